From an optimization exercise on the open Yosys and OpenROAD flow, aimed at small area and a short achievable clock period; shortcuts taken in it are not production practice.
At most, simulation tests tie the RTL to the original design; equivalence was not proved.
The runs stand in the order in which they began. Some may have run side by side, so a run need not build on the results above it, and the first need not be the original design.
Some runs may be left out. An edit can pass the tests and still lose a function that they never use.
Function not checked in runs 2, 6, 7, 10 to 12, 18, 19, 22, 29 and 30: the RTL went through the layout flow alone.

File: flow/run.sh
#!/bin/bash
# synth_recipe.tcl (not shown) runs the flow's synth.tcl, then flattens the netlist and writes it again
# the make line also repeats each setting of config.mk as NAME=value (left out here)
make -C /OpenROAD-flow-scripts/flow DESIGN_CONFIG=/design/flow/config.mk WORK_HOME=/design/flow/orfs CLKGATE_MAP_FILE= SYNTH_SCRIPT=/design/flow/synth_recipe.tcl finish
File: flow/config.mk
export PLATFORM = sky130hd
export DESIGN_NAME = hex_to_dec
export DESIGN_NICKNAME = hex_to_dec
export VERILOG_FILES = /design/flow/design.v
export SDC_FILE = /design/flow/constraint.sdc
export NUM_CORES = 4
export LEC_CHECK = 0
export CAP_MARGIN = 20
export CORE_MARGIN = 2
export CORE_UTILIZATION = 40
export SLEW_MARGIN = 20
File: flow/constraint.sdc
create_clock -name core_clock -period 75.0 [get_ports {clk_25MHz}]
set_input_delay 15.0000 -clock core_clock [delete_from_list [all_inputs] [get_ports {clk_25MHz}]]
set_output_delay 15.0000 -clock core_clock [all_outputs]
set_load 0.01 [all_outputs]
File: flow/design.v
module hex_to_dec(
    input wire clk_25MHz,
    input wire [31: 0]hex,
    output reg [31: 0]dec
);
reg [26: 0]temp7;
reg [23: 0]temp6;
reg [19: 0]temp5;
reg [16: 0]temp4;
reg [13: 0]temp3;
reg [9: 0]temp2;
reg [6: 0]temp1;
reg [3: 0]temp0;
always @(posedge clk_25MHz)begin
    temp7 = hex[26: 0];
    dec[31: 28] = temp7 / 27'd10_000_000;
    temp6 = temp7 - dec[31: 28] * 27'd10_000_000;
    dec[27: 24] = temp6 / 24'd1_000_000;
    temp5 = temp6 - dec[27: 24] * 24'd1_000_000;
    dec[23: 20] = temp5 / 20'd100_000;
    temp4 = temp5 - dec[23: 20] * 20'd100_000;
    dec[19: 16] = temp4 / 17'd10_000;
    temp3 = temp4 - dec[19: 16] * 17'd10_000;
    dec[15: 12] = temp3 / 14'd1_000;
    temp2 = temp3 - dec[15: 12] * 14'd1_000;
    dec[11: 8] = temp2 / 10'd100;
    temp1 = temp2 - dec[11: 8] * 10'd100;
    dec[7: 4] =  temp1 / 7'd10;
    temp0 = temp1 - dec[7: 4] * 7'd10;
    dec[3: 0] =  temp0;
end
endmodule
==> results of run 1 <==
-- logic make-up (layout without fill, tap and decap cells) --
group,Yosys count,after routing
flops,32,32
compound gates,678,678
simple gates,701,701
xor+xnor,153,153
fa+ha+maj,151,151
mux,56,56
buf+inv,210,227
-- cells in the mapped netlist (12+ instances only) --
library cell  count
o31ai_1          15
buf_6            17
nor4_1           28
xnor2_1         110
o211ai_1         24
a21o_1           31
a211oi_1         24
o21ai_0          91
nand2_1         165
and2_1           13
o22ai_1          15
inv_1           125
a21boi_0         12
nand4_1          22
o21a_1           23
or3_1            22
nand3_1          63
nor2b_1          15
mux2i_1          37
dfxtp_1          32
nor2_1          172
nor3_1           75
o21bai_1         26
or2_2            12
ha_1            126
xor2_1           38
clkbuf_1         26
o21ai_1          14
a21oi_1         123
fa_1             19
a31oi_1          31
-- layout make-up --
cell class	count	area, µm²
clock buffers	5	125
clock inverters	3	42.5
fillers	3630	20100
flip-flops and latches	32	641
repair buffers	72	688
inverters	147	572
well taps	461	577
multi-input cells	1739	12900
-- stage by stage --
step | instance area [µm²] | hold WS, ns | utilization | setup slack, ns
after detailed placement | 15400 | 15.65 | 0.431 | 12.78
after floorplan | 14500 | 15.03 | - | 22.03
final | 15500 | 15.32 | 0.435 | 12.59
after global placement | 15400 | 15.67 | 0.431 | 12.96
after CTS | 15500 | 15.30 | 0.435 | 12.99
after global routing | 15500 | 15.34 | 0.435 | 9.18
-- path summary, 6_finish.rpt --
path | startpoint | end | cells after the start
worst min-delay path | hex[0] | dec[0]$_DFF_P_ | 1
worst max-delay path | hex[22] | dec[3]$_DFF_P_ | 166
-- cell usage in the layout (no fill, tap or decap), drive strengths merged, types with 23 or more instances in the layout --
cell           synthesis  routed
o211ai                24      24
clkdlybuf4s50          0      59
or3                   30      30
o21bai                27      27
dfxtp                 32      32
nor4                  32      32
a21o                  41      41
inv                  138     138
nand2                169     169
a21oi                129     129
a211oi                32      32
xor2                  38      38
o21ai                113     113
ha                   126     126
nor3                  80      80
xnor2                114     114
mux2i                 40      40
a31oi                 33      33
nand4                 23      23
nor2                 179     179
o21a                  24      24
nand3                 64      64
-- metal layers --
metal  global-route usage  share of wire
met5                    0              0
met4               0.0684          0.023
met3               0.0274          0.054
met2                0.368           0.45
met1                0.311           0.47
==> results.ini, run 1 <==
[critical_path]
worst-setup-path-type=primary input to flop
path_common_cell=ha_1
crit_required_ns=75.21
worstPathArrival_ns=62.61
crit_family=compound AO/OA/AOI/OAI gates
path_max_fanout=26
cp-start-kind=primary input
cp_slowest_cell=a21oi_1
crit_buf_inv=23
end_kind=flop
cpPeakStageDelay_ns=0.81

[logic_synthesis]
synthTopCellsByArea=ha_1 11%, xnor2_1 6.6%, nor2_1 4.4%
synth_top_area_cell=ha_1
yosysTopAreaCellShare=0.108
synth.yosys.seq_area_share=0.0441
synth_top_family_by_area=compound AO/OA/AOI/OAI gates
synth_compound_area_frac=0.358
synthFlopType=dfxtp_1
synth.cell_area_um2=14500
synth_cells=1981
yosysWarnings=1
yosys.area_share.simple=0.249
synthAdderAreaFrac=0.139
muxShareOfSynthArea=0.0423
ys_types=156
synth_edf_count=0
synthArstFlopShare=0
synth_seq_cells=32
syn_avg_cell_area_um2=7.34
synth_xor_area_frac=0.0967

[place]
io_buffers=59
dp_hpwl_um=35200
place.gp.congestion=0.882
post-place-cells=2451

[hold_path]
min_path_type=primary input to flop

[clocking]
htree_levels=2
postCtsHoldBufs=0
clockBufferDepth=2
clkTransAtPathRegs_ns=0.06
cts_resized=0
postCtsSetupRepairBufs=0
cts_num_sinks=32
cts-buffers-inserted=5
cts_tree=done
clock-root-buffer=clkbuf_16

[routing]
antenna_left=0
drc_errors=0
viasPerCell=6.25
post_drt_wl_per_cell_um=17.8
drtIter0Drc=1330
dr.pass1.iters=5
wl_um=43700
dr_total_vias=15373

[grt]
grt_start_max_net_pins=27
first_global_vias=14209
antenna_found_initial=0
grtUsageTotal=0.226
overflow=0
grt_pass1_wl_um=71900

[floorplanning]
start_util=0.408
fp-row-count=69
core_area_um2=35700
die_area_um2=37900
io_pins=65
die_w_um=195
fp.dieH_um=195

[timing]
worst_pin_slew_ns=1.03
slew_viol_final=0
finalCritPeriodShare=0.832
tns_ns=0
setup_viol=0
relSlewSlack=0.311
fmax_mhz=16.0
rsz0062_at_grt=false
hold_violations=0
min_period_ns=62.41

[finish]
largest_reg_flops=32
drive_gt1_frac=0.117
stdcell_count=2459
antenna_cells=0
syn_to_final_growth_pct=6.74
fin_nets=2175

[status]
outcome=no timing/DRC/antenna violations

[flow_run]
drv_cap=0

Power of run 1 is not shown: default switching activity piles up to over one toggle a cycle in this logic, so the estimate is an artifact.
==> run 2: changes to the inputs <==
==> flow/design.v (replaced) <==
module dd_cell(input wire [3:0] d, input wire b, output wire [3:0] q, output wire c);
assign c = d[3] | (d[2] & (d[1] | d[0]));
assign q[0] = b;
assign q[1] = (~d[3] & ~d[2] & d[0]) | (d[2] & d[1] & ~d[0]) | (d[3] & ~d[0]);
assign q[2] = (d[1] & (~d[2] | d[0])) | (d[3] & ~d[0]);
assign q[3] = (d[2] & ~d[1] & ~d[0]) | (d[3] & d[0]);
endmodule
module hex_to_dec(
    input wire clk_25MHz,
    input wire [31: 0]hex,
    output reg [31: 0]dec
);
wire [3:0] w1;
wire w1_c;
dd_cell c1(.d({1'b0,hex[26],hex[25],hex[24]}), .b(hex[23]), .q(w1), .c(w1_c));
wire [3:0] w2;
wire w2_c;
dd_cell c2(.d({w1[3],w1[2],w1[1],w1[0]}), .b(hex[22]), .q(w2), .c(w2_c));
wire [3:0] w3;
wire w3_c;
dd_cell c3(.d({w2[3],w2[2],w2[1],w2[0]}), .b(hex[21]), .q(w3), .c(w3_c));
wire [3:0] w4;
wire w4_c;
dd_cell c4(.d({w3[3],w3[2],w3[1],w3[0]}), .b(hex[20]), .q(w4), .c(w4_c));
wire [3:0] w5;
wire w5_c;
dd_cell c5(.d({w4[3],w4[2],w4[1],w4[0]}), .b(hex[19]), .q(w5), .c(w5_c));
wire [3:0] w6;
wire w6_c;
dd_cell c6(.d({w1_c,w2_c,w3_c,w4_c}), .b(w5_c), .q(w6), .c(w6_c));
wire [3:0] w7;
wire w7_c;
dd_cell c7(.d({w5[3],w5[2],w5[1],w5[0]}), .b(hex[18]), .q(w7), .c(w7_c));
wire [3:0] w8;
wire w8_c;
dd_cell c8(.d({w6[3],w6[2],w6[1],w6[0]}), .b(w7_c), .q(w8), .c(w8_c));
wire [3:0] w9;
wire w9_c;
dd_cell c9(.d({w7[3],w7[2],w7[1],w7[0]}), .b(hex[17]), .q(w9), .c(w9_c));
wire [3:0] w10;
wire w10_c;
dd_cell c10(.d({w8[3],w8[2],w8[1],w8[0]}), .b(w9_c), .q(w10), .c(w10_c));
wire [3:0] w11;
wire w11_c;
dd_cell c11(.d({w9[3],w9[2],w9[1],w9[0]}), .b(hex[16]), .q(w11), .c(w11_c));
wire [3:0] w12;
wire w12_c;
dd_cell c12(.d({w10[3],w10[2],w10[1],w10[0]}), .b(w11_c), .q(w12), .c(w12_c));
wire [3:0] w13;
wire w13_c;
dd_cell c13(.d({1'b0,w6_c,w8_c,w10_c}), .b(w12_c), .q(w13), .c(w13_c));
wire [3:0] w14;
wire w14_c;
dd_cell c14(.d({w11[3],w11[2],w11[1],w11[0]}), .b(hex[15]), .q(w14), .c(w14_c));
wire [3:0] w15;
wire w15_c;
dd_cell c15(.d({w12[3],w12[2],w12[1],w12[0]}), .b(w14_c), .q(w15), .c(w15_c));
wire [3:0] w16;
wire w16_c;
dd_cell c16(.d({w13[3],w13[2],w13[1],w13[0]}), .b(w15_c), .q(w16), .c(w16_c));
wire [3:0] w17;
wire w17_c;
dd_cell c17(.d({w14[3],w14[2],w14[1],w14[0]}), .b(hex[14]), .q(w17), .c(w17_c));
wire [3:0] w18;
wire w18_c;
dd_cell c18(.d({w15[3],w15[2],w15[1],w15[0]}), .b(w17_c), .q(w18), .c(w18_c));
wire [3:0] w19;
wire w19_c;
dd_cell c19(.d({w16[3],w16[2],w16[1],w16[0]}), .b(w18_c), .q(w19), .c(w19_c));
wire [3:0] w20;
wire w20_c;
dd_cell c20(.d({w17[3],w17[2],w17[1],w17[0]}), .b(hex[13]), .q(w20), .c(w20_c));
wire [3:0] w21;
wire w21_c;
dd_cell c21(.d({w18[3],w18[2],w18[1],w18[0]}), .b(w20_c), .q(w21), .c(w21_c));
wire [3:0] w22;
wire w22_c;
dd_cell c22(.d({w19[3],w19[2],w19[1],w19[0]}), .b(w21_c), .q(w22), .c(w22_c));
wire [3:0] w23;
wire w23_c;
dd_cell c23(.d({1'b0,w13_c,w16_c,w19_c}), .b(w22_c), .q(w23), .c(w23_c));
wire [3:0] w24;
wire w24_c;
dd_cell c24(.d({w20[3],w20[2],w20[1],w20[0]}), .b(hex[12]), .q(w24), .c(w24_c));
wire [3:0] w25;
wire w25_c;
dd_cell c25(.d({w21[3],w21[2],w21[1],w21[0]}), .b(w24_c), .q(w25), .c(w25_c));
wire [3:0] w26;
wire w26_c;
dd_cell c26(.d({w22[3],w22[2],w22[1],w22[0]}), .b(w25_c), .q(w26), .c(w26_c));
wire [3:0] w27;
wire w27_c;
dd_cell c27(.d({w23[3],w23[2],w23[1],w23[0]}), .b(w26_c), .q(w27), .c(w27_c));
wire [3:0] w28;
wire w28_c;
dd_cell c28(.d({w24[3],w24[2],w24[1],w24[0]}), .b(hex[11]), .q(w28), .c(w28_c));
wire [3:0] w29;
wire w29_c;
dd_cell c29(.d({w25[3],w25[2],w25[1],w25[0]}), .b(w28_c), .q(w29), .c(w29_c));
wire [3:0] w30;
wire w30_c;
dd_cell c30(.d({w26[3],w26[2],w26[1],w26[0]}), .b(w29_c), .q(w30), .c(w30_c));
wire [3:0] w31;
wire w31_c;
dd_cell c31(.d({w27[3],w27[2],w27[1],w27[0]}), .b(w30_c), .q(w31), .c(w31_c));
wire [3:0] w32;
wire w32_c;
dd_cell c32(.d({w28[3],w28[2],w28[1],w28[0]}), .b(hex[10]), .q(w32), .c(w32_c));
wire [3:0] w33;
wire w33_c;
dd_cell c33(.d({w29[3],w29[2],w29[1],w29[0]}), .b(w32_c), .q(w33), .c(w33_c));
wire [3:0] w34;
wire w34_c;
dd_cell c34(.d({w30[3],w30[2],w30[1],w30[0]}), .b(w33_c), .q(w34), .c(w34_c));
wire [3:0] w35;
wire w35_c;
dd_cell c35(.d({w31[3],w31[2],w31[1],w31[0]}), .b(w34_c), .q(w35), .c(w35_c));
wire [3:0] w36;
wire w36_c;
dd_cell c36(.d({w32[3],w32[2],w32[1],w32[0]}), .b(hex[9]), .q(w36), .c(w36_c));
wire [3:0] w37;
wire w37_c;
dd_cell c37(.d({w33[3],w33[2],w33[1],w33[0]}), .b(w36_c), .q(w37), .c(w37_c));
wire [3:0] w38;
wire w38_c;
dd_cell c38(.d({w34[3],w34[2],w34[1],w34[0]}), .b(w37_c), .q(w38), .c(w38_c));
wire [3:0] w39;
wire w39_c;
dd_cell c39(.d({w35[3],w35[2],w35[1],w35[0]}), .b(w38_c), .q(w39), .c(w39_c));
wire [3:0] w40;
wire w40_c;
dd_cell c40(.d({w23_c,w27_c,w31_c,w35_c}), .b(w39_c), .q(w40), .c(w40_c));
wire [3:0] w41;
wire w41_c;
dd_cell c41(.d({w36[3],w36[2],w36[1],w36[0]}), .b(hex[8]), .q(w41), .c(w41_c));
wire [3:0] w42;
wire w42_c;
dd_cell c42(.d({w37[3],w37[2],w37[1],w37[0]}), .b(w41_c), .q(w42), .c(w42_c));
wire [3:0] w43;
wire w43_c;
dd_cell c43(.d({w38[3],w38[2],w38[1],w38[0]}), .b(w42_c), .q(w43), .c(w43_c));
wire [3:0] w44;
wire w44_c;
dd_cell c44(.d({w39[3],w39[2],w39[1],w39[0]}), .b(w43_c), .q(w44), .c(w44_c));
wire [3:0] w45;
wire w45_c;
dd_cell c45(.d({w40[3],w40[2],w40[1],w40[0]}), .b(w44_c), .q(w45), .c(w45_c));
wire [3:0] w46;
wire w46_c;
dd_cell c46(.d({w41[3],w41[2],w41[1],w41[0]}), .b(hex[7]), .q(w46), .c(w46_c));
wire [3:0] w47;
wire w47_c;
dd_cell c47(.d({w42[3],w42[2],w42[1],w42[0]}), .b(w46_c), .q(w47), .c(w47_c));
wire [3:0] w48;
wire w48_c;
dd_cell c48(.d({w43[3],w43[2],w43[1],w43[0]}), .b(w47_c), .q(w48), .c(w48_c));
wire [3:0] w49;
wire w49_c;
dd_cell c49(.d({w44[3],w44[2],w44[1],w44[0]}), .b(w48_c), .q(w49), .c(w49_c));
wire [3:0] w50;
wire w50_c;
dd_cell c50(.d({w45[3],w45[2],w45[1],w45[0]}), .b(w49_c), .q(w50), .c(w50_c));
wire [3:0] w51;
wire w51_c;
dd_cell c51(.d({w46[3],w46[2],w46[1],w46[0]}), .b(hex[6]), .q(w51), .c(w51_c));
wire [3:0] w52;
wire w52_c;
dd_cell c52(.d({w47[3],w47[2],w47[1],w47[0]}), .b(w51_c), .q(w52), .c(w52_c));
wire [3:0] w53;
wire w53_c;
dd_cell c53(.d({w48[3],w48[2],w48[1],w48[0]}), .b(w52_c), .q(w53), .c(w53_c));
wire [3:0] w54;
wire w54_c;
dd_cell c54(.d({w49[3],w49[2],w49[1],w49[0]}), .b(w53_c), .q(w54), .c(w54_c));
wire [3:0] w55;
wire w55_c;
dd_cell c55(.d({w50[3],w50[2],w50[1],w50[0]}), .b(w54_c), .q(w55), .c(w55_c));
wire [3:0] w56;
wire w56_c;
dd_cell c56(.d({1'b0,w40_c,w45_c,w50_c}), .b(w55_c), .q(w56), .c(w56_c));
wire [3:0] w57;
wire w57_c;
dd_cell c57(.d({w51[3],w51[2],w51[1],w51[0]}), .b(hex[5]), .q(w57), .c(w57_c));
wire [3:0] w58;
wire w58_c;
dd_cell c58(.d({w52[3],w52[2],w52[1],w52[0]}), .b(w57_c), .q(w58), .c(w58_c));
wire [3:0] w59;
wire w59_c;
dd_cell c59(.d({w53[3],w53[2],w53[1],w53[0]}), .b(w58_c), .q(w59), .c(w59_c));
wire [3:0] w60;
wire w60_c;
dd_cell c60(.d({w54[3],w54[2],w54[1],w54[0]}), .b(w59_c), .q(w60), .c(w60_c));
wire [3:0] w61;
wire w61_c;
dd_cell c61(.d({w55[3],w55[2],w55[1],w55[0]}), .b(w60_c), .q(w61), .c(w61_c));
wire [3:0] w62;
wire w62_c;
dd_cell c62(.d({w56[3],w56[2],w56[1],w56[0]}), .b(w61_c), .q(w62), .c(w62_c));
wire [3:0] w63;
wire w63_c;
dd_cell c63(.d({w57[3],w57[2],w57[1],w57[0]}), .b(hex[4]), .q(w63), .c(w63_c));
wire [3:0] w64;
wire w64_c;
dd_cell c64(.d({w58[3],w58[2],w58[1],w58[0]}), .b(w63_c), .q(w64), .c(w64_c));
wire [3:0] w65;
wire w65_c;
dd_cell c65(.d({w59[3],w59[2],w59[1],w59[0]}), .b(w64_c), .q(w65), .c(w65_c));
wire [3:0] w66;
wire w66_c;
dd_cell c66(.d({w60[3],w60[2],w60[1],w60[0]}), .b(w65_c), .q(w66), .c(w66_c));
wire [3:0] w67;
wire w67_c;
dd_cell c67(.d({w61[3],w61[2],w61[1],w61[0]}), .b(w66_c), .q(w67), .c(w67_c));
wire [3:0] w68;
wire w68_c;
dd_cell c68(.d({w62[3],w62[2],w62[1],w62[0]}), .b(w67_c), .q(w68), .c(w68_c));
wire [3:0] w69;
wire w69_c;
dd_cell c69(.d({w63[3],w63[2],w63[1],w63[0]}), .b(hex[3]), .q(w69), .c(w69_c));
wire [3:0] w70;
wire w70_c;
dd_cell c70(.d({w64[3],w64[2],w64[1],w64[0]}), .b(w69_c), .q(w70), .c(w70_c));
wire [3:0] w71;
wire w71_c;
dd_cell c71(.d({w65[3],w65[2],w65[1],w65[0]}), .b(w70_c), .q(w71), .c(w71_c));
wire [3:0] w72;
wire w72_c;
dd_cell c72(.d({w66[3],w66[2],w66[1],w66[0]}), .b(w71_c), .q(w72), .c(w72_c));
wire [3:0] w73;
wire w73_c;
dd_cell c73(.d({w67[3],w67[2],w67[1],w67[0]}), .b(w72_c), .q(w73), .c(w73_c));
wire [3:0] w74;
wire w74_c;
dd_cell c74(.d({w68[3],w68[2],w68[1],w68[0]}), .b(w73_c), .q(w74), .c(w74_c));
wire [3:0] w75;
wire w75_c;
dd_cell c75(.d({1'b0,w56_c,w62_c,w68_c}), .b(w74_c), .q(w75), .c(w75_c));
wire [3:0] w76;
wire w76_c;
dd_cell c76(.d({w69[3],w69[2],w69[1],w69[0]}), .b(hex[2]), .q(w76), .c(w76_c));
wire [3:0] w77;
wire w77_c;
dd_cell c77(.d({w70[3],w70[2],w70[1],w70[0]}), .b(w76_c), .q(w77), .c(w77_c));
wire [3:0] w78;
wire w78_c;
dd_cell c78(.d({w71[3],w71[2],w71[1],w71[0]}), .b(w77_c), .q(w78), .c(w78_c));
wire [3:0] w79;
wire w79_c;
dd_cell c79(.d({w72[3],w72[2],w72[1],w72[0]}), .b(w78_c), .q(w79), .c(w79_c));
wire [3:0] w80;
wire w80_c;
dd_cell c80(.d({w73[3],w73[2],w73[1],w73[0]}), .b(w79_c), .q(w80), .c(w80_c));
wire [3:0] w81;
wire w81_c;
dd_cell c81(.d({w74[3],w74[2],w74[1],w74[0]}), .b(w80_c), .q(w81), .c(w81_c));
wire [3:0] w82;
wire w82_c;
dd_cell c82(.d({w75[3],w75[2],w75[1],w75[0]}), .b(w81_c), .q(w82), .c(w82_c));
wire [3:0] w83;
wire w83_c;
dd_cell c83(.d({w76[3],w76[2],w76[1],w76[0]}), .b(hex[1]), .q(w83), .c(w83_c));
wire [3:0] w84;
wire w84_c;
dd_cell c84(.d({w77[3],w77[2],w77[1],w77[0]}), .b(w83_c), .q(w84), .c(w84_c));
wire [3:0] w85;
wire w85_c;
dd_cell c85(.d({w78[3],w78[2],w78[1],w78[0]}), .b(w84_c), .q(w85), .c(w85_c));
wire [3:0] w86;
wire w86_c;
dd_cell c86(.d({w79[3],w79[2],w79[1],w79[0]}), .b(w85_c), .q(w86), .c(w86_c));
wire [3:0] w87;
wire w87_c;
dd_cell c87(.d({w80[3],w80[2],w80[1],w80[0]}), .b(w86_c), .q(w87), .c(w87_c));
wire [3:0] w88;
wire w88_c;
dd_cell c88(.d({w81[3],w81[2],w81[1],w81[0]}), .b(w87_c), .q(w88), .c(w88_c));
wire [3:0] w89;
wire w89_c;
dd_cell c89(.d({w82[3],w82[2],w82[1],w82[0]}), .b(w88_c), .q(w89), .c(w89_c));
wire [3:0] w90;
wire w90_c;
dd_cell c90(.d({w83[3],w83[2],w83[1],w83[0]}), .b(hex[0]), .q(w90), .c(w90_c));
wire [3:0] w91;
wire w91_c;
dd_cell c91(.d({w84[3],w84[2],w84[1],w84[0]}), .b(w90_c), .q(w91), .c(w91_c));
wire [3:0] w92;
wire w92_c;
dd_cell c92(.d({w85[3],w85[2],w85[1],w85[0]}), .b(w91_c), .q(w92), .c(w92_c));
wire [3:0] w93;
wire w93_c;
dd_cell c93(.d({w86[3],w86[2],w86[1],w86[0]}), .b(w92_c), .q(w93), .c(w93_c));
wire [3:0] w94;
wire w94_c;
dd_cell c94(.d({w87[3],w87[2],w87[1],w87[0]}), .b(w93_c), .q(w94), .c(w94_c));
wire [3:0] w95;
wire w95_c;
dd_cell c95(.d({w88[3],w88[2],w88[1],w88[0]}), .b(w94_c), .q(w95), .c(w95_c));
wire [3:0] w96;
wire w96_c;
dd_cell c96(.d({w89[3],w89[2],w89[1],w89[0]}), .b(w95_c), .q(w96), .c(w96_c));
always @(posedge clk_25MHz) begin
    dec <= {{w75_c,w82_c,w89_c,w96_c},{w96[3],w96[2],w96[1],w96[0]},{w95[3],w95[2],w95[1],w95[0]},{w94[3],w94[2],w94[1],w94[0]},{w93[3],w93[2],w93[1],w93[0]},{w92[3],w92[2],w92[1],w92[0]},{w91[3],w91[2],w91[1],w91[0]},{w90[3],w90[2],w90[1],w90[0]}};
end
endmodule
==> run 2 against run 1 <==
Net effect:
- setup slack improved by 34 ns
- sequential share of layout area about the same
- final area increased by 0.38%
- area after synthesis increased by 2.8%
- core utilization decreased by 1.1 points
- maximum frequency increased by 120%
- die area increased by 2.7%
- sequential cell count unchanged
- critical path type unchanged
- largest cell class unchanged
==> results.ini, run 2 <==
[clocking]
postCtsHoldBufs=0  ; unchanged
cts_tree=done
clkTransAtPathRegs_ns=0.06  ; about the same
htree_levels=2  ; unchanged
cts_resized=0  ; unchanged
cts-buffers-inserted=5  ; unchanged
postCtsSetupRepairBufs=0  ; unchanged
clockBufferDepth=2  ; unchanged
clock-root-buffer=clkbuf_16
cts_num_sinks=32  ; unchanged

[floorplanning]
fp-row-count=70  ; +1.4%
io_pins=65  ; unchanged
die_area_um2=38900  ; +2.7%
core_area_um2=36700  ; +2.9%
fp.dieH_um=197  ; +1.3%
die_w_um=197  ; +1.3%
start_util=0.407  ; -0.000638

[grt]
overflow=0  ; unchanged
first_global_vias=15864  ; +12%
antenna_found_initial=0  ; unchanged
grt_pass1_wl_um=75600  ; +5.2%
grt_start_max_net_pins=43  ; +59%
grtUsageTotal=0.216  ; -0.0100

[critical_path]
path_common_cell=a32oi_1
cpPeakStageDelay_ns=1.04  ; +0.23 ns
cp-start-kind=primary input
worstPathArrival_ns=28.22  ; -34.39 ns
crit_family=compound AO/OA/AOI/OAI gates
path_max_fanout=28  ; +7.7%
worst-setup-path-type=primary input to flop
crit_required_ns=75.17  ; -0.04 ns
end_kind=flop
crit_buf_inv=2  ; -91%
cp_slowest_cell=clkdlybuf4s50_1

[finish]
drive_gt1_frac=0.0813  ; -0.0353
largest_reg_flops=32  ; unchanged
layout_common_cells=232 x nor2_1, 203 x nand2_1, 161 x a21oi_1, 144 x o21ai_0, 103 x nand3_1
syn_to_final_growth_pct=4.26
fillers=3752  ; +3.4%
final_common_cell=nor2_1
fin_nets=2234  ; +2.7%
antenna_cells=0  ; unchanged

[routing]
dr.pass1.iters=6  ; +1
wl_um=44100  ; +1.0%
met1_length_um=20600  ; -0.26%
viasPerCell=6.81  ; +9.0%
antenna_left=0  ; unchanged
post_drt_wl_per_cell_um=16.5  ; -7.0%
wl_met3_um=2510  ; +5.5%
dr_total_vias=18194  ; +18%
topRoutingLayerUsed=met4
wl_met2_um=20900  ; +5.9%
drc_errors=0  ; unchanged
drtIter0Drc=1924  ; +45%

[logic_synthesis]
synth_top_area_cell=nor2_1
synthFlopType=dfxtp_1
yosysWarnings=1  ; unchanged
synth_most_common_cell=nor2_1
syn_avg_cell_area_um2=6.51  ; -11%
synth_top_cells_by_count=232 x nor2_1, 203 x nand2_1, 163 x a21oi_1
synthTopCellsByArea=nor2_1 5.8%, a21oi_1 5.5%, nand2_1 5.1%
yosysTopAreaCellShare=0.0583  ; -0.0501
synth.yosys.seq_area_share=0.0429  ; -0.00118
synth_edf_count=0  ; unchanged
synth.cell_area_um2=14900  ; +2.8%
ys_types=131  ; -16%
synth_seq_cells=32  ; unchanged
synthArstFlopShare=0  ; unchanged
synth_cells=2296  ; +16%

[timing]
layout_setup_ws_ns=46.95  ; +34.36 ns
slew_viol_final=0  ; unchanged
relSlewSlack=0.230  ; -0.0814
fmax_mhz=35.7  ; +120%
min_period_ns=28.05  ; -34.36 ns
rsz0062_at_grt=false
hold-worst-slack_ns=15.16  ; -0.157 ns
tns_ns=0  ; unchanged
worst_pin_slew_ns=1.16  ; +0.130 ns
finalCritPeriodShare=0.374  ; -0.458
hold_violations=0  ; unchanged
setup_viol=0  ; unchanged

[place]
dp_hpwl_um=31400  ; -11%
io_buffers=59  ; unchanged
place.gp.congestion=0.907  ; +2.8%
place_ws_ns=46.47  ; +33.69 ns

[hold_path]
min_path_type=primary input to flop

[flow_run]
drv_cap=0  ; unchanged

[status]
outcome=no timing/DRC/antenna violations

[run 2: cells by family (layout without fill, tap and decap cells)]
kind of cell	count (synthesis)	after routing	synth area share
multiplexers	54	54	0.0379
AND/OR/NAND/NOR	891	891	0.297
flip-flops	32	32	0.0429
XOR/XNOR	25	25	0.0147
buffers and inverters	240	146	0.0754
AO/OA/AOI/OAI	1040	1040	0.522
adder cells (fa/ha/maj)	14	14	0.00955
[run 2: per-stage QoR]
stage,utilization,cells,area [µm²]
after global routing,0.425,2670,15600
final,0.425,2670,15600
after global placement,0.420,2662,15400
after floorplan,-,2296,14900
after detailed placement,0.420,2662,15400
after CTS,0.424,2670,15600
[run 2: worst paths after layout]
check,from,to,cells past startpoint
max,hex[23],dec[21]$_DFF_P_,35
min,hex[0],dec[0]$_DFF_P_,1
[run 2: area by class of cell]
type / instances / area (µm²) / area share
well taps: 468 / 586 / 0.0376
clock inverters: 3 / 23.8 / 0.00153
inverters: 49 / 184 / 0.0118
multi-input cells: 2024 / 13200 / 0.848
repair buffers: 89 / 811 / 0.0520
clock buffers: 5 / 125 / 0.00803
flip-flops and latches: 32 / 641 / 0.0411
[run 2: per-layer routing]
layer  vias to the layer above  GRT usage
met4                         0     0.0192
met5                         -          0
li1                       8937          -
met2                       687      0.365
met1                      8541      0.308
met3                        29     0.0186
Power of run 2 is left out for the same reason.
==> run 3: changes to the inputs <==
--- a/flow/design.v
+++ b/flow/design.v
@@ -10,3 +10,3 @@
     input wire [31: 0]hex,
-    output reg [31: 0]dec
+    output wire [31: 0]dec
 );
@@ -81,17 +81,47 @@
 dd_cell c23(.d({1'b0,w13_c,w16_c,w19_c}), .b(w22_c), .q(w23), .c(w23_c));
+reg s_d0_0;
+reg s_d0_1;
+reg s_d0_2;
+reg s_d0_3;
+reg s_d1_0;
+reg s_d1_1;
+reg s_d1_2;
+reg s_d1_3;
+reg s_d2_0;
+reg s_d2_1;
+reg s_d2_2;
+reg s_d2_3;
+reg s_d3_0;
+reg s_d3_1;
+reg s_d3_2;
+reg s_d3_3;
+reg s_d4_0;
+reg s_h12;
+reg s_h11;
+reg s_h10;
+reg s_h9;
+reg s_h8;
+reg s_h7;
+reg s_h6;
+reg s_h5;
+reg s_h4;
+reg s_h3;
+reg s_h2;
+reg s_h1;
+reg s_h0;
 wire [3:0] w24;
 wire w24_c;
-dd_cell c24(.d({w20[3],w20[2],w20[1],w20[0]}), .b(hex[12]), .q(w24), .c(w24_c));
+dd_cell c24(.d({s_d0_3,s_d0_2,s_d0_1,s_d0_0}), .b(s_h12), .q(w24), .c(w24_c));
 wire [3:0] w25;
 wire w25_c;
-dd_cell c25(.d({w21[3],w21[2],w21[1],w21[0]}), .b(w24_c), .q(w25), .c(w25_c));
+dd_cell c25(.d({s_d1_3,s_d1_2,s_d1_1,s_d1_0}), .b(w24_c), .q(w25), .c(w25_c));
 wire [3:0] w26;
 wire w26_c;
-dd_cell c26(.d({w22[3],w22[2],w22[1],w22[0]}), .b(w25_c), .q(w26), .c(w26_c));
+dd_cell c26(.d({s_d2_3,s_d2_2,s_d2_1,s_d2_0}), .b(w25_c), .q(w26), .c(w26_c));
 wire [3:0] w27;
 wire w27_c;
-dd_cell c27(.d({w23[3],w23[2],w23[1],w23[0]}), .b(w26_c), .q(w27), .c(w27_c));
+dd_cell c27(.d({s_d3_3,s_d3_2,s_d3_1,s_d3_0}), .b(w26_c), .q(w27), .c(w27_c));
 wire [3:0] w28;
 wire w28_c;
-dd_cell c28(.d({w24[3],w24[2],w24[1],w24[0]}), .b(hex[11]), .q(w28), .c(w28_c));
+dd_cell c28(.d({w24[3],w24[2],w24[1],w24[0]}), .b(s_h11), .q(w28), .c(w28_c));
 wire [3:0] w29;
@@ -107,3 +137,3 @@
 wire w32_c;
-dd_cell c32(.d({w28[3],w28[2],w28[1],w28[0]}), .b(hex[10]), .q(w32), .c(w32_c));
+dd_cell c32(.d({w28[3],w28[2],w28[1],w28[0]}), .b(s_h10), .q(w32), .c(w32_c));
 wire [3:0] w33;
@@ -119,3 +149,3 @@
 wire w36_c;
-dd_cell c36(.d({w32[3],w32[2],w32[1],w32[0]}), .b(hex[9]), .q(w36), .c(w36_c));
+dd_cell c36(.d({w32[3],w32[2],w32[1],w32[0]}), .b(s_h9), .q(w36), .c(w36_c));
 wire [3:0] w37;
@@ -131,6 +161,6 @@
 wire w40_c;
-dd_cell c40(.d({w23_c,w27_c,w31_c,w35_c}), .b(w39_c), .q(w40), .c(w40_c));
+dd_cell c40(.d({s_d4_0,w27_c,w31_c,w35_c}), .b(w39_c), .q(w40), .c(w40_c));
 wire [3:0] w41;
 wire w41_c;
-dd_cell c41(.d({w36[3],w36[2],w36[1],w36[0]}), .b(hex[8]), .q(w41), .c(w41_c));
+dd_cell c41(.d({w36[3],w36[2],w36[1],w36[0]}), .b(s_h8), .q(w41), .c(w41_c));
 wire [3:0] w42;
@@ -149,3 +179,3 @@
 wire w46_c;
-dd_cell c46(.d({w41[3],w41[2],w41[1],w41[0]}), .b(hex[7]), .q(w46), .c(w46_c));
+dd_cell c46(.d({w41[3],w41[2],w41[1],w41[0]}), .b(s_h7), .q(w46), .c(w46_c));
 wire [3:0] w47;
@@ -164,3 +194,3 @@
 wire w51_c;
-dd_cell c51(.d({w46[3],w46[2],w46[1],w46[0]}), .b(hex[6]), .q(w51), .c(w51_c));
+dd_cell c51(.d({w46[3],w46[2],w46[1],w46[0]}), .b(s_h6), .q(w51), .c(w51_c));
 wire [3:0] w52;
@@ -182,3 +212,3 @@
 wire w57_c;
-dd_cell c57(.d({w51[3],w51[2],w51[1],w51[0]}), .b(hex[5]), .q(w57), .c(w57_c));
+dd_cell c57(.d({w51[3],w51[2],w51[1],w51[0]}), .b(s_h5), .q(w57), .c(w57_c));
 wire [3:0] w58;
@@ -200,3 +230,3 @@
 wire w63_c;
-dd_cell c63(.d({w57[3],w57[2],w57[1],w57[0]}), .b(hex[4]), .q(w63), .c(w63_c));
+dd_cell c63(.d({w57[3],w57[2],w57[1],w57[0]}), .b(s_h4), .q(w63), .c(w63_c));
 wire [3:0] w64;
@@ -218,3 +248,3 @@
 wire w69_c;
-dd_cell c69(.d({w63[3],w63[2],w63[1],w63[0]}), .b(hex[3]), .q(w69), .c(w69_c));
+dd_cell c69(.d({w63[3],w63[2],w63[1],w63[0]}), .b(s_h3), .q(w69), .c(w69_c));
 wire [3:0] w70;
@@ -239,3 +269,3 @@
 wire w76_c;
-dd_cell c76(.d({w69[3],w69[2],w69[1],w69[0]}), .b(hex[2]), .q(w76), .c(w76_c));
+dd_cell c76(.d({w69[3],w69[2],w69[1],w69[0]}), .b(s_h2), .q(w76), .c(w76_c));
 wire [3:0] w77;
@@ -260,3 +290,3 @@
 wire w83_c;
-dd_cell c83(.d({w76[3],w76[2],w76[1],w76[0]}), .b(hex[1]), .q(w83), .c(w83_c));
+dd_cell c83(.d({w76[3],w76[2],w76[1],w76[0]}), .b(s_h1), .q(w83), .c(w83_c));
 wire [3:0] w84;
@@ -281,3 +311,3 @@
 wire w90_c;
-dd_cell c90(.d({w83[3],w83[2],w83[1],w83[0]}), .b(hex[0]), .q(w90), .c(w90_c));
+dd_cell c90(.d({w83[3],w83[2],w83[1],w83[0]}), .b(s_h0), .q(w90), .c(w90_c));
 wire [3:0] w91;
@@ -301,4 +331,34 @@
 always @(posedge clk_25MHz) begin
-    dec <= {{w75_c,w82_c,w89_c,w96_c},{w96[3],w96[2],w96[1],w96[0]},{w95[3],w95[2],w95[1],w95[0]},{w94[3],w94[2],w94[1],w94[0]},{w93[3],w93[2],w93[1],w93[0]},{w92[3],w92[2],w92[1],w92[0]},{w91[3],w91[2],w91[1],w91[0]},{w90[3],w90[2],w90[1],w90[0]}};
+    s_d0_0 <= w20[0];
+    s_d0_1 <= w20[1];
+    s_d0_2 <= w20[2];
+    s_d0_3 <= w20[3];
+    s_d1_0 <= w21[0];
+    s_d1_1 <= w21[1];
+    s_d1_2 <= w21[2];
+    s_d1_3 <= w21[3];
+    s_d2_0 <= w22[0];
+    s_d2_1 <= w22[1];
+    s_d2_2 <= w22[2];
+    s_d2_3 <= w22[3];
+    s_d3_0 <= w23[0];
+    s_d3_1 <= w23[1];
+    s_d3_2 <= w23[2];
+    s_d3_3 <= w23[3];
+    s_d4_0 <= w23_c;
+    s_h12 <= hex[12];
+    s_h11 <= hex[11];
+    s_h10 <= hex[10];
+    s_h9 <= hex[9];
+    s_h8 <= hex[8];
+    s_h7 <= hex[7];
+    s_h6 <= hex[6];
+    s_h5 <= hex[5];
+    s_h4 <= hex[4];
+    s_h3 <= hex[3];
+    s_h2 <= hex[2];
+    s_h1 <= hex[1];
+    s_h0 <= hex[0];
 end
+assign dec = {{w75_c,w82_c,w89_c,w96_c},{w96[3],w96[2],w96[1],w96[0]},{w95[3],w95[2],w95[1],w95[0]},{w94[3],w94[2],w94[1],w94[0]},{w93[3],w93[2],w93[1],w93[0]},{w92[3],w92[2],w92[1],w92[0]},{w91[3],w91[2],w91[1],w91[0]},{w90[3],w90[2],w90[1],w90[0]}};
 endmodule
==> run 3 against run 2 <==
Net effect:
- still clean on timing, DRC and antenna
- worst hold slack got worse by 0.0052 ns
- final area fell by 11%
- core utilization fell by 0.66 points
- routed wire length decreased by 18%
- critical path depth decreased by 13
- non-clock buffer count fell by 12
- sequential cell count decreased by 2
- die area down 10%
- count of clock-buffer cells in the layout stayed put
- synthesized cell count decreased by 10%
- sequential share of layout area grew 0.21 points
- largest cell class unchanged
==> results.ini, run 3 <==
[timing]
hold-worst-slack_ns=15.16  ; -0.00520 ns
worst_pin_slew_ns=1.06  ; -0.0947 ns
rsz0062_at_grt=false
hold_violations=0  ; unchanged
min_period_ns=24.43  ; -3.62 ns
fmax_mhz=40.9  ; +15%
relSlewSlack=0.293  ; +0.0631
tns_ns=0  ; unchanged
setup_viol=0  ; unchanged
slew_viol_final=0  ; unchanged
finalCritPeriodShare=0.326  ; -0.0483

[finish]
syn_to_final_growth_pct=3.87
layout_common_cells=191 x nor2_1, 191 x nand2_1, 148 x a21oi_1, 135 x o21ai_0, 111 x nand3_1
antenna_cells=0  ; unchanged
postLayoutCellArea_um2=13900  ; -11%
fin_nets=1996  ; -11%
stdcell_count=2412  ; -9.7%
fillers=3518  ; -6.2%
drive_gt1_frac=0.0855  ; +0.00425

[critical_path]
end_kind=output pin
worstPathArrival_ns=9.43  ; -18.79 ns
crit_buf_inv=1  ; -1
cpPeakStageDelay_ns=1.02  ; -0.02 ns
cp-start-kind=flop
path_max_fanout=28  ; unchanged
crit_chain=or3b_4 -> o2111a_1 -> mux2i_1 -> a211oi_1 -> and2_1 -> o311ai_2 -> nor3_1 -> o211a_2 -> a211oi_2 -> o21ai_1 -> o211ai_1 -> a221oi_2 -> or2_1 -> o221a_1 -> nand2_2 -> o2bb2ai_4 -> nand2_2 -> a2111oi_4 -> mux2_4 -> a311oi_1 -> a32oi_1 -> clkdlybuf4s50_1
crit_required_ns=60.00  ; -15.17 ns
crit_family=compound AO/OA/AOI/OAI gates
path_common_cell=nand2_2
worst-setup-path-type=flop to output pin
cp_slowest_cell=a2111oi_4

[logic_synthesis]
synthFlopType=dfxtp_1
yosysWarnings=1  ; unchanged
synthTopCellsByArea=a21oi_1 5.5%, nand2_1 5.4%, nor2_1 5.4%
ys_types=141  ; +7.6%
synthArstFlopShare=0  ; unchanged
synth_edf_count=0  ; unchanged
syn_avg_cell_area_um2=6.50  ; -0.15%
synth.yosys.seq_area_share=0.0448  ; +0.00197
synth_top_cells_by_count=191 x nand2_1, 191 x nor2_1, 148 x a21oi_1
synth_top_area_cell=a21oi_1
synth_cells=2061  ; -10%
yosysTopAreaCellShare=0.0553  ; -0.00297
synth_seq_cells=30  ; -6.3%
synth.cell_area_um2=13400  ; -10%

[grt]
overflow=0  ; unchanged
grtUsageTotal=0.195  ; -0.0212
grt-busiest-layer=met2
grt_start_max_net_pins=34  ; -21%
first_global_vias=13443  ; -15%
use_met3=0.0107  ; -0.00792
grt_pass1_wl_um=62400  ; -17%
antenna_found_initial=0  ; unchanged
use_met2=0.326  ; -0.0389
use_met1=0.280  ; -0.0280

[flow_run]
drv_cap=0  ; unchanged

[floorplanning]
core_area_um2=33300  ; -9.3%
fp.dieH_um=187  ; -5.2%
die_area_um2=35000  ; -10%
die_w_um=187  ; -5.2%
fp-row-count=67  ; -4.3%
io_pins=65  ; unchanged
start_util=0.402  ; -0.00477

[place]
post-place-cells=2404  ; -9.7%
dp_hpwl_um=26000  ; -17%
place_area_um2=13700  ; -11%
io_buffers=59  ; unchanged
place.gp.congestion=0.899  ; -0.94%

[routing]
viasPerCell=6.46  ; -5.2%
drc_errors=0  ; unchanged
post_drt_wl_per_cell_um=15.0  ; -9.0%
dr.pass1.iters=6  ; unchanged
antenna_left=0  ; unchanged
drtIter0Drc=1457  ; -24%
wl_um=36300  ; -18%
dr_total_vias=15585  ; -14%

[clocking]
cts_num_sinks=30  ; -6.3%
clock-root-buffer=clkbuf_16
cts_tree=done
clockBufferDepth=2  ; unchanged
cts_resized=0  ; unchanged
clkTransAtPathRegs_ns=0.06  ; about the same
postCtsHoldBufs=0  ; unchanged
htree_levels=2  ; unchanged
postCtsSetupRepairBufs=0  ; unchanged
cts-buffers-inserted=5  ; unchanged

[hold_path]
min_path_type=primary input to flop

[status]
outcome=no timing/DRC/antenna violations

[run 3: changes by cell type after synthesis, sizes merged, moves of 11 or more]
cell,before,now
a31oi,46,32
or3,25,14
nor2b,11,22
nor2,238,196
a211oi,64,41
a21oi,167,151
o21ai,200,171
[run 3: logic make-up (layout without fill, tap and decap cells)]
family / Yosys count / count (layout) / synth area share
flops: 30 / 30 / 0.0448
simple gates: 850 / 850 / 0.322
buf+inv: 233 / 136 / 0.0865
xor+xnor: 28 / 28 / 0.0189
compound gates: 857 / 857 / 0.479
mux: 50 / 50 / 0.0393
fa+ha+maj: 13 / 13 / 0.00981
[run 3: per-stage QoR]
stage | utilization | setup slack, ns
after floorplan | - | 54.01
after global placement | 0.412 | 51.01
after detailed placement | 0.412 | 51.00
after CTS | 0.417 | 50.67
after global routing | 0.418 | 49.66
final | 0.418 | 50.57
[run 3: cell type report]
type	count	area [µm²]	area share
Multi-Input combinational cell	1798	11700	0.839
Timing Repair Buffer	77	726	0.0522
Sequential cell	30	601	0.0432
Tap cell	448	561	0.0403
Inverter	51	191	0.0138
Clock buffer	5	125	0.00899
Clock inverter	3	40.0	0.00288
[run 3: final timing paths]
| path | from | to | slack [ns] | cells after the start |
|---|---|---|---|---|
| worst max-delay path | s_d0_2$_DFF_P_ | dec[22] | 50.57 | 22 |
| worst min-delay path | hex[2] | s_h2$_DFF_P_ | 15.16 | 1 |
[run 3: per-layer routing]
layer / up-vias / part of all wire
li1: 7872 / -
met1: 7256 / 0.49
met2: 433 / 0.46
met3: 24 / 0.042
met4: 0 / 0.0071
met5: - / 0
Power of run 3 is left out for the same reason.
==> run 4: changes to the inputs <==
--- a/flow/config.mk
+++ b/flow/config.mk
@@ -7,2 +7,3 @@
 export LEC_CHECK = 0
+export ABC_AREA = 1
 export CAP_MARGIN = 20
==> run 4 against run 3 <==
Net effect:
- area after synthesis down 40%
- first-iteration DRC count down 74%
- largest cell class unchanged
- count of clock-buffer cells in the layout up 2
- worst hold slack better by 0.0072 ns
- critical endpoint is now dec[9]
- core utilization up 4.2 points
- cell count down 20%
==> results.ini, run 4 <==
[status]
outcome=no timing/DRC/antenna violations

[logic_synthesis]
synth_most_common_cell=nand2_1
ys_types=34  ; -76%
yosys.area_share.simple=0.642  ; +0.320
synth_top_family_by_area=simple AND/OR/NAND/NOR gates
synth_top_area_cell=nand2_1
synth.cell_area_um2=8010  ; -40%
yosysTopAreaCellShare=0.259  ; +0.204
syn_avg_cell_area_um2=4.97  ; -23%
synth_xor_area_frac=0  ; -0.0189
synth_cells=1611  ; -22%
muxShareOfSynthArea=0  ; -0.0393
synthTopCellsByArea=nand2_1 26%, nand3_1 14%, nor2_1 9.2%
synth_edf_count=0  ; unchanged
synthArstFlopShare=0  ; unchanged
yosysWarnings=1  ; unchanged
synthAdderAreaFrac=0  ; -0.00981
synth_compound_area_frac=0.168  ; -0.311
synth_seq_cells=30  ; unchanged
synthFlopType=dfxtp_1
synth.yosys.seq_area_share=0.0749  ; +0.0301
synth_top_cells_by_count=554 x nand2_1, 218 x nand3_1, 196 x nor2_1

[place]
io_buffers=59  ; unchanged
place.gp.congestion=0.821  ; -8.6%
dp_hpwl_um=14300  ; -45%
place_area_um2=8850  ; -35%

[critical_path]
crit_buf_inv=4  ; +3
cpPeakStageDelay_ns=0.53  ; -0.49 ns
crit_required_ns=60.00  ; about the same
cp-start-kind=flop
crit_family=simple AND/OR/NAND/NOR gates
worst-setup-path-type=flop to output pin
worstPathArrival_ns=5.05  ; -4.38 ns
end_kind=output pin
path_common_cell=nand2_1
path_max_fanout=6  ; -79%
cp_slowest_cell=clkdlybuf4s50_1
cp-startpoint=s_d0_0$_DFF_P_

[routing]
dr_total_vias=9325  ; -40%
drtIter0Drc=374  ; -74%
drc_errors=0  ; unchanged
antenna_left=0  ; unchanged
post_drt_wl_per_cell_um=8.64  ; -43%
dr.pass1.iters=5  ; -1
wl_um=16700  ; -54%
viasPerCell=4.83  ; -25%

[grt]
grtUsageTotal=0.156  ; -0.0392
first_global_vias=7862  ; -42%
grt_start_max_net_pins=10  ; -71%
antenna_found_initial=0  ; unchanged
grt_pass1_wl_um=30900  ; -50%
overflow=0  ; unchanged

[clocking]
htree_levels=2  ; unchanged
postCtsHoldBufs=0  ; unchanged
clock-root-buffer=clkbuf_16
cts_tree=done
cts_resized=0  ; unchanged
cts_num_sinks=30  ; unchanged
cts-buffers-inserted=5  ; unchanged
clkTransAtPathRegs_ns=0.05  ; about the same
clockBufferDepth=2  ; unchanged
postCtsSetupRepairBufs=0  ; unchanged

[timing]
fmax_mhz=49.9  ; +22%
slew_viol_final=0  ; unchanged
worst_pin_slew_ns=0.459  ; -0.602 ns
min_period_ns=20.05  ; -4.38 ns
rsz0062_at_grt=false
setup_viol=0  ; unchanged
hold_violations=0  ; unchanged
relSlewSlack=0.692  ; +0.399
finalCritPeriodShare=0.267  ; -0.0584
tns_ns=0  ; unchanged

[finish]
fin_nets=1699  ; -15%
antenna_cells=0  ; unchanged
final_common_cell=nand2_1
syn_to_final_growth_pct=12.5
drive_gt1_frac=0.141  ; +0.0554
postLayoutCellArea_um2=9020  ; -35%
layout_common_cells=554 x nand2_1, 218 x nand3_1, 196 x nor2_1, 174 x inv_1, 67 x nand2_2

[flow_run]
drv_cap=0  ; unchanged

[floorplanning]
fp.dieH_um=146  ; -22%
fp-row-count=51  ; -24%
start_util=0.409  ; +0.00666
io_pins=65  ; unchanged
die_w_um=146  ; -22%
core_area_um2=19600  ; -41%
die_area_um2=21200  ; -39%

[hold_path]
worstHoldStart=hex[12]
min_path_type=primary input to flop

==> run 4: cell count changes after synthesis, moves of 80 or more <==
cell,before,now
o21ai_0,135,26
nor3_1,87,7
nand3_1,111,218
nand2_1,191,554
a21oi_1,148,47
clkbuf_1,96,0
inv_1,39,174
==> run 4: through the flow <==
step	setup slack (ns)	std cells	utilization	hold slack, ns
final	54.95	1932	0.460	15.17
after global routing	54.18	1932	0.460	15.16
after CTS	54.94	1932	0.460	15.16
after detailed placement	55.24	1924	0.452	15.45
after global placement	55.29	1924	0.452	15.45
after floorplan	56.24	1611	-	15.03
==> run 4: cells by family (layout without fill, tap and decap cells) <==
family,count (synthesis),count (layout)
and+or+nand+nor,1146,1146
DFF,30,30
AOI/OAI and AO/OA,199,199
buffers and inverters,236,292
==> run 4: routing by layer <==
metal  wire [µm]  track usage  vias up
met3         261      0.00752        4
met5           0            0        -
met2        7270        0.270       78
met4          73       0.0216        0
li1            -            -     5326
met1        9090        0.219     3917
==> run 4: cell type report <==
class / count / area, µm²
fill: 2181 / 10600
tap: 265 / 332
inverter: 225 / 845
clock buffer: 7 / 133
timing repair buffer: 59 / 591
multi-input combinational: 1345 / 6490
clock inverter: 1 / 30.0
sequential: 30 / 601
==> run 4: worst paths after layout <==
| kind | endpoint | slack (ns) | cells after the start |
|---|---|---|---|
| worst min-delay path | s_h12$_DFF_P_ | 15.17 | 1 |
| worst max-delay path | dec[9] | 54.95 | 32 |
Power of run 4 is left out for the same reason.
==> run 5: changes to the inputs <==
--- a/flow/config.mk
+++ b/flow/config.mk
@@ -12 +12,3 @@
 export SLEW_MARGIN = 20
+export SYNTH_HIERARCHICAL = 1
+export SYNTH_MINIMUM_KEEP_SIZE = 0
==> run 5 against run 4 <==
Net effect:
- worst hold slack worse by 0.0031 ns
- via count is 17% lower
- non-clock buffer count stayed put
- area after synthesis is 11% lower
- global-route usage is 1.7 points lower
- synthesized cell count is 8.4% lower
- highest routed layer unchanged
- sequential cell count stayed put
- setup slack worse by 0.26 ns
==> results.ini, run 5 <==
[critical_path]
crit_family=simple AND/OR/NAND/NOR gates
cp.depth=36  ; +13%
worst-setup-path-type=flop to output pin
crit_buf_inv=6  ; +2
end_kind=output pin
crit_required_ns=60.00  ; about the same
path_common_cell=nand2_1
cpPeakStageDelay_ns=0.54  ; about the same
worstPathArrival_ns=5.32  ; +0.27 ns
cp_slowest_cell=clkdlybuf4s50_1
cp-start-kind=flop
path_max_fanout=4  ; -2

[finish]
fillers=1946  ; -11%
multiInputGateArea_um2=5120  ; -21%
syn_to_final_growth_pct=4.83
postLayoutCellArea_um2=7460  ; -17%
fin_nets=1493  ; -12%
antenna_cells=0  ; unchanged
regArea_um2=601  ; unchanged
final_common_cell=nand2_1
drive_gt1_frac=0.137  ; -0.00408
layout_common_cells=576 x nand2_1, 192 x nand3_1

[grt]
grt_pass1_wl_um=23500  ; -24%
overflow=0  ; unchanged
first_global_vias=6285  ; -20%
antenna_found_initial=0  ; unchanged
grt_start_max_net_pins=11  ; +1
grtUsageTotal=0.138  ; -0.0174

[logic_synthesis]
yosysWarnings=7  ; +6
synth_cells=1475  ; -8.4%
synthArstFlopShare=0  ; unchanged
synth_top_area_cell=nand2_1
synthTopCellsByArea=nand2_1 30%, nand3_1 13%, buf_4 11%
synth_top_cells_by_count=576 x nand2_1, 192 x nand3_1, 100 x buf_4
syn_avg_cell_area_um2=4.83  ; -3.0%
synthFlopType=dfxtp_1
synth.yosys.seq_area_share=0.0843  ; +0.00940
synth_most_common_cell=nand2_1
synth.cell_area_um2=7120  ; -11%
synth_seq_cells=30  ; unchanged
ys_types=11  ; -68%
synth_edf_count=0  ; unchanged
yosysTopAreaCellShare=0.304  ; +0.0442

[floorplanning]
io_pins=65  ; unchanged
core_area_um2=17400  ; -11%
fp.dieH_um=137  ; -5.6%
die_w_um=137  ; -5.6%
die_area_um2=18900  ; -11%
fp-row-count=48  ; -5.9%
start_util=0.410  ; +0.00117

[clocking]
cts_tree=done
clkTransAtPathRegs_ns=0.05  ; about the same
cts-buffers-inserted=5  ; unchanged
cts_num_sinks=30  ; unchanged
htree_levels=2  ; unchanged
postCtsSetupRepairBufs=0  ; unchanged
clock-root-buffer=clkbuf_16
clockBufferDepth=2  ; unchanged
cts_resized=0  ; unchanged
postCtsHoldBufs=0  ; unchanged

[status]
outcome=no timing/DRC/antenna violations

[place]
place_area_um2=7310  ; -17%
io_buffers=59  ; unchanged
place.gp.congestion=0.768  ; -6.5%
dp_hpwl_um=10900  ; -24%

[timing]
finalCritPeriodShare=0.271  ; +0.00352
rsz0062_at_grt=false
min_period_ns=20.32  ; +0.264 ns
slew_viol_final=0  ; unchanged
setup_viol=0  ; unchanged
tns_ns=0  ; unchanged
hold_violations=0  ; unchanged
fmax_mhz=49.2  ; -1.3%

[hold_path]
worstHoldStart=hex[3]
holdPathStages=1  ; unchanged
min_path_type=primary input to flop
whs_endpoint=s_h3$_DFF_P_

[flow_run]
drv_cap=0  ; unchanged

[routing]
dr_total_vias=7775  ; -17%
post_drt_wl_per_cell_um=7.47  ; -14%
viasPerCell=4.61  ; -4.5%
drc_errors=0  ; unchanged
wl_um=12600  ; -25%
antenna_left=0  ; unchanged
drtIter0Drc=310  ; -17%
dr.pass1.iters=5  ; unchanged

[run 5: kinds of logic after synthesis]
group | synth area share
simple gates | 0.574
buf+inv | 0.207
compound gates | 0.135
flops | 0.0843
other cells | 0.000527
[run 5: layer usage]
layer,up-vias,share of wire,wire length (µm),global-route usage
li1,4516,-,-,-
met1,3202,0.51,6450,0.177
met2,52,0.47,5870,0.253
met3,5,0.013,160,0.00993
met4,0,0.0090,113,0.0281
met5,-,0,0,0
[run 5: final cells by class]
class / count / share of cell area
clock buffers: 6 / 0.0186
repair buffers: 59 / 0.0791
clock inverters: 2 / 0.00168
well taps: 225 / 0.0377
multi-input cells: 1172 / 0.686
inverters: 192 / 0.0965
flip-flops and latches: 30 / 0.0805
[run 5: worst max-delay path by stage]
stage                        start      end  slack (ns)
global placement    s_d0_0$_DFF_P_  dec[19]       55.05
floorplan           s_d0_1$_DFF_P_  dec[28]       55.73
detailed placement  s_d0_0$_DFF_P_  dec[23]       54.91
finish              s_d0_0$_DFF_P_  dec[19]       54.68
global route        s_d0_0$_DFF_P_  dec[19]       53.85
CTS                 s_d0_0$_DFF_P_  dec[23]       54.61
[run 5: per-module statistics from Yosys (local to each module, per instance)]
| module | times used | area, µm² | flip-flops and latches |
|---|---|---|---|
| dd_cell | 96 | 67.6 | 0 |
| hex_to_dec | 1 | 634 | 30 |
[run 5: metrics by stage]
step | instances | setup WS, ns | hold slack (ns) | util
3_3_place_gp | 1678 | 55.05 | 15.45 | 0.421
3_5_place_dp | 1678 | 54.91 | 15.45 | 0.421
4_1_cts | 1686 | 54.61 | 15.15 | 0.430
2_1_floorplan | 1494 | 55.73 | 15.03 | -
6_report | 1686 | 54.68 | 15.16 | 0.430
5_1_grt | 1686 | 53.85 | 15.16 | 0.430
Power of run 5 is left out for the same reason.
==> run 6: changes to the inputs <==
--- a/flow/design.v
+++ b/flow/design.v
@@ -81,2 +81,26 @@
 dd_cell c23(.d({1'b0,w13_c,w16_c,w19_c}), .b(w22_c), .q(w23), .c(w23_c));
+wire [3:0] w24;
+wire w24_c;
+dd_cell c24(.d({w20[3],w20[2],w20[1],w20[0]}), .b(hex[12]), .q(w24), .c(w24_c));
+wire [3:0] w25;
+wire w25_c;
+dd_cell c25(.d({w21[3],w21[2],w21[1],w21[0]}), .b(w24_c), .q(w25), .c(w25_c));
+wire [3:0] w26;
+wire w26_c;
+dd_cell c26(.d({w22[3],w22[2],w22[1],w22[0]}), .b(w25_c), .q(w26), .c(w26_c));
+wire [3:0] w27;
+wire w27_c;
+dd_cell c27(.d({w23[3],w23[2],w23[1],w23[0]}), .b(w26_c), .q(w27), .c(w27_c));
+wire [3:0] w28;
+wire w28_c;
+dd_cell c28(.d({w24[3],w24[2],w24[1],w24[0]}), .b(hex[11]), .q(w28), .c(w28_c));
+wire [3:0] w29;
+wire w29_c;
+dd_cell c29(.d({w25[3],w25[2],w25[1],w25[0]}), .b(w28_c), .q(w29), .c(w29_c));
+wire [3:0] w30;
+wire w30_c;
+dd_cell c30(.d({w26[3],w26[2],w26[1],w26[0]}), .b(w29_c), .q(w30), .c(w30_c));
+wire [3:0] w31;
+wire w31_c;
+dd_cell c31(.d({w27[3],w27[2],w27[1],w27[0]}), .b(w30_c), .q(w31), .c(w31_c));
 reg s_d0_0;
@@ -98,4 +122,4 @@
 reg s_d4_0;
-reg s_h12;
-reg s_h11;
+reg s_d4_1;
+reg s_d4_2;
 reg s_h10;
@@ -111,38 +135,14 @@
 reg s_h0;
-wire [3:0] w24;
-wire w24_c;
-dd_cell c24(.d({s_d0_3,s_d0_2,s_d0_1,s_d0_0}), .b(s_h12), .q(w24), .c(w24_c));
-wire [3:0] w25;
-wire w25_c;
-dd_cell c25(.d({s_d1_3,s_d1_2,s_d1_1,s_d1_0}), .b(w24_c), .q(w25), .c(w25_c));
-wire [3:0] w26;
-wire w26_c;
-dd_cell c26(.d({s_d2_3,s_d2_2,s_d2_1,s_d2_0}), .b(w25_c), .q(w26), .c(w26_c));
-wire [3:0] w27;
-wire w27_c;
-dd_cell c27(.d({s_d3_3,s_d3_2,s_d3_1,s_d3_0}), .b(w26_c), .q(w27), .c(w27_c));
-wire [3:0] w28;
-wire w28_c;
-dd_cell c28(.d({w24[3],w24[2],w24[1],w24[0]}), .b(s_h11), .q(w28), .c(w28_c));
-wire [3:0] w29;
-wire w29_c;
-dd_cell c29(.d({w25[3],w25[2],w25[1],w25[0]}), .b(w28_c), .q(w29), .c(w29_c));
-wire [3:0] w30;
-wire w30_c;
-dd_cell c30(.d({w26[3],w26[2],w26[1],w26[0]}), .b(w29_c), .q(w30), .c(w30_c));
-wire [3:0] w31;
-wire w31_c;
-dd_cell c31(.d({w27[3],w27[2],w27[1],w27[0]}), .b(w30_c), .q(w31), .c(w31_c));
 wire [3:0] w32;
 wire w32_c;
-dd_cell c32(.d({w28[3],w28[2],w28[1],w28[0]}), .b(s_h10), .q(w32), .c(w32_c));
+dd_cell c32(.d({s_d0_3,s_d0_2,s_d0_1,s_d0_0}), .b(s_h10), .q(w32), .c(w32_c));
 wire [3:0] w33;
 wire w33_c;
-dd_cell c33(.d({w29[3],w29[2],w29[1],w29[0]}), .b(w32_c), .q(w33), .c(w33_c));
+dd_cell c33(.d({s_d1_3,s_d1_2,s_d1_1,s_d1_0}), .b(w32_c), .q(w33), .c(w33_c));
 wire [3:0] w34;
 wire w34_c;
-dd_cell c34(.d({w30[3],w30[2],w30[1],w30[0]}), .b(w33_c), .q(w34), .c(w34_c));
+dd_cell c34(.d({s_d2_3,s_d2_2,s_d2_1,s_d2_0}), .b(w33_c), .q(w34), .c(w34_c));
 wire [3:0] w35;
 wire w35_c;
-dd_cell c35(.d({w31[3],w31[2],w31[1],w31[0]}), .b(w34_c), .q(w35), .c(w35_c));
+dd_cell c35(.d({s_d3_3,s_d3_2,s_d3_1,s_d3_0}), .b(w34_c), .q(w35), .c(w35_c));
 wire [3:0] w36;
@@ -161,3 +161,3 @@
 wire w40_c;
-dd_cell c40(.d({s_d4_0,w27_c,w31_c,w35_c}), .b(w39_c), .q(w40), .c(w40_c));
+dd_cell c40(.d({s_d4_2,s_d4_1,s_d4_0,w35_c}), .b(w39_c), .q(w40), .c(w40_c));
 wire [3:0] w41;
@@ -331,21 +331,21 @@
 always @(posedge clk_25MHz) begin
-    s_d0_0 <= w20[0];
-    s_d0_1 <= w20[1];
-    s_d0_2 <= w20[2];
-    s_d0_3 <= w20[3];
-    s_d1_0 <= w21[0];
-    s_d1_1 <= w21[1];
-    s_d1_2 <= w21[2];
-    s_d1_3 <= w21[3];
-    s_d2_0 <= w22[0];
-    s_d2_1 <= w22[1];
-    s_d2_2 <= w22[2];
-    s_d2_3 <= w22[3];
-    s_d3_0 <= w23[0];
-    s_d3_1 <= w23[1];
-    s_d3_2 <= w23[2];
-    s_d3_3 <= w23[3];
-    s_d4_0 <= w23_c;
-    s_h12 <= hex[12];
-    s_h11 <= hex[11];
+    s_d0_0 <= w28[0];
+    s_d0_1 <= w28[1];
+    s_d0_2 <= w28[2];
+    s_d0_3 <= w28[3];
+    s_d1_0 <= w29[0];
+    s_d1_1 <= w29[1];
+    s_d1_2 <= w29[2];
+    s_d1_3 <= w29[3];
+    s_d2_0 <= w30[0];
+    s_d2_1 <= w30[1];
+    s_d2_2 <= w30[2];
+    s_d2_3 <= w30[3];
+    s_d3_0 <= w31[0];
+    s_d3_1 <= w31[1];
+    s_d3_2 <= w31[2];
+    s_d3_3 <= w31[3];
+    s_d4_0 <= w31_c;
+    s_d4_1 <= w27_c;
+    s_d4_2 <= w23_c;
     s_h10 <= hex[10];
--- a/flow/config.mk
+++ b/flow/config.mk
@@ -8,2 +8,3 @@
 export ABC_AREA = 1
+export ABC_CLOCK_PERIOD_IN_PS = 100000
 export CAP_MARGIN = 20
==> run 6 against run 5 <==
Net effect:
- synthesized cell count stayed put
- highest routed layer unchanged
- global-route usage decreased by 0.052 points
- critical endpoint is now dec[21]
- setup slack gained 0.66 ns
- sequential share of layout area is the same
- maximum frequency is 3.4% higher
==> results.ini, run 6 <==
[critical_path]
path_max_fanout=4  ; unchanged
path_common_cell=nand2_1
cp-startpoint=s_d2_0$_DFF_P_
crit_required_ns=60.00  ; about the same
worstPathArrival_ns=4.66  ; -0.66 ns
end_kind=output pin
cp_slowest_cell=clkdlybuf4s50_1
cp-start-kind=flop
worst-setup-path-type=flop to output pin
cpPeakStageDelay_ns=0.53  ; about the same
endpoint=dec[21]

[logic_synthesis]
yosysWarnings=7  ; unchanged
synth_cells=1475  ; unchanged
synth_top_area_cell=nand2_1
synth.cell_area_um2=7120  ; unchanged
synth_seq_cells=30  ; unchanged
yosysTopAreaCellShare=0.304  ; unchanged
synth_edf_count=0  ; unchanged
yosys.area_share.simple=0.574  ; unchanged
muxShareOfSynthArea=0  ; unchanged
ys_types=11  ; unchanged
synthAdderAreaFrac=0  ; unchanged
synth_top_cells_by_count=576 x nand2_1, 192 x nand3_1, 100 x buf_4
syn_avg_cell_area_um2=4.83  ; unchanged
synthTopCellsByArea=nand2_1 30%, nand3_1 13%, buf_4 11%
synth.yosys.seq_area_share=0.0843  ; unchanged
synthFlopType=dfxtp_1
synth_most_common_cell=nand2_1
synth_compound_area_frac=0.135  ; unchanged
synth_top_family_by_area=simple AND/OR/NAND/NOR gates
synthArstFlopShare=0  ; unchanged
synth_xor_area_frac=0  ; unchanged

[grt]
overflow=0  ; unchanged
antenna_found_initial=0  ; unchanged
grtUsageTotal=0.138  ; -0.000519
grt_start_max_net_pins=11  ; unchanged
grt_pass1_wl_um=23600  ; +0.15%
first_global_vias=6372  ; +1.4%

[timing]
min_period_ns=19.66  ; -0.659 ns
hold_violations=0  ; unchanged
fmax_mhz=50.9  ; +3.4%
rsz0062_at_grt=false
finalCritPeriodShare=0.262  ; -0.00879
tns_ns=0  ; unchanged
setup_viol=0  ; unchanged
slew_viol_final=0  ; unchanged

[finish]
regArea_um2=601  ; unchanged
drive_gt1_frac=0.137  ; unchanged
antenna_cells=0  ; unchanged
multiInputGateArea_um2=5120  ; unchanged
syn_to_final_growth_pct=4.83  ; unchanged
fillers=1928  ; -0.92%
final_common_cell=nand2_1
layout_common_cells=576 x nand2_1, 192 x nand3_1
postLayoutCellArea_um2=7460  ; unchanged
fin_nets=1493  ; unchanged

[routing]
topRoutingLayerUsed=met4
antenna_left=0  ; unchanged
drtIter0Drc=331  ; +6.8%
drc_errors=0  ; unchanged
dr.pass1.iters=4  ; -1
post_drt_wl_per_cell_um=7.45  ; -0.31%
wl_met3_um=198  ; +24%
viasPerCell=4.66  ; +0.96%
met1_length_um=6510  ; +0.88%
wl_met2_um=5770  ; -1.7%
wl_um=12600  ; -0.31%
dr_total_vias=7850  ; +0.96%

[clocking]
cts-buffers-inserted=5  ; unchanged
postCtsHoldBufs=0  ; unchanged
clkTransAtPathRegs_ns=0.05  ; about the same
clock-root-buffer=clkbuf_16
postCtsSetupRepairBufs=0  ; unchanged
clockBufferDepth=2  ; unchanged
cts_num_sinks=30  ; unchanged
htree_levels=2  ; unchanged
cts_resized=0  ; unchanged
cts_tree=done

[status]
outcome=no timing/DRC/antenna violations

[place]
place.gp.congestion=0.767  ; -0.17%
io_buffers=59  ; unchanged
dp_hpwl_um=10900  ; +0.13%
place_area_um2=7310  ; unchanged

[floorplanning]
die_area_um2=18900  ; unchanged
die_w_um=137  ; unchanged
core_area_um2=17400  ; unchanged
start_util=0.410  ; unchanged
io_pins=65  ; unchanged
fp-row-count=48  ; unchanged
fp.dieH_um=137  ; unchanged

[flow_run]
drv_cap=0  ; unchanged

[hold_path]
min_path_type=primary input to flop

[run 6: cell counts in the layout (fill, tap and decap cells not counted)]
No cell type changed its count.
[run 6: final cells by class]
cell class,count,area share
Timing Repair Buffer,59,0.0791
Clock buffer,6,0.0186
Sequential cell,30,0.0805
Clock inverter,2,0.00168
Inverter,192,0.0965
Tap cell,225,0.0377
Multi-Input combinational cell,1172,0.686
[run 6: cell families (layout without fill, tap and decap cells)]
| logic type | count (synthesis) | in the layout |
|---|---|---|
| buf+inv | 292 | 259 |
| flops | 30 | 30 |
| other cells | 1 | 20 |
| compound gates | 192 | 192 |
| simple gates | 960 | 960 |
[run 6: metrics by stage]
| step | utilization | setup WS, ns | std cells | hold WS [ns] |
|---|---|---|---|---|
| after CTS | 0.430 | 55.32 | 1686 | 15.16 |
| after detailed placement | 0.421 | 55.28 | 1678 | 15.45 |
| after global routing | 0.430 | 54.67 | 1686 | 15.16 |
| after global placement | 0.421 | 55.33 | 1678 | 15.45 |
| after floorplan | - | 56.28 | 1494 | 15.03 |
| final | 0.430 | 55.34 | 1686 | 15.17 |
[run 6: critical path: cells and delay by family (launching register included)]
kind / cells / cell delay, ns
AOI/OAI and AO/OA: 7 / 1.57
DFF: 1 / 0.34
buffers and inverters: 5 / 0.90
and+or+nand+nor: 18 / 1.58
[run 6: worst min path at each step]
stage	from	end	slack (ns)	depth (start not counted)
finish	hex[9]	s_h9$_DFF_P_	15.17	1
global route	hex[6]	s_h6$_DFF_P_	15.16	1
CTS	hex[4]	s_h4$_DFF_P_	15.16	1
detailed placement	hex[11]	s_d0_0$_DFF_P_	15.45	1
global placement	hex[0]	s_h0$_DFF_P_	15.45	1
floorplan	hex[0]	s_h0$_DFF_P_	15.03	0
[run 6: per-module statistics from Yosys, one instance, submodules excluded]
module,area [µm²],cells inside,copies in the design
dd_cell,67.6,15,96
hex_to_dec,634,35,1
[run 6: metal layers]
metal | vias up | track usage
met3 | 5 | 0.00625
met1 | 3267 | 0.177
li1 | 4524 | -
met2 | 54 | 0.257
met4 | 0 | 0.0241
met5 | - | 0
Power of run 6 is left out for the same reason.
==> run 7: changes to the inputs <==
==> flow/design.v (replaced) <==
module enter0(input wire [3:0] i, output wire [4:0] o);
wire w_new_n10;
wire w_new_n11;
wire w_new_n12;
wire w_new_n13;
wire w_new_n14;
wire w_new_n15;
wire w_new_n17;
wire w_new_n18;
wire w_new_n19;
wire w_new_n20;
wire w_new_n22;
wire w_new_n24;
assign w_new_n10 = (~i[3]);
assign w_new_n11 = (i[1]) | (w_new_n10);
assign w_new_n12 = (~i[2]);
assign w_new_n13 = (~w_new_n12) | (~w_new_n10) | (~i[1]);
assign w_new_n14 = (~i[0]);
assign w_new_n15 = (~w_new_n14) | (~i[2]);
assign o[0] = (~w_new_n11) | (~w_new_n13) | (~w_new_n15);
assign w_new_n17 = (~w_new_n10) | (~i[1]);
assign w_new_n18 = (~w_new_n17) | (~w_new_n12);
assign w_new_n19 = (~w_new_n18) | (~w_new_n14);
assign w_new_n20 = (~w_new_n17) | (~i[0]) | (~w_new_n12);
assign o[1] = (~w_new_n19) | (~w_new_n20);
assign w_new_n22 = (~w_new_n14) | (~w_new_n10) | (~i[1]);
assign o[2] = (~w_new_n10&~w_new_n15) | (~w_new_n22);
assign w_new_n24 = (~i[0]&~w_new_n12);
assign o[3] = (~i[1]&~w_new_n24) | (~w_new_n22);
assign o[4] = (~i[1]&~w_new_n14&~w_new_n12);
endmodule
module step0(input wire [3:0] i, output wire [3:0] o);
wire w_new_n10;
wire w_new_n11;
wire w_new_n12;
wire w_new_n13;
wire w_new_n14;
wire w_new_n15;
wire w_new_n17;
wire w_new_n18;
wire w_new_n9;
assign w_new_n9 = (~i[0]);
assign w_new_n10 = (~w_new_n9) | (~i[2]);
assign w_new_n11 = (~i[2]);
assign w_new_n12 = (~w_new_n11) | (~i[1]);
assign w_new_n13 = (~w_new_n10) | (~w_new_n12) | (~i[3]);
assign w_new_n14 = (~i[3]);
assign w_new_n15 = (~w_new_n14) | (~i[1]);
assign o[0] = (~w_new_n13) | (~w_new_n15);
assign w_new_n17 = (~w_new_n15) | (~i[0]);
assign w_new_n18 = (~w_new_n9) | (~w_new_n14) | (~i[1]);
assign o[1] = (~w_new_n17) | (~w_new_n18) | (~w_new_n11);
assign o[2] = (~w_new_n11&~w_new_n14) | (~w_new_n18);
assign o[3] = (~i[0]&~i[3]) | (~i[1]);
endmodule
module enter1(input wire [4:0] i, output wire [4:0] o);
wire w_new_n11;
wire w_new_n12;
wire w_new_n13;
wire w_new_n14;
wire w_new_n15;
wire w_new_n16;
wire w_new_n17;
wire w_new_n18;
wire w_new_n19;
wire w_new_n20;
wire w_new_n21;
wire w_new_n22;
wire w_new_n23;
wire w_new_n25;
wire w_new_n26;
wire w_new_n27;
wire w_new_n28;
wire w_new_n29;
wire w_new_n31;
wire w_new_n32;
wire w_new_n33;
wire w_new_n34;
wire w_new_n35;
wire w_new_n36;
wire w_new_n38;
wire w_new_n39;
wire w_new_n40;
wire w_new_n41;
wire w_new_n42;
assign w_new_n11 = (~i[2]);
assign w_new_n12 = (~w_new_n11) | (~i[0]);
assign w_new_n13 = (~i[4]);
assign w_new_n14 = (~w_new_n13) | (~i[1]);
assign w_new_n15 = (~w_new_n12) | (~w_new_n14);
assign w_new_n16 = (~i[3]);
assign w_new_n17 = (~i[1]);
assign w_new_n18 = (~w_new_n17) | (~i[4]);
assign w_new_n19 = (~w_new_n15) | (~w_new_n16) | (~w_new_n18);
assign w_new_n20 = (~i[0]&~w_new_n11);
assign w_new_n21 = (~i[4]&~w_new_n20) | (~i[3]);
assign w_new_n22 = (~w_new_n18);
assign w_new_n23 = (~w_new_n22) | (~w_new_n12);
assign o[0] = (~w_new_n19) | (~w_new_n21) | (~w_new_n23);
assign w_new_n25 = (~i[4]&~w_new_n16);
assign w_new_n26 = (~w_new_n20&~w_new_n25) | (~w_new_n18&~w_new_n25);
assign w_new_n27 = (~i[0]);
assign w_new_n28 = (~w_new_n27) | (~i[2]);
assign w_new_n29 = (~w_new_n22) | (~w_new_n28);
assign o[1] = (~w_new_n26) | (~w_new_n12) | (~w_new_n29);
assign w_new_n31 = (~i[2]&~w_new_n27);
assign w_new_n32 = (~w_new_n31&~i[3]) | (~w_new_n14&~i[3]);
assign w_new_n33 = (~w_new_n29) | (~w_new_n12);
assign w_new_n34 = (~w_new_n32) | (~w_new_n33);
assign w_new_n35 = (~i[1]&~i[2]);
assign w_new_n36 = (~w_new_n35&~w_new_n20) | (~w_new_n25);
assign o[2] = (~w_new_n34) | (~w_new_n36);
assign w_new_n38 = (~w_new_n35&~w_new_n22) | (~i[0]);
assign w_new_n39 = (~i[2]) | (~i[3]);
assign w_new_n40 = (~w_new_n12) | (~i[1]) | (~w_new_n39);
assign w_new_n41 = (~i[0]&~i[2]);
assign w_new_n42 = (~i[3]&~i[4]) | (~w_new_n41);
assign o[3] = (~w_new_n38) | (~w_new_n40) | (~w_new_n42);
assign o[4] = (i[3]) | (w_new_n35) | (w_new_n41);
endmodule
module step1(input wire [3:0] i, output wire [3:0] o);
wire w_new_n10;
wire w_new_n11;
wire w_new_n13;
wire w_new_n14;
wire w_new_n15;
wire w_new_n9;
assign w_new_n9 = (i[1]) | (i[3]);
assign w_new_n10 = (~i[2]);
assign w_new_n11 = (~i[1]) | (~i[3]);
assign o[0] = (~w_new_n9) | (~w_new_n10) | (~w_new_n11);
assign w_new_n13 = (~i[0]);
assign w_new_n14 = (~w_new_n13) | (~i[1]) | (~i[3]);
assign w_new_n15 = (~w_new_n11) | (~i[0]);
assign o[1] = (~w_new_n14) | (~w_new_n15) | (~w_new_n10);
assign o[2] = (~w_new_n10&~i[3]) | (~w_new_n14);
assign o[3] = (~i[1]&~i[2]) | (~w_new_n14);
endmodule
module enter2(input wire [3:0] i, output wire [4:0] o);
wire w_new_n10;
wire w_new_n11;
wire w_new_n12;
wire w_new_n13;
wire w_new_n14;
wire w_new_n15;
wire w_new_n16;
wire w_new_n18;
wire w_new_n19;
wire w_new_n20;
wire w_new_n21;
wire w_new_n22;
wire w_new_n24;
wire w_new_n25;
wire w_new_n26;
wire w_new_n28;
wire w_new_n29;
wire w_new_n30;
wire w_new_n32;
assign w_new_n10 = (~i[1]);
assign w_new_n11 = (~i[3]&~w_new_n10);
assign w_new_n12 = (~i[0]) | (~i[2]);
assign w_new_n13 = (~w_new_n12) | (~w_new_n10) | (~i[3]);
assign w_new_n14 = (~w_new_n12);
assign w_new_n15 = (~w_new_n10) | (~i[3]);
assign w_new_n16 = (~w_new_n14) | (~w_new_n15);
assign o[0] = (w_new_n11) | (~w_new_n13) | (~w_new_n16);
assign w_new_n18 = (~i[0]);
assign w_new_n19 = (~i[2]);
assign w_new_n20 = (~w_new_n18) | (~w_new_n19);
assign w_new_n21 = (~w_new_n20) | (~w_new_n10) | (~i[3]);
assign w_new_n22 = (~w_new_n15) | (~w_new_n18) | (~w_new_n19);
assign o[1] = (~w_new_n21) | (~w_new_n22) | (~w_new_n12);
assign w_new_n24 = (~w_new_n11) | (~w_new_n14);
assign w_new_n25 = (~w_new_n24) | (~w_new_n13);
assign w_new_n26 = (~w_new_n25) | (~w_new_n20);
assign o[2] = (~w_new_n26);
assign w_new_n28 = (~w_new_n10&~w_new_n12);
assign w_new_n29 = (~w_new_n12) | (~w_new_n10);
assign w_new_n30 = (~w_new_n20&~w_new_n29) | (~i[3]&~w_new_n29);
assign o[3] = (~w_new_n28&~w_new_n30);
assign w_new_n32 = (~w_new_n18&~w_new_n10) | (~i[2]);
assign o[4] = (~w_new_n32);
endmodule
module enter3(input wire [3:0] i, output wire [4:0] o);
wire w_new_n10;
wire w_new_n11;
wire w_new_n12;
wire w_new_n13;
wire w_new_n14;
wire w_new_n15;
wire w_new_n16;
wire w_new_n18;
wire w_new_n19;
wire w_new_n20;
wire w_new_n21;
wire w_new_n22;
wire w_new_n23;
wire w_new_n25;
wire w_new_n26;
wire w_new_n27;
wire w_new_n28;
wire w_new_n29;
wire w_new_n30;
wire w_new_n31;
wire w_new_n33;
wire w_new_n34;
wire w_new_n35;
assign w_new_n10 = (~i[0]) | (~i[2]);
assign w_new_n11 = (~w_new_n10) | (~i[3]);
assign w_new_n12 = (~w_new_n11) | (~i[1]);
assign w_new_n13 = (~i[2]);
assign w_new_n14 = (i[3]) | (w_new_n13);
assign w_new_n15 = (~i[1]);
assign w_new_n16 = (~w_new_n15) | (~w_new_n13) | (~i[3]);
assign o[0] = (~w_new_n12) | (~w_new_n14) | (~w_new_n16);
assign w_new_n18 = (~w_new_n15) | (~i[3]);
assign w_new_n19 = (~w_new_n18) | (~w_new_n13);
assign w_new_n20 = (~w_new_n15) | (~i[2]);
assign w_new_n21 = (~i[0]);
assign w_new_n22 = (~w_new_n20) | (~w_new_n21);
assign w_new_n23 = (~w_new_n19) | (~w_new_n22);
assign o[1] = (~i[0]&~w_new_n19) | (~w_new_n23);
assign w_new_n25 = (~i[3]&~w_new_n15);
assign w_new_n26 = (~w_new_n10);
assign w_new_n27 = (~w_new_n25) | (~w_new_n26);
assign w_new_n28 = (~w_new_n10) | (~w_new_n15) | (~i[3]);
assign w_new_n29 = (~w_new_n27) | (~w_new_n28);
assign w_new_n30 = (~w_new_n21) | (~w_new_n13);
assign w_new_n31 = (~w_new_n29) | (~w_new_n30);
assign o[2] = (~w_new_n31);
assign w_new_n33 = (~w_new_n15&~w_new_n10);
assign w_new_n34 = (~w_new_n10) | (~w_new_n15);
assign w_new_n35 = (~w_new_n30&~w_new_n34) | (~i[3]&~w_new_n34);
assign o[3] = (~w_new_n33&~w_new_n35);
assign o[4] = (~i[0]&~w_new_n13) | (~i[1]&~w_new_n13);
endmodule
module out0(input wire [2:0] i, output wire [2:0] o);
wire w_new_n7;
wire w_new_n9;
assign w_new_n7 = (~i[0]);
assign o[0] = (~i[2]&~w_new_n7);
assign w_new_n9 = (~i[1]);
assign o[1] = (~i[2]&~w_new_n9);
assign o[2] = (i[2]);
endmodule
module hex_to_dec(
    input wire clk_25MHz,
    input wire [31: 0]hex,
    output wire [31: 0]dec
);
reg s0_h;
reg s0_r0;
reg s0_r1;
reg s0_r2;
reg s1_h;
reg s1_r0;
reg s1_r1;
reg s1_r2;
reg s2_h;
reg s2_r0;
reg s2_r1;
reg s2_r2;
reg s3_h;
reg s3_r0;
reg s3_r1;
reg s3_r2;
reg s4_0;
reg s_x12;
reg s_x11;
reg s_x10;
reg s_x9;
reg s_x8;
reg s_x7;
reg s_x6;
reg s_x5;
reg s_x4;
reg s_x3;
reg s_x2;
reg s_x1;
reg s_x0;
wire [4:0] n1;
enter0 u1(.i({hex[23],hex[26],hex[25],hex[24]}), .o(n1));
wire [3:0] n2;
step0 u2(.i({hex[22],n1[2],n1[1],n1[0]}), .o(n2));
wire [3:0] n3;
step0 u3(.i({hex[21],n2[2],n2[1],n2[0]}), .o(n3));
wire [3:0] n4;
step0 u4(.i({hex[20],n3[2],n3[1],n3[0]}), .o(n4));
wire [3:0] n5;
step0 u5(.i({hex[19],n4[2],n4[1],n4[0]}), .o(n5));
wire [4:0] n6;
enter1 u6(.i({n4[3],n1[4],n1[3],n2[3],n3[3]}), .o(n6));
wire [3:0] n7;
step0 u7(.i({hex[18],n5[2],n5[1],n5[0]}), .o(n7));
wire [3:0] n8;
step1 u8(.i({n5[3],n6[2],n6[1],n6[0]}), .o(n8));
wire [3:0] n9;
step0 u9(.i({hex[17],n7[2],n7[1],n7[0]}), .o(n9));
wire [3:0] n10;
step1 u10(.i({n7[3],n8[2],n8[1],n8[0]}), .o(n10));
wire [3:0] n11;
step0 u11(.i({hex[16],n9[2],n9[1],n9[0]}), .o(n11));
wire [3:0] n12;
step1 u12(.i({n9[3],n10[2],n10[1],n10[0]}), .o(n12));
wire [4:0] n13;
enter2 u13(.i({n10[3],n6[4],n6[3],n8[3]}), .o(n13));
wire [3:0] n14;
step0 u14(.i({hex[15],n11[2],n11[1],n11[0]}), .o(n14));
wire [3:0] n15;
step1 u15(.i({n11[3],n12[2],n12[1],n12[0]}), .o(n15));
wire [3:0] n16;
step1 u16(.i({n12[3],n13[2],n13[1],n13[0]}), .o(n16));
wire [3:0] n17;
step0 u17(.i({hex[14],n14[2],n14[1],n14[0]}), .o(n17));
wire [3:0] n18;
step1 u18(.i({n14[3],n15[2],n15[1],n15[0]}), .o(n18));
wire [3:0] n19;
step1 u19(.i({n15[3],n16[2],n16[1],n16[0]}), .o(n19));
wire [3:0] n20;
step0 u20(.i({hex[13],n17[2],n17[1],n17[0]}), .o(n20));
wire [3:0] n21;
step1 u21(.i({n17[3],n18[2],n18[1],n18[0]}), .o(n21));
wire [3:0] n22;
step1 u22(.i({n18[3],n19[2],n19[1],n19[0]}), .o(n22));
wire [4:0] n23;
enter3 u23(.i({n19[3],n13[4],n13[3],n16[3]}), .o(n23));
wire [3:0] n24;
step0 u24(.i({s_x12,s0_r2,s0_r1,s0_r0}), .o(n24));
wire [3:0] n25;
step1 u25(.i({s0_h,s1_r2,s1_r1,s1_r0}), .o(n25));
wire [3:0] n26;
step1 u26(.i({s1_h,s2_r2,s2_r1,s2_r0}), .o(n26));
wire [3:0] n27;
step1 u27(.i({s2_h,s3_r2,s3_r1,s3_r0}), .o(n27));
wire [3:0] n28;
step0 u28(.i({s_x11,n24[2],n24[1],n24[0]}), .o(n28));
wire [3:0] n29;
step1 u29(.i({n24[3],n25[2],n25[1],n25[0]}), .o(n29));
wire [3:0] n30;
step1 u30(.i({n25[3],n26[2],n26[1],n26[0]}), .o(n30));
wire [3:0] n31;
step1 u31(.i({n26[3],n27[2],n27[1],n27[0]}), .o(n31));
wire [3:0] n32;
step0 u32(.i({s_x10,n28[2],n28[1],n28[0]}), .o(n32));
wire [3:0] n33;
step1 u33(.i({n28[3],n29[2],n29[1],n29[0]}), .o(n33));
wire [3:0] n34;
step1 u34(.i({n29[3],n30[2],n30[1],n30[0]}), .o(n34));
wire [3:0] n35;
step1 u35(.i({n30[3],n31[2],n31[1],n31[0]}), .o(n35));
wire [3:0] n36;
step0 u36(.i({s_x9,n32[2],n32[1],n32[0]}), .o(n36));
wire [3:0] n37;
step1 u37(.i({n32[3],n33[2],n33[1],n33[0]}), .o(n37));
wire [3:0] n38;
step1 u38(.i({n33[3],n34[2],n34[1],n34[0]}), .o(n38));
wire [3:0] n39;
step1 u39(.i({n34[3],n35[2],n35[1],n35[0]}), .o(n39));
wire [4:0] n40;
enter1 u40(.i({n35[3],s4_0,s3_h,n27[3],n31[3]}), .o(n40));
wire [3:0] n41;
step0 u41(.i({s_x8,n36[2],n36[1],n36[0]}), .o(n41));
wire [3:0] n42;
step1 u42(.i({n36[3],n37[2],n37[1],n37[0]}), .o(n42));
wire [3:0] n43;
step1 u43(.i({n37[3],n38[2],n38[1],n38[0]}), .o(n43));
wire [3:0] n44;
step1 u44(.i({n38[3],n39[2],n39[1],n39[0]}), .o(n44));
wire [3:0] n45;
step1 u45(.i({n39[3],n40[2],n40[1],n40[0]}), .o(n45));
wire [3:0] n46;
step0 u46(.i({s_x7,n41[2],n41[1],n41[0]}), .o(n46));
wire [3:0] n47;
step1 u47(.i({n41[3],n42[2],n42[1],n42[0]}), .o(n47));
wire [3:0] n48;
step1 u48(.i({n42[3],n43[2],n43[1],n43[0]}), .o(n48));
wire [3:0] n49;
step1 u49(.i({n43[3],n44[2],n44[1],n44[0]}), .o(n49));
wire [3:0] n50;
step1 u50(.i({n44[3],n45[2],n45[1],n45[0]}), .o(n50));
wire [3:0] n51;
step0 u51(.i({s_x6,n46[2],n46[1],n46[0]}), .o(n51));
wire [3:0] n52;
step1 u52(.i({n46[3],n47[2],n47[1],n47[0]}), .o(n52));
wire [3:0] n53;
step1 u53(.i({n47[3],n48[2],n48[1],n48[0]}), .o(n53));
wire [3:0] n54;
step1 u54(.i({n48[3],n49[2],n49[1],n49[0]}), .o(n54));
wire [3:0] n55;
step1 u55(.i({n49[3],n50[2],n50[1],n50[0]}), .o(n55));
wire [4:0] n56;
enter2 u56(.i({n50[3],n40[4],n40[3],n45[3]}), .o(n56));
wire [3:0] n57;
step0 u57(.i({s_x5,n51[2],n51[1],n51[0]}), .o(n57));
wire [3:0] n58;
step1 u58(.i({n51[3],n52[2],n52[1],n52[0]}), .o(n58));
wire [3:0] n59;
step1 u59(.i({n52[3],n53[2],n53[1],n53[0]}), .o(n59));
wire [3:0] n60;
step1 u60(.i({n53[3],n54[2],n54[1],n54[0]}), .o(n60));
wire [3:0] n61;
step1 u61(.i({n54[3],n55[2],n55[1],n55[0]}), .o(n61));
wire [3:0] n62;
step1 u62(.i({n55[3],n56[2],n56[1],n56[0]}), .o(n62));
wire [3:0] n63;
step0 u63(.i({s_x4,n57[2],n57[1],n57[0]}), .o(n63));
wire [3:0] n64;
step1 u64(.i({n57[3],n58[2],n58[1],n58[0]}), .o(n64));
wire [3:0] n65;
step1 u65(.i({n58[3],n59[2],n59[1],n59[0]}), .o(n65));
wire [3:0] n66;
step1 u66(.i({n59[3],n60[2],n60[1],n60[0]}), .o(n66));
wire [3:0] n67;
step1 u67(.i({n60[3],n61[2],n61[1],n61[0]}), .o(n67));
wire [3:0] n68;
step1 u68(.i({n61[3],n62[2],n62[1],n62[0]}), .o(n68));
wire [3:0] n69;
step0 u69(.i({s_x3,n63[2],n63[1],n63[0]}), .o(n69));
wire [3:0] n70;
step1 u70(.i({n63[3],n64[2],n64[1],n64[0]}), .o(n70));
wire [3:0] n71;
step1 u71(.i({n64[3],n65[2],n65[1],n65[0]}), .o(n71));
wire [3:0] n72;
step1 u72(.i({n65[3],n66[2],n66[1],n66[0]}), .o(n72));
wire [3:0] n73;
step1 u73(.i({n66[3],n67[2],n67[1],n67[0]}), .o(n73));
wire [3:0] n74;
step1 u74(.i({n67[3],n68[2],n68[1],n68[0]}), .o(n74));
wire [4:0] n75;
enter3 u75(.i({n68[3],n56[4],n56[3],n62[3]}), .o(n75));
wire [3:0] n76;
step0 u76(.i({s_x2,n69[2],n69[1],n69[0]}), .o(n76));
wire [3:0] n77;
step1 u77(.i({n69[3],n70[2],n70[1],n70[0]}), .o(n77));
wire [3:0] n78;
step1 u78(.i({n70[3],n71[2],n71[1],n71[0]}), .o(n78));
wire [3:0] n79;
step1 u79(.i({n71[3],n72[2],n72[1],n72[0]}), .o(n79));
wire [3:0] n80;
step1 u80(.i({n72[3],n73[2],n73[1],n73[0]}), .o(n80));
wire [3:0] n81;
step1 u81(.i({n73[3],n74[2],n74[1],n74[0]}), .o(n81));
wire [3:0] n82;
step1 u82(.i({n74[3],n75[2],n75[1],n75[0]}), .o(n82));
wire [3:0] n83;
step0 u83(.i({s_x1,n76[2],n76[1],n76[0]}), .o(n83));
wire [3:0] n84;
step1 u84(.i({n76[3],n77[2],n77[1],n77[0]}), .o(n84));
wire [3:0] n85;
step1 u85(.i({n77[3],n78[2],n78[1],n78[0]}), .o(n85));
wire [3:0] n86;
step1 u86(.i({n78[3],n79[2],n79[1],n79[0]}), .o(n86));
wire [3:0] n87;
step1 u87(.i({n79[3],n80[2],n80[1],n80[0]}), .o(n87));
wire [3:0] n88;
step1 u88(.i({n80[3],n81[2],n81[1],n81[0]}), .o(n88));
wire [3:0] n89;
step1 u89(.i({n81[3],n82[2],n82[1],n82[0]}), .o(n89));
wire [2:0] n90;
out0 u90(.i({n83[2],n83[1],n83[0]}), .o(n90));
wire [2:0] n91;
out0 u91(.i({n84[2],n84[1],n84[0]}), .o(n91));
wire [2:0] n92;
out0 u92(.i({n85[2],n85[1],n85[0]}), .o(n92));
wire [2:0] n93;
out0 u93(.i({n86[2],n86[1],n86[0]}), .o(n93));
wire [2:0] n94;
out0 u94(.i({n87[2],n87[1],n87[0]}), .o(n94));
wire [2:0] n95;
out0 u95(.i({n88[2],n88[1],n88[0]}), .o(n95));
wire [2:0] n96;
out0 u96(.i({n89[2],n89[1],n89[0]}), .o(n96));
always @(posedge clk_25MHz) begin
    s0_h <= n20[3];
    s0_r0 <= n20[0];
    s0_r1 <= n20[1];
    s0_r2 <= n20[2];
    s1_h <= n21[3];
    s1_r0 <= n21[0];
    s1_r1 <= n21[1];
    s1_r2 <= n21[2];
    s2_h <= n22[3];
    s2_r0 <= n22[0];
    s2_r1 <= n22[1];
    s2_r2 <= n22[2];
    s3_h <= n23[3];
    s3_r0 <= n23[0];
    s3_r1 <= n23[1];
    s3_r2 <= n23[2];
    s4_0 <= n23[4];
    s_x12 <= hex[12];
    s_x11 <= hex[11];
    s_x10 <= hex[10];
    s_x9 <= hex[9];
    s_x8 <= hex[8];
    s_x7 <= hex[7];
    s_x6 <= hex[6];
    s_x5 <= hex[5];
    s_x4 <= hex[4];
    s_x3 <= hex[3];
    s_x2 <= hex[2];
    s_x1 <= hex[1];
    s_x0 <= hex[0];
end
assign dec = {{n75[4],~n75[3],~n82[3],~n89[3]}, {n96[2],n96[1],n96[0],~n88[3]}, {n95[2],n95[1],n95[0],~n87[3]}, {n94[2],n94[1],n94[0],~n86[3]}, {n93[2],n93[1],n93[0],~n85[3]}, {n92[2],n92[1],n92[0],~n84[3]}, {n91[2],n91[1],n91[0],~n83[3]}, {n90[2],n90[1],n90[0],s_x0}};
endmodule
--- a/flow/config.mk
+++ b/flow/config.mk
@@ -8,3 +8,2 @@
 export ABC_AREA = 1
-export ABC_CLOCK_PERIOD_IN_PS = 100000
 export CAP_MARGIN = 20
==> run 7 against run 6 <==
Net effect:
- maximum frequency fell by 5.5%
- area after synthesis fell by 20%
- sequential share of layout area rose by 1.1 points
- synthesized cell count fell by 17%
- cell count fell by 13%
- critical endpoint is now dec[19]
- final area fell by 12%
==> results.ini, run 7 <==
[critical_path]
path_common_cell=o21ai_0
worst-setup-path-type=flop to output pin
cp_slowest_cell=clkdlybuf4s50_1
cpPeakStageDelay_ns=0.59  ; +0.06 ns
worstPathArrival_ns=5.80  ; +1.14 ns
path_max_fanout=5  ; +1
crit_buf_inv=10  ; +5
end_kind=output pin
crit_family=compound AO/OA/AOI/OAI gates
crit_required_ns=60.00  ; about the same
cp-start-kind=flop

[logic_synthesis]
synth_top_cells_by_count=357 x nand2_1, 219 x inv_1, 213 x nand3_1
yosysWarnings=7  ; unchanged
yosysTopAreaCellShare=0.235  ; -0.0689
synth_cells=1222  ; -17%
synthArstFlopShare=0  ; unchanged
synthFlopType=dfxtp_1
synth.cell_area_um2=5710  ; -20%
synth_edf_count=0  ; unchanged
syn_avg_cell_area_um2=4.67  ; -3.2%
synthTopCellsByArea=nand2_1 23%, nand3_1 19%, inv_1 14%
synth_top_area_cell=nand2_1
synth_seq_cells=30  ; unchanged
ys_types=19  ; +8
synth.yosys.seq_area_share=0.105  ; +0.0209
synth_most_common_cell=nand2_1

[grt]
overflow=0  ; unchanged
grt_start_max_net_pins=10  ; -1
grt_pass1_wl_um=20900  ; -11%
first_global_vias=5724  ; -10%
grtUsageTotal=0.153  ; +0.0154
antenna_found_initial=0  ; unchanged

[timing]
fmax_mhz=48.1  ; -5.5%
worst_pin_slew_ns=0.725
slew_viol_final=0  ; unchanged
hold_violations=0  ; unchanged
relSlewSlack=0.513
setup_viol=0  ; unchanged
rsz0062_at_grt=false
finalCritPeriodShare=0.277  ; +0.0153
min_period_ns=20.80  ; +1.14 ns
tns_ns=0  ; unchanged

[floorplanning]
start_util=0.410  ; -0.000625
io_pins=65  ; unchanged
core_area_um2=13900  ; -20%
die_w_um=123  ; -10%
fp.dieH_um=123  ; -10%
die_area_um2=15200  ; -19%
fp-row-count=43  ; -10%

[clocking]
clkTransAtPathRegs_ns=0.05  ; about the same
cts_num_sinks=30  ; unchanged
postCtsHoldBufs=0  ; unchanged
cts_tree=done
cts_resized=0  ; unchanged
postCtsSetupRepairBufs=0  ; unchanged
htree_levels=2  ; unchanged
cts-buffers-inserted=5  ; unchanged
clock-root-buffer=clkbuf_16
clockBufferDepth=2  ; unchanged

[place]
dp_hpwl_um=9730  ; -11%
place.gp.congestion=0.784  ; +2.2%
io_buffers=59  ; unchanged
post-place-cells=1453  ; -13%

[routing]
dr.pass1.iters=5  ; +1
viasPerCell=4.68  ; +0.49%
wl_um=11200  ; -11%
post_drt_wl_per_cell_um=7.64  ; +2.6%
drtIter0Drc=209  ; -37%
dr_total_vias=6831  ; -13%
antenna_left=0  ; unchanged
drc_errors=0  ; unchanged

[finish]
regArea_um2=601  ; unchanged
syn_to_final_growth_pct=15.6
layout_common_cells=357 x nand2_1, 219 x inv_1, 213 x nand3_1, 151 x nor2_1, 147 x o21ai_0
multiInputGateArea_um2=4120  ; -19%
drive_gt1_frac=0.0547  ; -0.0822
antenna_cells=0  ; unchanged
fin_nets=1313  ; -12%
final_common_cell=nand2_1
fillers=1516  ; -21%
stdcell_count=1460  ; -13%

[hold_path]
holdPathStages=1  ; unchanged
worstHoldStart=hex[2]
whs_endpoint=s_x2$_DFF_P_
min_path_type=primary input to flop

[flow_run]
drv_cap=0  ; unchanged

[status]
outcome=no timing/DRC/antenna violations

run 7: cell types whose count changed after synthesis, sizes merged, moves of 2 or more:
cell    before  now
o21ai      192  170
nand4        0    2
a21oi        0    4
nor2        96  157
o21bai       0    2
a21boi       0    2
buf        100    8
nand2      672  385
inv        192  246
nand3      192  214
run 7: how the worst max path moves through the flow:
| stage | startpoint | slack, ns | cells after the start | end |
|---|---|---|---|---|
| 6_report | s1_r1$_DFF_P_ | 54.20 | 28 | dec[19] |
| 5_1_grt | s1_r1$_DFF_P_ | 53.26 | 28 | dec[19] |
| 4_1_cts | s1_r1$_DFF_P_ | 54.14 | 28 | dec[19] |
| 3_5_place_dp | s1_r1$_DFF_P_ | 54.44 | 28 | dec[19] |
| 3_3_place_gp | s1_r1$_DFF_P_ | 54.52 | 28 | dec[19] |
| 2_1_floorplan | s1_r1$_DFF_P_ | 55.78 | 28 | dec[19] |
run 7: area by class of cell:
class	instances	area share
repair buffers	59	0.0895
inverters	246	0.140
multi-input cells	938	0.625
flip-flops and latches	30	0.0910
well taps	180	0.0341
clock inverters	2	0.00152
clock buffers	5	0.0190
run 7: per-module statistics from Yosys (local to each module, per instance), a selection:
module,flops+latches,times used
enter0,0,1
step1,0,60
enter2,0,2
hex_to_dec,30,1
step0,0,22
out0,0,7
enter3,0,2
run 7: cells by family after synthesis:
kind of cell    count (synthesis)  share of synthesized area
compound gates                178                      0.158
flops                          30                      0.105
simple gates                  760                      0.564
buf+inv                       254                      0.172
run 7: metal layers:
layer  GRT usage  vias up  wire (µm)
li1            -     3964          -
met1       0.200     2818       5840
met2       0.280       45       5090
met3     0.00830        4        136
met4      0.0277        0         87
met5           0        -          0
run 7: stage by stage:
step / hold slack (ns) / setup WS (ns) / utilization / area (µm²)
final: 15.17 / 54.20 / 0.474 / 6600
after global routing: 15.16 / 53.26 / 0.474 / 6600
after CTS: 15.16 / 54.14 / 0.474 / 6600
after detailed placement: 15.45 / 54.44 / 0.464 / 6460
after global placement: 15.45 / 54.52 / 0.464 / 6460
after floorplan: 15.03 / 55.78 / - / 5710
Power of run 7 is left out for the same reason.
==> run 8: changes to the inputs <==
==> flow/design.v (replaced) <==
module enter0(input wire [3:0] i, output wire [4:0] o);
wire w_new_n10;
wire w_new_n11;
wire w_new_n12;
wire w_new_n13;
wire w_new_n15;
wire w_new_n16;
wire w_new_n17;
wire w_new_n18;
wire w_new_n20;
wire w_new_n22;
wire w_new_n23;
assign w_new_n10 = (i[1]) | (i[3]);
assign w_new_n11 = (~i[0]);
assign w_new_n12 = (~w_new_n11) | (~i[2]);
assign w_new_n13 = (~i[1]) | (~i[3]);
assign o[0] = (~w_new_n10) | (~w_new_n12) | (~w_new_n13);
assign w_new_n15 = (~i[2]);
assign w_new_n16 = (~w_new_n13) | (~w_new_n15);
assign w_new_n17 = (~w_new_n16) | (~w_new_n11);
assign w_new_n18 = (~w_new_n13) | (~i[0]) | (~w_new_n15);
assign o[1] = (~w_new_n17) | (~w_new_n18);
assign w_new_n20 = (~w_new_n11) | (~i[1]) | (~i[3]);
assign o[2] = (~i[3]&~w_new_n12) | (~w_new_n20);
assign w_new_n22 = (~i[1]);
assign w_new_n23 = (~w_new_n12) | (~w_new_n22);
assign o[3] = (~w_new_n23) | (~w_new_n20);
assign o[4] = (~i[0]) | (~i[2]);
endmodule
module step0(input wire [3:0] i, output wire [3:0] o);
wire w_new_n10;
wire w_new_n11;
wire w_new_n13;
wire w_new_n14;
wire w_new_n15;
wire w_new_n9;
assign w_new_n9 = (i[1]) | (i[3]);
assign w_new_n10 = (~i[2]);
assign w_new_n11 = (~i[1]) | (~i[3]);
assign o[0] = (~w_new_n9) | (~w_new_n10) | (~w_new_n11);
assign w_new_n13 = (~i[0]);
assign w_new_n14 = (~w_new_n13) | (~i[1]) | (~i[3]);
assign w_new_n15 = (~w_new_n11) | (~i[0]);
assign o[1] = (~w_new_n14) | (~w_new_n15) | (~w_new_n10);
assign o[2] = (~w_new_n10&~i[3]) | (~w_new_n14);
assign o[3] = (~i[1]&~i[2]) | (~w_new_n14);
endmodule
module conv0(input wire [3:0] i, output wire [3:0] o);
wire w_new_n10;
wire w_new_n11;
wire w_new_n13;
wire w_new_n14;
wire w_new_n15;
wire w_new_n16;
wire w_new_n17;
wire w_new_n9;
assign w_new_n9 = (~i[2]);
assign w_new_n10 = (i[0]) | (w_new_n9);
assign w_new_n11 = (~w_new_n9) | (~i[0]);
assign o[0] = (~w_new_n10) | (~w_new_n11) | (~i[3]);
assign w_new_n13 = (~i[3]);
assign w_new_n14 = (~w_new_n9) | (~w_new_n13);
assign w_new_n15 = (~i[1]) | (~i[3]);
assign w_new_n16 = (~w_new_n14) | (~w_new_n11) | (~w_new_n15);
assign w_new_n17 = (~w_new_n9) | (~i[0]) | (~i[1]);
assign o[1] = (~w_new_n16) | (~w_new_n17);
assign o[2] = (~i[0]&~i[3]) | (~w_new_n17);
assign o[3] = (~w_new_n9&~w_new_n13) | (~w_new_n17);
endmodule
module conv1(input wire [2:0] i, output wire [3:0] o);
wire w_new_n10;
wire w_new_n11;
wire w_new_n13;
wire w_new_n14;
wire w_new_n15;
wire w_new_n8;
wire w_new_n9;
assign w_new_n8 = (~i[2]);
assign w_new_n9 = (~w_new_n8) | (~i[0]);
assign w_new_n10 = (~i[0]);
assign w_new_n11 = (~w_new_n10) | (~i[2]);
assign o[0] = (~w_new_n9) | (~w_new_n11);
assign w_new_n13 = (~i[1]);
assign w_new_n14 = (~w_new_n9) | (~w_new_n13);
assign w_new_n15 = (~w_new_n8) | (~i[0]) | (~i[1]);
assign o[1] = (~w_new_n14) | (~w_new_n15);
assign o[2] = (~w_new_n15);
assign o[3] = (~w_new_n10&~w_new_n13) | (~w_new_n8);
endmodule
module conv2(input wire [2:0] i, output wire [3:0] o);
wire w_new_n10;
wire w_new_n11;
wire w_new_n13;
wire w_new_n14;
wire w_new_n15;
wire w_new_n18;
wire w_new_n8;
wire w_new_n9;
assign w_new_n8 = (~i[2]);
assign w_new_n9 = (~w_new_n8) | (~i[0]);
assign w_new_n10 = (~i[0]);
assign w_new_n11 = (~w_new_n10) | (~i[2]);
assign o[0] = (~w_new_n9) | (~w_new_n11);
assign w_new_n13 = (~w_new_n8) | (~i[0]) | (~i[1]);
assign w_new_n14 = (~i[1]);
assign w_new_n15 = (~w_new_n14) | (~i[2]);
assign o[1] = (~w_new_n13) | (~w_new_n15);
assign o[2] = (~w_new_n13);
assign w_new_n18 = (~i[0]) | (~i[1]);
assign o[3] = (~w_new_n18) | (~w_new_n8);
endmodule
module out0(input wire [2:0] i, output wire [2:0] o);
wire w_new_n7;
wire w_new_n9;
assign w_new_n7 = (~i[0]);
assign o[0] = (~i[2]&~w_new_n7);
assign w_new_n9 = (~i[1]);
assign o[1] = (~i[2]&~w_new_n9);
assign o[2] = (i[2]);
endmodule
module hex_to_dec(
    input wire clk_25MHz,
    input wire [31: 0]hex,
    output wire [31: 0]dec
);
reg s0_h;
reg s0_r0;
reg s0_r1;
reg s0_r2;
reg s1_h;
reg s1_r0;
reg s1_r1;
reg s1_r2;
reg s2_h;
reg s2_r0;
reg s2_r1;
reg s2_r2;
reg s3_h;
reg s3_r0;
reg s3_r1;
reg s3_r2;
reg s4_0;
reg s_x12;
reg s_x11;
reg s_x10;
reg s_x9;
reg s_x8;
reg s_x7;
reg s_x6;
reg s_x5;
reg s_x4;
reg s_x3;
reg s_x2;
reg s_x1;
reg s_x0;
wire [4:0] n1;
enter0 u1(.i({~hex[23],hex[26],hex[25],hex[24]}), .o(n1));
wire [3:0] n2;
step0 u2(.i({~hex[22],n1[2],n1[1],n1[0]}), .o(n2));
wire [3:0] n3;
step0 u3(.i({~hex[21],n2[2],n2[1],n2[0]}), .o(n3));
wire [3:0] n4;
step0 u4(.i({~hex[20],n3[2],n3[1],n3[0]}), .o(n4));
wire [3:0] n5;
step0 u5(.i({~hex[19],n4[2],n4[1],n4[0]}), .o(n5));
wire [3:0] n6;
conv0 u6(.i({n1[4],n1[3],n2[3],n3[3]}), .o(n6));
wire [3:0] n7;
step0 u7(.i({n4[3],n6[2],n6[1],n6[0]}), .o(n7));
wire [3:0] n8;
step0 u8(.i({~hex[18],n5[2],n5[1],n5[0]}), .o(n8));
wire [3:0] n9;
step0 u9(.i({n5[3],n7[2],n7[1],n7[0]}), .o(n9));
wire [3:0] n10;
step0 u10(.i({~hex[17],n8[2],n8[1],n8[0]}), .o(n10));
wire [3:0] n11;
step0 u11(.i({n8[3],n9[2],n9[1],n9[0]}), .o(n11));
wire [3:0] n12;
step0 u12(.i({~hex[16],n10[2],n10[1],n10[0]}), .o(n12));
wire [3:0] n13;
step0 u13(.i({n10[3],n11[2],n11[1],n11[0]}), .o(n13));
wire [3:0] n14;
conv1 u14(.i({n6[3],n7[3],n9[3]}), .o(n14));
wire [3:0] n15;
step0 u15(.i({n11[3],n14[2],n14[1],n14[0]}), .o(n15));
wire [3:0] n16;
step0 u16(.i({~hex[15],n12[2],n12[1],n12[0]}), .o(n16));
wire [3:0] n17;
step0 u17(.i({n12[3],n13[2],n13[1],n13[0]}), .o(n17));
wire [3:0] n18;
step0 u18(.i({n13[3],n15[2],n15[1],n15[0]}), .o(n18));
wire [3:0] n19;
step0 u19(.i({~hex[14],n16[2],n16[1],n16[0]}), .o(n19));
wire [3:0] n20;
step0 u20(.i({n16[3],n17[2],n17[1],n17[0]}), .o(n20));
wire [3:0] n21;
step0 u21(.i({n17[3],n18[2],n18[1],n18[0]}), .o(n21));
wire [3:0] n22;
step0 u22(.i({~hex[13],n19[2],n19[1],n19[0]}), .o(n22));
wire [3:0] n23;
step0 u23(.i({n19[3],n20[2],n20[1],n20[0]}), .o(n23));
wire [3:0] n24;
step0 u24(.i({n20[3],n21[2],n21[1],n21[0]}), .o(n24));
wire [3:0] n25;
conv2 u25(.i({n14[3],n15[3],n18[3]}), .o(n25));
wire [3:0] n26;
step0 u26(.i({n21[3],n25[2],n25[1],n25[0]}), .o(n26));
wire [3:0] n27;
step0 u27(.i({~s_x12,s0_r2,s0_r1,s0_r0}), .o(n27));
wire [3:0] n28;
step0 u28(.i({s0_h,s1_r2,s1_r1,s1_r0}), .o(n28));
wire [3:0] n29;
step0 u29(.i({s1_h,s2_r2,s2_r1,s2_r0}), .o(n29));
wire [3:0] n30;
step0 u30(.i({s2_h,s3_r2,s3_r1,s3_r0}), .o(n30));
wire [3:0] n31;
step0 u31(.i({~s_x11,n27[2],n27[1],n27[0]}), .o(n31));
wire [3:0] n32;
step0 u32(.i({n27[3],n28[2],n28[1],n28[0]}), .o(n32));
wire [3:0] n33;
step0 u33(.i({n28[3],n29[2],n29[1],n29[0]}), .o(n33));
wire [3:0] n34;
step0 u34(.i({n29[3],n30[2],n30[1],n30[0]}), .o(n34));
wire [3:0] n35;
step0 u35(.i({~s_x10,n31[2],n31[1],n31[0]}), .o(n35));
wire [3:0] n36;
step0 u36(.i({n31[3],n32[2],n32[1],n32[0]}), .o(n36));
wire [3:0] n37;
step0 u37(.i({n32[3],n33[2],n33[1],n33[0]}), .o(n37));
wire [3:0] n38;
step0 u38(.i({n33[3],n34[2],n34[1],n34[0]}), .o(n38));
wire [3:0] n39;
step0 u39(.i({~s_x9,n35[2],n35[1],n35[0]}), .o(n39));
wire [3:0] n40;
step0 u40(.i({n35[3],n36[2],n36[1],n36[0]}), .o(n40));
wire [3:0] n41;
step0 u41(.i({n36[3],n37[2],n37[1],n37[0]}), .o(n41));
wire [3:0] n42;
step0 u42(.i({n37[3],n38[2],n38[1],n38[0]}), .o(n42));
wire [3:0] n43;
conv0 u43(.i({s4_0,s3_h,n30[3],n34[3]}), .o(n43));
wire [3:0] n44;
step0 u44(.i({n38[3],n43[2],n43[1],n43[0]}), .o(n44));
wire [3:0] n45;
step0 u45(.i({~s_x8,n39[2],n39[1],n39[0]}), .o(n45));
wire [3:0] n46;
step0 u46(.i({n39[3],n40[2],n40[1],n40[0]}), .o(n46));
wire [3:0] n47;
step0 u47(.i({n40[3],n41[2],n41[1],n41[0]}), .o(n47));
wire [3:0] n48;
step0 u48(.i({n41[3],n42[2],n42[1],n42[0]}), .o(n48));
wire [3:0] n49;
step0 u49(.i({n42[3],n44[2],n44[1],n44[0]}), .o(n49));
wire [3:0] n50;
step0 u50(.i({~s_x7,n45[2],n45[1],n45[0]}), .o(n50));
wire [3:0] n51;
step0 u51(.i({n45[3],n46[2],n46[1],n46[0]}), .o(n51));
wire [3:0] n52;
step0 u52(.i({n46[3],n47[2],n47[1],n47[0]}), .o(n52));
wire [3:0] n53;
step0 u53(.i({n47[3],n48[2],n48[1],n48[0]}), .o(n53));
wire [3:0] n54;
step0 u54(.i({n48[3],n49[2],n49[1],n49[0]}), .o(n54));
wire [3:0] n55;
step0 u55(.i({~s_x6,n50[2],n50[1],n50[0]}), .o(n55));
wire [3:0] n56;
step0 u56(.i({n50[3],n51[2],n51[1],n51[0]}), .o(n56));
wire [3:0] n57;
step0 u57(.i({n51[3],n52[2],n52[1],n52[0]}), .o(n57));
wire [3:0] n58;
step0 u58(.i({n52[3],n53[2],n53[1],n53[0]}), .o(n58));
wire [3:0] n59;
step0 u59(.i({n53[3],n54[2],n54[1],n54[0]}), .o(n59));
wire [3:0] n60;
conv1 u60(.i({n43[3],n44[3],n49[3]}), .o(n60));
wire [3:0] n61;
step0 u61(.i({n54[3],n60[2],n60[1],n60[0]}), .o(n61));
wire [3:0] n62;
step0 u62(.i({~s_x5,n55[2],n55[1],n55[0]}), .o(n62));
wire [3:0] n63;
step0 u63(.i({n55[3],n56[2],n56[1],n56[0]}), .o(n63));
wire [3:0] n64;
step0 u64(.i({n56[3],n57[2],n57[1],n57[0]}), .o(n64));
wire [3:0] n65;
step0 u65(.i({n57[3],n58[2],n58[1],n58[0]}), .o(n65));
wire [3:0] n66;
step0 u66(.i({n58[3],n59[2],n59[1],n59[0]}), .o(n66));
wire [3:0] n67;
step0 u67(.i({n59[3],n61[2],n61[1],n61[0]}), .o(n67));
wire [3:0] n68;
step0 u68(.i({~s_x4,n62[2],n62[1],n62[0]}), .o(n68));
wire [3:0] n69;
step0 u69(.i({n62[3],n63[2],n63[1],n63[0]}), .o(n69));
wire [3:0] n70;
step0 u70(.i({n63[3],n64[2],n64[1],n64[0]}), .o(n70));
wire [3:0] n71;
step0 u71(.i({n64[3],n65[2],n65[1],n65[0]}), .o(n71));
wire [3:0] n72;
step0 u72(.i({n65[3],n66[2],n66[1],n66[0]}), .o(n72));
wire [3:0] n73;
step0 u73(.i({n66[3],n67[2],n67[1],n67[0]}), .o(n73));
wire [3:0] n74;
step0 u74(.i({~s_x3,n68[2],n68[1],n68[0]}), .o(n74));
wire [3:0] n75;
step0 u75(.i({n68[3],n69[2],n69[1],n69[0]}), .o(n75));
wire [3:0] n76;
step0 u76(.i({n69[3],n70[2],n70[1],n70[0]}), .o(n76));
wire [3:0] n77;
step0 u77(.i({n70[3],n71[2],n71[1],n71[0]}), .o(n77));
wire [3:0] n78;
step0 u78(.i({n71[3],n72[2],n72[1],n72[0]}), .o(n78));
wire [3:0] n79;
step0 u79(.i({n72[3],n73[2],n73[1],n73[0]}), .o(n79));
wire [3:0] n80;
conv2 u80(.i({n60[3],n61[3],n67[3]}), .o(n80));
wire [3:0] n81;
step0 u81(.i({n73[3],n80[2],n80[1],n80[0]}), .o(n81));
wire [3:0] n82;
step0 u82(.i({~s_x2,n74[2],n74[1],n74[0]}), .o(n82));
wire [3:0] n83;
step0 u83(.i({n74[3],n75[2],n75[1],n75[0]}), .o(n83));
wire [3:0] n84;
step0 u84(.i({n75[3],n76[2],n76[1],n76[0]}), .o(n84));
wire [3:0] n85;
step0 u85(.i({n76[3],n77[2],n77[1],n77[0]}), .o(n85));
wire [3:0] n86;
step0 u86(.i({n77[3],n78[2],n78[1],n78[0]}), .o(n86));
wire [3:0] n87;
step0 u87(.i({n78[3],n79[2],n79[1],n79[0]}), .o(n87));
wire [3:0] n88;
step0 u88(.i({n79[3],n81[2],n81[1],n81[0]}), .o(n88));
wire [3:0] n89;
step0 u89(.i({~s_x1,n82[2],n82[1],n82[0]}), .o(n89));
wire [3:0] n90;
step0 u90(.i({n82[3],n83[2],n83[1],n83[0]}), .o(n90));
wire [3:0] n91;
step0 u91(.i({n83[3],n84[2],n84[1],n84[0]}), .o(n91));
wire [3:0] n92;
step0 u92(.i({n84[3],n85[2],n85[1],n85[0]}), .o(n92));
wire [3:0] n93;
step0 u93(.i({n85[3],n86[2],n86[1],n86[0]}), .o(n93));
wire [3:0] n94;
step0 u94(.i({n86[3],n87[2],n87[1],n87[0]}), .o(n94));
wire [3:0] n95;
step0 u95(.i({n87[3],n88[2],n88[1],n88[0]}), .o(n95));
wire [2:0] n96;
out0 u96(.i({n89[2],n89[1],n89[0]}), .o(n96));
wire [2:0] n97;
out0 u97(.i({n90[2],n90[1],n90[0]}), .o(n97));
wire [2:0] n98;
out0 u98(.i({n91[2],n91[1],n91[0]}), .o(n98));
wire [2:0] n99;
out0 u99(.i({n92[2],n92[1],n92[0]}), .o(n99));
wire [2:0] n100;
out0 u100(.i({n93[2],n93[1],n93[0]}), .o(n100));
wire [2:0] n101;
out0 u101(.i({n94[2],n94[1],n94[0]}), .o(n101));
wire [2:0] n102;
out0 u102(.i({n95[2],n95[1],n95[0]}), .o(n102));
always @(posedge clk_25MHz) begin
    s0_h <= n22[3];
    s0_r0 <= n22[0];
    s0_r1 <= n22[1];
    s0_r2 <= n22[2];
    s1_h <= n23[3];
    s1_r0 <= n23[0];
    s1_r1 <= n23[1];
    s1_r2 <= n23[2];
    s2_h <= n24[3];
    s2_r0 <= n24[0];
    s2_r1 <= n24[1];
    s2_r2 <= n24[2];
    s3_h <= n26[3];
    s3_r0 <= n26[0];
    s3_r1 <= n26[1];
    s3_r2 <= n26[2];
    s4_0 <= n25[3];
    s_x12 <= hex[12];
    s_x11 <= hex[11];
    s_x10 <= hex[10];
    s_x9 <= hex[9];
    s_x8 <= hex[8];
    s_x7 <= hex[7];
    s_x6 <= hex[6];
    s_x5 <= hex[5];
    s_x4 <= hex[4];
    s_x3 <= hex[3];
    s_x2 <= hex[2];
    s_x1 <= hex[1];
    s_x0 <= hex[0];
end
assign dec = {{~n80[3],~n81[3],~n88[3],~n95[3]}, {n102[2],n102[1],n102[0],~n94[3]}, {n101[2],n101[1],n101[0],~n93[3]}, {n100[2],n100[1],n100[0],~n92[3]}, {n99[2],n99[1],n99[0],~n91[3]}, {n98[2],n98[1],n98[0],~n90[3]}, {n97[2],n97[1],n97[0],~n89[3]}, {n96[2],n96[1],n96[0],s_x0}};
endmodule
==> flow/flow/run.sh (new file) <==
#!/bin/bash
# The standard layout (standard.sh), except that the buffers that the flow puts
# on every input and output port are buf_1 cells instead of the resizer's
# default choice (a 10 um2 delay buffer).
set -euo pipefail
bash standard.sh BUFFER_PORTS_ARGS="-buffer_cell sky130_fd_sc_hd__buf_1" finish > standard_make.log 2>&1
==> flow/standard.sh (new file) <==
#!/bin/bash
# synth_recipe.tcl (not shown) runs the flow's synth.tcl, then flattens the netlist and writes it again
# the make line also repeats each setting of config.mk as NAME=value (left out here)
make -C /OpenROAD-flow-scripts/flow DESIGN_CONFIG=/design/flow/config.mk WORK_HOME=/design/flow/orfs CLKGATE_MAP_FILE= SYNTH_SCRIPT=/design/flow/synth_recipe.tcl "${@:-finish}"
removed: flow/run.sh
==> run 8 against run 7 <==
Net effect:
- via count shrank 7.8%
- final area shrank 11%
- synthesized cell count shrank 6.6%
- area after synthesis shrank 6.4%
- global-route usage shrank 1.3 points
- non-clock buffer count is the same
- largest cell class unchanged
- routed wire length shrank 12%
- count of clock-buffer cells in the layout grew 1
- core utilization shrank 2.6 points
- still clean
- maximum frequency grew 2.4%
- setup slack gained 0.49 ns
- critical path depth is the same
==> results.ini, run 8 <==
[status]
outcome=no timing/DRC/antenna violations

[place]
io_buffers=59  ; unchanged
dp_hpwl_um=8570  ; -12%
place.gp.congestion=0.767  ; -2.2%

[critical_path]
end_kind=output pin
cp-start-kind=flop
worstPathArrival_ns=5.31  ; -0.49 ns
cp-startpoint=s_x12$_DFF_P_
cpPeakStageDelay_ns=0.30  ; -0.29 ns
path_common_cell=o21ai_0
cp_slowest_cell=o21ai_0
cp.depth=28  ; unchanged
worst-setup-path-type=flop to output pin
path_max_fanout=4  ; -1
crit_family=compound AO/OA/AOI/OAI gates
crit_buf_inv=8  ; -2
endpoint=dec[22]
crit_required_ns=60.00  ; about the same

[finish]
layout_common_cells=292 x nand2_1, 241 x inv_1, 190 x nor2_1, 180 x nand3_1, 178 x o21ai_0
fin_nets=1240  ; -5.6%
final_common_cell=nand2_1
syn_to_final_growth_pct=9.98
fillers=1505  ; -0.73%
antenna_cells=0  ; unchanged
drive_gt1_frac=0.0150  ; -0.0397

[grt]
overflow=0  ; unchanged
grtUsageTotal=0.140  ; -0.0131
grt_pass1_wl_um=18400  ; -12%
antenna_found_initial=0  ; unchanged
grt_start_max_net_pins=11  ; +1
first_global_vias=5151  ; -10%

[timing]
tns_ns=0  ; unchanged
min_period_ns=20.31  ; -0.491 ns
rsz0062_at_grt=false
fmax_mhz=49.2  ; +2.4%
slew_viol_final=0  ; unchanged
hold_violations=0  ; unchanged
setup_viol=0  ; unchanged
hold-worst-slack_ns=14.82  ; -0.349 ns
worst_pin_slew_ns=0.514  ; -0.211 ns
relSlewSlack=0.654  ; +0.141
finalCritPeriodShare=0.271  ; -0.00655

[clocking]
cts-buffers-inserted=5  ; unchanged
cts_resized=0  ; unchanged
postCtsSetupRepairBufs=0  ; unchanged
clock-root-buffer=clkbuf_16
cts_tree=done
cts_num_sinks=30  ; unchanged
clockBufferDepth=2  ; unchanged
clkTransAtPathRegs_ns=0.05  ; about the same
postCtsHoldBufs=0  ; unchanged
htree_levels=2  ; unchanged

[logic_synthesis]
ys_types=13  ; -6
yosysWarnings=7  ; unchanged
synthFlopType=dfxtp_1
synthArstFlopShare=0  ; unchanged
synth_top_cells_by_count=292 x nand2_1, 241 x inv_1, 190 x nor2_1
synth.cell_area_um2=5340  ; -6.4%
synth_top_area_cell=nand2_1
synth_most_common_cell=nand2_1
synth_edf_count=0  ; unchanged
synth_cells=1141  ; -6.6%
yosysTopAreaCellShare=0.205  ; -0.0296
synth_seq_cells=30  ; unchanged
synth.yosys.seq_area_share=0.112  ; +0.00722
synthTopCellsByArea=nand2_1 21%, inv_1 17%, nand3_1 17%
syn_avg_cell_area_um2=4.68  ; +0.22%

[routing]
drtIter0Drc=217  ; +3.8%
dr.pass1.iters=5  ; unchanged
wl_um=9770  ; -12%
viasPerCell=4.58  ; -2.1%
dr_total_vias=6300  ; -7.8%
post_drt_wl_per_cell_um=7.10  ; -7.1%
drc_errors=0  ; unchanged
antenna_left=0  ; unchanged

[flow_run]
drv_cap=0  ; unchanged

[floorplanning]
start_util=0.407  ; -0.00305
fp.dieH_um=120  ; -3.2%
die_area_um2=14300  ; -6.2%
fp-row-count=42  ; -2.3%
die_w_um=120  ; -3.2%
core_area_um2=13100  ; -5.7%
io_pins=65  ; unchanged

[hold_path]
min_path_type=primary input to flop

run 8: cell types whose count changed in the layout (fill, tap and decap cells not counted), moves of 22 or more:
cell	before	now
nand2_1	357	292
nand3_1	213	180
inv_2	27	5
o21ai_0	147	178
nand2_2	28	4
buf_1	0	59
inv_1	219	241
clkdlybuf4s50_1	59	0
nor2_1	151	190
run 8: cell type report:
type / count / area [µm²] / area share
multi-input combinational: 857 / 3760 / 0.640
inverter: 246 / 923 / 0.157
sequential: 30 / 601 / 0.102
timing repair buffer: 59 / 221 / 0.0377
tap: 176 / 220 / 0.0375
clock buffer: 6 / 139 / 0.0236
clock inverter: 2 / 12.5 / 0.00213
run 8: worst min path at each step:
| stage | start | endpoint | slack, ns | cells after the start |
|---|---|---|---|---|
| finish | hex[1] | s_x1$_DFF_P_ | 14.82 | 1 |
| global route | hex[0] | s_x0$_DFF_P_ | 14.81 | 1 |
| CTS | hex[1] | s_x1$_DFF_P_ | 14.81 | 1 |
| detailed placement | hex[5] | s_x5$_DFF_P_ | 15.10 | 1 |
| global placement | hex[0] | s_x0$_DFF_P_ | 15.09 | 1 |
| floorplan | hex[0] | s_x0$_DFF_P_ | 15.03 | 0 |
run 8: modules after synthesis, one instance, submodules excluded:
module      cell area [µm²]  cells
conv2                  46.3     10
step0                  46.3     11
conv1                  46.3      7
hex_to_dec              732     64
conv0                  57.6     12
out0                   22.5      5
enter0                 77.6     16
run 8: cells by family after synthesis:
logic type,synth area share
and+or+nand+nor,0.515
buffers and inverters,0.184
AOI/OAI and AO/OA,0.170
DFF,0.112
adders and majority gates,0.0187
run 8: routing by layer:
layer	vias to the layer above	wire length (µm)	track usage
met4	0	50	0.0294
li1	3700	-	-
met1	2552	5210	0.182
met2	46	4380	0.255
met5	-	0	0
met3	2	126	0.00856
run 8: per-stage QoR:
| step | area (µm²) | util | setup slack, ns | std cells |
|---|---|---|---|---|
| after floorplan | 5340 | - | 55.80 | 1141 |
| after global placement | 5720 | 0.436 | 55.06 | 1368 |
| after detailed placement | 5720 | 0.436 | 54.95 | 1368 |
| after CTS | 5870 | 0.447 | 54.65 | 1376 |
| after global routing | 5870 | 0.447 | 53.84 | 1376 |
| final | 5870 | 0.447 | 54.69 | 1376 |
Power of run 8 is left out for the same reason.
==> run 9: changes to the inputs <==
--- a/flow/config.mk
+++ b/flow/config.mk
@@ -11,2 +11,3 @@
 export CORE_UTILIZATION = 40
+export CTS_BUF_LIST = sky130_fd_sc_hd__clkbuf_4
 export SLEW_MARGIN = 20
==> run 9 against run 8 <==
Net effect:
- still clean on timing, DRC and antenna
- sequential cell count unchanged
- worst hold slack got worse by 0.057 ns
- die area unchanged
- cell count did not move
==> results.ini, run 9 <==
[logic_synthesis]
synth_edf_count=0  ; unchanged
yosysTopAreaCellShare=0.205  ; unchanged
synth.yosys.seq_area_share=0.112  ; unchanged
syn_avg_cell_area_um2=4.68  ; unchanged
synth_top_area_cell=nand2_1
synthArstFlopShare=0  ; unchanged
synth_seq_cells=30  ; unchanged
synth.cell_area_um2=5340  ; unchanged
synthTopCellsByArea=nand2_1 21%, inv_1 17%, nand3_1 17%
synth_most_common_cell=nand2_1
yosysWarnings=7  ; unchanged
synth_cells=1141  ; unchanged
synth_top_cells_by_count=292 x nand2_1, 241 x inv_1, 190 x nor2_1
synthFlopType=dfxtp_1
ys_types=13  ; unchanged

[floorplanning]
die_w_um=120  ; unchanged
die_area_um2=14300  ; unchanged
fp-row-count=42  ; unchanged
start_util=0.407  ; unchanged
fp.dieH_um=120  ; unchanged
io_pins=65  ; unchanged
core_area_um2=13100  ; unchanged

[grt]
use_met2=0.256  ; +0.000714
first_global_vias=5164  ; +0.25%
antenna_found_initial=0  ; unchanged
use_met3=0.00713  ; -0.00143
grtUsageTotal=0.140  ; +0.000201
grt-busiest-layer=met2
grt_pass1_wl_um=18500  ; +0.18%
overflow=0  ; unchanged
grt_start_max_net_pins=11  ; unchanged
use_met1=0.182  ; unchanged

[timing]
hold-worst-slack_ns=14.76  ; -0.0570 ns
setup_viol=0  ; unchanged
fmax_mhz=49.1  ; -0.31%
hold_violations=0  ; unchanged
worst_pin_slew_ns=0.522  ; +0.00835 ns
min_period_ns=20.37  ; +0.0629 ns
finalCritPeriodShare=0.272  ; +0.000839
relSlewSlack=0.648  ; -0.00563
slew_viol_final=0  ; unchanged
rsz0062_at_grt=false
tns_ns=0  ; unchanged

[finish]
antenna_cells=0  ; unchanged
syn_to_final_growth_pct=8.15
final_common_cell=nand2_1
postLayoutCellArea_um2=5780  ; -1.7%
drive_gt1_frac=0.0142  ; -0.000833
layout_common_cells=292 x nand2_1, 241 x inv_1, 190 x nor2_1, 180 x nand3_1, 178 x o21ai_0
fin_nets=1240  ; unchanged

[routing]
antenna_left=0  ; unchanged
dr.pass1.iters=4  ; -1
viasPerCell=4.58  ; about the same
post_drt_wl_per_cell_um=7.11  ; about the same
drtIter0Drc=240  ; +11%
wl_um=9780  ; about the same
dr_total_vias=6305  ; +0.079%
drc_errors=0  ; unchanged

[place]
io_buffers=59  ; unchanged
place.gp.congestion=0.767  ; unchanged
place_area_um2=5720  ; unchanged
dp_hpwl_um=8570  ; unchanged

[critical_path]
crit_buf_inv=8  ; unchanged
cpPeakStageDelay_ns=0.31  ; about the same
path_common_cell=o21ai_0
worst-setup-path-type=flop to output pin
crit_required_ns=60.00  ; about the same
cp_slowest_cell=dfxtp_1
path_max_fanout=4  ; unchanged
crit_family=compound AO/OA/AOI/OAI gates
end_kind=output pin
worstPathArrival_ns=5.37  ; +0.06 ns
cp-start-kind=flop

[status]
outcome=no timing/DRC/antenna violations

[clocking]
postCtsHoldBufs=0  ; unchanged
clock-root-buffer=clkbuf_4
cts_resized=0  ; unchanged
clkTransAtPathRegs_ns=0.10  ; +0.05 ns
htree_levels=2  ; unchanged
postCtsSetupRepairBufs=0  ; unchanged
cts-buffers-inserted=5  ; unchanged
cts_num_sinks=30  ; unchanged
clockBufferDepth=2  ; unchanged
cts_tree=done

[flow_run]
drv_cap=0  ; unchanged

[hold_path]
min_path_type=primary input to flop

run 9: cell counts after synthesis:
No cell type changed its count.
run 9: kinds of logic (layout without fill, tap and decap cells):
family / Yosys count / count (layout) / synth area share
DFF: 30 / 30 / 0.112
adders and majority gates: 8 / 8 / 0.0187
buffers and inverters: 254 / 313 / 0.184
AOI/OAI and AO/OA: 181 / 181 / 0.170
and+or+nand+nor: 668 / 668 / 0.515
run 9: through the flow:
stage                util  std cells  worst slack, ns
floorplan               -       1141            55.80
global placement    0.436       1368            55.06
detailed placement  0.436       1368            54.95
CTS                 0.440       1376            54.56
global route        0.440       1376            53.74
finish              0.440       1376            54.63
run 9: metal layers:
layer	vias up	share of wire
met5	-	0
met4	0	0.0094
met3	5	0.013
met2	47	0.45
met1	2549	0.53
li1	3704	-
run 9: worst paths after layout:
kind                          start  cells after the start           end  slack, ns
worst max-delay path  s_x12$_DFF_P_                     28       dec[22]      54.63
worst min-delay path         hex[0]                      1  s_x0$_DFF_P_      14.76
run 9: modules after synthesis (local to each module, per instance):
module | copies in the design | cells
hex_to_dec | 1 | 64
conv2 | 2 | 10
conv1 | 2 | 7
step0 | 88 | 11
out0 | 7 | 5
enter0 | 1 | 16
conv0 | 2 | 12
run 9: final cells by class:
class	count	area (µm²)
Sequential cell	30	601
Multi-Input combinational cell	857	3760
Clock inverter	3	16.3
Clock buffer	5	37.5
Fill cell	1516	7360
Timing Repair Buffer	59	221
Tap cell	176	220
Inverter	246	923
Power of run 9 is left out for the same reason.
==> run 10: changes to the inputs <==
--- a/flow/design.v
+++ b/flow/design.v
@@ -142,3 +142,3 @@
 reg s4_0;
-reg s_x12;
+reg s4_1;
 reg s_x11;
@@ -208,17 +208,17 @@
 wire [3:0] n27;
-step0 u27(.i({~s_x12,s0_r2,s0_r1,s0_r0}), .o(n27));
+step0 u27(.i({~hex[12],n22[2],n22[1],n22[0]}), .o(n27));
 wire [3:0] n28;
-step0 u28(.i({s0_h,s1_r2,s1_r1,s1_r0}), .o(n28));
+step0 u28(.i({n22[3],n23[2],n23[1],n23[0]}), .o(n28));
 wire [3:0] n29;
-step0 u29(.i({s1_h,s2_r2,s2_r1,s2_r0}), .o(n29));
+step0 u29(.i({n23[3],n24[2],n24[1],n24[0]}), .o(n29));
 wire [3:0] n30;
-step0 u30(.i({s2_h,s3_r2,s3_r1,s3_r0}), .o(n30));
+step0 u30(.i({n24[3],n26[2],n26[1],n26[0]}), .o(n30));
 wire [3:0] n31;
-step0 u31(.i({~s_x11,n27[2],n27[1],n27[0]}), .o(n31));
+step0 u31(.i({~s_x11,s0_r2,s0_r1,s0_r0}), .o(n31));
 wire [3:0] n32;
-step0 u32(.i({n27[3],n28[2],n28[1],n28[0]}), .o(n32));
+step0 u32(.i({s0_h,s1_r2,s1_r1,s1_r0}), .o(n32));
 wire [3:0] n33;
-step0 u33(.i({n28[3],n29[2],n29[1],n29[0]}), .o(n33));
+step0 u33(.i({s1_h,s2_r2,s2_r1,s2_r0}), .o(n33));
 wire [3:0] n34;
-step0 u34(.i({n29[3],n30[2],n30[1],n30[0]}), .o(n34));
+step0 u34(.i({s2_h,s3_r2,s3_r1,s3_r0}), .o(n34));
 wire [3:0] n35;
@@ -240,3 +240,3 @@
 wire [3:0] n43;
-conv0 u43(.i({s4_0,s3_h,n30[3],n34[3]}), .o(n43));
+conv0 u43(.i({s4_1,s4_0,s3_h,n34[3]}), .o(n43));
 wire [3:0] n44;
@@ -360,20 +360,20 @@
 always @(posedge clk_25MHz) begin
-    s0_h <= n22[3];
-    s0_r0 <= n22[0];
-    s0_r1 <= n22[1];
-    s0_r2 <= n22[2];
-    s1_h <= n23[3];
-    s1_r0 <= n23[0];
-    s1_r1 <= n23[1];
-    s1_r2 <= n23[2];
-    s2_h <= n24[3];
-    s2_r0 <= n24[0];
-    s2_r1 <= n24[1];
-    s2_r2 <= n24[2];
-    s3_h <= n26[3];
-    s3_r0 <= n26[0];
-    s3_r1 <= n26[1];
-    s3_r2 <= n26[2];
-    s4_0 <= n25[3];
-    s_x12 <= hex[12];
+    s0_h <= n27[3];
+    s0_r0 <= n27[0];
+    s0_r1 <= n27[1];
+    s0_r2 <= n27[2];
+    s1_h <= n28[3];
+    s1_r0 <= n28[0];
+    s1_r1 <= n28[1];
+    s1_r2 <= n28[2];
+    s2_h <= n29[3];
+    s2_r0 <= n29[0];
+    s2_r1 <= n29[1];
+    s2_r2 <= n29[2];
+    s3_h <= n30[3];
+    s3_r0 <= n30[0];
+    s3_r1 <= n30[1];
+    s3_r2 <= n30[2];
+    s4_0 <= n26[3];
+    s4_1 <= n25[3];
     s_x11 <= hex[11];
==> run 10 against run 9 <==
Net effect:
- critical path type unchanged
- sequential share of layout area is the same
- area after synthesis is the same
- worst hold slack lost 0.010 ns
- die area is the same
- highest routed layer unchanged
- critical path depth shrank 4
==> results.ini, run 10 <==
[status]
outcome=no timing/DRC/antenna violations

[routing]
drtIter0Drc=261  ; +8.8%
dr.pass1.iters=5  ; +1
wl_um=9780  ; about the same
antenna_left=0  ; unchanged
viasPerCell=4.61  ; +0.54%
post_drt_wl_per_cell_um=7.11  ; about the same
drc_errors=0  ; unchanged
dr_total_vias=6339  ; +0.54%

[place]
io_buffers=59  ; unchanged
dp_hpwl_um=8530  ; -0.45%
place.gp.congestion=0.759  ; -1.0%
place_ws_ns=55.34  ; +0.392 ns
place_area_um2=5720  ; unchanged

[floorplanning]
fp-row-count=42  ; unchanged
io_pins=65  ; unchanged
fp.dieH_um=120  ; unchanged
core_area_um2=13100  ; unchanged
die_area_um2=14300  ; unchanged
die_w_um=120  ; unchanged
start_util=0.407  ; unchanged

[critical_path]
cpPeakStageDelay_ns=0.41  ; +0.10 ns
path_max_fanout=4  ; unchanged
cp-startpoint=s1_r1$_DFF_P_
end_kind=output pin
path_common_cell=o21ai_0
worst-setup-path-type=flop to output pin
crit_chain=o21ai_0 -> nand3_1 -> o21ai_0 -> nand3_1 -> o21ai_0 -> nand3_1 -> o21ai_0 -> ha_1 -> ha_1 -> inv_1 -> nand3_1 -> o21ai_0 -> inv_1 -> o21ai_0 -> inv_1 -> o21ai_0 -> inv_1 -> o21ai_0 -> inv_1 -> o21ai_0 -> inv_1 -> o21ai_0 -> nor2_1 -> buf_1
cp_slowest_cell=o21ai_0
endpoint=dec[21]
crit_required_ns=60.00  ; about the same
cp-start-kind=flop
worstPathArrival_ns=5.00  ; -0.37 ns

[finish]
postLayoutCellArea_um2=5780  ; unchanged
fillers=1505  ; -0.73%
antenna_cells=0  ; unchanged
drive_gt1_frac=0.0142  ; unchanged
final_common_cell=nand2_1
regArea_um2=601  ; unchanged
fin_nets=1240  ; unchanged
layout_common_cells=292 x nand2_1, 241 x inv_1, 190 x nor2_1, 180 x nand3_1, 178 x o21ai_0
multiInputGateArea_um2=3760  ; unchanged
syn_to_final_growth_pct=8.15  ; unchanged

[timing]
finalCritPeriodShare=0.267  ; -0.00497
worst_pin_slew_ns=0.499  ; -0.0233 ns
fmax_mhz=50.0  ; +1.9%
rsz0062_at_grt=false
hold_violations=0  ; unchanged
min_period_ns=20.00  ; -0.373 ns
tns_ns=0  ; unchanged
slew_viol_final=0  ; unchanged
setup_viol=0  ; unchanged
hold-worst-slack_ns=14.75  ; -0.0103 ns
layout_setup_ws_ns=55.00  ; +0.373 ns
relSlewSlack=0.664  ; +0.0157

[clocking]
cts_num_sinks=30  ; unchanged
clockBufferDepth=2  ; unchanged
postCtsSetupRepairBufs=0  ; unchanged
cts_tree=done
postCtsHoldBufs=0  ; unchanged
cts-buffers-inserted=5  ; unchanged
cts_resized=0  ; unchanged
htree_levels=2  ; unchanged
clkTransAtPathRegs_ns=0.10  ; about the same
clock-root-buffer=clkbuf_4

[logic_synthesis]
synth_cells=1141  ; unchanged
yosysWarnings=7  ; unchanged
synth_xor_area_frac=0  ; unchanged
synthFlopType=dfxtp_1
muxShareOfSynthArea=0  ; unchanged
synth_most_common_cell=nand2_1
syn_avg_cell_area_um2=4.68  ; unchanged
synthTopCellsByArea=nand2_1 21%, inv_1 17%, nand3_1 17%
synth.yosys.seq_area_share=0.112  ; unchanged
yosys.area_share.simple=0.515  ; unchanged
synth_seq_cells=30  ; unchanged
synth_top_cells_by_count=292 x nand2_1, 241 x inv_1, 190 x nor2_1
yosysTopAreaCellShare=0.205  ; unchanged
synthArstFlopShare=0  ; unchanged
synthAdderAreaFrac=0.0187  ; unchanged
synth.cell_area_um2=5340  ; unchanged
synth_top_area_cell=nand2_1
synth_edf_count=0  ; unchanged
ys_types=13  ; unchanged
synth_compound_area_frac=0.170  ; unchanged
synth_top_family_by_area=simple AND/OR/NAND/NOR gates

[flow_run]
drv_cap=0  ; unchanged

[grt]
grt_pass1_wl_um=18700  ; +1.4%
grtUsageTotal=0.142  ; +0.00201
first_global_vias=5217  ; +1.0%
antenna_found_initial=0  ; unchanged
overflow=0  ; unchanged
grt_start_max_net_pins=11  ; unchanged

[hold_path]
min_path_type=primary input to flop

[run 10: cell counts after synthesis]
No cell type changed its count.
[run 10: cell type report]
class | count | share of cell area
multi-input cells | 857 | 0.650
inverters | 246 | 0.160
flip-flops and latches | 30 | 0.104
repair buffers | 59 | 0.0383
well taps | 176 | 0.0381
clock buffers | 5 | 0.00650
clock inverters | 3 | 0.00282
[run 10: logic make-up (layout without fill, tap and decap cells)]
family | Yosys count | after routing
flops | 30 | 30
fa+ha+maj | 8 | 8
simple gates | 668 | 668
buf+inv | 254 | 313
compound gates | 181 | 181
[run 10: worst min path at each step]
stage / end / cells past startpoint / start / slack (ns)
floorplan: s_x0$_DFF_P_ / 0 / hex[0] / 15.03
global placement: s_x0$_DFF_P_ / 1 / hex[0] / 15.09
detailed placement: s_x6$_DFF_P_ / 1 / hex[6] / 15.09
CTS: s_x11$_DFF_P_ / 1 / hex[11] / 14.73
global route: s_x3$_DFF_P_ / 1 / hex[3] / 14.74
finish: s_x0$_DFF_P_ / 1 / hex[0] / 14.75
[run 10: per-stage QoR]
stage               instances  utilization
CTS                      1376        0.440
finish                   1376        0.440
global route             1376        0.440
floorplan                1141            -
detailed placement       1368        0.436
global placement         1368        0.436
[run 10: Yosys stat by module, one instance, submodules excluded]
module      flops+latches  cells  cell area (µm²)  times used
out0                    0      5             22.5           7
conv2                   0     10             46.3           2
conv0                   0     12             57.6           2
step0                   0     11             46.3          88
hex_to_dec             30     64              732           1
conv1                   0      7             46.3           2
enter0                  0     16             77.6           1
[run 10: critical path: cells and delay by family, from the launching register on]
kind / cells / cell delay (ns)
buffers and inverters: 7 / 0.68
adder cells (fa/ha/maj): 2 / 0.41
flip-flops: 1 / 0.34
AND/OR/NAND/NOR: 5 / 0.71
AO/OA/AOI/OAI: 10 / 2.52
[run 10: layer usage]
metal	wire length (µm)	vias up	global-route usage
li1	-	3698	-
met5	0	-	0
met2	4390	44	0.261
met1	5150	2590	0.183
met3	130	7	0.00570
met4	106	0	0.0346
Power of run 10 is left out for the same reason.
==> run 11: changes to the inputs <==
--- a/flow/design.v
+++ b/flow/design.v
@@ -143,3 +143,3 @@
 reg s4_1;
-reg s_x11;
+reg s4_2;
 reg s_x10;
@@ -216,17 +216,17 @@
 wire [3:0] n31;
-step0 u31(.i({~s_x11,s0_r2,s0_r1,s0_r0}), .o(n31));
+step0 u31(.i({~hex[11],n27[2],n27[1],n27[0]}), .o(n31));
 wire [3:0] n32;
-step0 u32(.i({s0_h,s1_r2,s1_r1,s1_r0}), .o(n32));
+step0 u32(.i({n27[3],n28[2],n28[1],n28[0]}), .o(n32));
 wire [3:0] n33;
-step0 u33(.i({s1_h,s2_r2,s2_r1,s2_r0}), .o(n33));
+step0 u33(.i({n28[3],n29[2],n29[1],n29[0]}), .o(n33));
 wire [3:0] n34;
-step0 u34(.i({s2_h,s3_r2,s3_r1,s3_r0}), .o(n34));
+step0 u34(.i({n29[3],n30[2],n30[1],n30[0]}), .o(n34));
 wire [3:0] n35;
-step0 u35(.i({~s_x10,n31[2],n31[1],n31[0]}), .o(n35));
+step0 u35(.i({~s_x10,s0_r2,s0_r1,s0_r0}), .o(n35));
 wire [3:0] n36;
-step0 u36(.i({n31[3],n32[2],n32[1],n32[0]}), .o(n36));
+step0 u36(.i({s0_h,s1_r2,s1_r1,s1_r0}), .o(n36));
 wire [3:0] n37;
-step0 u37(.i({n32[3],n33[2],n33[1],n33[0]}), .o(n37));
+step0 u37(.i({s1_h,s2_r2,s2_r1,s2_r0}), .o(n37));
 wire [3:0] n38;
-step0 u38(.i({n33[3],n34[2],n34[1],n34[0]}), .o(n38));
+step0 u38(.i({s2_h,s3_r2,s3_r1,s3_r0}), .o(n38));
 wire [3:0] n39;
@@ -240,3 +240,3 @@
 wire [3:0] n43;
-conv0 u43(.i({s4_1,s4_0,s3_h,n34[3]}), .o(n43));
+conv0 u43(.i({s4_2,s4_1,s4_0,s3_h}), .o(n43));
 wire [3:0] n44;
@@ -360,21 +360,21 @@
 always @(posedge clk_25MHz) begin
-    s0_h <= n27[3];
-    s0_r0 <= n27[0];
-    s0_r1 <= n27[1];
-    s0_r2 <= n27[2];
-    s1_h <= n28[3];
-    s1_r0 <= n28[0];
-    s1_r1 <= n28[1];
-    s1_r2 <= n28[2];
-    s2_h <= n29[3];
-    s2_r0 <= n29[0];
-    s2_r1 <= n29[1];
-    s2_r2 <= n29[2];
-    s3_h <= n30[3];
-    s3_r0 <= n30[0];
-    s3_r1 <= n30[1];
-    s3_r2 <= n30[2];
-    s4_0 <= n26[3];
-    s4_1 <= n25[3];
-    s_x11 <= hex[11];
+    s0_h <= n31[3];
+    s0_r0 <= n31[0];
+    s0_r1 <= n31[1];
+    s0_r2 <= n31[2];
+    s1_h <= n32[3];
+    s1_r0 <= n32[0];
+    s1_r1 <= n32[1];
+    s1_r2 <= n32[2];
+    s2_h <= n33[3];
+    s2_r0 <= n33[0];
+    s2_r1 <= n33[1];
+    s2_r2 <= n33[2];
+    s3_h <= n34[3];
+    s3_r0 <= n34[0];
+    s3_r1 <= n34[1];
+    s3_r2 <= n34[2];
+    s4_0 <= n30[3];
+    s4_1 <= n26[3];
+    s4_2 <= n25[3];
     s_x10 <= hex[10];
==> run 11 against run 10 <==
Net effect:
- routed wire length barely moved
- highest routed layer unchanged
- setup slack improved by 0.41 ns
- maximum frequency rose by 2.1%
- area after synthesis did not move
- sequential share of layout area is the same
- via count down 1.4%
- sequential cell count unchanged
- core utilization unchanged
- final area unchanged
- count of clock-buffer cells in the layout did not move
- largest cell class unchanged
==> results.ini, run 11 <==
[routing]
dr_total_vias=6249  ; -1.4%
drtIter0Drc=262  ; +0.38%
post_drt_wl_per_cell_um=7.10  ; about the same
wl_um=9770  ; about the same
topRoutingLayerUsed=met4
antenna_left=0  ; unchanged
wl_met2_um=4340  ; -1.3%
viasPerCell=4.54  ; -1.4%
wl_met3_um=108  ; -17%
drc_errors=0  ; unchanged
dr.pass1.iters=4  ; -1
met1_length_um=5250  ; +2.1%

[floorplanning]
io_pins=65  ; unchanged
start_util=0.407  ; unchanged
die_area_um2=14300  ; unchanged
fp-row-count=42  ; unchanged
die_w_um=120  ; unchanged
core_area_um2=13100  ; unchanged
fp.dieH_um=120  ; unchanged

[timing]
slew_viol_final=0  ; unchanged
hold_violations=0  ; unchanged
fmax_mhz=51.1  ; +2.1%
tns_ns=0  ; unchanged
setup_viol=0  ; unchanged
relSlewSlack=0.636  ; -0.0278
rsz0062_at_grt=false
finalCritPeriodShare=0.261  ; -0.00550
worst_pin_slew_ns=0.540  ; +0.0412 ns
min_period_ns=19.59  ; -0.413 ns

[critical_path]
path_max_fanout=3  ; -1
end_kind=output pin
crit_required_ns=60.00  ; about the same
worstPathArrival_ns=4.59  ; -0.41 ns
cpPeakStageDelay_ns=0.31  ; -0.10 ns
worst-setup-path-type=flop to output pin
cp_slowest_cell=dfxtp_1
cp-start-kind=flop
cp-startpoint=s4_1$_DFF_P_
crit_chain=inv_1 -> ha_1 -> nand2_1 -> o21ai_0 -> inv_1 -> o21ai_0 -> inv_1 -> o21ai_0 -> inv_1 -> o21ai_0 -> inv_1 -> o21ai_0 -> inv_1 -> o21ai_0 -> inv_1 -> o21ai_0 -> inv_1 -> o21ai_0 -> inv_1 -> o21ai_0 -> inv_1 -> o21ai_0 -> nor2_1 -> buf_1

[place]
post-place-cells=1368  ; unchanged
io_buffers=59  ; unchanged
place.gp.congestion=0.763  ; +0.58%
dp_hpwl_um=8550  ; +0.23%

[finish]
final_common_cell=nand2_1
drive_gt1_frac=0.0142  ; unchanged
layout_common_cells=292 x nand2_1, 241 x inv_1, 190 x nor2_1, 180 x nand3_1, 178 x o21ai_0
antenna_cells=0  ; unchanged
fin_nets=1240  ; unchanged
stdcell_count=1376  ; unchanged
syn_to_final_growth_pct=8.15  ; unchanged

[logic_synthesis]
synthTopCellsByArea=nand2_1 21%, inv_1 17%, nand3_1 17%
synthArstFlopShare=0  ; unchanged
synth_seq_cells=30  ; unchanged
yosysWarnings=7  ; unchanged
synth_edf_count=0  ; unchanged
synthFlopType=dfxtp_1
synth.cell_area_um2=5340  ; unchanged
synth_top_area_cell=nand2_1
synth_most_common_cell=nand2_1
yosysTopAreaCellShare=0.205  ; unchanged
syn_avg_cell_area_um2=4.68  ; unchanged
synth.yosys.seq_area_share=0.112  ; unchanged
synth_top_cells_by_count=292 x nand2_1, 241 x inv_1, 190 x nor2_1
ys_types=13  ; unchanged
synth_cells=1141  ; unchanged

[hold_path]
worstHoldStart=hex[5]
min_path_type=primary input to flop
holdPathStages=1  ; unchanged
whs_endpoint=s_x5$_DFF_P_

[clocking]
postCtsSetupRepairBufs=0  ; unchanged
clockBufferDepth=2  ; unchanged
clock-root-buffer=clkbuf_4
cts_num_sinks=30  ; unchanged
cts_resized=0  ; unchanged
cts-buffers-inserted=5  ; unchanged
cts_tree=done
clkTransAtPathRegs_ns=0.10  ; about the same
postCtsHoldBufs=0  ; unchanged
htree_levels=2  ; unchanged

[flow_run]
drv_cap=0  ; unchanged

[grt]
first_global_vias=5380  ; +3.1%
antenna_found_initial=0  ; unchanged
grtUsageTotal=0.147  ; +0.00440
overflow=0  ; unchanged
grt_pass1_wl_um=19400  ; +3.7%
grt_start_max_net_pins=11  ; unchanged

[status]
outcome=no timing/DRC/antenna violations

==> run 11: cell counts in the layout (fill, tap and decap cells not counted) <==
No cell type changed its count.
==> run 11: critical path, delay by kind of cell (launching register included) <==
kind                     cells  cell delay (ns)
AO/OA/AOI/OAI               10             2.62
adder cells (fa/ha/maj)      1             0.16
buffers and inverters       11             1.02
flip-flops                   1             0.31
AND/OR/NAND/NOR              2             0.16
==> run 11: kinds of logic (layout without fill, tap and decap cells) <==
| group | Yosys count | in the layout | share of synthesized area |
|---|---|---|---|
| buffers and inverters | 254 | 313 | 0.184 |
| AND/OR/NAND/NOR | 668 | 668 | 0.515 |
| adder cells (fa/ha/maj) | 8 | 8 | 0.0187 |
| AO/OA/AOI/OAI | 181 | 181 | 0.170 |
| flip-flops | 30 | 30 | 0.112 |
==> run 11: cell type report <==
type	count	area, µm²
clock buffer	5	37.5
clock inverter	3	16.3
timing repair buffer	59	221
multi-input combinational	857	3760
fill	1514	7360
sequential	30	601
tap	176	220
inverter	246	923
==> run 11: per-module statistics from Yosys (local to each module, per instance) <==
module      flip-flops and latches  times used  cells inside
conv0                            0           2            12
out0                             0           7             5
hex_to_dec                      30           1            64
enter0                           0           1            16
conv2                            0           2            10
step0                            0          88            11
conv1                            0           2             7
==> run 11: how the worst max path moves through the flow <==
stage	slack, ns	depth (start not counted)	end
final	55.41	24	dec[17]
after CTS	55.34	23	dec[22]
after global routing	54.53	22	dec[6]
after floorplan	56.04	34	s2_r2$_DFF_P_
after detailed placement	55.28	28	s2_r2$_DFF_P_
after global placement	55.26	28	s0_r2$_DFF_P_
==> run 11: per-layer routing <==
layer  up-vias  global-route usage
li1       3694                   -
met3         4             0.00618
met1      2513               0.191
met2        38               0.269
met4         0              0.0294
met5         -                   0
==> run 11: stage by stage <==
step	instance area [µm²]	hold WS, ns	worst slack, ns	util
floorplan	5340	15.03	56.04	-
global placement	5720	15.09	55.26	0.436
detailed placement	5720	15.10	55.28	0.436
CTS	5780	14.75	55.34	0.440
global route	5780	14.74	54.53	0.440
finish	5780	14.76	55.41	0.440
Power of run 11 is left out for the same reason.
==> run 12: changes to the inputs <==
--- a/flow/design.v
+++ b/flow/design.v
@@ -144,3 +144,3 @@
 reg s4_2;
-reg s_x10;
+reg s4_3;
 reg s_x9;
@@ -224,21 +224,21 @@
 wire [3:0] n35;
-step0 u35(.i({~s_x10,s0_r2,s0_r1,s0_r0}), .o(n35));
+step0 u35(.i({~hex[10],n31[2],n31[1],n31[0]}), .o(n35));
 wire [3:0] n36;
-step0 u36(.i({s0_h,s1_r2,s1_r1,s1_r0}), .o(n36));
+step0 u36(.i({n31[3],n32[2],n32[1],n32[0]}), .o(n36));
 wire [3:0] n37;
-step0 u37(.i({s1_h,s2_r2,s2_r1,s2_r0}), .o(n37));
+step0 u37(.i({n32[3],n33[2],n33[1],n33[0]}), .o(n37));
 wire [3:0] n38;
-step0 u38(.i({s2_h,s3_r2,s3_r1,s3_r0}), .o(n38));
+step0 u38(.i({n33[3],n34[2],n34[1],n34[0]}), .o(n38));
 wire [3:0] n39;
-step0 u39(.i({~s_x9,n35[2],n35[1],n35[0]}), .o(n39));
+step0 u39(.i({~s_x9,s0_r2,s0_r1,s0_r0}), .o(n39));
 wire [3:0] n40;
-step0 u40(.i({n35[3],n36[2],n36[1],n36[0]}), .o(n40));
+step0 u40(.i({s0_h,s1_r2,s1_r1,s1_r0}), .o(n40));
 wire [3:0] n41;
-step0 u41(.i({n36[3],n37[2],n37[1],n37[0]}), .o(n41));
+step0 u41(.i({s1_h,s2_r2,s2_r1,s2_r0}), .o(n41));
 wire [3:0] n42;
-step0 u42(.i({n37[3],n38[2],n38[1],n38[0]}), .o(n42));
+step0 u42(.i({s2_h,s3_r2,s3_r1,s3_r0}), .o(n42));
 wire [3:0] n43;
-conv0 u43(.i({s4_2,s4_1,s4_0,s3_h}), .o(n43));
+conv0 u43(.i({s4_3,s4_2,s4_1,s4_0}), .o(n43));
 wire [3:0] n44;
-step0 u44(.i({n38[3],n43[2],n43[1],n43[0]}), .o(n44));
+step0 u44(.i({s3_h,n43[2],n43[1],n43[0]}), .o(n44));
 wire [3:0] n45;
@@ -360,22 +360,22 @@
 always @(posedge clk_25MHz) begin
-    s0_h <= n31[3];
-    s0_r0 <= n31[0];
-    s0_r1 <= n31[1];
-    s0_r2 <= n31[2];
-    s1_h <= n32[3];
-    s1_r0 <= n32[0];
-    s1_r1 <= n32[1];
-    s1_r2 <= n32[2];
-    s2_h <= n33[3];
-    s2_r0 <= n33[0];
-    s2_r1 <= n33[1];
-    s2_r2 <= n33[2];
-    s3_h <= n34[3];
-    s3_r0 <= n34[0];
-    s3_r1 <= n34[1];
-    s3_r2 <= n34[2];
-    s4_0 <= n30[3];
-    s4_1 <= n26[3];
-    s4_2 <= n25[3];
-    s_x10 <= hex[10];
+    s0_h <= n35[3];
+    s0_r0 <= n35[0];
+    s0_r1 <= n35[1];
+    s0_r2 <= n35[2];
+    s1_h <= n36[3];
+    s1_r0 <= n36[0];
+    s1_r1 <= n36[1];
+    s1_r2 <= n36[2];
+    s2_h <= n37[3];
+    s2_r0 <= n37[0];
+    s2_r1 <= n37[1];
+    s2_r2 <= n37[2];
+    s3_h <= n38[3];
+    s3_r0 <= n38[0];
+    s3_r1 <= n38[1];
+    s3_r2 <= n38[2];
+    s4_0 <= n34[3];
+    s4_1 <= n30[3];
+    s4_2 <= n26[3];
+    s4_3 <= n25[3];
     s_x9 <= hex[9];
==> run 12 against run 11 <==
Net effect:
- critical path depth up 6
- cell count unchanged
- sequential share of layout area unchanged
- first-iteration DRC count down 37%
- area after synthesis unchanged
- routed wire length down 1.0%
- synthesized cell count unchanged
- die area unchanged
- core utilization unchanged
==> results.ini, run 12 <==
[timing]
relSlewSlack=0.652  ; +0.0164
worst_pin_slew_ns=0.516  ; -0.0244 ns
slew_viol_final=0  ; unchanged
hold-worst-slack_ns=14.76  ; +0.00350 ns
fmax_mhz=50.6  ; -0.93%
finalCritPeriodShare=0.264  ; +0.00245
rsz0062_at_grt=false
hold_violations=0  ; unchanged
setup_viol=0  ; unchanged
min_period_ns=19.77  ; +0.183 ns
tns_ns=0  ; unchanged

[logic_synthesis]
yosysTopAreaCellShare=0.205  ; unchanged
synth.cell_area_um2=5340  ; unchanged
ys_types=13  ; unchanged
synth_top_area_cell=nand2_1
synth_top_cells_by_count=292 x nand2_1, 241 x inv_1, 190 x nor2_1
synth_edf_count=0  ; unchanged
synthFlopType=dfxtp_1
synthTopCellsByArea=nand2_1 21%, inv_1 17%, nand3_1 17%
synthArstFlopShare=0  ; unchanged
synth.yosys.seq_area_share=0.112  ; unchanged
synth_cells=1141  ; unchanged
yosysWarnings=7  ; unchanged
syn_avg_cell_area_um2=4.68  ; unchanged
synth_most_common_cell=nand2_1
synth_seq_cells=30  ; unchanged

[floorplanning]
fp-row-count=42  ; unchanged
core_area_um2=13100  ; unchanged
die_area_um2=14300  ; unchanged
start_util=0.407  ; unchanged
io_pins=65  ; unchanged
fp.dieH_um=120  ; unchanged
die_w_um=120  ; unchanged

[place]
io_buffers=59  ; unchanged
place_area_um2=5720  ; unchanged
place.gp.congestion=0.759  ; -0.52%
dp_hpwl_um=8490  ; -0.68%

[flow_run]
drv_cap=0  ; unchanged

[routing]
antenna_left=0  ; unchanged
drc_errors=0  ; unchanged
wl_um=9670  ; -1.0%
drtIter0Drc=165  ; -37%
viasPerCell=4.53  ; -0.34%
dr_total_vias=6228  ; -0.34%
post_drt_wl_per_cell_um=7.03  ; -1.0%
dr.pass1.iters=5  ; +1

[critical_path]
path_max_fanout=4  ; +1
worstPathArrival_ns=20.01  ; +15.42 ns
end_kind=flop
cp-start-kind=primary input
path_common_cell=o21ai_0
cpPeakStageDelay_ns=0.29  ; -0.02 ns
cp_slowest_cell=o21ai_0
worst-setup-path-type=primary input to flop
crit_required_ns=75.24  ; +15.24 ns

[clocking]
cts_resized=0  ; unchanged
postCtsHoldBufs=0  ; unchanged
postCtsSetupRepairBufs=0  ; unchanged
cts_tree=done
cts-buffers-inserted=5  ; unchanged
clockBufferDepth=2  ; unchanged
cts_num_sinks=30  ; unchanged
clkTransAtPathRegs_ns=0.10  ; about the same
clock-root-buffer=clkbuf_4
htree_levels=2  ; unchanged

[grt]
grt_start_max_net_pins=11  ; unchanged
grt_pass1_wl_um=18900  ; -2.7%
overflow=0  ; unchanged
grtUsageTotal=0.143  ; -0.00419
antenna_found_initial=0  ; unchanged
first_global_vias=5299  ; -1.5%

[hold_path]
min_path_type=primary input to flop

[finish]
drive_gt1_frac=0.0142  ; unchanged
fin_nets=1240  ; unchanged
fillers=1513  ; -0.066%
antenna_cells=0  ; unchanged
fin_util=0.440  ; unchanged
layout_common_cells=292 x nand2_1, 241 x inv_1, 190 x nor2_1, 180 x nand3_1, 178 x o21ai_0
postLayoutCellArea_um2=5780  ; unchanged
syn_to_final_growth_pct=8.15  ; unchanged
multiInputGateArea_um2=3760  ; unchanged
final_common_cell=nand2_1
regArea_um2=601  ; unchanged

[status]
outcome=no timing/DRC/antenna violations

-- run 12: critical path, delay by kind of cell --
family	cells	cell delay, ns
AOI/OAI and AO/OA	13	3.08
buffers and inverters	12	1.09
adders and majority gates	2	0.48
and+or+nand+nor	3	0.35
-- run 12: cells by family (layout without fill, tap and decap cells) --
kind of cell | after synthesis | in the layout | synth area share
buffers and inverters | 254 | 313 | 0.184
and+or+nand+nor | 668 | 668 | 0.515
adders and majority gates | 8 | 8 | 0.0187
DFF | 30 | 30 | 0.112
AOI/OAI and AO/OA | 181 | 181 | 0.170
-- run 12: final timing paths --
path | start | end | slack [ns] | depth (start not counted)
worst max-delay path | hex[24] | s2_r2$_DFF_P_ | 55.23 | 30
worst min-delay path | hex[2] | s_x2$_DFF_P_ | 14.76 | 1
-- run 12: area by class of cell --
class / count / share of cell area
timing repair buffer: 59 / 0.0383
multi-input combinational: 857 / 0.650
sequential: 30 / 0.104
tap: 176 / 0.0381
clock inverter: 3 / 0.00282
inverter: 246 / 0.160
clock buffer: 5 / 0.00650
-- run 12: per-layer routing --
| layer | global-route usage | vias up | part of all wire |
|---|---|---|---|
| met5 | 0 | - | 0 |
| met4 | 0.0309 | 0 | 0.0067 |
| met3 | 0.00665 | 4 | 0.014 |
| met2 | 0.264 | 40 | 0.45 |
| met1 | 0.183 | 2495 | 0.53 |
| li1 | - | 3689 | - |
-- run 12: through the flow --
stage | instances | worst slack (ns)
6_report | 1376 | 55.23
3_5_place_dp | 1368 | 54.87
5_1_grt | 1376 | 54.19
2_1_floorplan | 1141 | 55.74
3_3_place_gp | 1368 | 54.87
4_1_cts | 1376 | 55.21
-- run 12: modules after synthesis (local to each module, per instance) --
module,cells,flops+latches,copies in the design
conv2,10,0,2
hex_to_dec,64,30,1
conv1,7,0,2
out0,5,0,7
enter0,16,0,1
conv0,12,0,2
step0,11,0,88
Power of run 12 is left out for the same reason.
==> run 13: changes to the inputs <==
--- a/flow/design.v
+++ b/flow/design.v
@@ -111,10 +111,25 @@
 endmodule
-module out0(input wire [2:0] i, output wire [2:0] o);
-wire w_new_n7;
+module stepout0(input wire [3:0] i, output wire [3:0] o);
+wire w_new_n10;
+wire w_new_n11;
+wire w_new_n13;
+wire w_new_n14;
+wire w_new_n15;
+wire w_new_n16;
+wire w_new_n17;
+wire w_new_n19;
 wire w_new_n9;
-assign w_new_n7 = (~i[0]);
-assign o[0] = (~i[2]&~w_new_n7);
-assign w_new_n9 = (~i[1]);
-assign o[1] = (~i[2]&~w_new_n9);
-assign o[2] = (i[2]);
+assign w_new_n9 = (~i[3]);
+assign w_new_n10 = (~i[2]&~w_new_n9);
+assign w_new_n11 = (~i[0]) | (~i[1]) | (~i[3]);
+assign o[0] = (~i[1]&~w_new_n10) | (~w_new_n11);
+assign w_new_n13 = (~i[2]);
+assign w_new_n14 = (~w_new_n13) | (~w_new_n9);
+assign w_new_n15 = (~w_new_n14) | (~i[1]);
+assign w_new_n16 = (~w_new_n15) | (~i[0]);
+assign w_new_n17 = (~i[2]) | (~i[3]);
+assign o[1] = (~w_new_n16) | (~w_new_n17);
+assign w_new_n19 = (~i[1]) | (~i[3]);
+assign o[2] = (~i[0]&~w_new_n19) | (~i[3]&~w_new_n13);
+assign o[3] = (~i[0]&~w_new_n9) | (~i[1]);
 endmodule
@@ -144,3 +159,3 @@
 reg s4_2;
-reg s4_3;
+reg s_x10;
 reg s_x9;
@@ -224,21 +239,21 @@
 wire [3:0] n35;
-step0 u35(.i({~hex[10],n31[2],n31[1],n31[0]}), .o(n35));
+step0 u35(.i({~s_x10,s0_r2,s0_r1,s0_r0}), .o(n35));
 wire [3:0] n36;
-step0 u36(.i({n31[3],n32[2],n32[1],n32[0]}), .o(n36));
+step0 u36(.i({s0_h,s1_r2,s1_r1,s1_r0}), .o(n36));
 wire [3:0] n37;
-step0 u37(.i({n32[3],n33[2],n33[1],n33[0]}), .o(n37));
+step0 u37(.i({s1_h,s2_r2,s2_r1,s2_r0}), .o(n37));
 wire [3:0] n38;
-step0 u38(.i({n33[3],n34[2],n34[1],n34[0]}), .o(n38));
+step0 u38(.i({s2_h,s3_r2,s3_r1,s3_r0}), .o(n38));
 wire [3:0] n39;
-step0 u39(.i({~s_x9,s0_r2,s0_r1,s0_r0}), .o(n39));
+step0 u39(.i({~s_x9,n35[2],n35[1],n35[0]}), .o(n39));
 wire [3:0] n40;
-step0 u40(.i({s0_h,s1_r2,s1_r1,s1_r0}), .o(n40));
+step0 u40(.i({n35[3],n36[2],n36[1],n36[0]}), .o(n40));
 wire [3:0] n41;
-step0 u41(.i({s1_h,s2_r2,s2_r1,s2_r0}), .o(n41));
+step0 u41(.i({n36[3],n37[2],n37[1],n37[0]}), .o(n41));
 wire [3:0] n42;
-step0 u42(.i({s2_h,s3_r2,s3_r1,s3_r0}), .o(n42));
+step0 u42(.i({n37[3],n38[2],n38[1],n38[0]}), .o(n42));
 wire [3:0] n43;
-conv0 u43(.i({s4_3,s4_2,s4_1,s4_0}), .o(n43));
+conv0 u43(.i({s4_2,s4_1,s4_0,s3_h}), .o(n43));
 wire [3:0] n44;
-step0 u44(.i({s3_h,n43[2],n43[1],n43[0]}), .o(n44));
+step0 u44(.i({n38[3],n43[2],n43[1],n43[0]}), .o(n44));
 wire [3:0] n45;
@@ -332,50 +347,36 @@
 wire [3:0] n89;
-step0 u89(.i({~s_x1,n82[2],n82[1],n82[0]}), .o(n89));
+stepout0 u89(.i({~s_x1,n82[2],n82[1],n82[0]}), .o(n89));
 wire [3:0] n90;
-step0 u90(.i({n82[3],n83[2],n83[1],n83[0]}), .o(n90));
+stepout0 u90(.i({n82[3],n83[2],n83[1],n83[0]}), .o(n90));
 wire [3:0] n91;
-step0 u91(.i({n83[3],n84[2],n84[1],n84[0]}), .o(n91));
+stepout0 u91(.i({n83[3],n84[2],n84[1],n84[0]}), .o(n91));
 wire [3:0] n92;
-step0 u92(.i({n84[3],n85[2],n85[1],n85[0]}), .o(n92));
+stepout0 u92(.i({n84[3],n85[2],n85[1],n85[0]}), .o(n92));
 wire [3:0] n93;
-step0 u93(.i({n85[3],n86[2],n86[1],n86[0]}), .o(n93));
+stepout0 u93(.i({n85[3],n86[2],n86[1],n86[0]}), .o(n93));
 wire [3:0] n94;
-step0 u94(.i({n86[3],n87[2],n87[1],n87[0]}), .o(n94));
+stepout0 u94(.i({n86[3],n87[2],n87[1],n87[0]}), .o(n94));
 wire [3:0] n95;
-step0 u95(.i({n87[3],n88[2],n88[1],n88[0]}), .o(n95));
-wire [2:0] n96;
-out0 u96(.i({n89[2],n89[1],n89[0]}), .o(n96));
-wire [2:0] n97;
-out0 u97(.i({n90[2],n90[1],n90[0]}), .o(n97));
-wire [2:0] n98;
-out0 u98(.i({n91[2],n91[1],n91[0]}), .o(n98));
-wire [2:0] n99;
-out0 u99(.i({n92[2],n92[1],n92[0]}), .o(n99));
-wire [2:0] n100;
-out0 u100(.i({n93[2],n93[1],n93[0]}), .o(n100));
-wire [2:0] n101;
-out0 u101(.i({n94[2],n94[1],n94[0]}), .o(n101));
-wire [2:0] n102;
-out0 u102(.i({n95[2],n95[1],n95[0]}), .o(n102));
+stepout0 u95(.i({n87[3],n88[2],n88[1],n88[0]}), .o(n95));
 always @(posedge clk_25MHz) begin
-    s0_h <= n35[3];
-    s0_r0 <= n35[0];
-    s0_r1 <= n35[1];
-    s0_r2 <= n35[2];
-    s1_h <= n36[3];
-    s1_r0 <= n36[0];
-    s1_r1 <= n36[1];
-    s1_r2 <= n36[2];
-    s2_h <= n37[3];
-    s2_r0 <= n37[0];
-    s2_r1 <= n37[1];
-    s2_r2 <= n37[2];
-    s3_h <= n38[3];
-    s3_r0 <= n38[0];
-    s3_r1 <= n38[1];
-    s3_r2 <= n38[2];
-    s4_0 <= n34[3];
-    s4_1 <= n30[3];
-    s4_2 <= n26[3];
-    s4_3 <= n25[3];
+    s0_h <= n31[3];
+    s0_r0 <= n31[0];
+    s0_r1 <= n31[1];
+    s0_r2 <= n31[2];
+    s1_h <= n32[3];
+    s1_r0 <= n32[0];
+    s1_r1 <= n32[1];
+    s1_r2 <= n32[2];
+    s2_h <= n33[3];
+    s2_r0 <= n33[0];
+    s2_r1 <= n33[1];
+    s2_r2 <= n33[2];
+    s3_h <= n34[3];
+    s3_r0 <= n34[0];
+    s3_r1 <= n34[1];
+    s3_r2 <= n34[2];
+    s4_0 <= n30[3];
+    s4_1 <= n26[3];
+    s4_2 <= n25[3];
+    s_x10 <= hex[10];
     s_x9 <= hex[9];
@@ -391,3 +392,3 @@
 end
-assign dec = {{~n80[3],~n81[3],~n88[3],~n95[3]}, {n102[2],n102[1],n102[0],~n94[3]}, {n101[2],n101[1],n101[0],~n93[3]}, {n100[2],n100[1],n100[0],~n92[3]}, {n99[2],n99[1],n99[0],~n91[3]}, {n98[2],n98[1],n98[0],~n90[3]}, {n97[2],n97[1],n97[0],~n89[3]}, {n96[2],n96[1],n96[0],s_x0}};
+assign dec = {{~n80[3],~n81[3],~n88[3],~n95[3]}, {n95[2],n95[1],n95[0],~n94[3]}, {n94[2],n94[1],n94[0],~n93[3]}, {n93[2],n93[1],n93[0],~n92[3]}, {n92[2],n92[1],n92[0],~n91[3]}, {n91[2],n91[1],n91[0],~n90[3]}, {n90[2],n90[1],n90[0],~n89[3]}, {n89[2],n89[1],n89[0],s_x0}};
 endmodule
==> run 13 against run 12 <==
Net effect:
- still clean on timing, DRC and antenna
- maximum frequency is 1.4% higher
- die area fell by 1.4%
- count of clock-buffer cells in the layout stayed put
- cell count shrank 1.8%
- core utilization up 1.2 points
- area after synthesis fell by 1.5%
- sequential cell count unchanged
- final area down 0.54%
- worst hold slack got worse by 0.0087 ns
- critical endpoint is now dec[5]
- highest routed layer unchanged
==> results.ini, run 13 <==
[critical_path]
path_max_fanout=4  ; unchanged
cp-startpoint=s0_r1$_DFF_P_
worst-setup-path-type=flop to output pin
worstPathArrival_ns=4.50  ; -15.51 ns
end_kind=output pin
endpoint=dec[5]
crit_required_ns=60.00  ; -15.24 ns
cp-start-kind=flop

[timing]
slew_viol_final=0  ; unchanged
min_period_ns=19.50  ; -0.270 ns
finalCritPeriodShare=0.260  ; -0.00360
worst_pin_slew_ns=0.669  ; +0.154 ns
setup_viol=0  ; unchanged
tns_ns=0  ; unchanged
rsz0062_at_grt=false
fmax_mhz=51.3  ; +1.4%
hold_violations=0  ; unchanged
relSlewSlack=0.549  ; -0.103
hold-worst-slack_ns=14.75  ; -0.00870 ns

[hold_path]
min_path_type=primary input to flop
holdPathStages=1  ; unchanged

[logic_synthesis]
synth_xor_area_frac=0  ; unchanged
yosysTopAreaCellShare=0.218  ; +0.0131
ys_types=15  ; +2
synth.yosys.seq_area_share=0.114  ; +0.00168
synth_compound_area_frac=0.190  ; +0.0208
synth_top_area_cell=nand2_1
yosysWarnings=7  ; unchanged
yosys.area_share.simple=0.515  ; -0.000606
synthArstFlopShare=0  ; unchanged
synthFlopType=dfxtp_1
synth_top_cells_by_count=306 x nand2_1, 213 x inv_1, 173 x nand3_1
synthAdderAreaFrac=0.0190  ; +0.000281
synth_seq_cells=30  ; unchanged
synth_top_family_by_area=simple AND/OR/NAND/NOR gates
synthTopCellsByArea=nand2_1 22%, nand3_1 16%, o21ai_0 16%
synth.cell_area_um2=5260  ; -1.5%
synth_most_common_cell=nand2_1
synth_edf_count=0  ; unchanged
muxShareOfSynthArea=0  ; unchanged
synth_cells=1113  ; -2.5%
syn_avg_cell_area_um2=4.73  ; +1.0%

[routing]
dr_total_vias=6255  ; +0.43%
dr.pass1.iters=5  ; unchanged
drc_errors=0  ; unchanged
antenna_left=0  ; unchanged
viasPerCell=4.63  ; +2.3%
post_drt_wl_per_cell_um=7.31  ; +3.9%
drtIter0Drc=281  ; +70%
wl_um=9870  ; +2.0%

[finish]
fin_nets=1219  ; -1.7%
layout_common_cells=306 x nand2_1, 213 x inv_1, 173 x nand3_1, 164 x o21ai_0, 162 x nor2_1
drive_gt1_frac=0.0322  ; +0.0181
antenna_cells=0  ; unchanged
syn_to_final_growth_pct=9.18
regArea_um2=601  ; unchanged
final_common_cell=nand2_1
multiInputGateArea_um2=3810  ; +1.4%
fillers=1478  ; -2.3%
postLayoutCellArea_um2=5750  ; -0.54%

[clocking]
clockBufferDepth=2  ; unchanged
cts_resized=0  ; unchanged
clkTransAtPathRegs_ns=0.10  ; about the same
postCtsHoldBufs=0  ; unchanged
cts_tree=done
clock-root-buffer=clkbuf_4
cts-buffers-inserted=5  ; unchanged
cts_num_sinks=30  ; unchanged
postCtsSetupRepairBufs=0  ; unchanged
htree_levels=2  ; unchanged

[floorplanning]
start_util=0.414  ; +0.00708
fp-row-count=41  ; -2.4%
io_pins=65  ; unchanged
die_w_um=119  ; -0.72%
die_area_um2=14100  ; -1.4%
fp.dieH_um=119  ; -0.72%
core_area_um2=12700  ; -3.2%

[place]
dp_hpwl_um=8530  ; +0.53%
place.gp.congestion=0.791  ; +4.2%
place_area_um2=5690  ; -0.55%
io_buffers=59  ; unchanged

[grt]
antenna_found_initial=0  ; unchanged
overflow=0  ; unchanged
grt_start_max_net_pins=11  ; unchanged
grtUsageTotal=0.147  ; +0.00459
first_global_vias=5223  ; -1.4%
grt_pass1_wl_um=19100  ; +1.4%

[status]
outcome=no timing/DRC/antenna violations

[flow_run]
drv_cap=0  ; unchanged

[run 13: cell count changes after synthesis]
cell / before / now
inv_1: 241 / 213
nor2_1: 190 / 162
o21ai_1: 3 / 24
nand2_1: 292 / 306
o21ai_0: 178 / 164
buf_4: 8 / 1
inv_2: 5 / 12
nand3_1: 180 / 173
nor2_2: 0 / 7
o21ai_2: 0 / 7
[run 13: layer usage]
layer / track usage / share of wire
met1: 0.192 / 0.53
met2: 0.267 / 0.45
met3: 0.00483 / 0.014
met4: 0.0335 / 0.0075
met5: 0 / 0
[run 13: worst min-delay path by stage]
stage	startpoint	endpoint	slack, ns
2_1_floorplan	hex[0]	s_x0$_DFF_P_	15.03
3_5_place_dp	hex[1]	s_x1$_DFF_P_	15.09
3_3_place_gp	hex[0]	s_x0$_DFF_P_	15.09
6_report	hex[3]	s_x3$_DFF_P_	14.75
4_1_cts	hex[4]	s_x4$_DFF_P_	14.74
5_1_grt	hex[7]	s_x7$_DFF_P_	14.74
[run 13: layout make-up]
class,instances,area share
tap,172,0.0375
clock inverter,3,0.00283
clock buffer,5,0.00653
multi-input combinational,857,0.663
inverter,225,0.147
timing repair buffer,59,0.0385
sequential,30,0.105
[run 13: per-stage QoR]
stage	std cells	worst slack, ns	util
global placement	1343	55.25	0.447
detailed placement	1343	55.27	0.447
global route	1351	54.60	0.452
floorplan	1113	56.04	-
CTS	1351	55.48	0.452
finish	1351	55.50	0.452
[run 13: modules after synthesis (local to each module, per instance)]
module / cells inside / times used
hex_to_dec: 64 / 1
stepout0: 12 / 7
enter0: 16 / 1
step0: 11 / 81
conv0: 12 / 2
conv1: 7 / 2
conv2: 10 / 2
[run 13: cell families after synthesis]
family | Yosys count
fa+ha+maj | 8
flops | 30
buf+inv | 226
compound gates | 195
simple gates | 654
[run 13: worst max-delay path, cell delays in order, from the launching register on]
cell	delay, ns
dfxtp_1	0.34
o21ai_0	0.37
nand3_1	0.18
o21ai_0	0.17
inv_1	0.09
o21ai_0	0.28
inv_1	0.09
o21ai_0	0.27
inv_1	0.09
o21ai_0	0.28
inv_1	0.09
o21ai_0	0.28
inv_1	0.09
o21ai_0	0.26
inv_1	0.09
o21ai_0	0.29
inv_1	0.10
o21ai_0	0.43
nor2_2	0.08
o21ai_1	0.13
buf_1	0.16
Power of run 13 is left out for the same reason.
==> run 14: changes to the inputs <==
--- a/flow/config.mk
+++ b/flow/config.mk
@@ -10,4 +10,5 @@
 export CORE_MARGIN = 2
-export CORE_UTILIZATION = 40
+export CORE_UTILIZATION = 65
 export CTS_BUF_LIST = sky130_fd_sc_hd__clkbuf_4
+export PLACE_DENSITY = 0.8
 export SLEW_MARGIN = 20
==> run 14 against run 13 <==
Net effect:
- worst hold slack better by 0.012 ns
- synthesized cell count stayed put
- critical path depth is 2 higher
- count of clock-buffer cells in the layout stayed put
- core utilization is 28 points higher
- first-iteration DRC count is 52% lower
- non-clock buffer count stayed put
- area after synthesis stayed put
==> results.ini, run 14 <==
[status]
outcome=no timing/DRC/antenna violations

[grt]
grt_start_max_net_pins=10  ; -1
antenna_found_initial=0  ; unchanged
first_global_vias=5328  ; +2.0%
grt_pass1_wl_um=18200  ; -5.1%
grtUsageTotal=0.231  ; +0.0838
overflow=0  ; unchanged

[critical_path]
worst-setup-path-type=flop to output pin
end_kind=output pin
path_max_fanout=4  ; unchanged
crit_required_ns=60.00  ; about the same
worstPathArrival_ns=4.55  ; +0.05 ns
cp-start-kind=flop

[timing]
hold_violations=0  ; unchanged
finalCritPeriodShare=0.261  ; +0.000645
tns_ns=0  ; unchanged
slew_viol_final=0  ; unchanged
worst_pin_slew_ns=0.561  ; -0.109 ns
rsz0062_at_grt=false
fmax_mhz=51.2  ; -0.25%
setup_viol=0  ; unchanged
min_period_ns=19.55  ; +0.0484 ns
relSlewSlack=0.622  ; +0.0732

[routing]
viasPerCell=4.96  ; +7.1%
dr.pass1.iters=5  ; unchanged
topRoutingLayerUsed=met4
drtIter0Drc=134  ; -52%
met1_length_um=4570  ; -13%
drc_errors=0  ; unchanged
antenna_left=0  ; unchanged
wl_met3_um=149  ; +4.9%
dr_total_vias=6348  ; +1.5%
post_drt_wl_per_cell_um=7.51  ; +2.7%
wl_um=9610  ; -2.7%
wl_met2_um=4790  ; +8.4%

[clocking]
cts-buffers-inserted=5  ; unchanged
postCtsHoldBufs=0  ; unchanged
cts_tree=done
cts_num_sinks=30  ; unchanged
htree_levels=2  ; unchanged
clkTransAtPathRegs_ns=0.09  ; about the same
clockBufferDepth=2  ; unchanged
postCtsSetupRepairBufs=0  ; unchanged
cts_resized=0  ; unchanged
clock-root-buffer=clkbuf_4

[logic_synthesis]
yosysTopAreaCellShare=0.218  ; unchanged
synth.yosys.seq_area_share=0.114  ; unchanged
synth_top_area_cell=nand2_1
synthArstFlopShare=0  ; unchanged
synth_seq_cells=30  ; unchanged
synth_top_cells_by_count=306 x nand2_1, 213 x inv_1, 173 x nand3_1
syn_avg_cell_area_um2=4.73  ; unchanged
synthFlopType=dfxtp_1
synth_edf_count=0  ; unchanged
ys_types=15  ; unchanged
synth.cell_area_um2=5260  ; unchanged
synth_most_common_cell=nand2_1
synthTopCellsByArea=nand2_1 22%, nand3_1 16%, o21ai_0 16%
yosysWarnings=7  ; unchanged
synth_cells=1113  ; unchanged

[place]
io_buffers=59  ; unchanged
dp_hpwl_um=8400  ; -1.6%
place.gp.congestion=0.806  ; +1.9%

[finish]
drive_gt1_frac=0.0314  ; -0.000822
fillers=783  ; -47%
fin_nets=1219  ; unchanged
multiInputGateArea_um2=3810  ; unchanged
layout_common_cells=306 x nand2_1, 213 x inv_1, 173 x nand3_1, 164 x o21ai_0, 162 x nor2_1
antenna_cells=0  ; unchanged
regArea_um2=601  ; unchanged
final_common_cell=nand2_1
syn_to_final_growth_pct=7.85

[floorplanning]
die_area_um2=8830  ; -37%
start_util=0.678  ; +0.264
die_w_um=94.0  ; -21%
fp-row-count=32  ; -22%
core_area_um2=7770  ; -39%
fp.dieH_um=94.0  ; -21%
io_pins=65  ; unchanged

[flow_run]
drv_cap=0  ; unchanged

[hold_path]
worstHoldStart=hex[4]
min_path_type=primary input to flop
whs_endpoint=s_x4$_DFF_P_
holdPathStages=1  ; unchanged

run 14: changes by cell type in the layout (fill, tap and decap cells not counted):
cell        change
clkinv_2        -1
bufinv_16       +1
clkinvlp_4      -1
run 14: critical path, cell delays in order (launching register included):
cell	delay, ns
dfxtp_1	0.33
o21ai_0	0.47
nand2_1	0.13
nand2_1	0.09
nand3_1	0.13
nand3_1	0.15
o21ai_0	0.13
ha_1	0.22
ha_1	0.26
inv_1	0.10
nand3_1	0.12
o21ai_0	0.17
inv_1	0.09
o21ai_0	0.26
inv_1	0.10
o21ai_0	0.29
inv_1	0.09
o21ai_0	0.26
inv_1	0.08
o21ai_0	0.40
nand2_1	0.13
o21ai_2	0.07
buf_1	0.16
run 14: how the worst max path moves through the flow:
stage                  startpoint            end  slack [ns]
finish              s3_r1$_DFF_P_        dec[23]       55.45
global route              hex[24]  s0_r2$_DFF_P_       54.49
CTS                  s4_1$_DFF_P_        dec[23]       55.47
detailed placement        hex[24]  s0_r2$_DFF_P_       55.30
global placement          hex[24]  s0_r2$_DFF_P_       55.32
floorplan                 hex[23]  s2_r2$_DFF_P_       56.04
run 14: layout make-up:
type | instances | share of cell area
repair buffers | 59 | 0.0390
well taps | 102 | 0.0225
clock buffers | 5 | 0.00661
inverters | 225 | 0.149
clock inverters | 2 | 0.00595
flip-flops and latches | 30 | 0.106
multi-input cells | 857 | 0.671
run 14: metal layers:
layer  vias to the layer above  GRT usage
met3                         6     0.0201
met2                        59      0.460
met5                         -          0
met1                      2613      0.261
met4                         0     0.0531
li1                       3670          -
run 14: logic make-up (layout without fill, tap and decap cells):
kind of cell,count (synthesis),count (layout),synth area share
compound gates,195,195,0.190
fa+ha+maj,8,8,0.0190
buf+inv,226,291,0.162
flops,30,30,0.114
simple gates,654,654,0.515
run 14: metrics by stage:
stage / cells / hold slack [ns] / worst slack, ns / util / cell area (µm²)
CTS: 1280 / 14.75 / 55.47 / 0.731 / 5680
global placement: 1273 / 15.09 / 55.32 / 0.721 / 5600
finish: 1280 / 14.76 / 55.45 / 0.731 / 5680
detailed placement: 1273 / 15.09 / 55.30 / 0.721 / 5600
floorplan: 1113 / 15.03 / 56.04 / - / 5260
global route: 1280 / 14.75 / 54.49 / 0.731 / 5680
run 14: modules after synthesis (local to each module, per instance):
module / area [µm²] / flip-flops and latches
conv0: 57.6 / 0
stepout0: 57.6 / 0
hex_to_dec: 732 / 30
conv1: 46.3 / 0
step0: 46.3 / 0
enter0: 77.6 / 0
conv2: 46.3 / 0
Power of run 14 is left out for the same reason.
==> run 15: changes to the inputs <==
==> flow/flow/run.sh (replaced) <==
#!/bin/bash
# The standard layout (standard.sh), with two changes:
# - the buffers that the flow puts on every input and output port are buf_1
#   cells instead of the resizer's default choice (a 10 um2 delay buffer);
# - the weakest drive of some cells is not used where the next drive has the
#   same area (o21ai_0 -> o21ai_1 and so on), so paths get faster at no area.
#   The list repeats the platform's own don't-use cells.
set -euo pipefail
DU="sky130_fd_sc_hd__probe_p_8 sky130_fd_sc_hd__probec_p_8 sky130_fd_sc_hd__lpflow_bleeder_1 sky130_fd_sc_hd__lpflow_clkbufkapwr_1 sky130_fd_sc_hd__lpflow_clkbufkapwr_16 sky130_fd_sc_hd__lpflow_clkbufkapwr_2 sky130_fd_sc_hd__lpflow_clkbufkapwr_4 sky130_fd_sc_hd__lpflow_clkbufkapwr_8 sky130_fd_sc_hd__lpflow_clkinvkapwr_1 sky130_fd_sc_hd__lpflow_clkinvkapwr_16 sky130_fd_sc_hd__lpflow_clkinvkapwr_2 sky130_fd_sc_hd__lpflow_clkinvkapwr_4 sky130_fd_sc_hd__lpflow_clkinvkapwr_8 sky130_fd_sc_hd__lpflow_decapkapwr_12 sky130_fd_sc_hd__lpflow_decapkapwr_3 sky130_fd_sc_hd__lpflow_decapkapwr_4 sky130_fd_sc_hd__lpflow_decapkapwr_6 sky130_fd_sc_hd__lpflow_decapkapwr_8 sky130_fd_sc_hd__lpflow_inputiso0n_1 sky130_fd_sc_hd__lpflow_inputiso0p_1 sky130_fd_sc_hd__lpflow_inputiso1n_1 sky130_fd_sc_hd__lpflow_inputiso1p_1 sky130_fd_sc_hd__lpflow_inputisolatch_1 sky130_fd_sc_hd__lpflow_isobufsrc_1 sky130_fd_sc_hd__lpflow_isobufsrc_16 sky130_fd_sc_hd__lpflow_isobufsrc_2 sky130_fd_sc_hd__lpflow_isobufsrc_4 sky130_fd_sc_hd__lpflow_isobufsrc_8 sky130_fd_sc_hd__lpflow_isobufsrckapwr_16 sky130_fd_sc_hd__lpflow_lsbuf_lh_hl_isowell_tap_1 sky130_fd_sc_hd__lpflow_lsbuf_lh_hl_isowell_tap_2 sky130_fd_sc_hd__lpflow_lsbuf_lh_hl_isowell_tap_4 sky130_fd_sc_hd__lpflow_lsbuf_lh_isowell_4 sky130_fd_sc_hd__lpflow_lsbuf_lh_isowell_tap_1 sky130_fd_sc_hd__lpflow_lsbuf_lh_isowell_tap_2 sky130_fd_sc_hd__lpflow_lsbuf_lh_isowell_tap_4  sky130_fd_sc_hd__o21ai_0 sky130_fd_sc_hd__a21boi_0 sky130_fd_sc_hd__and2_0 sky130_fd_sc_hd__or2_0 sky130_fd_sc_hd__o311ai_0"
bash standard.sh BUFFER_PORTS_ARGS="-buffer_cell sky130_fd_sc_hd__buf_1" DONT_USE_CELLS="$DU" finish > standard_make.log 2>&1
--- a/flow/config.mk
+++ b/flow/config.mk
@@ -10,5 +10,4 @@
 export CORE_MARGIN = 2
-export CORE_UTILIZATION = 65
+export CORE_UTILIZATION = 40
 export CTS_BUF_LIST = sky130_fd_sc_hd__clkbuf_4
-export PLACE_DENSITY = 0.8
 export SLEW_MARGIN = 20
==> run 15 against run 14 <==
Net effect:
- setup slack better by 0.39 ns
- sequential cell count unchanged
- cell count increased by 13%
- routed wire length grew 2.1%
- maximum frequency is 2.0% higher
- area after synthesis up 7.5%
- count of clock-buffer cells in the layout is the same
- via count is 2.4% higher
- sequential share of layout area down 0.82 points
- first-iteration DRC count is 6.7% higher
- non-clock buffer count unchanged
==> results.ini, run 15 <==
[timing]
fmax_mhz=52.2  ; +2.0%
worst_pin_slew_ns=0.397  ; -0.164 ns
slew_viol_final=0  ; unchanged
relSlewSlack=0.734  ; +0.112
min_period_ns=19.16  ; -0.391 ns
hold_violations=0  ; unchanged
tns_ns=0  ; unchanged
rsz0062_at_grt=false
layout_setup_ws_ns=55.84  ; +0.391 ns
setup_viol=0  ; unchanged
finalCritPeriodShare=0.255  ; -0.00521

[logic_synthesis]
yosysTopAreaCellShare=0.249  ; +0.0312
synth_seq_cells=30  ; unchanged
ys_types=12  ; -3
syn_avg_cell_area_um2=4.74  ; +0.22%
synth_edf_count=0  ; unchanged
synth.yosys.seq_area_share=0.106  ; -0.00797
synth.cell_area_um2=5660  ; +7.5%
synth_most_common_cell=inv_1
synth_top_area_cell=inv_1
synthFlopType=dfxtp_1
synth_top_cells_by_count=376 x inv_1, 308 x nand2_1, 255 x nand3_1
synthArstFlopShare=0  ; unchanged
synth_cells=1194  ; +7.3%
yosysWarnings=7  ; unchanged
synthTopCellsByArea=inv_1 25%, nand3_1 23%, nand2_1 20%

[place]
place.gp.congestion=0.775  ; -3.9%
place_ws_ns=55.54  ; +0.243 ns
dp_hpwl_um=8720  ; +3.8%
io_buffers=59  ; unchanged

[finish]
final_common_cell=inv_1
syn_to_final_growth_pct=8.71
layout_common_cells=376 x inv_1, 308 x nand2_1, 255 x nand3_1, 188 x o21ai_1, 59 x buf_1
fin_nets=1300  ; +6.6%
drive_gt1_frac=0.0270  ; -0.00443
regArea_um2=601  ; unchanged
antenna_cells=0  ; unchanged
multiInputGateArea_um2=3600  ; -5.6%
fillers=1595  ; +100%

[clocking]
postCtsHoldBufs=0  ; unchanged
htree_levels=2  ; unchanged
cts_num_sinks=30  ; unchanged
cts_tree=done
postCtsSetupRepairBufs=0  ; unchanged
cts-buffers-inserted=5  ; unchanged
clock-root-buffer=clkbuf_4
clkTransAtPathRegs_ns=0.10  ; about the same
cts_resized=0  ; unchanged
clockBufferDepth=2  ; unchanged

[critical_path]
endpoint=dec[27]
cpPeakStageDelay_ns=0.31  ; -0.16 ns
crit_buf_inv=2  ; -4
path_max_fanout=5  ; +1
crit_chain=inv_1 -> nand3_1 -> o21ai_1 -> nand3_1 -> o21ai_1 -> nand3_1 -> o21ai_1 -> nand3_1 -> o21ai_1 -> nand3_1 -> o21ai_1 -> nand3_1 -> nand3_1 -> nand2_1 -> nand2_1 -> nand3_1 -> nand2_1 -> nand2_1 -> nand3_1 -> nand3_1 -> o21ai_1 -> nand2_1 -> o21ai_2 -> buf_1
end_kind=output pin
cp.depth=24  ; +9.1%
cp-startpoint=s_x10$_DFF_P_
worstPathArrival_ns=4.16  ; -0.39 ns
worst-setup-path-type=flop to output pin
cp_slowest_cell=dfxtp_1
path_common_cell=nand3_1
crit_required_ns=60.00  ; about the same
cp-start-kind=flop
crit_family=simple AND/OR/NAND/NOR gates

[hold_path]
min_path_type=primary input to flop

[flow_run]
drv_cap=0  ; unchanged

[grt]
grtUsageTotal=0.134  ; -0.0971
grt_start_max_net_pins=11  ; +1
grt_pass1_wl_um=18300  ; +0.53%
antenna_found_initial=0  ; unchanged
overflow=0  ; unchanged
first_global_vias=5103  ; -4.2%

[routing]
dr_total_vias=6502  ; +2.4%
drtIter0Drc=143  ; +6.7%
viasPerCell=4.52  ; -9.0%
drc_errors=0  ; unchanged
dr.pass1.iters=4  ; -1
wl_um=9810  ; +2.1%
post_drt_wl_per_cell_um=6.81  ; -9.2%
antenna_left=0  ; unchanged

[status]
outcome=no timing/DRC/antenna violations

[floorplanning]
fp-row-count=43  ; +34%
die_area_um2=15100  ; +71%
fp.dieH_um=123  ; +31%
io_pins=65  ; unchanged
die_w_um=123  ; +31%
start_util=0.409  ; -0.268
core_area_um2=13800  ; +78%

## run 15: cell types whose count changed after synthesis
cell     before  now
inv_1       213  376
nand3_1     173  255
nand3_2       1    0
nor2_1      162    0
o21ai_0     164    0
o21ai_1      24  188
nand2_1     306  308
inv_2        12   11
nand2_2       4    2
## run 15: area by class of cell
cell class,count,share of cell area
clock buffers,5,0.00610
clock inverters,3,0.00264
inverters,387,0.236
multi-input cells,776,0.585
flip-flops and latches,30,0.0976
well taps,180,0.0366
repair buffers,59,0.0360
## run 15: stage by stage
step | util | instances | hold WS, ns | instance area (µm²)
after floorplan | - | 1194 | 15.03 | 5660
after global placement | 0.441 | 1432 | 15.09 | 6100
after detailed placement | 0.441 | 1432 | 15.09 | 6100
after CTS | 0.445 | 1440 | 14.75 | 6150
after global routing | 0.445 | 1440 | 14.75 | 6150
final | 0.445 | 1440 | 14.76 | 6150
## run 15: per-module statistics from Yosys, one instance, submodules excluded
module,times used,flops+latches,cell area (µm²),cells
conv1,2,0,46.3,7
conv2,2,0,46.3,10
stepout0,7,0,57.6,12
step0,81,0,51.3,12
enter0,1,0,67.6,16
hex_to_dec,1,30,732,64
conv0,2,0,57.6,12
## run 15: how the worst min path moves through the flow
stage                     slack (ns)            to  cells after the start  startpoint
after floorplan                15.03  s_x0$_DFF_P_                      0      hex[0]
after global placement         15.09  s_x0$_DFF_P_                      1      hex[0]
after detailed placement       15.09  s_x0$_DFF_P_                      1      hex[0]
after CTS                      14.75  s_x3$_DFF_P_                      1      hex[3]
after global routing           14.75  s_x4$_DFF_P_                      1      hex[4]
final                          14.76  s_x3$_DFF_P_                      1      hex[3]
## run 15: layer usage
layer  routed length (µm)  GRT usage
met3                  119    0.00692
met4                   65     0.0259
met2                 4400      0.245
met5                    0          0
met1                 5230      0.174
## run 15: logic make-up (layout without fill, tap and decap cells)
kind of cell	count (synthesis)	in the layout	synth area share
adder cells (fa/ha/maj)	8	8	0.0177
buffers and inverters	388	454	0.258
AND/OR/NAND/NOR	573	573	0.441
AO/OA/AOI/OAI	195	195	0.177
flip-flops	30	30	0.106
Power of run 15 is left out for the same reason.
==> run 16: changes to the inputs <==
==> flow/flow/run.sh (replaced) <==
#!/bin/bash
# The standard layout (standard.sh), with two changes:
# - the buffers that the flow puts on every input and output port are buf_1
#   cells instead of the resizer's default choice (a 10 um2 delay buffer);
# - the weakest drive of some cells is not used where the next drive has the
#   same area (o21ai_0 -> o21ai_1, inv_1 -> inv_2 and so on), so paths get faster at no area.
#   The list repeats the platform's own don't-use cells.
set -euo pipefail
DU="sky130_fd_sc_hd__probe_p_8 sky130_fd_sc_hd__probec_p_8 sky130_fd_sc_hd__lpflow_bleeder_1 sky130_fd_sc_hd__lpflow_clkbufkapwr_1 sky130_fd_sc_hd__lpflow_clkbufkapwr_16 sky130_fd_sc_hd__lpflow_clkbufkapwr_2 sky130_fd_sc_hd__lpflow_clkbufkapwr_4 sky130_fd_sc_hd__lpflow_clkbufkapwr_8 sky130_fd_sc_hd__lpflow_clkinvkapwr_1 sky130_fd_sc_hd__lpflow_clkinvkapwr_16 sky130_fd_sc_hd__lpflow_clkinvkapwr_2 sky130_fd_sc_hd__lpflow_clkinvkapwr_4 sky130_fd_sc_hd__lpflow_clkinvkapwr_8 sky130_fd_sc_hd__lpflow_decapkapwr_12 sky130_fd_sc_hd__lpflow_decapkapwr_3 sky130_fd_sc_hd__lpflow_decapkapwr_4 sky130_fd_sc_hd__lpflow_decapkapwr_6 sky130_fd_sc_hd__lpflow_decapkapwr_8 sky130_fd_sc_hd__lpflow_inputiso0n_1 sky130_fd_sc_hd__lpflow_inputiso0p_1 sky130_fd_sc_hd__lpflow_inputiso1n_1 sky130_fd_sc_hd__lpflow_inputiso1p_1 sky130_fd_sc_hd__lpflow_inputisolatch_1 sky130_fd_sc_hd__lpflow_isobufsrc_1 sky130_fd_sc_hd__lpflow_isobufsrc_16 sky130_fd_sc_hd__lpflow_isobufsrc_2 sky130_fd_sc_hd__lpflow_isobufsrc_4 sky130_fd_sc_hd__lpflow_isobufsrc_8 sky130_fd_sc_hd__lpflow_isobufsrckapwr_16 sky130_fd_sc_hd__lpflow_lsbuf_lh_hl_isowell_tap_1 sky130_fd_sc_hd__lpflow_lsbuf_lh_hl_isowell_tap_2 sky130_fd_sc_hd__lpflow_lsbuf_lh_hl_isowell_tap_4 sky130_fd_sc_hd__lpflow_lsbuf_lh_isowell_4 sky130_fd_sc_hd__lpflow_lsbuf_lh_isowell_tap_1 sky130_fd_sc_hd__lpflow_lsbuf_lh_isowell_tap_2 sky130_fd_sc_hd__lpflow_lsbuf_lh_isowell_tap_4  sky130_fd_sc_hd__o21ai_0 sky130_fd_sc_hd__a21boi_0 sky130_fd_sc_hd__and2_0 sky130_fd_sc_hd__or2_0 sky130_fd_sc_hd__o311ai_0 sky130_fd_sc_hd__inv_1"
bash standard.sh BUFFER_PORTS_ARGS="-buffer_cell sky130_fd_sc_hd__buf_1" DONT_USE_CELLS="$DU" finish > standard_make.log 2>&1
==> run 16 against run 15 <==
Net effect:
- still clean
- critical path depth fell by 3
- routed wire length fell by 0.45%
- first-iteration DRC count rose by 2.8%
- synthesized cell count did not move
- setup slack got worse by 0.25 ns
==> results.ini, run 16 <==
[critical_path]
crit_required_ns=60.00  ; about the same
cp-start-kind=flop
end_kind=output pin
worstPathArrival_ns=4.40  ; +0.24 ns
worst-setup-path-type=flop to output pin
path_max_fanout=4  ; -1

[grt]
overflow=0  ; unchanged
grt_pass1_wl_um=18100  ; -1.2%
grtUsageTotal=0.133  ; -0.000750
first_global_vias=5025  ; -1.5%
antenna_found_initial=0  ; unchanged
grt_start_max_net_pins=10  ; -1

[logic_synthesis]
synthFlopType=dfxtp_1
syn_avg_cell_area_um2=4.74  ; +0.13%
synth_cells=1194  ; unchanged
yosysWarnings=7  ; unchanged
synthArstFlopShare=0  ; unchanged
synth_top_area_cell=nand3_1
synthTopCellsByArea=nand3_1 23%, nand2_1 20%, inv_2 20%
synth_most_common_cell=nand2_1
synth.cell_area_um2=5670  ; +0.13%
synth.yosys.seq_area_share=0.106  ; -0.000141
synth_seq_cells=30  ; unchanged
synth_top_cells_by_count=305 x nand2_1, 304 x inv_2, 255 x nand3_1
ys_types=12  ; unchanged
yosysTopAreaCellShare=0.225  ; -0.0242
synth_edf_count=0  ; unchanged

[timing]
finalCritPeriodShare=0.259  ; +0.00329
tns_ns=0  ; unchanged
rsz0062_at_grt=false
fmax_mhz=51.5  ; -1.3%
slew_viol_final=0  ; unchanged
min_period_ns=19.40  ; +0.247 ns
hold_violations=0  ; unchanged
setup_viol=0  ; unchanged
worst_pin_slew_ns=0.445  ; +0.0479 ns
relSlewSlack=0.702  ; -0.0322

[routing]
viasPerCell=4.51  ; -0.22%
antenna_left=0  ; unchanged
drtIter0Drc=147  ; +2.8%
wl_um=9770  ; -0.45%
drc_errors=0  ; unchanged
dr.pass1.iters=4  ; unchanged
post_drt_wl_per_cell_um=6.79  ; -0.38%
dr_total_vias=6483  ; -0.29%

[floorplanning]
fp.dieH_um=123  ; about the same
die_area_um2=15100  ; +0.13%
die_w_um=123  ; about the same
io_pins=65  ; unchanged
start_util=0.408  ; -0.00105
core_area_um2=13900  ; +0.39%
fp-row-count=43  ; unchanged

[clocking]
postCtsSetupRepairBufs=0  ; unchanged
cts-buffers-inserted=5  ; unchanged
htree_levels=2  ; unchanged
clock-root-buffer=clkbuf_4
cts_resized=0  ; unchanged
cts_tree=done
clockBufferDepth=2  ; unchanged
clkTransAtPathRegs_ns=0.09  ; about the same
postCtsHoldBufs=0  ; unchanged
cts_num_sinks=30  ; unchanged

[finish]
layout_common_cells=305 x nand2_1, 304 x inv_2, 255 x nand3_1, 188 x o21ai_1, 84 x clkinv_1
syn_to_final_growth_pct=9.01
fillers=1586  ; -0.56%
regArea_um2=601  ; unchanged
antenna_cells=0  ; unchanged
fin_nets=1300  ; unchanged
drive_gt1_frac=0.261  ; +0.234
final_common_cell=nand2_1
multiInputGateArea_um2=3600  ; +0.21%

[place]
dp_hpwl_um=8790  ; +0.82%
io_buffers=59  ; unchanged
place.gp.congestion=0.766  ; -1.1%

[status]
outcome=no timing/DRC/antenna violations

[hold_path]
min_path_type=primary input to flop

[flow_run]
drv_cap=0  ; unchanged

[run 16: cell families (layout without fill, tap and decap cells)]
logic type | after synthesis | after routing | share of synthesized area
and+or+nand+nor | 573 | 573 | 0.442
DFF | 30 | 30 | 0.106
adders and majority gates | 8 | 8 | 0.0177
AOI/OAI and AO/OA | 195 | 195 | 0.177
buffers and inverters | 388 | 453 | 0.258
[run 16: routing by layer]
layer	GRT usage	wire length, µm
met5	0	0
met1	0.172	5150
met3	0.00692	135
met4	0.0341	48
met2	0.241	4430
[run 16: path summary, 6_finish.rpt]
check                      from           end  slack [ns]  cells past startpoint
setup / recovery  s0_r1$_DFF_P_       dec[25]       55.60                     21
hold / removal           hex[3]  s_x3$_DFF_P_       14.76                      1
[run 16: area by class of cell]
class	instances	share of cell area
multi-input cells	776	0.584
inverters	387	0.235
flip-flops and latches	30	0.0972
well taps	180	0.0365
repair buffers	59	0.0359
clock buffers	5	0.00608
clock inverters	2	0.00547
[run 16: Yosys stat by module (local to each module, per instance)]
module,cells,area [µm²],times used,flip-flops and latches
hex_to_dec,64,732,1,30
enter0,16,70.1,1,0
conv0,12,57.6,2,0
stepout0,12,57.6,7,0
step0,12,51.3,81,0
conv2,10,48.8,2,0
conv1,7,46.3,2,0
[run 16: metrics by stage]
stage,std cells,setup WS [ns],hold slack (ns),util,area (µm²)
after CTS,1439,55.52,14.73,0.445,6180
final,1439,55.60,14.76,0.445,6180
after floorplan,1194,55.98,15.03,-,5670
after detailed placement,1432,55.34,15.09,0.440,6100
after global routing,1439,54.95,14.74,0.445,6180
after global placement,1432,55.37,15.09,0.440,6100
[run 16: worst max-delay path, stage by stage (launching register included)]
cell      delay, ns
dfxtp_1        0.39
nand3_1        0.13
o21ai_1        0.21
nand3_1        0.17
o21ai_1        0.24
nand3_1        0.18
o21ai_1        0.22
nand3_1        0.17
o21ai_1        0.21
nand3_1        0.16
o21ai_1        0.22
nand3_1        0.17
nand3_1        0.17
nand3_1        0.14
o21ai_1        0.21
nand3_1        0.17
o21ai_1        0.14
clkinv_1       0.13
o21ai_1        0.30
nor2_2         0.07
o21ai_1        0.11
buf_1          0.16
Power of run 16 is left out for the same reason.
==> run 17: changes to the inputs <==
==> flow/flow/run.sh (replaced) <==
#!/bin/bash
# The standard layout (standard.sh), with two changes:
# - the buffers that the flow puts on every input and output port are buf_1
#   cells instead of the resizer's default choice (a 10 um2 delay buffer);
# - after synthesis, cells whose next drive strength has the same area are
#   swapped to it (o21ai_0 -> o21ai_1 and so on, see swap.tcl): same
#   function, same area, faster.
set -euo pipefail
here=$(pwd)
args=(BUFFER_PORTS_ARGS="-buffer_cell sky130_fd_sc_hd__buf_1")
bash standard.sh "${args[@]}" synth > standard_synth.log 2>&1
res=orfs/results/$FLOW_PLATFORM/hex_to_dec/base
SWAP_DB=$res/1_synth.odb openroad -no_init -exit flow/swap.tcl > swap.log 2>&1
bash standard.sh "${args[@]}" finish > standard_finish.log 2>&1
==> flow/flow/swap.tcl (new file) <==
# Swap cells for the same-area next drive strength in the synthesized design.
set pairs {
  sky130_fd_sc_hd__o21ai_0 sky130_fd_sc_hd__o21ai_1
  sky130_fd_sc_hd__a21boi_0 sky130_fd_sc_hd__a21boi_1
  sky130_fd_sc_hd__and2_0 sky130_fd_sc_hd__and2_1
  sky130_fd_sc_hd__or2_0 sky130_fd_sc_hd__or2_2
  sky130_fd_sc_hd__or2_1 sky130_fd_sc_hd__or2_2
  sky130_fd_sc_hd__o311ai_0 sky130_fd_sc_hd__o311ai_1
  sky130_fd_sc_hd__a21bo_1 sky130_fd_sc_hd__a21bo_2
  sky130_fd_sc_hd__a31o_1 sky130_fd_sc_hd__a31o_2
  sky130_fd_sc_hd__mux2_1 sky130_fd_sc_hd__mux2_2
  sky130_fd_sc_hd__o211a_1 sky130_fd_sc_hd__o211a_2
  sky130_fd_sc_hd__o21ba_1 sky130_fd_sc_hd__o21ba_2
  sky130_fd_sc_hd__o221a_1 sky130_fd_sc_hd__o221a_2
  sky130_fd_sc_hd__or3b_1 sky130_fd_sc_hd__or3b_2
  sky130_fd_sc_hd__or4b_1 sky130_fd_sc_hd__or4b_2
  sky130_fd_sc_hd__and4bb_1 sky130_fd_sc_hd__and4bb_2
}
if {[info exists ::env(SWAP_EXTRA)]} { lappend pairs {*}$::env(SWAP_EXTRA) }
read_db $::env(SWAP_DB)
set db [ord::get_db]
set block [ord::get_db_block]
array set to {}
foreach {a b} $pairs { set to($a) $b }
set n 0
foreach inst [$block getInsts] {
  set m [[$inst getMaster] getName]
  if {[info exists to($m)]} {
    set nm [$db findMaster $to($m)]
    if {$nm ne "NULL" && $nm ne ""} {
      $inst swapMaster $nm
      incr n
    }
  }
}
puts "swapped $n cells"
write_db $::env(SWAP_DB)
==> run 17 against run 16 <==
Net effect:
- final area is 7.0% lower
- die area is 6.9% lower
- area after synthesis is 7.1% lower
- synthesized cell count is 6.8% lower
- sequential cell count stayed put
- global-route usage is 1.3 points higher
- first-iteration DRC count is 52% higher
- setup slack better by 0.24 ns
- via count is 2.8% lower
- maximum frequency is 1.3% higher
- critical endpoint is now dec[26]
- routed wire length is 0.71% higher
- cell count is 6.1% lower
- still clean on timing, DRC and antenna
- largest cell class unchanged
==> results.ini, run 17 <==
[status]
outcome=no timing/DRC/antenna violations

[routing]
wl_um=9840  ; +0.71%
post_drt_wl_per_cell_um=7.28  ; +7.3%
antenna_left=0  ; unchanged
drtIter0Drc=224  ; +52%
dr_total_vias=6303  ; -2.8%
viasPerCell=4.67  ; +3.6%
drc_errors=0  ; unchanged
dr.pass1.iters=5  ; +1

[grt]
first_global_vias=5188  ; +3.2%
grt_start_max_net_pins=11  ; +1
antenna_found_initial=0  ; unchanged
grtUsageTotal=0.146  ; +0.0132
overflow=0  ; unchanged
grt_pass1_wl_um=19100  ; +5.6%

[logic_synthesis]
yosysWarnings=7  ; unchanged
synthFlopType=dfxtp_1
synth_top_area_cell=nand2_1
synth_most_common_cell=nand2_1
synthArstFlopShare=0  ; unchanged
synth_top_cells_by_count=306 x nand2_1, 213 x inv_1, 173 x nand3_1
ys_types=15  ; +3
synth.cell_area_um2=5260  ; -7.1%
synth_edf_count=0  ; unchanged
synth_seq_cells=30  ; unchanged
synth.yosys.seq_area_share=0.114  ; +0.00812
synth_cells=1113  ; -6.8%
yosysTopAreaCellShare=0.218  ; -0.00701
synthTopCellsByArea=nand2_1 22%, nand3_1 16%, o21ai_0 16%
syn_avg_cell_area_um2=4.73  ; -0.35%

[place]
post-place-cells=1343  ; -6.2%
place.gp.congestion=0.772  ; +0.74%
place_area_um2=5690  ; -6.8%
io_buffers=59  ; unchanged
dp_hpwl_um=8570  ; -2.5%

[floorplanning]
core_area_um2=12700  ; -8.3%
fp-row-count=41  ; -4.7%
start_util=0.414  ; +0.00550
fp.dieH_um=119  ; -3.5%
die_area_um2=14100  ; -6.9%
die_w_um=119  ; -3.5%
io_pins=65  ; unchanged

[hold_path]
worstHoldStart=hex[3]
min_path_type=primary input to flop

[clocking]
clock-root-buffer=clkbuf_4
cts-buffers-inserted=5  ; unchanged
cts_num_sinks=30  ; unchanged
postCtsSetupRepairBufs=0  ; unchanged
postCtsHoldBufs=0  ; unchanged
clkTransAtPathRegs_ns=0.10  ; about the same
cts_resized=0  ; unchanged
clockBufferDepth=2  ; unchanged
htree_levels=2  ; unchanged
cts_tree=done

[critical_path]
path_common_cell=nand3_1
cp-start-kind=flop
cp-startpoint=s_x10$_DFF_P_
cp_slowest_cell=dfxtp_1
worstPathArrival_ns=4.16  ; -0.24 ns
end_kind=output pin
worst-setup-path-type=flop to output pin
cpPeakStageDelay_ns=0.31  ; -0.08 ns
crit_chain=inv_1 -> nand3_1 -> o21ai_1 -> nand3_1 -> o21ai_1 -> nand3_1 -> o21ai_1 -> nand3_1 -> o21ai_1 -> nand3_1 -> o21ai_1 -> nand3_1 -> nand3_1 -> nand3_1 -> o21ai_1 -> nand2_1 -> nand2_1 -> nand3_1 -> nand3_1 -> o21ai_1 -> o21ai_1 -> nand2_1 -> nand2_1 -> buf_1
path_max_fanout=4  ; unchanged
crit_required_ns=60.00  ; about the same

[finish]
final_common_cell=nand2_1
postLayoutCellArea_um2=5750  ; -7.0%
drive_gt1_frac=0.0331  ; -0.228
layout_common_cells=306 x nand2_1, 213 x inv_1, 188 x o21ai_1, 173 x nand3_1, 162 x nor2_1
fin_util=0.452  ; +0.00669
fin_nets=1219  ; -6.2%
stdcell_count=1351  ; -6.1%
syn_to_final_growth_pct=9.18
antenna_cells=0  ; unchanged

[timing]
slew_viol_final=0  ; unchanged
setup_viol=0  ; unchanged
worst_pin_slew_ns=0.454  ; +0.00952 ns
rsz0062_at_grt=false
hold_violations=0  ; unchanged
tns_ns=0  ; unchanged
relSlewSlack=0.695  ; -0.00639
min_period_ns=19.16  ; -0.245 ns
finalCritPeriodShare=0.255  ; -0.00326
fmax_mhz=52.2  ; +1.3%

[flow_run]
drv_cap=0  ; unchanged

run 17: cell types whose count changed after synthesis:
cell	change
o21ai_1	-164
nand2_1	+1
nand3_1	-82
inv_1	+213
o21ai_0	+164
nor2_1	+162
inv_2	-292
nand2_2	-1
nand3_2	+1
clkinv_1	-83
run 17: critical path, delay by kind of cell (launching register included):
family	cells	cell delay (ns)
compound gates	8	1.46
buf+inv	2	0.25
flops	1	0.31
simple gates	14	1.84
run 17: worst paths after layout:
kind,end,slack [ns],cells after the start
setup / recovery,dec[26],55.84,24
hold / removal,s_x3$_DFF_P_,14.76,1
run 17: layout make-up:
class / instances / area (µm²)
well taps: 172 / 215
flip-flops and latches: 30 / 601
repair buffers: 59 / 221
fillers: 1530 / 6980
inverters: 225 / 845
clock buffers: 5 / 37.5
multi-input cells: 857 / 3810
clock inverters: 3 / 16.3
run 17: metrics by stage:
stage	hold slack [ns]	worst slack, ns
2_1_floorplan	15.03	56.08
3_3_place_gp	15.09	55.52
3_5_place_dp	15.09	55.51
4_1_cts	14.74	55.80
5_1_grt	14.74	55.08
6_report	14.76	55.84
run 17: Yosys stat by module, one instance, submodules excluded:
module,flip-flops and latches,cells inside,cell area [µm²]
conv2,0,10,46.3
hex_to_dec,30,64,732
conv1,0,7,46.3
enter0,0,16,77.6
conv0,0,12,57.6
stepout0,0,12,57.6
step0,0,11,46.3
run 17: layer usage:
layer	up-vias	global-route usage	share of wire
met4	0	0.0313	0.0071
li1	3685	-	-
met2	42	0.259	0.45
met1	2572	0.195	0.54
met3	4	0.00869	0.013
met5	-	0	0
run 17: cells by family after synthesis:
| group | count (synthesis) | share of synthesized area |
|---|---|---|
| buffers and inverters | 226 | 0.162 |
| DFF | 30 | 0.114 |
| AOI/OAI and AO/OA | 195 | 0.190 |
| adders and majority gates | 8 | 0.0190 |
| and+or+nand+nor | 654 | 0.515 |
Power of run 17 is left out for the same reason.
==> run 18: changes to the inputs <==
==> flow/design.v (replaced) <==
module conv0(input wire [2:0] i, output wire [3:0] o);
assign o[0] = i[0] | (~i[1] & ~i[2]);
assign o[1] = (~i[0] & ~i[1]) | (i[0] & i[1]) | i[2];
assign o[2] = (~i[0] & i[2]) | (i[0] & i[1] & ~i[2]);
assign o[3] = ~i[0] | ~i[2];
endmodule
module step0(input wire [3:0] i, output wire [3:0] o);
assign o[0] = (i[1] & i[3]) | (~i[2] & ~i[3]);
assign o[1] = ~i[0] | (~i[1] & ~i[3]) | (i[1] & ~i[2] & i[3]);
assign o[2] = (~i[0] & i[1]) | (~i[0] & i[3]) | (i[0] & ~i[1] & ~i[3]);
assign o[3] = (i[0] & ~i[2]) | (i[1] & ~i[2]) | (~i[2] & i[3]);
endmodule
module conv1(input wire [3:0] i, output wire [3:0] o);
assign o[0] = (~i[0] & ~i[1] & i[2]) | (i[0] & i[1] & i[2]) | (~i[0] & i[1] & i[3]) | (i[0] & ~i[1] & ~i[2] & i[3]);
assign o[1] = (i[0] & i[1]) | (i[1] & ~i[2]) | (~i[0] & ~i[1] & i[2]) | ~i[3];
assign o[2] = (i[0] & i[1] & ~i[2]) | (~i[0] & ~i[1] & i[2]) | ~i[3];
assign o[3] = (i[0] & i[1] & ~i[2]) | (i[2] & i[3]);
endmodule
module conv2(input wire [2:0] i, output wire [3:0] o);
assign o[0] = (~i[0] & i[1]) | (~i[0] & i[2]) | (i[1] & i[2]) | (i[0] & ~i[1] & ~i[2]);
assign o[1] = (i[0] & i[1]) | (i[1] & ~i[2]) | (~i[0] & ~i[1] & i[2]);
assign o[2] = (i[0] & i[1] & ~i[2]) | (~i[0] & ~i[1] & i[2]);
assign o[3] = (i[0] & i[1]) | i[2];
endmodule
module conv3(input wire [2:0] i, output wire [3:0] o);
assign o[0] = ~i[0] | (~i[1] & ~i[2]) | (i[1] & i[2]);
assign o[1] = (~i[0] & ~i[1]) | (i[0] & i[1]) | (~i[0] & ~i[2]);
assign o[2] = (~i[0] & ~i[1]) | (i[0] & i[1] & ~i[2]);
assign o[3] = (i[0] & i[1]) | i[2];
endmodule
module stepout0(input wire [3:0] i, output wire [3:0] o);
assign o[0] = (i[2] & i[3]) | (i[0] & ~i[2] & ~i[3]);
assign o[1] = (i[0] & ~i[1]) | (~i[0] & i[1] & i[3]) | (i[0] & i[2] & ~i[3]);
assign o[2] = (~i[0] & i[1] & ~i[3]) | (~i[0] & ~i[1] & i[3]);
assign o[3] = (i[0] & ~i[2]) | (i[1] & ~i[2]) | (~i[2] & i[3]);
endmodule
module hex_to_dec(
    input wire clk_25MHz,
    input wire [31: 0]hex,
    output wire [31: 0]dec
);
reg s0_h;
reg s0_r0;
reg s0_r1;
reg s0_r2;
reg s1_h;
reg s1_r0;
reg s1_r1;
reg s1_r2;
reg s2_h;
reg s2_r0;
reg s2_r1;
reg s2_r2;
reg s3_h;
reg s3_r0;
reg s3_r1;
reg s3_r2;
reg s4_0;
reg s4_1;
reg s4_2;
reg s_x10;
reg s_x9;
reg s_x8;
reg s_x7;
reg s_x6;
reg s_x5;
reg s_x4;
reg s_x3;
reg s_x2;
reg s_x1;
reg s_x0;
wire [3:0] n1;
conv0 u1(.i({hex[26],hex[25],hex[24]}), .o(n1));
wire [3:0] n2;
step0 u2(.i({~hex[23],n1[2],n1[1],n1[0]}), .o(n2));
wire [3:0] n3;
step0 u3(.i({~hex[22],n2[2],n2[1],n2[0]}), .o(n3));
wire [3:0] n4;
step0 u4(.i({~hex[21],n3[2],n3[1],n3[0]}), .o(n4));
wire [3:0] n5;
step0 u5(.i({~hex[20],n4[2],n4[1],n4[0]}), .o(n5));
wire [3:0] n6;
step0 u6(.i({~hex[19],n5[2],n5[1],n5[0]}), .o(n6));
wire [3:0] n7;
conv1 u7(.i({n1[3],n2[3],n3[3],n4[3]}), .o(n7));
wire [3:0] n8;
step0 u8(.i({n5[3],n7[2],n7[1],n7[0]}), .o(n8));
wire [3:0] n9;
step0 u9(.i({~hex[18],n6[2],n6[1],n6[0]}), .o(n9));
wire [3:0] n10;
step0 u10(.i({n6[3],n8[2],n8[1],n8[0]}), .o(n10));
wire [3:0] n11;
step0 u11(.i({~hex[17],n9[2],n9[1],n9[0]}), .o(n11));
wire [3:0] n12;
step0 u12(.i({n9[3],n10[2],n10[1],n10[0]}), .o(n12));
wire [3:0] n13;
step0 u13(.i({~hex[16],n11[2],n11[1],n11[0]}), .o(n13));
wire [3:0] n14;
step0 u14(.i({n11[3],n12[2],n12[1],n12[0]}), .o(n14));
wire [3:0] n15;
conv2 u15(.i({n7[3],n8[3],n10[3]}), .o(n15));
wire [3:0] n16;
step0 u16(.i({n12[3],n15[2],n15[1],n15[0]}), .o(n16));
wire [3:0] n17;
step0 u17(.i({~hex[15],n13[2],n13[1],n13[0]}), .o(n17));
wire [3:0] n18;
step0 u18(.i({n13[3],n14[2],n14[1],n14[0]}), .o(n18));
wire [3:0] n19;
step0 u19(.i({n14[3],n16[2],n16[1],n16[0]}), .o(n19));
wire [3:0] n20;
step0 u20(.i({~hex[14],n17[2],n17[1],n17[0]}), .o(n20));
wire [3:0] n21;
step0 u21(.i({n17[3],n18[2],n18[1],n18[0]}), .o(n21));
wire [3:0] n22;
step0 u22(.i({n18[3],n19[2],n19[1],n19[0]}), .o(n22));
wire [3:0] n23;
step0 u23(.i({~hex[13],n20[2],n20[1],n20[0]}), .o(n23));
wire [3:0] n24;
step0 u24(.i({n20[3],n21[2],n21[1],n21[0]}), .o(n24));
wire [3:0] n25;
step0 u25(.i({n21[3],n22[2],n22[1],n22[0]}), .o(n25));
wire [3:0] n26;
conv3 u26(.i({n15[3],n16[3],n19[3]}), .o(n26));
wire [3:0] n27;
step0 u27(.i({n22[3],n26[2],n26[1],n26[0]}), .o(n27));
wire [3:0] n28;
step0 u28(.i({~hex[12],n23[2],n23[1],n23[0]}), .o(n28));
wire [3:0] n29;
step0 u29(.i({n23[3],n24[2],n24[1],n24[0]}), .o(n29));
wire [3:0] n30;
step0 u30(.i({n24[3],n25[2],n25[1],n25[0]}), .o(n30));
wire [3:0] n31;
step0 u31(.i({n25[3],n27[2],n27[1],n27[0]}), .o(n31));
wire [3:0] n32;
step0 u32(.i({~hex[11],n28[2],n28[1],n28[0]}), .o(n32));
wire [3:0] n33;
step0 u33(.i({n28[3],n29[2],n29[1],n29[0]}), .o(n33));
wire [3:0] n34;
step0 u34(.i({n29[3],n30[2],n30[1],n30[0]}), .o(n34));
wire [3:0] n35;
step0 u35(.i({n30[3],n31[2],n31[1],n31[0]}), .o(n35));
wire [3:0] n36;
step0 u36(.i({~s_x10,s0_r2,s0_r1,s0_r0}), .o(n36));
wire [3:0] n37;
step0 u37(.i({s0_h,s1_r2,s1_r1,s1_r0}), .o(n37));
wire [3:0] n38;
step0 u38(.i({s1_h,s2_r2,s2_r1,s2_r0}), .o(n38));
wire [3:0] n39;
step0 u39(.i({s2_h,s3_r2,s3_r1,s3_r0}), .o(n39));
wire [3:0] n40;
step0 u40(.i({~s_x9,n36[2],n36[1],n36[0]}), .o(n40));
wire [3:0] n41;
step0 u41(.i({n36[3],n37[2],n37[1],n37[0]}), .o(n41));
wire [3:0] n42;
step0 u42(.i({n37[3],n38[2],n38[1],n38[0]}), .o(n42));
wire [3:0] n43;
step0 u43(.i({n38[3],n39[2],n39[1],n39[0]}), .o(n43));
wire [3:0] n44;
conv1 u44(.i({s4_2,s4_1,s4_0,s3_h}), .o(n44));
wire [3:0] n45;
step0 u45(.i({n39[3],n44[2],n44[1],n44[0]}), .o(n45));
wire [3:0] n46;
step0 u46(.i({~s_x8,n40[2],n40[1],n40[0]}), .o(n46));
wire [3:0] n47;
step0 u47(.i({n40[3],n41[2],n41[1],n41[0]}), .o(n47));
wire [3:0] n48;
step0 u48(.i({n41[3],n42[2],n42[1],n42[0]}), .o(n48));
wire [3:0] n49;
step0 u49(.i({n42[3],n43[2],n43[1],n43[0]}), .o(n49));
wire [3:0] n50;
step0 u50(.i({n43[3],n45[2],n45[1],n45[0]}), .o(n50));
wire [3:0] n51;
step0 u51(.i({~s_x7,n46[2],n46[1],n46[0]}), .o(n51));
wire [3:0] n52;
step0 u52(.i({n46[3],n47[2],n47[1],n47[0]}), .o(n52));
wire [3:0] n53;
step0 u53(.i({n47[3],n48[2],n48[1],n48[0]}), .o(n53));
wire [3:0] n54;
step0 u54(.i({n48[3],n49[2],n49[1],n49[0]}), .o(n54));
wire [3:0] n55;
step0 u55(.i({n49[3],n50[2],n50[1],n50[0]}), .o(n55));
wire [3:0] n56;
step0 u56(.i({~s_x6,n51[2],n51[1],n51[0]}), .o(n56));
wire [3:0] n57;
step0 u57(.i({n51[3],n52[2],n52[1],n52[0]}), .o(n57));
wire [3:0] n58;
step0 u58(.i({n52[3],n53[2],n53[1],n53[0]}), .o(n58));
wire [3:0] n59;
step0 u59(.i({n53[3],n54[2],n54[1],n54[0]}), .o(n59));
wire [3:0] n60;
step0 u60(.i({n54[3],n55[2],n55[1],n55[0]}), .o(n60));
wire [3:0] n61;
conv2 u61(.i({n44[3],n45[3],n50[3]}), .o(n61));
wire [3:0] n62;
step0 u62(.i({n55[3],n61[2],n61[1],n61[0]}), .o(n62));
wire [3:0] n63;
step0 u63(.i({~s_x5,n56[2],n56[1],n56[0]}), .o(n63));
wire [3:0] n64;
step0 u64(.i({n56[3],n57[2],n57[1],n57[0]}), .o(n64));
wire [3:0] n65;
step0 u65(.i({n57[3],n58[2],n58[1],n58[0]}), .o(n65));
wire [3:0] n66;
step0 u66(.i({n58[3],n59[2],n59[1],n59[0]}), .o(n66));
wire [3:0] n67;
step0 u67(.i({n59[3],n60[2],n60[1],n60[0]}), .o(n67));
wire [3:0] n68;
step0 u68(.i({n60[3],n62[2],n62[1],n62[0]}), .o(n68));
wire [3:0] n69;
step0 u69(.i({~s_x4,n63[2],n63[1],n63[0]}), .o(n69));
wire [3:0] n70;
step0 u70(.i({n63[3],n64[2],n64[1],n64[0]}), .o(n70));
wire [3:0] n71;
step0 u71(.i({n64[3],n65[2],n65[1],n65[0]}), .o(n71));
wire [3:0] n72;
step0 u72(.i({n65[3],n66[2],n66[1],n66[0]}), .o(n72));
wire [3:0] n73;
step0 u73(.i({n66[3],n67[2],n67[1],n67[0]}), .o(n73));
wire [3:0] n74;
step0 u74(.i({n67[3],n68[2],n68[1],n68[0]}), .o(n74));
wire [3:0] n75;
step0 u75(.i({~s_x3,n69[2],n69[1],n69[0]}), .o(n75));
wire [3:0] n76;
step0 u76(.i({n69[3],n70[2],n70[1],n70[0]}), .o(n76));
wire [3:0] n77;
step0 u77(.i({n70[3],n71[2],n71[1],n71[0]}), .o(n77));
wire [3:0] n78;
step0 u78(.i({n71[3],n72[2],n72[1],n72[0]}), .o(n78));
wire [3:0] n79;
step0 u79(.i({n72[3],n73[2],n73[1],n73[0]}), .o(n79));
wire [3:0] n80;
step0 u80(.i({n73[3],n74[2],n74[1],n74[0]}), .o(n80));
wire [3:0] n81;
conv3 u81(.i({n61[3],n62[3],n68[3]}), .o(n81));
wire [3:0] n82;
step0 u82(.i({n74[3],n81[2],n81[1],n81[0]}), .o(n82));
wire [3:0] n83;
step0 u83(.i({~s_x2,n75[2],n75[1],n75[0]}), .o(n83));
wire [3:0] n84;
step0 u84(.i({n75[3],n76[2],n76[1],n76[0]}), .o(n84));
wire [3:0] n85;
step0 u85(.i({n76[3],n77[2],n77[1],n77[0]}), .o(n85));
wire [3:0] n86;
step0 u86(.i({n77[3],n78[2],n78[1],n78[0]}), .o(n86));
wire [3:0] n87;
step0 u87(.i({n78[3],n79[2],n79[1],n79[0]}), .o(n87));
wire [3:0] n88;
step0 u88(.i({n79[3],n80[2],n80[1],n80[0]}), .o(n88));
wire [3:0] n89;
step0 u89(.i({n80[3],n82[2],n82[1],n82[0]}), .o(n89));
wire [3:0] n90;
stepout0 u90(.i({~s_x1,n83[2],n83[1],n83[0]}), .o(n90));
wire [3:0] n91;
stepout0 u91(.i({n83[3],n84[2],n84[1],n84[0]}), .o(n91));
wire [3:0] n92;
stepout0 u92(.i({n84[3],n85[2],n85[1],n85[0]}), .o(n92));
wire [3:0] n93;
stepout0 u93(.i({n85[3],n86[2],n86[1],n86[0]}), .o(n93));
wire [3:0] n94;
stepout0 u94(.i({n86[3],n87[2],n87[1],n87[0]}), .o(n94));
wire [3:0] n95;
stepout0 u95(.i({n87[3],n88[2],n88[1],n88[0]}), .o(n95));
wire [3:0] n96;
stepout0 u96(.i({n88[3],n89[2],n89[1],n89[0]}), .o(n96));
always @(posedge clk_25MHz) begin
    s0_h <= n32[3];
    s0_r0 <= n32[0];
    s0_r1 <= n32[1];
    s0_r2 <= n32[2];
    s1_h <= n33[3];
    s1_r0 <= n33[0];
    s1_r1 <= n33[1];
    s1_r2 <= n33[2];
    s2_h <= n34[3];
    s2_r0 <= n34[0];
    s2_r1 <= n34[1];
    s2_r2 <= n34[2];
    s3_h <= n35[3];
    s3_r0 <= n35[0];
    s3_r1 <= n35[1];
    s3_r2 <= n35[2];
    s4_0 <= n31[3];
    s4_1 <= n27[3];
    s4_2 <= n26[3];
    s_x10 <= hex[10];
    s_x9 <= hex[9];
    s_x8 <= hex[8];
    s_x7 <= hex[7];
    s_x6 <= hex[6];
    s_x5 <= hex[5];
    s_x4 <= hex[4];
    s_x3 <= hex[3];
    s_x2 <= hex[2];
    s_x1 <= hex[1];
    s_x0 <= hex[0];
end
assign dec = {{~n81[3],~n82[3],~n89[3],~n96[3]}, {n96[2],n96[1],n96[0],~n95[3]}, {n95[2],n95[1],n95[0],~n94[3]}, {n94[2],n94[1],n94[0],~n93[3]}, {n93[2],n93[1],n93[0],~n92[3]}, {n92[2],n92[1],n92[0],~n91[3]}, {n91[2],n91[1],n91[0],~n90[3]}, {n90[2],n90[1],n90[0],s_x0}};
endmodule
==> flow/flow/run.sh (replaced) <==
#!/bin/bash
# Layout flow: the standard layout (standard.sh) with three changes.
# 1. Synthesis maps each module's logic with flow/abc_area.script instead of
#    ORFS's abc_area.script: the design is synthesized one module at a time
#    (SYNTH_HIERARCHICAL 1) and its modules are small cells, so ABC can
#    collapse each one to its function and map that for area.  To do so the
#    synthesis step runs on a copy of ORFS's scripts folder in which only
#    abc_area.script differs; synthesis is otherwise the standard one
#    (synth_recipe.tcl: -nofsm -noshare, flattened, renamed).
# 2. After synthesis, cells whose next drive strength has the same area are
#    swapped to it (o21ai_0 -> o21ai_1 and so on, see flow/swap.tcl).
# 3. The buffers the flow puts on every input and output port are buf_1
#    cells instead of the resizer's default choice (a 10 um2 delay buffer).
# Each step's full output goes to a log file of its own in this folder.
set -euo pipefail
rm -rf scripts_local
mkdir -p scripts_local
cp -r "$FLOW_HOME/scripts/." scripts_local/
cp flow/abc_area.script scripts_local/abc_area.script
args=(BUFFER_PORTS_ARGS="-buffer_cell sky130_fd_sc_hd__buf_1")
bash standard.sh "${args[@]}" SCRIPTS_DIR="$PWD/scripts_local" synth > standard_synth.log 2>&1
res=orfs/results/$FLOW_PLATFORM/hex_to_dec/base
SWAP_DB=$res/1_synth.odb openroad -no_init -exit flow/swap.tcl > swap.log 2>&1
bash standard.sh "${args[@]}" finish > standard_finish.log 2>&1
==> flow/flow/abc_area.script (new file) <==
collapse
strash
dch -f
map -a
==> run 18 against run 17 <==
Net effect:
- still clean
- core utilization barely moved
- synthesized cell count shrank 23%
- sequential share of layout area is 1.2 points higher
- sequential cell count unchanged
- count of clock-buffer cells in the layout stayed put
- setup slack lost 1.2 ns
- via count shrank 20%
- global-route usage down 1.7 points
- final area decreased by 10%
- largest cell class unchanged
- highest routed layer unchanged
==> results.ini, run 18 <==
[timing]
finalCritPeriodShare=0.271  ; +0.0158
worst_pin_slew_ns=0.344  ; -0.110 ns
hold_violations=0  ; unchanged
tns_ns=0  ; unchanged
min_period_ns=20.34  ; +1.18 ns
rsz0062_at_grt=false
fmax_mhz=49.2  ; -5.8%
setup_viol=0  ; unchanged
slew_viol_final=0  ; unchanged
relSlewSlack=0.769  ; +0.0741

[critical_path]
cp_slowest_cell=ha_1
worst-setup-path-type=primary input to flop
path_common_cell=nor2_1
path_max_fanout=4  ; unchanged
worstPathArrival_ns=20.54  ; +16.38 ns
end_kind=flop
cp-start-kind=primary input
crit_required_ns=75.20  ; +15.20 ns
cpPeakStageDelay_ns=0.28  ; -0.03 ns

[clocking]
postCtsSetupRepairBufs=0  ; unchanged
cts_tree=done
htree_levels=2  ; unchanged
cts_num_sinks=30  ; unchanged
clockBufferDepth=2  ; unchanged
clock-root-buffer=clkbuf_4
cts-buffers-inserted=5  ; unchanged
postCtsHoldBufs=0  ; unchanged
cts_resized=0  ; unchanged
clkTransAtPathRegs_ns=0.09  ; about the same

[flow_run]
drv_cap=0  ; unchanged

[logic_synthesis]
ys_types=16  ; +1
synth.yosys.seq_area_share=0.127  ; +0.0129
synthTopCellsByArea=nor2_1 20%, xnor2_1 16%, o211ai_1 14%
synthFlopType=dfxtp_1
synth.cell_area_um2=4730  ; -10%
synthArstFlopShare=0  ; unchanged
synth_top_area_cell=nor2_1
synth_cells=857  ; -23%
synth_top_cells_by_count=255 x nor2_1, 139 x clkinv_1, 111 x nand2_1
syn_avg_cell_area_um2=5.52  ; +17%
synth_most_common_cell=nor2_1
synth_edf_count=0  ; unchanged
yosysTopAreaCellShare=0.202  ; -0.0158
yosysWarnings=7  ; unchanged
synth_seq_cells=30  ; unchanged

[floorplanning]
io_pins=65  ; unchanged
fp-row-count=39  ; -4.9%
die_area_um2=12700  ; -9.8%
die_w_um=113  ; -5.0%
core_area_um2=11500  ; -9.9%
fp.dieH_um=113  ; -5.0%
start_util=0.412  ; -0.00143

[status]
outcome=no timing/DRC/antenna violations

[grt]
overflow=0  ; unchanged
first_global_vias=4126  ; -20%
grt_pass1_wl_um=15100  ; -21%
grtUsageTotal=0.130  ; -0.0169
grt_start_max_net_pins=11  ; unchanged
antenna_found_initial=0  ; unchanged

[routing]
dr_total_vias=5052  ; -20%
drtIter0Drc=112  ; -50%
antenna_left=0  ; unchanged
post_drt_wl_per_cell_um=7.30  ; +0.29%
dr.pass1.iters=4  ; -1
viasPerCell=4.74  ; +1.6%
drc_errors=0  ; unchanged
wl_um=7780  ; -21%

[finish]
antenna_cells=0  ; unchanged
final_common_cell=nor2_1
drive_gt1_frac=0.00758  ; -0.0255
fin_nets=960  ; -21%
syn_to_final_growth_pct=9.45
fillers=1223  ; -20%
layout_common_cells=255 x nor2_1, 140 x clkinv_1, 111 x nand2_1, 88 x o21ai_1, 86 x o211ai_1

[place]
dp_hpwl_um=7120  ; -17%
io_buffers=59  ; unchanged
place.gp.congestion=0.748  ; -3.1%

[hold_path]
worstHoldStart=hex[10]
min_path_type=primary input to flop
whs_endpoint=s_x10$_DFF_P_
holdPathStages=1  ; unchanged

[run 18: cell count changes after synthesis, sizes merged, moves of 8 or more]
cell / previous run / this run
a21oi: 0 / 32
clkinv: 0 / 139
inv: 225 / 0
nand2: 310 / 111
nand3: 174 / 2
nor2: 169 / 255
o211ai: 0 / 86
o21a: 0 / 8
o21ai: 195 / 88
xnor2: 0 / 84
[run 18: Yosys stat by module, one instance, submodules excluded, excerpt]
module | flip-flops and latches | cells inside | times used | cell area [µm²]
hex_to_dec | 30 | 64 | 1 | 732
conv1 | 0 | 12 | 2 | 58.8
conv2 | 0 | 10 | 2 | 51.3
stepout0 | 0 | 9 | 7 | 45.0
step0 | 0 | 8 | 82 | 40.0
conv0 | 0 | 6 | 1 | 38.8
[run 18: metrics by stage]
step / area (µm²) / hold slack, ns / utilization / setup slack, ns / cells
4_1_cts: 5170 / 14.74 / 0.451 / 54.62 / 1066
5_1_grt: 5170 / 14.73 / 0.451 / 53.74 / 1066
3_3_place_gp: 5120 / 15.09 / 0.446 / 54.31 / 1058
3_5_place_dp: 5120 / 15.10 / 0.446 / 54.28 / 1058
2_1_floorplan: 4730 / 15.03 / - / 55.04 / 857
6_report: 5170 / 14.76 / 0.451 / 54.66 / 1066
[run 18: cell families (layout without fill, tap and decap cells)]
kind of cell	after synthesis	count (layout)	synth area share
simple gates	370	370	0.295
compound gates	226	226	0.294
buf+inv	140	206	0.112
xor+xnor	86	86	0.159
flops	30	30	0.127
fa+ha+maj	5	5	0.0132
[run 18: worst max path at each step]
stage	from	to	slack [ns]	depth (start not counted)
after floorplan	hex[24]	s3_h$_DFF_P_	55.04	45
after global placement	hex[24]	s3_h$_DFF_P_	54.31	46
after CTS	hex[24]	s3_h$_DFF_P_	54.62	46
final	hex[24]	s3_h$_DFF_P_	54.66	46
after global routing	hex[24]	s3_h$_DFF_P_	53.74	46
after detailed placement	hex[24]	s3_h$_DFF_P_	54.28	46
[run 18: area by class of cell]
cell class | instances | area (µm²) | share of cell area
multi-input cells | 687 | 3600 | 0.695
flip-flops and latches | 30 | 601 | 0.116
inverters | 139 | 522 | 0.101
repair buffers | 59 | 221 | 0.0428
well taps | 143 | 179 | 0.0346
clock buffers | 5 | 37.5 | 0.00726
clock inverters | 3 | 16.3 | 0.00314
[run 18: worst max-delay path: cells and delay by family]
family	cells	cell delay, ns
compound gates	9	0.94
xor+xnor	1	0.16
fa+ha+maj	2	0.56
buf+inv	13	1.20
simple gates	21	2.66
[run 18: layer usage]
metal | global-route usage | up-vias | wire length, µm
met5 | 0 | - | 0
met4 | 0.0317 | 0 | 85
met3 | 0.0112 | 8 | 173
met2 | 0.222 | 50 | 3380
met1 | 0.176 | 2022 | 4150
li1 | - | 2972 | -
Power of run 18 is left out for the same reason.
==> run 19: changes to the inputs <==
--- a/flow/design.v
+++ b/flow/design.v
@@ -1,36 +1,36 @@
 module conv0(input wire [2:0] i, output wire [3:0] o);
-assign o[0] = i[0] | (~i[1] & ~i[2]);
-assign o[1] = (~i[0] & ~i[1]) | (i[0] & i[1]) | i[2];
-assign o[2] = (~i[0] & i[2]) | (i[0] & i[1] & ~i[2]);
-assign o[3] = ~i[0] | ~i[2];
+assign o[0] = ~i[1] | (i[0] & i[2]);
+assign o[1] = (i[0] & i[2]) | (~i[1] & ~i[2]);
+assign o[2] = (i[0] & i[1]) | (i[0] & ~i[2]) | (~i[0] & i[2]);
+assign o[3] = (i[0] & ~i[1] & i[2]);
 endmodule
 module step0(input wire [3:0] i, output wire [3:0] o);
-assign o[0] = (i[1] & i[3]) | (~i[2] & ~i[3]);
-assign o[1] = ~i[0] | (~i[1] & ~i[3]) | (i[1] & ~i[2] & i[3]);
-assign o[2] = (~i[0] & i[1]) | (~i[0] & i[3]) | (i[0] & ~i[1] & ~i[3]);
-assign o[3] = (i[0] & ~i[2]) | (i[1] & ~i[2]) | (~i[2] & i[3]);
+assign o[0] = ~i[2] | (~i[0] & ~i[3]) | (i[0] & ~i[1] & i[3]);
+assign o[1] = (i[0] & ~i[2]) | (~i[2] & i[3]) | (~i[0] & i[2] & ~i[3]);
+assign o[2] = (i[0] & i[3]) | (~i[1] & ~i[3]);
+assign o[3] = (i[0] & ~i[1]) | (~i[1] & i[2]) | (~i[1] & i[3]);
 endmodule
 module conv1(input wire [3:0] i, output wire [3:0] o);
-assign o[0] = (~i[0] & ~i[1] & i[2]) | (i[0] & i[1] & i[2]) | (~i[0] & i[1] & i[3]) | (i[0] & ~i[1] & ~i[2] & i[3]);
-assign o[1] = (i[0] & i[1]) | (i[1] & ~i[2]) | (~i[0] & ~i[1] & i[2]) | ~i[3];
-assign o[2] = (i[0] & i[1] & ~i[2]) | (~i[0] & ~i[1] & i[2]) | ~i[3];
-assign o[3] = (i[0] & i[1] & ~i[2]) | (i[2] & i[3]);
+assign o[0] = (~i[0] & i[2]) | (i[0] & ~i[1] & ~i[2]) | (~i[1] & ~i[3]);
+assign o[1] = (~i[0] & i[1] & i[2]) | (i[0] & ~i[1] & ~i[3]) | (~i[1] & ~i[2] & ~i[3]);
+assign o[2] = (i[0] & ~i[2]) | (~i[0] & i[2]) | (~i[0] & i[3]);
+assign o[3] = (i[0] & i[2]) | (i[1] & i[2]) | (~i[2] & i[3]);
 endmodule
 module conv2(input wire [2:0] i, output wire [3:0] o);
-assign o[0] = (~i[0] & i[1]) | (~i[0] & i[2]) | (i[1] & i[2]) | (i[0] & ~i[1] & ~i[2]);
-assign o[1] = (i[0] & i[1]) | (i[1] & ~i[2]) | (~i[0] & ~i[1] & i[2]);
-assign o[2] = (i[0] & i[1] & ~i[2]) | (~i[0] & ~i[1] & i[2]);
-assign o[3] = (i[0] & i[1]) | i[2];
+assign o[0] = ~i[1] | (~i[0] & i[2]);
+assign o[1] = (i[0] & ~i[1]) | (~i[1] & ~i[2]) | (~i[0] & i[1] & i[2]);
+assign o[2] = (i[0] & ~i[2]) | (~i[0] & i[2]);
+assign o[3] = (i[0] & i[2]) | (i[1] & i[2]);
 endmodule
 module conv3(input wire [2:0] i, output wire [3:0] o);
-assign o[0] = ~i[0] | (~i[1] & ~i[2]) | (i[1] & i[2]);
-assign o[1] = (~i[0] & ~i[1]) | (i[0] & i[1]) | (~i[0] & ~i[2]);
-assign o[2] = (~i[0] & ~i[1]) | (i[0] & i[1] & ~i[2]);
-assign o[3] = (i[0] & i[1]) | i[2];
+assign o[0] = ~i[1] | i[2];
+assign o[1] = (i[0] & ~i[1]) | (~i[1] & ~i[2]) | (i[1] & i[2]);
+assign o[2] = (i[0] & ~i[2]) | (~i[0] & i[2]);
+assign o[3] = (i[0] & i[2]) | (i[1] & i[2]);
 endmodule
 module stepout0(input wire [3:0] i, output wire [3:0] o);
-assign o[0] = (i[2] & i[3]) | (i[0] & ~i[2] & ~i[3]);
-assign o[1] = (i[0] & ~i[1]) | (~i[0] & i[1] & i[3]) | (i[0] & i[2] & ~i[3]);
-assign o[2] = (~i[0] & i[1] & ~i[3]) | (~i[0] & ~i[1] & i[3]);
-assign o[3] = (i[0] & ~i[2]) | (i[1] & ~i[2]) | (~i[2] & i[3]);
+assign o[0] = (i[0] & ~i[1] & ~i[3]) | (i[0] & i[1] & i[3]) | (~i[1] & i[2] & ~i[3]) | (i[1] & i[2] & i[3]);
+assign o[1] = (i[0] & i[1] & i[2]) | (i[0] & i[2] & ~i[3]) | (~i[0] & i[2] & i[3]);
+assign o[2] = (i[0] & ~i[1] & i[3]) | (~i[0] & ~i[2] & ~i[3]);
+assign o[3] = (~i[1] & i[2]) | (~i[1] & i[3]);
 endmodule
@@ -74,11 +74,11 @@
 wire [3:0] n2;
-step0 u2(.i({~hex[23],n1[2],n1[1],n1[0]}), .o(n2));
+step0 u2(.i({hex[23],n1[2],n1[1],n1[0]}), .o(n2));
 wire [3:0] n3;
-step0 u3(.i({~hex[22],n2[2],n2[1],n2[0]}), .o(n3));
+step0 u3(.i({hex[22],n2[2],n2[1],n2[0]}), .o(n3));
 wire [3:0] n4;
-step0 u4(.i({~hex[21],n3[2],n3[1],n3[0]}), .o(n4));
+step0 u4(.i({hex[21],n3[2],n3[1],n3[0]}), .o(n4));
 wire [3:0] n5;
-step0 u5(.i({~hex[20],n4[2],n4[1],n4[0]}), .o(n5));
+step0 u5(.i({hex[20],n4[2],n4[1],n4[0]}), .o(n5));
 wire [3:0] n6;
-step0 u6(.i({~hex[19],n5[2],n5[1],n5[0]}), .o(n6));
+step0 u6(.i({hex[19],n5[2],n5[1],n5[0]}), .o(n6));
 wire [3:0] n7;
@@ -88,3 +88,3 @@
 wire [3:0] n9;
-step0 u9(.i({~hex[18],n6[2],n6[1],n6[0]}), .o(n9));
+step0 u9(.i({hex[18],n6[2],n6[1],n6[0]}), .o(n9));
 wire [3:0] n10;
@@ -92,3 +92,3 @@
 wire [3:0] n11;
-step0 u11(.i({~hex[17],n9[2],n9[1],n9[0]}), .o(n11));
+step0 u11(.i({hex[17],n9[2],n9[1],n9[0]}), .o(n11));
 wire [3:0] n12;
@@ -96,3 +96,3 @@
 wire [3:0] n13;
-step0 u13(.i({~hex[16],n11[2],n11[1],n11[0]}), .o(n13));
+step0 u13(.i({hex[16],n11[2],n11[1],n11[0]}), .o(n13));
 wire [3:0] n14;
@@ -104,3 +104,3 @@
 wire [3:0] n17;
-step0 u17(.i({~hex[15],n13[2],n13[1],n13[0]}), .o(n17));
+step0 u17(.i({hex[15],n13[2],n13[1],n13[0]}), .o(n17));
 wire [3:0] n18;
@@ -110,3 +110,3 @@
 wire [3:0] n20;
-step0 u20(.i({~hex[14],n17[2],n17[1],n17[0]}), .o(n20));
+step0 u20(.i({hex[14],n17[2],n17[1],n17[0]}), .o(n20));
 wire [3:0] n21;
@@ -116,3 +116,3 @@
 wire [3:0] n23;
-step0 u23(.i({~hex[13],n20[2],n20[1],n20[0]}), .o(n23));
+step0 u23(.i({hex[13],n20[2],n20[1],n20[0]}), .o(n23));
 wire [3:0] n24;
@@ -126,3 +126,3 @@
 wire [3:0] n28;
-step0 u28(.i({~hex[12],n23[2],n23[1],n23[0]}), .o(n28));
+step0 u28(.i({hex[12],n23[2],n23[1],n23[0]}), .o(n28));
 wire [3:0] n29;
@@ -134,3 +134,3 @@
 wire [3:0] n32;
-step0 u32(.i({~hex[11],n28[2],n28[1],n28[0]}), .o(n32));
+step0 u32(.i({hex[11],n28[2],n28[1],n28[0]}), .o(n32));
 wire [3:0] n33;
@@ -142,3 +142,3 @@
 wire [3:0] n36;
-step0 u36(.i({~s_x10,s0_r2,s0_r1,s0_r0}), .o(n36));
+step0 u36(.i({s_x10,s0_r2,s0_r1,s0_r0}), .o(n36));
 wire [3:0] n37;
@@ -150,3 +150,3 @@
 wire [3:0] n40;
-step0 u40(.i({~s_x9,n36[2],n36[1],n36[0]}), .o(n40));
+step0 u40(.i({s_x9,n36[2],n36[1],n36[0]}), .o(n40));
 wire [3:0] n41;
@@ -162,3 +162,3 @@
 wire [3:0] n46;
-step0 u46(.i({~s_x8,n40[2],n40[1],n40[0]}), .o(n46));
+step0 u46(.i({s_x8,n40[2],n40[1],n40[0]}), .o(n46));
 wire [3:0] n47;
@@ -172,3 +172,3 @@
 wire [3:0] n51;
-step0 u51(.i({~s_x7,n46[2],n46[1],n46[0]}), .o(n51));
+step0 u51(.i({s_x7,n46[2],n46[1],n46[0]}), .o(n51));
 wire [3:0] n52;
@@ -182,3 +182,3 @@
 wire [3:0] n56;
-step0 u56(.i({~s_x6,n51[2],n51[1],n51[0]}), .o(n56));
+step0 u56(.i({s_x6,n51[2],n51[1],n51[0]}), .o(n56));
 wire [3:0] n57;
@@ -196,3 +196,3 @@
 wire [3:0] n63;
-step0 u63(.i({~s_x5,n56[2],n56[1],n56[0]}), .o(n63));
+step0 u63(.i({s_x5,n56[2],n56[1],n56[0]}), .o(n63));
 wire [3:0] n64;
@@ -208,3 +208,3 @@
 wire [3:0] n69;
-step0 u69(.i({~s_x4,n63[2],n63[1],n63[0]}), .o(n69));
+step0 u69(.i({s_x4,n63[2],n63[1],n63[0]}), .o(n69));
 wire [3:0] n70;
@@ -220,3 +220,3 @@
 wire [3:0] n75;
-step0 u75(.i({~s_x3,n69[2],n69[1],n69[0]}), .o(n75));
+step0 u75(.i({s_x3,n69[2],n69[1],n69[0]}), .o(n75));
 wire [3:0] n76;
@@ -236,3 +236,3 @@
 wire [3:0] n83;
-step0 u83(.i({~s_x2,n75[2],n75[1],n75[0]}), .o(n83));
+step0 u83(.i({s_x2,n75[2],n75[1],n75[0]}), .o(n83));
 wire [3:0] n84;
@@ -250,3 +250,3 @@
 wire [3:0] n90;
-stepout0 u90(.i({~s_x1,n83[2],n83[1],n83[0]}), .o(n90));
+stepout0 u90(.i({s_x1,n83[2],n83[1],n83[0]}), .o(n90));
 wire [3:0] n91;
@@ -295,3 +295,3 @@
 end
-assign dec = {{~n81[3],~n82[3],~n89[3],~n96[3]}, {n96[2],n96[1],n96[0],~n95[3]}, {n95[2],n95[1],n95[0],~n94[3]}, {n94[2],n94[1],n94[0],~n93[3]}, {n93[2],n93[1],n93[0],~n92[3]}, {n92[2],n92[1],n92[0],~n91[3]}, {n91[2],n91[1],n91[0],~n90[3]}, {n90[2],n90[1],n90[0],s_x0}};
-endmodule
+assign dec = {{n81[3],n82[3],n89[3],n96[3]}, {n96[2],n96[1],n96[0],n95[3]}, {n95[2],n95[1],n95[0],n94[3]}, {n94[2],n94[1],n94[0],n93[3]}, {n93[2],n93[1],n93[0],n92[3]}, {n92[2],n92[1],n92[0],n91[3]}, {n91[2],n91[1],n91[0],n90[3]}, {n90[2],n90[1],n90[0],s_x0}};
+endmodule
==> run 19 against run 18 <==
Net effect:
- sequential cell count unchanged
- core utilization up 0.59 points
- non-clock buffer count unchanged
- worst hold slack about the same
- via count down 2.0%
- first-iteration DRC count up 24%
- critical path type unchanged
==> results.ini, run 19 <==
[status]
outcome=no timing/DRC/antenna violations

[routing]
post_drt_wl_per_cell_um=7.96  ; +9.0%
drtIter0Drc=139  ; +24%
drc_errors=0  ; unchanged
wl_um=8100  ; +4.0%
viasPerCell=4.87  ; +2.7%
antenna_left=0  ; unchanged
dr_total_vias=4950  ; -2.0%
dr.pass1.iters=4  ; unchanged

[logic_synthesis]
synth_most_common_cell=nor2_1
yosysTopAreaCellShare=0.222  ; +0.0198
synth_top_area_cell=nor2_1
synth_seq_cells=30  ; unchanged
syn_avg_cell_area_um2=5.61  ; +1.8%
yosysWarnings=7  ; unchanged
ys_types=16  ; unchanged
synthFlopType=dfxtp_1
synth.cell_area_um2=4560  ; -3.5%
synth.yosys.seq_area_share=0.132  ; +0.00467
synthArstFlopShare=0  ; unchanged
synth_top_cells_by_count=270 x nor2_1, 103 x clkinv_1, 96 x o21ai_0
synth_edf_count=0  ; unchanged
synthTopCellsByArea=nor2_1 22%, xnor2_1 16%, o211ai_1 14%
synth_cells=812  ; -5.3%

[clocking]
postCtsSetupRepairBufs=0  ; unchanged
clock-root-buffer=clkbuf_4
cts_resized=0  ; unchanged
postCtsHoldBufs=0  ; unchanged
cts_tree=done
clockBufferDepth=2  ; unchanged
cts_num_sinks=30  ; unchanged
htree_levels=2  ; unchanged
cts-buffers-inserted=5  ; unchanged
clkTransAtPathRegs_ns=0.10  ; about the same

[critical_path]
worst-setup-path-type=primary input to flop
cpPeakStageDelay_ns=0.33  ; +0.05 ns
crit_required_ns=75.20  ; about the same
end_kind=flop
path_common_cell=nor2_1
cp-start-kind=primary input
worstPathArrival_ns=20.21  ; -0.33 ns
path_max_fanout=4  ; unchanged
cp_slowest_cell=or2_2

[finish]
syn_to_final_growth_pct=10.1
fin_nets=918  ; -4.4%
drive_gt1_frac=0.0114  ; +0.00382
layout_common_cells=270 x nor2_1, 104 x clkinv_1, 96 x o21ai_1, 94 x nand2_1
multiInputGateArea_um2=3560  ; -0.90%
stdcell_count=1017  ; -4.6%
regArea_um2=601  ; unchanged
antenna_cells=0  ; unchanged
final_common_cell=nor2_1
fillers=1227  ; +0.33%

[floorplanning]
core_area_um2=11000  ; -4.2%
start_util=0.415  ; +0.00291
fp-row-count=38  ; -2.6%
die_w_um=111  ; -1.7%
fp.dieH_um=111  ; -1.7%
io_pins=65  ; unchanged
die_area_um2=12300  ; -3.4%

[timing]
slew_viol_final=0  ; unchanged
tns_ns=0  ; unchanged
min_period_ns=20.01  ; -0.334 ns
fmax_mhz=50.0  ; +1.7%
finalCritPeriodShare=0.267  ; -0.00445
hold_violations=0  ; unchanged
relSlewSlack=0.758  ; -0.0118
setup_viol=0  ; unchanged
worst_pin_slew_ns=0.362  ; +0.0184 ns
rsz0062_at_grt=false

[grt]
grt_pass1_wl_um=16000  ; +6.0%
antenna_found_initial=0  ; unchanged
grtUsageTotal=0.141  ; +0.0113
overflow=0  ; unchanged
first_global_vias=4406  ; +6.8%
grt_start_max_net_pins=10  ; -1

[place]
post-place-cells=1010  ; -4.5%
io_buffers=59  ; unchanged
dp_hpwl_um=7300  ; +2.6%
place.gp.congestion=0.763  ; +2.1%

[hold_path]
worstHoldStart=hex[5]
min_path_type=primary input to flop
holdPathStages=1  ; unchanged
whs_endpoint=s_x5$_DFF_P_

[flow_run]
drv_cap=0  ; unchanged

[run 19: changes by cell type after synthesis, moves of 3 or more]
cell,before,now
a31oi_1,7,0
nand2_1,111,94
o21ai_0,88,96
ha_1,5,8
o211ai_1,86,82
a21oi_1,32,22
clkinv_1,139,103
nor2_1,255,270
o22ai_1,0,7
[run 19: through the flow]
stage | util | hold slack [ns] | area (µm²) | worst slack (ns)
global route | 0.457 | 14.73 | 5020 | 53.92
global placement | 0.451 | 15.09 | 4950 | 54.66
finish | 0.457 | 14.76 | 5020 | 54.99
detailed placement | 0.451 | 15.09 | 4950 | 54.62
floorplan | - | 15.03 | 4560 | 55.29
CTS | 0.457 | 14.74 | 5020 | 54.94
[run 19: per-layer routing]
layer | part of all wire | GRT usage | wire, µm | up-vias
met5 | 0 | 0 | 0 | -
met4 | 0.0049 | 0.0283 | 40 | 0
met3 | 0.020 | 0.0153 | 158 | 2
met2 | 0.50 | 0.276 | 4020 | 32
met1 | 0.48 | 0.164 | 3880 | 2065
li1 | - | - | - | 2851
[run 19: how the worst max path moves through the flow]
stage	from	slack [ns]	endpoint	cells after the start
floorplan	hex[26]	55.29	s3_h$_DFF_P_	44
global placement	hex[26]	54.66	s3_h$_DFF_P_	45
detailed placement	hex[26]	54.62	s3_h$_DFF_P_	45
CTS	hex[26]	54.94	s3_h$_DFF_P_	45
global route	hex[26]	53.92	s3_h$_DFF_P_	42
finish	hex[26]	54.99	s3_h$_DFF_P_	45
[run 19: critical path, delay by kind of cell]
family	cells	cell delay (ns)
AND/OR/NAND/NOR	22	2.76
adder cells (fa/ha/maj)	1	0.20
buffers and inverters	13	1.16
AO/OA/AOI/OAI	9	1.08
[run 19: logic make-up (layout without fill, tap and decap cells)]
group | after synthesis | after routing | synth area share
buf+inv | 104 | 169 | 0.0864
compound gates | 220 | 220 | 0.296
flops | 30 | 30 | 0.132
fa+ha+maj | 8 | 8 | 0.0220
simple gates | 366 | 366 | 0.302
xor+xnor | 84 | 84 | 0.161
[run 19: cell type report]
type | count | area share
clock buffers | 5 | 0.00748
clock inverters | 2 | 0.00673
inverters | 103 | 0.0770
multi-input cells | 678 | 0.710
flip-flops and latches | 30 | 0.120
well taps | 140 | 0.0349
repair buffers | 59 | 0.0441
[run 19: Yosys stat by module (local to each module, per instance)]
| module | area, µm² | cells | copies in the design |
|---|---|---|---|
| conv1 | 66.3 | 12 | 2 |
| hex_to_dec | 608 | 31 | 1 |
| stepout0 | 43.8 | 9 | 7 |
| conv3 | 41.3 | 7 | 2 |
| step0 | 40.0 | 8 | 82 |
| conv2 | 61.3 | 9 | 2 |
| conv0 | 23.8 | 6 | 1 |
Power of run 19 is left out for the same reason.
==> run 20: changes to the inputs <==
--- a/flow/design.v
+++ b/flow/design.v
@@ -1,36 +1,78 @@
 module conv0(input wire [2:0] i, output wire [3:0] o);
-assign o[0] = ~i[1] | (i[0] & i[2]);
-assign o[1] = (i[0] & i[2]) | (~i[1] & ~i[2]);
-assign o[2] = (i[0] & i[1]) | (i[0] & ~i[2]) | (~i[0] & i[2]);
-assign o[3] = (i[0] & ~i[1] & i[2]);
+wire w_new_n11;
+wire w_new_n8;
+assign w_new_n8 = (~i[0]) | (~i[2]);
+assign o[0] = (~w_new_n8) | (~i[1]);
+assign o[1] = (~i[1]&~i[2]) | (~w_new_n8);
+assign w_new_n11 = (~i[0]&~i[2]);
+assign o[3] = (~i[1]&~w_new_n8);
+assign o[2] = (~w_new_n11&~o[3]);
 endmodule
 module step0(input wire [3:0] i, output wire [3:0] o);
-assign o[0] = ~i[2] | (~i[0] & ~i[3]) | (i[0] & ~i[1] & i[3]);
-assign o[1] = (i[0] & ~i[2]) | (~i[2] & i[3]) | (~i[0] & i[2] & ~i[3]);
-assign o[2] = (i[0] & i[3]) | (~i[1] & ~i[3]);
-assign o[3] = (i[0] & ~i[1]) | (~i[1] & i[2]) | (~i[1] & i[3]);
+wire w_new_n10;
+wire w_new_n12;
+wire w_new_n9;
+assign w_new_n9 = (~i[0]) | (~i[3]);
+assign w_new_n10 = (i[0]&i[2]) | (i[3]&i[2]);
+assign o[0] = (~i[1]&~w_new_n9) | (~w_new_n10);
+assign w_new_n12 = (~i[0]&~i[2]&~i[3]);
+assign o[1] = (~w_new_n12&~w_new_n10);
+assign o[2] = (~i[1]&~i[3]) | (~w_new_n9);
+assign o[3] = (~i[1]&~w_new_n12);
 endmodule
 module conv1(input wire [3:0] i, output wire [3:0] o);
-assign o[0] = (~i[0] & i[2]) | (i[0] & ~i[1] & ~i[2]) | (~i[1] & ~i[3]);
-assign o[1] = (~i[0] & i[1] & i[2]) | (i[0] & ~i[1] & ~i[3]) | (~i[1] & ~i[2] & ~i[3]);
-assign o[2] = (i[0] & ~i[2]) | (~i[0] & i[2]) | (~i[0] & i[3]);
-assign o[3] = (i[0] & i[2]) | (i[1] & i[2]) | (~i[2] & i[3]);
+wire w_new_n10;
+wire w_new_n11;
+wire w_new_n13;
+wire w_new_n15;
+wire w_new_n9;
+assign w_new_n9 = (~i[2]);
+assign w_new_n10 = (~w_new_n9) | (~i[0]);
+assign w_new_n11 = (i[1]&i[0]) | (i[3]&i[0]) | (i[1]&w_new_n9) | (i[3]&w_new_n9);
+assign o[0] = (~i[1]&~w_new_n10) | (~w_new_n11);
+assign w_new_n13 = (~i[0]&~i[1]&~w_new_n9);
+assign o[1] = (~w_new_n13&~w_new_n11);
+assign w_new_n15 = (~i[2]&~i[3]);
+assign o[2] = (~i[0]&~w_new_n15) | (~w_new_n10);
+assign o[3] = (~w_new_n15&~w_new_n13);
 endmodule
 module conv2(input wire [2:0] i, output wire [3:0] o);
-assign o[0] = ~i[1] | (~i[0] & i[2]);
-assign o[1] = (i[0] & ~i[1]) | (~i[1] & ~i[2]) | (~i[0] & i[1] & i[2]);
-assign o[2] = (i[0] & ~i[2]) | (~i[0] & i[2]);
-assign o[3] = (i[0] & i[2]) | (i[1] & i[2]);
+wire w_new_n11;
+wire w_new_n13;
+wire w_new_n8;
+wire w_new_n9;
+assign w_new_n8 = (~i[2]);
+assign w_new_n9 = (i[0]) | (w_new_n8);
+assign o[0] = (~w_new_n9) | (~i[1]);
+assign w_new_n11 = (~i[0]&~i[1]);
+assign o[1] = (~i[2]&o[0]) | (~w_new_n11&o[0]);
+assign w_new_n13 = (~w_new_n8) | (~i[0]);
+assign o[2] = (~w_new_n9) | (~w_new_n13);
+assign o[3] = (~w_new_n8&~w_new_n11);
 endmodule
 module conv3(input wire [2:0] i, output wire [3:0] o);
-assign o[0] = ~i[1] | i[2];
-assign o[1] = (i[0] & ~i[1]) | (~i[1] & ~i[2]) | (i[1] & i[2]);
-assign o[2] = (i[0] & ~i[2]) | (~i[0] & i[2]);
-assign o[3] = (i[0] & i[2]) | (i[1] & i[2]);
+wire w_new_n10;
+wire w_new_n8;
+assign w_new_n8 = (~i[2]);
+assign o[0] = (~w_new_n8) | (~i[1]);
+assign w_new_n10 = (~i[0]&~i[1]) | (~i[2]);
+assign o[1] = (~i[1]&~i[2]) | (~w_new_n10);
+assign o[2] = (i[0]&~i[2]) | (~i[0]&i[2]);
+assign o[3] = (~w_new_n10);
 endmodule
 module stepout0(input wire [3:0] i, output wire [3:0] o);
-assign o[0] = (i[0] & ~i[1] & ~i[3]) | (i[0] & i[1] & i[3]) | (~i[1] & i[2] & ~i[3]) | (i[1] & i[2] & i[3]);
-assign o[1] = (i[0] & i[1] & i[2]) | (i[0] & i[2] & ~i[3]) | (~i[0] & i[2] & i[3]);
-assign o[2] = (i[0] & ~i[1] & i[3]) | (~i[0] & ~i[2] & ~i[3]);
-assign o[3] = (~i[1] & i[2]) | (~i[1] & i[3]);
+wire w_new_n10;
+wire w_new_n12;
+wire w_new_n13;
+wire w_new_n16;
+wire w_new_n9;
+assign w_new_n9 = (~i[3]);
+assign w_new_n10 = (~i[1]&~w_new_n9) | (~i[0]&~i[2]);
+assign o[0] = (~i[1]&~w_new_n10) | (~w_new_n9&~w_new_n10);
+assign w_new_n12 = (~i[1]&~w_new_n9);
+assign w_new_n13 = (~i[0]&~i[3]) | (~i[2]);
+assign o[1] = (~w_new_n12&~w_new_n13) | (~i[0]&~w_new_n13);
+assign o[2] = (i[0]&w_new_n10) | (w_new_n9&w_new_n10);
+assign w_new_n16 = (~i[2]&~i[3]);
+assign o[3] = (~i[1]&~w_new_n16);
 endmodule
--- a/flow/flow/run.sh
+++ b/flow/flow/run.sh
@@ -2,6 +2,8 @@
 # Layout flow: the standard layout (standard.sh) with three changes.
-# 1. Synthesis maps each module's logic with flow/abc_area.script instead of
-#    ORFS's abc_area.script: the design is synthesized one module at a time
-#    (SYNTH_HIERARCHICAL 1) and its modules are small cells, so ABC can
-#    collapse each one to its function and map that for area.  To do so the
+# 1. Synthesis maps logic with flow/abc_area.script ("strash; map -a": an
+#    area-only mapping of the logic as written) instead of ORFS's
+#    abc_area.script, whose delay-driven mapping and resizing at a 75 ps
+#    target remap the design's small cells (written as the gates of an
+#    area-optimised mapping, see gen/) into larger ones.  The design is
+#    synthesized one module at a time (SYNTH_HIERARCHICAL 1).  To do so the
 #    synthesis step runs on a copy of ORFS's scripts folder in which only
==> flow/flow/abc_area.script (replaced) <==
strash
map -a
==> run 20 against run 19 <==
Net effect:
- still clean
- critical path depth shrank 15
- setup slack better by 0.14 ns
- cell count shrank 9.2%
- area after synthesis is 13% lower
- sequential share of layout area is 1.6 points higher
- maximum frequency rose by 0.70%
- routed wire length is 1.1% higher
- global-route usage is 1.8 points higher
- non-clock buffer count unchanged
- worst hold slack about the same
- die area is 12% lower
- final area is 12% lower
- critical path type unchanged
- critical endpoint is now s3_r1$_DFF_P_
==> results.ini, run 20 <==
[hold_path]
worstHoldStart=hex[4]
whs_endpoint=s_x4$_DFF_P_
holdPathStages=1  ; unchanged
min_path_type=primary input to flop

[floorplanning]
die_area_um2=10800  ; -12%
io_pins=65  ; unchanged
start_util=0.409  ; -0.00618
die_w_um=104  ; -6.3%
core_area_um2=9730  ; -11%
fp.dieH_um=104  ; -6.3%
fp-row-count=36  ; -5.3%

[finish]
fin_util=0.454  ; -0.00348
layout_common_cells=188 x nor2_1, 184 x o21ai_1, 91 x o21a_1, 90 x nand2_1, 82 x nor3_1
antenna_cells=0  ; unchanged
postLayoutCellArea_um2=4410  ; -12%
final_common_cell=nor2_1
drive_gt1_frac=0.0114  ; about the same
fillers=1076  ; -12%
fin_nets=824  ; -10%
stdcell_count=923  ; -9.2%
syn_to_final_growth_pct=10.9

[logic_synthesis]
synth_seq_cells=30  ; unchanged
yosysTopAreaCellShare=0.231  ; +0.00916
synth_top_cells_by_count=188 x nor2_1, 184 x o21ai_0, 91 x o21a_1
synth.yosys.seq_area_share=0.151  ; +0.0192
ys_types=17  ; +1
synthTopCellsByArea=o21ai_0 23%, nor2_1 18%, o21a_1 17%
synthFlopType=dfxtp_1
syn_avg_cell_area_um2=5.50  ; -2.1%
synth.cell_area_um2=3980  ; -13%
synth_top_area_cell=o21ai_0
synth_cells=724  ; -11%
synth_most_common_cell=nor2_1
yosysWarnings=7  ; unchanged
synthArstFlopShare=0  ; unchanged
synth_edf_count=0  ; unchanged

[grt]
grt_pass1_wl_um=15600  ; -2.4%
overflow=0  ; unchanged
antenna_found_initial=0  ; unchanged
first_global_vias=4203  ; -4.6%
grtUsageTotal=0.158  ; +0.0176
grt_start_max_net_pins=11  ; +1

[timing]
setup_viol=0  ; unchanged
min_period_ns=19.87  ; -0.139 ns
relSlewSlack=0.740  ; -0.0178
slew_viol_final=0  ; unchanged
hold_violations=0  ; unchanged
finalCritPeriodShare=0.265  ; -0.00185
tns_ns=0  ; unchanged
rsz0062_at_grt=false
worst_pin_slew_ns=0.387  ; +0.0249 ns
fmax_mhz=50.3  ; +0.70%

[clocking]
clkTransAtPathRegs_ns=0.10  ; about the same
cts-buffers-inserted=5  ; unchanged
cts_num_sinks=30  ; unchanged
cts_resized=0  ; unchanged
clockBufferDepth=2  ; unchanged
postCtsSetupRepairBufs=0  ; unchanged
cts_tree=done
postCtsHoldBufs=0  ; unchanged
htree_levels=2  ; unchanged
clock-root-buffer=clkbuf_4

[routing]
viasPerCell=5.30  ; +9.0%
drc_errors=0  ; unchanged
dr.pass1.iters=7  ; +3
antenna_left=0  ; unchanged
wl_um=8180  ; +1.1%
post_drt_wl_per_cell_um=8.86  ; +11%
dr_total_vias=4895  ; -1.1%
drtIter0Drc=173  ; +24%

[critical_path]
cp-startpoint=hex[26]
path_max_fanout=5  ; +1
cpPeakStageDelay_ns=0.41  ; +0.08 ns
cp-start-kind=primary input
crit_required_ns=75.20  ; about the same
path_common_cell=nor2_1
cp_slowest_cell=o31ai_1
worst-setup-path-type=primary input to flop
crit_family=simple AND/OR/NAND/NOR gates
crit_buf_inv=3  ; -10
end_kind=flop
worstPathArrival_ns=20.07  ; -0.14 ns

[place]
place.gp.congestion=0.765  ; +0.20%
io_buffers=59  ; unchanged
dp_hpwl_um=7010  ; -4.1%
place_area_um2=4360  ; -12%
post-place-cells=915  ; -9.4%

[status]
outcome=no timing/DRC/antenna violations

[flow_run]
drv_cap=0  ; unchanged

==> run 20: changes by cell type after synthesis, moves of 4 or more <==
cell      delta
o211ai_1    -80
xnor2_1     -82
nor2_1      -82
nor3_1      +82
nand2_1      -4
o21a_1      +84
a21oi_1      -8
o21ai_0     +88
ha_1         -6
o21bai_1     -4
clkinv_1    -80
==> run 20: metal layers <==
metal	vias up	wire [µm]	global-route usage
met1	2088	4160	0.202
met2	55	3760	0.288
met3	4	198	0.0145
li1	2748	-	-
met5	-	0	0
met4	0	63	0.0376
==> run 20: cell type report <==
cell class / instances / area [µm²] / share of cell area
clock buffer: 5 / 37.5 / 0.00851
tap: 133 / 166 / 0.0377
sequential: 30 / 601 / 0.136
inverter: 23 / 86.3 / 0.0196
clock inverter: 3 / 16.3 / 0.00369
multi-input combinational: 670 / 3280 / 0.744
timing repair buffer: 59 / 221 / 0.0502
==> run 20: worst max-delay path by stage <==
stage	to	slack, ns	cells after the start
floorplan	s3_r1$_DFF_P_	55.59	30
global placement	s3_r1$_DFF_P_	55.07	30
detailed placement	s3_r1$_DFF_P_	54.81	30
CTS	s3_r1$_DFF_P_	55.14	30
global route	s3_r1$_DFF_P_	54.29	30
finish	s3_r1$_DFF_P_	55.13	30
==> run 20: cell families after synthesis <==
logic type / synth area share
simple gates: 0.369
flops: 0.151
xor+xnor: 0.00440
buf+inv: 0.0236
fa+ha+maj: 0.00629
compound gates: 0.446
==> run 20: Yosys stat by module (local to each module, per instance) <==
module	cells inside	flops+latches
stepout0	9	0
conv1	10	0
step0	7	0
conv3	6	0
conv2	9	0
conv0	6	0
hex_to_dec	31	30
==> run 20: per-stage QoR <==
step | setup slack (ns) | hold slack, ns
finish | 55.13 | 14.76
floorplan | 55.59 | 15.03
detailed placement | 54.81 | 15.09
global placement | 55.07 | 15.09
global route | 54.29 | 14.74
CTS | 55.14 | 14.75
Power of run 20 is left out for the same reason.
==> run 21: changes to the inputs <==
--- a/flow/design.v
+++ b/flow/design.v
@@ -101,3 +101,3 @@
 reg s4_1;
-reg s4_2;
+reg s_x11;
 reg s_x10;
@@ -176,17 +176,17 @@
 wire [3:0] n32;
-step0 u32(.i({hex[11],n28[2],n28[1],n28[0]}), .o(n32));
+step0 u32(.i({s_x11,s0_r2,s0_r1,s0_r0}), .o(n32));
 wire [3:0] n33;
-step0 u33(.i({n28[3],n29[2],n29[1],n29[0]}), .o(n33));
+step0 u33(.i({s0_h,s1_r2,s1_r1,s1_r0}), .o(n33));
 wire [3:0] n34;
-step0 u34(.i({n29[3],n30[2],n30[1],n30[0]}), .o(n34));
+step0 u34(.i({s1_h,s2_r2,s2_r1,s2_r0}), .o(n34));
 wire [3:0] n35;
-step0 u35(.i({n30[3],n31[2],n31[1],n31[0]}), .o(n35));
+step0 u35(.i({s2_h,s3_r2,s3_r1,s3_r0}), .o(n35));
 wire [3:0] n36;
-step0 u36(.i({s_x10,s0_r2,s0_r1,s0_r0}), .o(n36));
+step0 u36(.i({s_x10,n32[2],n32[1],n32[0]}), .o(n36));
 wire [3:0] n37;
-step0 u37(.i({s0_h,s1_r2,s1_r1,s1_r0}), .o(n37));
+step0 u37(.i({n32[3],n33[2],n33[1],n33[0]}), .o(n37));
 wire [3:0] n38;
-step0 u38(.i({s1_h,s2_r2,s2_r1,s2_r0}), .o(n38));
+step0 u38(.i({n33[3],n34[2],n34[1],n34[0]}), .o(n38));
 wire [3:0] n39;
-step0 u39(.i({s2_h,s3_r2,s3_r1,s3_r0}), .o(n39));
+step0 u39(.i({n34[3],n35[2],n35[1],n35[0]}), .o(n39));
 wire [3:0] n40;
@@ -200,3 +200,3 @@
 wire [3:0] n44;
-conv1 u44(.i({s4_2,s4_1,s4_0,s3_h}), .o(n44));
+conv1 u44(.i({s4_1,s4_0,s3_h,n35[3]}), .o(n44));
 wire [3:0] n45;
@@ -306,21 +306,21 @@
 always @(posedge clk_25MHz) begin
-    s0_h <= n32[3];
-    s0_r0 <= n32[0];
-    s0_r1 <= n32[1];
-    s0_r2 <= n32[2];
-    s1_h <= n33[3];
-    s1_r0 <= n33[0];
-    s1_r1 <= n33[1];
-    s1_r2 <= n33[2];
-    s2_h <= n34[3];
-    s2_r0 <= n34[0];
-    s2_r1 <= n34[1];
-    s2_r2 <= n34[2];
-    s3_h <= n35[3];
-    s3_r0 <= n35[0];
-    s3_r1 <= n35[1];
-    s3_r2 <= n35[2];
-    s4_0 <= n31[3];
-    s4_1 <= n27[3];
-    s4_2 <= n26[3];
+    s0_h <= n28[3];
+    s0_r0 <= n28[0];
+    s0_r1 <= n28[1];
+    s0_r2 <= n28[2];
+    s1_h <= n29[3];
+    s1_r0 <= n29[0];
+    s1_r1 <= n29[1];
+    s1_r2 <= n29[2];
+    s2_h <= n30[3];
+    s2_r0 <= n30[0];
+    s2_r1 <= n30[1];
+    s2_r2 <= n30[2];
+    s3_h <= n31[3];
+    s3_r0 <= n31[0];
+    s3_r1 <= n31[1];
+    s3_r2 <= n31[2];
+    s4_0 <= n27[3];
+    s4_1 <= n26[3];
+    s_x11 <= hex[11];
     s_x10 <= hex[10];
==> run 21 against run 20 <==
Net effect:
- non-clock buffer count is the same
- critical path depth shrank 4
- final area unchanged
- routed wire length is essentially flat
- first-iteration DRC count is 20% lower
- sequential cell count unchanged
- synthesized cell count unchanged
- still clean on timing, DRC and antenna
==> results.ini, run 21 <==
[status]
outcome=no timing/DRC/antenna violations

[floorplanning]
fp.dieH_um=104  ; unchanged
start_util=0.409  ; unchanged
fp-row-count=36  ; unchanged
die_w_um=104  ; unchanged
io_pins=65  ; unchanged
core_area_um2=9730  ; unchanged
die_area_um2=10800  ; unchanged

[timing]
finalCritPeriodShare=0.265  ; about the same
relSlewSlack=0.745  ; +0.00476
tns_ns=0  ; unchanged
fmax_mhz=50.4  ; about the same
rsz0062_at_grt=false
setup_viol=0  ; unchanged
slew_viol_final=0  ; unchanged
worst_pin_slew_ns=0.382  ; -0.00524 ns
hold_violations=0  ; unchanged
min_period_ns=19.85  ; -0.0194 ns

[place]
dp_hpwl_um=6970  ; -0.55%
io_buffers=59  ; unchanged
place.gp.congestion=0.779  ; +1.8%

[critical_path]
crit_required_ns=60.00  ; -15.20 ns
worstPathArrival_ns=4.85  ; -15.22 ns
cp-start-kind=flop
cp_slowest_cell=dfxtp_1
crit_buf_inv=4  ; +1
end_kind=output pin
cpPeakStageDelay_ns=0.38  ; -0.03 ns
worst-setup-path-type=flop to output pin
path_max_fanout=5  ; unchanged
crit_family=compound AO/OA/AOI/OAI gates

[logic_synthesis]
synthTopCellsByArea=o21ai_0 23%, nor2_1 18%, o21a_1 17%
synth_most_common_cell=nor2_1
synth_top_cells_by_count=188 x nor2_1, 184 x o21ai_0, 91 x o21a_1
synth.cell_area_um2=3980  ; unchanged
synth_seq_cells=30  ; unchanged
synthFlopType=dfxtp_1
ys_types=17  ; unchanged
synth_cells=724  ; unchanged
synthArstFlopShare=0  ; unchanged
yosysWarnings=7  ; unchanged
synth.yosys.seq_area_share=0.151  ; unchanged
synth_edf_count=0  ; unchanged
syn_avg_cell_area_um2=5.50  ; unchanged
yosysTopAreaCellShare=0.231  ; unchanged
synth_top_area_cell=o21ai_0

[finish]
antenna_cells=0  ; unchanged
layout_common_cells=188 x nor2_1, 184 x o21ai_1, 91 x o21a_1, 90 x nand2_1, 82 x nor3_1
fillers=1068  ; -0.74%
final_common_cell=nor2_1
fin_nets=824  ; unchanged
drive_gt1_frac=0.0114  ; unchanged
syn_to_final_growth_pct=10.9  ; unchanged

[clocking]
clkTransAtPathRegs_ns=0.09  ; about the same
postCtsHoldBufs=0  ; unchanged
cts-buffers-inserted=5  ; unchanged
cts_resized=0  ; unchanged
cts_num_sinks=30  ; unchanged
htree_levels=2  ; unchanged
cts_tree=done
clockBufferDepth=2  ; unchanged
postCtsSetupRepairBufs=0  ; unchanged
clock-root-buffer=clkbuf_4

[routing]
dr_total_vias=4869  ; -0.53%
antenna_left=0  ; unchanged
drtIter0Drc=139  ; -20%
drc_errors=0  ; unchanged
wl_um=8180  ; about the same
dr.pass1.iters=4  ; -3
post_drt_wl_per_cell_um=8.87  ; about the same
viasPerCell=5.28  ; -0.53%

[hold_path]
min_path_type=primary input to flop

[grt]
first_global_vias=4041  ; -3.9%
grt_start_max_net_pins=11  ; unchanged
grtUsageTotal=0.152  ; -0.00603
overflow=0  ; unchanged
grt_pass1_wl_um=15100  ; -3.5%
antenna_found_initial=0  ; unchanged

[flow_run]
drv_cap=0  ; unchanged

[run 21: cell counts after synthesis]
No cell type changed its count.
[run 21: logic make-up after synthesis]
kind of cell,Yosys count,synth area share
AO/OA/AOI/OAI,304,0.446
buffers and inverters,24,0.0236
AND/OR/NAND/NOR,362,0.369
adder cells (fa/ha/maj),2,0.00629
flip-flops,30,0.151
XOR/XNOR,2,0.00440
[run 21: path summary, 6_finish.rpt]
kind                  cells after the start    startpoint  slack (ns)            to
worst min-delay path                      1        hex[4]       14.77  s_x4$_DFF_P_
worst max-delay path                     26  s2_h$_DFF_P_       55.15       dec[27]
[run 21: per-stage QoR]
| step | instance area [µm²] | hold WS, ns | worst slack, ns | util | std cells |
|---|---|---|---|---|---|
| 2_1_floorplan | 3980 | 15.03 | 55.89 | - | 724 |
| 6_report | 4410 | 14.77 | 55.15 | 0.454 | 923 |
| 5_1_grt | 4410 | 14.75 | 54.59 | 0.454 | 923 |
| 4_1_cts | 4410 | 14.75 | 55.12 | 0.454 | 923 |
| 3_3_place_gp | 4360 | 15.09 | 55.40 | 0.448 | 915 |
| 3_5_place_dp | 4360 | 15.09 | 55.23 | 0.448 | 915 |
[run 21: layout make-up]
class / instances / area [µm²] / area share
clock inverter: 3 / 16.3 / 0.00369
timing repair buffer: 59 / 221 / 0.0502
multi-input combinational: 670 / 3280 / 0.744
tap: 133 / 166 / 0.0377
sequential: 30 / 601 / 0.136
clock buffer: 5 / 37.5 / 0.00851
inverter: 23 / 86.3 / 0.0196
[run 21: layer usage]
layer  share of wire  global-route usage
met5               0                   0
met4          0.0044              0.0319
met3           0.017              0.0126
met2            0.46               0.281
met1            0.52               0.194
[run 21: Yosys stat by module, one instance, submodules excluded]
module	times used	cell area, µm²	cells inside
hex_to_dec	1	608	31
conv1	2	52.6	10
conv2	2	52.6	9
stepout0	7	43.8	9
step0	82	33.8	7
conv3	2	30.0	6
conv0	1	23.8	6
Power of run 21 is left out for the same reason.
==> run 22: changes to the inputs <==
--- a/flow/design.v
+++ b/flow/design.v
@@ -100,3 +100,3 @@
 reg s4_0;
-reg s4_1;
+reg s_x12;
 reg s_x11;
@@ -168,17 +168,17 @@
 wire [3:0] n28;
-step0 u28(.i({hex[12],n23[2],n23[1],n23[0]}), .o(n28));
+step0 u28(.i({s_x12,s0_r2,s0_r1,s0_r0}), .o(n28));
 wire [3:0] n29;
-step0 u29(.i({n23[3],n24[2],n24[1],n24[0]}), .o(n29));
+step0 u29(.i({s0_h,s1_r2,s1_r1,s1_r0}), .o(n29));
 wire [3:0] n30;
-step0 u30(.i({n24[3],n25[2],n25[1],n25[0]}), .o(n30));
+step0 u30(.i({s1_h,s2_r2,s2_r1,s2_r0}), .o(n30));
 wire [3:0] n31;
-step0 u31(.i({n25[3],n27[2],n27[1],n27[0]}), .o(n31));
+step0 u31(.i({s2_h,s3_r2,s3_r1,s3_r0}), .o(n31));
 wire [3:0] n32;
-step0 u32(.i({s_x11,s0_r2,s0_r1,s0_r0}), .o(n32));
+step0 u32(.i({s_x11,n28[2],n28[1],n28[0]}), .o(n32));
 wire [3:0] n33;
-step0 u33(.i({s0_h,s1_r2,s1_r1,s1_r0}), .o(n33));
+step0 u33(.i({n28[3],n29[2],n29[1],n29[0]}), .o(n33));
 wire [3:0] n34;
-step0 u34(.i({s1_h,s2_r2,s2_r1,s2_r0}), .o(n34));
+step0 u34(.i({n29[3],n30[2],n30[1],n30[0]}), .o(n34));
 wire [3:0] n35;
-step0 u35(.i({s2_h,s3_r2,s3_r1,s3_r0}), .o(n35));
+step0 u35(.i({n30[3],n31[2],n31[1],n31[0]}), .o(n35));
 wire [3:0] n36;
@@ -200,3 +200,3 @@
 wire [3:0] n44;
-conv1 u44(.i({s4_1,s4_0,s3_h,n35[3]}), .o(n44));
+conv1 u44(.i({s4_0,s3_h,n31[3],n35[3]}), .o(n44));
 wire [3:0] n45;
@@ -306,20 +306,20 @@
 always @(posedge clk_25MHz) begin
-    s0_h <= n28[3];
-    s0_r0 <= n28[0];
-    s0_r1 <= n28[1];
-    s0_r2 <= n28[2];
-    s1_h <= n29[3];
-    s1_r0 <= n29[0];
-    s1_r1 <= n29[1];
-    s1_r2 <= n29[2];
-    s2_h <= n30[3];
-    s2_r0 <= n30[0];
-    s2_r1 <= n30[1];
-    s2_r2 <= n30[2];
-    s3_h <= n31[3];
-    s3_r0 <= n31[0];
-    s3_r1 <= n31[1];
-    s3_r2 <= n31[2];
-    s4_0 <= n27[3];
-    s4_1 <= n26[3];
+    s0_h <= n23[3];
+    s0_r0 <= n23[0];
+    s0_r1 <= n23[1];
+    s0_r2 <= n23[2];
+    s1_h <= n24[3];
+    s1_r0 <= n24[0];
+    s1_r1 <= n24[1];
+    s1_r2 <= n24[2];
+    s2_h <= n25[3];
+    s2_r0 <= n25[0];
+    s2_r1 <= n25[1];
+    s2_r2 <= n25[2];
+    s3_h <= n27[3];
+    s3_r0 <= n27[0];
+    s3_r1 <= n27[1];
+    s3_r2 <= n27[2];
+    s4_0 <= n26[3];
+    s_x12 <= hex[12];
     s_x11 <= hex[11];
==> run 22 against run 21 <==
Net effect:
- still clean on timing, DRC and antenna
- sequential cell count did not move
- non-clock buffer count did not move
- worst hold slack got worse by 0.0080 ns
- routed wire length rose by 4.2%
- maximum frequency fell by 1.8%
- cell count fell by 0.11%
- synthesized cell count did not move
- count of clock-buffer cells in the layout did not move
- highest routed layer unchanged
==> results.ini, run 22 <==
[grt]
overflow=0  ; unchanged
first_global_vias=4270  ; +5.7%
grtUsageTotal=0.161  ; +0.00892
grt_pass1_wl_um=15800  ; +5.0%
antenna_found_initial=0  ; unchanged
grt_start_max_net_pins=10  ; -1

[routing]
viasPerCell=5.36  ; +1.5%
dr_total_vias=4939  ; +1.4%
dr.pass1.iters=4  ; unchanged
post_drt_wl_per_cell_um=9.25  ; +4.3%
drc_errors=0  ; unchanged
wl_um=8530  ; +4.2%
drtIter0Drc=178  ; +28%
antenna_left=0  ; unchanged

[timing]
slew_viol_final=0  ; unchanged
setup_viol=0  ; unchanged
min_period_ns=20.20  ; +0.355 ns
rsz0062_at_grt=false
finalCritPeriodShare=0.269  ; +0.00473
relSlewSlack=0.724  ; -0.0204
tns_ns=0  ; unchanged
fmax_mhz=49.5  ; -1.8%
hold_violations=0  ; unchanged
worst_pin_slew_ns=0.412  ; +0.0306 ns

[finish]
fin_nets=824  ; unchanged
final_common_cell=nor2_1
layout_common_cells=188 x nor2_1, 184 x o21ai_1, 91 x o21a_1, 90 x nand2_1, 82 x nor3_1
fin_util=0.455  ; +0.00180
antenna_cells=0  ; unchanged
postLayoutCellArea_um2=4430  ; +0.40%
drive_gt1_frac=0.0101  ; -0.00125
syn_to_final_growth_pct=11.4

[clocking]
cts-buffers-inserted=5  ; unchanged
postCtsHoldBufs=0  ; unchanged
clock-root-buffer=clkbuf_4
clockBufferDepth=2  ; unchanged
postCtsSetupRepairBufs=0  ; unchanged
cts_num_sinks=30  ; unchanged
cts_resized=0  ; unchanged
cts_tree=done
htree_levels=2  ; unchanged
clkTransAtPathRegs_ns=0.09  ; about the same

[place]
place.gp.congestion=0.771  ; -0.99%
place_area_um2=4360  ; unchanged
dp_hpwl_um=7150  ; +2.7%
io_buffers=59  ; unchanged

[critical_path]
worstPathArrival_ns=5.20  ; +0.35 ns
crit_family=compound AO/OA/AOI/OAI gates
end_kind=output pin
path_common_cell=o21ai_1
cp_slowest_cell=dfxtp_1
worst-setup-path-type=flop to output pin
path_max_fanout=5  ; unchanged
cp-start-kind=flop
crit_buf_inv=4  ; unchanged
crit_required_ns=60.00  ; about the same
cpPeakStageDelay_ns=0.39  ; about the same

[logic_synthesis]
muxShareOfSynthArea=0  ; unchanged
synth_most_common_cell=nor2_1
synth_top_cells_by_count=188 x nor2_1, 184 x o21ai_0, 91 x o21a_1
synth_top_area_cell=o21ai_0
synthTopCellsByArea=o21ai_0 23%, nor2_1 18%, o21a_1 17%
synth_xor_area_frac=0.00440  ; unchanged
ys_types=17  ; unchanged
yosys.area_share.simple=0.369  ; unchanged
synth_seq_cells=30  ; unchanged
synthFlopType=dfxtp_1
synth_compound_area_frac=0.446  ; unchanged
synth_top_family_by_area=compound AO/OA/AOI/OAI gates
synth_edf_count=0  ; unchanged
syn_avg_cell_area_um2=5.50  ; unchanged
synthAdderAreaFrac=0.00629  ; unchanged
synthArstFlopShare=0  ; unchanged
synth_cells=724  ; unchanged
synth.cell_area_um2=3980  ; unchanged
synth.yosys.seq_area_share=0.151  ; unchanged
yosysWarnings=7  ; unchanged
yosysTopAreaCellShare=0.231  ; unchanged

[status]
outcome=no timing/DRC/antenna violations

[floorplanning]
start_util=0.409  ; unchanged
io_pins=65  ; unchanged
core_area_um2=9730  ; unchanged
fp-row-count=36  ; unchanged
die_w_um=104  ; unchanged
fp.dieH_um=104  ; unchanged
die_area_um2=10800  ; unchanged

[hold_path]
worstHoldStart=hex[4]
min_path_type=primary input to flop
holdPathStages=1  ; unchanged
whs_endpoint=s_x4$_DFF_P_

[flow_run]
drv_cap=0  ; unchanged

run 22: cell counts after synthesis:
No cell type changed its count.
run 22: layout make-up:
type,instances,area [µm²]
fillers,1068,5300
multi-input cells,670,3280
flip-flops and latches,30,601
repair buffers,59,221
well taps,133,166
inverters,23,86.3
clock buffers,5,37.5
clock inverters,2,33.8
run 22: worst max path at each step:
| stage | start | to | slack, ns | depth (start not counted) |
|---|---|---|---|---|
| after floorplan | s3_r0$_DFF_P_ | dec[25] | 55.77 | 26 |
| after global placement | s1_h$_DFF_P_ | dec[27] | 55.34 | 27 |
| after detailed placement | s2_h$_DFF_P_ | dec[25] | 55.20 | 27 |
| after CTS | s2_h$_DFF_P_ | dec[27] | 54.80 | 27 |
| after global routing | s2_h$_DFF_P_ | dec[27] | 54.10 | 27 |
| final | s2_h$_DFF_P_ | dec[27] | 54.80 | 28 |
run 22: per-stage QoR:
step / hold slack, ns / setup WS [ns] / std cells
2_1_floorplan: 15.03 / 55.77 / 724
3_3_place_gp: 15.09 / 55.34 / 915
3_5_place_dp: 15.09 / 55.20 / 915
4_1_cts: 14.74 / 54.80 / 922
5_1_grt: 14.74 / 54.10 / 922
6_report: 14.76 / 54.80 / 922
run 22: Yosys stat by module (local to each module, per instance):
module,copies in the design,area (µm²)
conv0,1,23.8
conv1,2,52.6
conv2,2,52.6
conv3,2,30.0
hex_to_dec,1,608
step0,82,33.8
stepout0,7,43.8
run 22: kinds of logic after synthesis:
family | Yosys count
DFF | 30
and+or+nand+nor | 362
AOI/OAI and AO/OA | 304
adders and majority gates | 2
xor gates and xnor gates | 2
buffers and inverters | 24
run 22: per-layer routing:
metal  vias up  wire [µm]  GRT usage
li1       2757          -          -
met5         -          0          0
met1      2134       4330      0.199
met2        42       3960      0.300
met4         0         70     0.0386
met3         6        167     0.0164
Power of run 22 is left out for the same reason.
==> run 23: changes to the inputs <==
--- a/flow/design.v
+++ b/flow/design.v
@@ -100,3 +100,3 @@
 reg s4_0;
-reg s_x12;
+reg s4_1;
 reg s_x11;
@@ -168,17 +168,17 @@
 wire [3:0] n28;
-step0 u28(.i({s_x12,s0_r2,s0_r1,s0_r0}), .o(n28));
+step0 u28(.i({hex[12],n23[2],n23[1],n23[0]}), .o(n28));
 wire [3:0] n29;
-step0 u29(.i({s0_h,s1_r2,s1_r1,s1_r0}), .o(n29));
+step0 u29(.i({n23[3],n24[2],n24[1],n24[0]}), .o(n29));
 wire [3:0] n30;
-step0 u30(.i({s1_h,s2_r2,s2_r1,s2_r0}), .o(n30));
+step0 u30(.i({n24[3],n25[2],n25[1],n25[0]}), .o(n30));
 wire [3:0] n31;
-step0 u31(.i({s2_h,s3_r2,s3_r1,s3_r0}), .o(n31));
+step0 u31(.i({n25[3],n27[2],n27[1],n27[0]}), .o(n31));
 wire [3:0] n32;
-step0 u32(.i({s_x11,n28[2],n28[1],n28[0]}), .o(n32));
+step0 u32(.i({s_x11,s0_r2,s0_r1,s0_r0}), .o(n32));
 wire [3:0] n33;
-step0 u33(.i({n28[3],n29[2],n29[1],n29[0]}), .o(n33));
+step0 u33(.i({s0_h,s1_r2,s1_r1,s1_r0}), .o(n33));
 wire [3:0] n34;
-step0 u34(.i({n29[3],n30[2],n30[1],n30[0]}), .o(n34));
+step0 u34(.i({s1_h,s2_r2,s2_r1,s2_r0}), .o(n34));
 wire [3:0] n35;
-step0 u35(.i({n30[3],n31[2],n31[1],n31[0]}), .o(n35));
+step0 u35(.i({s2_h,s3_r2,s3_r1,s3_r0}), .o(n35));
 wire [3:0] n36;
@@ -200,3 +200,3 @@
 wire [3:0] n44;
-conv1 u44(.i({s4_0,s3_h,n31[3],n35[3]}), .o(n44));
+conv1 u44(.i({s4_1,s4_0,s3_h,n35[3]}), .o(n44));
 wire [3:0] n45;
@@ -306,20 +306,20 @@
 always @(posedge clk_25MHz) begin
-    s0_h <= n23[3];
-    s0_r0 <= n23[0];
-    s0_r1 <= n23[1];
-    s0_r2 <= n23[2];
-    s1_h <= n24[3];
-    s1_r0 <= n24[0];
-    s1_r1 <= n24[1];
-    s1_r2 <= n24[2];
-    s2_h <= n25[3];
-    s2_r0 <= n25[0];
-    s2_r1 <= n25[1];
-    s2_r2 <= n25[2];
-    s3_h <= n27[3];
-    s3_r0 <= n27[0];
-    s3_r1 <= n27[1];
-    s3_r2 <= n27[2];
-    s4_0 <= n26[3];
-    s_x12 <= hex[12];
+    s0_h <= n28[3];
+    s0_r0 <= n28[0];
+    s0_r1 <= n28[1];
+    s0_r2 <= n28[2];
+    s1_h <= n29[3];
+    s1_r0 <= n29[0];
+    s1_r1 <= n29[1];
+    s1_r2 <= n29[2];
+    s2_h <= n30[3];
+    s2_r0 <= n30[0];
+    s2_r1 <= n30[1];
+    s2_r2 <= n30[2];
+    s3_h <= n31[3];
+    s3_r0 <= n31[0];
+    s3_r1 <= n31[1];
+    s3_r2 <= n31[2];
+    s4_0 <= n27[3];
+    s4_1 <= n26[3];
     s_x11 <= hex[11];
--- a/flow/flow/run.sh
+++ b/flow/flow/run.sh
@@ -2,4 +2,4 @@
 # Layout flow: the standard layout (standard.sh) with three changes.
-# 1. Synthesis maps logic with flow/abc_area.script ("strash; map -a": an
-#    area-only mapping of the logic as written) instead of ORFS's
+# 1. Synthesis maps logic with flow/abc_area.script (area-only mapping of
+#    the logic as written, twice over) instead of ORFS's
 #    abc_area.script, whose delay-driven mapping and resizing at a 75 ps
@@ -10,3 +10,5 @@
 #    abc_area.script differs; synthesis is otherwise the standard one
-#    (synth_recipe.tcl: -nofsm -noshare, flattened, renamed).
+#    (synth_recipe.tcl: -nofsm -noshare, flattened, renamed), except that
+#    ADDER_MAP_FILE is left empty so that Yosys does not turn XOR/AND pairs
+#    into half-adder cells (ha_1) before ABC maps the logic.
 # 2. After synthesis, cells whose next drive strength has the same area are
@@ -22,3 +24,3 @@
 args=(BUFFER_PORTS_ARGS="-buffer_cell sky130_fd_sc_hd__buf_1")
-bash standard.sh "${args[@]}" SCRIPTS_DIR="$PWD/scripts_local" synth > standard_synth.log 2>&1
+bash standard.sh "${args[@]}" SCRIPTS_DIR="$PWD/scripts_local" ADDER_MAP_FILE= synth > standard_synth.log 2>&1
 res=orfs/results/$FLOW_PLATFORM/hex_to_dec/base
==> flow/flow/abc_area.script (replaced) <==
strash
dch -f
map -a
strash
dch -f
map -a
--- a/flow/flow/swap.tcl
+++ b/flow/flow/swap.tcl
@@ -17,2 +17,4 @@
   sky130_fd_sc_hd__and4bb_1 sky130_fd_sc_hd__and4bb_2
+  sky130_fd_sc_hd__clkinv_1 sky130_fd_sc_hd__inv_2
+  sky130_fd_sc_hd__inv_1 sky130_fd_sc_hd__inv_2
 }
==> run 23 against run 22 <==
Net effect:
- via count decreased by 2.4%
- setup slack improved by 0.67 ns
- routed wire length decreased by 5.4%
- core utilization decreased by 0.21 points
- global-route usage decreased by 1.1 points
- maximum frequency increased by 3.4%
- sequential cell count unchanged
- final area decreased by 0.93%
- critical path depth decreased by 5
- synthesized cell count decreased by 1.1%
- largest cell class unchanged
==> results.ini, run 23 <==
[clocking]
cts-buffers-inserted=5  ; unchanged
cts_tree=done
cts_resized=0  ; unchanged
clockBufferDepth=2  ; unchanged
cts_num_sinks=30  ; unchanged
postCtsHoldBufs=0  ; unchanged
clock-root-buffer=clkbuf_4
clkTransAtPathRegs_ns=0.09  ; about the same
htree_levels=2  ; unchanged
postCtsSetupRepairBufs=0  ; unchanged

[finish]
fillers=1038  ; -2.8%
antenna_cells=0  ; unchanged
fin_util=0.453  ; -0.00215
drive_gt1_frac=0.0384  ; +0.0283
regArea_um2=601  ; unchanged
multiInputGateArea_um2=3250  ; -1.1%
layout_common_cells=180 x nor2_1, 180 x o21ai_1, 92 x nand2_1, 91 x o21a_1, 84 x nor3_1
fin_nets=814  ; -1.2%
syn_to_final_growth_pct=11.5
stdcell_count=914  ; -0.87%

[routing]
drtIter0Drc=119  ; -33%
antenna_left=0  ; unchanged
drc_errors=0  ; unchanged
post_drt_wl_per_cell_um=8.83  ; -4.5%
dr.pass1.iters=5  ; +1
dr_total_vias=4820  ; -2.4%
wl_um=8070  ; -5.4%
viasPerCell=5.27  ; -1.6%

[logic_synthesis]
muxShareOfSynthArea=0  ; unchanged
synth_top_family_by_area=compound AO/OA/AOI/OAI gates
synthArstFlopShare=0  ; unchanged
yosysWarnings=7  ; unchanged
synth_top_area_cell=o21ai_0
synth_top_cells_by_count=180 x nor2_1, 180 x o21ai_0, 92 x nand2_1
synth_compound_area_frac=0.445  ; -0.00104
ys_types=12  ; -5
synthFlopType=dfxtp_1
synthTopCellsByArea=o21ai_0 23%, o21a_1 17%, nor2_1 17%
synthAdderAreaFrac=0  ; -0.00629
yosysTopAreaCellShare=0.229  ; -0.00266
syn_avg_cell_area_um2=5.50  ; about the same
synth_cells=716  ; -1.1%
yosys.area_share.simple=0.366  ; -0.00249
synth_edf_count=0  ; unchanged
synth_seq_cells=30  ; unchanged
synth.cell_area_um2=3940  ; -1.0%
synth_xor_area_frac=0.0133  ; +0.00894
synth.yosys.seq_area_share=0.153  ; +0.00158

[place]
dp_hpwl_um=6850  ; -4.3%
io_buffers=59  ; unchanged
place.gp.congestion=0.753  ; -2.4%
post-place-cells=907  ; -0.87%

[hold_path]
holdPathStages=1  ; unchanged
worstHoldStart=hex[1]
min_path_type=primary input to flop

[critical_path]
path_max_fanout=4  ; -1
end_kind=output pin
worstPathArrival_ns=4.53  ; -0.67 ns
cp_slowest_cell=dfxtp_1
worst-setup-path-type=flop to output pin
crit_chain=nor3_1 -> nor2_1 -> nor3_1 -> nor2_1 -> nor3_1 -> nor2_1 -> nor3_1 -> nor2_1 -> nor3_1 -> nor2_1 -> o21a_1 -> o21ai_1 -> nand2_1 -> o21ai_1 -> o21a_1 -> o21ai_1 -> nor3_1 -> nor2_1 -> o21a_1 -> nor2_1 -> o22ai_1 -> a21oi_1 -> buf_1
path_common_cell=nor2_1
crit_required_ns=60.00  ; about the same
cp.depth=23  ; -18%
cp-startpoint=s0_r0$_DFF_P_
cpPeakStageDelay_ns=0.33  ; -0.06 ns
crit_buf_inv=1  ; -3
cp-start-kind=flop
crit_family=simple AND/OR/NAND/NOR gates

[floorplanning]
start_util=0.407  ; -0.00236
die_w_um=103  ; -0.50%
io_pins=65  ; unchanged
fp-row-count=36  ; unchanged
fp.dieH_um=103  ; -0.50%
core_area_um2=9680  ; -0.46%
die_area_um2=10700  ; -1.0%

[timing]
slew_viol_final=0  ; unchanged
min_period_ns=19.53  ; -0.673 ns
fmax_mhz=51.2  ; +3.4%
hold_violations=0  ; unchanged
hold-worst-slack_ns=14.76  ; +0.00240 ns
rsz0062_at_grt=false
setup_viol=0  ; unchanged
worst_pin_slew_ns=0.304  ; -0.108 ns
finalCritPeriodShare=0.260  ; -0.00898
relSlewSlack=0.796  ; +0.0722
tns_ns=0  ; unchanged

[status]
outcome=no timing/DRC/antenna violations

[flow_run]
drv_cap=0  ; unchanged

[grt]
first_global_vias=3837  ; -10%
grt_pass1_wl_um=14100  ; -11%
overflow=0  ; unchanged
grt_start_max_net_pins=10  ; unchanged
antenna_found_initial=0  ; unchanged
grtUsageTotal=0.151  ; -0.0105

[run 23: worst paths after layout]
path / endpoint / slack (ns)
worst min-delay path: s_x1$_DFF_P_ / 14.76
worst max-delay path: dec[25] / 55.47
[run 23: cell type report]
type / instances / share of cell area
clock inverters: 2 / 0.00770
clock buffers: 5 / 0.00855
flip-flops and latches: 30 / 0.137
inverters: 22 / 0.0188
well taps: 133 / 0.0379
repair buffers: 59 / 0.0505
multi-input cells: 663 / 0.740
[run 23: kinds of logic after synthesis]
family / count (synthesis)
and+or+nand+nor: 356
AOI/OAI and AO/OA: 301
DFF: 30
buffers and inverters: 23
xor gates and xnor gates: 6
[run 23: metrics by stage]
step,setup WS (ns),cell area (µm²)
floorplan,56.30,3940
global placement,55.86,4320
detailed placement,55.66,4320
CTS,55.49,4390
global route,54.73,4390
finish,55.47,4390
[run 23: routing by layer]
metal | up-vias | track usage | part of all wire
li1 | 2706 | - | -
met1 | 2069 | 0.190 | 0.51
met2 | 38 | 0.280 | 0.46
met3 | 7 | 0.0128 | 0.015
met4 | 0 | 0.0304 | 0.0087
met5 | - | 0 | 0
[run 23: modules after synthesis, one instance, submodules excluded]
module      cells inside  flip-flops and latches  times used  cell area (µm²)
stepout0               9                       0           7             45.0
step0                  7                       0          82             33.8
conv0                  6                       0           1             23.8
hex_to_dec            31                      30           1              608
conv3                  6                       0           2             30.0
conv2                  6                       0           2             36.3
conv1                  9                       0           2             43.8
Power of run 23 is left out for the same reason.
==> run 24: changes to the inputs <==
--- a/flow/flow/swap.tcl
+++ b/flow/flow/swap.tcl
@@ -17,4 +17,2 @@
   sky130_fd_sc_hd__and4bb_1 sky130_fd_sc_hd__and4bb_2
-  sky130_fd_sc_hd__clkinv_1 sky130_fd_sc_hd__inv_2
-  sky130_fd_sc_hd__inv_1 sky130_fd_sc_hd__inv_2
 }
==> run 24 against run 23 <==
Net effect:
- via count shrank 0.60%
- first-iteration DRC count shrank 29%
- area after synthesis is the same
- setup slack lost 0.0088 ns
- critical path depth grew 1
- routed wire length shrank 2.8%
- non-clock buffer count is the same
- count of clock-buffer cells in the layout is the same
- die area is the same
- worst hold slack lost 0.0059 ns
- critical path type unchanged
- largest cell class unchanged
- highest routed layer unchanged
==> results.ini, run 24 <==
[status]
outcome=no timing/DRC/antenna violations

[critical_path]
crit_required_ns=60.00  ; about the same
end_kind=output pin
crit_chain=nor3_1 -> nor2_1 -> nor3_1 -> nor2_1 -> o21a_1 -> o21ai_1 -> nand2_1 -> o21ai_1 -> o21a_1 -> o21ai_1 -> nor3_1 -> nor2_1 -> nor3_1 -> nor2_1 -> nor3_1 -> nor2_1 -> o21a_1 -> o21ai_1 -> nor3_1 -> nor2_1 -> clkinv_1 -> o22ai_1 -> o21a_1 -> buf_1
cp-start-kind=flop
path_max_fanout=5  ; +1
worstPathArrival_ns=4.54  ; about the same
crit_buf_inv=2  ; +1
cpPeakStageDelay_ns=0.33  ; about the same
crit_family=simple AND/OR/NAND/NOR gates
worst-setup-path-type=flop to output pin
cp_slowest_cell=dfxtp_1

[finish]
layout_common_cells=180 x nor2_1, 180 x o21ai_1, 92 x nand2_1, 91 x o21a_1, 84 x nor3_1
multiInputGateArea_um2=3250  ; unchanged
fin_nets=814  ; unchanged
fin_util=0.451  ; -0.00181
drive_gt1_frac=0.0115  ; -0.0269
fillers=1043  ; +0.48%
syn_to_final_growth_pct=11.0
regArea_um2=601  ; unchanged
antenna_cells=0  ; unchanged

[grt]
grt_start_max_net_pins=11  ; +1
antenna_found_initial=0  ; unchanged
grtUsageTotal=0.151  ; +0.000441
overflow=0  ; unchanged
grt_pass1_wl_um=14200  ; +0.69%
first_global_vias=3899  ; +1.6%

[timing]
finalCritPeriodShare=0.261  ; about the same
relSlewSlack=0.807  ; +0.0106
rsz0062_at_grt=false
tns_ns=0  ; unchanged
layout_setup_ws_ns=55.46  ; -0.00880 ns
worst_pin_slew_ns=0.288  ; -0.0167 ns
slew_viol_final=0  ; unchanged
fmax_mhz=51.2  ; about the same
setup_viol=0  ; unchanged
min_period_ns=19.54  ; +0.00880 ns
hold_violations=0  ; unchanged

[logic_synthesis]
synth_top_area_cell=o21ai_0
synth_edf_count=0  ; unchanged
synth_top_cells_by_count=180 x nor2_1, 180 x o21ai_0, 92 x nand2_1
synth.cell_area_um2=3940  ; unchanged
ys_types=12  ; unchanged
yosysTopAreaCellShare=0.229  ; unchanged
synth.yosys.seq_area_share=0.153  ; unchanged
synthTopCellsByArea=o21ai_0 23%, o21a_1 17%, nor2_1 17%
synth_cells=716  ; unchanged
synth_seq_cells=30  ; unchanged
synthArstFlopShare=0  ; unchanged
syn_avg_cell_area_um2=5.50  ; unchanged
synthFlopType=dfxtp_1
yosysWarnings=7  ; unchanged

[routing]
wl_um=7850  ; -2.8%
antenna_left=0  ; unchanged
drtIter0Drc=85  ; -29%
drc_errors=0  ; unchanged
dr.pass1.iters=5  ; unchanged
post_drt_wl_per_cell_um=8.58  ; -2.9%
dr_total_vias=4791  ; -0.60%
viasPerCell=5.24  ; -0.71%

[clocking]
cts_resized=0  ; unchanged
clockBufferDepth=2  ; unchanged
cts_tree=done
clock-root-buffer=clkbuf_4
cts-buffers-inserted=5  ; unchanged
postCtsSetupRepairBufs=0  ; unchanged
htree_levels=2  ; unchanged
cts_num_sinks=30  ; unchanged
clkTransAtPathRegs_ns=0.10  ; about the same
postCtsHoldBufs=0  ; unchanged

[floorplanning]
core_area_um2=9680  ; unchanged
start_util=0.407  ; unchanged
io_pins=65  ; unchanged
fp-row-count=36  ; unchanged
die_area_um2=10700  ; unchanged
fp.dieH_um=103  ; unchanged
die_w_um=103  ; unchanged

[place]
place.gp.congestion=0.760  ; +0.94%
dp_hpwl_um=6640  ; -3.0%
place_ws_ns=55.74  ; +0.0718 ns
io_buffers=59  ; unchanged

[flow_run]
drv_cap=0  ; unchanged

[hold_path]
min_path_type=primary input to flop

run 24: changes by cell type in the layout (fill, tap and decap cells not counted), sizes merged:
cell	delta
clkinv	+23
inv	-22
bufinv	-1
clkinvlp	+1
run 24: cell type report:
type | instances | area share
multi-input cells | 663 | 0.743
flip-flops and latches | 30 | 0.137
repair buffers | 59 | 0.0507
well taps | 133 | 0.0381
inverters | 22 | 0.0189
clock buffers | 5 | 0.00859
clock inverters | 3 | 0.00372
run 24: logic make-up after synthesis:
| kind of cell | after synthesis | share of synthesized area |
|---|---|---|
| and+or+nand+nor | 356 | 0.366 |
| DFF | 30 | 0.153 |
| AOI/OAI and AO/OA | 301 | 0.445 |
| xor gates and xnor gates | 6 | 0.0133 |
| buffers and inverters | 23 | 0.0229 |
run 24: per-stage QoR:
stage | cells | cell area (µm²) | hold WS [ns]
detailed placement | 907 | 4320 | 15.09
global route | 915 | 4370 | 14.75
finish | 915 | 4370 | 14.76
floorplan | 716 | 3940 | 15.03
CTS | 915 | 4370 | 14.74
global placement | 907 | 4320 | 15.09
run 24: final timing paths:
check | start | endpoint | slack (ns) | cells past startpoint
setup / recovery | s0_r0$_DFF_P_ | dec[27] | 55.46 | 24
hold / removal | hex[11] | s_x11$_DFF_P_ | 14.76 | 1
run 24: per-layer routing:
| layer | routed length (µm) | vias to the layer above | GRT usage |
|---|---|---|---|
| met5 | 0 | - | 0 |
| met4 | 76 | 0 | 0.0344 |
| met3 | 124 | 7 | 0.0134 |
| met1 | 4070 | 2024 | 0.196 |
| met2 | 3580 | 38 | 0.272 |
| li1 | - | 2722 | - |
run 24: Yosys stat by module, one instance, submodules excluded:
module / cell area [µm²] / cells inside / times used / flops+latches
conv2: 36.3 / 6 / 2 / 0
conv0: 23.8 / 6 / 1 / 0
step0: 33.8 / 7 / 82 / 0
stepout0: 45.0 / 9 / 7 / 0
conv1: 43.8 / 9 / 2 / 0
hex_to_dec: 608 / 31 / 1 / 30
conv3: 30.0 / 6 / 2 / 0
Power of run 24 is left out for the same reason.
==> run 25: changes to the inputs <==
--- a/flow/config.mk
+++ b/flow/config.mk
@@ -12,2 +12,4 @@
 export CTS_BUF_LIST = sky130_fd_sc_hd__clkbuf_4
+export CTS_CLUSTER_DIAMETER = 150
+export CTS_CLUSTER_SIZE = 16
 export SLEW_MARGIN = 20
==> run 25 against run 24 <==
Net effect:
- still clean
- routed wire length did not move
- via count did not move
- maximum frequency did not move
- sequential share of layout area did not move
- first-iteration DRC count did not move
- die area did not move
- core utilization did not move
- count of clock-buffer cells in the layout did not move
- non-clock buffer count did not move
- setup slack did not move
- final area did not move
- highest routed layer unchanged
==> results.ini, run 25 <==
[timing]
rsz0062_at_grt=false
relSlewSlack=0.807  ; unchanged
slew_viol_final=0  ; unchanged
worst_pin_slew_ns=0.288  ; unchanged
tns_ns=0  ; unchanged
fmax_mhz=51.2  ; unchanged
min_period_ns=19.54  ; unchanged
setup_viol=0  ; unchanged
hold_violations=0  ; unchanged
hold-worst-slack_ns=14.76  ; unchanged
finalCritPeriodShare=0.261  ; unchanged

[routing]
dr.pass1.iters=5  ; unchanged
drc_errors=0  ; unchanged
dr_total_vias=4791  ; unchanged
viasPerCell=5.24  ; unchanged
post_drt_wl_per_cell_um=8.58  ; unchanged
wl_um=7850  ; unchanged
antenna_left=0  ; unchanged
drtIter0Drc=85  ; unchanged

[finish]
fin_nets=814  ; unchanged
syn_to_final_growth_pct=11.0  ; unchanged
postLayoutCellArea_um2=4370  ; unchanged
layout_common_cells=180 x nor2_1, 180 x o21ai_1, 92 x nand2_1, 91 x o21a_1, 84 x nor3_1
multiInputGateArea_um2=3250  ; unchanged
regArea_um2=601  ; unchanged
drive_gt1_frac=0.0115  ; unchanged
fillers=1043  ; unchanged
antenna_cells=0  ; unchanged

[place]
dp_hpwl_um=6640  ; unchanged
place_area_um2=4320  ; unchanged
io_buffers=59  ; unchanged
place.gp.congestion=0.760  ; unchanged

[clocking]
htree_levels=2  ; unchanged
clockBufferDepth=2  ; unchanged
clkTransAtPathRegs_ns=0.10  ; about the same
cts_num_sinks=30  ; unchanged
cts_resized=0  ; unchanged
postCtsSetupRepairBufs=0  ; unchanged
cts_tree=done
postCtsHoldBufs=0  ; unchanged
clock-root-buffer=clkbuf_4
cts-buffers-inserted=5  ; unchanged

[floorplanning]
fp.dieH_um=103  ; unchanged
die_area_um2=10700  ; unchanged
fp-row-count=36  ; unchanged
die_w_um=103  ; unchanged
start_util=0.407  ; unchanged
io_pins=65  ; unchanged
core_area_um2=9680  ; unchanged

[logic_synthesis]
synthFlopType=dfxtp_1
synthArstFlopShare=0  ; unchanged
yosysTopAreaCellShare=0.229  ; unchanged
synth_top_area_cell=o21ai_0
synth_seq_cells=30  ; unchanged
yosysWarnings=7  ; unchanged
syn_avg_cell_area_um2=5.50  ; unchanged
ys_types=12  ; unchanged
synth_cells=716  ; unchanged
synth_top_cells_by_count=180 x nor2_1, 180 x o21ai_0, 92 x nand2_1
synth_edf_count=0  ; unchanged
synth.cell_area_um2=3940  ; unchanged
synth.yosys.seq_area_share=0.153  ; unchanged
synthTopCellsByArea=o21ai_0 23%, o21a_1 17%, nor2_1 17%

[critical_path]
crit_required_ns=60.00  ; about the same
end_kind=output pin
cp-start-kind=flop
worst-setup-path-type=flop to output pin
worstPathArrival_ns=4.54  ; about the same
path_max_fanout=5  ; unchanged

[grt]
antenna_found_initial=0  ; unchanged
first_global_vias=3899  ; unchanged
use_met1=0.196  ; unchanged
overflow=0  ; unchanged
use_met3=0.0134  ; unchanged
grtUsageTotal=0.151  ; unchanged
grt_pass1_wl_um=14200  ; unchanged
grt_start_max_net_pins=11  ; unchanged
use_met2=0.272  ; unchanged
grt-busiest-layer=met2

[hold_path]
min_path_type=primary input to flop

[status]
outcome=no timing/DRC/antenna violations

[flow_run]
drv_cap=0  ; unchanged

==> run 25: path summary, 6_finish.rpt <==
path / start / to / cells after the start
setup / recovery: s0_r0$_DFF_P_ / dec[27] / 24
hold / removal: hex[11] / s_x11$_DFF_P_ / 1
==> run 25: cell type report <==
| cell class | count | share of cell area |
|---|---|---|
| clock buffers | 5 | 0.00859 |
| clock inverters | 3 | 0.00372 |
| inverters | 22 | 0.0189 |
| multi-input cells | 663 | 0.743 |
| flip-flops and latches | 30 | 0.137 |
| well taps | 133 | 0.0381 |
| repair buffers | 59 | 0.0507 |
==> run 25: critical path, cell delays in order (launching register included) <==
cell and delay, ns:
dfxtp_1 0.33, nor3_1 0.25, nor2_1 0.13, nor3_1 0.21
nor2_1 0.13, o21a_1 0.19, o21ai_1 0.13, nand2_1 0.09
o21ai_1 0.21, o21a_1 0.17, o21ai_1 0.10, nor3_1 0.27
nor2_1 0.12, nor3_1 0.21, nor2_1 0.11, nor3_1 0.22
nor2_1 0.12, o21a_1 0.19, o21ai_1 0.12, nor3_1 0.10
nor2_1 0.15, clkinv_1 0.16, o22ai_1 0.18, o21a_1 0.15
buf_1 0.14
==> run 25: cell families (layout without fill, tap and decap cells) <==
kind of cell    after synthesis  in the layout  share of synthesized area
compound gates              301            301                      0.445
xor+xnor                      6              6                     0.0133
buf+inv                      23             89                     0.0229
flops                        30             30                      0.153
simple gates                356            356                      0.366
==> run 25: per-layer routing <==
layer / vias up / wire (µm)
li1: 2722 / -
met5: - / 0
met4: 0 / 76
met2: 38 / 3580
met3: 7 / 124
met1: 2024 / 4070
==> run 25: per-stage QoR <==
step	utilization	std cells	setup WS, ns
floorplan	-	716	56.30
global placement	0.446	907	55.86
detailed placement	0.446	907	55.74
CTS	0.451	915	55.48
global route	0.451	915	54.78
finish	0.451	915	55.46
==> run 25: per-module statistics from Yosys (local to each module, per instance) <==
module	cells	area, µm²
hex_to_dec	31	608
conv0	6	23.8
conv1	9	43.8
conv3	6	30.0
conv2	6	36.3
stepout0	9	45.0
step0	7	33.8
Power of run 25 is left out for the same reason.
==> run 26: changes to the inputs <==
--- a/flow/design.v
+++ b/flow/design.v
@@ -81,34 +81,4 @@
     input wire [31: 0]hex,
-    output wire [31: 0]dec
+    output reg [31: 0]dec
 );
-reg s0_h;
-reg s0_r0;
-reg s0_r1;
-reg s0_r2;
-reg s1_h;
-reg s1_r0;
-reg s1_r1;
-reg s1_r2;
-reg s2_h;
-reg s2_r0;
-reg s2_r1;
-reg s2_r2;
-reg s3_h;
-reg s3_r0;
-reg s3_r1;
-reg s3_r2;
-reg s4_0;
-reg s4_1;
-reg s_x11;
-reg s_x10;
-reg s_x9;
-reg s_x8;
-reg s_x7;
-reg s_x6;
-reg s_x5;
-reg s_x4;
-reg s_x3;
-reg s_x2;
-reg s_x1;
-reg s_x0;
 wire [3:0] n1;
@@ -176,11 +146,11 @@
 wire [3:0] n32;
-step0 u32(.i({s_x11,s0_r2,s0_r1,s0_r0}), .o(n32));
+step0 u32(.i({hex[11],n28[2],n28[1],n28[0]}), .o(n32));
 wire [3:0] n33;
-step0 u33(.i({s0_h,s1_r2,s1_r1,s1_r0}), .o(n33));
+step0 u33(.i({n28[3],n29[2],n29[1],n29[0]}), .o(n33));
 wire [3:0] n34;
-step0 u34(.i({s1_h,s2_r2,s2_r1,s2_r0}), .o(n34));
+step0 u34(.i({n29[3],n30[2],n30[1],n30[0]}), .o(n34));
 wire [3:0] n35;
-step0 u35(.i({s2_h,s3_r2,s3_r1,s3_r0}), .o(n35));
+step0 u35(.i({n30[3],n31[2],n31[1],n31[0]}), .o(n35));
 wire [3:0] n36;
-step0 u36(.i({s_x10,n32[2],n32[1],n32[0]}), .o(n36));
+step0 u36(.i({hex[10],n32[2],n32[1],n32[0]}), .o(n36));
 wire [3:0] n37;
@@ -192,3 +162,3 @@
 wire [3:0] n40;
-step0 u40(.i({s_x9,n36[2],n36[1],n36[0]}), .o(n40));
+step0 u40(.i({hex[9],n36[2],n36[1],n36[0]}), .o(n40));
 wire [3:0] n41;
@@ -200,3 +170,3 @@
 wire [3:0] n44;
-conv1 u44(.i({s4_1,s4_0,s3_h,n35[3]}), .o(n44));
+conv1 u44(.i({n26[3],n27[3],n31[3],n35[3]}), .o(n44));
 wire [3:0] n45;
@@ -204,3 +174,3 @@
 wire [3:0] n46;
-step0 u46(.i({s_x8,n40[2],n40[1],n40[0]}), .o(n46));
+step0 u46(.i({hex[8],n40[2],n40[1],n40[0]}), .o(n46));
 wire [3:0] n47;
@@ -214,3 +184,3 @@
 wire [3:0] n51;
-step0 u51(.i({s_x7,n46[2],n46[1],n46[0]}), .o(n51));
+step0 u51(.i({hex[7],n46[2],n46[1],n46[0]}), .o(n51));
 wire [3:0] n52;
@@ -224,3 +194,3 @@
 wire [3:0] n56;
-step0 u56(.i({s_x6,n51[2],n51[1],n51[0]}), .o(n56));
+step0 u56(.i({hex[6],n51[2],n51[1],n51[0]}), .o(n56));
 wire [3:0] n57;
@@ -238,3 +208,3 @@
 wire [3:0] n63;
-step0 u63(.i({s_x5,n56[2],n56[1],n56[0]}), .o(n63));
+step0 u63(.i({hex[5],n56[2],n56[1],n56[0]}), .o(n63));
 wire [3:0] n64;
@@ -250,3 +220,3 @@
 wire [3:0] n69;
-step0 u69(.i({s_x4,n63[2],n63[1],n63[0]}), .o(n69));
+step0 u69(.i({hex[4],n63[2],n63[1],n63[0]}), .o(n69));
 wire [3:0] n70;
@@ -262,3 +232,3 @@
 wire [3:0] n75;
-step0 u75(.i({s_x3,n69[2],n69[1],n69[0]}), .o(n75));
+step0 u75(.i({hex[3],n69[2],n69[1],n69[0]}), .o(n75));
 wire [3:0] n76;
@@ -278,3 +248,3 @@
 wire [3:0] n83;
-step0 u83(.i({s_x2,n75[2],n75[1],n75[0]}), .o(n83));
+step0 u83(.i({hex[2],n75[2],n75[1],n75[0]}), .o(n83));
 wire [3:0] n84;
@@ -292,3 +262,3 @@
 wire [3:0] n90;
-stepout0 u90(.i({s_x1,n83[2],n83[1],n83[0]}), .o(n90));
+stepout0 u90(.i({hex[1],n83[2],n83[1],n83[0]}), .o(n90));
 wire [3:0] n91;
@@ -306,34 +276,4 @@
 always @(posedge clk_25MHz) begin
-    s0_h <= n28[3];
-    s0_r0 <= n28[0];
-    s0_r1 <= n28[1];
-    s0_r2 <= n28[2];
-    s1_h <= n29[3];
-    s1_r0 <= n29[0];
-    s1_r1 <= n29[1];
-    s1_r2 <= n29[2];
-    s2_h <= n30[3];
-    s2_r0 <= n30[0];
-    s2_r1 <= n30[1];
-    s2_r2 <= n30[2];
-    s3_h <= n31[3];
-    s3_r0 <= n31[0];
-    s3_r1 <= n31[1];
-    s3_r2 <= n31[2];
-    s4_0 <= n27[3];
-    s4_1 <= n26[3];
-    s_x11 <= hex[11];
-    s_x10 <= hex[10];
-    s_x9 <= hex[9];
-    s_x8 <= hex[8];
-    s_x7 <= hex[7];
-    s_x6 <= hex[6];
-    s_x5 <= hex[5];
-    s_x4 <= hex[4];
-    s_x3 <= hex[3];
-    s_x2 <= hex[2];
-    s_x1 <= hex[1];
-    s_x0 <= hex[0];
+    dec <= {{n81[3],n82[3],n89[3],n96[3]}, {n96[2],n96[1],n96[0],n95[3]}, {n95[2],n95[1],n95[0],n94[3]}, {n94[2],n94[1],n94[0],n93[3]}, {n93[2],n93[1],n93[0],n92[3]}, {n92[2],n92[1],n92[0],n91[3]}, {n91[2],n91[1],n91[0],n90[3]}, {n90[2],n90[1],n90[0],hex[0]}};
 end
-assign dec = {{n81[3],n82[3],n89[3],n96[3]}, {n96[2],n96[1],n96[0],n95[3]}, {n95[2],n95[1],n95[0],n94[3]}, {n94[2],n94[1],n94[0],n93[3]}, {n93[2],n93[1],n93[0],n92[3]}, {n92[2],n92[1],n92[0],n91[3]}, {n91[2],n91[1],n91[0],n90[3]}, {n90[2],n90[1],n90[0],s_x0}};
 endmodule
--- a/flow/config.mk
+++ b/flow/config.mk
@@ -12,4 +12,2 @@
 export CTS_BUF_LIST = sky130_fd_sc_hd__clkbuf_4
-export CTS_CLUSTER_DIAMETER = 150
-export CTS_CLUSTER_SIZE = 16
 export SLEW_MARGIN = 20
==> run 26 against run 25 <==
Net effect:
- final area rose by 1.5%
- area after synthesis rose by 0.83%
- sequential cell count rose by 2
- largest cell class unchanged
==> results.ini, run 26 <==
[timing]
finalCritPeriodShare=0.301  ; +0.0406
rsz0062_at_grt=false
worst_pin_slew_ns=0.321  ; +0.0328 ns
min_period_ns=22.59  ; +3.05 ns
layout_setup_ws_ns=52.41  ; -3.05 ns
fmax_mhz=44.3  ; -13%
hold_violations=0  ; unchanged
setup_viol=0  ; unchanged
tns_ns=0  ; unchanged
relSlewSlack=0.785  ; -0.0220
slew_viol_final=0  ; unchanged

[finish]
postLayoutCellArea_um2=4440  ; +1.5%
antenna_cells=0  ; unchanged
syn_to_final_growth_pct=11.8
largest_reg_flops=32
layout_common_cells=180 x nor2_1, 180 x o21ai_1, 92 x nand2_1, 91 x o21a_1, 84 x nor3_1
fillers=1034  ; -0.86%
drive_gt1_frac=0.0128  ; +0.00125
fin_nets=816  ; +0.25%

[logic_synthesis]
synthArstFlopShare=0  ; unchanged
syn_avg_cell_area_um2=5.54  ; +0.69%
synth_top_cells_by_count=180 x nor2_1, 180 x o21ai_0, 92 x nand2_1
synth_seq_cells=32  ; +6.7%
synth.cell_area_um2=3970  ; +0.83%
yosysTopAreaCellShare=0.227  ; -0.00187
synthFlopType=dfxtp_1
ys_types=11  ; -1
synth_cells=717  ; +0.14%
synth_top_area_cell=o21ai_0
yosysWarnings=7  ; unchanged
synth_edf_count=0  ; unchanged
synthTopCellsByArea=o21ai_0 23%, o21a_1 17%, nor2_1 17%
synth.yosys.seq_area_share=0.161  ; +0.00884

[critical_path]
worstPathArrival_ns=22.81  ; +18.27 ns
crit_buf_inv=2  ; unchanged
path_common_cell=o21ai_1
path_max_fanout=4  ; -1
cp.depth=49  ; +100%
cp-startpoint=hex[26]
crit_required_ns=75.22  ; +15.22 ns
cp_slowest_cell=nor3_1
worst-setup-path-type=primary input to flop
cp-start-kind=primary input
crit_family=compound AO/OA/AOI/OAI gates
end_kind=flop
cpPeakStageDelay_ns=0.27  ; -0.06 ns
endpoint=dec[23]$_DFF_P_

[flow_run]
drv_cap=0  ; unchanged

[routing]
wl_um=8000  ; +2.0%
dr_total_vias=4823  ; +0.67%
post_drt_wl_per_cell_um=8.73  ; +1.8%
drtIter0Drc=140  ; +65%
dr.pass1.iters=4  ; -1
antenna_left=0  ; unchanged
viasPerCell=5.26  ; +0.45%
drc_errors=0  ; unchanged

[clocking]
cts_num_sinks=32  ; +6.7%
clkTransAtPathRegs_ns=0.10  ; about the same
clockBufferDepth=2  ; unchanged
postCtsSetupRepairBufs=0  ; unchanged
cts-buffers-inserted=5  ; unchanged
cts_tree=done
postCtsHoldBufs=0  ; unchanged
htree_levels=2  ; unchanged
cts_resized=0  ; unchanged
clock-root-buffer=clkbuf_4

[place]
place_area_um2=4360  ; +0.93%
io_buffers=59  ; unchanged
place_ws_ns=52.08  ; -3.65 ns
place.gp.congestion=0.780  ; +2.7%
dp_hpwl_um=6870  ; +3.5%

[grt]
grt_pass1_wl_um=14900  ; +5.0%
antenna_found_initial=0  ; unchanged
overflow=0  ; unchanged
first_global_vias=4162  ; +6.7%
grtUsageTotal=0.150  ; -0.000957
grt_start_max_net_pins=11  ; unchanged

[floorplanning]
fp-row-count=36  ; unchanged
fp.dieH_um=104  ; +0.40%
io_pins=65  ; unchanged
start_util=0.410  ; +0.00336
die_area_um2=10700  ; +0.80%
die_w_um=104  ; +0.40%
core_area_um2=9680  ; unchanged

[hold_path]
min_path_type=primary input to flop

[status]
outcome=no timing/DRC/antenna violations

==> run 26: modules after synthesis, one instance, submodules excluded <==
| module | cells | flops+latches |
|---|---|---|
| conv2 | 6 | 0 |
| stepout0 | 9 | 0 |
| conv0 | 6 | 0 |
| hex_to_dec | 32 | 32 |
| conv1 | 9 | 0 |
| conv3 | 6 | 0 |
| step0 | 7 | 0 |
==> run 26: worst min path at each step <==
stage | from | endpoint | slack [ns] | cells past startpoint
global placement | hex[0] | dec[0]$_DFF_P_ | 15.09 | 1
CTS | hex[0] | dec[0]$_DFF_P_ | 14.75 | 1
detailed placement | hex[0] | dec[0]$_DFF_P_ | 15.10 | 1
global route | hex[0] | dec[0]$_DFF_P_ | 14.75 | 1
finish | hex[0] | dec[0]$_DFF_P_ | 14.76 | 1
floorplan | hex[0] | dec[0]$_DFF_P_ | 15.03 | 0
==> run 26: cells by family (layout without fill, tap and decap cells) <==
group / Yosys count / count (layout) / synth area share
compound gates: 301 / 301 / 0.442
xor+xnor: 6 / 6 / 0.0132
buf+inv: 22 / 89 / 0.0208
flops: 32 / 32 / 0.161
simple gates: 356 / 356 / 0.363
==> run 26: area by class of cell <==
class / count / area, µm² / area share
timing repair buffer: 59 / 221 / 0.0499
clock inverter: 2 / 35.0 / 0.00789
sequential: 32 / 641 / 0.144
multi-input combinational: 663 / 3250 / 0.732
inverter: 22 / 82.6 / 0.0186
clock buffer: 6 / 45.0 / 0.0101
tap: 133 / 166 / 0.0375
==> run 26: routing by layer <==
layer	vias to the layer above	wire length, µm	track usage
met4	0	9	0.0145
met3	2	162	0.0277
met1	2062	3980	0.169
li1	2730	-	-
met2	29	3850	0.301
met5	-	0	0
==> run 26: stage by stage <==
stage               hold WS [ns]  instances  utilization
floorplan                  15.03        717            -
global placement           15.09        909        0.450
detailed placement         15.10        909        0.450
CTS                        14.75        917        0.458
global route               14.75        917        0.458
finish                     14.76        917        0.458
Power of run 26 is left out for the same reason.
==> run 27: changes to the inputs <==
==> flow/design.v: back to that of run 21 <==
--- a/flow/config.mk
+++ b/flow/config.mk
@@ -12,2 +12,3 @@
 export CTS_BUF_LIST = sky130_fd_sc_hd__clkbuf_4
+export GPL_TIMING_DRIVEN = 1
 export SLEW_MARGIN = 20
==> run 27 against run 26 <==
Net effect:
- core utilization down 0.68 points
- worst hold slack worse by 0.0040 ns
- synthesized cell count down 0.14%
- critical path depth down 25
- sequential share of layout area down 0.70 points
- setup slack better by 3.0 ns
- first-iteration DRC count down 39%
- final area down 1.5%
- still clean
- critical endpoint is now dec[27]
- global-route usage up 0.096 points
- count of clock-buffer cells in the layout down 1
- non-clock buffer count unchanged
- die area down 0.79%
==> results.ini, run 27 <==
[timing]
min_period_ns=19.54  ; -3.05 ns
fmax_mhz=51.2  ; +16%
hold_violations=0  ; unchanged
worst_pin_slew_ns=0.288  ; -0.0328 ns
relSlewSlack=0.807  ; +0.0220
rsz0062_at_grt=false
slew_viol_final=0  ; unchanged
finalCritPeriodShare=0.261  ; -0.0406
tns_ns=0  ; unchanged
setup_viol=0  ; unchanged

[finish]
antenna_cells=0  ; unchanged
fin_nets=814  ; -0.25%
drive_gt1_frac=0.0115  ; -0.00125
syn_to_final_growth_pct=11.0
layout_common_cells=180 x nor2_1, 180 x o21ai_1, 92 x nand2_1, 91 x o21a_1, 84 x nor3_1
fillers=1043  ; +0.87%
fin_util=0.451  ; -0.00685

[logic_synthesis]
syn_avg_cell_area_um2=5.50  ; -0.68%
synth_edf_count=0  ; unchanged
ys_types=12  ; +1
yosysTopAreaCellShare=0.229  ; +0.00187
synth.yosys.seq_area_share=0.153  ; -0.00884
synth_seq_cells=30  ; -6.3%
synth.cell_area_um2=3940  ; -0.82%
synthFlopType=dfxtp_1
synth_top_cells_by_count=180 x nor2_1, 180 x o21ai_0, 92 x nand2_1
yosysWarnings=7  ; unchanged
synthArstFlopShare=0  ; unchanged
synth_top_area_cell=o21ai_0
synth_cells=716  ; -0.14%
synthTopCellsByArea=o21ai_0 23%, o21a_1 17%, nor2_1 17%

[routing]
dr.pass1.iters=5  ; +1
wl_um=7850  ; -1.9%
drc_errors=0  ; unchanged
viasPerCell=5.24  ; -0.45%
drtIter0Drc=85  ; -39%
antenna_left=0  ; unchanged
post_drt_wl_per_cell_um=8.58  ; -1.7%
dr_total_vias=4791  ; -0.66%

[status]
outcome=no timing/DRC/antenna violations

[clocking]
cts_resized=0  ; unchanged
postCtsHoldBufs=0  ; unchanged
clockBufferDepth=2  ; unchanged
htree_levels=2  ; unchanged
postCtsSetupRepairBufs=0  ; unchanged
clkTransAtPathRegs_ns=0.10  ; about the same
clock-root-buffer=clkbuf_4
cts_num_sinks=30  ; -6.3%
cts-buffers-inserted=5  ; unchanged
cts_tree=done

[flow_run]
drv_cap=0  ; unchanged

[critical_path]
cpPeakStageDelay_ns=0.33  ; +0.06 ns
crit_required_ns=60.00  ; -15.22 ns
worstPathArrival_ns=4.54  ; -18.27 ns
crit_chain=nor3_1 -> nor2_1 -> nor3_1 -> nor2_1 -> o21a_1 -> o21ai_1 -> nand2_1 -> o21ai_1 -> o21a_1 -> o21ai_1 -> nor3_1 -> nor2_1 -> nor3_1 -> nor2_1 -> nor3_1 -> nor2_1 -> o21a_1 -> o21ai_1 -> nor3_1 -> nor2_1 -> clkinv_1 -> o22ai_1 -> o21a_1 -> buf_1
cp_slowest_cell=dfxtp_1
worst-setup-path-type=flop to output pin
path_max_fanout=5  ; +1
end_kind=output pin
cp-startpoint=s0_r0$_DFF_P_
cp-start-kind=flop

[place]
io_buffers=59  ; unchanged
dp_hpwl_um=6640  ; -3.3%
place.gp.congestion=0.760  ; -2.6%

[hold_path]
min_path_type=primary input to flop
worstHoldStart=hex[11]

[floorplanning]
core_area_um2=9680  ; unchanged
fp.dieH_um=103  ; -0.40%
start_util=0.407  ; -0.00336
die_area_um2=10700  ; -0.79%
die_w_um=103  ; -0.40%
io_pins=65  ; unchanged
fp-row-count=36  ; unchanged

[grt]
antenna_found_initial=0  ; unchanged
grt_pass1_wl_um=14200  ; -4.8%
grtUsageTotal=0.151  ; +0.000957
grt_start_max_net_pins=11  ; unchanged
overflow=0  ; unchanged
first_global_vias=3899  ; -6.3%

[run 27: metrics by stage]
stage	setup WS (ns)	hold WS (ns)	cells	area [µm²]
floorplan	56.30	15.03	716	3940
global placement	55.86	15.09	907	4320
CTS	55.48	14.74	915	4370
finish	55.46	14.76	915	4370
detailed placement	55.74	15.09	907	4320
global route	54.78	14.75	915	4370
[run 27: layout make-up]
class                      count  area (µm²)  share of cell area
clock inverter                 3        16.3             0.00372
multi-input combinational    663        3250               0.743
clock buffer                   5        37.5             0.00859
sequential                    30         601               0.137
tap                          133         166              0.0381
inverter                      22        82.6              0.0189
timing repair buffer          59         221              0.0507
[run 27: final timing paths]
kind	endpoint	slack, ns	depth (start not counted)
hold / removal	s_x11$_DFF_P_	14.76	1
setup / recovery	dec[27]	55.46	24
[run 27: routing by layer]
layer / global-route usage / vias up / share of wire
li1: - / 2722 / -
met1: 0.196 / 2024 / 0.52
met2: 0.272 / 38 / 0.46
met3: 0.0134 / 7 / 0.016
met4: 0.0344 / 0 / 0.0097
met5: 0 / - / 0
[run 27: cells by family after synthesis]
| logic type | synth area share |
|---|---|
| DFF | 0.153 |
| buffers and inverters | 0.0229 |
| xor gates and xnor gates | 0.0133 |
| AOI/OAI and AO/OA | 0.445 |
| and+or+nand+nor | 0.366 |
[run 27: worst max-delay path, delay by kind of cell, from the launching register on]
kind / cells / cell delay [ns]
AOI/OAI and AO/OA: 9 / 1.44
and+or+nand+nor: 13 / 2.11
buffers and inverters: 2 / 0.30
DFF: 1 / 0.33
[run 27: per-module statistics from Yosys, one instance, submodules excluded]
module	copies in the design	cell area, µm²	flops+latches	cells
conv3	2	30.0	0	6
stepout0	7	45.0	0	9
step0	82	33.8	0	7
conv0	1	23.8	0	6
hex_to_dec	1	608	30	31
conv2	2	36.3	0	6
conv1	2	43.8	0	9
Power of run 27 is left out for the same reason.
==> run 28: changes to the inputs <==
--- a/flow/config.mk
+++ b/flow/config.mk
@@ -10,5 +10,5 @@
 export CORE_MARGIN = 2
-export CORE_UTILIZATION = 40
+export CORE_UTILIZATION = 55
 export CTS_BUF_LIST = sky130_fd_sc_hd__clkbuf_4
-export GPL_TIMING_DRIVEN = 1
+export PLACE_DENSITY = 0.75
 export SLEW_MARGIN = 20
==> run 28 against run 27 <==
Net effect:
- setup slack lost 0.0025 ns
- sequential cell count is the same
- routed wire length grew 3.4%
- maximum frequency is essentially flat
- critical path type unchanged
- die area shrank 26%
- worst hold slack gained 0.019 ns
- sequential share of layout area grew 0.15 points
- synthesized cell count is the same
- final area shrank 1.1%
- first-iteration DRC count grew 92%
==> results.ini, run 28 <==
[clocking]
clkTransAtPathRegs_ns=0.09  ; about the same
cts_tree=done
cts-buffers-inserted=5  ; unchanged
cts_num_sinks=30  ; unchanged
clockBufferDepth=2  ; unchanged
cts_resized=0  ; unchanged
clock-root-buffer=clkbuf_4
postCtsHoldBufs=0  ; unchanged
postCtsSetupRepairBufs=0  ; unchanged
htree_levels=2  ; unchanged

[finish]
antenna_cells=0  ; unchanged
multiInputGateArea_um2=3250  ; unchanged
fillers=681  ; -35%
regArea_um2=601  ; unchanged
fin_nets=814  ; unchanged
syn_to_final_growth_pct=9.85
layout_common_cells=180 x nor2_1, 180 x o21ai_1, 92 x nand2_1, 91 x o21a_1, 84 x nor3_1
drive_gt1_frac=0.0115  ; unchanged

[status]
outcome=no timing/DRC/antenna violations

[logic_synthesis]
synth_seq_cells=30  ; unchanged
synth.cell_area_um2=3940  ; unchanged
syn_avg_cell_area_um2=5.50  ; unchanged
synthTopCellsByArea=o21ai_0 23%, o21a_1 17%, nor2_1 17%
synth_cells=716  ; unchanged
synthArstFlopShare=0  ; unchanged
ys_types=12  ; unchanged
synth_edf_count=0  ; unchanged
yosysWarnings=7  ; unchanged
synth.yosys.seq_area_share=0.153  ; unchanged
synth_top_area_cell=o21ai_0
synthFlopType=dfxtp_1
yosysTopAreaCellShare=0.229  ; unchanged
synth_top_cells_by_count=180 x nor2_1, 180 x o21ai_0, 92 x nand2_1

[critical_path]
path_max_fanout=5  ; unchanged
cp-start-kind=flop
crit_required_ns=60.00  ; about the same
end_kind=output pin
worst-setup-path-type=flop to output pin
worstPathArrival_ns=4.54  ; about the same
cp-startpoint=s0_h$_DFF_P_

[flow_run]
drv_cap=0  ; unchanged

[timing]
min_period_ns=19.54  ; +0.00250 ns
hold-worst-slack_ns=14.78  ; +0.0191 ns
slew_viol_final=0  ; unchanged
relSlewSlack=0.809  ; +0.00203
hold_violations=0  ; unchanged
setup_viol=0  ; unchanged
layout_setup_ws_ns=55.46  ; -0.00250 ns
worst_pin_slew_ns=0.286  ; -0.00217 ns
rsz0062_at_grt=false
tns_ns=0  ; unchanged
finalCritPeriodShare=0.261  ; about the same
fmax_mhz=51.2  ; about the same

[grt]
grt_pass1_wl_um=14400  ; +1.5%
antenna_found_initial=0  ; unchanged
overflow=0  ; unchanged
first_global_vias=4048  ; +3.8%
grt_start_max_net_pins=11  ; unchanged
grtUsageTotal=0.211  ; +0.0596

[floorplanning]
die_area_um2=7850  ; -26%
io_pins=65  ; unchanged
start_util=0.573  ; +0.167
die_w_um=88.6  ; -14%
fp.dieH_um=88.6  ; -14%
core_area_um2=6870  ; -29%
fp-row-count=30  ; -17%

[routing]
post_drt_wl_per_cell_um=9.24  ; +7.8%
wl_um=8120  ; +3.4%
drtIter0Drc=163  ; +92%
dr.pass1.iters=5  ; unchanged
viasPerCell=5.49  ; +4.9%
dr_total_vias=4824  ; +0.69%
antenna_left=0  ; unchanged
drc_errors=0  ; unchanged

[place]
place.gp.congestion=0.809  ; +6.5%
dp_hpwl_um=6890  ; +3.8%
io_buffers=59  ; unchanged
place_ws_ns=55.65  ; -0.0879 ns

[hold_path]
min_path_type=primary input to flop
worstHoldStart=hex[8]
whs_endpoint=s_x8$_DFF_P_
holdPathStages=1  ; unchanged

run 28: kinds of logic (layout without fill, tap and decap cells):
kind of cell	count (synthesis)	count (layout)	share of synthesized area
flops	30	30	0.153
xor+xnor	6	6	0.0133
compound gates	301	301	0.445
simple gates	356	356	0.366
buf+inv	23	89	0.0229
run 28: metrics by stage:
step	cells	util	cell area (µm²)
global placement	870	0.622	4270
floorplan	716	-	3940
finish	878	0.630	4330
detailed placement	870	0.622	4270
global route	878	0.630	4330
CTS	878	0.630	4330
run 28: how the worst max path moves through the flow:
stage,slack (ns),to,cells after the start
3_5_place_dp,55.65,s3_r1$_DFF_P_,28
2_1_floorplan,56.30,s3_r1$_DFF_P_,27
4_1_cts,55.50,dec[27],24
3_3_place_gp,55.87,s3_r1$_DFF_P_,27
6_report,55.46,dec[27],24
5_1_grt,54.70,dec[27],23
run 28: Yosys stat by module (local to each module, per instance):
module / flops+latches / times used / cells / cell area (µm²)
conv2: 0 / 2 / 6 / 36.3
conv0: 0 / 1 / 6 / 23.8
conv1: 0 / 2 / 9 / 43.8
step0: 0 / 82 / 7 / 33.8
hex_to_dec: 30 / 1 / 31 / 608
conv3: 0 / 2 / 6 / 30.0
stepout0: 0 / 7 / 9 / 45.0
run 28: cell type report:
type,instances,area share
Inverter,22,0.0191
Timing Repair Buffer,59,0.0512
Clock inverter,3,0.00376
Tap cell,96,0.0278
Clock buffer,5,0.00868
Sequential cell,30,0.139
Multi-Input combinational cell,663,0.751
run 28: worst max-delay path, stage by stage (launching register included):
cell and delay [ns]:
dfxtp_1 0.39, nand2_1 0.09, o21ai_1 0.20, o21a_1 0.18, o21ai_1 0.10, nor3_1 0.24
nor2_1 0.12, o21a_1 0.20, o21ai_1 0.13, o21a_1 0.18, o21ai_1 0.11, nor3_1 0.27
nor2_1 0.12, nor3_1 0.24, nor2_1 0.12, o21a_1 0.20, o21ai_1 0.13, nor3_1 0.09
nor2_1 0.23, nor3_1 0.10, nor2_1 0.16, clkinv_1 0.16, o22ai_1 0.17, o21a_1 0.15
buf_1 0.14
run 28: routing by layer:
layer | vias up | share of wire | global-route usage
li1 | 2715 | - | -
met1 | 2062 | 0.51 | 0.256
met2 | 45 | 0.47 | 0.405
met3 | 2 | 0.017 | 0.0205
met4 | 0 | 0.0026 | 0.0344
met5 | - | 0 | 0
Power of run 28 is left out for the same reason.
==> run 29: changes to the inputs <==
--- a/flow/design.v
+++ b/flow/design.v
@@ -83,32 +83,32 @@
 );
-reg s0_h;
-reg s0_r0;
-reg s0_r1;
-reg s0_r2;
-reg s1_h;
-reg s1_r0;
-reg s1_r1;
-reg s1_r2;
-reg s2_h;
-reg s2_r0;
-reg s2_r1;
-reg s2_r2;
-reg s3_h;
-reg s3_r0;
-reg s3_r1;
-reg s3_r2;
-reg s4_0;
-reg s4_1;
-reg s_x11;
-reg s_x10;
-reg s_x9;
-reg s_x8;
-reg s_x7;
-reg s_x6;
-reg s_x5;
-reg s_x4;
-reg s_x3;
-reg s_x2;
-reg s_x1;
-reg s_x0;
+reg q0;
+reg q1;
+reg q2;
+reg q3;
+reg q4;
+reg q5;
+reg q6;
+reg q7;
+reg q8;
+reg q9;
+reg q10;
+reg q11;
+reg q12;
+reg q13;
+reg q14;
+reg q15;
+reg q16;
+reg q17;
+reg q18;
+reg q19;
+reg q20;
+reg q21;
+reg q22;
+reg q23;
+reg q24;
+reg q25;
+reg q26;
+reg q27;
+reg q28;
+reg q29;
 wire [3:0] n1;
@@ -176,15 +176,15 @@
 wire [3:0] n32;
-step0 u32(.i({s_x11,s0_r2,s0_r1,s0_r0}), .o(n32));
+step0 u32(.i({hex[11],n28[2],n28[1],n28[0]}), .o(n32));
 wire [3:0] n33;
-step0 u33(.i({s0_h,s1_r2,s1_r1,s1_r0}), .o(n33));
+step0 u33(.i({n28[3],n29[2],n29[1],n29[0]}), .o(n33));
 wire [3:0] n34;
-step0 u34(.i({s1_h,s2_r2,s2_r1,s2_r0}), .o(n34));
+step0 u34(.i({q3,q2,q1,q0}), .o(n34));
 wire [3:0] n35;
-step0 u35(.i({s2_h,s3_r2,s3_r1,s3_r0}), .o(n35));
+step0 u35(.i({q7,q6,q5,q4}), .o(n35));
 wire [3:0] n36;
-step0 u36(.i({s_x10,n32[2],n32[1],n32[0]}), .o(n36));
+step0 u36(.i({q11,q10,q9,q8}), .o(n36));
 wire [3:0] n37;
-step0 u37(.i({n32[3],n33[2],n33[1],n33[0]}), .o(n37));
+step0 u37(.i({q15,q14,q13,q12}), .o(n37));
 wire [3:0] n38;
-step0 u38(.i({n33[3],n34[2],n34[1],n34[0]}), .o(n38));
+step0 u38(.i({q16,n34[2],n34[1],n34[0]}), .o(n38));
 wire [3:0] n39;
@@ -192,3 +192,3 @@
 wire [3:0] n40;
-step0 u40(.i({s_x9,n36[2],n36[1],n36[0]}), .o(n40));
+step0 u40(.i({q17,n36[2],n36[1],n36[0]}), .o(n40));
 wire [3:0] n41;
@@ -200,3 +200,3 @@
 wire [3:0] n44;
-conv1 u44(.i({s4_1,s4_0,s3_h,n35[3]}), .o(n44));
+conv1 u44(.i({q20,q19,q18,n35[3]}), .o(n44));
 wire [3:0] n45;
@@ -204,3 +204,3 @@
 wire [3:0] n46;
-step0 u46(.i({s_x8,n40[2],n40[1],n40[0]}), .o(n46));
+step0 u46(.i({q21,n40[2],n40[1],n40[0]}), .o(n46));
 wire [3:0] n47;
@@ -214,3 +214,3 @@
 wire [3:0] n51;
-step0 u51(.i({s_x7,n46[2],n46[1],n46[0]}), .o(n51));
+step0 u51(.i({q22,n46[2],n46[1],n46[0]}), .o(n51));
 wire [3:0] n52;
@@ -224,3 +224,3 @@
 wire [3:0] n56;
-step0 u56(.i({s_x6,n51[2],n51[1],n51[0]}), .o(n56));
+step0 u56(.i({q23,n51[2],n51[1],n51[0]}), .o(n56));
 wire [3:0] n57;
@@ -238,3 +238,3 @@
 wire [3:0] n63;
-step0 u63(.i({s_x5,n56[2],n56[1],n56[0]}), .o(n63));
+step0 u63(.i({q24,n56[2],n56[1],n56[0]}), .o(n63));
 wire [3:0] n64;
@@ -250,3 +250,3 @@
 wire [3:0] n69;
-step0 u69(.i({s_x4,n63[2],n63[1],n63[0]}), .o(n69));
+step0 u69(.i({q25,n63[2],n63[1],n63[0]}), .o(n69));
 wire [3:0] n70;
@@ -262,3 +262,3 @@
 wire [3:0] n75;
-step0 u75(.i({s_x3,n69[2],n69[1],n69[0]}), .o(n75));
+step0 u75(.i({q26,n69[2],n69[1],n69[0]}), .o(n75));
 wire [3:0] n76;
@@ -278,3 +278,3 @@
 wire [3:0] n83;
-step0 u83(.i({s_x2,n75[2],n75[1],n75[0]}), .o(n83));
+step0 u83(.i({q27,n75[2],n75[1],n75[0]}), .o(n83));
 wire [3:0] n84;
@@ -292,3 +292,3 @@
 wire [3:0] n90;
-stepout0 u90(.i({s_x1,n83[2],n83[1],n83[0]}), .o(n90));
+stepout0 u90(.i({q28,n83[2],n83[1],n83[0]}), .o(n90));
 wire [3:0] n91;
@@ -306,34 +306,34 @@
 always @(posedge clk_25MHz) begin
-    s0_h <= n28[3];
-    s0_r0 <= n28[0];
-    s0_r1 <= n28[1];
-    s0_r2 <= n28[2];
-    s1_h <= n29[3];
-    s1_r0 <= n29[0];
-    s1_r1 <= n29[1];
-    s1_r2 <= n29[2];
-    s2_h <= n30[3];
-    s2_r0 <= n30[0];
-    s2_r1 <= n30[1];
-    s2_r2 <= n30[2];
-    s3_h <= n31[3];
-    s3_r0 <= n31[0];
-    s3_r1 <= n31[1];
-    s3_r2 <= n31[2];
-    s4_0 <= n27[3];
-    s4_1 <= n26[3];
-    s_x11 <= hex[11];
-    s_x10 <= hex[10];
-    s_x9 <= hex[9];
-    s_x8 <= hex[8];
-    s_x7 <= hex[7];
-    s_x6 <= hex[6];
-    s_x5 <= hex[5];
-    s_x4 <= hex[4];
-    s_x3 <= hex[3];
-    s_x2 <= hex[2];
-    s_x1 <= hex[1];
-    s_x0 <= hex[0];
+    q0 <= n30[0];
+    q1 <= n30[1];
+    q2 <= n30[2];
+    q3 <= n29[3];
+    q4 <= n31[0];
+    q5 <= n31[1];
+    q6 <= n31[2];
+    q7 <= n30[3];
+    q8 <= n32[0];
+    q9 <= n32[1];
+    q10 <= n32[2];
+    q11 <= hex[10];
+    q12 <= n33[0];
+    q13 <= n33[1];
+    q14 <= n33[2];
+    q15 <= n32[3];
+    q16 <= n33[3];
+    q17 <= hex[9];
+    q18 <= n31[3];
+    q19 <= n27[3];
+    q20 <= n26[3];
+    q21 <= hex[8];
+    q22 <= hex[7];
+    q23 <= hex[6];
+    q24 <= hex[5];
+    q25 <= hex[4];
+    q26 <= hex[3];
+    q27 <= hex[2];
+    q28 <= hex[1];
+    q29 <= hex[0];
 end
-assign dec = {{n81[3],n82[3],n89[3],n96[3]}, {n96[2],n96[1],n96[0],n95[3]}, {n95[2],n95[1],n95[0],n94[3]}, {n94[2],n94[1],n94[0],n93[3]}, {n93[2],n93[1],n93[0],n92[3]}, {n92[2],n92[1],n92[0],n91[3]}, {n91[2],n91[1],n91[0],n90[3]}, {n90[2],n90[1],n90[0],s_x0}};
+assign dec = {{n81[3],n82[3],n89[3],n96[3]}, {n96[2],n96[1],n96[0],n95[3]}, {n95[2],n95[1],n95[0],n94[3]}, {n94[2],n94[1],n94[0],n93[3]}, {n93[2],n93[1],n93[0],n92[3]}, {n92[2],n92[1],n92[0],n91[3]}, {n91[2],n91[1],n91[0],n90[3]}, {n90[2],n90[1],n90[0],q29}};
 endmodule
--- a/flow/config.mk
+++ b/flow/config.mk
@@ -10,5 +10,4 @@
 export CORE_MARGIN = 2
-export CORE_UTILIZATION = 55
+export CORE_UTILIZATION = 40
 export CTS_BUF_LIST = sky130_fd_sc_hd__clkbuf_4
-export PLACE_DENSITY = 0.75
 export SLEW_MARGIN = 20
==> run 29 against run 28 <==
Net effect:
- still clean
- non-clock buffer count unchanged
- first-iteration DRC count decreased by 34%
- count of clock-buffer cells in the layout unchanged
- highest routed layer unchanged
- critical endpoint unchanged
- routed wire length decreased by 2.3%
- cell count increased by 4.2%
==> results.ini, run 29 <==
[status]
outcome=no timing/DRC/antenna violations

[logic_synthesis]
syn_avg_cell_area_um2=5.50  ; unchanged
synth_edf_count=0  ; unchanged
yosysTopAreaCellShare=0.229  ; unchanged
synth.yosys.seq_area_share=0.153  ; unchanged
synthArstFlopShare=0  ; unchanged
ys_types=12  ; unchanged
yosysWarnings=7  ; unchanged
synth_top_cells_by_count=180 x nor2_1, 180 x o21ai_0, 92 x nand2_1
synthFlopType=dfxtp_1
synth.cell_area_um2=3940  ; unchanged
synth_seq_cells=30  ; unchanged
synth_top_area_cell=o21ai_0
synthTopCellsByArea=o21ai_0 23%, o21a_1 17%, nor2_1 17%
synth_cells=716  ; unchanged

[hold_path]
whs_endpoint=q28$_DFF_P_
min_path_type=primary input to flop
holdPathStages=1  ; unchanged
worstHoldStart=hex[1]

[clocking]
postCtsSetupRepairBufs=0  ; unchanged
cts_tree=done
postCtsHoldBufs=0  ; unchanged
clockBufferDepth=2  ; unchanged
cts-buffers-inserted=5  ; unchanged
cts_resized=0  ; unchanged
cts_num_sinks=30  ; unchanged
clkTransAtPathRegs_ns=0.09  ; about the same
htree_levels=2  ; unchanged
clock-root-buffer=clkbuf_4

[place]
place.gp.congestion=0.755  ; -6.7%
post-place-cells=907  ; +4.3%
io_buffers=59  ; unchanged
dp_hpwl_um=6790  ; -1.4%

[timing]
hold_violations=0  ; unchanged
finalCritPeriodShare=0.259  ; -0.00158
relSlewSlack=0.801  ; -0.00828
setup_viol=0  ; unchanged
hold-worst-slack_ns=14.76  ; -0.0172 ns
worst_pin_slew_ns=0.297  ; +0.0115 ns
rsz0062_at_grt=false
tns_ns=0  ; unchanged
fmax_mhz=51.5  ; +0.61%
min_period_ns=19.42  ; -0.118 ns
slew_viol_final=0  ; unchanged

[grt]
grt_start_max_net_pins=11  ; unchanged
grt_pass1_wl_um=14100  ; -2.4%
grtUsageTotal=0.150  ; -0.0605
first_global_vias=3852  ; -4.8%
overflow=0  ; unchanged
antenna_found_initial=0  ; unchanged

[routing]
dr_total_vias=4776  ; -1.0%
topRoutingLayerUsed=met4
drtIter0Drc=108  ; -34%
post_drt_wl_per_cell_um=8.67  ; -6.2%
met1_length_um=4110  ; +0.15%
viasPerCell=5.22  ; -5.0%
antenna_left=0  ; unchanged
dr.pass1.iters=5  ; unchanged
wl_met2_um=3620  ; -6.1%
wl_um=7930  ; -2.3%
drc_errors=0  ; unchanged
wl_met3_um=118  ; -14%

[critical_path]
worst-setup-path-type=flop to output pin
cp-start-kind=flop
path_max_fanout=5  ; unchanged
end_kind=output pin
worstPathArrival_ns=4.42  ; -0.12 ns
crit_required_ns=60.00  ; about the same

[finish]
layout_common_cells=180 x nor2_1, 180 x o21ai_1, 92 x nand2_1, 91 x o21a_1, 84 x nor3_1
fillers=1034  ; +52%
fin_nets=814  ; unchanged
antenna_cells=0  ; unchanged
syn_to_final_growth_pct=11.0
stdcell_count=915  ; +4.2%
drive_gt1_frac=0.0115  ; unchanged

[flow_run]
drv_cap=0  ; unchanged

[floorplanning]
start_util=0.407  ; -0.167
fp.dieH_um=103  ; +16%
fp-row-count=36  ; +20%
core_area_um2=9680  ; +41%
die_area_um2=10700  ; +36%
die_w_um=103  ; +16%
io_pins=65  ; unchanged

==> run 29: cell counts after synthesis <==
No cell type changed its count.
==> run 29: critical path: stages, from the launching register on <==
cell      delay, ns
dfxtp_1        0.38
nand2_1        0.08
o21ai_1        0.19
o21a_1         0.17
o21ai_1        0.09
nor3_1         0.27
nor2_1         0.13
o21a_1         0.19
o21ai_1        0.12
o21a_1         0.18
o21ai_1        0.10
nor3_1         0.25
nor2_1         0.12
nor3_1         0.22
nor2_1         0.12
o21a_1         0.19
o21ai_1        0.13
nand2_1        0.10
o21ai_1        0.21
nor3_1         0.10
nor2_1         0.15
clkinv_1       0.16
o22ai_1        0.19
o21a_1         0.15
buf_1          0.14
==> run 29: how the worst max path moves through the flow <==
stage / from / end / slack, ns / depth (start not counted)
floorplan: hex[24] / q13$_DFF_P_ / 56.06 / 28
global placement: hex[26] / q13$_DFF_P_ / 55.64 / 29
detailed placement: hex[26] / q16$_DFF_P_ / 55.35 / 30
CTS: q3$_DFF_P_ / dec[27] / 55.58 / 24
global route: hex[26] / q16$_DFF_P_ / 54.77 / 29
finish: q3$_DFF_P_ / dec[27] / 55.58 / 24
==> run 29: per-layer routing <==
layer	global-route usage	up-vias
li1	-	2714
met1	0.190	2014
met2	0.279	43
met3	0.0101	5
met4	0.0334	0
met5	0	-
==> run 29: logic make-up after synthesis <==
group                     synth area share
AOI/OAI and AO/OA                    0.445
DFF                                  0.153
xor gates and xnor gates            0.0133
buffers and inverters               0.0229
and+or+nand+nor                      0.366
==> run 29: layout make-up <==
cell class	instances	area [µm²]	area share
repair buffers	59	221	0.0507
clock inverters	3	16.3	0.00372
clock buffers	5	37.5	0.00859
multi-input cells	663	3250	0.743
flip-flops and latches	30	601	0.137
well taps	133	166	0.0381
inverters	22	82.6	0.0189
==> run 29: per-module statistics from Yosys, one instance, submodules excluded <==
| module | cell area [µm²] | flops+latches | copies in the design |
|---|---|---|---|
| conv0 | 23.8 | 0 | 1 |
| conv1 | 43.8 | 0 | 2 |
| stepout0 | 45.0 | 0 | 7 |
| step0 | 33.8 | 0 | 82 |
| conv3 | 30.0 | 0 | 2 |
| hex_to_dec | 608 | 30 | 1 |
| conv2 | 36.3 | 0 | 2 |
==> run 29: per-stage QoR <==
step / cell area, µm² / worst slack [ns] / utilization
2_1_floorplan: 3940 / 56.06 / -
5_1_grt: 4370 / 54.77 / 0.451
6_report: 4370 / 55.58 / 0.451
3_3_place_gp: 4320 / 55.64 / 0.446
3_5_place_dp: 4320 / 55.35 / 0.446
4_1_cts: 4370 / 55.58 / 0.451
Power of run 29 is left out for the same reason.
==> run 30: changes to the inputs <==
--- a/flow/design.v
+++ b/flow/design.v
@@ -180,13 +180,13 @@
 wire [3:0] n34;
-step0 u34(.i({q3,q2,q1,q0}), .o(n34));
+step0 u34(.i({n29[3],n30[2],n30[1],n30[0]}), .o(n34));
 wire [3:0] n35;
-step0 u35(.i({q7,q6,q5,q4}), .o(n35));
+step0 u35(.i({q3,q2,q1,q0}), .o(n35));
 wire [3:0] n36;
-step0 u36(.i({q11,q10,q9,q8}), .o(n36));
+step0 u36(.i({q7,q6,q5,q4}), .o(n36));
 wire [3:0] n37;
-step0 u37(.i({q15,q14,q13,q12}), .o(n37));
+step0 u37(.i({q11,q10,q9,q8}), .o(n37));
 wire [3:0] n38;
-step0 u38(.i({q16,n34[2],n34[1],n34[0]}), .o(n38));
+step0 u38(.i({q15,q14,q13,q12}), .o(n38));
 wire [3:0] n39;
-step0 u39(.i({n34[3],n35[2],n35[1],n35[0]}), .o(n39));
+step0 u39(.i({q16,n35[2],n35[1],n35[0]}), .o(n39));
 wire [3:0] n40;
@@ -306,19 +306,19 @@
 always @(posedge clk_25MHz) begin
-    q0 <= n30[0];
-    q1 <= n30[1];
-    q2 <= n30[2];
-    q3 <= n29[3];
-    q4 <= n31[0];
-    q5 <= n31[1];
-    q6 <= n31[2];
-    q7 <= n30[3];
-    q8 <= n32[0];
-    q9 <= n32[1];
-    q10 <= n32[2];
-    q11 <= hex[10];
-    q12 <= n33[0];
-    q13 <= n33[1];
-    q14 <= n33[2];
-    q15 <= n32[3];
-    q16 <= n33[3];
+    q0 <= n31[0];
+    q1 <= n31[1];
+    q2 <= n31[2];
+    q3 <= n30[3];
+    q4 <= n32[0];
+    q5 <= n32[1];
+    q6 <= n32[2];
+    q7 <= hex[10];
+    q8 <= n33[0];
+    q9 <= n33[1];
+    q10 <= n33[2];
+    q11 <= n32[3];
+    q12 <= n34[0];
+    q13 <= n34[1];
+    q14 <= n34[2];
+    q15 <= n33[3];
+    q16 <= n34[3];
     q17 <= hex[9];
==> run 30 against run 29 <==
Net effect:
- setup slack improved by 0.010 ns
- worst hold slack improved by 0.0057 ns
- critical path depth did not move
- sequential cell count did not move
- routed wire length fell by 1.7%
- via count barely moved
- first-iteration DRC count fell by 21%
- cell count did not move
- non-clock buffer count did not move
- area after synthesis did not move
- sequential share of layout area did not move
- largest cell class unchanged
- highest routed layer unchanged
==> results.ini, run 30 <==
[timing]
tns_ns=0  ; unchanged
rsz0062_at_grt=false
worst_pin_slew_ns=0.278  ; -0.0189 ns
fmax_mhz=51.5  ; about the same
hold_violations=0  ; unchanged
setup_viol=0  ; unchanged
finalCritPeriodShare=0.259  ; about the same
relSlewSlack=0.813  ; +0.0127
min_period_ns=19.41  ; -0.0103 ns
slew_viol_final=0  ; unchanged

[grt]
grt-busiest-layer=met2
use_met3=0.0128  ; +0.00269
use_met1=0.188  ; -0.00196
first_global_vias=3930  ; +2.0%
antenna_found_initial=0  ; unchanged
use_met2=0.279  ; unchanged
grt_start_max_net_pins=11  ; unchanged
grtUsageTotal=0.150  ; -0.000259
overflow=0  ; unchanged
grt_pass1_wl_um=14100  ; about the same

[routing]
drtIter0Drc=85  ; -21%
post_drt_wl_per_cell_um=8.52  ; -1.7%
drc_errors=0  ; unchanged
wl_um=7790  ; -1.7%
antenna_left=0  ; unchanged
dr.pass1.iters=5  ; unchanged
dr_total_vias=4775  ; -0.021%
viasPerCell=5.22  ; about the same

[logic_synthesis]
synth_top_area_cell=o21ai_0
synth_edf_count=0  ; unchanged
synthArstFlopShare=0  ; unchanged
yosysTopAreaCellShare=0.229  ; unchanged
synthFlopType=dfxtp_1
synth_cells=716  ; unchanged
synth_seq_cells=30  ; unchanged
synth_top_cells_by_count=180 x nor2_1, 180 x o21ai_0, 92 x nand2_1
yosysWarnings=7  ; unchanged
synth.yosys.seq_area_share=0.153  ; unchanged
synth.cell_area_um2=3940  ; unchanged
syn_avg_cell_area_um2=5.50  ; unchanged
ys_types=12  ; unchanged
synthTopCellsByArea=o21ai_0 23%, o21a_1 17%, nor2_1 17%

[critical_path]
end_kind=output pin
path_max_fanout=5  ; unchanged
crit_required_ns=60.00  ; about the same
worst-setup-path-type=flop to output pin
worstPathArrival_ns=4.41  ; about the same
cp-start-kind=flop

[clocking]
clkTransAtPathRegs_ns=0.10  ; about the same
cts_num_sinks=30  ; unchanged
clockBufferDepth=2  ; unchanged
cts_tree=done
htree_levels=2  ; unchanged
postCtsHoldBufs=0  ; unchanged
cts-buffers-inserted=5  ; unchanged
cts_resized=0  ; unchanged
postCtsSetupRepairBufs=0  ; unchanged
clock-root-buffer=clkbuf_4

[finish]
syn_to_final_growth_pct=11.0  ; unchanged
fin_nets=814  ; unchanged
drive_gt1_frac=0.0115  ; unchanged
layout_common_cells=180 x nor2_1, 180 x o21ai_1, 92 x nand2_1, 91 x o21a_1, 84 x nor3_1
fillers=1026  ; -0.77%
antenna_cells=0  ; unchanged

[place]
dp_hpwl_um=6610  ; -2.6%
place.gp.congestion=0.739  ; -2.1%
io_buffers=59  ; unchanged

[flow_run]
drv_cap=0  ; unchanged

[floorplanning]
fp.dieH_um=103  ; unchanged
start_util=0.407  ; unchanged
die_w_um=103  ; unchanged
core_area_um2=9680  ; unchanged
fp-row-count=36  ; unchanged
io_pins=65  ; unchanged
die_area_um2=10700  ; unchanged

[hold_path]
holdPathStages=1  ; unchanged
min_path_type=primary input to flop

[status]
outcome=no timing/DRC/antenna violations

## run 30: cell counts after synthesis
Identical to the previous run, type by type.
## run 30: Yosys stat by module (local to each module, per instance)
module / times used / area, µm² / flip-flops and latches / cells
conv1: 2 / 43.8 / 0 / 9
stepout0: 7 / 45.0 / 0 / 9
hex_to_dec: 1 / 608 / 30 / 31
conv3: 2 / 30.0 / 0 / 6
step0: 82 / 33.8 / 0 / 7
conv0: 1 / 23.8 / 0 / 6
conv2: 2 / 36.3 / 0 / 6
## run 30: logic make-up (layout without fill, tap and decap cells)
group           after synthesis  in the layout  synth area share
compound gates              301            301             0.445
simple gates                356            356             0.366
buf+inv                      23             89            0.0229
flops                        30             30             0.153
xor+xnor                      6              6            0.0133
## run 30: per-layer routing
metal | vias up | wire [µm] | part of all wire
met4 | 0 | 61 | 0.0078
met5 | - | 0 | 0
met1 | 2014 | 4090 | 0.52
li1 | 2712 | - | -
met2 | 43 | 3500 | 0.45
met3 | 6 | 143 | 0.018
## run 30: critical path: stages (launching register included)
cell,delay [ns]
dfxtp_1,0.38
o21a_1,0.14
o21ai_1,0.10
nor3_1,0.26
nor2_1,0.12
o21a_1,0.20
o21ai_1,0.13
o21a_1,0.17
o21ai_1,0.09
nor3_1,0.27
nor2_1,0.13
o21a_1,0.20
o21ai_1,0.12
o21a_1,0.17
o21ai_1,0.09
o21a_1,0.21
o21ai_1,0.12
nand2_1,0.10
o21ai_1,0.20
nor3_1,0.10
nor2_1,0.13
clkinv_1,0.16
o22ai_1,0.19
o21a_1,0.15
buf_1,0.14
## run 30: area by class of cell
cell class                      count  area [µm²]  share of cell area
Tap cell                          133         166              0.0381
Timing Repair Buffer               59         221              0.0507
Clock buffer                        5        37.5             0.00859
Sequential cell                    30         601               0.137
Multi-Input combinational cell    663        3250               0.743
Inverter                           22        82.6              0.0189
Clock inverter                      3        16.3             0.00372
## run 30: path summary, 6_finish.rpt
path  startpoint          end
max   q3$_DFF_P_      dec[27]
min       hex[8]  q21$_DFF_P_
## run 30: stage by stage
step | instances | area, µm² | hold WS (ns) | setup WS [ns] | util
after global placement | 907 | 4320 | 15.09 | 55.60 | 0.446
after CTS | 915 | 4370 | 14.74 | 55.59 | 0.451
after global routing | 915 | 4370 | 14.75 | 54.80 | 0.451
after detailed placement | 907 | 4320 | 15.09 | 55.46 | 0.446
final | 915 | 4370 | 14.76 | 55.59 | 0.451
after floorplan | 716 | 3940 | 15.03 | 56.03 | -
Power of run 30 is left out for the same reason.
==> run 31: changes to the inputs <==
==> flow/design.v: back to that of run 20 <==
==> run 31 against run 30 <==
Net effect:
- first-iteration DRC count up 60%
- non-clock buffer count unchanged
- cell count unchanged
- worst hold slack worse by 0.0018 ns
- critical path type is now primary input to flop
- core utilization unchanged
- final area unchanged
- routed wire length about the same
- global-route usage down 0.20 points
- setup slack better by 0.11 ns
- highest routed layer unchanged
- largest cell class unchanged
- critical path depth up 6
- maximum frequency up 0.56%
==> results.ini, run 31 <==
[finish]
drive_gt1_frac=0.0115  ; unchanged
fin_util=0.451  ; unchanged
fillers=1032  ; +0.58%
syn_to_final_growth_pct=11.0  ; unchanged
antenna_cells=0  ; unchanged
layout_common_cells=180 x nor2_1, 180 x o21ai_1, 92 x nand2_1, 91 x o21a_1, 84 x nor3_1
fin_nets=814  ; unchanged

[logic_synthesis]
yosysTopAreaCellShare=0.229  ; unchanged
synth.cell_area_um2=3940  ; unchanged
yosysWarnings=7  ; unchanged
synth_top_area_cell=o21ai_0
synth.yosys.seq_area_share=0.153  ; unchanged
synthArstFlopShare=0  ; unchanged
ys_types=12  ; unchanged
syn_avg_cell_area_um2=5.50  ; unchanged
synthFlopType=dfxtp_1
synth_top_cells_by_count=180 x nor2_1, 180 x o21ai_0, 92 x nand2_1
synthTopCellsByArea=o21ai_0 23%, o21a_1 17%, nor2_1 17%
synth_edf_count=0  ; unchanged
synth_seq_cells=30  ; unchanged
synth_cells=716  ; unchanged

[timing]
min_period_ns=19.31  ; -0.107 ns
finalCritPeriodShare=0.257  ; -0.00143
hold-worst-slack_ns=14.76  ; -0.00180 ns
worst_pin_slew_ns=0.287  ; +0.00862 ns
relSlewSlack=0.808  ; -0.00579
tns_ns=0  ; unchanged
rsz0062_at_grt=false
layout_setup_ws_ns=55.69  ; +0.107 ns
setup_viol=0  ; unchanged
slew_viol_final=0  ; unchanged
hold_violations=0  ; unchanged
fmax_mhz=51.8  ; +0.56%

[grt]
grtUsageTotal=0.148  ; -0.00204
overflow=0  ; unchanged
antenna_found_initial=0  ; unchanged
grt_pass1_wl_um=13900  ; -1.4%
grt_start_max_net_pins=11  ; unchanged
first_global_vias=3769  ; -4.1%

[routing]
viasPerCell=5.21  ; -0.25%
dr_total_vias=4763  ; -0.25%
wl_um=7800  ; about the same
post_drt_wl_per_cell_um=8.52  ; about the same
dr.pass1.iters=4  ; -1
antenna_left=0  ; unchanged
drc_errors=0  ; unchanged
drtIter0Drc=136  ; +60%

[floorplanning]
die_area_um2=10700  ; unchanged
start_util=0.407  ; unchanged
core_area_um2=9680  ; unchanged
fp-row-count=36  ; unchanged
fp.dieH_um=103  ; unchanged
io_pins=65  ; unchanged
die_w_um=103  ; unchanged

[critical_path]
worst-setup-path-type=primary input to flop
worstPathArrival_ns=19.51  ; +15.10 ns
path_max_fanout=4  ; -1
cp-start-kind=primary input
cpPeakStageDelay_ns=0.26  ; -0.12 ns
cp_slowest_cell=nor3_1
end_kind=flop
crit_required_ns=75.21  ; +15.21 ns
path_common_cell=o21ai_1

[clocking]
cts_num_sinks=30  ; unchanged
htree_levels=2  ; unchanged
clkTransAtPathRegs_ns=0.09  ; about the same
clockBufferDepth=2  ; unchanged
cts-buffers-inserted=5  ; unchanged
postCtsHoldBufs=0  ; unchanged
cts_tree=done
cts_resized=0  ; unchanged
clock-root-buffer=clkbuf_4
postCtsSetupRepairBufs=0  ; unchanged

[hold_path]
worstHoldStart=hex[8]
min_path_type=primary input to flop
holdPathStages=1  ; unchanged
whs_endpoint=s_x8$_DFF_P_

[place]
io_buffers=59  ; unchanged
place.gp.congestion=0.733  ; -0.83%
dp_hpwl_um=6590  ; -0.31%
place_ws_ns=55.37  ; -0.0898 ns

[status]
outcome=no timing/DRC/antenna violations

[flow_run]
drv_cap=0  ; unchanged

==> run 31: cell counts after synthesis <==
No cell type changed its count.
==> run 31: worst max-delay path by stage <==
stage                     startpoint       endpoint  slack, ns
after floorplan              hex[24]  s3_r1$_DFF_P_      56.02
after global placement       hex[26]  s3_r1$_DFF_P_      55.55
after detailed placement     hex[26]  s3_r1$_DFF_P_      55.37
after CTS                    hex[26]  s3_r1$_DFF_P_      55.71
after global routing         hex[26]  s2_r1$_DFF_P_      54.87
final                        hex[26]  s3_r1$_DFF_P_      55.69
==> run 31: logic make-up (layout without fill, tap and decap cells) <==
| family | Yosys count | after routing | synth area share |
|---|---|---|---|
| and+or+nand+nor | 356 | 356 | 0.366 |
| AOI/OAI and AO/OA | 301 | 301 | 0.445 |
| DFF | 30 | 30 | 0.153 |
| buffers and inverters | 23 | 89 | 0.0229 |
| xor gates and xnor gates | 6 | 6 | 0.0133 |
==> run 31: per-module statistics from Yosys, one instance, submodules excluded <==
module      copies in the design  area, µm²  flops+latches
conv0                          1       23.8              0
conv1                          2       43.8              0
conv2                          2       36.3              0
conv3                          2       30.0              0
hex_to_dec                     1        608             30
step0                         82       33.8              0
stepout0                       7       45.0              0
==> run 31: through the flow <==
step           cells  instance area, µm²
6_report         915                4370
5_1_grt          915                4370
4_1_cts          915                4370
3_5_place_dp     907                4320
3_3_place_gp     907                4320
2_1_floorplan    716                3940
==> run 31: final cells by class <==
class | instances | area, µm² | share of cell area
multi-input cells | 663 | 3250 | 0.743
flip-flops and latches | 30 | 601 | 0.137
repair buffers | 59 | 221 | 0.0507
well taps | 133 | 166 | 0.0381
inverters | 22 | 82.6 | 0.0189
clock buffers | 5 | 37.5 | 0.00859
clock inverters | 3 | 16.3 | 0.00372
==> run 31: critical path, delay by kind of cell <==
family,cells,cell delay (ns)
and+or+nand+nor,12,1.91
AOI/OAI and AO/OA,17,2.49
buffers and inverters,1,0.12
==> run 31: metal layers <==
metal / global-route usage / share of wire
met5: 0 / 0
met4: 0.0344 / 0.010
met3: 0.0148 / 0.021
met2: 0.256 / 0.44
met1: 0.199 / 0.52
Power of run 31 is left out for the same reason.

[afterwards: timing with drivers on the ports]
No port has a modelled driver above. Below, the same layouts with a new extraction and two added sets of constraints.
Step 1, drivers: a clkbuf_16 drives clk_25MHz and a buf_2 each remaining input, both assumed.
Step 2, shift: input delay + t, output delay - t, t = (earliest + latest rising clock arrival at the registers) / 2. This alone moves slack from input paths to output paths.
Slacks: no drivers / after step 1 / after step 2; pairs: no drivers / after step 1.
| run | t (ns) | slack for setup (ns) | latest minus earliest clock arrival (ns) | worst register clock-pin slew, ns | pins driven straight from the clock port |
|---|---|---|---|---|---|
| run 1 | 0.365 | 12.594 / 12.617 / 12.252 | 0.023 / 0.024 | 0.08 / 0.08 | 1 |
| run 2 | 0.318 | 46.950 / 46.959 / 46.642 | 0.009 / 0.009 | 0.06 / 0.06 | 1 |
| run 3 | 0.320 | 50.571 / 50.527 / 50.847 | 0.008 / 0.009 | 0.06 / 0.06 | 1 |
| run 4 | 0.300 | 54.948 / 54.918 / 55.218 | 0.009 / 0.008 | 0.05 / 0.05 | 1 |
| run 5 | 0.310 | 54.684 / 54.647 / 54.958 | 0.007 / 0.007 | 0.05 / 0.05 | 1 |
| run 6 | 0.303 | 55.343 / 55.311 / 55.244 | 0.006 / 0.007 | 0.05 / 0.05 | 1 |
| run 7 | 0.303 | 54.199 / 54.165 / 54.468 | 0.006 / 0.007 | 0.05 / 0.05 | 1 |
| run 8 | 0.298 | 54.690 / 54.657 / 54.956 | 0.007 / 0.007 | 0.05 / 0.05 | 1 |
| run 9 | 0.339 | 54.627 / 54.601 / 54.940 | 0.013 / 0.013 | 0.10 / 0.10 | 1 |
| run 10 | 0.350 | 55.000 / 54.974 / 55.324 | 0.012 / 0.013 | 0.10 / 0.10 | 1 |
| run 11 | 0.345 | 55.413 / 55.387 / 55.243 | 0.011 / 0.011 | 0.10 / 0.10 | 1 |
| run 12 | 0.336 | 55.230 / 55.232 / 54.896 | 0.017 / 0.018 | 0.10 / 0.10 | 1 |
| run 13 | 0.351 | 55.500 / 55.472 / 55.247 | 0.010 / 0.010 | 0.10 / 0.10 | 1 |
| run 14 | 0.342 | 55.451 / 55.424 / 55.241 | 0.007 / 0.007 | 0.09 / 0.09 | 1 |
| run 15 | 0.338 | 55.842 / 55.817 / 55.546 | 0.017 / 0.017 | 0.10 / 0.10 | 1 |
| run 16 | 0.343 | 55.595 / 55.572 / 55.336 | 0.013 / 0.013 | 0.09 / 0.09 | 1 |
| run 17 | 0.344 | 55.840 / 55.811 / 55.521 | 0.013 / 0.014 | 0.10 / 0.10 | 1 |
| run 18 | 0.340 | 54.659 / 54.665 / 54.325 | 0.011 / 0.011 | 0.09 / 0.09 | 1 |
| run 19 | 0.337 | 54.993 / 54.999 / 54.663 | 0.017 / 0.017 | 0.10 / 0.10 | 1 |
| run 20 | 0.338 | 55.131 / 55.135 / 54.797 | 0.009 / 0.010 | 0.10 / 0.10 | 1 |
| run 21 | 0.336 | 55.151 / 55.125 / 55.232 | 0.006 / 0.006 | 0.09 / 0.09 | 1 |
| run 22 | 0.343 | 54.796 / 54.767 / 55.110 | 0.012 / 0.012 | 0.09 / 0.09 | 1 |
| run 23 | 0.337 | 55.469 / 55.445 / 55.649 | 0.013 / 0.013 | 0.09 / 0.09 | 1 |
| run 24 | 0.345 | 55.460 / 55.435 / 55.729 | 0.009 / 0.009 | 0.10 / 0.10 | 1 |
| run 25 | 0.345 | 55.460 / 55.435 / 55.729 | 0.009 / 0.009 | 0.10 / 0.10 | 1 |
| run 26 | 0.340 | 52.413 / 52.411 / 52.071 | 0.010 / 0.010 | 0.10 / 0.10 | 1 |
| run 27 | 0.345 | 55.460 / 55.435 / 55.729 | 0.009 / 0.009 | 0.10 / 0.10 | 1 |
| run 28 | 0.327 | 55.458 / 55.435 / 55.611 | 0.003 / 0.004 | 0.09 / 0.09 | 1 |
| run 29 | 0.339 | 55.576 / 55.553 / 55.332 | 0.013 / 0.012 | 0.09 / 0.09 | 1 |
| run 30 | 0.336 | 55.586 / 55.562 / 55.467 | 0.009 / 0.008 | 0.10 / 0.10 | 1 |
| run 31 | 0.341 | 55.694 / 55.698 / 55.357 | 0.008 / 0.008 | 0.09 / 0.09 | 1 |
After both steps every run listed still meets setup and hold.
